Background: an optimization exercise with open tools, aiming at small area. Do not read the settings as production practice.
Where RTL was checked, it was by simulation tests only, not by an equivalence proof against the original.
The runs stand in the order in which they began. Some may have run side by side, so a run need not build on the results above it, and the first need not be the original design.
The series may have gaps, and a smaller design here may also do less where the tests do not look.
No functional check of the RTL was part of run 1. The clock port is modelled as an ideal driver; clocking choices that lean on that would not hold on a real chip.

`design.v`:
```
module top(
  input clk,
  input [7:0] sig,
  output signed [7:0] out_1M, out_3M
);
  reg [478:0] x3;   
  reg [545:0] x4;   
  reg [946:0] x5;   
  reg [952:0] x6;   
  reg [958:0] x7;   
  reg [452:0] sl;   
  wire n0, n1;
  fa3 un0 (.a(x7[143]), .b(x7[144]), .c(x7[145]), .s(n0), .co(n1));
  wire n2, n3;
  fa3 un2 (.a(x7[159]), .b(x7[160]), .c(x7[161]), .s(n2), .co(n3));
  wire n4, n5;
  fa3 un4 (.a(x7[162]), .b(x7[163]), .c(x7[164]), .s(n4), .co(n5));
  wire n6, n7;
  fa3 un6 (.a(x7[165]), .b(x7[191]), .c(x7[192]), .s(n6), .co(n7));
  wire n8, n9;
  fa3 un8 (.a(x7[146]), .b(x7[147]), .c(x7[175]), .s(n8), .co(n9));
  wire n10, n11;
  fa3 un10 (.a(x7[176]), .b(x7[177]), .c(x7[178]), .s(n10), .co(n11));
  wire n12, n13;
  fa3 un12 (.a(x7[179]), .b(x7[180]), .c(x7[181]), .s(n12), .co(n13));
  wire n14, n15;
  fa3 un14 (.a(x7[193]), .b(x7[194]), .c(x7[195]), .s(n14), .co(n15));
  wire n16, n17;
  fa3 un16 (.a(x7[196]), .b(x7[197]), .c(x7[198]), .s(n16), .co(n17));
  wire n18, n19;
  fa3 un18 (.a(x7[199]), .b(x7[225]), .c(x7[226]), .s(n18), .co(n19));
  wire n20, n21;
  fa3 un20 (.a(x7[182]), .b(x7[208]), .c(x7[209]), .s(n20), .co(n21));
  wire n22, n23;
  fa3 un22 (.a(x7[210]), .b(x7[211]), .c(x7[212]), .s(n22), .co(n23));
  wire n24, n25;
  fa3 un24 (.a(x7[213]), .b(x7[214]), .c(x7[215]), .s(n24), .co(n25));
  wire n26, n27;
  fa3 un26 (.a(x7[227]), .b(x7[228]), .c(x7[229]), .s(n26), .co(n27));
  wire n28, n29;
  fa3 un28 (.a(x7[230]), .b(x7[231]), .c(x7[306]), .s(n28), .co(n29));
  wire n30, n31;
  fa3 un30 (.a(x7[216]), .b(x7[291]), .c(x7[292]), .s(n30), .co(n31));
  wire n32, n33;
  fa3 un32 (.a(x7[293]), .b(x7[294]), .c(x7[295]), .s(n32), .co(n33));
  wire n34, n35;
  fa3 un34 (.a(x7[296]), .b(x7[297]), .c(x7[298]), .s(n34), .co(n35));
  wire n36, n37;
  fa3 un36 (.a(x7[307]), .b(x6[308]), .c(x6[309]), .s(n36), .co(n37));
  wire n38, n39;
  fa3 un38 (.a(x6[310]), .b(x5[311]), .c(x5[312]), .s(n38), .co(n39));
  wire n40, n41;
  fa3 un40 (.a(x7[299]), .b(x7[300]), .c(x7[311]), .s(n40), .co(n41));
  wire n42, n43;
  fa3 un42 (.a(x5[313]), .b(x5[314]), .c(x6[315]), .s(n42), .co(n43));
  wire n44, n45;
  fa3 un44 (.a(x7[312]), .b(x7[313]), .c(x7[314]), .s(n44), .co(n45));
  wire n46, n47;
  fa3 un46 (.a(x6[316]), .b(x7[317]), .c(x7[318]), .s(n46), .co(n47));
  wire n48, n49;
  fa3 un48 (.a(x7[322]), .b(x6[323]), .c(x6[324]), .s(n48), .co(n49));
  wire n50, n51;
  fa3 un50 (.a(x7[325]), .b(x7[326]), .c(x7[332]), .s(n50), .co(n51));
  wire n52, n53;
  fa3 un52 (.a(x5[325]), .b(x5[326]), .c(x5[327]), .s(n52), .co(n53));
  wire n54, n55;
  fa3 un54 (.a(x5[328]), .b(x5[329]), .c(x5[330]), .s(n54), .co(n55));
  wire n56, n57;
  fa3 un56 (.a(x5[331]), .b(x5[332]), .c(x5[333]), .s(n56), .co(n57));
  wire n58, n59;
  fa3 un58 (.a(x7[333]), .b(x7[338]), .c(x6[339]), .s(n58), .co(n59));
  wire n60, n61;
  fa3 un60 (.a(x5[340]), .b(x5[341]), .c(x5[342]), .s(n60), .co(n61));
  wire n62, n63;
  fa3 un62 (.a(x6[334]), .b(x7[335]), .c(x7[340]), .s(n62), .co(n63));
  wire n64, n65;
  fa3 un64 (.a(x5[343]), .b(x7[343]), .c(x5[344]), .s(n64), .co(n65));
  wire n66, n67;
  fa3 un66 (.a(x7[344]), .b(x4[345]), .c(x4[346]), .s(n66), .co(n67));
  wire n68, n69;
  fa3 un68 (.a(x5[347]), .b(x7[347]), .c(x5[348]), .s(n68), .co(n69));
  wire n70, n71;
  fa3 un70 (.a(x7[348]), .b(x5[349]), .c(x5[350]), .s(n70), .co(n71));
  wire n72, n73;
  fa3 un72 (.a(x6[345]), .b(x6[346]), .c(x7[350]), .s(n72), .co(n73));
  wire n74, n75;
  fa3 un74 (.a(x6[351]), .b(x7[352]), .c(x7[356]), .s(n74), .co(n75));
  wire n76, n77;
  fa3 un76 (.a(x6[355]), .b(x5[356]), .c(x5[357]), .s(n76), .co(n77));
  wire n78, n79;
  fa3 un78 (.a(x5[358]), .b(x7[358]), .c(x4[359]), .s(n78), .co(n79));
  wire n80, n81;
  fa3 un80 (.a(x6[359]), .b(x7[360]), .c(x7[361]), .s(n80), .co(n81));
  wire n82, n83;
  fa3 un82 (.a(x4[360]), .b(x4[361]), .c(x4[362]), .s(n82), .co(n83));
  wire n84, n85;
  fa3 un84 (.a(x7[362]), .b(x7[363]), .c(x7[364]), .s(n84), .co(n85));
  wire n86, n87;
  fa3 un86 (.a(x4[363]), .b(x4[364]), .c(x4[365]), .s(n86), .co(n87));
  wire n88, n89;
  fa3 un88 (.a(x6[365]), .b(x7[371]), .c(x5[372]), .s(n88), .co(n89));
  wire n90, n91;
  fa3 un90 (.a(x5[366]), .b(x7[366]), .c(x5[367]), .s(n90), .co(n91));
  wire n92, n93;
  fa3 un92 (.a(x6[368]), .b(x7[369]), .c(x7[372]), .s(n92), .co(n93));
  wire n94, n95;
  fa3 un94 (.a(x5[373]), .b(x5[374]), .c(x7[374]), .s(n94), .co(n95));
  wire n96, n97;
  fa3 un96 (.a(x4[375]), .b(x4[376]), .c(x4[377]), .s(n96), .co(n97));
  wire n98, n99;
  fa3 un98 (.a(x4[378]), .b(x4[379]), .c(x4[380]), .s(n98), .co(n99));
  wire n100, n101;
  fa3 un100 (.a(x4[381]), .b(x4[382]), .c(x5[383]), .s(n100), .co(n101));
  wire n102, n103;
  fa3 un102 (.a(x7[375]), .b(x7[376]), .c(x7[382]), .s(n102), .co(n103));
  wire n104, n105;
  fa3 un104 (.a(x7[383]), .b(x5[384]), .c(x6[385]), .s(n104), .co(n105));
  wire n106, n107;
  fa3 un106 (.a(x7[386]), .b(x7[391]), .c(x7[399]), .s(n106), .co(n107));
  wire n108, n109;
  fa3 un108 (.a(x6[388]), .b(x5[389]), .c(x5[390]), .s(n108), .co(n109));
  wire n110, n111;
  fa3 un110 (.a(x7[390]), .b(x4[391]), .c(x4[392]), .s(n110), .co(n111));
  wire n112, n113;
  fa3 un112 (.a(x4[393]), .b(x7[393]), .c(x4[394]), .s(n112), .co(n113));
  wire n114, n115;
  fa3 un114 (.a(x7[394]), .b(x4[395]), .c(x6[395]), .s(n114), .co(n115));
  wire n116, n117;
  fa3 un116 (.a(x4[396]), .b(x6[396]), .c(x4[397]), .s(n116), .co(n117));
  wire n118, n119;
  fa3 un118 (.a(x7[397]), .b(x4[398]), .c(x4[399]), .s(n118), .co(n119));
  wire n120, n121;
  fa3 un120 (.a(x6[400]), .b(x7[404]), .c(x5[405]), .s(n120), .co(n121));
  wire n122, n123;
  fa3 un122 (.a(x4[400]), .b(x5[401]), .c(x6[402]), .s(n122), .co(n123));
  wire n124, n125;
  fa3 un124 (.a(x5[406]), .b(x7[406]), .c(x4[407]), .s(n124), .co(n125));
  wire n126, n127;
  fa3 un126 (.a(x4[408]), .b(x4[409]), .c(x7[409]), .s(n126), .co(n127));
  wire n128, n129;
  fa3 un128 (.a(x4[410]), .b(x6[410]), .c(x4[411]), .s(n128), .co(n129));
  wire n130, n131;
  fa3 un130 (.a(x6[411]), .b(x3[412]), .c(x4[413]), .s(n130), .co(n131));
  wire n132, n133;
  fa3 un132 (.a(x7[405]), .b(x6[407]), .c(x5[412]), .s(n132), .co(n133));
  wire n134, n135;
  fa3 un134 (.a(x6[413]), .b(x4[414]), .c(x6[414]), .s(n134), .co(n135));
  wire n136, n137;
  fa3 un136 (.a(x4[415]), .b(x7[415]), .c(x4[416]), .s(n136), .co(n137));
  wire n138, n139;
  fa3 un138 (.a(x4[417]), .b(x5[418]), .c(x6[419]), .s(n138), .co(n139));
  wire n140, n141;
  fa3 un140 (.a(x7[412]), .b(x7[416]), .c(x6[417]), .s(n140), .co(n141));
  wire n142, n143;
  fa3 un142 (.a(x6[421]), .b(x5[422]), .c(x4[423]), .s(n142), .co(n143));
  wire n144, n145;
  fa3 un144 (.a(x6[423]), .b(x7[424]), .c(x5[427]), .s(n144), .co(n145));
  wire n146, n147;
  fa3 un146 (.a(x4[424]), .b(x4[425]), .c(x7[425]), .s(n146), .co(n147));
  wire n148, n149;
  fa3 un148 (.a(x4[426]), .b(x6[426]), .c(x3[427]), .s(n148), .co(n149));
  wire n150, n151;
  fa3 un150 (.a(x7[427]), .b(x5[428]), .c(x7[428]), .s(n150), .co(n151));
  wire n152, n153;
  fa3 un152 (.a(x5[429]), .b(x7[429]), .c(x5[430]), .s(n152), .co(n153));
  wire n154, n155;
  fa3 un154 (.a(x3[428]), .b(x3[429]), .c(x3[430]), .s(n154), .co(n155));
  wire n156, n157;
  fa3 un156 (.a(x7[430]), .b(x7[433]), .c(x7[435]), .s(n156), .co(n157));
  wire n158, n159;
  fa3 un158 (.a(x4[431]), .b(x6[431]), .c(x4[432]), .s(n158), .co(n159));
  wire n160, n161;
  fa3 un160 (.a(x7[432]), .b(x4[433]), .c(x5[434]), .s(n160), .co(n161));
  wire n162, n163;
  fa3 un162 (.a(x7[434]), .b(x5[435]), .c(x7[436]), .s(n162), .co(n163));
  wire n164, n165;
  fa3 un164 (.a(x6[438]), .b(x5[439]), .c(x7[439]), .s(n164), .co(n165));
  wire n166, n167;
  fa3 un166 (.a(x4[440]), .b(x4[441]), .c(x4[442]), .s(n166), .co(n167));
  wire n168, n169;
  fa3 un168 (.a(x7[442]), .b(x4[443]), .c(x6[443]), .s(n168), .co(n169));
  wire n170, n171;
  fa3 un170 (.a(x3[444]), .b(x3[445]), .c(x3[446]), .s(n170), .co(n171));
  wire n172, n173;
  fa3 un172 (.a(x6[440]), .b(x5[444]), .c(x7[444]), .s(n172), .co(n173));
  wire n174, n175;
  fa3 un174 (.a(x5[445]), .b(x7[445]), .c(x5[446]), .s(n174), .co(n175));
  wire n176, n177;
  fa3 un176 (.a(x4[447]), .b(x6[447]), .c(x4[448]), .s(n176), .co(n177));
  wire n178, n179;
  fa3 un178 (.a(x7[448]), .b(x4[449]), .c(x4[450]), .s(n178), .co(n179));
  wire n180, n181;
  fa3 un180 (.a(x5[451]), .b(x7[451]), .c(x6[452]), .s(n180), .co(n181));
  wire n182, n183;
  fa3 un182 (.a(x7[446]), .b(x6[450]), .c(x7[454]), .s(n182), .co(n183));
  wire n184, n185;
  fa3 un184 (.a(x7[455]), .b(x7[457]), .c(x5[460]), .s(n184), .co(n185));
  wire n186, n187;
  fa3 un186 (.a(x5[455]), .b(x5[456]), .c(x7[456]), .s(n186), .co(n187));
  wire n188, n189;
  fa3 un188 (.a(x4[457]), .b(x4[458]), .c(x7[458]), .s(n188), .co(n189));
  wire n190, n191;
  fa3 un190 (.a(x4[459]), .b(x6[459]), .c(x3[460]), .s(n190), .co(n191));
  wire n192, n193;
  fa3 un192 (.a(x7[460]), .b(x5[461]), .c(x7[461]), .s(n192), .co(n193));
  wire n194, n195;
  fa3 un194 (.a(x5[462]), .b(x7[462]), .c(x5[463]), .s(n194), .co(n195));
  wire n196, n197;
  fa3 un196 (.a(x3[461]), .b(x3[462]), .c(x3[463]), .s(n196), .co(n197));
  wire n198, n199;
  fa3 un198 (.a(x7[463]), .b(x7[466]), .c(x6[467]), .s(n198), .co(n199));
  wire n200, n201;
  fa3 un200 (.a(x4[464]), .b(x6[464]), .c(x4[465]), .s(n200), .co(n201));
  wire n202, n203;
  fa3 un202 (.a(x7[465]), .b(x4[466]), .c(x4[467]), .s(n202), .co(n203));
  wire n204, n205;
  fa3 un204 (.a(x6[471]), .b(x5[472]), .c(x4[473]), .s(n204), .co(n205));
  wire n206, n207;
  fa3 un206 (.a(x5[468]), .b(x6[469]), .c(x6[473]), .s(n206), .co(n207));
  wire n208, n209;
  fa3 un208 (.a(x4[474]), .b(x4[475]), .c(x7[475]), .s(n208), .co(n209));
  wire n210, n211;
  fa3 un210 (.a(x4[476]), .b(x6[476]), .c(x4[477]), .s(n210), .co(n211));
  wire n212, n213;
  fa3 un212 (.a(x6[477]), .b(x3[478]), .c(x4[479]), .s(n212), .co(n213));
  wire n214, n215;
  fa3 un214 (.a(x7[474]), .b(x5[478]), .c(x7[478]), .s(n214), .co(n215));
  wire n216, n217;
  fa3 un216 (.a(x6[479]), .b(x4[480]), .c(x6[480]), .s(n216), .co(n217));
  wire n218, n219;
  fa3 un218 (.a(x4[481]), .b(x7[481]), .c(x4[482]), .s(n218), .co(n219));
  wire n220, n221;
  fa3 un220 (.a(x4[483]), .b(x5[484]), .c(x7[484]), .s(n220), .co(n221));
  wire n222, n223;
  fa3 un222 (.a(x5[485]), .b(x7[486]), .c(x6[490]), .s(n222), .co(n223));
  wire n224, n225;
  fa3 un224 (.a(x6[483]), .b(x7[485]), .c(x6[488]), .s(n224), .co(n225));
  wire n226, n227;
  fa3 un226 (.a(x5[489]), .b(x4[490]), .c(x4[491]), .s(n226), .co(n227));
  wire n228, n229;
  fa3 un228 (.a(x7[491]), .b(x7[499]), .c(x7[504]), .s(n228), .co(n229));
  wire n230, n231;
  fa3 un230 (.a(x4[492]), .b(x4[493]), .c(x7[493]), .s(n230), .co(n231));
  wire n232, n233;
  fa3 un232 (.a(x4[494]), .b(x6[494]), .c(x4[495]), .s(n232), .co(n233));
  wire n234, n235;
  fa3 un234 (.a(x6[495]), .b(x4[496]), .c(x7[496]), .s(n234), .co(n235));
  wire n236, n237;
  fa3 un236 (.a(x4[497]), .b(x7[497]), .c(x4[498]), .s(n236), .co(n237));
  wire n238, n239;
  fa3 un238 (.a(x4[499]), .b(x5[500]), .c(x7[500]), .s(n238), .co(n239));
  wire n240, n241;
  fa3 un240 (.a(x6[505]), .b(x5[506]), .c(x5[507]), .s(n240), .co(n241));
  wire n242, n243;
  fa3 un242 (.a(x7[507]), .b(x4[508]), .c(x4[509]), .s(n242), .co(n243));
  wire n244, n245;
  fa3 un244 (.a(x5[501]), .b(x6[502]), .c(x7[508]), .s(n244), .co(n245));
  wire n246, n247;
  fa3 un246 (.a(x4[510]), .b(x4[511]), .c(x4[512]), .s(n246), .co(n247));
  wire n248, n249;
  fa3 un248 (.a(x4[513]), .b(x4[514]), .c(x4[515]), .s(n248), .co(n249));
  wire n250, n251;
  fa3 un250 (.a(x5[516]), .b(x7[516]), .c(x5[517]), .s(n250), .co(n251));
  wire n252, n253;
  fa3 un252 (.a(x5[518]), .b(x7[519]), .c(x6[525]), .s(n252), .co(n253));
  wire n254, n255;
  fa3 un254 (.a(x7[514]), .b(x7[515]), .c(x7[518]), .s(n254), .co(n255));
  wire n256, n257;
  fa3 un256 (.a(x7[521]), .b(x6[522]), .c(x5[523]), .s(n256), .co(n257));
  wire n258, n259;
  fa3 un258 (.a(x5[524]), .b(x7[524]), .c(x4[525]), .s(n258), .co(n259));
  wire n260, n261;
  fa3 un260 (.a(x7[526]), .b(x7[527]), .c(x7[528]), .s(n260), .co(n261));
  wire n262, n263;
  fa3 un262 (.a(x4[526]), .b(x4[527]), .c(x4[528]), .s(n262), .co(n263));
  wire n264, n265;
  fa3 un264 (.a(x7[529]), .b(x7[530]), .c(x6[531]), .s(n264), .co(n265));
  wire n266, n267;
  fa3 un266 (.a(x4[529]), .b(x4[530]), .c(x4[531]), .s(n266), .co(n267));
  wire n268, n269;
  fa3 un268 (.a(x5[532]), .b(x7[532]), .c(x5[533]), .s(n268), .co(n269));
  wire n270, n271;
  fa3 un270 (.a(x7[534]), .b(x7[538]), .c(x6[539]), .s(n270), .co(n271));
  wire n272, n273;
  fa3 un272 (.a(x5[540]), .b(x5[541]), .c(x5[542]), .s(n272), .co(n273));
  wire n274, n275;
  fa3 un274 (.a(x5[534]), .b(x6[535]), .c(x7[540]), .s(n274), .co(n275));
  wire n276, n277;
  fa3 un276 (.a(x7[542]), .b(x5[543]), .c(x7[543]), .s(n276), .co(n277));
  wire n278, n279;
  fa3 un278 (.a(x4[544]), .b(x4[545]), .c(x5[546]), .s(n278), .co(n279));
  wire n280, n281;
  fa3 un280 (.a(x7[546]), .b(x5[547]), .c(x7[547]), .s(n280), .co(n281));
  wire n282, n283;
  fa3 un282 (.a(x5[548]), .b(x5[549]), .c(x5[550]), .s(n282), .co(n283));
  wire n284, n285;
  fa3 un284 (.a(x6[544]), .b(x6[545]), .c(x7[550]), .s(n284), .co(n285));
  wire n286, n287;
  fa3 un286 (.a(x6[551]), .b(x7[552]), .c(x7[557]), .s(n286), .co(n287));
  wire n288, n289;
  fa3 un288 (.a(x7[555]), .b(x6[556]), .c(x5[557]), .s(n288), .co(n289));
  wire n290, n291;
  fa3 un290 (.a(x7[558]), .b(x7[564]), .c(x7[565]), .s(n290), .co(n291));
  wire n292, n293;
  fa3 un292 (.a(x5[558]), .b(x5[559]), .c(x5[560]), .s(n292), .co(n293));
  wire n294, n295;
  fa3 un294 (.a(x5[561]), .b(x5[562]), .c(x5[563]), .s(n294), .co(n295));
  wire n296, n297;
  fa3 un296 (.a(x5[564]), .b(x5[565]), .c(x6[566]), .s(n296), .co(n297));
  wire n298, n299;
  fa3 un298 (.a(x7[572]), .b(x7[573]), .c(x6[574]), .s(n298), .co(n299));
  wire n300, n301;
  fa3 un300 (.a(x6[575]), .b(x5[576]), .c(x5[577]), .s(n300), .co(n301));
  wire n302, n303;
  fa3 un302 (.a(x6[567]), .b(x7[568]), .c(x7[576]), .s(n302), .co(n303));
  wire n304, n305;
  fa3 un304 (.a(x5[578]), .b(x5[579]), .c(x6[580]), .s(n304), .co(n305));
  wire n306, n307;
  fa3 un306 (.a(x7[577]), .b(x7[578]), .c(x7[579]), .s(n306), .co(n307));
  wire n308, n309;
  fa3 un308 (.a(x6[581]), .b(x6[582]), .c(x7[583]), .s(n308), .co(n309));
  wire n310, n311;
  fa3 un310 (.a(x7[584]), .b(x7[659]), .c(x7[660]), .s(n310), .co(n311));
  wire n312, n313;
  fa3 un312 (.a(x7[590]), .b(x7[591]), .c(x7[592]), .s(n312), .co(n313));
  wire n314, n315;
  fa3 un314 (.a(x7[593]), .b(x7[594]), .c(x7[595]), .s(n314), .co(n315));
  wire n316, n317;
  fa3 un316 (.a(x7[596]), .b(x7[597]), .c(x7[598]), .s(n316), .co(n317));
  wire n318, n319;
  fa3 un318 (.a(x7[661]), .b(x7[662]), .c(x7[663]), .s(n318), .co(n319));
  wire n320, n321;
  fa3 un320 (.a(x7[664]), .b(x7[665]), .c(x7[691]), .s(n320), .co(n321));
  wire n322, n323;
  fa3 un322 (.a(x7[599]), .b(x7[674]), .c(x7[675]), .s(n322), .co(n323));
  wire n324, n325;
  fa3 un324 (.a(x7[676]), .b(x7[677]), .c(x7[678]), .s(n324), .co(n325));
  wire n326, n327;
  fa3 un326 (.a(x7[679]), .b(x7[680]), .c(x7[681]), .s(n326), .co(n327));
  wire n328, n329;
  fa3 un328 (.a(x7[692]), .b(x7[693]), .c(x7[694]), .s(n328), .co(n329));
  wire n330, n331;
  fa3 un330 (.a(x7[695]), .b(x7[696]), .c(x7[697]), .s(n330), .co(n331));
  wire n332, n333;
  fa3 un332 (.a(x7[698]), .b(x7[699]), .c(x7[725]), .s(n332), .co(n333));
  wire n334, n335;
  fa3 un334 (.a(x7[682]), .b(x7[708]), .c(x7[709]), .s(n334), .co(n335));
  wire n336, n337;
  fa3 un336 (.a(x7[710]), .b(x7[711]), .c(x7[712]), .s(n336), .co(n337));
  wire n338, n339;
  fa3 un338 (.a(x7[713]), .b(x7[714]), .c(x7[715]), .s(n338), .co(n339));
  wire n340, n341;
  fa3 un340 (.a(x7[726]), .b(x7[727]), .c(x7[728]), .s(n340), .co(n341));
  wire n342, n343;
  fa3 un342 (.a(x7[729]), .b(x7[730]), .c(x7[731]), .s(n342), .co(n343));
  wire n344, n345;
  fa3 un344 (.a(x7[743]), .b(x7[744]), .c(x7[745]), .s(n344), .co(n345));
  wire n346 = ~x7[746] ^ ~x7[747] ^ 1'b1;
  wire n347 = (~x7[746] & ~x7[747]) | (~x7[746] & 1'b1) | (~x7[747] & 1'b1);
  wire n348, n349;
  fa3 un348 (.a(n2), .b(n4), .c(n6), .s(n348), .co(n349));
  wire n350, n351;
  fa3 un350 (.a(n0), .b(n8), .c(n10), .s(n350), .co(n351));
  wire n352, n353;
  fa3 un352 (.a(n14), .b(n16), .c(n18), .s(n352), .co(n353));
  wire n354, n355;
  fa3 un354 (.a(n12), .b(n20), .c(n22), .s(n354), .co(n355));
  wire n356, n357;
  fa3 un356 (.a(n26), .b(n28), .c(n36), .s(n356), .co(n357));
  wire n358, n359;
  fa3 un358 (.a(n24), .b(n30), .c(n32), .s(n358), .co(n359));
  wire n360, n361;
  fa3 un360 (.a(n38), .b(n42), .c(n46), .s(n360), .co(n361));
  wire n362, n363;
  fa3 un362 (.a(n34), .b(n40), .c(n44), .s(n362), .co(n363));
  wire n364, n365;
  fa3 un364 (.a(n50), .b(n58), .c(n60), .s(n364), .co(n365));
  wire n366, n367;
  fa3 un366 (.a(n48), .b(n52), .c(n54), .s(n366), .co(n367));
  wire n368, n369;
  fa3 un368 (.a(n64), .b(n66), .c(n68), .s(n368), .co(n369));
  wire n370, n371;
  fa3 un370 (.a(n70), .b(n74), .c(n80), .s(n370), .co(n371));
  wire n372, n373;
  fa3 un372 (.a(n56), .b(n62), .c(n72), .s(n372), .co(n373));
  wire n374, n375;
  fa3 un374 (.a(n76), .b(n78), .c(n82), .s(n374), .co(n375));
  wire n376, n377;
  fa3 un376 (.a(n84), .b(n88), .c(n94), .s(n376), .co(n377));
  wire n378, n379;
  fa3 un378 (.a(n86), .b(n90), .c(n92), .s(n378), .co(n379));
  wire n380, n381;
  fa3 un380 (.a(n96), .b(n98), .c(n100), .s(n380), .co(n381));
  wire n382, n383;
  fa3 un382 (.a(n104), .b(n106), .c(n120), .s(n382), .co(n383));
  wire n384, n385;
  fa3 un384 (.a(n102), .b(n108), .c(n110), .s(n384), .co(n385));
  wire n386, n387;
  fa3 un386 (.a(n112), .b(n114), .c(n116), .s(n386), .co(n387));
  wire n388, n389;
  fa3 un388 (.a(n124), .b(n126), .c(n128), .s(n388), .co(n389));
  wire n390, n391;
  fa3 un390 (.a(n130), .b(n134), .c(n136), .s(n390), .co(n391));
  wire n392, n393;
  fa3 un392 (.a(n118), .b(n122), .c(n132), .s(n392), .co(n393));
  wire n394, n395;
  fa3 un394 (.a(n138), .b(n144), .c(n150), .s(n394), .co(n395));
  wire n396, n397;
  fa3 un396 (.a(n140), .b(n142), .c(n146), .s(n396), .co(n397));
  wire n398, n399;
  fa3 un398 (.a(n152), .b(n156), .c(n164), .s(n398), .co(n399));
  wire n400, n401;
  fa3 un400 (.a(n148), .b(n154), .c(n158), .s(n400), .co(n401));
  wire n402, n403;
  fa3 un402 (.a(n166), .b(n168), .c(n170), .s(n402), .co(n403));
  wire n404, n405;
  fa3 un404 (.a(n160), .b(n162), .c(n172), .s(n404), .co(n405));
  wire n406, n407;
  fa3 un406 (.a(n176), .b(n178), .c(n180), .s(n406), .co(n407));
  wire n408, n409;
  fa3 un408 (.a(n184), .b(n192), .c(n194), .s(n408), .co(n409));
  wire n410, n411;
  fa3 un410 (.a(n174), .b(n182), .c(n186), .s(n410), .co(n411));
  wire n412, n413;
  fa3 un412 (.a(n188), .b(n190), .c(n196), .s(n412), .co(n413));
  wire n414, n415;
  fa3 un414 (.a(n198), .b(n204), .c(n208), .s(n414), .co(n415));
  wire n416, n417;
  fa3 un416 (.a(n200), .b(n202), .c(n206), .s(n416), .co(n417));
  wire n418, n419;
  fa3 un418 (.a(n210), .b(n212), .c(n216), .s(n418), .co(n419));
  wire n420, n421;
  fa3 un420 (.a(n218), .b(n220), .c(n222), .s(n420), .co(n421));
  wire n422, n423;
  fa3 un422 (.a(n214), .b(n224), .c(n226), .s(n422), .co(n423));
  wire n424, n425;
  fa3 un424 (.a(n228), .b(n240), .c(n242), .s(n424), .co(n425));
  wire n426, n427;
  fa3 un426 (.a(n230), .b(n232), .c(n234), .s(n426), .co(n427));
  wire n428, n429;
  fa3 un428 (.a(n236), .b(n238), .c(n244), .s(n428), .co(n429));
  wire n430, n431;
  fa3 un430 (.a(n246), .b(n248), .c(n250), .s(n430), .co(n431));
  wire n432, n433;
  fa3 un432 (.a(n252), .b(n260), .c(n264), .s(n432), .co(n433));
  wire n434, n435;
  fa3 un434 (.a(n254), .b(n256), .c(n258), .s(n434), .co(n435));
  wire n436, n437;
  fa3 un436 (.a(n262), .b(n266), .c(n268), .s(n436), .co(n437));
  wire n438, n439;
  fa3 un438 (.a(n270), .b(n272), .c(n276), .s(n438), .co(n439));
  wire n440, n441;
  fa3 un440 (.a(n278), .b(n280), .c(n282), .s(n440), .co(n441));
  wire n442, n443;
  fa3 un442 (.a(n286), .b(n290), .c(n298), .s(n442), .co(n443));
  wire n444, n445;
  fa3 un444 (.a(n274), .b(n284), .c(n288), .s(n444), .co(n445));
  wire n446, n447;
  fa3 un446 (.a(n292), .b(n294), .c(n296), .s(n446), .co(n447));
  wire n448, n449;
  fa3 un448 (.a(n300), .b(n304), .c(n308), .s(n448), .co(n449));
  wire n450, n451;
  fa3 un450 (.a(n310), .b(n318), .c(n320), .s(n450), .co(n451));
  wire n452, n453;
  fa3 un452 (.a(n302), .b(n306), .c(n312), .s(n452), .co(n453));
  wire n454, n455;
  fa3 un454 (.a(n314), .b(n316), .c(n322), .s(n454), .co(n455));
  wire n456, n457;
  fa3 un456 (.a(n328), .b(n330), .c(n332), .s(n456), .co(n457));
  wire n458, n459;
  fa3 un458 (.a(n324), .b(n326), .c(n334), .s(n458), .co(n459));
  wire n460, n461;
  fa3 un460 (.a(n340), .b(n342), .c(n346), .s(n460), .co(n461));
  wire n462, n463;
  fa3 un462 (.a(n336), .b(n338), .c(n344), .s(n462), .co(n463));
  wire n464, n465;
  fa3 un464 (.a(n348), .b(n352), .c(n356), .s(n464), .co(n465));
  wire n466, n467;
  fa3 un466 (.a(n350), .b(n354), .c(n358), .s(n466), .co(n467));
  wire n468, n469;
  fa3 un468 (.a(n360), .b(n364), .c(n368), .s(n468), .co(n469));
  wire n470, n471;
  fa3 un470 (.a(n370), .b(n376), .c(n380), .s(n470), .co(n471));
  wire n472, n473;
  fa3 un472 (.a(n362), .b(n366), .c(n372), .s(n472), .co(n473));
  wire n474, n475;
  fa3 un474 (.a(n382), .b(n388), .c(n390), .s(n474), .co(n475));
  wire n476, n477;
  fa3 un476 (.a(n374), .b(n378), .c(n384), .s(n476), .co(n477));
  wire n478, n479;
  fa3 un478 (.a(n394), .b(n398), .c(n402), .s(n478), .co(n479));
  wire n480, n481;
  fa3 un480 (.a(n386), .b(n392), .c(n396), .s(n480), .co(n481));
  wire n482, n483;
  fa3 un482 (.a(n406), .b(n408), .c(n414), .s(n482), .co(n483));
  wire n484, n485;
  fa3 un484 (.a(n400), .b(n404), .c(n410), .s(n484), .co(n485));
  wire n486, n487;
  fa3 un486 (.a(n418), .b(n420), .c(n424), .s(n486), .co(n487));
  wire n488, n489;
  fa3 un488 (.a(n412), .b(n416), .c(n422), .s(n488), .co(n489));
  wire n490, n491;
  fa3 un490 (.a(n430), .b(n432), .c(n438), .s(n490), .co(n491));
  wire n492, n493;
  fa3 un492 (.a(n426), .b(n428), .c(n434), .s(n492), .co(n493));
  wire n494, n495;
  fa3 un494 (.a(n440), .b(n442), .c(n448), .s(n494), .co(n495));
  wire n496, n497;
  fa3 un496 (.a(n436), .b(n444), .c(n446), .s(n496), .co(n497));
  wire n498, n499;
  fa3 un498 (.a(n450), .b(n456), .c(n460), .s(n498), .co(n499));
  wire n500, n501;
  fa3 un500 (.a(n452), .b(n454), .c(n458), .s(n500), .co(n501));
  wire n502, n503;
  fa3 un502 (.a(n464), .b(n468), .c(n470), .s(n502), .co(n503));
  wire n504, n505;
  fa3 un504 (.a(n462), .b(n466), .c(n472), .s(n504), .co(n505));
  wire n506, n507;
  fa3 un506 (.a(n474), .b(n478), .c(n482), .s(n506), .co(n507));
  wire n508, n509;
  fa3 un508 (.a(n476), .b(n480), .c(n484), .s(n508), .co(n509));
  wire n510, n511;
  fa3 un510 (.a(n486), .b(n490), .c(n494), .s(n510), .co(n511));
  wire n512, n513;
  fa3 un512 (.a(n488), .b(n492), .c(n496), .s(n512), .co(n513));
  wire n514, n515;
  fa3 un514 (.a(n498), .b(n502), .c(n506), .s(n514), .co(n515));
  wire n516, n517;
  fa3 un516 (.a(n500), .b(n504), .c(n508), .s(n516), .co(n517));
  wire n518, n519;
  fa3 un518 (.a(n510), .b(~n512), .c(n514), .s(n518), .co(n519));
  wire n520 = ~n516 & n518;
  wire n521, n522;
  fa3 un521 (.a(x7[308]), .b(x7[309]), .c(x7[310]), .s(n521), .co(n522));
  wire n523, n524;
  fa3 un523 (.a(x6[311]), .b(x6[312]), .c(x6[313]), .s(n523), .co(n524));
  wire n525, n526;
  fa3 un525 (.a(x6[314]), .b(x7[315]), .c(x7[316]), .s(n525), .co(n526));
  wire n527, n528;
  fa3 un527 (.a(x7[323]), .b(x7[324]), .c(x6[325]), .s(n527), .co(n528));
  wire n529, n530;
  fa3 un529 (.a(x6[326]), .b(x6[327]), .c(x6[328]), .s(n529), .co(n530));
  wire n531, n532;
  fa3 un531 (.a(x6[329]), .b(x6[330]), .c(x6[331]), .s(n531), .co(n532));
  wire n533, n534;
  fa3 un533 (.a(x6[332]), .b(x6[333]), .c(x7[334]), .s(n533), .co(n534));
  wire n535, n536;
  fa3 un535 (.a(x7[339]), .b(x6[340]), .c(x6[341]), .s(n535), .co(n536));
  wire n537, n538;
  fa3 un537 (.a(x6[342]), .b(x6[343]), .c(x6[344]), .s(n537), .co(n538));
  wire n539, n540;
  fa3 un539 (.a(x5[345]), .b(x5[346]), .c(x6[347]), .s(n539), .co(n540));
  wire n541, n542;
  fa3 un541 (.a(x6[348]), .b(x6[349]), .c(x6[350]), .s(n541), .co(n542));
  wire n543, n544;
  fa3 un543 (.a(x7[351]), .b(x7[359]), .c(x7[365]), .s(n543), .co(n544));
  wire n545, n546;
  fa3 un545 (.a(x7[345]), .b(x7[346]), .c(x7[355]), .s(n545), .co(n546));
  wire n547, n548;
  fa3 un547 (.a(x6[356]), .b(x6[357]), .c(x6[358]), .s(n547), .co(n548));
  wire n549, n550;
  fa3 un549 (.a(x5[359]), .b(x5[360]), .c(x5[361]), .s(n549), .co(n550));
  wire n551, n552;
  fa3 un551 (.a(x5[362]), .b(x5[363]), .c(x5[364]), .s(n551), .co(n552));
  wire n553, n554;
  fa3 un553 (.a(x5[365]), .b(x6[366]), .c(x6[367]), .s(n553), .co(n554));
  wire n555, n556;
  fa3 un555 (.a(x6[372]), .b(x6[373]), .c(x6[374]), .s(n555), .co(n556));
  wire n557, n558;
  fa3 un557 (.a(x5[375]), .b(x5[376]), .c(x5[377]), .s(n557), .co(n558));
  wire n559, n560;
  fa3 un559 (.a(x5[378]), .b(x5[379]), .c(x5[380]), .s(n559), .co(n560));
  wire n561, n562;
  fa3 un561 (.a(x5[381]), .b(x5[382]), .c(x6[383]), .s(n561), .co(n562));
  wire n563, n564;
  fa3 un563 (.a(x6[384]), .b(x7[385]), .c(x7[400]), .s(n563), .co(n564));
  wire n565, n566;
  fa3 un565 (.a(x7[368]), .b(x7[388]), .c(x6[389]), .s(n565), .co(n566));
  wire n567, n568;
  fa3 un567 (.a(x6[390]), .b(x5[391]), .c(x5[392]), .s(n567), .co(n568));
  wire n569, n570;
  fa3 un569 (.a(x5[393]), .b(x5[394]), .c(x5[395]), .s(n569), .co(n570));
  wire n571, n572;
  fa3 un571 (.a(x7[395]), .b(x5[396]), .c(x7[396]), .s(n571), .co(n572));
  wire n573, n574;
  fa3 un573 (.a(x5[397]), .b(x5[398]), .c(x5[399]), .s(n573), .co(n574));
  wire n575, n576;
  fa3 un575 (.a(x5[400]), .b(x6[401]), .c(x7[402]), .s(n575), .co(n576));
  wire n577, n578;
  fa3 un577 (.a(x6[405]), .b(x6[406]), .c(x5[407]), .s(n577), .co(n578));
  wire n579, n580;
  fa3 un579 (.a(x5[408]), .b(x5[409]), .c(x5[410]), .s(n579), .co(n580));
  wire n581, n582;
  fa3 un581 (.a(x7[410]), .b(x5[411]), .c(x7[411]), .s(n581), .co(n582));
  wire n583, n584;
  fa3 un583 (.a(x4[412]), .b(x5[413]), .c(x7[413]), .s(n583), .co(n584));
  wire n585, n586;
  fa3 un585 (.a(x5[414]), .b(x7[414]), .c(x5[415]), .s(n585), .co(n586));
  wire n587, n588;
  fa3 un587 (.a(x5[416]), .b(x5[417]), .c(x6[418]), .s(n587), .co(n588));
  wire n589, n590;
  fa3 un589 (.a(x7[407]), .b(x6[412]), .c(x7[417]), .s(n589), .co(n590));
  wire n591, n592;
  fa3 un591 (.a(x7[419]), .b(x7[423]), .c(x6[427]), .s(n591), .co(n592));
  wire n593, n594;
  fa3 un593 (.a(x7[421]), .b(x6[422]), .c(x5[423]), .s(n593), .co(n594));
  wire n595, n596;
  fa3 un595 (.a(x5[424]), .b(x5[425]), .c(x5[426]), .s(n595), .co(n596));
  wire n597, n598;
  fa3 un597 (.a(x7[426]), .b(x4[427]), .c(x4[428]), .s(n597), .co(n598));
  wire n599, n600;
  fa3 un599 (.a(x6[428]), .b(x6[429]), .c(x6[430]), .s(n599), .co(n600));
  wire n601, n602;
  fa3 un601 (.a(x4[429]), .b(x4[430]), .c(x5[431]), .s(n601), .co(n602));
  wire n603, n604;
  fa3 un603 (.a(x7[431]), .b(x5[432]), .c(x5[433]), .s(n603), .co(n604));
  wire n605, n606;
  fa3 un605 (.a(x7[438]), .b(x6[439]), .c(x5[440]), .s(n605), .co(n606));
  wire n607, n608;
  fa3 un607 (.a(x6[434]), .b(x6[435]), .c(x7[440]), .s(n607), .co(n608));
  wire n609, n610;
  fa3 un609 (.a(x5[441]), .b(x5[442]), .c(x5[443]), .s(n609), .co(n610));
  wire n611, n612;
  fa3 un611 (.a(x7[443]), .b(x4[444]), .c(x4[445]), .s(n611), .co(n612));
  wire n613, n614;
  fa3 un613 (.a(x4[446]), .b(x5[447]), .c(x7[447]), .s(n613), .co(n614));
  wire n615, n616;
  fa3 un615 (.a(x6[444]), .b(x6[445]), .c(x6[446]), .s(n615), .co(n616));
  wire n617, n618;
  fa3 un617 (.a(x5[448]), .b(x5[449]), .c(x5[450]), .s(n617), .co(n618));
  wire n619, n620;
  fa3 un619 (.a(x6[451]), .b(x7[452]), .c(x6[460]), .s(n619), .co(n620));
  wire n621, n622;
  fa3 un621 (.a(x7[450]), .b(x6[455]), .c(x6[456]), .s(n621), .co(n622));
  wire n623, n624;
  fa3 un623 (.a(x5[457]), .b(x5[458]), .c(x5[459]), .s(n623), .co(n624));
  wire n625, n626;
  fa3 un625 (.a(x7[459]), .b(x4[460]), .c(x4[461]), .s(n625), .co(n626));
  wire n627, n628;
  fa3 un627 (.a(x6[461]), .b(x6[462]), .c(x6[463]), .s(n627), .co(n628));
  wire n629, n630;
  fa3 un629 (.a(x4[462]), .b(x4[463]), .c(x5[464]), .s(n629), .co(n630));
  wire n631, n632;
  fa3 un631 (.a(x7[464]), .b(x5[465]), .c(x5[466]), .s(n631), .co(n632));
  wire n633, n634;
  fa3 un633 (.a(x7[467]), .b(x7[471]), .c(x6[472]), .s(n633), .co(n634));
  wire n635, n636;
  fa3 un635 (.a(x5[467]), .b(x6[468]), .c(x7[469]), .s(n635), .co(n636));
  wire n637, n638;
  fa3 un637 (.a(x5[473]), .b(x5[474]), .c(x5[475]), .s(n637), .co(n638));
  wire n639, n640;
  fa3 un639 (.a(x5[476]), .b(x7[476]), .c(x5[477]), .s(n639), .co(n640));
  wire n641, n642;
  fa3 un641 (.a(x7[477]), .b(x4[478]), .c(x5[479]), .s(n641), .co(n642));
  wire n643, n644;
  fa3 un643 (.a(x7[479]), .b(x5[480]), .c(x7[480]), .s(n643), .co(n644));
  wire n645, n646;
  fa3 un645 (.a(x5[481]), .b(x5[482]), .c(x5[483]), .s(n645), .co(n646));
  wire n647, n648;
  fa3 un647 (.a(x7[473]), .b(x6[478]), .c(x7[483]), .s(n647), .co(n648));
  wire n649, n650;
  fa3 un649 (.a(x6[484]), .b(x6[485]), .c(x7[490]), .s(n649), .co(n650));
  wire n651, n652;
  fa3 un651 (.a(x7[488]), .b(x6[489]), .c(x5[490]), .s(n651), .co(n652));
  wire n653, n654;
  fa3 un653 (.a(x5[491]), .b(x5[492]), .c(x5[493]), .s(n653), .co(n654));
  wire n655, n656;
  fa3 un655 (.a(x5[494]), .b(x7[494]), .c(x5[495]), .s(n655), .co(n656));
  wire n657, n658;
  fa3 un657 (.a(x7[495]), .b(x5[496]), .c(x5[497]), .s(n657), .co(n658));
  wire n659, n660;
  fa3 un659 (.a(x5[498]), .b(x5[499]), .c(x6[500]), .s(n659), .co(n660));
  wire n661, n662;
  fa3 un661 (.a(x7[505]), .b(x6[506]), .c(x6[507]), .s(n661), .co(n662));
  wire n663, n664;
  fa3 un663 (.a(x5[508]), .b(x5[509]), .c(x5[510]), .s(n663), .co(n664));
  wire n665, n666;
  fa3 un665 (.a(x5[511]), .b(x5[512]), .c(x5[513]), .s(n665), .co(n666));
  wire n667, n668;
  fa3 un667 (.a(x5[514]), .b(x5[515]), .c(x6[516]), .s(n667), .co(n668));
  wire n669, n670;
  fa3 un669 (.a(x6[517]), .b(x6[518]), .c(x7[525]), .s(n669), .co(n670));
  wire n671, n672;
  fa3 un671 (.a(x6[501]), .b(x7[502]), .c(x7[522]), .s(n671), .co(n672));
  wire n673, n674;
  fa3 un673 (.a(x6[523]), .b(x6[524]), .c(x5[525]), .s(n673), .co(n674));
  wire n675, n676;
  fa3 un675 (.a(x5[526]), .b(x5[527]), .c(x5[528]), .s(n675), .co(n676));
  wire n677, n678;
  fa3 un677 (.a(x5[529]), .b(x5[530]), .c(x5[531]), .s(n677), .co(n678));
  wire n679, n680;
  fa3 un679 (.a(x7[531]), .b(x7[539]), .c(x6[540]), .s(n679), .co(n680));
  wire n681, n682;
  fa3 un681 (.a(x6[532]), .b(x6[533]), .c(x6[534]), .s(n681), .co(n682));
  wire n683, n684;
  fa3 un683 (.a(x6[541]), .b(x6[542]), .c(x6[543]), .s(n683), .co(n684));
  wire n685, n686;
  fa3 un685 (.a(x5[544]), .b(x5[545]), .c(x6[546]), .s(n685), .co(n686));
  wire n687, n688;
  fa3 un687 (.a(x7[535]), .b(x7[544]), .c(x7[545]), .s(n687), .co(n688));
  wire n689, n690;
  fa3 un689 (.a(x6[547]), .b(x6[548]), .c(x6[549]), .s(n689), .co(n690));
  wire n691, n692;
  fa3 un691 (.a(x6[550]), .b(x7[551]), .c(x7[574]), .s(n691), .co(n692));
  wire n693, n694;
  fa3 un693 (.a(x7[556]), .b(x6[557]), .c(x6[558]), .s(n693), .co(n694));
  wire n695, n696;
  fa3 un695 (.a(x6[559]), .b(x6[560]), .c(x6[561]), .s(n695), .co(n696));
  wire n697, n698;
  fa3 un697 (.a(x6[562]), .b(x6[563]), .c(x6[564]), .s(n697), .co(n698));
  wire n699, n700;
  fa3 un699 (.a(x6[565]), .b(x7[566]), .c(x7[567]), .s(n699), .co(n700));
  wire n701, n702;
  fa3 un701 (.a(x7[575]), .b(x6[576]), .c(x6[577]), .s(n701), .co(n702));
  wire n703, n704;
  fa3 un703 (.a(x6[578]), .b(x6[579]), .c(x7[580]), .s(n703), .co(n704));
  wire n705 = x7[581] ^ x7[582] ^ 1'b1;
  wire n706 = (x7[581] & x7[582]) | (x7[581] & 1'b1) | (x7[582] & 1'b1);
  wire n707, n708;
  fa3 un707 (.a(n3), .b(n5), .c(n7), .s(n707), .co(n708));
  wire n709, n710;
  fa3 un709 (.a(n1), .b(n9), .c(n11), .s(n709), .co(n710));
  wire n711, n712;
  fa3 un711 (.a(n15), .b(n17), .c(n19), .s(n711), .co(n712));
  wire n713, n714;
  fa3 un713 (.a(n13), .b(n21), .c(n23), .s(n713), .co(n714));
  wire n715, n716;
  fa3 un715 (.a(n27), .b(n29), .c(n37), .s(n715), .co(n716));
  wire n717, n718;
  fa3 un717 (.a(n25), .b(n31), .c(n33), .s(n717), .co(n718));
  wire n719, n720;
  fa3 un719 (.a(n39), .b(n43), .c(n47), .s(n719), .co(n720));
  wire n721, n722;
  fa3 un721 (.a(n35), .b(n41), .c(n45), .s(n721), .co(n722));
  wire n723, n724;
  fa3 un723 (.a(n51), .b(n59), .c(n61), .s(n723), .co(n724));
  wire n725, n726;
  fa3 un725 (.a(n49), .b(n53), .c(n55), .s(n725), .co(n726));
  wire n727, n728;
  fa3 un727 (.a(n65), .b(n67), .c(n69), .s(n727), .co(n728));
  wire n729, n730;
  fa3 un729 (.a(n71), .b(n75), .c(n81), .s(n729), .co(n730));
  wire n731, n732;
  fa3 un731 (.a(n57), .b(n63), .c(n73), .s(n731), .co(n732));
  wire n733, n734;
  fa3 un733 (.a(n77), .b(n79), .c(n83), .s(n733), .co(n734));
  wire n735, n736;
  fa3 un735 (.a(n85), .b(n89), .c(n95), .s(n735), .co(n736));
  wire n737, n738;
  fa3 un737 (.a(n87), .b(n91), .c(n93), .s(n737), .co(n738));
  wire n739, n740;
  fa3 un739 (.a(n97), .b(n99), .c(n101), .s(n739), .co(n740));
  wire n741, n742;
  fa3 un741 (.a(n105), .b(n107), .c(n121), .s(n741), .co(n742));
  wire n743, n744;
  fa3 un743 (.a(n103), .b(n109), .c(n111), .s(n743), .co(n744));
  wire n745, n746;
  fa3 un745 (.a(n113), .b(n115), .c(n117), .s(n745), .co(n746));
  wire n747, n748;
  fa3 un747 (.a(n125), .b(n127), .c(n129), .s(n747), .co(n748));
  wire n749, n750;
  fa3 un749 (.a(n131), .b(n135), .c(n137), .s(n749), .co(n750));
  wire n751, n752;
  fa3 un751 (.a(n119), .b(n123), .c(n133), .s(n751), .co(n752));
  wire n753, n754;
  fa3 un753 (.a(n139), .b(n145), .c(n151), .s(n753), .co(n754));
  wire n755, n756;
  fa3 un755 (.a(n141), .b(n143), .c(n147), .s(n755), .co(n756));
  wire n757, n758;
  fa3 un757 (.a(n153), .b(n157), .c(n165), .s(n757), .co(n758));
  wire n759, n760;
  fa3 un759 (.a(n149), .b(n155), .c(n159), .s(n759), .co(n760));
  wire n761, n762;
  fa3 un761 (.a(n167), .b(n169), .c(n171), .s(n761), .co(n762));
  wire n763, n764;
  fa3 un763 (.a(n161), .b(n163), .c(n173), .s(n763), .co(n764));
  wire n765, n766;
  fa3 un765 (.a(n177), .b(n179), .c(n181), .s(n765), .co(n766));
  wire n767, n768;
  fa3 un767 (.a(n185), .b(n193), .c(n195), .s(n767), .co(n768));
  wire n769, n770;
  fa3 un769 (.a(n175), .b(n183), .c(n187), .s(n769), .co(n770));
  wire n771, n772;
  fa3 un771 (.a(n189), .b(n191), .c(n197), .s(n771), .co(n772));
  wire n773, n774;
  fa3 un773 (.a(n199), .b(n205), .c(n209), .s(n773), .co(n774));
  wire n775, n776;
  fa3 un775 (.a(n201), .b(n203), .c(n207), .s(n775), .co(n776));
  wire n777, n778;
  fa3 un777 (.a(n211), .b(n213), .c(n217), .s(n777), .co(n778));
  wire n779, n780;
  fa3 un779 (.a(n219), .b(n221), .c(n223), .s(n779), .co(n780));
  wire n781, n782;
  fa3 un781 (.a(n215), .b(n225), .c(n227), .s(n781), .co(n782));
  wire n783, n784;
  fa3 un783 (.a(n229), .b(n241), .c(n243), .s(n783), .co(n784));
  wire n785, n786;
  fa3 un785 (.a(n231), .b(n233), .c(n235), .s(n785), .co(n786));
  wire n787, n788;
  fa3 un787 (.a(n237), .b(n239), .c(n245), .s(n787), .co(n788));
  wire n789, n790;
  fa3 un789 (.a(n247), .b(n249), .c(n251), .s(n789), .co(n790));
  wire n791, n792;
  fa3 un791 (.a(n253), .b(n261), .c(n265), .s(n791), .co(n792));
  wire n793, n794;
  fa3 un793 (.a(n255), .b(n257), .c(n259), .s(n793), .co(n794));
  wire n795, n796;
  fa3 un795 (.a(n263), .b(n267), .c(n269), .s(n795), .co(n796));
  wire n797, n798;
  fa3 un797 (.a(n271), .b(n273), .c(n277), .s(n797), .co(n798));
  wire n799, n800;
  fa3 un799 (.a(n279), .b(n281), .c(n283), .s(n799), .co(n800));
  wire n801, n802;
  fa3 un801 (.a(n287), .b(n291), .c(n299), .s(n801), .co(n802));
  wire n803, n804;
  fa3 un803 (.a(n275), .b(n285), .c(n289), .s(n803), .co(n804));
  wire n805, n806;
  fa3 un805 (.a(n293), .b(n295), .c(n297), .s(n805), .co(n806));
  wire n807, n808;
  fa3 un807 (.a(n301), .b(n305), .c(n309), .s(n807), .co(n808));
  wire n809, n810;
  fa3 un809 (.a(n311), .b(n319), .c(n321), .s(n809), .co(n810));
  wire n811, n812;
  fa3 un811 (.a(n303), .b(n307), .c(n313), .s(n811), .co(n812));
  wire n813, n814;
  fa3 un813 (.a(n315), .b(n317), .c(n323), .s(n813), .co(n814));
  wire n815, n816;
  fa3 un815 (.a(n329), .b(n331), .c(n333), .s(n815), .co(n816));
  wire n817, n818;
  fa3 un817 (.a(n325), .b(n327), .c(n335), .s(n817), .co(n818));
  wire n819, n820;
  fa3 un819 (.a(n341), .b(n343), .c(n347), .s(n819), .co(n820));
  wire n821, n822;
  fa3 un821 (.a(n337), .b(n339), .c(n345), .s(n821), .co(n822));
  wire n823, n824;
  fa3 un823 (.a(n521), .b(n523), .c(n525), .s(n823), .co(n824));
  wire n825, n826;
  fa3 un825 (.a(n527), .b(n529), .c(n531), .s(n825), .co(n826));
  wire n827, n828;
  fa3 un827 (.a(n535), .b(n537), .c(n539), .s(n827), .co(n828));
  wire n829, n830;
  fa3 un829 (.a(n541), .b(n543), .c(n555), .s(n829), .co(n830));
  wire n831, n832;
  fa3 un831 (.a(n533), .b(n545), .c(n547), .s(n831), .co(n832));
  wire n833, n834;
  fa3 un833 (.a(n549), .b(n551), .c(n553), .s(n833), .co(n834));
  wire n835, n836;
  fa3 un835 (.a(n557), .b(n559), .c(n561), .s(n835), .co(n836));
  wire n837, n838;
  fa3 un837 (.a(n563), .b(n577), .c(n579), .s(n837), .co(n838));
  wire n839, n840;
  fa3 un839 (.a(n565), .b(n567), .c(n569), .s(n839), .co(n840));
  wire n841, n842;
  fa3 un841 (.a(n571), .b(n573), .c(n575), .s(n841), .co(n842));
  wire n843, n844;
  fa3 un843 (.a(n581), .b(n583), .c(n585), .s(n843), .co(n844));
  wire n845, n846;
  fa3 un845 (.a(n587), .b(n591), .c(n599), .s(n845), .co(n846));
  wire n847, n848;
  fa3 un847 (.a(n589), .b(n593), .c(n595), .s(n847), .co(n848));
  wire n849, n850;
  fa3 un849 (.a(n597), .b(n601), .c(n603), .s(n849), .co(n850));
  wire n851, n852;
  fa3 un851 (.a(n605), .b(n609), .c(n611), .s(n851), .co(n852));
  wire n853, n854;
  fa3 un853 (.a(n613), .b(n617), .c(n619), .s(n853), .co(n854));
  wire n855, n856;
  fa3 un855 (.a(n607), .b(n615), .c(n621), .s(n855), .co(n856));
  wire n857, n858;
  fa3 un857 (.a(n627), .b(n633), .c(n637), .s(n857), .co(n858));
  wire n859, n860;
  fa3 un859 (.a(n623), .b(n625), .c(n629), .s(n859), .co(n860));
  wire n861, n862;
  fa3 un861 (.a(n639), .b(n641), .c(n643), .s(n861), .co(n862));
  wire n863, n864;
  fa3 un863 (.a(n645), .b(n649), .c(n661), .s(n863), .co(n864));
  wire n865, n866;
  fa3 un865 (.a(n631), .b(n635), .c(n647), .s(n865), .co(n866));
  wire n867, n868;
  fa3 un867 (.a(n651), .b(n653), .c(n655), .s(n867), .co(n868));
  wire n869, n870;
  fa3 un869 (.a(n663), .b(n665), .c(n667), .s(n869), .co(n870));
  wire n871, n872;
  fa3 un871 (.a(n669), .b(n679), .c(n683), .s(n871), .co(n872));
  wire n873, n874;
  fa3 un873 (.a(n657), .b(n659), .c(n671), .s(n873), .co(n874));
  wire n875, n876;
  fa3 un875 (.a(n673), .b(n675), .c(n677), .s(n875), .co(n876));
  wire n877, n878;
  fa3 un877 (.a(n685), .b(n689), .c(n691), .s(n877), .co(n878));
  wire n879, n880;
  fa3 un879 (.a(n681), .b(n687), .c(n693), .s(n879), .co(n880));
  wire n881, n882;
  fa3 un881 (.a(n695), .b(n697), .c(n699), .s(n881), .co(n882));
  wire n883, n884;
  fa3 un883 (.a(n701), .b(n703), .c(n705), .s(n883), .co(n884));
  wire n885, n886;
  fa3 un885 (.a(n349), .b(n353), .c(n357), .s(n885), .co(n886));
  wire n887, n888;
  fa3 un887 (.a(n351), .b(n355), .c(n359), .s(n887), .co(n888));
  wire n889, n890;
  fa3 un889 (.a(n361), .b(n365), .c(n369), .s(n889), .co(n890));
  wire n891, n892;
  fa3 un891 (.a(n371), .b(n377), .c(n381), .s(n891), .co(n892));
  wire n893, n894;
  fa3 un893 (.a(n363), .b(n367), .c(n373), .s(n893), .co(n894));
  wire n895, n896;
  fa3 un895 (.a(n383), .b(n389), .c(n391), .s(n895), .co(n896));
  wire n897, n898;
  fa3 un897 (.a(n375), .b(n379), .c(n385), .s(n897), .co(n898));
  wire n899, n900;
  fa3 un899 (.a(n395), .b(n399), .c(n403), .s(n899), .co(n900));
  wire n901, n902;
  fa3 un901 (.a(n387), .b(n393), .c(n397), .s(n901), .co(n902));
  wire n903, n904;
  fa3 un903 (.a(n407), .b(n409), .c(n415), .s(n903), .co(n904));
  wire n905, n906;
  fa3 un905 (.a(n401), .b(n405), .c(n411), .s(n905), .co(n906));
  wire n907, n908;
  fa3 un907 (.a(n419), .b(n421), .c(n425), .s(n907), .co(n908));
  wire n909, n910;
  fa3 un909 (.a(n413), .b(n417), .c(n423), .s(n909), .co(n910));
  wire n911, n912;
  fa3 un911 (.a(n431), .b(n433), .c(n439), .s(n911), .co(n912));
  wire n913, n914;
  fa3 un913 (.a(n427), .b(n429), .c(n435), .s(n913), .co(n914));
  wire n915, n916;
  fa3 un915 (.a(n441), .b(n443), .c(n449), .s(n915), .co(n916));
  wire n917, n918;
  fa3 un917 (.a(n437), .b(n445), .c(n447), .s(n917), .co(n918));
  wire n919, n920;
  fa3 un919 (.a(n451), .b(n457), .c(n461), .s(n919), .co(n920));
  wire n921, n922;
  fa3 un921 (.a(n453), .b(n455), .c(n459), .s(n921), .co(n922));
  wire n923, n924;
  fa3 un923 (.a(n707), .b(n711), .c(n715), .s(n923), .co(n924));
  wire n925, n926;
  fa3 un925 (.a(n463), .b(n709), .c(n713), .s(n925), .co(n926));
  wire n927, n928;
  fa3 un927 (.a(n719), .b(n723), .c(n727), .s(n927), .co(n928));
  wire n929, n930;
  fa3 un929 (.a(n717), .b(n721), .c(n725), .s(n929), .co(n930));
  wire n931, n932;
  fa3 un931 (.a(n729), .b(n735), .c(n739), .s(n931), .co(n932));
  wire n933, n934;
  fa3 un933 (.a(n731), .b(n733), .c(n737), .s(n933), .co(n934));
  wire n935, n936;
  fa3 un935 (.a(n741), .b(n747), .c(n749), .s(n935), .co(n936));
  wire n937, n938;
  fa3 un937 (.a(n743), .b(n745), .c(n751), .s(n937), .co(n938));
  wire n939, n940;
  fa3 un939 (.a(n753), .b(n757), .c(n761), .s(n939), .co(n940));
  wire n941, n942;
  fa3 un941 (.a(n755), .b(n759), .c(n763), .s(n941), .co(n942));
  wire n943, n944;
  fa3 un943 (.a(n765), .b(n767), .c(n773), .s(n943), .co(n944));
  wire n945, n946;
  fa3 un945 (.a(n769), .b(n771), .c(n775), .s(n945), .co(n946));
  wire n947, n948;
  fa3 un947 (.a(n777), .b(n779), .c(n783), .s(n947), .co(n948));
  wire n949, n950;
  fa3 un949 (.a(n781), .b(n785), .c(n787), .s(n949), .co(n950));
  wire n951, n952;
  fa3 un951 (.a(n789), .b(n791), .c(n797), .s(n951), .co(n952));
  wire n953, n954;
  fa3 un953 (.a(n799), .b(n801), .c(n807), .s(n953), .co(n954));
  wire n955, n956;
  fa3 un955 (.a(n793), .b(n795), .c(n803), .s(n955), .co(n956));
  wire n957, n958;
  fa3 un957 (.a(n809), .b(n815), .c(n819), .s(n957), .co(n958));
  wire n959, n960;
  fa3 un959 (.a(n805), .b(n811), .c(n813), .s(n959), .co(n960));
  wire n961, n962;
  fa3 un961 (.a(n823), .b(n827), .c(n829), .s(n961), .co(n962));
  wire n963, n964;
  fa3 un963 (.a(n817), .b(n821), .c(n825), .s(n963), .co(n964));
  wire n965, n966;
  fa3 un965 (.a(n835), .b(n837), .c(n843), .s(n965), .co(n966));
  wire n967, n968;
  fa3 un967 (.a(n831), .b(n833), .c(n839), .s(n967), .co(n968));
  wire n969, n970;
  fa3 un969 (.a(n845), .b(n851), .c(n853), .s(n969), .co(n970));
  wire n971, n972;
  fa3 un971 (.a(n841), .b(n847), .c(n849), .s(n971), .co(n972));
  wire n973, n974;
  fa3 un973 (.a(n857), .b(n861), .c(n863), .s(n973), .co(n974));
  wire n975, n976;
  fa3 un975 (.a(n855), .b(n859), .c(n865), .s(n975), .co(n976));
  wire n977, n978;
  fa3 un977 (.a(n869), .b(n871), .c(n877), .s(n977), .co(n978));
  wire n979, n980;
  fa3 un979 (.a(n867), .b(n873), .c(n875), .s(n979), .co(n980));
  wire n981, n982;
  fa3 un981 (.a(~n879), .b(~n881), .c(n883), .s(n981), .co(n982));
  wire n983, n984;
  fa3 un983 (.a(n465), .b(n469), .c(n471), .s(n983), .co(n984));
  wire n985, n986;
  fa3 un985 (.a(n475), .b(n479), .c(n483), .s(n985), .co(n986));
  wire n987, n988;
  fa3 un987 (.a(n467), .b(n473), .c(n477), .s(n987), .co(n988));
  wire n989, n990;
  fa3 un989 (.a(n487), .b(n491), .c(n495), .s(n989), .co(n990));
  wire n991, n992;
  fa3 un991 (.a(n481), .b(n485), .c(n489), .s(n991), .co(n992));
  wire n993, n994;
  fa3 un993 (.a(n499), .b(n885), .c(n889), .s(n993), .co(n994));
  wire n995, n996;
  fa3 un995 (.a(n493), .b(n497), .c(n501), .s(n995), .co(n996));
  wire n997, n998;
  fa3 un997 (.a(n891), .b(n895), .c(n899), .s(n997), .co(n998));
  wire n999, n1000;
  fa3 un999 (.a(n887), .b(n893), .c(n897), .s(n999), .co(n1000));
  wire n1001, n1002;
  fa3 un1001 (.a(n903), .b(n907), .c(n911), .s(n1001), .co(n1002));
  wire n1003, n1004;
  fa3 un1003 (.a(n901), .b(n905), .c(n909), .s(n1003), .co(n1004));
  wire n1005, n1006;
  fa3 un1005 (.a(n915), .b(n919), .c(n923), .s(n1005), .co(n1006));
  wire n1007, n1008;
  fa3 un1007 (.a(n913), .b(n917), .c(n921), .s(n1007), .co(n1008));
  wire n1009, n1010;
  fa3 un1009 (.a(n927), .b(n931), .c(n935), .s(n1009), .co(n1010));
  wire n1011, n1012;
  fa3 un1011 (.a(n925), .b(n929), .c(n933), .s(n1011), .co(n1012));
  wire n1013, n1014;
  fa3 un1013 (.a(n939), .b(n943), .c(n947), .s(n1013), .co(n1014));
  wire n1015, n1016;
  fa3 un1015 (.a(n937), .b(n941), .c(n945), .s(n1015), .co(n1016));
  wire n1017, n1018;
  fa3 un1017 (.a(n951), .b(n953), .c(n957), .s(n1017), .co(n1018));
  wire n1019, n1020;
  fa3 un1019 (.a(n949), .b(n955), .c(n959), .s(n1019), .co(n1020));
  wire n1021, n1022;
  fa3 un1021 (.a(n961), .b(n965), .c(n969), .s(n1021), .co(n1022));
  wire n1023, n1024;
  fa3 un1023 (.a(n963), .b(n967), .c(n971), .s(n1023), .co(n1024));
  wire n1025, n1026;
  fa3 un1025 (.a(n973), .b(n977), .c(n981), .s(n1025), .co(n1026));
  wire n1027, n1028;
  fa3 un1027 (.a(n503), .b(n507), .c(n511), .s(n1027), .co(n1028));
  wire n1029, n1030;
  fa3 un1029 (.a(n975), .b(n979), .c(n505), .s(n1029), .co(n1030));
  wire n1031, n1032;
  fa3 un1031 (.a(n983), .b(n985), .c(n989), .s(n1031), .co(n1032));
  wire n1033, n1034;
  fa3 un1033 (.a(n509), .b(n513), .c(n987), .s(n1033), .co(n1034));
  wire n1035, n1036;
  fa3 un1035 (.a(n993), .b(n997), .c(n1001), .s(n1035), .co(n1036));
  wire n1037, n1038;
  fa3 un1037 (.a(n991), .b(n995), .c(n999), .s(n1037), .co(n1038));
  wire n1039, n1040;
  fa3 un1039 (.a(n1005), .b(n1009), .c(n1013), .s(n1039), .co(n1040));
  wire n1041, n1042;
  fa3 un1041 (.a(n1003), .b(n1007), .c(n1011), .s(n1041), .co(n1042));
  wire n1043, n1044;
  fa3 un1043 (.a(~n1015), .b(n1017), .c(~n1019), .s(n1043), .co(n1044));
  wire n1045, n1046;
  fa3 un1045 (.a(n1021), .b(~n1023), .c(n1025), .s(n1045), .co(n1046));
  wire n1047, n1048;
  fa3 un1047 (.a(n515), .b(n1027), .c(n1031), .s(n1047), .co(n1048));
  wire n1049, n1050;
  fa3 un1049 (.a(n517), .b(n1029), .c(n1033), .s(n1049), .co(n1050));
  wire n1051, n1052;
  fa3 un1051 (.a(n1035), .b(n1039), .c(n1043), .s(n1051), .co(n1052));
  wire n1053, n1054;
  fa3 un1053 (.a(~n1037), .b(~n1041), .c(n1045), .s(n1053), .co(n1054));
  wire n1055, n1056;
  fa3 un1055 (.a(n519), .b(n1047), .c(n1051), .s(n1055), .co(n1056));
  wire n1057, n1058;
  fa3 un1057 (.a(~n1049), .b(n1053), .c(n520), .s(n1057), .co(n1058));
  wire n1059 = n1055 & n1057;
  wire n1060, n1061;
  fa3 un1060 (.a(x7[311]), .b(x7[312]), .c(x7[313]), .s(n1060), .co(n1061));
  wire n1062, n1063;
  fa3 un1062 (.a(x7[314]), .b(x7[340]), .c(x7[341]), .s(n1062), .co(n1063));
  wire n1064, n1065;
  fa3 un1064 (.a(x7[325]), .b(x7[326]), .c(x7[327]), .s(n1064), .co(n1065));
  wire n1066, n1067;
  fa3 un1066 (.a(x7[328]), .b(x7[329]), .c(x7[330]), .s(n1066), .co(n1067));
  wire n1068, n1069;
  fa3 un1068 (.a(x7[331]), .b(x7[332]), .c(x7[333]), .s(n1068), .co(n1069));
  wire n1070, n1071;
  fa3 un1070 (.a(x7[342]), .b(x7[343]), .c(x7[344]), .s(n1070), .co(n1071));
  wire n1072, n1073;
  fa3 un1072 (.a(x6[345]), .b(x6[346]), .c(x7[347]), .s(n1072), .co(n1073));
  wire n1074, n1075;
  fa3 un1074 (.a(x7[348]), .b(x7[349]), .c(x7[350]), .s(n1074), .co(n1075));
  wire n1076, n1077;
  fa3 un1076 (.a(x7[356]), .b(x7[357]), .c(x7[358]), .s(n1076), .co(n1077));
  wire n1078, n1079;
  fa3 un1078 (.a(x6[359]), .b(x6[360]), .c(x6[361]), .s(n1078), .co(n1079));
  wire n1080, n1081;
  fa3 un1080 (.a(x6[362]), .b(x6[363]), .c(x6[364]), .s(n1080), .co(n1081));
  wire n1082, n1083;
  fa3 un1082 (.a(x6[365]), .b(x7[366]), .c(x7[367]), .s(n1082), .co(n1083));
  wire n1084, n1085;
  fa3 un1084 (.a(x7[372]), .b(x7[373]), .c(x7[374]), .s(n1084), .co(n1085));
  wire n1086, n1087;
  fa3 un1086 (.a(x6[375]), .b(x6[376]), .c(x6[377]), .s(n1086), .co(n1087));
  wire n1088, n1089;
  fa3 un1088 (.a(x6[378]), .b(x6[379]), .c(x6[380]), .s(n1088), .co(n1089));
  wire n1090, n1091;
  fa3 un1090 (.a(x6[381]), .b(x6[382]), .c(x7[383]), .s(n1090), .co(n1091));
  wire n1092, n1093;
  fa3 un1092 (.a(x7[384]), .b(x7[405]), .c(x7[406]), .s(n1092), .co(n1093));
  wire n1094, n1095;
  fa3 un1094 (.a(x7[389]), .b(x7[390]), .c(x6[391]), .s(n1094), .co(n1095));
  wire n1096, n1097;
  fa3 un1096 (.a(x6[392]), .b(x6[393]), .c(x6[394]), .s(n1096), .co(n1097));
  wire n1098, n1099;
  fa3 un1098 (.a(x6[395]), .b(x6[396]), .c(x6[397]), .s(n1098), .co(n1099));
  wire n1100, n1101;
  fa3 un1100 (.a(x6[398]), .b(x6[399]), .c(x6[400]), .s(n1100), .co(n1101));
  wire n1102, n1103;
  fa3 un1102 (.a(x6[407]), .b(x6[408]), .c(x6[409]), .s(n1102), .co(n1103));
  wire n1104, n1105;
  fa3 un1104 (.a(x6[410]), .b(x6[411]), .c(x5[412]), .s(n1104), .co(n1105));
  wire n1106, n1107;
  fa3 un1106 (.a(x6[413]), .b(x6[414]), .c(x6[415]), .s(n1106), .co(n1107));
  wire n1108, n1109;
  fa3 un1108 (.a(x6[416]), .b(x6[417]), .c(x7[418]), .s(n1108), .co(n1109));
  wire n1110, n1111;
  fa3 un1110 (.a(x7[401]), .b(x7[412]), .c(x7[422]), .s(n1110), .co(n1111));
  wire n1112, n1113;
  fa3 un1112 (.a(x6[423]), .b(x6[424]), .c(x6[425]), .s(n1112), .co(n1113));
  wire n1114, n1115;
  fa3 un1114 (.a(x7[427]), .b(x7[428]), .c(x7[429]), .s(n1114), .co(n1115));
  wire n1116, n1117;
  fa3 un1116 (.a(x6[426]), .b(x5[427]), .c(x5[428]), .s(n1116), .co(n1117));
  wire n1118, n1119;
  fa3 un1118 (.a(x7[430]), .b(x7[439]), .c(x6[440]), .s(n1118), .co(n1119));
  wire n1120, n1121;
  fa3 un1120 (.a(x5[429]), .b(x5[430]), .c(x6[431]), .s(n1120), .co(n1121));
  wire n1122, n1123;
  fa3 un1122 (.a(x6[432]), .b(x6[433]), .c(x7[434]), .s(n1122), .co(n1123));
  wire n1124, n1125;
  fa3 un1124 (.a(x6[441]), .b(x6[442]), .c(x6[443]), .s(n1124), .co(n1125));
  wire n1126, n1127;
  fa3 un1126 (.a(x5[444]), .b(x5[445]), .c(x5[446]), .s(n1126), .co(n1127));
  wire n1128, n1129;
  fa3 un1128 (.a(x7[435]), .b(x7[444]), .c(x7[445]), .s(n1128), .co(n1129));
  wire n1130, n1131;
  fa3 un1130 (.a(x6[447]), .b(x6[448]), .c(x6[449]), .s(n1130), .co(n1131));
  wire n1132, n1133;
  fa3 un1132 (.a(x6[450]), .b(x7[451]), .c(x7[460]), .s(n1132), .co(n1133));
  wire n1134, n1135;
  fa3 un1134 (.a(x7[446]), .b(x7[455]), .c(x7[456]), .s(n1134), .co(n1135));
  wire n1136, n1137;
  fa3 un1136 (.a(x6[457]), .b(x6[458]), .c(x6[459]), .s(n1136), .co(n1137));
  wire n1138, n1139;
  fa3 un1138 (.a(x7[461]), .b(x7[462]), .c(x7[463]), .s(n1138), .co(n1139));
  wire n1140, n1141;
  fa3 un1140 (.a(x5[460]), .b(x5[461]), .c(x5[462]), .s(n1140), .co(n1141));
  wire n1142, n1143;
  fa3 un1142 (.a(x5[463]), .b(x6[464]), .c(x6[465]), .s(n1142), .co(n1143));
  wire n1144, n1145;
  fa3 un1144 (.a(x6[466]), .b(x6[467]), .c(x7[468]), .s(n1144), .co(n1145));
  wire n1146, n1147;
  fa3 un1146 (.a(x7[472]), .b(x6[473]), .c(x6[474]), .s(n1146), .co(n1147));
  wire n1148, n1149;
  fa3 un1148 (.a(x6[475]), .b(x6[476]), .c(x6[477]), .s(n1148), .co(n1149));
  wire n1150, n1151;
  fa3 un1150 (.a(x5[478]), .b(x6[479]), .c(x6[480]), .s(n1150), .co(n1151));
  wire n1152, n1153;
  fa3 un1152 (.a(x6[481]), .b(x6[482]), .c(x6[483]), .s(n1152), .co(n1153));
  wire n1154, n1155;
  fa3 un1154 (.a(x7[484]), .b(x7[485]), .c(x7[506]), .s(n1154), .co(n1155));
  wire n1156, n1157;
  fa3 un1156 (.a(x7[478]), .b(x7[489]), .c(x6[490]), .s(n1156), .co(n1157));
  wire n1158, n1159;
  fa3 un1158 (.a(x6[491]), .b(x6[492]), .c(x6[493]), .s(n1158), .co(n1159));
  wire n1160, n1161;
  fa3 un1160 (.a(x6[494]), .b(x6[495]), .c(x6[496]), .s(n1160), .co(n1161));
  wire n1162, n1163;
  fa3 un1162 (.a(x6[497]), .b(x6[498]), .c(x6[499]), .s(n1162), .co(n1163));
  wire n1164, n1165;
  fa3 un1164 (.a(x7[507]), .b(x6[508]), .c(x6[509]), .s(n1164), .co(n1165));
  wire n1166, n1167;
  fa3 un1166 (.a(x6[510]), .b(x6[511]), .c(x6[512]), .s(n1166), .co(n1167));
  wire n1168, n1169;
  fa3 un1168 (.a(x6[513]), .b(x6[514]), .c(x6[515]), .s(n1168), .co(n1169));
  wire n1170, n1171;
  fa3 un1170 (.a(x7[516]), .b(x7[517]), .c(x7[518]), .s(n1170), .co(n1171));
  wire n1172, n1173;
  fa3 un1172 (.a(x7[500]), .b(x7[501]), .c(x7[523]), .s(n1172), .co(n1173));
  wire n1174, n1175;
  fa3 un1174 (.a(x7[524]), .b(x6[525]), .c(x6[526]), .s(n1174), .co(n1175));
  wire n1176, n1177;
  fa3 un1176 (.a(x6[527]), .b(x6[528]), .c(x6[529]), .s(n1176), .co(n1177));
  wire n1178, n1179;
  fa3 un1178 (.a(x6[530]), .b(x6[531]), .c(x7[532]), .s(n1178), .co(n1179));
  wire n1180, n1181;
  fa3 un1180 (.a(x7[540]), .b(x7[541]), .c(x7[542]), .s(n1180), .co(n1181));
  wire n1182, n1183;
  fa3 un1182 (.a(x7[543]), .b(x6[544]), .c(x6[545]), .s(n1182), .co(n1183));
  wire n1184, n1185;
  fa3 un1184 (.a(x7[546]), .b(x7[547]), .c(x7[548]), .s(n1184), .co(n1185));
  wire n1186, n1187;
  fa3 un1186 (.a(x7[549]), .b(x7[550]), .c(x7[576]), .s(n1186), .co(n1187));
  wire n1188, n1189;
  fa3 un1188 (.a(x7[533]), .b(x7[534]), .c(x7[557]), .s(n1188), .co(n1189));
  wire n1190, n1191;
  fa3 un1190 (.a(x7[558]), .b(x7[559]), .c(x7[560]), .s(n1190), .co(n1191));
  wire n1192, n1193;
  fa3 un1192 (.a(x7[561]), .b(x7[562]), .c(x7[563]), .s(n1192), .co(n1193));
  wire n1194, n1195;
  fa3 un1194 (.a(x7[577]), .b(x7[578]), .c(x7[579]), .s(n1194), .co(n1195));
  wire n1196 = ~x7[564] ^ ~x7[565] ^ 1'b1;
  wire n1197 = (~x7[564] & ~x7[565]) | (~x7[564] & 1'b1) | (~x7[565] & 1'b1);
  wire n1198, n1199;
  fa3 un1198 (.a(n522), .b(n524), .c(n526), .s(n1198), .co(n1199));
  wire n1200, n1201;
  fa3 un1200 (.a(n528), .b(n530), .c(n532), .s(n1200), .co(n1201));
  wire n1202, n1203;
  fa3 un1202 (.a(n536), .b(n538), .c(n540), .s(n1202), .co(n1203));
  wire n1204, n1205;
  fa3 un1204 (.a(n542), .b(n544), .c(n556), .s(n1204), .co(n1205));
  wire n1206, n1207;
  fa3 un1206 (.a(n534), .b(n546), .c(n548), .s(n1206), .co(n1207));
  wire n1208, n1209;
  fa3 un1208 (.a(n550), .b(n552), .c(n554), .s(n1208), .co(n1209));
  wire n1210, n1211;
  fa3 un1210 (.a(n558), .b(n560), .c(n562), .s(n1210), .co(n1211));
  wire n1212, n1213;
  fa3 un1212 (.a(n564), .b(n578), .c(n580), .s(n1212), .co(n1213));
  wire n1214, n1215;
  fa3 un1214 (.a(n566), .b(n568), .c(n570), .s(n1214), .co(n1215));
  wire n1216, n1217;
  fa3 un1216 (.a(n572), .b(n574), .c(n576), .s(n1216), .co(n1217));
  wire n1218, n1219;
  fa3 un1218 (.a(n582), .b(n584), .c(n586), .s(n1218), .co(n1219));
  wire n1220, n1221;
  fa3 un1220 (.a(n588), .b(n592), .c(n600), .s(n1220), .co(n1221));
  wire n1222, n1223;
  fa3 un1222 (.a(n590), .b(n594), .c(n596), .s(n1222), .co(n1223));
  wire n1224, n1225;
  fa3 un1224 (.a(n598), .b(n602), .c(n604), .s(n1224), .co(n1225));
  wire n1226, n1227;
  fa3 un1226 (.a(n606), .b(n610), .c(n612), .s(n1226), .co(n1227));
  wire n1228, n1229;
  fa3 un1228 (.a(n614), .b(n618), .c(n620), .s(n1228), .co(n1229));
  wire n1230, n1231;
  fa3 un1230 (.a(n608), .b(n616), .c(n622), .s(n1230), .co(n1231));
  wire n1232, n1233;
  fa3 un1232 (.a(n628), .b(n634), .c(n638), .s(n1232), .co(n1233));
  wire n1234, n1235;
  fa3 un1234 (.a(n624), .b(n626), .c(n630), .s(n1234), .co(n1235));
  wire n1236, n1237;
  fa3 un1236 (.a(n640), .b(n642), .c(n644), .s(n1236), .co(n1237));
  wire n1238, n1239;
  fa3 un1238 (.a(n646), .b(n650), .c(n662), .s(n1238), .co(n1239));
  wire n1240, n1241;
  fa3 un1240 (.a(n632), .b(n636), .c(n648), .s(n1240), .co(n1241));
  wire n1242, n1243;
  fa3 un1242 (.a(n652), .b(n654), .c(n656), .s(n1242), .co(n1243));
  wire n1244, n1245;
  fa3 un1244 (.a(n664), .b(n666), .c(n668), .s(n1244), .co(n1245));
  wire n1246, n1247;
  fa3 un1246 (.a(n670), .b(n680), .c(n684), .s(n1246), .co(n1247));
  wire n1248, n1249;
  fa3 un1248 (.a(n658), .b(n660), .c(n672), .s(n1248), .co(n1249));
  wire n1250, n1251;
  fa3 un1250 (.a(n674), .b(n676), .c(n678), .s(n1250), .co(n1251));
  wire n1252, n1253;
  fa3 un1252 (.a(n686), .b(n690), .c(n692), .s(n1252), .co(n1253));
  wire n1254, n1255;
  fa3 un1254 (.a(n682), .b(n688), .c(n694), .s(n1254), .co(n1255));
  wire n1256, n1257;
  fa3 un1256 (.a(n696), .b(n698), .c(n700), .s(n1256), .co(n1257));
  wire n1258, n1259;
  fa3 un1258 (.a(n702), .b(n704), .c(n706), .s(n1258), .co(n1259));
  wire n1260, n1261;
  fa3 un1260 (.a(n1060), .b(n1062), .c(n1070), .s(n1260), .co(n1261));
  wire n1262, n1263;
  fa3 un1262 (.a(n1064), .b(n1066), .c(n1068), .s(n1262), .co(n1263));
  wire n1264, n1265;
  fa3 un1264 (.a(n1072), .b(n1074), .c(n1084), .s(n1264), .co(n1265));
  wire n1266, n1267;
  fa3 un1266 (.a(n1076), .b(n1078), .c(n1080), .s(n1266), .co(n1267));
  wire n1268, n1269;
  fa3 un1268 (.a(n1086), .b(n1088), .c(n1090), .s(n1268), .co(n1269));
  wire n1270, n1271;
  fa3 un1270 (.a(n1092), .b(n1102), .c(n1104), .s(n1270), .co(n1271));
  wire n1272, n1273;
  fa3 un1272 (.a(n1082), .b(n1094), .c(n1096), .s(n1272), .co(n1273));
  wire n1274, n1275;
  fa3 un1274 (.a(n1106), .b(n1108), .c(n1114), .s(n1274), .co(n1275));
  wire n1276, n1277;
  fa3 un1276 (.a(n1098), .b(n1100), .c(n1110), .s(n1276), .co(n1277));
  wire n1278, n1279;
  fa3 un1278 (.a(n1118), .b(n1124), .c(n1126), .s(n1278), .co(n1279));
  wire n1280, n1281;
  fa3 un1280 (.a(n1112), .b(n1116), .c(n1120), .s(n1280), .co(n1281));
  wire n1282, n1283;
  fa3 un1282 (.a(n1130), .b(n1132), .c(n1138), .s(n1282), .co(n1283));
  wire n1284, n1285;
  fa3 un1284 (.a(n1122), .b(n1128), .c(n1134), .s(n1284), .co(n1285));
  wire n1286, n1287;
  fa3 un1286 (.a(n1136), .b(n1140), .c(n1142), .s(n1286), .co(n1287));
  wire n1288, n1289;
  fa3 un1288 (.a(n1146), .b(n1148), .c(n1150), .s(n1288), .co(n1289));
  wire n1290, n1291;
  fa3 un1290 (.a(n1152), .b(n1154), .c(n1164), .s(n1290), .co(n1291));
  wire n1292, n1293;
  fa3 un1292 (.a(n1144), .b(n1156), .c(n1158), .s(n1292), .co(n1293));
  wire n1294, n1295;
  fa3 un1294 (.a(n1166), .b(n1168), .c(n1170), .s(n1294), .co(n1295));
  wire n1296, n1297;
  fa3 un1296 (.a(n1160), .b(n1162), .c(n1172), .s(n1296), .co(n1297));
  wire n1298, n1299;
  fa3 un1298 (.a(n1174), .b(n1176), .c(n1178), .s(n1298), .co(n1299));
  wire n1300, n1301;
  fa3 un1300 (.a(n1180), .b(n1182), .c(n1184), .s(n1300), .co(n1301));
  wire n1302, n1303;
  fa3 un1302 (.a(n1186), .b(n1194), .c(n1196), .s(n1302), .co(n1303));
  wire n1304, n1305;
  fa3 un1304 (.a(n1188), .b(n1190), .c(n1192), .s(n1304), .co(n1305));
  wire n1306, n1307;
  fa3 un1306 (.a(n708), .b(n712), .c(n716), .s(n1306), .co(n1307));
  wire n1308, n1309;
  fa3 un1308 (.a(n710), .b(n714), .c(n718), .s(n1308), .co(n1309));
  wire n1310, n1311;
  fa3 un1310 (.a(n720), .b(n724), .c(n728), .s(n1310), .co(n1311));
  wire n1312, n1313;
  fa3 un1312 (.a(n730), .b(n736), .c(n740), .s(n1312), .co(n1313));
  wire n1314, n1315;
  fa3 un1314 (.a(n722), .b(n726), .c(n732), .s(n1314), .co(n1315));
  wire n1316, n1317;
  fa3 un1316 (.a(n742), .b(n748), .c(n750), .s(n1316), .co(n1317));
  wire n1318, n1319;
  fa3 un1318 (.a(n734), .b(n738), .c(n744), .s(n1318), .co(n1319));
  wire n1320, n1321;
  fa3 un1320 (.a(n754), .b(n758), .c(n762), .s(n1320), .co(n1321));
  wire n1322, n1323;
  fa3 un1322 (.a(n746), .b(n752), .c(n756), .s(n1322), .co(n1323));
  wire n1324, n1325;
  fa3 un1324 (.a(n766), .b(n768), .c(n774), .s(n1324), .co(n1325));
  wire n1326, n1327;
  fa3 un1326 (.a(n760), .b(n764), .c(n770), .s(n1326), .co(n1327));
  wire n1328, n1329;
  fa3 un1328 (.a(n778), .b(n780), .c(n784), .s(n1328), .co(n1329));
  wire n1330, n1331;
  fa3 un1330 (.a(n772), .b(n776), .c(n782), .s(n1330), .co(n1331));
  wire n1332, n1333;
  fa3 un1332 (.a(n790), .b(n792), .c(n798), .s(n1332), .co(n1333));
  wire n1334, n1335;
  fa3 un1334 (.a(n786), .b(n788), .c(n794), .s(n1334), .co(n1335));
  wire n1336, n1337;
  fa3 un1336 (.a(n800), .b(n802), .c(n808), .s(n1336), .co(n1337));
  wire n1338, n1339;
  fa3 un1338 (.a(n796), .b(n804), .c(n806), .s(n1338), .co(n1339));
  wire n1340, n1341;
  fa3 un1340 (.a(n810), .b(n816), .c(n820), .s(n1340), .co(n1341));
  wire n1342, n1343;
  fa3 un1342 (.a(n812), .b(n814), .c(n818), .s(n1342), .co(n1343));
  wire n1344, n1345;
  fa3 un1344 (.a(n824), .b(n828), .c(n830), .s(n1344), .co(n1345));
  wire n1346, n1347;
  fa3 un1346 (.a(n822), .b(n826), .c(n832), .s(n1346), .co(n1347));
  wire n1348, n1349;
  fa3 un1348 (.a(n836), .b(n838), .c(n844), .s(n1348), .co(n1349));
  wire n1350, n1351;
  fa3 un1350 (.a(n834), .b(n840), .c(n842), .s(n1350), .co(n1351));
  wire n1352, n1353;
  fa3 un1352 (.a(n846), .b(n852), .c(n854), .s(n1352), .co(n1353));
  wire n1354, n1355;
  fa3 un1354 (.a(n848), .b(n850), .c(n856), .s(n1354), .co(n1355));
  wire n1356, n1357;
  fa3 un1356 (.a(n858), .b(n862), .c(n864), .s(n1356), .co(n1357));
  wire n1358, n1359;
  fa3 un1358 (.a(n860), .b(n866), .c(n868), .s(n1358), .co(n1359));
  wire n1360, n1361;
  fa3 un1360 (.a(n870), .b(n872), .c(n878), .s(n1360), .co(n1361));
  wire n1362, n1363;
  fa3 un1362 (.a(n874), .b(n876), .c(n880), .s(n1362), .co(n1363));
  wire n1364, n1365;
  fa3 un1364 (.a(n884), .b(n1198), .c(n1202), .s(n1364), .co(n1365));
  wire n1366, n1367;
  fa3 un1366 (.a(n1204), .b(n1210), .c(n1212), .s(n1366), .co(n1367));
  wire n1368, n1369;
  fa3 un1368 (.a(n882), .b(n1200), .c(n1206), .s(n1368), .co(n1369));
  wire n1370, n1371;
  fa3 un1370 (.a(n1208), .b(n1214), .c(n1216), .s(n1370), .co(n1371));
  wire n1372, n1373;
  fa3 un1372 (.a(n1218), .b(n1220), .c(n1226), .s(n1372), .co(n1373));
  wire n1374, n1375;
  fa3 un1374 (.a(n1228), .b(n1232), .c(n1236), .s(n1374), .co(n1375));
  wire n1376, n1377;
  fa3 un1376 (.a(n1222), .b(n1224), .c(n1230), .s(n1376), .co(n1377));
  wire n1378, n1379;
  fa3 un1378 (.a(n1238), .b(n1244), .c(n1246), .s(n1378), .co(n1379));
  wire n1380, n1381;
  fa3 un1380 (.a(n1234), .b(n1240), .c(n1242), .s(n1380), .co(n1381));
  wire n1382, n1383;
  fa3 un1382 (.a(n1248), .b(n1250), .c(n1254), .s(n1382), .co(n1383));
  wire n1384, n1385;
  fa3 un1384 (.a(n1252), .b(~n1256), .c(n1258), .s(n1384), .co(n1385));
  wire n1386, n1387;
  fa3 un1386 (.a(n1260), .b(n1264), .c(n1268), .s(n1386), .co(n1387));
  wire n1388, n1389;
  fa3 un1388 (.a(n1270), .b(n1274), .c(n1278), .s(n1388), .co(n1389));
  wire n1390, n1391;
  fa3 un1390 (.a(n1262), .b(n1266), .c(n1272), .s(n1390), .co(n1391));
  wire n1392, n1393;
  fa3 un1392 (.a(n1282), .b(n1288), .c(n1290), .s(n1392), .co(n1393));
  wire n1394, n1395;
  fa3 un1394 (.a(n1276), .b(n1280), .c(n1284), .s(n1394), .co(n1395));
  wire n1396, n1397;
  fa3 un1396 (.a(n1294), .b(n1300), .c(n1302), .s(n1396), .co(n1397));
  wire n1398, n1399;
  fa3 un1398 (.a(n1286), .b(n1292), .c(n1296), .s(n1398), .co(n1399));
  wire n1400, n1401;
  fa3 un1400 (.a(n886), .b(n890), .c(n892), .s(n1400), .co(n1401));
  wire n1402, n1403;
  fa3 un1402 (.a(n1298), .b(n1304), .c(n888), .s(n1402), .co(n1403));
  wire n1404, n1405;
  fa3 un1404 (.a(n896), .b(n900), .c(n904), .s(n1404), .co(n1405));
  wire n1406, n1407;
  fa3 un1406 (.a(n894), .b(n898), .c(n902), .s(n1406), .co(n1407));
  wire n1408, n1409;
  fa3 un1408 (.a(n908), .b(n912), .c(n916), .s(n1408), .co(n1409));
  wire n1410, n1411;
  fa3 un1410 (.a(n906), .b(n910), .c(n914), .s(n1410), .co(n1411));
  wire n1412, n1413;
  fa3 un1412 (.a(n920), .b(n924), .c(n928), .s(n1412), .co(n1413));
  wire n1414, n1415;
  fa3 un1414 (.a(n918), .b(n922), .c(n926), .s(n1414), .co(n1415));
  wire n1416, n1417;
  fa3 un1416 (.a(n932), .b(n936), .c(n940), .s(n1416), .co(n1417));
  wire n1418, n1419;
  fa3 un1418 (.a(n930), .b(n934), .c(n938), .s(n1418), .co(n1419));
  wire n1420, n1421;
  fa3 un1420 (.a(n944), .b(n948), .c(n952), .s(n1420), .co(n1421));
  wire n1422, n1423;
  fa3 un1422 (.a(n942), .b(n946), .c(n950), .s(n1422), .co(n1423));
  wire n1424, n1425;
  fa3 un1424 (.a(n954), .b(n958), .c(n1306), .s(n1424), .co(n1425));
  wire n1426, n1427;
  fa3 un1426 (.a(n956), .b(n960), .c(n1308), .s(n1426), .co(n1427));
  wire n1428, n1429;
  fa3 un1428 (.a(n1310), .b(n1312), .c(n1316), .s(n1428), .co(n1429));
  wire n1430, n1431;
  fa3 un1430 (.a(n1320), .b(n1324), .c(n1328), .s(n1430), .co(n1431));
  wire n1432, n1433;
  fa3 un1432 (.a(n1314), .b(n1318), .c(n1322), .s(n1432), .co(n1433));
  wire n1434, n1435;
  fa3 un1434 (.a(n1332), .b(n1336), .c(n1340), .s(n1434), .co(n1435));
  wire n1436, n1437;
  fa3 un1436 (.a(n1326), .b(n1330), .c(n1334), .s(n1436), .co(n1437));
  wire n1438, n1439;
  fa3 un1438 (.a(n962), .b(n966), .c(n970), .s(n1438), .co(n1439));
  wire n1440, n1441;
  fa3 un1440 (.a(n1338), .b(n1342), .c(n964), .s(n1440), .co(n1441));
  wire n1442, n1443;
  fa3 un1442 (.a(n974), .b(n978), .c(n982), .s(n1442), .co(n1443));
  wire n1444, n1445;
  fa3 un1444 (.a(n968), .b(n972), .c(n976), .s(n1444), .co(n1445));
  wire n1446, n1447;
  fa3 un1446 (.a(n1344), .b(n1348), .c(n1352), .s(n1446), .co(n1447));
  wire n1448, n1449;
  fa3 un1448 (.a(n980), .b(n1346), .c(n1350), .s(n1448), .co(n1449));
  wire n1450, n1451;
  fa3 un1450 (.a(n1356), .b(n1360), .c(n1364), .s(n1450), .co(n1451));
  wire n1452, n1453;
  fa3 un1452 (.a(n1354), .b(n1358), .c(n1362), .s(n1452), .co(n1453));
  wire n1454, n1455;
  fa3 un1454 (.a(n1366), .b(n1372), .c(n1374), .s(n1454), .co(n1455));
  wire n1456, n1457;
  fa3 un1456 (.a(n1368), .b(n1370), .c(n1376), .s(n1456), .co(n1457));
  wire n1458, n1459;
  fa3 un1458 (.a(n1378), .b(~n1380), .c(~n1382), .s(n1458), .co(n1459));
  wire n1460, n1461;
  fa3 un1460 (.a(n1384), .b(n1386), .c(n1388), .s(n1460), .co(n1461));
  wire n1462, n1463;
  fa3 un1462 (.a(n1390), .b(n1394), .c(n1398), .s(n1462), .co(n1463));
  wire n1464, n1465;
  fa3 un1464 (.a(n1392), .b(n1396), .c(n984), .s(n1464), .co(n1465));
  wire n1466, n1467;
  fa3 un1466 (.a(n986), .b(n990), .c(n994), .s(n1466), .co(n1467));
  wire n1468, n1469;
  fa3 un1468 (.a(n988), .b(n992), .c(n996), .s(n1468), .co(n1469));
  wire n1470, n1471;
  fa3 un1470 (.a(n998), .b(n1002), .c(n1006), .s(n1470), .co(n1471));
  wire n1472, n1473;
  fa3 un1472 (.a(n1000), .b(n1004), .c(n1008), .s(n1472), .co(n1473));
  wire n1474, n1475;
  fa3 un1474 (.a(n1010), .b(n1014), .c(n1018), .s(n1474), .co(n1475));
  wire n1476, n1477;
  fa3 un1476 (.a(n1012), .b(n1016), .c(n1020), .s(n1476), .co(n1477));
  wire n1478, n1479;
  fa3 un1478 (.a(n1400), .b(n1404), .c(n1408), .s(n1478), .co(n1479));
  wire n1480, n1481;
  fa3 un1480 (.a(n1402), .b(n1406), .c(n1410), .s(n1480), .co(n1481));
  wire n1482, n1483;
  fa3 un1482 (.a(n1412), .b(n1416), .c(n1420), .s(n1482), .co(n1483));
  wire n1484, n1485;
  fa3 un1484 (.a(n1414), .b(n1418), .c(n1422), .s(n1484), .co(n1485));
  wire n1486, n1487;
  fa3 un1486 (.a(n1424), .b(n1428), .c(n1430), .s(n1486), .co(n1487));
  wire n1488, n1489;
  fa3 un1488 (.a(n1426), .b(n1432), .c(n1436), .s(n1488), .co(n1489));
  wire n1490, n1491;
  fa3 un1490 (.a(n1434), .b(n1022), .c(n1026), .s(n1490), .co(n1491));
  wire n1492, n1493;
  fa3 un1492 (.a(n1438), .b(n1442), .c(n1446), .s(n1492), .co(n1493));
  wire n1494, n1495;
  fa3 un1494 (.a(n1024), .b(n1440), .c(n1444), .s(n1494), .co(n1495));
  wire n1496, n1497;
  fa3 un1496 (.a(n1450), .b(n1454), .c(n1458), .s(n1496), .co(n1497));
  wire n1498, n1499;
  fa3 un1498 (.a(n1448), .b(n1452), .c(n1456), .s(n1498), .co(n1499));
  wire n1500, n1501;
  fa3 un1500 (.a(n1460), .b(n1028), .c(n1032), .s(n1500), .co(n1501));
  wire n1502, n1503;
  fa3 un1502 (.a(n1462), .b(n1030), .c(n1034), .s(n1502), .co(n1503));
  wire n1504, n1505;
  fa3 un1504 (.a(n1036), .b(n1040), .c(n1044), .s(n1504), .co(n1505));
  wire n1506, n1507;
  fa3 un1506 (.a(n1464), .b(n1466), .c(n1470), .s(n1506), .co(n1507));
  wire n1508, n1509;
  fa3 un1508 (.a(n1038), .b(n1042), .c(n1468), .s(n1508), .co(n1509));
  wire n1510, n1511;
  fa3 un1510 (.a(n1474), .b(n1478), .c(n1482), .s(n1510), .co(n1511));
  wire n1512, n1513;
  fa3 un1512 (.a(n1472), .b(n1476), .c(n1480), .s(n1512), .co(n1513));
  wire n1514, n1515;
  fa3 un1514 (.a(~n1484), .b(n1486), .c(~n1488), .s(n1514), .co(n1515));
  wire n1516, n1517;
  fa3 un1516 (.a(n1046), .b(n1490), .c(n1492), .s(n1516), .co(n1517));
  wire n1518, n1519;
  fa3 un1518 (.a(~n1494), .b(n1496), .c(~n1498), .s(n1518), .co(n1519));
  wire n1520, n1521;
  fa3 un1520 (.a(n1048), .b(n1052), .c(n1500), .s(n1520), .co(n1521));
  wire n1522, n1523;
  fa3 un1522 (.a(n1504), .b(n1506), .c(n1510), .s(n1522), .co(n1523));
  wire n1524, n1525;
  fa3 un1524 (.a(n1050), .b(n1502), .c(n1508), .s(n1524), .co(n1525));
  wire n1526, n1527;
  fa3 un1526 (.a(n1514), .b(n1054), .c(n1516), .s(n1526), .co(n1527));
  wire n1528, n1529;
  fa3 un1528 (.a(n1518), .b(n1056), .c(n1520), .s(n1528), .co(n1529));
  wire n1530, n1531;
  fa3 un1530 (.a(~n1512), .b(n1522), .c(~n1524), .s(n1530), .co(n1531));
  wire n1532, n1533;
  fa3 un1532 (.a(n1526), .b(n1058), .c(n1528), .s(n1532), .co(n1533));
  wire n1534 = (n1530 & n1059) | (n1530 & n1532) | (n1059 & n1532);
  wire n1535, n1536;
  fa3 un1535 (.a(x7[345]), .b(x7[346]), .c(x7[375]), .s(n1535), .co(n1536));
  wire n1537, n1538;
  fa3 un1537 (.a(x7[359]), .b(x7[360]), .c(x7[361]), .s(n1537), .co(n1538));
  wire n1539, n1540;
  fa3 un1539 (.a(x7[362]), .b(x7[363]), .c(x7[364]), .s(n1539), .co(n1540));
  wire n1541, n1542;
  fa3 un1541 (.a(x7[376]), .b(x7[377]), .c(x7[378]), .s(n1541), .co(n1542));
  wire n1543, n1544;
  fa3 un1543 (.a(x7[379]), .b(x7[380]), .c(x7[381]), .s(n1543), .co(n1544));
  wire n1545, n1546;
  fa3 un1545 (.a(x7[382]), .b(x7[407]), .c(x7[408]), .s(n1545), .co(n1546));
  wire n1547, n1548;
  fa3 un1547 (.a(x7[365]), .b(x7[391]), .c(x7[392]), .s(n1547), .co(n1548));
  wire n1549, n1550;
  fa3 un1549 (.a(x7[393]), .b(x7[394]), .c(x7[395]), .s(n1549), .co(n1550));
  wire n1551, n1552;
  fa3 un1551 (.a(x7[396]), .b(x7[397]), .c(x7[398]), .s(n1551), .co(n1552));
  wire n1553, n1554;
  fa3 un1553 (.a(x7[409]), .b(x7[410]), .c(x7[411]), .s(n1553), .co(n1554));
  wire n1555, n1556;
  fa3 un1555 (.a(x6[412]), .b(x7[413]), .c(x7[414]), .s(n1555), .co(n1556));
  wire n1557, n1558;
  fa3 un1557 (.a(x7[415]), .b(x7[416]), .c(x7[417]), .s(n1557), .co(n1558));
  wire n1559, n1560;
  fa3 un1559 (.a(x7[399]), .b(x7[400]), .c(x7[423]), .s(n1559), .co(n1560));
  wire n1561, n1562;
  fa3 un1561 (.a(x7[424]), .b(x7[425]), .c(x7[426]), .s(n1561), .co(n1562));
  wire n1563, n1564;
  fa3 un1563 (.a(x6[427]), .b(x6[428]), .c(x6[429]), .s(n1563), .co(n1564));
  wire n1565, n1566;
  fa3 un1565 (.a(x6[430]), .b(x7[431]), .c(x7[432]), .s(n1565), .co(n1566));
  wire n1567, n1568;
  fa3 un1567 (.a(x7[440]), .b(x7[441]), .c(x7[442]), .s(n1567), .co(n1568));
  wire n1569, n1570;
  fa3 un1569 (.a(x7[443]), .b(x6[444]), .c(x6[445]), .s(n1569), .co(n1570));
  wire n1571, n1572;
  fa3 un1571 (.a(x6[446]), .b(x7[447]), .c(x7[448]), .s(n1571), .co(n1572));
  wire n1573, n1574;
  fa3 un1573 (.a(x7[449]), .b(x7[450]), .c(x7[473]), .s(n1573), .co(n1574));
  wire n1575, n1576;
  fa3 un1575 (.a(x7[433]), .b(x7[457]), .c(x7[458]), .s(n1575), .co(n1576));
  wire n1577, n1578;
  fa3 un1577 (.a(x7[459]), .b(x6[460]), .c(x6[461]), .s(n1577), .co(n1578));
  wire n1579, n1580;
  fa3 un1579 (.a(x6[462]), .b(x6[463]), .c(x7[464]), .s(n1579), .co(n1580));
  wire n1581, n1582;
  fa3 un1581 (.a(x7[465]), .b(x7[466]), .c(x7[467]), .s(n1581), .co(n1582));
  wire n1583, n1584;
  fa3 un1583 (.a(x7[474]), .b(x7[475]), .c(x7[476]), .s(n1583), .co(n1584));
  wire n1585, n1586;
  fa3 un1585 (.a(x7[477]), .b(x6[478]), .c(x7[479]), .s(n1585), .co(n1586));
  wire n1587, n1588;
  fa3 un1587 (.a(x7[480]), .b(x7[481]), .c(x7[482]), .s(n1587), .co(n1588));
  wire n1589, n1590;
  fa3 un1589 (.a(x7[483]), .b(x7[508]), .c(x7[509]), .s(n1589), .co(n1590));
  wire n1591, n1592;
  fa3 un1591 (.a(x7[490]), .b(x7[491]), .c(x7[492]), .s(n1591), .co(n1592));
  wire n1593, n1594;
  fa3 un1593 (.a(x7[493]), .b(x7[494]), .c(x7[495]), .s(n1593), .co(n1594));
  wire n1595, n1596;
  fa3 un1595 (.a(x7[496]), .b(x7[497]), .c(x7[498]), .s(n1595), .co(n1596));
  wire n1597, n1598;
  fa3 un1597 (.a(x7[510]), .b(x7[511]), .c(x7[512]), .s(n1597), .co(n1598));
  wire n1599, n1600;
  fa3 un1599 (.a(x7[513]), .b(x7[514]), .c(x7[515]), .s(n1599), .co(n1600));
  wire n1601, n1602;
  fa3 un1601 (.a(x7[499]), .b(x7[525]), .c(x7[526]), .s(n1601), .co(n1602));
  wire n1603, n1604;
  fa3 un1603 (.a(x7[527]), .b(x7[528]), .c(x7[529]), .s(n1603), .co(n1604));
  wire n1605, n1606;
  fa3 un1605 (.a(~x7[530]), .b(~x7[531]), .c(x7[544]), .s(n1605), .co(n1606));
  wire n1607, n1608;
  fa3 un1607 (.a(x7[545]), .b(n1061), .c(n1063), .s(n1607), .co(n1608));
  wire n1609, n1610;
  fa3 un1609 (.a(n1065), .b(n1067), .c(n1069), .s(n1609), .co(n1610));
  wire n1611, n1612;
  fa3 un1611 (.a(n1071), .b(n1073), .c(n1075), .s(n1611), .co(n1612));
  wire n1613, n1614;
  fa3 un1613 (.a(n1077), .b(n1079), .c(n1081), .s(n1613), .co(n1614));
  wire n1615, n1616;
  fa3 un1615 (.a(n1085), .b(n1087), .c(n1089), .s(n1615), .co(n1616));
  wire n1617, n1618;
  fa3 un1617 (.a(n1091), .b(n1093), .c(n1103), .s(n1617), .co(n1618));
  wire n1619, n1620;
  fa3 un1619 (.a(n1083), .b(n1095), .c(n1097), .s(n1619), .co(n1620));
  wire n1621, n1622;
  fa3 un1621 (.a(n1105), .b(n1107), .c(n1109), .s(n1621), .co(n1622));
  wire n1623, n1624;
  fa3 un1623 (.a(n1099), .b(n1101), .c(n1111), .s(n1623), .co(n1624));
  wire n1625, n1626;
  fa3 un1625 (.a(n1115), .b(n1119), .c(n1125), .s(n1625), .co(n1626));
  wire n1627, n1628;
  fa3 un1627 (.a(n1113), .b(n1117), .c(n1121), .s(n1627), .co(n1628));
  wire n1629, n1630;
  fa3 un1629 (.a(n1127), .b(n1131), .c(n1133), .s(n1629), .co(n1630));
  wire n1631, n1632;
  fa3 un1631 (.a(n1123), .b(n1129), .c(n1135), .s(n1631), .co(n1632));
  wire n1633, n1634;
  fa3 un1633 (.a(n1139), .b(n1147), .c(n1149), .s(n1633), .co(n1634));
  wire n1635, n1636;
  fa3 un1635 (.a(n1137), .b(n1141), .c(n1143), .s(n1635), .co(n1636));
  wire n1637, n1638;
  fa3 un1637 (.a(n1151), .b(n1153), .c(n1155), .s(n1637), .co(n1638));
  wire n1639, n1640;
  fa3 un1639 (.a(n1145), .b(n1157), .c(n1159), .s(n1639), .co(n1640));
  wire n1641, n1642;
  fa3 un1641 (.a(n1165), .b(n1167), .c(n1169), .s(n1641), .co(n1642));
  wire n1643, n1644;
  fa3 un1643 (.a(n1171), .b(n1181), .c(n1183), .s(n1643), .co(n1644));
  wire n1645, n1646;
  fa3 un1645 (.a(n1161), .b(n1163), .c(n1173), .s(n1645), .co(n1646));
  wire n1647, n1648;
  fa3 un1647 (.a(n1175), .b(n1177), .c(n1179), .s(n1647), .co(n1648));
  wire n1649, n1650;
  fa3 un1649 (.a(n1185), .b(n1187), .c(n1195), .s(n1649), .co(n1650));
  wire n1651, n1652;
  fa3 un1651 (.a(n1189), .b(n1191), .c(n1193), .s(n1651), .co(n1652));
  wire n1653, n1654;
  fa3 un1653 (.a(n1197), .b(n1535), .c(n1541), .s(n1653), .co(n1654));
  wire n1655, n1656;
  fa3 un1655 (.a(n1543), .b(n1545), .c(n1553), .s(n1655), .co(n1656));
  wire n1657, n1658;
  fa3 un1657 (.a(n1537), .b(n1539), .c(n1547), .s(n1657), .co(n1658));
  wire n1659, n1660;
  fa3 un1659 (.a(n1555), .b(n1557), .c(n1567), .s(n1659), .co(n1660));
  wire n1661, n1662;
  fa3 un1661 (.a(n1549), .b(n1551), .c(n1559), .s(n1661), .co(n1662));
  wire n1663, n1664;
  fa3 un1663 (.a(n1561), .b(n1563), .c(n1565), .s(n1663), .co(n1664));
  wire n1665, n1666;
  fa3 un1665 (.a(n1569), .b(n1571), .c(n1573), .s(n1665), .co(n1666));
  wire n1667, n1668;
  fa3 un1667 (.a(n1575), .b(n1577), .c(n1579), .s(n1667), .co(n1668));
  wire n1669, n1670;
  fa3 un1669 (.a(n1583), .b(n1585), .c(n1587), .s(n1669), .co(n1670));
  wire n1671, n1672;
  fa3 un1671 (.a(n1589), .b(n1597), .c(n1599), .s(n1671), .co(n1672));
  wire n1673, n1674;
  fa3 un1673 (.a(n1581), .b(n1591), .c(n1593), .s(n1673), .co(n1674));
  wire n1675, n1676;
  fa3 un1675 (.a(n1595), .b(n1601), .c(n1603), .s(n1675), .co(n1676));
  wire n1677, n1678;
  fa3 un1677 (.a(n1605), .b(n1199), .c(n1203), .s(n1677), .co(n1678));
  wire n1679, n1680;
  fa3 un1679 (.a(n1205), .b(n1211), .c(n1213), .s(n1679), .co(n1680));
  wire n1681, n1682;
  fa3 un1681 (.a(n1201), .b(n1207), .c(n1209), .s(n1681), .co(n1682));
  wire n1683, n1684;
  fa3 un1683 (.a(n1219), .b(n1221), .c(n1227), .s(n1683), .co(n1684));
  wire n1685, n1686;
  fa3 un1685 (.a(n1215), .b(n1217), .c(n1223), .s(n1685), .co(n1686));
  wire n1687, n1688;
  fa3 un1687 (.a(n1229), .b(n1233), .c(n1237), .s(n1687), .co(n1688));
  wire n1689, n1690;
  fa3 un1689 (.a(n1225), .b(n1231), .c(n1235), .s(n1689), .co(n1690));
  wire n1691, n1692;
  fa3 un1691 (.a(n1239), .b(n1245), .c(n1247), .s(n1691), .co(n1692));
  wire n1693, n1694;
  fa3 un1693 (.a(n1241), .b(n1243), .c(n1249), .s(n1693), .co(n1694));
  wire n1695, n1696;
  fa3 un1695 (.a(n1251), .b(n1255), .c(n1257), .s(n1695), .co(n1696));
  wire n1697, n1698;
  fa3 un1697 (.a(n1253), .b(n1259), .c(n1261), .s(n1697), .co(n1698));
  wire n1699, n1700;
  fa3 un1699 (.a(n1265), .b(n1269), .c(n1271), .s(n1699), .co(n1700));
  wire n1701, n1702;
  fa3 un1701 (.a(n1263), .b(n1267), .c(n1273), .s(n1701), .co(n1702));
  wire n1703, n1704;
  fa3 un1703 (.a(n1275), .b(n1279), .c(n1283), .s(n1703), .co(n1704));
  wire n1705, n1706;
  fa3 un1705 (.a(n1277), .b(n1281), .c(n1285), .s(n1705), .co(n1706));
  wire n1707, n1708;
  fa3 un1707 (.a(n1289), .b(n1291), .c(n1295), .s(n1707), .co(n1708));
  wire n1709, n1710;
  fa3 un1709 (.a(n1287), .b(n1293), .c(n1297), .s(n1709), .co(n1710));
  wire n1711, n1712;
  fa3 un1711 (.a(n1301), .b(n1303), .c(n1607), .s(n1711), .co(n1712));
  wire n1713, n1714;
  fa3 un1713 (.a(n1299), .b(n1305), .c(n1609), .s(n1713), .co(n1714));
  wire n1715, n1716;
  fa3 un1715 (.a(n1611), .b(n1615), .c(n1617), .s(n1715), .co(n1716));
  wire n1717, n1718;
  fa3 un1717 (.a(n1621), .b(n1625), .c(n1629), .s(n1717), .co(n1718));
  wire n1719, n1720;
  fa3 un1719 (.a(n1613), .b(n1619), .c(n1623), .s(n1719), .co(n1720));
  wire n1721, n1722;
  fa3 un1721 (.a(n1633), .b(n1637), .c(n1641), .s(n1721), .co(n1722));
  wire n1723, n1724;
  fa3 un1723 (.a(n1627), .b(n1631), .c(n1635), .s(n1723), .co(n1724));
  wire n1725, n1726;
  fa3 un1725 (.a(n1639), .b(n1645), .c(n1647), .s(n1725), .co(n1726));
  wire n1727, n1728;
  fa3 un1727 (.a(n1643), .b(n1649), .c(~n1651), .s(n1727), .co(n1728));
  wire n1729, n1730;
  fa3 un1729 (.a(n1653), .b(n1655), .c(n1659), .s(n1729), .co(n1730));
  wire n1731, n1732;
  fa3 un1731 (.a(n1657), .b(n1661), .c(n1663), .s(n1731), .co(n1732));
  wire n1733, n1734;
  fa3 un1733 (.a(n1665), .b(n1669), .c(n1671), .s(n1733), .co(n1734));
  wire n1735, n1736;
  fa3 un1735 (.a(n1667), .b(n1673), .c(n1675), .s(n1735), .co(n1736));
  wire n1737, n1738;
  fa3 un1737 (.a(n1307), .b(n1311), .c(n1313), .s(n1737), .co(n1738));
  wire n1739, n1740;
  fa3 un1739 (.a(n1317), .b(n1321), .c(n1325), .s(n1739), .co(n1740));
  wire n1741, n1742;
  fa3 un1741 (.a(n1309), .b(n1315), .c(n1319), .s(n1741), .co(n1742));
  wire n1743, n1744;
  fa3 un1743 (.a(n1329), .b(n1333), .c(n1337), .s(n1743), .co(n1744));
  wire n1745, n1746;
  fa3 un1745 (.a(n1323), .b(n1327), .c(n1331), .s(n1745), .co(n1746));
  wire n1747, n1748;
  fa3 un1747 (.a(n1335), .b(n1339), .c(n1343), .s(n1747), .co(n1748));
  wire n1749, n1750;
  fa3 un1749 (.a(n1341), .b(n1345), .c(n1349), .s(n1749), .co(n1750));
  wire n1751, n1752;
  fa3 un1751 (.a(n1353), .b(n1357), .c(n1361), .s(n1751), .co(n1752));
  wire n1753, n1754;
  fa3 un1753 (.a(n1347), .b(n1351), .c(n1355), .s(n1753), .co(n1754));
  wire n1755, n1756;
  fa3 un1755 (.a(n1365), .b(n1367), .c(n1373), .s(n1755), .co(n1756));
  wire n1757, n1758;
  fa3 un1757 (.a(n1359), .b(n1363), .c(n1369), .s(n1757), .co(n1758));
  wire n1759, n1760;
  fa3 un1759 (.a(n1375), .b(n1379), .c(n1385), .s(n1759), .co(n1760));
  wire n1761, n1762;
  fa3 un1761 (.a(n1371), .b(n1377), .c(n1381), .s(n1761), .co(n1762));
  wire n1763, n1764;
  fa3 un1763 (.a(n1677), .b(n1679), .c(n1683), .s(n1763), .co(n1764));
  wire n1765, n1766;
  fa3 un1765 (.a(n1383), .b(n1681), .c(n1685), .s(n1765), .co(n1766));
  wire n1767, n1768;
  fa3 un1767 (.a(n1689), .b(n1693), .c(n1695), .s(n1767), .co(n1768));
  wire n1769, n1770;
  fa3 un1769 (.a(n1687), .b(n1691), .c(n1387), .s(n1769), .co(n1770));
  wire n1771, n1772;
  fa3 un1771 (.a(n1389), .b(n1393), .c(n1397), .s(n1771), .co(n1772));
  wire n1773, n1774;
  fa3 un1773 (.a(n1391), .b(n1395), .c(n1399), .s(n1773), .co(n1774));
  wire n1775, n1776;
  fa3 un1775 (.a(n1697), .b(n1699), .c(n1703), .s(n1775), .co(n1776));
  wire n1777, n1778;
  fa3 un1777 (.a(n1707), .b(n1711), .c(n1715), .s(n1777), .co(n1778));
  wire n1779, n1780;
  fa3 un1779 (.a(n1701), .b(n1705), .c(n1709), .s(n1779), .co(n1780));
  wire n1781, n1782;
  fa3 un1781 (.a(n1717), .b(n1721), .c(n1727), .s(n1781), .co(n1782));
  wire n1783, n1784;
  fa3 un1783 (.a(n1713), .b(n1719), .c(n1723), .s(n1783), .co(n1784));
  wire n1785, n1786;
  fa3 un1785 (.a(n1725), .b(n1731), .c(n1735), .s(n1785), .co(n1786));
  wire n1787, n1788;
  fa3 un1787 (.a(n1729), .b(n1733), .c(n1401), .s(n1787), .co(n1788));
  wire n1789, n1790;
  fa3 un1789 (.a(n1405), .b(n1409), .c(n1413), .s(n1789), .co(n1790));
  wire n1791, n1792;
  fa3 un1791 (.a(n1403), .b(n1407), .c(n1411), .s(n1791), .co(n1792));
  wire n1793, n1794;
  fa3 un1793 (.a(n1417), .b(n1421), .c(n1425), .s(n1793), .co(n1794));
  wire n1795, n1796;
  fa3 un1795 (.a(n1415), .b(n1419), .c(n1423), .s(n1795), .co(n1796));
  wire n1797, n1798;
  fa3 un1797 (.a(n1429), .b(n1431), .c(n1435), .s(n1797), .co(n1798));
  wire n1799, n1800;
  fa3 un1799 (.a(n1427), .b(n1433), .c(n1437), .s(n1799), .co(n1800));
  wire n1801, n1802;
  fa3 un1801 (.a(n1737), .b(n1739), .c(n1743), .s(n1801), .co(n1802));
  wire n1803, n1804;
  fa3 un1803 (.a(n1741), .b(n1745), .c(n1747), .s(n1803), .co(n1804));
  wire n1805, n1806;
  fa3 un1805 (.a(n1439), .b(n1443), .c(n1447), .s(n1805), .co(n1806));
  wire n1807, n1808;
  fa3 un1807 (.a(n1441), .b(n1445), .c(n1449), .s(n1807), .co(n1808));
  wire n1809, n1810;
  fa3 un1809 (.a(n1451), .b(n1455), .c(n1459), .s(n1809), .co(n1810));
  wire n1811, n1812;
  fa3 un1811 (.a(n1749), .b(n1751), .c(n1755), .s(n1811), .co(n1812));
  wire n1813, n1814;
  fa3 un1813 (.a(n1453), .b(n1457), .c(n1753), .s(n1813), .co(n1814));
  wire n1815, n1816;
  fa3 un1815 (.a(n1757), .b(n1761), .c(n1765), .s(n1815), .co(n1816));
  wire n1817, n1818;
  fa3 un1817 (.a(n1759), .b(n1763), .c(~n1767), .s(n1817), .co(n1818));
  wire n1819, n1820;
  fa3 un1819 (.a(n1461), .b(n1769), .c(n1771), .s(n1819), .co(n1820));
  wire n1821, n1822;
  fa3 un1821 (.a(n1775), .b(n1777), .c(n1781), .s(n1821), .co(n1822));
  wire n1823, n1824;
  fa3 un1823 (.a(n1463), .b(n1773), .c(n1779), .s(n1823), .co(n1824));
  wire n1825, n1826;
  fa3 un1825 (.a(n1465), .b(n1467), .c(n1471), .s(n1825), .co(n1826));
  wire n1827, n1828;
  fa3 un1827 (.a(n1783), .b(n1785), .c(n1469), .s(n1827), .co(n1828));
  wire n1829, n1830;
  fa3 un1829 (.a(n1475), .b(n1479), .c(n1483), .s(n1829), .co(n1830));
  wire n1831, n1832;
  fa3 un1831 (.a(n1473), .b(n1477), .c(n1481), .s(n1831), .co(n1832));
  wire n1833, n1834;
  fa3 un1833 (.a(n1487), .b(n1787), .c(n1789), .s(n1833), .co(n1834));
  wire n1835, n1836;
  fa3 un1835 (.a(n1485), .b(n1489), .c(n1791), .s(n1835), .co(n1836));
  wire n1837, n1838;
  fa3 un1837 (.a(n1793), .b(n1797), .c(n1801), .s(n1837), .co(n1838));
  wire n1839, n1840;
  fa3 un1839 (.a(n1795), .b(n1799), .c(n1803), .s(n1839), .co(n1840));
  wire n1841, n1842;
  fa3 un1841 (.a(n1491), .b(n1493), .c(n1497), .s(n1841), .co(n1842));
  wire n1843, n1844;
  fa3 un1843 (.a(n1805), .b(n1809), .c(n1811), .s(n1843), .co(n1844));
  wire n1845, n1846;
  fa3 un1845 (.a(n1495), .b(n1499), .c(n1807), .s(n1845), .co(n1846));
  wire n1847, n1848;
  fa3 un1847 (.a(~n1813), .b(~n1815), .c(n1817), .s(n1847), .co(n1848));
  wire n1849, n1850;
  fa3 un1849 (.a(n1819), .b(n1821), .c(~n1823), .s(n1849), .co(n1850));
  wire n1851, n1852;
  fa3 un1851 (.a(n1501), .b(n1505), .c(n1507), .s(n1851), .co(n1852));
  wire n1853, n1854;
  fa3 un1853 (.a(n1511), .b(n1515), .c(n1825), .s(n1853), .co(n1854));
  wire n1855, n1856;
  fa3 un1855 (.a(n1503), .b(n1509), .c(n1513), .s(n1855), .co(n1856));
  wire n1857, n1858;
  fa3 un1857 (.a(n1829), .b(n1833), .c(n1837), .s(n1857), .co(n1858));
  wire n1859, n1860;
  fa3 un1859 (.a(n1827), .b(n1831), .c(n1835), .s(n1859), .co(n1860));
  wire n1861, n1862;
  fa3 un1861 (.a(n1517), .b(n1519), .c(n1841), .s(n1861), .co(n1862));
  wire n1863, n1864;
  fa3 un1863 (.a(~n1839), .b(n1843), .c(~n1845), .s(n1863), .co(n1864));
  wire n1865, n1866;
  fa3 un1865 (.a(n1847), .b(n1849), .c(n1521), .s(n1865), .co(n1866));
  wire n1867, n1868;
  fa3 un1867 (.a(n1523), .b(n1851), .c(n1853), .s(n1867), .co(n1868));
  wire n1869, n1870;
  fa3 un1869 (.a(n1525), .b(n1855), .c(n1859), .s(n1869), .co(n1870));
  wire n1871, n1872;
  fa3 un1871 (.a(n1857), .b(n1527), .c(n1861), .s(n1871), .co(n1872));
  wire n1873, n1874;
  fa3 un1873 (.a(n1863), .b(n1529), .c(n1531), .s(n1873), .co(n1874));
  wire n1875, n1876;
  fa3 un1875 (.a(n1865), .b(n1867), .c(~n1869), .s(n1875), .co(n1876));
  wire n1877, n1878;
  fa3 un1877 (.a(n1871), .b(n1873), .c(n1533), .s(n1877), .co(n1878));
  wire n1879, n1880;
  fa3 un1879 (.a(n1875), .b(n1534), .c(n1877), .s(n1879), .co(n1880));
  wire n1881, n1882;
  fa3 un1881 (.a(x7[412]), .b(x7[444]), .c(x7[445]), .s(n1881), .co(n1882));
  wire n1883, n1884;
  fa3 un1883 (.a(x7[427]), .b(x7[428]), .c(x7[429]), .s(n1883), .co(n1884));
  wire n1885, n1886;
  fa3 un1885 (.a(x7[430]), .b(x7[460]), .c(x7[461]), .s(n1885), .co(n1886));
  wire n1887, n1888;
  fa3 un1887 (.a(x7[446]), .b(~x7[462]), .c(~x7[463]), .s(n1887), .co(n1888));
  wire n1889, n1890;
  fa3 un1889 (.a(x7[478]), .b(n1536), .c(n1542), .s(n1889), .co(n1890));
  wire n1891, n1892;
  fa3 un1891 (.a(n1544), .b(n1546), .c(n1554), .s(n1891), .co(n1892));
  wire n1893, n1894;
  fa3 un1893 (.a(n1538), .b(n1540), .c(n1548), .s(n1893), .co(n1894));
  wire n1895, n1896;
  fa3 un1895 (.a(n1556), .b(n1558), .c(n1568), .s(n1895), .co(n1896));
  wire n1897, n1898;
  fa3 un1897 (.a(n1550), .b(n1552), .c(n1560), .s(n1897), .co(n1898));
  wire n1899, n1900;
  fa3 un1899 (.a(n1562), .b(n1564), .c(n1566), .s(n1899), .co(n1900));
  wire n1901, n1902;
  fa3 un1901 (.a(n1570), .b(n1572), .c(n1574), .s(n1901), .co(n1902));
  wire n1903, n1904;
  fa3 un1903 (.a(n1576), .b(n1578), .c(n1580), .s(n1903), .co(n1904));
  wire n1905, n1906;
  fa3 un1905 (.a(n1584), .b(n1586), .c(n1588), .s(n1905), .co(n1906));
  wire n1907, n1908;
  fa3 un1907 (.a(n1590), .b(n1598), .c(n1600), .s(n1907), .co(n1908));
  wire n1909, n1910;
  fa3 un1909 (.a(n1582), .b(n1592), .c(n1594), .s(n1909), .co(n1910));
  wire n1911, n1912;
  fa3 un1911 (.a(n1596), .b(n1602), .c(n1604), .s(n1911), .co(n1912));
  wire n1913, n1914;
  fa3 un1913 (.a(n1606), .b(n1881), .c(n1887), .s(n1913), .co(n1914));
  wire n1915, n1916;
  fa3 un1915 (.a(n1608), .b(n1612), .c(n1616), .s(n1915), .co(n1916));
  wire n1917, n1918;
  fa3 un1917 (.a(n1883), .b(n1885), .c(n1610), .s(n1917), .co(n1918));
  wire n1919, n1920;
  fa3 un1919 (.a(n1618), .b(n1622), .c(n1626), .s(n1919), .co(n1920));
  wire n1921, n1922;
  fa3 un1921 (.a(n1614), .b(n1620), .c(n1624), .s(n1921), .co(n1922));
  wire n1923, n1924;
  fa3 un1923 (.a(n1630), .b(n1634), .c(n1638), .s(n1923), .co(n1924));
  wire n1925, n1926;
  fa3 un1925 (.a(n1628), .b(n1632), .c(n1636), .s(n1925), .co(n1926));
  wire n1927, n1928;
  fa3 un1927 (.a(n1642), .b(n1644), .c(n1650), .s(n1927), .co(n1928));
  wire n1929, n1930;
  fa3 un1929 (.a(n1640), .b(n1646), .c(n1648), .s(n1929), .co(n1930));
  wire n1931, n1932;
  fa3 un1931 (.a(n1654), .b(n1656), .c(n1660), .s(n1931), .co(n1932));
  wire n1933, n1934;
  fa3 un1933 (.a(n1652), .b(n1658), .c(n1662), .s(n1933), .co(n1934));
  wire n1935, n1936;
  fa3 un1935 (.a(n1666), .b(n1670), .c(n1672), .s(n1935), .co(n1936));
  wire n1937, n1938;
  fa3 un1937 (.a(n1664), .b(n1668), .c(n1674), .s(n1937), .co(n1938));
  wire n1939, n1940;
  fa3 un1939 (.a(n1889), .b(n1891), .c(n1895), .s(n1939), .co(n1940));
  wire n1941, n1942;
  fa3 un1941 (.a(n1676), .b(n1893), .c(n1897), .s(n1941), .co(n1942));
  wire n1943, n1944;
  fa3 un1943 (.a(n1901), .b(n1905), .c(n1907), .s(n1943), .co(n1944));
  wire n1945, n1946;
  fa3 un1945 (.a(n1899), .b(n1903), .c(n1909), .s(n1945), .co(n1946));
  wire n1947, n1948;
  fa3 un1947 (.a(n1913), .b(n1678), .c(n1680), .s(n1947), .co(n1948));
  wire n1949, n1950;
  fa3 un1949 (.a(n1684), .b(n1688), .c(n1692), .s(n1949), .co(n1950));
  wire n1951, n1952;
  fa3 un1951 (.a(n1911), .b(n1682), .c(n1686), .s(n1951), .co(n1952));
  wire n1953, n1954;
  fa3 un1953 (.a(n1690), .b(n1694), .c(n1696), .s(n1953), .co(n1954));
  wire n1955, n1956;
  fa3 un1955 (.a(n1698), .b(n1700), .c(n1704), .s(n1955), .co(n1956));
  wire n1957, n1958;
  fa3 un1957 (.a(n1708), .b(n1712), .c(n1716), .s(n1957), .co(n1958));
  wire n1959, n1960;
  fa3 un1959 (.a(n1702), .b(n1706), .c(n1710), .s(n1959), .co(n1960));
  wire n1961, n1962;
  fa3 un1961 (.a(n1718), .b(n1722), .c(n1728), .s(n1961), .co(n1962));
  wire n1963, n1964;
  fa3 un1963 (.a(n1714), .b(n1720), .c(n1724), .s(n1963), .co(n1964));
  wire n1965, n1966;
  fa3 un1965 (.a(n1915), .b(n1919), .c(n1923), .s(n1965), .co(n1966));
  wire n1967, n1968;
  fa3 un1967 (.a(n1726), .b(n1917), .c(n1921), .s(n1967), .co(n1968));
  wire n1969, n1970;
  fa3 un1969 (.a(~n1925), .b(n1927), .c(~n1929), .s(n1969), .co(n1970));
  wire n1971, n1972;
  fa3 un1971 (.a(n1730), .b(n1734), .c(n1931), .s(n1971), .co(n1972));
  wire n1973, n1974;
  fa3 un1973 (.a(n1732), .b(n1736), .c(n1933), .s(n1973), .co(n1974));
  wire n1975, n1976;
  fa3 un1975 (.a(n1935), .b(n1939), .c(n1943), .s(n1975), .co(n1976));
  wire n1977, n1978;
  fa3 un1977 (.a(n1937), .b(n1941), .c(n1945), .s(n1977), .co(n1978));
  wire n1979, n1980;
  fa3 un1979 (.a(n1738), .b(n1740), .c(n1744), .s(n1979), .co(n1980));
  wire n1981, n1982;
  fa3 un1981 (.a(n1742), .b(n1746), .c(n1748), .s(n1981), .co(n1982));
  wire n1983, n1984;
  fa3 un1983 (.a(n1750), .b(n1752), .c(n1756), .s(n1983), .co(n1984));
  wire n1985, n1986;
  fa3 un1985 (.a(n1760), .b(n1764), .c(n1947), .s(n1985), .co(n1986));
  wire n1987, n1988;
  fa3 un1987 (.a(n1754), .b(n1758), .c(n1762), .s(n1987), .co(n1988));
  wire n1989, n1990;
  fa3 un1989 (.a(n1766), .b(n1768), .c(n1951), .s(n1989), .co(n1990));
  wire n1991, n1992;
  fa3 un1991 (.a(n1949), .b(n1770), .c(n1772), .s(n1991), .co(n1992));
  wire n1993, n1994;
  fa3 un1993 (.a(n1776), .b(n1778), .c(n1782), .s(n1993), .co(n1994));
  wire n1995, n1996;
  fa3 un1995 (.a(n1953), .b(n1774), .c(n1780), .s(n1995), .co(n1996));
  wire n1997, n1998;
  fa3 un1997 (.a(n1955), .b(n1957), .c(n1961), .s(n1997), .co(n1998));
  wire n1999, n2000;
  fa3 un1999 (.a(n1784), .b(n1959), .c(n1963), .s(n1999), .co(n2000));
  wire n2001, n2002;
  fa3 un2001 (.a(n1965), .b(~n1967), .c(n1969), .s(n2001), .co(n2002));
  wire n2003, n2004;
  fa3 un2003 (.a(n1786), .b(n1973), .c(n1977), .s(n2003), .co(n2004));
  wire n2005, n2006;
  fa3 un2005 (.a(n1971), .b(n1975), .c(n1788), .s(n2005), .co(n2006));
  wire n2007, n2008;
  fa3 un2007 (.a(n1790), .b(n1794), .c(n1798), .s(n2007), .co(n2008));
  wire n2009, n2010;
  fa3 un2009 (.a(n1792), .b(n1796), .c(n1800), .s(n2009), .co(n2010));
  wire n2011, n2012;
  fa3 un2011 (.a(n1802), .b(~n1804), .c(n1979), .s(n2011), .co(n2012));
  wire n2013, n2014;
  fa3 un2013 (.a(n1806), .b(n1810), .c(n1812), .s(n2013), .co(n2014));
  wire n2015, n2016;
  fa3 un2015 (.a(n1981), .b(n1808), .c(n1814), .s(n2015), .co(n2016));
  wire n2017, n2018;
  fa3 un2017 (.a(n1818), .b(n1983), .c(n1985), .s(n2017), .co(n2018));
  wire n2019, n2020;
  fa3 un2019 (.a(n1816), .b(n1987), .c(n1989), .s(n2019), .co(n2020));
  wire n2021, n2022;
  fa3 un2021 (.a(n1820), .b(n1822), .c(n1991), .s(n2021), .co(n2022));
  wire n2023, n2024;
  fa3 un2023 (.a(n1993), .b(n1997), .c(n2001), .s(n2023), .co(n2024));
  wire n2025, n2026;
  fa3 un2025 (.a(n1824), .b(n1995), .c(n1999), .s(n2025), .co(n2026));
  wire n2027, n2028;
  fa3 un2027 (.a(n1826), .b(n1830), .c(n1834), .s(n2027), .co(n2028));
  wire n2029, n2030;
  fa3 un2029 (.a(n2003), .b(n1828), .c(n1832), .s(n2029), .co(n2030));
  wire n2031, n2032;
  fa3 un2031 (.a(n1838), .b(n2005), .c(n2007), .s(n2031), .co(n2032));
  wire n2033, n2034;
  fa3 un2033 (.a(n1836), .b(n1840), .c(n2009), .s(n2033), .co(n2034));
  wire n2035, n2036;
  fa3 un2035 (.a(n2011), .b(n1842), .c(n1844), .s(n2035), .co(n2036));
  wire n2037, n2038;
  fa3 un2037 (.a(n1848), .b(n2013), .c(n2017), .s(n2037), .co(n2038));
  wire n2039, n2040;
  fa3 un2039 (.a(n1846), .b(n2015), .c(n2019), .s(n2039), .co(n2040));
  wire n2041, n2042;
  fa3 un2041 (.a(n1850), .b(n2021), .c(n2023), .s(n2041), .co(n2042));
  wire n2043, n2044;
  fa3 un2043 (.a(n1852), .b(n1854), .c(n1858), .s(n2043), .co(n2044));
  wire n2045, n2046;
  fa3 un2045 (.a(n2025), .b(n1856), .c(n1860), .s(n2045), .co(n2046));
  wire n2047, n2048;
  fa3 un2047 (.a(n2027), .b(~n2029), .c(n2031), .s(n2047), .co(n2048));
  wire n2049, n2050;
  fa3 un2049 (.a(n1862), .b(n1864), .c(n2035), .s(n2049), .co(n2050));
  wire n2051, n2052;
  fa3 un2051 (.a(~n2033), .b(n2037), .c(~n2039), .s(n2051), .co(n2052));
  wire n2053, n2054;
  fa3 un2053 (.a(n2041), .b(n1866), .c(n1868), .s(n2053), .co(n2054));
  wire n2055, n2056;
  fa3 un2055 (.a(~n1870), .b(n2043), .c(~n2045), .s(n2055), .co(n2056));
  wire n2057, n2058;
  fa3 un2057 (.a(n2047), .b(n1872), .c(n2049), .s(n2057), .co(n2058));
  wire n2059, n2060;
  fa3 un2059 (.a(n2051), .b(n1874), .c(n2053), .s(n2059), .co(n2060));
  wire n2061, n2062;
  fa3 un2061 (.a(n2055), .b(n1876), .c(n2057), .s(n2061), .co(n2062));
  wire n2063, n2064;
  fa3 un2063 (.a(n2059), .b(n1878), .c(n2061), .s(n2063), .co(n2064));
  wire n2065 = n1880 & n2063;
  wire n2066 = n1880 ^ n2063;
  wire n2067 = 1'b1 ^ n1882 ^ ~n1884;
  wire n2068 = (1'b1 & n1882) | (1'b1 & ~n1884) | (n1882 & ~n1884);
  wire n2069, n2070;
  fa3 un2069 (.a(n1888), .b(n1890), .c(n1892), .s(n2069), .co(n2070));
  wire n2071, n2072;
  fa3 un2071 (.a(n1896), .b(n1902), .c(n1906), .s(n2071), .co(n2072));
  wire n2073, n2074;
  fa3 un2073 (.a(n1886), .b(n1894), .c(n1898), .s(n2073), .co(n2074));
  wire n2075, n2076;
  fa3 un2075 (.a(n1900), .b(n1904), .c(n1910), .s(n2075), .co(n2076));
  wire n2077, n2078;
  fa3 un2077 (.a(n1908), .b(n1914), .c(n2067), .s(n2077), .co(n2078));
  wire n2079, n2080;
  fa3 un2079 (.a(n1916), .b(n1920), .c(n1924), .s(n2079), .co(n2080));
  wire n2081, n2082;
  fa3 un2081 (.a(n1912), .b(n1918), .c(n1922), .s(n2081), .co(n2082));
  wire n2083, n2084;
  fa3 un2083 (.a(~n1926), .b(n1928), .c(~n1930), .s(n2083), .co(n2084));
  wire n2085, n2086;
  fa3 un2085 (.a(n1932), .b(n1936), .c(n1940), .s(n2085), .co(n2086));
  wire n2087, n2088;
  fa3 un2087 (.a(n1934), .b(n1938), .c(n1942), .s(n2087), .co(n2088));
  wire n2089, n2090;
  fa3 un2089 (.a(n1944), .b(n2069), .c(n2071), .s(n2089), .co(n2090));
  wire n2091, n2092;
  fa3 un2091 (.a(n1946), .b(n2073), .c(n2075), .s(n2091), .co(n2092));
  wire n2093, n2094;
  fa3 un2093 (.a(n2077), .b(n1948), .c(n1950), .s(n2093), .co(n2094));
  wire n2095, n2096;
  fa3 un2095 (.a(n1956), .b(n1958), .c(n1962), .s(n2095), .co(n2096));
  wire n2097, n2098;
  fa3 un2097 (.a(n1952), .b(n1954), .c(n1960), .s(n2097), .co(n2098));
  wire n2099, n2100;
  fa3 un2099 (.a(n1966), .b(n1970), .c(n2079), .s(n2099), .co(n2100));
  wire n2101, n2102;
  fa3 un2101 (.a(n1964), .b(n1968), .c(n2081), .s(n2101), .co(n2102));
  wire n2103, n2104;
  fa3 un2103 (.a(n2083), .b(n1972), .c(n1976), .s(n2103), .co(n2104));
  wire n2105, n2106;
  fa3 un2105 (.a(n1974), .b(n1978), .c(n2087), .s(n2105), .co(n2106));
  wire n2107, n2108;
  fa3 un2107 (.a(n2085), .b(n2089), .c(~n2091), .s(n2107), .co(n2108));
  wire n2109, n2110;
  fa3 un2109 (.a(n1980), .b(n1984), .c(n1986), .s(n2109), .co(n2110));
  wire n2111, n2112;
  fa3 un2111 (.a(n1982), .b(n1988), .c(n1990), .s(n2111), .co(n2112));
  wire n2113, n2114;
  fa3 un2113 (.a(n2093), .b(n1992), .c(n1994), .s(n2113), .co(n2114));
  wire n2115, n2116;
  fa3 un2115 (.a(n1998), .b(n2002), .c(n2095), .s(n2115), .co(n2116));
  wire n2117, n2118;
  fa3 un2117 (.a(n1996), .b(n2000), .c(n2097), .s(n2117), .co(n2118));
  wire n2119, n2120;
  fa3 un2119 (.a(n2099), .b(n2103), .c(n2107), .s(n2119), .co(n2120));
  wire n2121, n2122;
  fa3 un2121 (.a(n2101), .b(n2004), .c(n2105), .s(n2121), .co(n2122));
  wire n2123, n2124;
  fa3 un2123 (.a(n2006), .b(n2008), .c(n2012), .s(n2123), .co(n2124));
  wire n2125, n2126;
  fa3 un2125 (.a(n2014), .b(n2018), .c(n2109), .s(n2125), .co(n2126));
  wire n2127, n2128;
  fa3 un2127 (.a(n2010), .b(n2016), .c(n2020), .s(n2127), .co(n2128));
  wire n2129, n2130;
  fa3 un2129 (.a(n2022), .b(n2024), .c(n2113), .s(n2129), .co(n2130));
  wire n2131, n2132;
  fa3 un2131 (.a(n2111), .b(n2026), .c(n2117), .s(n2131), .co(n2132));
  wire n2133, n2134;
  fa3 un2133 (.a(n2115), .b(n2119), .c(~n2121), .s(n2133), .co(n2134));
  wire n2135, n2136;
  fa3 un2135 (.a(n2028), .b(n2032), .c(n2123), .s(n2135), .co(n2136));
  wire n2137, n2138;
  fa3 un2137 (.a(n2036), .b(n2038), .c(n2125), .s(n2137), .co(n2138));
  wire n2139, n2140;
  fa3 un2139 (.a(n2030), .b(n2034), .c(n2040), .s(n2139), .co(n2140));
  wire n2141, n2142;
  fa3 un2141 (.a(~n2127), .b(n2042), .c(n2129), .s(n2141), .co(n2142));
  wire n2143, n2144;
  fa3 un2143 (.a(n2133), .b(n2044), .c(n2048), .s(n2143), .co(n2144));
  wire n2145, n2146;
  fa3 un2145 (.a(~n2131), .b(~n2046), .c(n2135), .s(n2145), .co(n2146));
  wire n2147, n2148;
  fa3 un2147 (.a(n2050), .b(n2052), .c(n2137), .s(n2147), .co(n2148));
  wire n2149, n2150;
  fa3 un2149 (.a(n2141), .b(n2054), .c(n2056), .s(n2149), .co(n2150));
  wire n2151, n2152;
  fa3 un2151 (.a(~n2139), .b(n2143), .c(n2145), .s(n2151), .co(n2152));
  wire n2153, n2154;
  fa3 un2153 (.a(n2058), .b(n2147), .c(n2060), .s(n2153), .co(n2154));
  wire n2155, n2156;
  fa3 un2155 (.a(n2149), .b(n2151), .c(n2062), .s(n2155), .co(n2156));
  wire n2157, n2158;
  fa3 un2157 (.a(n2153), .b(n2064), .c(n2155), .s(n2157), .co(n2158));
  wire n2159 = n2065 & n2157;
  wire n2160 = n2065 ^ n2157;
  wire n2161, n2162;
  fa3 un2161 (.a(n2068), .b(n2070), .c(n2072), .s(n2161), .co(n2162));
  wire n2163, n2164;
  fa3 un2163 (.a(~n2074), .b(~n2076), .c(n2078), .s(n2163), .co(n2164));
  wire n2165, n2166;
  fa3 un2165 (.a(n2080), .b(~n2082), .c(n2084), .s(n2165), .co(n2166));
  wire n2167, n2168;
  fa3 un2167 (.a(n2086), .b(n2090), .c(n2161), .s(n2167), .co(n2168));
  wire n2169, n2170;
  fa3 un2169 (.a(~n2088), .b(~n2092), .c(n2163), .s(n2169), .co(n2170));
  wire n2171, n2172;
  fa3 un2171 (.a(n2094), .b(n2096), .c(n2100), .s(n2171), .co(n2172));
  wire n2173, n2174;
  fa3 un2173 (.a(~n2098), .b(~n2102), .c(n2165), .s(n2173), .co(n2174));
  wire n2175, n2176;
  fa3 un2175 (.a(n2104), .b(n2108), .c(n2167), .s(n2175), .co(n2176));
  wire n2177, n2178;
  fa3 un2177 (.a(~n2106), .b(n2169), .c(n2110), .s(n2177), .co(n2178));
  wire n2179, n2180;
  fa3 un2179 (.a(n2114), .b(n2116), .c(n2171), .s(n2179), .co(n2180));
  wire n2181, n2182;
  fa3 un2181 (.a(~n2112), .b(~n2118), .c(n2173), .s(n2181), .co(n2182));
  wire n2183, n2184;
  fa3 un2183 (.a(n2120), .b(~n2122), .c(n2175), .s(n2183), .co(n2184));
  wire n2185, n2186;
  fa3 un2185 (.a(n2124), .b(n2126), .c(n2177), .s(n2185), .co(n2186));
  wire n2187, n2188;
  fa3 un2187 (.a(n2130), .b(n2179), .c(n2181), .s(n2187), .co(n2188));
  wire n2189, n2190;
  fa3 un2189 (.a(~n2128), .b(~n2132), .c(n2134), .s(n2189), .co(n2190));
  wire n2191, n2192;
  fa3 un2191 (.a(n2183), .b(n2136), .c(n2138), .s(n2191), .co(n2192));
  wire n2193, n2194;
  fa3 un2193 (.a(n2185), .b(n2142), .c(n2187), .s(n2193), .co(n2194));
  wire n2195, n2196;
  fa3 un2195 (.a(n2189), .b(n2144), .c(n2146), .s(n2195), .co(n2196));
  wire n2197, n2198;
  fa3 un2197 (.a(~n2140), .b(n2148), .c(n2191), .s(n2197), .co(n2198));
  wire n2199, n2200;
  fa3 un2199 (.a(n2193), .b(n2150), .c(n2152), .s(n2199), .co(n2200));
  wire n2201, n2202;
  fa3 un2201 (.a(n2195), .b(n2197), .c(n2154), .s(n2201), .co(n2202));
  wire n2203, n2204;
  fa3 un2203 (.a(n2199), .b(n2156), .c(n2201), .s(n2203), .co(n2204));
  wire n2205, n2206;
  fa3 un2205 (.a(n2158), .b(n2159), .c(n2203), .s(n2205), .co(n2206));
  wire n2207, n2208;
  fa3 un2207 (.a(n2162), .b(n2164), .c(n2166), .s(n2207), .co(n2208));
  wire n2209, n2210;
  fa3 un2209 (.a(n2168), .b(n2170), .c(n2172), .s(n2209), .co(n2210));
  wire n2211, n2212;
  fa3 un2211 (.a(n2174), .b(n2207), .c(n2176), .s(n2211), .co(n2212));
  wire n2213, n2214;
  fa3 un2213 (.a(n2178), .b(n2180), .c(n2182), .s(n2213), .co(n2214));
  wire n2215, n2216;
  fa3 un2215 (.a(n2209), .b(n2184), .c(n2211), .s(n2215), .co(n2216));
  wire n2217, n2218;
  fa3 un2217 (.a(n2186), .b(n2188), .c(n2213), .s(n2217), .co(n2218));
  wire n2219, n2220;
  fa3 un2219 (.a(n2190), .b(n2215), .c(n2192), .s(n2219), .co(n2220));
  wire n2221, n2222;
  fa3 un2221 (.a(n2194), .b(n2217), .c(n2196), .s(n2221), .co(n2222));
  wire n2223, n2224;
  fa3 un2223 (.a(n2198), .b(n2219), .c(n2221), .s(n2223), .co(n2224));
  wire n2225, n2226;
  fa3 un2225 (.a(n2200), .b(n2223), .c(n2202), .s(n2225), .co(n2226));
  wire n2227, n2228;
  fa3 un2227 (.a(n2204), .b(n2225), .c(n2206), .s(n2227), .co(n2228));
  wire n2229, n2230;
  fa3 un2229 (.a(n2208), .b(n2210), .c(n2212), .s(n2229), .co(n2230));
  wire n2231, n2232;
  fa3 un2231 (.a(n2214), .b(n2216), .c(n2229), .s(n2231), .co(n2232));
  wire n2233, n2234;
  fa3 un2233 (.a(n2218), .b(n2231), .c(n2220), .s(n2233), .co(n2234));
  wire n2235, n2236;
  fa3 un2235 (.a(n2222), .b(n2233), .c(n2224), .s(n2235), .co(n2236));
  wire n2237, n2238;
  fa3 un2237 (.a(n2235), .b(n2226), .c(n2228), .s(n2237), .co(n2238));
  wire n2239 = 1'b1 ^ n2230 ^ n2232;
  wire n2240 = (1'b1 & n2230) | (1'b1 & n2232) | (n2230 & n2232);
  wire n2241, n2242;
  fa3 un2241 (.a(n2239), .b(n2234), .c(n2236), .s(n2241), .co(n2242));
  wire n2243 = n2241 & n2238;
  wire n2244 = n2241 ^ n2238;
  wire n2245 = n2240 ^ n2242;
  wire n2246 = n2245 ^ n2243;
  wire n2247, n2248;
  fa3 un2247 (.a(x7[491]), .b(x7[492]), .c(x7[493]), .s(n2247), .co(n2248));
  wire n2249, n2250;
  fa3 un2249 (.a(x7[494]), .b(x7[495]), .c(x7[496]), .s(n2249), .co(n2250));
  wire n2251, n2252;
  fa3 un2251 (.a(x6[497]), .b(x6[498]), .c(x6[499]), .s(n2251), .co(n2252));
  wire n2253, n2254;
  fa3 un2253 (.a(x6[500]), .b(x6[501]), .c(x6[502]), .s(n2253), .co(n2254));
  wire n2255, n2256;
  fa3 un2255 (.a(x5[503]), .b(x5[504]), .c(x5[505]), .s(n2255), .co(n2256));
  wire n2257, n2258;
  fa3 un2257 (.a(x7[503]), .b(x7[504]), .c(x7[505]), .s(n2257), .co(n2258));
  wire n2259, n2260;
  fa3 un2259 (.a(x5[506]), .b(x5[507]), .c(x5[508]), .s(n2259), .co(n2260));
  wire n2261, n2262;
  fa3 un2261 (.a(x7[506]), .b(x7[507]), .c(x7[508]), .s(n2261), .co(n2262));
  wire n2263, n2264;
  fa3 un2263 (.a(x5[509]), .b(x5[510]), .c(x5[511]), .s(n2263), .co(n2264));
  wire n2265, n2266;
  fa3 un2265 (.a(x7[509]), .b(x7[510]), .c(x7[511]), .s(n2265), .co(n2266));
  wire n2267, n2268;
  fa3 un2267 (.a(x5[512]), .b(x5[513]), .c(x5[514]), .s(n2267), .co(n2268));
  wire n2269, n2270;
  fa3 un2269 (.a(x5[515]), .b(x5[516]), .c(x5[517]), .s(n2269), .co(n2270));
  wire n2271, n2272;
  fa3 un2271 (.a(x5[518]), .b(x5[519]), .c(x5[520]), .s(n2271), .co(n2272));
  wire n2273, n2274;
  fa3 un2273 (.a(x7[512]), .b(x7[519]), .c(x7[520]), .s(n2273), .co(n2274));
  wire n2275, n2276;
  fa3 un2275 (.a(x5[521]), .b(x5[522]), .c(x5[523]), .s(n2275), .co(n2276));
  wire n2277, n2278;
  fa3 un2277 (.a(x7[521]), .b(x7[522]), .c(x7[523]), .s(n2277), .co(n2278));
  wire n2279, n2280;
  fa3 un2279 (.a(x5[524]), .b(x5[525]), .c(x5[526]), .s(n2279), .co(n2280));
  wire n2281, n2282;
  fa3 un2281 (.a(x7[524]), .b(x7[525]), .c(x7[526]), .s(n2281), .co(n2282));
  wire n2283, n2284;
  fa3 un2283 (.a(x5[527]), .b(x5[528]), .c(x6[529]), .s(n2283), .co(n2284));
  wire n2285, n2286;
  fa3 un2285 (.a(x6[530]), .b(x6[531]), .c(x6[532]), .s(n2285), .co(n2286));
  wire n2287, n2288;
  fa3 un2287 (.a(x6[533]), .b(x6[534]), .c(x7[535]), .s(n2287), .co(n2288));
  wire n2289, n2290;
  fa3 un2289 (.a(x7[536]), .b(x7[537]), .c(x7[538]), .s(n2289), .co(n2290));
  wire n2291, n2292;
  fa3 un2291 (.a(~x7[527]), .b(~x7[528]), .c(x7[539]), .s(n2291), .co(n2292));
  wire n2293, n2294;
  fa3 un2293 (.a(x7[540]), .b(n2247), .c(n2249), .s(n2293), .co(n2294));
  wire n2295, n2296;
  fa3 un2295 (.a(n2251), .b(n2253), .c(n2255), .s(n2295), .co(n2296));
  wire n2297, n2298;
  fa3 un2297 (.a(n2259), .b(n2263), .c(n2267), .s(n2297), .co(n2298));
  wire n2299, n2300;
  fa3 un2299 (.a(n2257), .b(n2261), .c(n2265), .s(n2299), .co(n2300));
  wire n2301, n2302;
  fa3 un2301 (.a(n2269), .b(n2271), .c(n2275), .s(n2301), .co(n2302));
  wire n2303, n2304;
  fa3 un2303 (.a(n2279), .b(n2283), .c(n2285), .s(n2303), .co(n2304));
  wire n2305, n2306;
  fa3 un2305 (.a(n2273), .b(n2277), .c(n2281), .s(n2305), .co(n2306));
  wire n2307, n2308;
  fa3 un2307 (.a(n2287), .b(n2289), .c(n2291), .s(n2307), .co(n2308));
  wire n2309, n2310;
  fa3 un2309 (.a(n2293), .b(n2295), .c(n2297), .s(n2309), .co(n2310));
  wire n2311, n2312;
  fa3 un2311 (.a(n2301), .b(n2303), .c(n2307), .s(n2311), .co(n2312));
  wire n2313, n2314;
  fa3 un2313 (.a(~n2299), .b(~n2305), .c(n2309), .s(n2313), .co(n2314));
  wire n2315 = n2311 & n2313;
  wire n2316, n2317;
  fa3 un2316 (.a(x7[497]), .b(x7[498]), .c(x7[499]), .s(n2316), .co(n2317));
  wire n2318, n2319;
  fa3 un2318 (.a(x7[500]), .b(x7[501]), .c(x7[502]), .s(n2318), .co(n2319));
  wire n2320, n2321;
  fa3 un2320 (.a(x6[503]), .b(x6[504]), .c(x6[505]), .s(n2320), .co(n2321));
  wire n2322, n2323;
  fa3 un2322 (.a(x6[506]), .b(x6[507]), .c(x6[508]), .s(n2322), .co(n2323));
  wire n2324, n2325;
  fa3 un2324 (.a(x6[509]), .b(x6[510]), .c(x6[511]), .s(n2324), .co(n2325));
  wire n2326, n2327;
  fa3 un2326 (.a(x6[512]), .b(x6[513]), .c(x6[514]), .s(n2326), .co(n2327));
  wire n2328, n2329;
  fa3 un2328 (.a(x6[515]), .b(x6[516]), .c(x6[517]), .s(n2328), .co(n2329));
  wire n2330, n2331;
  fa3 un2330 (.a(x6[518]), .b(x6[519]), .c(x6[520]), .s(n2330), .co(n2331));
  wire n2332, n2333;
  fa3 un2332 (.a(x6[521]), .b(x6[522]), .c(x6[523]), .s(n2332), .co(n2333));
  wire n2334, n2335;
  fa3 un2334 (.a(x6[524]), .b(x6[525]), .c(x6[526]), .s(n2334), .co(n2335));
  wire n2336, n2337;
  fa3 un2336 (.a(x6[527]), .b(x6[528]), .c(x7[529]), .s(n2336), .co(n2337));
  wire n2338, n2339;
  fa3 un2338 (.a(x7[530]), .b(x7[531]), .c(x7[532]), .s(n2338), .co(n2339));
  wire n2340, n2341;
  fa3 un2340 (.a(x7[533]), .b(x7[534]), .c(n2248), .s(n2340), .co(n2341));
  wire n2342, n2343;
  fa3 un2342 (.a(n2250), .b(n2252), .c(n2254), .s(n2342), .co(n2343));
  wire n2344, n2345;
  fa3 un2344 (.a(n2256), .b(n2260), .c(n2264), .s(n2344), .co(n2345));
  wire n2346, n2347;
  fa3 un2346 (.a(n2258), .b(n2262), .c(n2266), .s(n2346), .co(n2347));
  wire n2348, n2349;
  fa3 un2348 (.a(n2268), .b(n2270), .c(n2272), .s(n2348), .co(n2349));
  wire n2350, n2351;
  fa3 un2350 (.a(n2276), .b(n2280), .c(n2284), .s(n2350), .co(n2351));
  wire n2352, n2353;
  fa3 un2352 (.a(n2274), .b(n2278), .c(n2282), .s(n2352), .co(n2353));
  wire n2354, n2355;
  fa3 un2354 (.a(n2286), .b(n2288), .c(n2290), .s(n2354), .co(n2355));
  wire n2356, n2357;
  fa3 un2356 (.a(n2292), .b(n2316), .c(n2318), .s(n2356), .co(n2357));
  wire n2358, n2359;
  fa3 un2358 (.a(n2320), .b(n2322), .c(n2324), .s(n2358), .co(n2359));
  wire n2360, n2361;
  fa3 un2360 (.a(n2326), .b(n2328), .c(n2330), .s(n2360), .co(n2361));
  wire n2362, n2363;
  fa3 un2362 (.a(n2332), .b(n2334), .c(n2336), .s(n2362), .co(n2363));
  wire n2364, n2365;
  fa3 un2364 (.a(n2338), .b(n2294), .c(n2296), .s(n2364), .co(n2365));
  wire n2366, n2367;
  fa3 un2366 (.a(n2298), .b(n2302), .c(n2304), .s(n2366), .co(n2367));
  wire n2368, n2369;
  fa3 un2368 (.a(n2308), .b(n2340), .c(n2342), .s(n2368), .co(n2369));
  wire n2370, n2371;
  fa3 un2370 (.a(n2344), .b(n2348), .c(n2350), .s(n2370), .co(n2371));
  wire n2372, n2373;
  fa3 un2372 (.a(n2300), .b(n2306), .c(n2346), .s(n2372), .co(n2373));
  wire n2374, n2375;
  fa3 un2374 (.a(n2354), .b(n2356), .c(n2358), .s(n2374), .co(n2375));
  wire n2376, n2377;
  fa3 un2376 (.a(~n2352), .b(n2360), .c(n2362), .s(n2376), .co(n2377));
  wire n2378, n2379;
  fa3 un2378 (.a(n2310), .b(n2312), .c(n2364), .s(n2378), .co(n2379));
  wire n2380, n2381;
  fa3 un2380 (.a(n2366), .b(n2368), .c(n2370), .s(n2380), .co(n2381));
  wire n2382, n2383;
  fa3 un2382 (.a(~n2372), .b(n2374), .c(n2376), .s(n2382), .co(n2383));
  wire n2384, n2385;
  fa3 un2384 (.a(n2314), .b(n2378), .c(n2380), .s(n2384), .co(n2385));
  wire n2386 = (n2382 & n2315) | (n2382 & n2384) | (n2315 & n2384);
  wire n2387, n2388;
  fa3 un2387 (.a(x7[503]), .b(x7[504]), .c(x7[505]), .s(n2387), .co(n2388));
  wire n2389, n2390;
  fa3 un2389 (.a(x7[506]), .b(x7[507]), .c(x7[508]), .s(n2389), .co(n2390));
  wire n2391, n2392;
  fa3 un2391 (.a(x7[509]), .b(x7[510]), .c(x7[511]), .s(n2391), .co(n2392));
  wire n2393, n2394;
  fa3 un2393 (.a(x7[512]), .b(x7[513]), .c(x7[514]), .s(n2393), .co(n2394));
  wire n2395, n2396;
  fa3 un2395 (.a(x7[515]), .b(x7[516]), .c(x7[517]), .s(n2395), .co(n2396));
  wire n2397, n2398;
  fa3 un2397 (.a(x7[518]), .b(x7[519]), .c(x7[520]), .s(n2397), .co(n2398));
  wire n2399, n2400;
  fa3 un2399 (.a(x7[521]), .b(x7[522]), .c(x7[523]), .s(n2399), .co(n2400));
  wire n2401, n2402;
  fa3 un2401 (.a(x7[524]), .b(x7[525]), .c(x7[526]), .s(n2401), .co(n2402));
  wire n2403 = x7[527] ^ x7[528] ^ 1'b1;
  wire n2404 = (x7[527] & x7[528]) | (x7[527] & 1'b1) | (x7[528] & 1'b1);
  wire n2405, n2406;
  fa3 un2405 (.a(n2317), .b(n2319), .c(n2321), .s(n2405), .co(n2406));
  wire n2407, n2408;
  fa3 un2407 (.a(n2323), .b(n2325), .c(n2327), .s(n2407), .co(n2408));
  wire n2409, n2410;
  fa3 un2409 (.a(n2329), .b(n2331), .c(n2333), .s(n2409), .co(n2410));
  wire n2411, n2412;
  fa3 un2411 (.a(n2335), .b(n2337), .c(n2339), .s(n2411), .co(n2412));
  wire n2413, n2414;
  fa3 un2413 (.a(n2387), .b(n2389), .c(n2391), .s(n2413), .co(n2414));
  wire n2415, n2416;
  fa3 un2415 (.a(n2393), .b(n2395), .c(n2397), .s(n2415), .co(n2416));
  wire n2417, n2418;
  fa3 un2417 (.a(n2399), .b(n2401), .c(n2403), .s(n2417), .co(n2418));
  wire n2419, n2420;
  fa3 un2419 (.a(n2341), .b(n2343), .c(n2345), .s(n2419), .co(n2420));
  wire n2421, n2422;
  fa3 un2421 (.a(n2349), .b(n2351), .c(n2355), .s(n2421), .co(n2422));
  wire n2423, n2424;
  fa3 un2423 (.a(n2357), .b(n2359), .c(n2361), .s(n2423), .co(n2424));
  wire n2425, n2426;
  fa3 un2425 (.a(n2363), .b(n2405), .c(n2407), .s(n2425), .co(n2426));
  wire n2427, n2428;
  fa3 un2427 (.a(~n2347), .b(~n2353), .c(n2409), .s(n2427), .co(n2428));
  wire n2429, n2430;
  fa3 un2429 (.a(n2411), .b(n2413), .c(n2415), .s(n2429), .co(n2430));
  wire n2431, n2432;
  fa3 un2431 (.a(n2417), .b(n2365), .c(n2367), .s(n2431), .co(n2432));
  wire n2433, n2434;
  fa3 un2433 (.a(n2369), .b(n2371), .c(n2419), .s(n2433), .co(n2434));
  wire n2435, n2436;
  fa3 un2435 (.a(n2421), .b(n2375), .c(n2377), .s(n2435), .co(n2436));
  wire n2437, n2438;
  fa3 un2437 (.a(n2423), .b(n2425), .c(n2427), .s(n2437), .co(n2438));
  wire n2439, n2440;
  fa3 un2439 (.a(n2429), .b(n2379), .c(n2381), .s(n2439), .co(n2440));
  wire n2441, n2442;
  fa3 un2441 (.a(~n2373), .b(n2431), .c(n2433), .s(n2441), .co(n2442));
  wire n2443, n2444;
  fa3 un2443 (.a(n2383), .b(n2435), .c(n2437), .s(n2443), .co(n2444));
  wire n2445, n2446;
  fa3 un2445 (.a(n2385), .b(n2439), .c(n2441), .s(n2445), .co(n2446));
  wire n2447 = (n2443 & n2386) | (n2443 & n2445) | (n2386 & n2445);
  wire n2448, n2449;
  fa3 un2448 (.a(n2388), .b(n2390), .c(n2392), .s(n2448), .co(n2449));
  wire n2450, n2451;
  fa3 un2450 (.a(n2394), .b(n2396), .c(n2398), .s(n2450), .co(n2451));
  wire n2452, n2453;
  fa3 un2452 (.a(n2400), .b(n2402), .c(n2404), .s(n2452), .co(n2453));
  wire n2454, n2455;
  fa3 un2454 (.a(n2406), .b(n2408), .c(n2410), .s(n2454), .co(n2455));
  wire n2456, n2457;
  fa3 un2456 (.a(n2412), .b(n2414), .c(n2416), .s(n2456), .co(n2457));
  wire n2458, n2459;
  fa3 un2458 (.a(n2418), .b(n2448), .c(n2450), .s(n2458), .co(n2459));
  wire n2460, n2461;
  fa3 un2460 (.a(n2452), .b(n2420), .c(n2422), .s(n2460), .co(n2461));
  wire n2462, n2463;
  fa3 un2462 (.a(n2424), .b(n2426), .c(n2428), .s(n2462), .co(n2463));
  wire n2464, n2465;
  fa3 un2464 (.a(n2454), .b(n2430), .c(n2456), .s(n2464), .co(n2465));
  wire n2466, n2467;
  fa3 un2466 (.a(n2458), .b(n2432), .c(n2434), .s(n2466), .co(n2467));
  wire n2468, n2469;
  fa3 un2468 (.a(n2460), .b(n2436), .c(n2438), .s(n2468), .co(n2469));
  wire n2470, n2471;
  fa3 un2470 (.a(n2462), .b(n2464), .c(n2440), .s(n2470), .co(n2471));
  wire n2472, n2473;
  fa3 un2472 (.a(n2442), .b(n2466), .c(n2444), .s(n2472), .co(n2473));
  wire n2474, n2475;
  fa3 un2474 (.a(n2468), .b(n2446), .c(n2470), .s(n2474), .co(n2475));
  wire n2476 = (n2472 & n2447) | (n2472 & n2474) | (n2447 & n2474);
  wire n2477 = 1'b1 ^ n2449 ^ n2451;
  wire n2478 = (1'b1 & n2449) | (1'b1 & n2451) | (n2449 & n2451);
  wire n2479, n2480;
  fa3 un2479 (.a(n2453), .b(n2455), .c(n2457), .s(n2479), .co(n2480));
  wire n2481, n2482;
  fa3 un2481 (.a(n2459), .b(n2477), .c(n2461), .s(n2481), .co(n2482));
  wire n2483, n2484;
  fa3 un2483 (.a(n2463), .b(n2465), .c(n2479), .s(n2483), .co(n2484));
  wire n2485, n2486;
  fa3 un2485 (.a(n2467), .b(n2481), .c(n2469), .s(n2485), .co(n2486));
  wire n2487, n2488;
  fa3 un2487 (.a(n2483), .b(n2471), .c(n2473), .s(n2487), .co(n2488));
  wire n2489, n2490;
  fa3 un2489 (.a(n2485), .b(n2475), .c(n2487), .s(n2489), .co(n2490));
  wire n2491 = n2476 & n2489;
  wire n2492 = 1'b1 ^ n2478 ^ n2480;
  wire n2493 = (1'b1 & n2478) | (1'b1 & n2480) | (n2478 & n2480);
  wire n2494, n2495;
  fa3 un2494 (.a(n2482), .b(n2484), .c(n2492), .s(n2494), .co(n2495));
  wire n2496, n2497;
  fa3 un2496 (.a(n2486), .b(n2494), .c(n2488), .s(n2496), .co(n2497));
  wire n2498 = (n2490 & n2496) | (n2490 & n2491) | (n2496 & n2491);
  wire n2499 = 1'b1 ^ n2493 ^ n2495;
  wire n2500 = (1'b1 & n2493) | (1'b1 & n2495) | (n2493 & n2495);
  wire n2501 = (n2499 & n2497) | (n2499 & n2498) | (n2497 & n2498);
  wire n2502 = n2500 ^ n2501;
  wire n2503, n2504;
  fa3 un2503 (.a(x7[874]), .b(x7[875]), .c(x7[876]), .s(n2503), .co(n2504));
  wire n2505, n2506;
  fa3 un2505 (.a(x7[877]), .b(x7[878]), .c(x7[879]), .s(n2505), .co(n2506));
  wire n2507, n2508;
  fa3 un2507 (.a(x6[880]), .b(x6[881]), .c(x6[882]), .s(n2507), .co(n2508));
  wire n2509, n2510;
  fa3 un2509 (.a(x6[883]), .b(x6[884]), .c(x6[885]), .s(n2509), .co(n2510));
  wire n2511, n2512;
  fa3 un2511 (.a(x5[886]), .b(x5[887]), .c(x5[888]), .s(n2511), .co(n2512));
  wire n2513, n2514;
  fa3 un2513 (.a(x7[886]), .b(x7[887]), .c(x7[888]), .s(n2513), .co(n2514));
  wire n2515, n2516;
  fa3 un2515 (.a(x5[889]), .b(x5[890]), .c(x5[891]), .s(n2515), .co(n2516));
  wire n2517, n2518;
  fa3 un2517 (.a(x7[889]), .b(x7[890]), .c(x7[891]), .s(n2517), .co(n2518));
  wire n2519, n2520;
  fa3 un2519 (.a(x5[892]), .b(x5[893]), .c(x5[894]), .s(n2519), .co(n2520));
  wire n2521, n2522;
  fa3 un2521 (.a(x7[892]), .b(x7[893]), .c(x7[894]), .s(n2521), .co(n2522));
  wire n2523, n2524;
  fa3 un2523 (.a(x5[895]), .b(x5[896]), .c(x5[897]), .s(n2523), .co(n2524));
  wire n2525, n2526;
  fa3 un2525 (.a(x5[898]), .b(x5[899]), .c(x5[900]), .s(n2525), .co(n2526));
  wire n2527, n2528;
  fa3 un2527 (.a(x5[901]), .b(x5[902]), .c(x5[903]), .s(n2527), .co(n2528));
  wire n2529, n2530;
  fa3 un2529 (.a(x7[895]), .b(x7[902]), .c(x7[903]), .s(n2529), .co(n2530));
  wire n2531, n2532;
  fa3 un2531 (.a(x5[904]), .b(x5[905]), .c(x5[906]), .s(n2531), .co(n2532));
  wire n2533, n2534;
  fa3 un2533 (.a(x7[904]), .b(x7[905]), .c(x7[906]), .s(n2533), .co(n2534));
  wire n2535, n2536;
  fa3 un2535 (.a(x5[907]), .b(x5[908]), .c(x5[909]), .s(n2535), .co(n2536));
  wire n2537, n2538;
  fa3 un2537 (.a(x7[907]), .b(x7[908]), .c(x7[909]), .s(n2537), .co(n2538));
  wire n2539, n2540;
  fa3 un2539 (.a(x5[910]), .b(x5[911]), .c(x6[912]), .s(n2539), .co(n2540));
  wire n2541, n2542;
  fa3 un2541 (.a(x6[913]), .b(x6[914]), .c(x6[915]), .s(n2541), .co(n2542));
  wire n2543, n2544;
  fa3 un2543 (.a(x6[916]), .b(x6[917]), .c(x7[918]), .s(n2543), .co(n2544));
  wire n2545, n2546;
  fa3 un2545 (.a(x7[919]), .b(x7[920]), .c(x7[921]), .s(n2545), .co(n2546));
  wire n2547, n2548;
  fa3 un2547 (.a(~x7[910]), .b(~x7[911]), .c(x7[922]), .s(n2547), .co(n2548));
  wire n2549, n2550;
  fa3 un2549 (.a(x7[923]), .b(n2503), .c(n2505), .s(n2549), .co(n2550));
  wire n2551, n2552;
  fa3 un2551 (.a(n2507), .b(n2509), .c(n2511), .s(n2551), .co(n2552));
  wire n2553, n2554;
  fa3 un2553 (.a(n2515), .b(n2519), .c(n2523), .s(n2553), .co(n2554));
  wire n2555, n2556;
  fa3 un2555 (.a(n2513), .b(n2517), .c(n2521), .s(n2555), .co(n2556));
  wire n2557, n2558;
  fa3 un2557 (.a(n2525), .b(n2527), .c(n2531), .s(n2557), .co(n2558));
  wire n2559, n2560;
  fa3 un2559 (.a(n2535), .b(n2539), .c(n2541), .s(n2559), .co(n2560));
  wire n2561, n2562;
  fa3 un2561 (.a(n2529), .b(n2533), .c(n2537), .s(n2561), .co(n2562));
  wire n2563, n2564;
  fa3 un2563 (.a(n2543), .b(n2545), .c(n2547), .s(n2563), .co(n2564));
  wire n2565, n2566;
  fa3 un2565 (.a(n2549), .b(n2551), .c(n2553), .s(n2565), .co(n2566));
  wire n2567, n2568;
  fa3 un2567 (.a(n2557), .b(n2559), .c(n2563), .s(n2567), .co(n2568));
  wire n2569, n2570;
  fa3 un2569 (.a(~n2555), .b(~n2561), .c(n2565), .s(n2569), .co(n2570));
  wire n2571 = n2567 & n2569;
  wire n2572, n2573;
  fa3 un2572 (.a(x7[880]), .b(x7[881]), .c(x7[882]), .s(n2572), .co(n2573));
  wire n2574, n2575;
  fa3 un2574 (.a(x7[883]), .b(x7[884]), .c(x7[885]), .s(n2574), .co(n2575));
  wire n2576, n2577;
  fa3 un2576 (.a(x6[886]), .b(x6[887]), .c(x6[888]), .s(n2576), .co(n2577));
  wire n2578, n2579;
  fa3 un2578 (.a(x6[889]), .b(x6[890]), .c(x6[891]), .s(n2578), .co(n2579));
  wire n2580, n2581;
  fa3 un2580 (.a(x6[892]), .b(x6[893]), .c(x6[894]), .s(n2580), .co(n2581));
  wire n2582, n2583;
  fa3 un2582 (.a(x6[895]), .b(x6[896]), .c(x6[897]), .s(n2582), .co(n2583));
  wire n2584, n2585;
  fa3 un2584 (.a(x6[898]), .b(x6[899]), .c(x6[900]), .s(n2584), .co(n2585));
  wire n2586, n2587;
  fa3 un2586 (.a(x6[901]), .b(x6[902]), .c(x6[903]), .s(n2586), .co(n2587));
  wire n2588, n2589;
  fa3 un2588 (.a(x6[904]), .b(x6[905]), .c(x6[906]), .s(n2588), .co(n2589));
  wire n2590, n2591;
  fa3 un2590 (.a(x6[907]), .b(x6[908]), .c(x6[909]), .s(n2590), .co(n2591));
  wire n2592, n2593;
  fa3 un2592 (.a(x6[910]), .b(x6[911]), .c(x7[912]), .s(n2592), .co(n2593));
  wire n2594, n2595;
  fa3 un2594 (.a(x7[913]), .b(x7[914]), .c(x7[915]), .s(n2594), .co(n2595));
  wire n2596, n2597;
  fa3 un2596 (.a(x7[916]), .b(x7[917]), .c(n2504), .s(n2596), .co(n2597));
  wire n2598, n2599;
  fa3 un2598 (.a(n2506), .b(n2508), .c(n2510), .s(n2598), .co(n2599));
  wire n2600, n2601;
  fa3 un2600 (.a(n2512), .b(n2516), .c(n2520), .s(n2600), .co(n2601));
  wire n2602, n2603;
  fa3 un2602 (.a(n2514), .b(n2518), .c(n2522), .s(n2602), .co(n2603));
  wire n2604, n2605;
  fa3 un2604 (.a(n2524), .b(n2526), .c(n2528), .s(n2604), .co(n2605));
  wire n2606, n2607;
  fa3 un2606 (.a(n2532), .b(n2536), .c(n2540), .s(n2606), .co(n2607));
  wire n2608, n2609;
  fa3 un2608 (.a(n2530), .b(n2534), .c(n2538), .s(n2608), .co(n2609));
  wire n2610, n2611;
  fa3 un2610 (.a(n2542), .b(n2544), .c(n2546), .s(n2610), .co(n2611));
  wire n2612, n2613;
  fa3 un2612 (.a(n2548), .b(n2572), .c(n2574), .s(n2612), .co(n2613));
  wire n2614, n2615;
  fa3 un2614 (.a(n2576), .b(n2578), .c(n2580), .s(n2614), .co(n2615));
  wire n2616, n2617;
  fa3 un2616 (.a(n2582), .b(n2584), .c(n2586), .s(n2616), .co(n2617));
  wire n2618, n2619;
  fa3 un2618 (.a(n2588), .b(n2590), .c(n2592), .s(n2618), .co(n2619));
  wire n2620, n2621;
  fa3 un2620 (.a(n2594), .b(n2550), .c(n2552), .s(n2620), .co(n2621));
  wire n2622, n2623;
  fa3 un2622 (.a(n2554), .b(n2558), .c(n2560), .s(n2622), .co(n2623));
  wire n2624, n2625;
  fa3 un2624 (.a(n2564), .b(n2596), .c(n2598), .s(n2624), .co(n2625));
  wire n2626, n2627;
  fa3 un2626 (.a(n2600), .b(n2604), .c(n2606), .s(n2626), .co(n2627));
  wire n2628, n2629;
  fa3 un2628 (.a(n2556), .b(n2562), .c(n2602), .s(n2628), .co(n2629));
  wire n2630, n2631;
  fa3 un2630 (.a(n2610), .b(n2612), .c(n2614), .s(n2630), .co(n2631));
  wire n2632, n2633;
  fa3 un2632 (.a(~n2608), .b(n2616), .c(n2618), .s(n2632), .co(n2633));
  wire n2634, n2635;
  fa3 un2634 (.a(n2566), .b(n2568), .c(n2620), .s(n2634), .co(n2635));
  wire n2636, n2637;
  fa3 un2636 (.a(n2622), .b(n2624), .c(n2626), .s(n2636), .co(n2637));
  wire n2638, n2639;
  fa3 un2638 (.a(~n2628), .b(n2630), .c(n2632), .s(n2638), .co(n2639));
  wire n2640, n2641;
  fa3 un2640 (.a(n2570), .b(n2634), .c(n2636), .s(n2640), .co(n2641));
  wire n2642 = (n2638 & n2571) | (n2638 & n2640) | (n2571 & n2640);
  wire n2643, n2644;
  fa3 un2643 (.a(x7[886]), .b(x7[887]), .c(x7[888]), .s(n2643), .co(n2644));
  wire n2645, n2646;
  fa3 un2645 (.a(x7[889]), .b(x7[890]), .c(x7[891]), .s(n2645), .co(n2646));
  wire n2647, n2648;
  fa3 un2647 (.a(x7[892]), .b(x7[893]), .c(x7[894]), .s(n2647), .co(n2648));
  wire n2649, n2650;
  fa3 un2649 (.a(x7[895]), .b(x7[896]), .c(x7[897]), .s(n2649), .co(n2650));
  wire n2651, n2652;
  fa3 un2651 (.a(x7[898]), .b(x7[899]), .c(x7[900]), .s(n2651), .co(n2652));
  wire n2653, n2654;
  fa3 un2653 (.a(x7[901]), .b(x7[902]), .c(x7[903]), .s(n2653), .co(n2654));
  wire n2655, n2656;
  fa3 un2655 (.a(x7[904]), .b(x7[905]), .c(x7[906]), .s(n2655), .co(n2656));
  wire n2657, n2658;
  fa3 un2657 (.a(x7[907]), .b(x7[908]), .c(x7[909]), .s(n2657), .co(n2658));
  wire n2659 = x7[910] ^ x7[911] ^ 1'b1;
  wire n2660 = (x7[910] & x7[911]) | (x7[910] & 1'b1) | (x7[911] & 1'b1);
  wire n2661, n2662;
  fa3 un2661 (.a(n2573), .b(n2575), .c(n2577), .s(n2661), .co(n2662));
  wire n2663, n2664;
  fa3 un2663 (.a(n2579), .b(n2581), .c(n2583), .s(n2663), .co(n2664));
  wire n2665, n2666;
  fa3 un2665 (.a(n2585), .b(n2587), .c(n2589), .s(n2665), .co(n2666));
  wire n2667, n2668;
  fa3 un2667 (.a(n2591), .b(n2593), .c(n2595), .s(n2667), .co(n2668));
  wire n2669, n2670;
  fa3 un2669 (.a(n2643), .b(n2645), .c(n2647), .s(n2669), .co(n2670));
  wire n2671, n2672;
  fa3 un2671 (.a(n2649), .b(n2651), .c(n2653), .s(n2671), .co(n2672));
  wire n2673, n2674;
  fa3 un2673 (.a(n2655), .b(n2657), .c(n2659), .s(n2673), .co(n2674));
  wire n2675, n2676;
  fa3 un2675 (.a(n2597), .b(n2599), .c(n2601), .s(n2675), .co(n2676));
  wire n2677, n2678;
  fa3 un2677 (.a(n2605), .b(n2607), .c(n2611), .s(n2677), .co(n2678));
  wire n2679, n2680;
  fa3 un2679 (.a(n2613), .b(n2615), .c(n2617), .s(n2679), .co(n2680));
  wire n2681, n2682;
  fa3 un2681 (.a(n2619), .b(n2661), .c(n2663), .s(n2681), .co(n2682));
  wire n2683, n2684;
  fa3 un2683 (.a(~n2603), .b(~n2609), .c(n2665), .s(n2683), .co(n2684));
  wire n2685, n2686;
  fa3 un2685 (.a(n2667), .b(n2669), .c(n2671), .s(n2685), .co(n2686));
  wire n2687, n2688;
  fa3 un2687 (.a(n2673), .b(n2621), .c(n2623), .s(n2687), .co(n2688));
  wire n2689, n2690;
  fa3 un2689 (.a(n2625), .b(n2627), .c(n2675), .s(n2689), .co(n2690));
  wire n2691, n2692;
  fa3 un2691 (.a(n2677), .b(n2631), .c(n2633), .s(n2691), .co(n2692));
  wire n2693, n2694;
  fa3 un2693 (.a(n2679), .b(n2681), .c(n2683), .s(n2693), .co(n2694));
  wire n2695, n2696;
  fa3 un2695 (.a(n2685), .b(n2635), .c(n2637), .s(n2695), .co(n2696));
  wire n2697, n2698;
  fa3 un2697 (.a(~n2629), .b(n2687), .c(n2689), .s(n2697), .co(n2698));
  wire n2699, n2700;
  fa3 un2699 (.a(n2639), .b(n2691), .c(n2693), .s(n2699), .co(n2700));
  wire n2701, n2702;
  fa3 un2701 (.a(n2641), .b(n2695), .c(n2697), .s(n2701), .co(n2702));
  wire n2703 = (n2699 & n2642) | (n2699 & n2701) | (n2642 & n2701);
  wire n2704, n2705;
  fa3 un2704 (.a(n2644), .b(n2646), .c(n2648), .s(n2704), .co(n2705));
  wire n2706, n2707;
  fa3 un2706 (.a(n2650), .b(n2652), .c(n2654), .s(n2706), .co(n2707));
  wire n2708, n2709;
  fa3 un2708 (.a(n2656), .b(n2658), .c(n2660), .s(n2708), .co(n2709));
  wire n2710, n2711;
  fa3 un2710 (.a(n2662), .b(n2664), .c(n2666), .s(n2710), .co(n2711));
  wire n2712, n2713;
  fa3 un2712 (.a(n2668), .b(n2670), .c(n2672), .s(n2712), .co(n2713));
  wire n2714, n2715;
  fa3 un2714 (.a(n2674), .b(n2704), .c(n2706), .s(n2714), .co(n2715));
  wire n2716, n2717;
  fa3 un2716 (.a(n2708), .b(n2676), .c(n2678), .s(n2716), .co(n2717));
  wire n2718, n2719;
  fa3 un2718 (.a(n2680), .b(n2682), .c(n2684), .s(n2718), .co(n2719));
  wire n2720, n2721;
  fa3 un2720 (.a(n2710), .b(n2686), .c(n2712), .s(n2720), .co(n2721));
  wire n2722, n2723;
  fa3 un2722 (.a(n2714), .b(n2688), .c(n2690), .s(n2722), .co(n2723));
  wire n2724, n2725;
  fa3 un2724 (.a(n2716), .b(n2692), .c(n2694), .s(n2724), .co(n2725));
  wire n2726, n2727;
  fa3 un2726 (.a(n2718), .b(n2720), .c(n2696), .s(n2726), .co(n2727));
  wire n2728, n2729;
  fa3 un2728 (.a(n2698), .b(n2722), .c(n2700), .s(n2728), .co(n2729));
  wire n2730, n2731;
  fa3 un2730 (.a(n2724), .b(n2702), .c(n2726), .s(n2730), .co(n2731));
  wire n2732 = (n2728 & n2703) | (n2728 & n2730) | (n2703 & n2730);
  wire n2733 = 1'b1 ^ n2705 ^ n2707;
  wire n2734 = (1'b1 & n2705) | (1'b1 & n2707) | (n2705 & n2707);
  wire n2735, n2736;
  fa3 un2735 (.a(n2709), .b(n2711), .c(n2713), .s(n2735), .co(n2736));
  wire n2737, n2738;
  fa3 un2737 (.a(n2715), .b(n2733), .c(n2717), .s(n2737), .co(n2738));
  wire n2739, n2740;
  fa3 un2739 (.a(n2719), .b(n2721), .c(n2735), .s(n2739), .co(n2740));
  wire n2741, n2742;
  fa3 un2741 (.a(n2723), .b(n2737), .c(n2725), .s(n2741), .co(n2742));
  wire n2743, n2744;
  fa3 un2743 (.a(n2739), .b(n2727), .c(n2729), .s(n2743), .co(n2744));
  wire n2745, n2746;
  fa3 un2745 (.a(n2741), .b(n2731), .c(n2743), .s(n2745), .co(n2746));
  wire n2747 = n2732 & n2745;
  wire n2748 = 1'b1 ^ n2734 ^ n2736;
  wire n2749 = (1'b1 & n2734) | (1'b1 & n2736) | (n2734 & n2736);
  wire n2750, n2751;
  fa3 un2750 (.a(n2738), .b(n2740), .c(n2748), .s(n2750), .co(n2751));
  wire n2752, n2753;
  fa3 un2752 (.a(n2742), .b(n2750), .c(n2744), .s(n2752), .co(n2753));
  wire n2754 = (n2746 & n2752) | (n2746 & n2747) | (n2752 & n2747);
  wire n2755 = 1'b1 ^ n2749 ^ n2751;
  wire n2756 = (1'b1 & n2749) | (1'b1 & n2751) | (n2749 & n2751);
  wire n2757 = (n2755 & n2753) | (n2755 & n2754) | (n2753 & n2754);
  wire n2758 = n2756 ^ n2757;
  wire n2759, n2760;
  fa3 un2759 (.a(x7[909]), .b(x7[910]), .c(x7[911]), .s(n2759), .co(n2760));
  wire n2761, n2762;
  fa3 un2761 (.a(x7[912]), .b(x7[913]), .c(x7[914]), .s(n2761), .co(n2762));
  wire n2763, n2764;
  fa3 un2763 (.a(x6[915]), .b(x6[916]), .c(x6[917]), .s(n2763), .co(n2764));
  wire n2765, n2766;
  fa3 un2765 (.a(x6[918]), .b(x6[919]), .c(x6[920]), .s(n2765), .co(n2766));
  wire n2767, n2768;
  fa3 un2767 (.a(x5[921]), .b(x5[922]), .c(x5[923]), .s(n2767), .co(n2768));
  wire n2769, n2770;
  fa3 un2769 (.a(x7[921]), .b(x7[922]), .c(x7[923]), .s(n2769), .co(n2770));
  wire n2771, n2772;
  fa3 un2771 (.a(x5[924]), .b(x5[925]), .c(x5[926]), .s(n2771), .co(n2772));
  wire n2773, n2774;
  fa3 un2773 (.a(x7[924]), .b(x7[925]), .c(x7[926]), .s(n2773), .co(n2774));
  wire n2775, n2776;
  fa3 un2775 (.a(x5[927]), .b(x5[928]), .c(x5[929]), .s(n2775), .co(n2776));
  wire n2777, n2778;
  fa3 un2777 (.a(x7[927]), .b(x7[928]), .c(x7[929]), .s(n2777), .co(n2778));
  wire n2779, n2780;
  fa3 un2779 (.a(x5[930]), .b(x5[931]), .c(x5[932]), .s(n2779), .co(n2780));
  wire n2781, n2782;
  fa3 un2781 (.a(x5[933]), .b(x5[934]), .c(x5[935]), .s(n2781), .co(n2782));
  wire n2783, n2784;
  fa3 un2783 (.a(x5[936]), .b(x5[937]), .c(x5[938]), .s(n2783), .co(n2784));
  wire n2785, n2786;
  fa3 un2785 (.a(x7[930]), .b(x7[937]), .c(x7[938]), .s(n2785), .co(n2786));
  wire n2787, n2788;
  fa3 un2787 (.a(x5[939]), .b(x5[940]), .c(x5[941]), .s(n2787), .co(n2788));
  wire n2789, n2790;
  fa3 un2789 (.a(x7[939]), .b(x7[940]), .c(x7[941]), .s(n2789), .co(n2790));
  wire n2791, n2792;
  fa3 un2791 (.a(x5[942]), .b(x5[943]), .c(x5[944]), .s(n2791), .co(n2792));
  wire n2793, n2794;
  fa3 un2793 (.a(x7[942]), .b(x7[943]), .c(x7[944]), .s(n2793), .co(n2794));
  wire n2795, n2796;
  fa3 un2795 (.a(x5[945]), .b(x5[946]), .c(x6[947]), .s(n2795), .co(n2796));
  wire n2797, n2798;
  fa3 un2797 (.a(x6[948]), .b(x6[949]), .c(x6[950]), .s(n2797), .co(n2798));
  wire n2799, n2800;
  fa3 un2799 (.a(x6[951]), .b(x6[952]), .c(x7[953]), .s(n2799), .co(n2800));
  wire n2801, n2802;
  fa3 un2801 (.a(x7[954]), .b(x7[955]), .c(x7[956]), .s(n2801), .co(n2802));
  wire n2803, n2804;
  fa3 un2803 (.a(~x7[945]), .b(~x7[946]), .c(x7[957]), .s(n2803), .co(n2804));
  wire n2805, n2806;
  fa3 un2805 (.a(x7[958]), .b(n2759), .c(n2761), .s(n2805), .co(n2806));
  wire n2807, n2808;
  fa3 un2807 (.a(n2763), .b(n2765), .c(n2767), .s(n2807), .co(n2808));
  wire n2809, n2810;
  fa3 un2809 (.a(n2771), .b(n2775), .c(n2779), .s(n2809), .co(n2810));
  wire n2811, n2812;
  fa3 un2811 (.a(n2769), .b(n2773), .c(n2777), .s(n2811), .co(n2812));
  wire n2813, n2814;
  fa3 un2813 (.a(n2781), .b(n2783), .c(n2787), .s(n2813), .co(n2814));
  wire n2815, n2816;
  fa3 un2815 (.a(n2791), .b(n2795), .c(n2797), .s(n2815), .co(n2816));
  wire n2817, n2818;
  fa3 un2817 (.a(n2785), .b(n2789), .c(n2793), .s(n2817), .co(n2818));
  wire n2819, n2820;
  fa3 un2819 (.a(n2799), .b(n2801), .c(n2803), .s(n2819), .co(n2820));
  wire n2821, n2822;
  fa3 un2821 (.a(n2805), .b(n2807), .c(n2809), .s(n2821), .co(n2822));
  wire n2823, n2824;
  fa3 un2823 (.a(n2813), .b(n2815), .c(n2819), .s(n2823), .co(n2824));
  wire n2825, n2826;
  fa3 un2825 (.a(~n2811), .b(~n2817), .c(n2821), .s(n2825), .co(n2826));
  wire n2827 = n2823 & n2825;
  wire n2828 = n2823 ^ n2825;
  wire n2829, n2830;
  fa3 un2829 (.a(x7[915]), .b(x7[916]), .c(x7[917]), .s(n2829), .co(n2830));
  wire n2831, n2832;
  fa3 un2831 (.a(x7[918]), .b(x7[919]), .c(x7[920]), .s(n2831), .co(n2832));
  wire n2833, n2834;
  fa3 un2833 (.a(x6[921]), .b(x6[922]), .c(x6[923]), .s(n2833), .co(n2834));
  wire n2835, n2836;
  fa3 un2835 (.a(x6[924]), .b(x6[925]), .c(x6[926]), .s(n2835), .co(n2836));
  wire n2837, n2838;
  fa3 un2837 (.a(x6[927]), .b(x6[928]), .c(x6[929]), .s(n2837), .co(n2838));
  wire n2839, n2840;
  fa3 un2839 (.a(x6[930]), .b(x6[931]), .c(x6[932]), .s(n2839), .co(n2840));
  wire n2841, n2842;
  fa3 un2841 (.a(x6[933]), .b(x6[934]), .c(x6[935]), .s(n2841), .co(n2842));
  wire n2843, n2844;
  fa3 un2843 (.a(x6[936]), .b(x6[937]), .c(x6[938]), .s(n2843), .co(n2844));
  wire n2845, n2846;
  fa3 un2845 (.a(x6[939]), .b(x6[940]), .c(x6[941]), .s(n2845), .co(n2846));
  wire n2847, n2848;
  fa3 un2847 (.a(x6[942]), .b(x6[943]), .c(x6[944]), .s(n2847), .co(n2848));
  wire n2849, n2850;
  fa3 un2849 (.a(x6[945]), .b(x6[946]), .c(x7[947]), .s(n2849), .co(n2850));
  wire n2851, n2852;
  fa3 un2851 (.a(x7[948]), .b(x7[949]), .c(x7[950]), .s(n2851), .co(n2852));
  wire n2853, n2854;
  fa3 un2853 (.a(x7[951]), .b(x7[952]), .c(n2760), .s(n2853), .co(n2854));
  wire n2855, n2856;
  fa3 un2855 (.a(n2762), .b(n2764), .c(n2766), .s(n2855), .co(n2856));
  wire n2857, n2858;
  fa3 un2857 (.a(n2768), .b(n2772), .c(n2776), .s(n2857), .co(n2858));
  wire n2859, n2860;
  fa3 un2859 (.a(n2770), .b(n2774), .c(n2778), .s(n2859), .co(n2860));
  wire n2861, n2862;
  fa3 un2861 (.a(n2780), .b(n2782), .c(n2784), .s(n2861), .co(n2862));
  wire n2863, n2864;
  fa3 un2863 (.a(n2788), .b(n2792), .c(n2796), .s(n2863), .co(n2864));
  wire n2865, n2866;
  fa3 un2865 (.a(n2786), .b(n2790), .c(n2794), .s(n2865), .co(n2866));
  wire n2867, n2868;
  fa3 un2867 (.a(n2798), .b(n2800), .c(n2802), .s(n2867), .co(n2868));
  wire n2869, n2870;
  fa3 un2869 (.a(n2804), .b(n2829), .c(n2831), .s(n2869), .co(n2870));
  wire n2871, n2872;
  fa3 un2871 (.a(n2833), .b(n2835), .c(n2837), .s(n2871), .co(n2872));
  wire n2873, n2874;
  fa3 un2873 (.a(n2839), .b(n2841), .c(n2843), .s(n2873), .co(n2874));
  wire n2875, n2876;
  fa3 un2875 (.a(n2845), .b(n2847), .c(n2849), .s(n2875), .co(n2876));
  wire n2877, n2878;
  fa3 un2877 (.a(n2851), .b(n2806), .c(n2808), .s(n2877), .co(n2878));
  wire n2879, n2880;
  fa3 un2879 (.a(n2810), .b(n2814), .c(n2816), .s(n2879), .co(n2880));
  wire n2881, n2882;
  fa3 un2881 (.a(n2820), .b(n2853), .c(n2855), .s(n2881), .co(n2882));
  wire n2883, n2884;
  fa3 un2883 (.a(n2857), .b(n2861), .c(n2863), .s(n2883), .co(n2884));
  wire n2885, n2886;
  fa3 un2885 (.a(n2812), .b(n2818), .c(n2859), .s(n2885), .co(n2886));
  wire n2887, n2888;
  fa3 un2887 (.a(n2867), .b(n2869), .c(n2871), .s(n2887), .co(n2888));
  wire n2889, n2890;
  fa3 un2889 (.a(~n2865), .b(n2873), .c(n2875), .s(n2889), .co(n2890));
  wire n2891, n2892;
  fa3 un2891 (.a(n2822), .b(n2824), .c(n2877), .s(n2891), .co(n2892));
  wire n2893, n2894;
  fa3 un2893 (.a(n2879), .b(n2881), .c(n2883), .s(n2893), .co(n2894));
  wire n2895, n2896;
  fa3 un2895 (.a(~n2885), .b(n2887), .c(n2889), .s(n2895), .co(n2896));
  wire n2897, n2898;
  fa3 un2897 (.a(n2826), .b(n2891), .c(n2893), .s(n2897), .co(n2898));
  wire n2899, n2900;
  fa3 un2899 (.a(n2895), .b(n2827), .c(n2897), .s(n2899), .co(n2900));
  wire n2901, n2902;
  fa3 un2901 (.a(x7[921]), .b(x7[922]), .c(x7[923]), .s(n2901), .co(n2902));
  wire n2903, n2904;
  fa3 un2903 (.a(x7[924]), .b(x7[925]), .c(x7[926]), .s(n2903), .co(n2904));
  wire n2905, n2906;
  fa3 un2905 (.a(x7[927]), .b(x7[928]), .c(x7[929]), .s(n2905), .co(n2906));
  wire n2907, n2908;
  fa3 un2907 (.a(x7[930]), .b(x7[931]), .c(x7[932]), .s(n2907), .co(n2908));
  wire n2909, n2910;
  fa3 un2909 (.a(x7[933]), .b(x7[934]), .c(x7[935]), .s(n2909), .co(n2910));
  wire n2911, n2912;
  fa3 un2911 (.a(x7[936]), .b(x7[937]), .c(x7[938]), .s(n2911), .co(n2912));
  wire n2913, n2914;
  fa3 un2913 (.a(x7[939]), .b(x7[940]), .c(x7[941]), .s(n2913), .co(n2914));
  wire n2915, n2916;
  fa3 un2915 (.a(x7[942]), .b(x7[943]), .c(x7[944]), .s(n2915), .co(n2916));
  wire n2917 = x7[945] ^ x7[946] ^ 1'b1;
  wire n2918 = (x7[945] & x7[946]) | (x7[945] & 1'b1) | (x7[946] & 1'b1);
  wire n2919, n2920;
  fa3 un2919 (.a(n2830), .b(n2832), .c(n2834), .s(n2919), .co(n2920));
  wire n2921, n2922;
  fa3 un2921 (.a(n2836), .b(n2838), .c(n2840), .s(n2921), .co(n2922));
  wire n2923, n2924;
  fa3 un2923 (.a(n2842), .b(n2844), .c(n2846), .s(n2923), .co(n2924));
  wire n2925, n2926;
  fa3 un2925 (.a(n2848), .b(n2850), .c(n2852), .s(n2925), .co(n2926));
  wire n2927, n2928;
  fa3 un2927 (.a(n2901), .b(n2903), .c(n2905), .s(n2927), .co(n2928));
  wire n2929, n2930;
  fa3 un2929 (.a(n2907), .b(n2909), .c(n2911), .s(n2929), .co(n2930));
  wire n2931, n2932;
  fa3 un2931 (.a(n2913), .b(n2915), .c(n2917), .s(n2931), .co(n2932));
  wire n2933, n2934;
  fa3 un2933 (.a(n2854), .b(n2856), .c(n2858), .s(n2933), .co(n2934));
  wire n2935, n2936;
  fa3 un2935 (.a(n2862), .b(n2864), .c(n2868), .s(n2935), .co(n2936));
  wire n2937, n2938;
  fa3 un2937 (.a(n2870), .b(n2872), .c(n2874), .s(n2937), .co(n2938));
  wire n2939, n2940;
  fa3 un2939 (.a(n2876), .b(n2919), .c(n2921), .s(n2939), .co(n2940));
  wire n2941, n2942;
  fa3 un2941 (.a(~n2860), .b(~n2866), .c(n2923), .s(n2941), .co(n2942));
  wire n2943, n2944;
  fa3 un2943 (.a(n2925), .b(n2927), .c(n2929), .s(n2943), .co(n2944));
  wire n2945, n2946;
  fa3 un2945 (.a(n2931), .b(n2878), .c(n2880), .s(n2945), .co(n2946));
  wire n2947, n2948;
  fa3 un2947 (.a(n2882), .b(n2884), .c(n2933), .s(n2947), .co(n2948));
  wire n2949, n2950;
  fa3 un2949 (.a(n2935), .b(n2888), .c(n2890), .s(n2949), .co(n2950));
  wire n2951, n2952;
  fa3 un2951 (.a(n2937), .b(n2939), .c(n2941), .s(n2951), .co(n2952));
  wire n2953, n2954;
  fa3 un2953 (.a(n2943), .b(n2892), .c(n2894), .s(n2953), .co(n2954));
  wire n2955, n2956;
  fa3 un2955 (.a(~n2886), .b(n2945), .c(n2947), .s(n2955), .co(n2956));
  wire n2957, n2958;
  fa3 un2957 (.a(n2896), .b(n2949), .c(n2951), .s(n2957), .co(n2958));
  wire n2959, n2960;
  fa3 un2959 (.a(n2898), .b(n2953), .c(n2955), .s(n2959), .co(n2960));
  wire n2961, n2962;
  fa3 un2961 (.a(n2957), .b(n2900), .c(n2959), .s(n2961), .co(n2962));
  wire n2963, n2964;
  fa3 un2963 (.a(n2902), .b(n2904), .c(n2906), .s(n2963), .co(n2964));
  wire n2965, n2966;
  fa3 un2965 (.a(n2908), .b(n2910), .c(n2912), .s(n2965), .co(n2966));
  wire n2967, n2968;
  fa3 un2967 (.a(n2914), .b(n2916), .c(n2918), .s(n2967), .co(n2968));
  wire n2969, n2970;
  fa3 un2969 (.a(n2920), .b(n2922), .c(n2924), .s(n2969), .co(n2970));
  wire n2971, n2972;
  fa3 un2971 (.a(n2926), .b(n2928), .c(n2930), .s(n2971), .co(n2972));
  wire n2973, n2974;
  fa3 un2973 (.a(n2932), .b(n2963), .c(n2965), .s(n2973), .co(n2974));
  wire n2975, n2976;
  fa3 un2975 (.a(n2967), .b(n2934), .c(n2936), .s(n2975), .co(n2976));
  wire n2977, n2978;
  fa3 un2977 (.a(n2938), .b(n2940), .c(n2942), .s(n2977), .co(n2978));
  wire n2979, n2980;
  fa3 un2979 (.a(n2969), .b(n2944), .c(n2971), .s(n2979), .co(n2980));
  wire n2981, n2982;
  fa3 un2981 (.a(n2973), .b(n2946), .c(n2948), .s(n2981), .co(n2982));
  wire n2983, n2984;
  fa3 un2983 (.a(n2975), .b(n2950), .c(n2952), .s(n2983), .co(n2984));
  wire n2985, n2986;
  fa3 un2985 (.a(n2977), .b(n2979), .c(n2954), .s(n2985), .co(n2986));
  wire n2987, n2988;
  fa3 un2987 (.a(n2956), .b(n2981), .c(n2958), .s(n2987), .co(n2988));
  wire n2989, n2990;
  fa3 un2989 (.a(n2983), .b(n2960), .c(n2985), .s(n2989), .co(n2990));
  wire n2991, n2992;
  fa3 un2991 (.a(n2987), .b(n2962), .c(n2989), .s(n2991), .co(n2992));
  wire n2993 = 1'b1 ^ n2964 ^ n2966;
  wire n2994 = (1'b1 & n2964) | (1'b1 & n2966) | (n2964 & n2966);
  wire n2995, n2996;
  fa3 un2995 (.a(n2968), .b(n2970), .c(n2972), .s(n2995), .co(n2996));
  wire n2997, n2998;
  fa3 un2997 (.a(n2974), .b(n2993), .c(n2976), .s(n2997), .co(n2998));
  wire n2999, n3000;
  fa3 un2999 (.a(n2978), .b(n2980), .c(n2995), .s(n2999), .co(n3000));
  wire n3001, n3002;
  fa3 un3001 (.a(n2982), .b(n2997), .c(n2984), .s(n3001), .co(n3002));
  wire n3003, n3004;
  fa3 un3003 (.a(n2999), .b(n2986), .c(n2988), .s(n3003), .co(n3004));
  wire n3005, n3006;
  fa3 un3005 (.a(n3001), .b(n2990), .c(n3003), .s(n3005), .co(n3006));
  wire n3007 = n2992 & n3005;
  wire n3008 = n2992 ^ n3005;
  wire n3009 = 1'b1 ^ n2994 ^ n2996;
  wire n3010 = (1'b1 & n2994) | (1'b1 & n2996) | (n2994 & n2996);
  wire n3011, n3012;
  fa3 un3011 (.a(n2998), .b(n3000), .c(n3009), .s(n3011), .co(n3012));
  wire n3013, n3014;
  fa3 un3013 (.a(n3002), .b(n3011), .c(n3004), .s(n3013), .co(n3014));
  wire n3015, n3016;
  fa3 un3015 (.a(n3006), .b(n3013), .c(n3007), .s(n3015), .co(n3016));
  wire n3017 = 1'b1 ^ n3010 ^ n3012;
  wire n3018 = (1'b1 & n3010) | (1'b1 & n3012) | (n3010 & n3012);
  wire n3019, n3020;
  fa3 un3019 (.a(n3017), .b(n3014), .c(n3016), .s(n3019), .co(n3020));
  wire n3021 = n3018 ^ n3020;
  wire n3022, n3023;
  fa3 un3022 (.a(sl[0]), .b(sl[1]), .c(sl[2]), .s(n3022), .co(n3023));
  wire n3024, n3025;
  fa3 un3024 (.a(sl[3]), .b(sl[4]), .c(sl[5]), .s(n3024), .co(n3025));
  wire n3026, n3027;
  fa3 un3026 (.a(sl[6]), .b(sl[7]), .c(sl[8]), .s(n3026), .co(n3027));
  wire n3028, n3029;
  fa3 un3028 (.a(sl[9]), .b(sl[10]), .c(sl[11]), .s(n3028), .co(n3029));
  wire n3030, n3031;
  fa3 un3030 (.a(sl[12]), .b(sl[13]), .c(sl[14]), .s(n3030), .co(n3031));
  wire n3032, n3033;
  fa3 un3032 (.a(sl[15]), .b(sl[16]), .c(sl[17]), .s(n3032), .co(n3033));
  wire n3034, n3035;
  fa3 un3034 (.a(sl[18]), .b(sl[19]), .c(sl[20]), .s(n3034), .co(n3035));
  wire n3036, n3037;
  fa3 un3036 (.a(sl[21]), .b(sl[22]), .c(sl[23]), .s(n3036), .co(n3037));
  wire n3038, n3039;
  fa3 un3038 (.a(sl[24]), .b(sl[25]), .c(sl[26]), .s(n3038), .co(n3039));
  wire n3040, n3041;
  fa3 un3040 (.a(sl[27]), .b(sl[28]), .c(sl[29]), .s(n3040), .co(n3041));
  wire n3042, n3043;
  fa3 un3042 (.a(sl[30]), .b(sl[31]), .c(sl[32]), .s(n3042), .co(n3043));
  wire n3044, n3045;
  fa3 un3044 (.a(sl[33]), .b(sl[35]), .c(sl[36]), .s(n3044), .co(n3045));
  wire n3046, n3047;
  fa3 un3046 (.a(sl[37]), .b(sl[38]), .c(sl[39]), .s(n3046), .co(n3047));
  wire n3048, n3049;
  fa3 un3048 (.a(sl[40]), .b(sl[41]), .c(sl[42]), .s(n3048), .co(n3049));
  wire n3050, n3051;
  fa3 un3050 (.a(sl[43]), .b(sl[44]), .c(sl[45]), .s(n3050), .co(n3051));
  wire n3052, n3053;
  fa3 un3052 (.a(sl[46]), .b(sl[47]), .c(sl[48]), .s(n3052), .co(n3053));
  wire n3054, n3055;
  fa3 un3054 (.a(sl[49]), .b(sl[50]), .c(sl[51]), .s(n3054), .co(n3055));
  wire n3056, n3057;
  fa3 un3056 (.a(sl[52]), .b(sl[53]), .c(sl[54]), .s(n3056), .co(n3057));
  wire n3058, n3059;
  fa3 un3058 (.a(sl[55]), .b(sl[56]), .c(sl[57]), .s(n3058), .co(n3059));
  wire n3060, n3061;
  fa3 un3060 (.a(sl[58]), .b(sl[59]), .c(sl[60]), .s(n3060), .co(n3061));
  wire n3062, n3063;
  fa3 un3062 (.a(sl[61]), .b(sl[62]), .c(sl[63]), .s(n3062), .co(n3063));
  wire n3064, n3065;
  fa3 un3064 (.a(sl[64]), .b(sl[65]), .c(sl[66]), .s(n3064), .co(n3065));
  wire n3066, n3067;
  fa3 un3066 (.a(sl[67]), .b(sl[68]), .c(~sl[452]), .s(n3066), .co(n3067));
  wire n3068 = 1'b1 ^ n3022 ^ n3024;
  wire n3069 = (1'b1 & n3022) | (1'b1 & n3024) | (n3022 & n3024);
  wire n3070, n3071;
  fa3 un3070 (.a(n3026), .b(n3028), .c(n3030), .s(n3070), .co(n3071));
  wire n3072, n3073;
  fa3 un3072 (.a(n3032), .b(n3034), .c(n3036), .s(n3072), .co(n3073));
  wire n3074, n3075;
  fa3 un3074 (.a(n3038), .b(n3040), .c(n3042), .s(n3074), .co(n3075));
  wire n3076, n3077;
  fa3 un3076 (.a(n3044), .b(n3046), .c(n3048), .s(n3076), .co(n3077));
  wire n3078, n3079;
  fa3 un3078 (.a(n3050), .b(n3052), .c(n3054), .s(n3078), .co(n3079));
  wire n3080, n3081;
  fa3 un3080 (.a(n3056), .b(n3058), .c(n3060), .s(n3080), .co(n3081));
  wire n3082, n3083;
  fa3 un3082 (.a(n3062), .b(n3064), .c(n3066), .s(n3082), .co(n3083));
  wire n3084, n3085;
  fa3 un3084 (.a(n3068), .b(n3070), .c(n3072), .s(n3084), .co(n3085));
  wire n3086, n3087;
  fa3 un3086 (.a(n3074), .b(n3076), .c(n3078), .s(n3086), .co(n3087));
  wire n3088, n3089;
  fa3 un3088 (.a(n3080), .b(n3082), .c(n3084), .s(n3088), .co(n3089));
  wire n3090, n3091;
  fa3 un3090 (.a(n3086), .b(n3088), .c(n2828), .s(n3090), .co(n3091));
  wire n3092, n3093;
  fa3 un3092 (.a(n3090), .b(~n2502), .c(~n3019), .s(n3092), .co(n3093));
  wire n3094, n3095;
  fa3 un3094 (.a(n3023), .b(n3025), .c(n3027), .s(n3094), .co(n3095));
  wire n3096, n3097;
  fa3 un3096 (.a(n3029), .b(n3031), .c(n3033), .s(n3096), .co(n3097));
  wire n3098, n3099;
  fa3 un3098 (.a(n3035), .b(n3037), .c(n3039), .s(n3098), .co(n3099));
  wire n3100, n3101;
  fa3 un3100 (.a(n3041), .b(n3043), .c(n3045), .s(n3100), .co(n3101));
  wire n3102, n3103;
  fa3 un3102 (.a(n3047), .b(n3049), .c(n3051), .s(n3102), .co(n3103));
  wire n3104, n3105;
  fa3 un3104 (.a(n3053), .b(n3055), .c(n3057), .s(n3104), .co(n3105));
  wire n3106, n3107;
  fa3 un3106 (.a(n3059), .b(n3061), .c(n3063), .s(n3106), .co(n3107));
  wire n3108, n3109;
  fa3 un3108 (.a(n3065), .b(n3067), .c(n3069), .s(n3108), .co(n3109));
  wire n3110, n3111;
  fa3 un3110 (.a(n3071), .b(n3073), .c(n3075), .s(n3110), .co(n3111));
  wire n3112, n3113;
  fa3 un3112 (.a(n3077), .b(n3079), .c(n3081), .s(n3112), .co(n3113));
  wire n3114, n3115;
  fa3 un3114 (.a(n3083), .b(n3094), .c(n3096), .s(n3114), .co(n3115));
  wire n3116, n3117;
  fa3 un3116 (.a(n3098), .b(n3100), .c(n3102), .s(n3116), .co(n3117));
  wire n3118, n3119;
  fa3 un3118 (.a(n3104), .b(n3106), .c(n3085), .s(n3118), .co(n3119));
  wire n3120, n3121;
  fa3 un3120 (.a(n3087), .b(n3108), .c(n3110), .s(n3120), .co(n3121));
  wire n3122, n3123;
  fa3 un3122 (.a(n3112), .b(n3114), .c(n3116), .s(n3122), .co(n3123));
  wire n3124, n3125;
  fa3 un3124 (.a(n3089), .b(n3118), .c(n3120), .s(n3124), .co(n3125));
  wire n3126, n3127;
  fa3 un3126 (.a(n3122), .b(n3124), .c(n3091), .s(n3126), .co(n3127));
  wire n3128, n3129;
  fa3 un3128 (.a(n2899), .b(n3126), .c(n3021), .s(n3128), .co(n3129));
  wire n3130 = n3093 & n3128;
  wire n3131 = n3093 ^ n3128;
  wire n3132 = 1'b1 ^ n3095 ^ n3097;
  wire n3133 = (1'b1 & n3095) | (1'b1 & n3097) | (n3095 & n3097);
  wire n3134, n3135;
  fa3 un3134 (.a(n3099), .b(n3101), .c(n3103), .s(n3134), .co(n3135));
  wire n3136, n3137;
  fa3 un3136 (.a(n3105), .b(n3107), .c(n3109), .s(n3136), .co(n3137));
  wire n3138, n3139;
  fa3 un3138 (.a(n3111), .b(n3113), .c(n3115), .s(n3138), .co(n3139));
  wire n3140, n3141;
  fa3 un3140 (.a(n3117), .b(n3132), .c(n3134), .s(n3140), .co(n3141));
  wire n3142, n3143;
  fa3 un3142 (.a(n3119), .b(n3121), .c(n3123), .s(n3142), .co(n3143));
  wire n3144, n3145;
  fa3 un3144 (.a(n3136), .b(n3138), .c(n3140), .s(n3144), .co(n3145));
  wire n3146, n3147;
  fa3 un3146 (.a(n3125), .b(n3142), .c(n3144), .s(n3146), .co(n3147));
  wire n3148, n3149;
  fa3 un3148 (.a(n3146), .b(n3127), .c(n2961), .s(n3148), .co(n3149));
  wire n3150, n3151;
  fa3 un3150 (.a(n3148), .b(n3129), .c(n3130), .s(n3150), .co(n3151));
  wire n3152 = 1'b1 ^ n3133 ^ n3135;
  wire n3153 = (1'b1 & n3133) | (1'b1 & n3135) | (n3133 & n3135);
  wire n3154, n3155;
  fa3 un3154 (.a(n3137), .b(n3139), .c(n3141), .s(n3154), .co(n3155));
  wire n3156, n3157;
  fa3 un3156 (.a(n3152), .b(n3143), .c(n3145), .s(n3156), .co(n3157));
  wire n3158, n3159;
  fa3 un3158 (.a(n3154), .b(n3147), .c(n3156), .s(n3158), .co(n3159));
  wire n3160, n3161;
  fa3 un3160 (.a(n3158), .b(n2991), .c(n3149), .s(n3160), .co(n3161));
  wire n3162 = n3160 & n3151;
  wire n3163 = n3160 ^ n3151;
  wire n3164 = 1'b1 ^ n3153 ^ n3155;
  wire n3165 = (1'b1 & n3153) | (1'b1 & n3155) | (n3153 & n3155);
  wire n3166, n3167;
  fa3 un3166 (.a(n3157), .b(n3164), .c(n3159), .s(n3166), .co(n3167));
  wire n3168, n3169;
  fa3 un3168 (.a(n3166), .b(n3008), .c(n3161), .s(n3168), .co(n3169));
  wire n3170 = n3168 & n3162;
  wire n3171 = n3168 ^ n3162;
  wire n3172 = 1'b1 ^ n3165 ^ n3167;
  wire n3173 = (1'b1 & n3165) | (1'b1 & n3167) | (n3165 & n3167);
  wire n3174, n3175;
  fa3 un3174 (.a(n3172), .b(n3015), .c(n3169), .s(n3174), .co(n3175));
  wire n3176 = n3174 & n3170;
  wire n3177 = n3174 ^ n3170;
  wire n3178 = 1'b1 ^ n3173 ^ n3019;
  wire n3179 = (1'b1 & n3173) | (1'b1 & n3019) | (n3173 & n3019);
  wire n3180, n3181;
  fa3 un3180 (.a(n3175), .b(n3178), .c(n3176), .s(n3180), .co(n3181));
  wire n3182 = n3021 ^ n3179;
  wire n3183 = n3182 ^ n3181;
  always @(posedge clk) begin
    x3 <= {x3[477:0], sig[3]};
    x4 <= {x4[544:0], sig[4]};
    x5 <= {x5[945:0], sig[5]};
    x6 <= {x6[951:0], sig[6]};
    x7 <= {x7[957:0], sig[7]};
    sl <= {sl[451:0], n2758};
  end
  assign out_3M = {n2246, n2244, n2237, n2227, n2205, n2160, n2066, n1879};
  assign out_1M = {~n3183, n3180, n3177, n3171, n3163, n3150, n3131, n3092};
endmodule
module fa3(input a, input b, input c, output s, output co);
  assign s = a ^ b ^ c;
  assign co = (a & b) | (a & c) | (b & c);
endmodule
```
`run.sh`:
```
#!/bin/bash
# synth_recipe.tcl (not shown) runs the flow's synth.tcl, then flattens the netlist and writes it again
# the make line also repeats each setting of config.mk as NAME=value (left out here)
make -C /OpenROAD-flow-scripts/flow DESIGN_CONFIG=/design/flow/config.mk WORK_HOME=/design/flow/orfs CLKGATE_MAP_FILE= SYNTH_SCRIPT=/design/flow/synth_recipe.tcl finish
```
`config.mk`:
```
export PLATFORM = sky130hd
export DESIGN_NAME = top
export DESIGN_NICKNAME = top
export VERILOG_FILES = /design/flow/design.v
export SDC_FILE = /design/flow/constraint.sdc
export NUM_CORES = 8
export LEC_CHECK = 0
export ABC_AREA = 1
export CAP_MARGIN = 20
export CORE_MARGIN = 2
export CORE_UTILIZATION = 60
export PLACE_DENSITY = 0.7
export SLEW_MARGIN = 20
export SYNTH_HIERARCHICAL = 1
```
`constraint.sdc`:
```
create_clock -name core_clock -period 10.0 [get_ports {clk}]
set_input_delay 2.0000 -clock core_clock [delete_from_list [all_inputs] [get_ports {clk}]]
set_output_delay 2.0000 -clock core_clock [all_outputs]
set_load 0.01 [all_outputs]
```
==> impl_metrics.yaml, run 1 <==
synthesis:
  yosysTopAreaCell: "dfxtp_1"
  synth_area_leaders: "dfxtp_1 (73%), fa_1 (26%), inv_1 (0.50%), ha_1 (0.34%), buf_4 (0.094%)"
  async_reset_ff_share_pct: 0
  yosysTopAreaCellShare_pct: 72.9
  ys_seq_elements: 4337
  synth_warnings: 7
  synthCells: 6142
  synth_edf_count: 0
  synth_most_common_cell: "dfxtp_1"
  syn_area_sq_um: 119000
  synth_cell_types: 15
  synth_ff_type: "dfxtp_1"
  synth_common_cells: "dfxtp_1 (4337), fa_1 (1548), inv_1 (158)"
  avgSynthCellArea_sq_um: 19.4
  seq_area_frac_synth_pct: 72.9
grt:
  antenna_found_initial: 2
  grt_overflow: 0
  grtUsageTotal_pct: 21.2
  grt_pass1_wl_um: 316000
  grt_pass1_vias: 52500
  grt_max_degree: 18
sta:
  rsz0062_at_grt: "yes"
  max_freq_mhz: 89.5
  tns_ps: -3640
  timing.final.hold_violations: 0
  final.setup.worst_slack_ps: -1180
  period_needed_ps: 11180
  min_period_over_period_pct: 112
  finClkSkew_ps: 96.2
  setup_viol: 7
  max-slew-margin-rel_pct: 76.1
  maxSlewViolCount: 0
  worst_slew_pin_slew_ps: 357
floorplanning:
  start_util_pct: 60.4
  placementRows: 163
  io_pins: 25
  dieArea_sq_um: 202000
  die_h_um: 450
  fp.dieW_um: 450
  coreArea_sq_um: 197000
clock_network:
  hold_buffers: 0
  numCtsBuffers: 391
  root_buffer: "clkbuf_16"
  clock_path_buffers: 4
  clk_pin_slew_ps: 70
  cts.sinks: 4337
  htree_num_levels: 5
  tritoncts: "yes"
  insertion_delay_ps: 990
detailed_routing:
  drt-initial-drc-count: 2360
  dr_total_vias: 44600
  wl_um: 202000
  drc: 0
  routedWlPerCell_um: 20.4
  viasPerCell: 4.51
  first_pass_iters: 5
  ant_nets: 0
final_layout:
  fin_cells: 9894
  fillCellCount: 12200
  area_growth_pct: 17.8
  drive_gt1_share_pct: 20.9
  nNetsFinal: 8548
setup_path:
  cp_max_fo: 2
  crit_start: "x7[399]"
  rr_worst_depth: 16
  regToRegSetupSlack_ps: 5140
  r2r_start: "x6[916]"
  r2r-end: "sl[0]"
  path_class: "flop to primary output"
  cp-end-kind: "primary output"
  cp.arrival_ps: 9180
  cp_data_required_time_ps: 8000
  start_kind: "flop"
  setup.worst_path.end: "out_3M[7]"
placed_design:
  hpwl_um: 143000
  gp_congestion: 0.910
  dp_cells: 9209
  pre_cts_ws_ps: -1500
  port_buffers: 21
outcome:
  so_faults: "negative setup slack"
  outcome: "failed layout checks"
job:
  cap_violations: 0
min_path:
  min_path_type: "flop to flop"
  hp-start: "sl[132]"
[cell type report]
| cell class | instances | area, sq um | area share [%] |
|---|---|---|---|
| clock buffer | 541 | 11300 | 8.06 |
| clock inverter | 145 | 2100 | 1.50 |
| timing repair buffer | 439 | 3400 | 2.42 |
| multi-input combinational | 1632 | 32800 | 23.3 |
| inverter | 158 | 593 | 0.423 |
| antenna | 2 | 5.00 | 0.00357 |
| sequential | 4337 | 86900 | 61.9 |
| tap | 2640 | 3300 | 2.35 |
[cell usage in the layout (no fill, tap or decap), types with 4 or more instances in the layout]
cell type	n
dfxtp_1	4294
fa_1	1145
buf_4	411
fa_2	403
clkbuf_16	396
inv_1	154
clkbuf_8	86
clkinv_2	62
clkbuf_1	59
bufinv_16	49
dfxtp_2	43
nand2_1	28
ha_1	25
inv_6	14
clkdlybuf4s50_1	10
clkinv_4	9
buf_6	8
clkinvlp_4	7
nor2_1	6
inv_2	4
nand3_1	4
ha_4	4
buf_12	4
[worst min-delay path by stage]
| stage | to | slack [ps] | cells past startpoint |
|---|---|---|---|
| 2_1_floorplan | sl[100] | 310 | 0 |
| 3_3_place_gp | x7[222] | 310 | 0 |
| 3_5_place_dp | sl[170] | 310 | 0 |
| 4_1_cts | x7[77] | 250 | 0 |
| 5_1_grt | x7[77] | 250 | 0 |
| 6_report | sl[133] | 260 | 0 |
[layer usage]
metal | share of wire (%) | GRT usage, %
met3 | 5.5 | 4.95
met1 | 45 | 30.4
met5 | 0 | 0
met2 | 46 | 32.5
met4 | 3.1 | 7.03
[worst max-delay path, stage by stage (launching register included)]
cell and delay [ps]:
dfxtp_1 340, fa_1 480, fa_2 410, fa_2 670
fa_2 520, fa_2 390, fa_1 440, fa_2 550
fa_2 480, fa_1 590, fa_2 460, fa_2 350
fa_1 460, ha_2 210, fa_2 350, fa_2 340
fa_2 380, ha_4 190, xnor2_4 180, xor2_4 240
buf_2 170
[flip-flops by register name, indices dropped and copies added (netlist names)]
register,cells
x7,959
x6,953
x5,947
x4,546
x3,479
sl,453
[what timing repair did]
item,in CTS,in global routing
setup endpoints to repair,13,11
pin swaps,153,78
endpoints found under the hold margin,0,0
setup buffers,1,0
gates resized for setup,395,108
cloned,0,0
[per-module statistics from Yosys, one instance, submodules excluded]
module	cells	cell area (sq um)	copies in the design	flops+latches
top	4594	88200	1	4337
fa3	1	20.0	1548	0
[stage by stage]
step           cell area, sq um  utilization [%]  hold slack, ps
2_1_floorplan            119000                -             310
3_3_place_gp             126000             63.7             310
3_5_place_dp             126000             63.7             312
4_1_cts                  140000             71.0             250
5_1_grt                  140000             71.1             252
6_report                 140000             71.1             263
[logic make-up (layout without fill, tap and decap cells)]
logic type                 Yosys count  after routing  share of synthesized area (%)
DFF                               4337           4337                           72.9
AOI/OAI and AO/OA                    5              5                         0.0252
adders and majority gates         1580           1580                           26.3
xor gates and xnor gates             5              5                         0.0367
other                                0              2                              0
and+or+nand+nor                     42             42                          0.145
buffers and inverters              173           1283                          0.592
Power of run 1 is not shown: the default activity estimate is doubtful for this run.
--- run 2: outline of the changes from run 1 ---
design.v: 3210 -> 3213 lines; modules unchanged: 1
  top: edited, 3206 -> 3209 lines, shown in part
==> module top, changes in run 2, first 44 of 1615 lines <==
@@ -3,360 +3,361 @@
   input [7:0] sig,
   output signed [7:0] out_1M, out_3M
 );
-  reg [478:0] x3;   
-  reg [545:0] x4;   
-  reg [946:0] x5;   
-  reg [952:0] x6;   
-  reg [958:0] x7;   
-  reg [452:0] sl;   
+  reg [477:0] x3;   
+  reg [544:0] x4;   
+  reg [945:0] x5;   
+  reg [951:0] x6;   
+  reg [957:0] x7;   
+  reg [451:0] sl;   
+  reg [7:0] o3, o1;   
   wire n0, n1;
-  fa3 un0 (.a(x7[143]), .b(x7[144]), .c(x7[145]), .s(n0), .co(n1));
+  fa3 un0 (.a(x7[142]), .b(x7[143]), .c(x7[144]), .s(n0), .co(n1));
   wire n2, n3;
-  fa3 un2 (.a(x7[159]), .b(x7[160]), .c(x7[161]), .s(n2), .co(n3));
+  fa3 un2 (.a(x7[158]), .b(x7[159]), .c(x7[160]), .s(n2), .co(n3));
   wire n4, n5;
-  fa3 un4 (.a(x7[162]), .b(x7[163]), .c(x7[164]), .s(n4), .co(n5));
+  fa3 un4 (.a(x7[161]), .b(x7[162]), .c(x7[163]), .s(n4), .co(n5));
   wire n6, n7;
-  fa3 un6 (.a(x7[165]), .b(x7[191]), .c(x7[192]), .s(n6), .co(n7));
+  fa3 un6 (.a(x7[164]), .b(x7[190]), .c(x7[191]), .s(n6), .co(n7));
   wire n8, n9;
-  fa3 un8 (.a(x7[146]), .b(x7[147]), .c(x7[175]), .s(n8), .co(n9));
+  fa3 un8 (.a(x7[145]), .b(x7[146]), .c(x7[174]), .s(n8), .co(n9));
   wire n10, n11;
-  fa3 un10 (.a(x7[176]), .b(x7[177]), .c(x7[178]), .s(n10), .co(n11));
+  fa3 un10 (.a(x7[175]), .b(x7[176]), .c(x7[177]), .s(n10), .co(n11));
   wire n12, n13;
-  fa3 un12 (.a(x7[179]), .b(x7[180]), .c(x7[181]), .s(n12), .co(n13));
+  fa3 un12 (.a(x7[178]), .b(x7[179]), .c(x7[180]), .s(n12), .co(n13));
   wire n14, n15;
-  fa3 un14 (.a(x7[193]), .b(x7[194]), .c(x7[195]), .s(n14), .co(n15));
+  fa3 un14 (.a(x7[192]), .b(x7[193]), .c(x7[194]), .s(n14), .co(n15));
   wire n16, n17;
-  fa3 un16 (.a(x7[196]), .b(x7[197]), .c(x7[198]), .s(n16), .co(n17));
+  fa3 un16 (.a(x7[195]), .b(x7[196]), .c(x7[197]), .s(n16), .co(n17));
--- a/config.mk
+++ b/config.mk
@@ -9,6 +9,8 @@
 export CAP_MARGIN = 20
 export CORE_MARGIN = 2
 export CORE_UTILIZATION = 60
+export CTS_BUF_LIST = sky130_fd_sc_hd__clkbuf_2 sky130_fd_sc_hd__clkbuf_8
+export GPL_TIMING_DRIVEN = 0
 export PLACE_DENSITY = 0.7
 export SLEW_MARGIN = 20
 export SYNTH_HIERARCHICAL = 1
==> run 2 against run 1 <==
Net effect:
- sequential share of layout area rose by 2.2 points
- synthesized cell count fell by 0.11%
- register-to-register slack got worse by 4300 ps
- setup slack improved by 2000 ps
- critical endpoint is now o3[7]
- the run now finishes clean
- cell area fell by 3.3%
- clock skew fell by 5.0 ps
- die area barely moved
- core utilization fell by 2.3 points
==> impl_metrics.yaml, run 2 <==
placed_design:
  post_dp_cell_area_sq_um: 123000
  gp_congestion: 0.925
  hpwl_um: 138000
  dp_cells: 8796
  port_buffers: 21
detailed_routing:
  dr_total_vias: 44200
  viasPerCell: 4.46
  drc: 0
  routedWlPerCell_um: 19.3
  drt-initial-drc-count: 2210
  first_pass_iters: 7
  ant_nets: 0
  wl_um: 191000
grt:
  grt_max_degree: 17
  antenna_found_initial: 3
  grtUsageTotal_pct: 20.1
  grt_pass1_vias: 52000
  grt_overflow: 0
  grt_pass1_wl_um: 303000
synthesis:
  synthCells: 6135
  synth_cell_types: 14
  synth_warnings: 7
  synth_edf_count: 0
  yosysTopAreaCellShare_pct: 73.0
  synth_area_leaders: "dfxtp_1 (73%), fa_1 (26%), inv_1 (0.49%), ha_1 (0.34%), nand2_1 (0.088%)"
  seq_area_frac_synth_pct: 73.0
  avgSynthCellArea_sq_um: 19.4
  syn_area_sq_um: 119000
  async_reset_ff_share_pct: 0
  synth_most_common_cell: "dfxtp_1"
  ys_seq_elements: 4347
  synth_common_cells: "dfxtp_1 (4347), fa_1 (1548), inv_1 (156)"
  synth_ff_type: "dfxtp_1"
  yosysTopAreaCell: "dfxtp_1"
final_layout:
  final_core_util_pct: 68.8
  fillCellCount: 12800
  nNetsFinal: 8383
  fin_cells: 9895
  top_register: "x7"
  largest_reg_flops: 958
  area_growth_pct: 13.8
  mostFrequentLayoutCells: "dfxtp_1 (4347), fa_1 (1548), clkbuf_8 (804)"
  drive_gt1_share_pct: 15.1
  fin_area_sq_um: 136000
  final_common_cell: "dfxtp_1"
  reg_top3: "x7: 958 flops, x6: 952 flops, x5: 946 flops"
sta:
  max-slew-margin-rel_pct: 68.3
  worst_slew_pin_slew_ps: 475
  rsz0062_at_grt: "no"
  min_period_over_period_pct: 91.5
  finClkSkew_ps: 91.3
  setup_viol: 0
  maxSlewViolCount: 0
  period_needed_ps: 9150
  max_freq_mhz: 109
  timing.final.hold_violations: 0
  tns_ps: 0
clock_network:
  cts_resized: 0
  insertion_delay_ps: 1060
  root_buffer: "clkbuf_8"
  clk_pin_slew_ps: 60
  cts_setup_buffers: 0
  numCtsBuffers: 636
  htree_num_levels: 6
  tritoncts: "yes"
  clock_path_buffers: 4
  cts.sinks: 4347
  hold_buffers: 0
setup_path:
  start_kind: "flop"
  regToRegSetupSlack_ps: 850
  cp_data_required_time_ps: 10920
  path_class: "flop to flop"
  cp-end-kind: "flop"
  cp_max_fo: 4
  cp.arrival_ps: 10070
floorplanning:
  die_h_um: 450
  placementRows: 163
  coreArea_sq_um: 197000
  dieArea_sq_um: 202000
  start_util_pct: 60.4
  fp.dieW_um: 450
  io_pins: 25
min_path:
  min_path_type: "flop to flop"
outcome:
  outcome: "no timing/DRC/antenna violations"
job:
  cap_violations: 0
==> run 2: per-module statistics from Yosys (local to each module, per instance) <==
module	cells	cell area, sq um
fa3	1	20.0
top	4587	88300
==> run 2: metrics by stage <==
step	hold WS (ps)	setup WS (ps)
6_report	280	852
2_1_floorplan	310	2000
4_1_cts	266	826
5_1_grt	277	666
3_5_place_dp	312	815
3_3_place_gp	310	822
==> run 2: area by class of cell <==
class | count | area [sq um] | area share [%]
multi-input cells | 1632 | 31600 | 23.3
diodes | 7 | 17.5 | 0.0129
inverters | 156 | 586 | 0.431
clock inverters | 95 | 925 | 0.681
well taps | 2640 | 3300 | 2.43
clock buffers | 997 | 12000 | 8.86
flip-flops and latches | 4347 | 87000 | 64.1
repair buffers | 21 | 210 | 0.155
==> run 2: final timing paths <==
path	startpoint	to	cells after the start
setup / recovery	x7[411]	o3[7]	20
setup reg to reg	x7[411]	o3[7]	20
hold reg to reg	x5[822]	x5[823]	0
hold / removal	x5[822]	x5[823]	0
==> run 2: critical path: stages (launching register included) <==
cell     delay [ps]
dfxtp_1         430
fa_1            500
fa_1            560
fa_1            660
fa_1            670
inv_1           100
fa_1            440
fa_1            470
fa_1            470
fa_1            490
fa_1            480
fa_1            390
fa_1            420
fa_1            520
fa_1            430
fa_1            410
fa_1            390
fa_1            390
ha_1            230
xnor2_1         170
xor2_1          400
==> run 2: cells by family (layout without fill, tap and decap cells) <==
family / count (synthesis) / count (layout) / synth area share [%]
simple gates: 42 / 42 / 0.145
other cells: 0 / 7 / 0
fa+ha+maj: 1580 / 1580 / 26.3
compound gates: 5 / 5 / 0.0252
flops: 4347 / 4347 / 73.0
buf+inv: 156 / 1269 / 0.491
xor+xnor: 5 / 5 / 0.0367
==> run 2: per-layer routing <==
metal | share of wire (%) | vias up | global-route usage (%)
met3 | 7.1 | 392 | 6.98
met5 | 0.11 | - | 0.758
met4 | 3.3 | 2 | 7.93
met1 | 45 | 22700 | 28.0
met2 | 44 | 925 | 29.2
li1 | - | 20200 | -
Power of run 2 is not shown: the default activity estimate is doubtful for this run.
==> run 3: changes to the inputs <==
--- a/config.mk
+++ b/config.mk
@@ -9,7 +9,7 @@
 export CAP_MARGIN = 20
 export CORE_MARGIN = 2
 export CORE_UTILIZATION = 60
-export CTS_BUF_LIST = sky130_fd_sc_hd__clkbuf_2 sky130_fd_sc_hd__clkbuf_8
+export CTS_BUF_LIST = sky130_fd_sc_hd__clkbuf_4
 export GPL_TIMING_DRIVEN = 0
 export PLACE_DENSITY = 0.7
 export SLEW_MARGIN = 20
==> run 3 against run 2 <==
Net effect:
- highest routed layer is now met4
- register-to-register slack better by 40 ps
- count of clock-buffer cells in the layout is 470 higher
- synthesized area stayed put
- fmax is 0.49% higher
==> impl_metrics.yaml, run 3 <==
outcome:
  outcome: "no timing/DRC/antenna violations"
final_layout:
  final_core_util_pct: 68.4
  fin_cells: 10500
  drive_gt1_share_pct: 19.5
  reg_top3: "x7: 958 flops, x6: 952 flops, x5: 946 flops"
  nNetsFinal: 8714
  mostFrequentLayoutCells: "dfxtp_1 (4347), fa_1 (1548), clkbuf_4 (1467)"
  final_common_cell: "dfxtp_1"
  largest_reg_flops: 958
  top_register: "x7"
  fillCellCount: 13300
  area_growth_pct: 13.3
min_path:
  min_path_type: "flop to flop"
  hp-start: "x5[857]"
placed_design:
  dp_cells: 8796
  gp_congestion: 0.925
  hpwl_um: 138000
  port_buffers: 21
sta:
  setup_viol: 0
  timing.final.hold_violations: 0
  period_needed_ps: 9100
  worst_slew_pin_slew_ps: 662
  finClkSkew_ps: 166
  maxSlewViolCount: 0
  min_period_over_period_pct: 91.0
  tns_ps: 0
  max_freq_mhz: 110
  max-slew-margin-rel_pct: 55.9
  rsz0062_at_grt: "no"
setup_path:
  start_kind: "flop"
  cp.arrival_ps: 10420
  cp_max_fo: 4
  r2r_start: "x7[411]"
  r2r-end: "o3[7]"
  cp-end-kind: "flop"
  setup.worst_path.end: "o3[7]"
  regToRegSetupSlack_ps: 900
  rr_worst_depth: 20
  cp_data_required_time_ps: 11320
  crit_start: "x7[411]"
  path_class: "flop to flop"
floorplanning:
  fp.dieW_um: 450
  coreArea_sq_um: 197000
  io_pins: 25
  start_util_pct: 60.4
  placementRows: 163
  die_h_um: 450
  dieArea_sq_um: 202000
detailed_routing:
  dr_total_vias: 46300
  drc: 0
  drt-initial-drc-count: 2047
  routedWlPerCell_um: 18.3
  ant_nets: 0
  viasPerCell: 4.41
  first_pass_iters: 5
  wl_um: 192000
clock_network:
  clock_path_buffers: 4
  hold_buffers: 0
  htree_num_levels: 6
  insertion_delay_ps: 1460
  cts_setup_buffers: 0
  numCtsBuffers: 967
  cts_resized: 0
  clk_pin_slew_ps: 70
  root_buffer: "clkbuf_4"
  cts.sinks: 4347
  tritoncts: "yes"
synthesis:
  yosysTopAreaCell: "dfxtp_1"
  yosysTopAreaCellShare_pct: 73.0
  seq_area_frac_synth_pct: 73.0
  synthCells: 6135
  ys_seq_elements: 4347
  synth_warnings: 7
  syn_area_sq_um: 119000
  synth_common_cells: "dfxtp_1 (4347), fa_1 (1548), inv_1 (156)"
  async_reset_ff_share_pct: 0
  synth_edf_count: 0
  synth_cell_types: 14
  synth_most_common_cell: "dfxtp_1"
  synth_ff_type: "dfxtp_1"
  synth_area_leaders: "dfxtp_1 (73%), fa_1 (26%), inv_1 (0.49%), ha_1 (0.34%), nand2_1 (0.088%)"
  avgSynthCellArea_sq_um: 19.4
grt:
  grt_overflow: 0
  grt_pass1_vias: 54700
  grtUsageTotal_pct: 20.3
  grt_max_degree: 23
  antenna_found_initial: 5
  grt_pass1_wl_um: 306000
job:
  cap_violations: 0
[run 3: routing by layer]
| metal | GRT usage (%) | part of all wire [%] | up-vias |
|---|---|---|---|
| li1 | - | - | 21400 |
| met1 | 27.6 | 45 | 23500 |
| met2 | 29.3 | 45 | 1002 |
| met3 | 7.90 | 7.3 | 325 |
| met4 | 8.45 | 3.1 | 0 |
| met5 | 0 | 0 | - |
[run 3: cell type report]
| class | instances | area (sq um) | share of cell area, % |
|---|---|---|---|
| Antenna cell | 12 | 30.0 | 0.0222 |
| Clock buffer | 1467 | 11000 | 8.15 |
| Clock inverter | 216 | 1310 | 0.968 |
| Inverter | 156 | 586 | 0.433 |
| Multi-Input combinational cell | 1632 | 31600 | 23.4 |
| Sequential cell | 4347 | 87000 | 64.4 |
| Tap cell | 2640 | 3300 | 2.44 |
| Timing Repair Buffer | 21 | 210 | 0.156 |
[run 3: per-module statistics from Yosys (local to each module, per instance)]
module / copies in the design / cell area [sq um] / cells inside
top: 1 / 88300 / 4587
fa3: 1548 / 20.0 / 1
[run 3: critical path, stage by stage (launching register included)]
cell and delay (ps):
dfxtp_1 430, fa_1 490, fa_1 570, fa_1 650
fa_1 670, inv_1 100, fa_1 440, fa_1 470
fa_1 470, fa_1 500, fa_1 480, fa_1 390
fa_1 420, fa_1 520, fa_1 430, fa_1 410
fa_1 390, fa_1 390, ha_1 230, xnor2_1 170
xor2_1 380
[run 3: worst min-delay path by stage]
stage | endpoint | depth (start not counted)
2_1_floorplan | sl[100] | 0
3_3_place_gp | x7[101] | 0
3_5_place_dp | sl[189] | 0
4_1_cts | x5[827] | 0
5_1_grt | x5[235] | 0
6_report | x5[858] | 0
[run 3: kinds of logic after synthesis]
family                   count (synthesis)  synth area share, %
AO/OA/AOI/OAI                            5               0.0252
XOR/XNOR                                 5               0.0367
adder cells (fa/ha/maj)               1580                 26.3
AND/OR/NAND/NOR                         42                0.145
buffers and inverters                  156                0.491
flip-flops                            4347                 73.0
[run 3: metrics by stage]
step	setup WS, ps	hold slack (ps)	instance area [sq um]
2_1_floorplan	2000	310	119000
3_3_place_gp	822	310	123000
3_5_place_dp	815	312	123000
4_1_cts	853	230	135000
5_1_grt	694	246	135000
6_report	897	250	135000
Power of run 3 is not shown: the default activity estimate is doubtful for this run.
==> run 4: changes to the inputs <==
--- a/config.mk
+++ b/config.mk
@@ -9,7 +9,9 @@
 export CAP_MARGIN = 20
 export CORE_MARGIN = 2
 export CORE_UTILIZATION = 60
-export CTS_BUF_LIST = sky130_fd_sc_hd__clkbuf_4
+export CTS_BUF_LIST = sky130_fd_sc_hd__clkbuf_8
+export CTS_CLUSTER_DIAMETER = 60
+export CTS_CLUSTER_SIZE = 18
 export GPL_TIMING_DRIVEN = 0
 export PLACE_DENSITY = 0.7
 export SLEW_MARGIN = 20
==> run 4 against run 3 <==
Net effect:
- still clean
- cell count fell by 13%
- via count down 10%
- hold slack lost 5.6 ps
- setup slack got worse by 65 ps
- register-to-register slack worse by 70 ps
- non-clock buffer count did not move
- fmax fell by 0.71%
- wire length fell by 5.1%
- synthesized area unchanged
- critical path depth stayed put
- sequential cell count unchanged
- highest routed layer unchanged
==> impl_metrics.yaml, run 4 <==
clock_network:
  cts_resized: 0
  root_buffer: "clkbuf_8"
  clock_path_buffers: 4
  numCtsBuffers: 302
  tritoncts: "yes"
  hold_buffers: 0
  cts.sinks: 4347
  insertion_delay_ps: 1090
  clk_pin_slew_ps: 110
  htree_num_levels: 5
  cts_setup_buffers: 0
synthesis:
  async_reset_ff_share_pct: 0
  synth_ff_type: "dfxtp_1"
  yosysTopAreaCell: "dfxtp_1"
  synth_common_cells: "dfxtp_1 (4347), fa_1 (1548), inv_1 (156)"
  yosysTopAreaCellShare_pct: 73.0
  synth-compound-area-share_pct: 0.0252
  ys_seq_elements: 4347
  synthSimpleGateAreaFrac_pct: 0.145
  syn_area_sq_um: 119000
  synth_warnings: 7
  synth-xor-area-share_pct: 0.0367
  synth_top_family_by_area: "adder cells"
  muxShareOfSynthArea_pct: 0
  synth_area_leaders: "dfxtp_1 (73%), fa_1 (26%), inv_1 (0.49%), ha_1 (0.34%), nand2_1 (0.088%)"
  synthCells: 6135
  synth_fa_ha_area_share_pct: 26.3
  synth_most_common_cell: "dfxtp_1"
  synth_edf_count: 0
  seq_area_frac_synth_pct: 73.0
  avgSynthCellArea_sq_um: 19.4
  synth_cell_types: 14
placed_design:
  pre_cts_ws_ps: 815
  port_buffers: 21
  post_dp_cell_area_sq_um: 123000
  hpwl_um: 138000
  gp_congestion: 0.925
final_layout:
  final_common_cell: "dfxtp_1"
  final_core_util_pct: 64.6
  fillCellCount: 13700
  top_register: "x7"
  largest_reg_flops: 958
  mostFrequentLayoutCells: "dfxtp_1 (4347), fa_1 (1548), clkbuf_8 (314)"
  regArea_sq_um: 87000
  area_growth_pct: 6.89
  nNetsFinal: 8049
  reg_top3: "x7: 958 flops, x6: 952 flops, x5: 946 flops"
  drive_gt1_share_pct: 5.36
  multiInputGateArea_sq_um: 31600
  fin_area_sq_um: 127000
grt:
  grt_pass1_wl_um: 286000
  grt_max_degree: 19
  grt_pass1_vias: 47900
  antenna_found_initial: 2
  grtUsageTotal_pct: 19.2
  grt_overflow: 0
sta:
  period_needed_ps: 9170
  maxSlewViolCount: 0
  min_period_over_period_pct: 91.7
  tns_ps: 0
  worst_slew_pin_slew_ps: 531
  rsz0062_at_grt: "no"
  max_freq_mhz: 109
  setup_viol: 0
  timing.final.hold_violations: 0
  final.setup.worst_slack_ps: 831
  max-slew-margin-rel_pct: 64.5
  finClkSkew_ps: 102
setup_path:
  crit_family: "adder cells"
  path_class: "flop to flop"
  start_kind: "flop"
  crit_chain: "fa_1, fa_1, fa_1, fa_1, inv_1, fa_1, fa_1, fa_1, fa_1, fa_1, fa_1, fa_1, fa_1, fa_1, fa_1, fa_1, fa_1, ha_1, xnor2_1, xor2_1"
  crit_buf_inv: 1
  cp-end-kind: "flop"
  r2r_start: "x7[411]"
  crit_path_max_incr_delay_ps: 680
  cp_data_required_time_ps: 10900
  crit_start: "x7[411]"
  cp_slowest_cell: "fa_1"
  cp_max_fo: 4
  cp.arrival_ps: 10070
  cp_common_cell: "fa_1"
min_path:
  hp-start: "x5[568]"
  min_path_type: "flop to flop"
detailed_routing:
  dr_wl_met3_um: 12800
  routedWlPerCell_um: 19.9
  dr_total_vias: 41600
  viasPerCell: 4.54
  drc: 0
  drt-initial-drc-count: 2302
  ant_nets: 0
  wl_met2_um: 79000
  wl_um: 182000
  wl_met1_um: 84300
  top_layer_used: "met4"
  first_pass_iters: 7
floorplanning:
  fp.dieW_um: 450
  io_pins: 25
  coreArea_sq_um: 197000
  placementRows: 163
  start_util_pct: 60.4
  dieArea_sq_um: 202000
  die_h_um: 450
outcome:
  outcome: "no timing/DRC/antenna violations"
job:
  cap_violations: 0
run 4: cell count changes in the layout (fill, tap and decap cells not counted), sizes merged:
cell / change
diode: -9
clkinvlp: -1
inv: +8
clkbuf: -1153
bufinv: -13
clkinv: -171
run 4: layout make-up:
type,instances,area share [%]
inverter,156,0.459
tap,2640,2.59
clock buffer,314,3.39
multi-input combinational,1632,24.8
sequential,4347,68.3
clock inverter,39,0.296
antenna,3,0.00589
timing repair buffer,21,0.165
run 4: metal layers:
| layer | up-vias | global-route usage, % |
|---|---|---|
| met3 | 314 | 6.04 |
| met1 | 21400 | 27.8 |
| li1 | 19100 | - |
| met4 | 0 | 6.34 |
| met5 | - | 0 |
| met2 | 729 | 27.7 |
run 4: logic make-up after synthesis:
kind of cell             after synthesis
flip-flops                          4347
adder cells (fa/ha/maj)             1580
buffers and inverters                156
AND/OR/NAND/NOR                       42
AO/OA/AOI/OAI                          5
XOR/XNOR                               5
run 4: final timing paths:
check,endpoint,slack (ps),depth (start not counted)
hold / removal,x5[569],240,0
setup / recovery,o3[7],830,20
setup reg to reg,o3[7],830,20
hold reg to reg,x5[569],240,0
run 4: per-stage QoR:
step           cells  hold slack (ps)
4_1_cts         9149              234
2_1_floorplan   6135              310
5_1_grt         9150              236
3_5_place_dp    8796              312
6_report        9152              245
3_3_place_gp    8796              310
run 4: modules after synthesis (local to each module, per instance):
module	flip-flops and latches	times used	cells
fa3	0	1548	1
top	4347	1	4587
Power of run 4 is not shown: the default activity estimate is doubtful for this run.
==> run 5: changes to the inputs <==
--- a/config.mk
+++ b/config.mk
@@ -9,9 +9,9 @@
 export CAP_MARGIN = 20
 export CORE_MARGIN = 2
 export CORE_UTILIZATION = 60
-export CTS_BUF_LIST = sky130_fd_sc_hd__clkbuf_8
-export CTS_CLUSTER_DIAMETER = 60
-export CTS_CLUSTER_SIZE = 18
+export CTS_BUF_LIST = sky130_fd_sc_hd__clkbuf_16
+export CTS_CLUSTER_DIAMETER = 80
+export CTS_CLUSTER_SIZE = 28
 export GPL_TIMING_DRIVEN = 0
 export PLACE_DENSITY = 0.7
 export SLEW_MARGIN = 20
==> run 5 against run 4 <==
Net effect:
- still clean
- non-clock buffer count unchanged
- critical path depth unchanged
- global-route usage decreased by 0.11 points
- hold slack improved by 58 ps
- setup slack improved by 11 ps
- synthesized cell count unchanged
- count of clock-buffer cells in the layout decreased by 131
- core utilization increased by 0.26 points
- sequential share of layout area decreased by 0.27 points
- die area unchanged
- cell count decreased by 1.4%
- fmax increased by 0.12%
- largest cell class unchanged
- highest routed layer unchanged
==> impl_metrics.yaml, run 5 <==
outcome:
  outcome: "no timing/DRC/antenna violations"
setup_path:
  cp_data_required_time_ps: 10730
  cp-end-kind: "flop"
  crit_chain: "fa_1, fa_1, fa_1, fa_1, inv_1, fa_1, fa_1, fa_1, fa_1, fa_1, fa_1, fa_1, fa_1, fa_1, fa_1, fa_1, fa_1, ha_1, xnor2_1, xor2_1"
  crit_family: "adder cells"
  crit_buf_inv: 1
  regToRegSetupSlack_ps: 840
  r2r_start: "x7[411]"
  cp_max_fo: 4
  start_kind: "flop"
  crit_path_max_incr_delay_ps: 660
  cp.arrival_ps: 9890
  cp_common_cell: "fa_1"
  path_class: "flop to flop"
  rr_worst_depth: 20
  worst-path-stages: 20
  crit_start: "x7[411]"
  cp_slowest_cell: "fa_1"
synthesis:
  synth_most_common_cell: "dfxtp_1"
  yosysTopAreaCell: "dfxtp_1"
  syn_area_sq_um: 119000
  async_reset_ff_share_pct: 0
  synth_common_cells: "dfxtp_1 (4347), fa_1 (1548), inv_1 (156)"
  synth_cell_types: 14
  seq_area_frac_synth_pct: 73.0
  synthCells: 6135
  avgSynthCellArea_sq_um: 19.4
  synth_warnings: 7
  ys_seq_elements: 4347
  yosysTopAreaCellShare_pct: 73.0
  synth_area_leaders: "dfxtp_1 (73%), fa_1 (26%), inv_1 (0.49%), ha_1 (0.34%), nand2_1 (0.088%)"
  synth_edf_count: 0
  synth_ff_type: "dfxtp_1"
clock_network:
  htree_num_levels: 4
  cts_resized: 0
  clk_pin_slew_ps: 110
  insertion_delay_ps: 860
  clock_path_buffers: 3
  tritoncts: "yes"
  cts_setup_buffers: 0
  cts.sinks: 4347
  root_buffer: "clkbuf_16"
  hold_buffers: 0
  numCtsBuffers: 182
detailed_routing:
  drc: 0
  wl_um: 181000
  first_pass_iters: 5
  ant_nets: 0
  dr_total_vias: 41000
  viasPerCell: 4.54
  drt-initial-drc-count: 2246
  routedWlPerCell_um: 20.1
final_layout:
  largest_reg_flops: 958
  nNetsFinal: 7929
  top_register: "x7"
  final_common_cell: "dfxtp_1"
  final_core_util_pct: 64.8
  mostFrequentLayoutCells: "dfxtp_1 (4347), fa_1 (1548), clkbuf_16 (183)"
  area_growth_pct: 7.32
  drive_gt1_share_pct: 3.54
  reg_top3: "x7: 958 flops, x6: 952 flops, x5: 946 flops"
sta:
  setup_viol: 0
  maxSlewViolCount: 0
  min_period_over_period_pct: 91.6
  finClkSkew_ps: 70.4
  worst_slew_pin_slew_ps: 524
  timing.final.hold_violations: 0
  tns_ps: 0
  period_needed_ps: 9160
  rsz0062_at_grt: "no"
  max-slew-margin-rel_pct: 65.0
  max_freq_mhz: 109
min_path:
  hp-start: "x5[501]"
  holdPathStages: 0
  min_path_type: "flop to flop"
placed_design:
  port_buffers: 21
  gp_congestion: 0.925
  hpwl_um: 138000
floorplanning:
  fp.dieW_um: 450
  die_h_um: 450
  placementRows: 163
  dieArea_sq_um: 202000
  start_util_pct: 60.4
  coreArea_sq_um: 197000
  io_pins: 25
grt:
  antenna_found_initial: 2
  grt_pass1_vias: 46900
  grt_max_degree: 29
  grt_overflow: 0
  grt_pass1_wl_um: 284000
  grtUsageTotal_pct: 19.0
job:
  cap_violations: 0
-- run 5: changes by cell type in the layout (fill, tap and decap cells not counted), moves of 2 or more --
cell / before / now
inv_12: 3 / 0
clkinvlp_4: 5 / 2
inv_16: 0 / 7
bufinv_16: 2 / 0
clkbuf_8: 314 / 0
inv_1: 164 / 156
clkinv_16: 0 / 9
clkbuf_16: 0 / 183
-- run 5: routing by layer --
metal / share of wire (%) / global-route usage (%) / vias to the layer above
li1: - / - / 18900
met1: 47 / 27.9 / 21200
met2: 44 / 27.9 / 596
met3: 6.6 / 5.45 / 265
met4: 2.9 / 5.70 / 0
met5: 0 / 0 / -
-- run 5: metrics by stage --
step	worst slack (ps)	cell area, sq um	hold slack (ps)	instances
2_1_floorplan	2000	119000	310	6135
3_3_place_gp	822	123000	310	8796
3_5_place_dp	815	123000	312	8796
4_1_cts	785	128000	299	9019
5_1_grt	624	128000	303	9020
6_report	842	128000	303	9021
-- run 5: cell type report --
type                    count  area, sq um
multi-input cells        1632        31600
clock buffers             183         4580
fillers                 13600        69400
well taps                2640         3300
diodes                      2         5.00
clock inverters            40          634
flip-flops and latches   4347        87000
repair buffers             21          210
inverters                 156          586
-- run 5: path summary, 6_finish.rpt --
| check | to |
|---|---|
| worst max-delay path | o3[7] |
| worst min-delay path | x5[502] |
| worst max register to register | o3[7] |
| worst min register to register | x5[502] |
-- run 5: logic make-up after synthesis --
family	synth area share (%)
AOI/OAI and AO/OA	0.0252
and+or+nand+nor	0.145
adders and majority gates	26.3
xor gates and xnor gates	0.0367
buffers and inverters	0.491
DFF	73.0
-- run 5: modules after synthesis, one instance, submodules excluded --
module  cells inside  times used  area, sq um
top             4587           1        88300
fa3                1        1548         20.0
Power of run 5 is not shown: the default activity estimate is doubtful for this run.
==> run 6: too many edits to list; what changed since run 5 <==
design.v: 3213 -> 3274 lines; modules unchanged: 1
  top: edited, 3209 -> 3270 lines, shown in part
==> module top, changes in run 6, first 35 of 5643 lines <==
@@ -11,1546 +11,1546 @@
   reg [451:0] sl;   
   reg [7:0] o3, o1;   
   wire n0, n1;
-  fa3 un0 (.a(x7[142]), .b(x7[143]), .c(x7[144]), .s(n0), .co(n1));
+  fa3 un0 (.a(x7[158]), .b(x7[159]), .c(x7[160]), .s(n0), .co(n1));
   wire n2, n3;
-  fa3 un2 (.a(x7[158]), .b(x7[159]), .c(x7[160]), .s(n2), .co(n3));
+  fa3 un2 (.a(x7[161]), .b(x7[162]), .c(x7[163]), .s(n2), .co(n3));
   wire n4, n5;
-  fa3 un4 (.a(x7[161]), .b(x7[162]), .c(x7[163]), .s(n4), .co(n5));
+  fa3 un4 (.a(x7[164]), .b(x7[190]), .c(x7[191]), .s(n4), .co(n5));
   wire n6, n7;
-  fa3 un6 (.a(x7[164]), .b(x7[190]), .c(x7[191]), .s(n6), .co(n7));
+  fa3 un6 (.a(x7[192]), .b(x7[193]), .c(x7[194]), .s(n6), .co(n7));
   wire n8, n9;
-  fa3 un8 (.a(x7[145]), .b(x7[146]), .c(x7[174]), .s(n8), .co(n9));
+  fa3 un8 (.a(x7[195]), .b(x7[196]), .c(x7[197]), .s(n8), .co(n9));
   wire n10, n11;
-  fa3 un10 (.a(x7[175]), .b(x7[176]), .c(x7[177]), .s(n10), .co(n11));
+  fa3 un10 (.a(x7[198]), .b(x7[224]), .c(x7[225]), .s(n10), .co(n11));
   wire n12, n13;
-  fa3 un12 (.a(x7[178]), .b(x7[179]), .c(x7[180]), .s(n12), .co(n13));
+  fa3 un12 (.a(x7[226]), .b(x7[227]), .c(x7[228]), .s(n12), .co(n13));
   wire n14, n15;
-  fa3 un14 (.a(x7[192]), .b(x7[193]), .c(x7[194]), .s(n14), .co(n15));
+  fa3 un14 (.a(x7[229]), .b(x7[230]), .c(x7[305]), .s(n14), .co(n15));
   wire n16, n17;
-  fa3 un16 (.a(x7[195]), .b(x7[196]), .c(x7[197]), .s(n16), .co(n17));
+  fa3 un16 (.a(x7[306]), .b(x6[307]), .c(x6[308]), .s(n16), .co(n17));
   wire n18, n19;
-  fa3 un18 (.a(x7[198]), .b(x7[224]), .c(x7[225]), .s(n18), .co(n19));
+  fa3 un18 (.a(x6[309]), .b(x5[310]), .c(x5[311]), .s(n18), .co(n19));
   wire n20, n21;
-  fa3 un20 (.a(x7[181]), .b(x7[207]), .c(x7[208]), .s(n20), .co(n21));
--- a/config.mk
+++ b/config.mk
@@ -9,9 +9,9 @@
 export CAP_MARGIN = 20
 export CORE_MARGIN = 2
 export CORE_UTILIZATION = 60
-export CTS_BUF_LIST = sky130_fd_sc_hd__clkbuf_16
-export CTS_CLUSTER_DIAMETER = 80
-export CTS_CLUSTER_SIZE = 28
+export CTS_BUF_LIST = sky130_fd_sc_hd__clkbuf_4
+export CTS_CLUSTER_DIAMETER = 40
+export CTS_CLUSTER_SIZE = 10
 export GPL_TIMING_DRIVEN = 0
 export PLACE_DENSITY = 0.7
 export SLEW_MARGIN = 20
==> run 6 against run 5 <==
Net effect:
- fmax grew 1.8%
- global-route usage grew 0.88 points
- critical path depth is the same
- die area is essentially flat
- via count grew 5.6%
- first-iteration DRC count shrank 7.9%
- clock skew grew 5.2 ps
- cell count grew 4.9%
- highest routed layer unchanged
==> impl_metrics.yaml, run 6 <==
final_layout:
  fillCellCount: 13900
  final_common_cell: "dfxtp_1"
  reg_top3: "x7: 958 flops, x6: 952 flops, x5: 946 flops"
  mostFrequentLayoutCells: "dfxtp_1 (4347), fa_1 (1548), clkbuf_4 (579)"
  drive_gt1_share_pct: 9.65
  largest_reg_flops: 958
  nNetsFinal: 8286
  top_register: "x7"
  area_growth_pct: 7.39
setup_path:
  cp_slowest_cell: "fa_1"
  crit_path_max_incr_delay_ps: 700
  crit_start: "x7[411]"
  crit_buf_inv: 1
  cp_common_cell: "fa_1"
  cp-end-kind: "flop"
  crit_family: "adder cells"
  cp_data_required_time_ps: 11190
  cp.arrival_ps: 10190
  start_kind: "flop"
  rr_worst_depth: 20
  worst-path-stages: 20
  crit_chain: "fa_1, fa_1, fa_1, fa_1, fa_1, fa_1, fa_1, fa_1, fa_1, fa_1, fa_1, fa_1, fa_1, fa_1, fa_1, inv_1, fa_1, ha_1, xnor2_1, xor2_1"
  r2r_start: "x7[411]"
  path_class: "flop to flop"
  cp_max_fo: 4
grt:
  grt_max_degree: 17
  antenna_found_initial: 3
  grt_pass1_wl_um: 299000
  grt_pass1_vias: 50400
  grtUsageTotal_pct: 19.9
  grt_overflow: 0
floorplanning:
  io_pins: 25
  fp.dieW_um: 450
  coreArea_sq_um: 197000
  placementRows: 163
  die_h_um: 450
  dieArea_sq_um: 202000
  start_util_pct: 60.4
clock_network:
  hold_buffers: 0
  cts_resized: 0
  root_buffer: "clkbuf_4"
  htree_num_levels: 6
  insertion_delay_ps: 1370
  cts.sinks: 4347
  clk_pin_slew_ps: 100
  clock_path_buffers: 4
  tritoncts: "yes"
  cts_setup_buffers: 0
  numCtsBuffers: 547
detailed_routing:
  first_pass_iters: 5
  routedWlPerCell_um: 19.8
  drc: 0
  wl_um: 187000
  dr_total_vias: 43300
  drt-initial-drc-count: 2069
  viasPerCell: 4.57
  ant_nets: 0
synthesis:
  synth_warnings: 7
  ys_seq_elements: 4347
  synth_area_leaders: "dfxtp_1 (73%), fa_1 (26%), inv_1 (0.47%), ha_1 (0.34%), nand2_1 (0.082%)"
  synthCells: 6127
  async_reset_ff_share_pct: 0
  synth_common_cells: "dfxtp_1 (4347), fa_1 (1548), inv_1 (148)"
  synth_edf_count: 0
  synth_ff_type: "dfxtp_1"
  avgSynthCellArea_sq_um: 19.5
  seq_area_frac_synth_pct: 73.0
  yosysTopAreaCellShare_pct: 73.0
  yosysTopAreaCell: "dfxtp_1"
  syn_area_sq_um: 119000
  synth_cell_types: 16
  synth_most_common_cell: "dfxtp_1"
sta:
  setup_viol: 0
  max-slew-margin-rel_pct: 56.0
  timing.final.hold_violations: 0
  period_needed_ps: 8990
  max_freq_mhz: 111
  tns_ps: 0
  worst_slew_pin_slew_ps: 660
  min_period_over_period_pct: 89.9
  rsz0062_at_grt: "no"
  finClkSkew_ps: 75.6
  maxSlewViolCount: 0
min_path:
  hp-start: "x7[52]"
  min_path_type: "flop to flop"
  holdPathStages: 0
placed_design:
  port_buffers: 21
  gp_congestion: 0.908
  hpwl_um: 141000
outcome:
  outcome: "no timing/DRC/antenna violations"
job:
  cap_violations: 0
-- run 6: changes by cell type after synthesis, sizes merged --
cell / delta
nand3: -2
inv: -6
o21ai: +3
a21oi: +1
nand2: -4
-- run 6: per-layer routing --
metal / GRT usage [%] / vias up / wire, um
li1: - / 19800 / -
met1: 29.5 / 22400 / 89400
met2: 29.6 / 778 / 84500
met3: 4.85 / 287 / 9410
met4: 5.78 / 0 / 3810
met5: 0 / - / 0
-- run 6: layout make-up --
| type | count | area, sq um | area share [%] |
|---|---|---|---|
| antenna | 3 | 7.51 | 0.00586 |
| clock buffer | 579 | 4350 | 3.39 |
| clock inverter | 94 | 947 | 0.740 |
| inverter | 150 | 563 | 0.440 |
| multi-input combinational | 1630 | 31600 | 24.7 |
| sequential | 4347 | 87000 | 68.0 |
| tap | 2640 | 3300 | 2.58 |
| timing repair buffer | 21 | 210 | 0.164 |
-- run 6: stage by stage --
stage | hold slack (ps) | cell area [sq um] | utilization (%) | setup WS (ps) | cells
after detailed placement | 312 | 123000 | 62.2 | 961 | 8788
after global placement | 310 | 123000 | 62.2 | 992 | 8788
after global routing | 245 | 128000 | 64.9 | 768 | 9464
after floorplan | 310 | 119000 | - | 2090 | 6127
after CTS | 249 | 128000 | 64.9 | 935 | 9461
final | 262 | 128000 | 64.9 | 1010 | 9464
-- run 6: logic make-up (layout without fill, tap and decap cells) --
logic type | count (synthesis) | after routing | share of synthesized area, %
DFF | 4347 | 4347 | 73.0
other | 0 | 3 | 0
AOI/OAI and AO/OA | 9 | 9 | 0.0420
xor gates and xnor gates | 5 | 5 | 0.0430
and+or+nand+nor | 36 | 36 | 0.124
adders and majority gates | 1580 | 1580 | 26.3
buffers and inverters | 150 | 844 | 0.472
-- run 6: worst reg2reg max path: stages (launching register included) --
cell     delay [ps]
dfxtp_1         590
fa_1            510
fa_1            700
fa_1            600
fa_1            490
fa_1            410
fa_1            470
fa_1            520
fa_1            530
fa_1            580
fa_1            460
fa_1            450
fa_1            400
fa_1            460
fa_1            400
fa_1            380
inv_1            80
fa_1            170
ha_1            170
xnor2_1         130
xor2_1          350
-- run 6: final timing paths --
check	end	slack [ps]
setup / recovery	o3[7]	1010
hold / removal	x7[53]	260
setup reg to reg	o3[7]	1010
hold reg to reg	x7[53]	260
-- run 6: modules after synthesis (local to each module, per instance) --
| module | times used | cells | flip-flops and latches | cell area [sq um] |
|---|---|---|---|---|
| top | 1 | 4579 | 4347 | 88200 |
| fa3 | 1548 | 1 | 0 | 20.0 |
Power of run 6 is not shown: the default activity estimate is doubtful for this run.
==> run 7: changes to the inputs <==
--- a/config.mk
+++ b/config.mk
@@ -9,9 +9,9 @@
 export CAP_MARGIN = 20
 export CORE_MARGIN = 2
 export CORE_UTILIZATION = 60
-export CTS_BUF_LIST = sky130_fd_sc_hd__clkbuf_4
-export CTS_CLUSTER_DIAMETER = 40
-export CTS_CLUSTER_SIZE = 10
+export CTS_BUF_LIST = sky130_fd_sc_hd__clkbuf_4 sky130_fd_sc_hd__clkbuf_8
+export CTS_CLUSTER_DIAMETER = 50
+export CTS_CLUSTER_SIZE = 16
 export GPL_TIMING_DRIVEN = 0
 export PLACE_DENSITY = 0.7
 export SLEW_MARGIN = 20
==> run 7 against run 6 <==
Net effect:
- still clean on timing, DRC and antenna
- core utilization up 0.18 points
- count of clock-buffer cells in the layout is 213 lower
- cell count decreased by 2.6%
- critical path type unchanged
- highest routed layer unchanged
==> impl_metrics.yaml, run 7 <==
grt:
  grtUsageTotal_pct: 19.6
  grt_pass1_vias: 48500
  grt_overflow: 0
  grt_pass1_wl_um: 293000
  grt_max_degree: 17
  antenna_found_initial: 3
placed_design:
  port_buffers: 21
  gp_congestion: 0.908
  hpwl_um: 141000
floorplanning:
  placementRows: 163
  dieArea_sq_um: 202000
  io_pins: 25
  start_util_pct: 60.4
  fp.dieW_um: 450
  die_h_um: 450
  coreArea_sq_um: 197000
sta:
  min_period_over_period_pct: 89.5
  maxSlewViolCount: 0
  max_freq_mhz: 112
  setup_viol: 0
  period_needed_ps: 8950
  rsz0062_at_grt: "no"
  worst_slew_pin_slew_ps: 461
  tns_ps: 0
  timing.final.hold_violations: 0
  finClkSkew_ps: 89.8
  max-slew-margin-rel_pct: 69.2
final_layout:
  final_core_util_pct: 65.0
  top_register: "x7"
  area_growth_pct: 7.69
  largest_reg_flops: 958
  drive_gt1_share_pct: 6.49
  fillCellCount: 13600
  multiInputGateArea_sq_um: 31600
  regArea_sq_um: 87000
  mostFrequentLayoutCells: "dfxtp_1 (4347), fa_1 (1548), clkbuf_8 (360)"
  reg_top3: "x7: 958 flops, x6: 952 flops, x5: 946 flops"
  nNetsFinal: 8083
  final_common_cell: "dfxtp_1"
min_path:
  min_path_type: "flop to flop"
setup_path:
  crit_path_max_incr_delay_ps: 690
  cp_data_required_time_ps: 10950
  cp-end-kind: "flop"
  crit_buf_inv: 1
  cp_slowest_cell: "fa_1"
  path_class: "flop to flop"
  cp.arrival_ps: 9900
  start_kind: "flop"
  cp_common_cell: "fa_1"
  crit_chain: "fa_1, fa_1, fa_1, fa_1, fa_1, fa_1, fa_1, fa_1, fa_1, fa_1, fa_1, fa_1, fa_1, fa_1, fa_1, inv_1, fa_1, ha_1, xnor2_1, xor2_1"
  crit_family: "adder cells"
  cp_max_fo: 4
synthesis:
  avgSynthCellArea_sq_um: 19.5
  synth_area_leaders: "dfxtp_1 (73%), fa_1 (26%), inv_1 (0.47%), ha_1 (0.34%), nand2_1 (0.082%)"
  synth_edf_count: 0
  synth_most_common_cell: "dfxtp_1"
  synth_warnings: 7
  synth_common_cells: "dfxtp_1 (4347), fa_1 (1548), inv_1 (148)"
  yosysTopAreaCell: "dfxtp_1"
  synth_ff_type: "dfxtp_1"
  yosysTopAreaCellShare_pct: 73.0
  async_reset_ff_share_pct: 0
  syn_area_sq_um: 119000
  synthCells: 6127
  seq_area_frac_synth_pct: 73.0
  ys_seq_elements: 4347
  synth_cell_types: 16
detailed_routing:
  wl_um: 185000
  ant_nets: 0
  drc: 0
  dr_total_vias: 42000
  routedWlPerCell_um: 20.1
  viasPerCell: 4.55
  drt-initial-drc-count: 2118
  first_pass_iters: 5
clock_network:
  insertion_delay_ps: 1080
  clock_path_buffers: 4
  cts.sinks: 4347
  cts_resized: 0
  cts_setup_buffers: 0
  hold_buffers: 0
  clk_pin_slew_ps: 100
  numCtsBuffers: 344
  tritoncts: "yes"
  root_buffer: "clkbuf_8"
  htree_num_levels: 5
outcome:
  outcome: "no timing/DRC/antenna violations"
job:
  cap_violations: 0
==> run 7: changes by cell type in the layout (fill, tap and decap cells not counted), moves of 7 or more <==
cell / previous run / this run
clkbuf_4: 579 / 6
inv_8: 0 / 8
clkinv_2: 24 / 8
clkbuf_8: 0 / 360
inv_2: 9 / 2
clkinv_1: 20 / 0
clkinv_8: 0 / 8
bufinv_16: 17 / 5
==> run 7: final timing paths <==
path	slack, ps	cells after the start	end	start
setup / recovery	1050	20	o3[7]	x7[411]
hold / removal	270	0	sl[439]	sl[438]
setup reg to reg	1050	20	o3[7]	x7[411]
hold reg to reg	270	0	sl[439]	sl[438]
==> run 7: per-stage QoR <==
stage               area [sq um]  instances  hold WS (ps)  worst slack [ps]
finish                    128000       9216           267              1050
global route              128000       9215           267               741
CTS                       128000       9209           256               937
detailed placement        123000       8788           312               961
global placement          123000       8788           310               992
floorplan                 119000       6127           310              2090
==> run 7: routing by layer <==
layer  share of wire (%)  GRT usage [%]  wire length (um)
met5                   0              0                 0
met2                  45           29.3             83100
met4                 2.3           5.21              4280
met3                 4.5           4.02              8430
met1                  48           29.6             89500
==> run 7: cells by family (layout without fill, tap and decap cells) <==
kind of cell / Yosys count / count (layout) / share of synthesized area [%]
DFF: 4347 / 4347 / 73.0
adders and majority gates: 1580 / 1580 / 26.3
buffers and inverters: 150 / 592 / 0.472
and+or+nand+nor: 36 / 36 / 0.124
AOI/OAI and AO/OA: 9 / 9 / 0.0420
xor gates and xnor gates: 5 / 5 / 0.0430
other: 0 / 7 / 0
==> run 7: layout make-up <==
| cell class | instances | share of cell area, % |
|---|---|---|
| Antenna cell | 7 | 0.0136 |
| Tap cell | 2640 | 2.57 |
| Clock buffer | 366 | 3.89 |
| Timing Repair Buffer | 21 | 0.164 |
| Clock inverter | 55 | 0.498 |
| Sequential cell | 4347 | 67.8 |
| Inverter | 150 | 0.439 |
| Multi-Input combinational cell | 1630 | 24.6 |
==> run 7: per-module statistics from Yosys (local to each module, per instance) <==
| module | area (sq um) | copies in the design | flops+latches |
|---|---|---|---|
| fa3 | 20.0 | 1548 | 0 |
| top | 88200 | 1 | 4347 |
Power of run 7 is not shown: the default activity estimate is doubtful for this run.
==> run 8: changes to the inputs <==
--- a/config.mk
+++ b/config.mk
@@ -9,8 +9,8 @@
 export CAP_MARGIN = 20
 export CORE_MARGIN = 2
 export CORE_UTILIZATION = 60
-export CTS_BUF_LIST = sky130_fd_sc_hd__clkbuf_4 sky130_fd_sc_hd__clkbuf_8
-export CTS_CLUSTER_DIAMETER = 50
+export CTS_BUF_LIST = sky130_fd_sc_hd__clkbuf_8
+export CTS_CLUSTER_DIAMETER = 80
 export CTS_CLUSTER_SIZE = 16
 export GPL_TIMING_DRIVEN = 0
 export PLACE_DENSITY = 0.7
==> run 8 against run 7 <==
Net effect:
- core utilization decreased by 0.47 points
- via count is 0.23% lower
- count of clock-buffer cells in the layout down 37
- first-iteration DRC count decreased by 1.2%
- synthesized area stayed put
- synthesized cell count stayed put
- largest cell class unchanged
- cell count fell by 0.84%
- wire length down 0.18%
==> impl_metrics.yaml, run 8 <==
outcome:
  outcome: "no timing/DRC/antenna violations"
floorplanning:
  coreArea_sq_um: 197000
  placementRows: 163
  io_pins: 25
  fp.dieW_um: 450
  start_util_pct: 60.4
  die_h_um: 450
  dieArea_sq_um: 202000
synthesis:
  synth_warnings: 7
  synth_common_cells: "dfxtp_1 (4347), fa_1 (1548), inv_1 (148)"
  synthSimpleGateAreaFrac_pct: 0.124
  yosysTopAreaCell: "dfxtp_1"
  yosysTopAreaCellShare_pct: 73.0
  synth-compound-area-share_pct: 0.0420
  synth_area_leaders: "dfxtp_1 (73%), fa_1 (26%), inv_1 (0.47%), ha_1 (0.34%), nand2_1 (0.082%)"
  synthCells: 6127
  synth_edf_count: 0
  synth_fa_ha_area_share_pct: 26.3
  synth_cell_types: 16
  muxShareOfSynthArea_pct: 0
  seq_area_frac_synth_pct: 73.0
  synth-xor-area-share_pct: 0.0430
  async_reset_ff_share_pct: 0
  ys_seq_elements: 4347
  synth_most_common_cell: "dfxtp_1"
  syn_area_sq_um: 119000
  synth_top_family_by_area: "adder cells"
  synth_ff_type: "dfxtp_1"
  avgSynthCellArea_sq_um: 19.5
sta:
  max-slew-margin-rel_pct: 68.9
  finClkSkew_ps: 99.3
  setup_viol: 0
  min_period_over_period_pct: 89.6
  period_needed_ps: 8960
  tns_ps: 0
  final.setup.worst_slack_ps: 1040
  rsz0062_at_grt: "no"
  worst_slew_pin_slew_ps: 466
  maxSlewViolCount: 0
  max_freq_mhz: 112
  hold_slack_ps: 254
  timing.final.hold_violations: 0
clock_network:
  clock_path_buffers: 4
  root_buffer: "clkbuf_8"
  numCtsBuffers: 325
  cts.sinks: 4347
  tritoncts: "yes"
  cts_resized: 0
  cts_setup_buffers: 0
  hold_buffers: 0
  htree_num_levels: 5
  insertion_delay_ps: 1070
  clk_pin_slew_ps: 100
placed_design:
  gp_congestion: 0.908
  hpwl_um: 141000
  port_buffers: 21
  pre_cts_ws_ps: 961
final_layout:
  mostFrequentLayoutCells: "dfxtp_1 (4347), fa_1 (1548), clkbuf_8 (329)"
  final_core_util_pct: 64.6
  drive_gt1_share_pct: 5.40
  top_register: "x7"
  reg_top3: "x7: 958 flops, x6: 952 flops, x5: 946 flops"
  largest_reg_flops: 958
  final_common_cell: "dfxtp_1"
  area_growth_pct: 6.91
  nNetsFinal: 8064
setup_path:
  cp-end-kind: "flop"
  cp_max_fo: 3
  cp.arrival_ps: 9910
  rr_worst_depth: 21
  path_class: "flop to flop"
  cp_data_required_time_ps: 10950
  r2r_start: "x6[399]"
  regToRegSetupSlack_ps: 1040
  start_kind: "flop"
  crit_start: "x6[399]"
detailed_routing:
  drt-initial-drc-count: 2093
  ant_nets: 0
  first_pass_iters: 5
  drc: 0
  routedWlPerCell_um: 20.2
  viasPerCell: 4.58
  dr_total_vias: 41900
  wl_um: 185000
grt:
  grt_overflow: 0
  grtUsageTotal_pct: 19.6
  grt_pass1_vias: 48200
  grt_pass1_wl_um: 293000
  antenna_found_initial: 2
  grt_max_degree: 17
min_path:
  hp-start: "x4[238]"
  holdPathStages: 0
  min_path_type: "flop to flop"
job:
  cap_violations: 0
-- run 8: cell count changes in the layout (fill, tap and decap cells not counted), sizes merged --
| cell | change |
|---|---|
| bufinv | -4 |
| clkbuf | -37 |
| clkinvlp | -4 |
| clkinv | -19 |
| diode | -2 |
| inv | -11 |
-- run 8: layer usage --
layer,track usage [%],up-vias,part of all wire (%)
met2,29.3,623,45
met1,29.7,21800,48
met3,3.77,334,4.5
met5,0,-,0
li1,-,19100,-
met4,5.44,0,2.6
-- run 8: modules after synthesis (local to each module, per instance) --
module	flops+latches	cells inside
top	4347	4579
fa3	0	1
-- run 8: worst max-delay path, stage by stage (launching register included) --
cell,delay (ps)
dfxtp_1,380
fa_1,540
fa_1,490
fa_1,580
fa_1,780
fa_1,470
fa_1,470
fa_1,480
fa_1,470
fa_1,570
fa_1,450
fa_1,520
inv_1,50
fa_1,420
fa_1,470
fa_1,400
fa_1,380
inv_1,80
fa_1,180
ha_1,170
xnor2_1,130
xor2_1,350
-- run 8: metrics by stage --
step / std cells / cell area [sq um]
detailed placement: 8788 / 123000
floorplan: 6127 / 119000
CTS: 9134 / 127000
finish: 9139 / 127000
global placement: 8788 / 123000
global route: 9139 / 127000
-- run 8: cell families (layout without fill, tap and decap cells) --
logic type / count (synthesis) / count (layout)
AND/OR/NAND/NOR: 36 / 36
AO/OA/AOI/OAI: 9 / 9
other: 0 / 5
flip-flops: 4347 / 4347
XOR/XNOR: 5 / 5
buffers and inverters: 150 / 517
adder cells (fa/ha/maj): 1580 / 1580
-- run 8: final cells by class --
| class | count | area [sq um] |
|---|---|---|
| Antenna cell | 5 | 12.5 |
| Clock buffer | 329 | 4530 |
| Clock inverter | 17 | 180 |
| Fill cell | 13700 | 70000 |
| Inverter | 150 | 563 |
| Multi-Input combinational cell | 1630 | 31600 |
| Sequential cell | 4347 | 87000 |
| Tap cell | 2640 | 3300 |
| Timing Repair Buffer | 21 | 210 |
-- run 8: path summary, 6_finish.rpt --
| kind | endpoint |
|---|---|
| hold / removal | x4[239] |
| setup reg to reg | o3[7] |
| setup / recovery | o3[7] |
| hold reg to reg | x4[239] |
Power of run 8 is not shown: the default activity estimate is doubtful for this run.
==> run 9: changes to the inputs <==
--- a/config.mk
+++ b/config.mk
@@ -10,8 +10,8 @@
 export CORE_MARGIN = 2
 export CORE_UTILIZATION = 60
 export CTS_BUF_LIST = sky130_fd_sc_hd__clkbuf_8
-export CTS_CLUSTER_DIAMETER = 80
-export CTS_CLUSTER_SIZE = 16
+export CTS_CLUSTER_DIAMETER = 60
+export CTS_CLUSTER_SIZE = 20
 export GPL_TIMING_DRIVEN = 0
 export PLACE_DENSITY = 0.7
 export SLEW_MARGIN = 20
==> run 9 against run 8 <==
Net effect:
- first-iteration DRC count up 5.4%
- sequential cell count did not move
- still clean on timing, DRC and antenna
- critical endpoint unchanged
- sequential share of layout area is 0.10 points higher
- critical path depth is 1 lower
- synthesized area unchanged
- fmax about the same
- synthesized cell count unchanged
- wire length down 0.44%
- hold slack better by 14 ps
- via count fell by 0.65%
- core utilization decreased by 0.096 points
- count of clock-buffer cells in the layout down 39
==> impl_metrics.yaml, run 9 <==
outcome:
  outcome: "no timing/DRC/antenna violations"
floorplanning:
  die_h_um: 450
  coreArea_sq_um: 197000
  placementRows: 163
  dieArea_sq_um: 202000
  fp.dieW_um: 450
  start_util_pct: 60.4
  io_pins: 25
sta:
  maxSlewViolCount: 0
  finClkSkew_ps: 79.8
  max_freq_mhz: 112
  min_period_over_period_pct: 89.7
  rsz0062_at_grt: "no"
  max-slew-margin-rel_pct: 70.6
  period_needed_ps: 8970
  worst_slew_pin_slew_ps: 440
  setup_viol: 0
  timing.final.hold_violations: 0
  tns_ps: 0
synthesis:
  synth_area_leaders: "dfxtp_1 (73%), fa_1 (26%), inv_1 (0.47%), ha_1 (0.34%), nand2_1 (0.082%)"
  synthCells: 6127
  ys_seq_elements: 4347
  synth_common_cells: "dfxtp_1 (4347), fa_1 (1548), inv_1 (148)"
  synth_most_common_cell: "dfxtp_1"
  synth_cell_types: 16
  avgSynthCellArea_sq_um: 19.5
  seq_area_frac_synth_pct: 73.0
  yosysTopAreaCell: "dfxtp_1"
  synth_ff_type: "dfxtp_1"
  yosysTopAreaCellShare_pct: 73.0
  async_reset_ff_share_pct: 0
  synth_edf_count: 0
  synth_warnings: 7
  syn_area_sq_um: 119000
setup_path:
  r2r-end: "o3[7]"
  start_kind: "flop"
  setup.worst_path.end: "o3[7]"
  cp_max_fo: 4
  crit_start: "x7[411]"
  cp.arrival_ps: 9900
  regToRegSetupSlack_ps: 1030
  path_class: "flop to flop"
  r2r_start: "x7[411]"
  cp_data_required_time_ps: 10930
  rr_worst_depth: 20
  cp-end-kind: "flop"
clock_network:
  tritoncts: "yes"
  cts_setup_buffers: 0
  cts.sinks: 4347
  clk_pin_slew_ps: 120
  root_buffer: "clkbuf_8"
  hold_buffers: 0
  insertion_delay_ps: 1080
  htree_num_levels: 5
  clock_path_buffers: 4
  numCtsBuffers: 280
  cts_resized: 0
placed_design:
  gp_congestion: 0.908
  hpwl_um: 141000
  port_buffers: 21
  post_dp_cell_area_sq_um: 123000
grt:
  grtUsageTotal_pct: 19.5
  grt_overflow: 0
  grt_pass1_vias: 47600
  grt_pass1_wl_um: 291000
  antenna_found_initial: 3
  grt_max_degree: 21
detailed_routing:
  top_layer_used: "met4"
  dr_total_vias: 41600
  wl_um: 184000
  drc: 0
  first_pass_iters: 5
  wl_met1_um: 89400
  dr_wl_met3_um: 8090
  ant_nets: 0
  viasPerCell: 4.55
  routedWlPerCell_um: 20.2
  drt-initial-drc-count: 2206
  wl_met2_um: 82200
final_layout:
  area_growth_pct: 6.75
  nNetsFinal: 8019
  largest_reg_flops: 958
  reg_top3: "x7: 958 flops, x6: 952 flops, x5: 946 flops"
  fin_area_sq_um: 127000
  final_common_cell: "dfxtp_1"
  drive_gt1_share_pct: 5.14
  mostFrequentLayoutCells: "dfxtp_1 (4347), fa_1 (1548), clkbuf_8 (290)"
  top_register: "x7"
  fillCellCount: 13700
job:
  cap_violations: 0
min_path:
  min_path_type: "flop to flop"
## run 9: cells by family after synthesis
logic type                 after synthesis  share of synthesized area, %
and+or+nand+nor                         36                         0.124
xor gates and xnor gates                 5                        0.0430
DFF                                   4347                          73.0
AOI/OAI and AO/OA                        9                        0.0420
buffers and inverters                  150                         0.472
adders and majority gates             1580                          26.3
## run 9: area by class of cell
type                            count  area, sq um  share of cell area (%)
Multi-Input combinational cell   1630        31600                    24.9
Timing Repair Buffer               21          210                   0.165
Clock buffer                      290         3990                    3.14
Tap cell                         2640         3300                    2.60
Inverter                          150          563                   0.442
Sequential cell                  4347        87000                    68.4
Clock inverter                     43          512                   0.402
Antenna cell                       11         27.5                  0.0216
## run 9: stage by stage
stage	utilization (%)	setup slack [ps]	std cells	hold slack (ps)
3_5_place_dp	62.2	961	8788	312
5_1_grt	64.5	753	9132	264
4_1_cts	64.5	939	9121	256
6_report	64.5	1030	9132	268
2_1_floorplan	-	2090	6127	310
3_3_place_gp	62.2	992	8788	310
## run 9: worst min path at each step
stage | startpoint | end | depth (start not counted)
after floorplan | sl[99] | sl[100] | 0
after global placement | x7[104] | x7[105] | 0
after detailed placement | sl[140] | sl[141] | 0
after CTS | x5[835] | x5[836] | 0
after global routing | x5[835] | x5[836] | 0
final | x5[835] | x5[836] | 0
## run 9: per-layer routing
metal | up-vias | track usage [%]
met2 | 605 | 29.0
li1 | 19100 | -
met3 | 293 | 3.58
met1 | 21600 | 29.7
met5 | - | 0
met4 | 0 | 5.27
## run 9: Yosys stat by module (local to each module, per instance)
module  times used  cell area (sq um)  cells  flip-flops and latches
top              1              88200   4579                    4347
fa3           1548               20.0      1                       0
## run 9: worst max-delay path: stages, from the launching register on
cell and delay [ps]:
dfxtp_1 600, fa_1 500, fa_1 690, fa_1 590, fa_1 490, fa_1 410
fa_1 470, fa_1 510, fa_1 530, fa_1 580, fa_1 450, fa_1 450
fa_1 400, fa_1 460, fa_1 400, fa_1 380, inv_1 80, fa_1 180
ha_1 170, xnor2_1 130, xor2_1 350
Power of run 9 is not shown: the default activity estimate is doubtful for this run.
==> run 10: changes to the inputs <==
==> flow/run.sh (new file) <==
#!/bin/bash
bash standard.sh CTS_ARGS="-sink_clustering_enable -repair_clock_nets -sink_clustering_size 20 -sink_clustering_max_diameter 60 -buf_list sky130_fd_sc_hd__clkbuf_8 -dont_use_dummy_load" finish > standard.log 2>&1
==> standard.sh (new file) <==
#!/bin/bash
# synth_recipe.tcl (not shown) runs the flow's synth.tcl, then flattens the netlist and writes it again
# the make line also repeats each setting of config.mk as NAME=value (left out here)
make -C /OpenROAD-flow-scripts/flow DESIGN_CONFIG=/design/flow/config.mk WORK_HOME=/design/flow/orfs CLKGATE_MAP_FILE= SYNTH_SCRIPT=/design/flow/synth_recipe.tcl "${@:-finish}"
--- a/config.mk
+++ b/config.mk
@@ -9,9 +9,6 @@
 export CAP_MARGIN = 20
 export CORE_MARGIN = 2
 export CORE_UTILIZATION = 60
-export CTS_BUF_LIST = sky130_fd_sc_hd__clkbuf_8
-export CTS_CLUSTER_DIAMETER = 60
-export CTS_CLUSTER_SIZE = 20
 export GPL_TIMING_DRIVEN = 0
 export PLACE_DENSITY = 0.7
 export SLEW_MARGIN = 20
removed: run.sh
==> run 10 against run 9 <==
Net effect:
- register-to-register slack improved by 40 ps
- die area unchanged
- sequential cell count unchanged
- count of clock-buffer cells in the layout decreased by 10
- synthesized cell count unchanged
- global-route usage about the same
- critical path depth unchanged
- synthesized area unchanged
- setup slack improved by 44 ps
- highest routed layer unchanged
==> impl_metrics.yaml, run 10 <==
clock_network:
  cts_setup_buffers: 0
  clock_path_buffers: 4
  cts.sinks: 4347
  cts_resized: 0
  clk_pin_slew_ps: 120
  htree_num_levels: 5
  root_buffer: "clkbuf_8"
  numCtsBuffers: 280
  tritoncts: "yes"
  insertion_delay_ps: 1080
  hold_buffers: 0
final_layout:
  mostFrequentLayoutCells: "dfxtp_1 (4347), fa_1 (1548), clkbuf_8 (280)"
  nNetsFinal: 8019
  fin_cells: 9074
  drive_gt1_share_pct: 4.43
  reg_top3: "x7: 958 flops, x6: 952 flops, x5: 946 flops"
  area_growth_pct: 6.19
  top_register: "x7"
  final_common_cell: "dfxtp_1"
  largest_reg_flops: 958
sta:
  maxSlewViolCount: 0
  timing.final.hold_violations: 0
  tns_ps: 0
  min_period_over_period_pct: 89.2
  worst_slew_pin_slew_ps: 440
  finClkSkew_ps: 104
  setup_viol: 0
  period_needed_ps: 8920
  max-slew-margin-rel_pct: 70.6
  max_freq_mhz: 112
  rsz0062_at_grt: "no"
synthesis:
  synth_area_leaders: "dfxtp_1 (73%), fa_1 (26%), inv_1 (0.47%), ha_1 (0.34%), nand2_1 (0.082%)"
  ys_seq_elements: 4347
  synth_edf_count: 0
  avgSynthCellArea_sq_um: 19.5
  synth_most_common_cell: "dfxtp_1"
  synth-compound-area-share_pct: 0.0420
  async_reset_ff_share_pct: 0
  synthSimpleGateAreaFrac_pct: 0.124
  synth_cell_types: 16
  synth_fa_ha_area_share_pct: 26.3
  synth-xor-area-share_pct: 0.0430
  synthCells: 6127
  synth_common_cells: "dfxtp_1 (4347), fa_1 (1548), inv_1 (148)"
  yosysTopAreaCell: "dfxtp_1"
  seq_area_frac_synth_pct: 73.0
  synth_warnings: 7
  syn_area_sq_um: 119000
  synth_ff_type: "dfxtp_1"
  yosysTopAreaCellShare_pct: 73.0
  muxShareOfSynthArea_pct: 0
  synth_top_family_by_area: "adder cells"
setup_path:
  crit_path_max_incr_delay_ps: 690
  cp_common_cell: "fa_1"
  crit_start: "x7[411]"
  setup.worst_path.end: "o3[7]"
  crit_buf_inv: 1
  start_kind: "flop"
  cp.arrival_ps: 9860
  regToRegSetupSlack_ps: 1080
  cp_slowest_cell: "fa_1"
  worst-path-stages: 20
  r2r-end: "o3[7]"
  r2r_start: "x7[411]"
  crit_chain: "fa_1, fa_1, fa_1, fa_1, fa_1, fa_1, fa_1, fa_1, fa_1, fa_1, fa_1, fa_1, fa_1, fa_1, fa_1, inv_1, fa_1, ha_1, xnor2_1, xor2_1"
  cp_data_required_time_ps: 10940
  cp_max_fo: 4
  crit_family: "adder cells"
  path_class: "flop to flop"
  rr_worst_depth: 20
  cp-end-kind: "flop"
detailed_routing:
  first_pass_iters: 5
  wl_um: 184000
  viasPerCell: 4.56
  ant_nets: 0
  dr_total_vias: 41400
  drt-initial-drc-count: 2124
  drc: 0
  routedWlPerCell_um: 20.2
floorplanning:
  dieArea_sq_um: 202000
  io_pins: 25
  placementRows: 163
  start_util_pct: 60.4
  coreArea_sq_um: 197000
  die_h_um: 450
  fp.dieW_um: 450
min_path:
  hp-start: "x6[273]"
  min_path_type: "flop to flop"
grt:
  grtUsageTotal_pct: 19.4
  grt_pass1_wl_um: 290000
  grt_pass1_vias: 47600
  grt_overflow: 0
  antenna_found_initial: 3
  grt_max_degree: 21
placed_design:
  dp_cells: 8788
  gp_congestion: 0.908
  port_buffers: 21
  hpwl_um: 141000
outcome:
  outcome: "no timing/DRC/antenna violations"
job:
  cap_violations: 0
[run 10: worst min-delay path by stage]
stage / slack [ps] / end / cells after the start
5_1_grt: 180 / x6[274] / 0
4_1_cts: 200 / x6[274] / 0
2_1_floorplan: 310 / sl[100] / 0
6_report: 220 / x6[274] / 0
3_5_place_dp: 310 / sl[141] / 0
3_3_place_gp: 310 / x7[105] / 0
[run 10: per-module statistics from Yosys (local to each module, per instance)]
module | flip-flops and latches | cells inside | area [sq um]
fa3 | 0 | 1 | 20.0
top | 4347 | 4579 | 88200
[run 10: cell families after synthesis]
| group | count (synthesis) |
|---|---|
| adder cells (fa/ha/maj) | 1580 |
| flip-flops | 4347 |
| AND/OR/NAND/NOR | 36 |
| buffers and inverters | 150 |
| AO/OA/AOI/OAI | 9 |
| XOR/XNOR | 5 |
[run 10: area by class of cell]
class                   count  area (sq um)
diodes                      6          15.0
clock buffers             280          3850
fillers                 13800         70800
inverters                 150           563
multi-input cells        1630         31600
flip-flops and latches   4347         87000
well taps                2640          3300
repair buffers             21           210
[run 10: per-layer routing]
metal | wire length, um | GRT usage [%]
met5 | 0 | 0
met4 | 4550 | 5.30
met3 | 7450 | 3.59
met2 | 82100 | 29.0
met1 | 89600 | 29.5
[run 10: metrics by stage]
stage	worst slack [ps]	utilization (%)	area [sq um]	hold slack (ps)
after floorplan	2090	-	119000	310
after global placement	992	62.2	123000	310
after detailed placement	961	62.2	123000	312
after CTS	939	64.1	127000	195
after global routing	753	64.1	127000	184
final	1080	64.1	127000	221
Power of run 10 is not shown: the default activity estimate is doubtful for this run.
==> run 11: changes to the inputs <==
==> flow/run.sh (replaced) <==
#!/bin/bash
bash standard.sh CTS_ARGS="-sink_clustering_enable -repair_clock_nets -sink_clustering_size 16 -sink_clustering_max_diameter 60 -buf_list sky130_fd_sc_hd__clkbuf_8 -dont_use_dummy_load" finish > standard.log 2>&1
==> run 11 against run 10 <==
Net effect:
- largest cell class unchanged
- core utilization increased by 0.35 points
- critical path type unchanged
- synthesized area unchanged
- clock skew increased by 4.9 ps
==> impl_metrics.yaml, run 11 <==
sta:
  tns_ps: 0
  setup_viol: 0
  min_period_over_period_pct: 89.6
  worst_slew_pin_slew_ps: 452
  max_freq_mhz: 112
  max-slew-margin-rel_pct: 69.8
  rsz0062_at_grt: "no"
  final.setup.worst_slack_ps: 1040
  period_needed_ps: 8960
  maxSlewViolCount: 0
  finClkSkew_ps: 109
  timing.final.hold_violations: 0
final_layout:
  fillCellCount: 13700
  mostFrequentLayoutCells: "dfxtp_1 (4347), fa_1 (1548), clkbuf_8 (331)"
  regArea_sq_um: 87000
  reg_top3: "x7: 958 flops, x6: 952 flops, x5: 946 flops"
  multiInputGateArea_sq_um: 31600
  drive_gt1_share_pct: 5.19
  final_common_cell: "dfxtp_1"
  top_register: "x7"
  fin_cells: 9120
  area_growth_pct: 6.77
  largest_reg_flops: 958
  nNetsFinal: 8070
min_path:
  holdPathStages: 0
  min_path_type: "flop to flop"
grt:
  grt_pass1_wl_um: 292000
  grt_pass1_vias: 48200
  grtUsageTotal_pct: 19.5
  grt_use_met2_pct: 29.2
  use_met1_pct: 29.6
  antenna_found_initial: 2
  gr-max-usage-layer: "met1"
  grt_max_degree: 17
  use_met3_pct: 4.10
  grt_overflow: 0
setup_path:
  cp_data_required_time_ps: 10910
  cp.arrival_ps: 9860
  crit_path_max_incr_delay_ps: 690
  path_class: "flop to flop"
  cp-end-kind: "flop"
  cp_max_fo: 4
  cp_slowest_cell: "fa_1"
  crit_chain: "fa_1, fa_1, fa_1, fa_1, fa_1, fa_1, fa_1, fa_1, fa_1, fa_1, fa_1, fa_1, fa_1, fa_1, fa_1, inv_1, fa_1, ha_1, xnor2_1, xor2_1"
  cp_common_cell: "fa_1"
  start_kind: "flop"
  rr_worst_depth: 20
clock_network:
  clock_path_buffers: 4
  htree_num_levels: 5
  cts_resized: 0
  cts_setup_buffers: 0
  insertion_delay_ps: 1040
  numCtsBuffers: 331
  clk_pin_slew_ps: 100
  tritoncts: "yes"
  hold_buffers: 0
  cts.sinks: 4347
  root_buffer: "clkbuf_8"
detailed_routing:
  first_pass_iters: 5
  wl_um: 184000
  dr_total_vias: 41700
  drt-initial-drc-count: 2199
  viasPerCell: 4.57
  ant_nets: 0
  drc: 0
  routedWlPerCell_um: 20.2
synthesis:
  synth_area_leaders: "dfxtp_1 (73%), fa_1 (26%), inv_1 (0.47%), ha_1 (0.34%), nand2_1 (0.082%)"
  synth_most_common_cell: "dfxtp_1"
  yosysTopAreaCellShare_pct: 73.0
  seq_area_frac_synth_pct: 73.0
  synth_edf_count: 0
  synth_cell_types: 16
  yosysTopAreaCell: "dfxtp_1"
  async_reset_ff_share_pct: 0
  syn_area_sq_um: 119000
  ys_seq_elements: 4347
  synth_warnings: 7
  synthCells: 6127
  synth_common_cells: "dfxtp_1 (4347), fa_1 (1548), inv_1 (148)"
  synth_ff_type: "dfxtp_1"
  avgSynthCellArea_sq_um: 19.5
floorplanning:
  coreArea_sq_um: 197000
  die_h_um: 450
  io_pins: 25
  start_util_pct: 60.4
  placementRows: 163
  fp.dieW_um: 450
  dieArea_sq_um: 202000
placed_design:
  dp_cells: 8788
  pre_cts_ws_ps: 961
  gp_congestion: 0.908
  hpwl_um: 141000
  port_buffers: 21
outcome:
  outcome: "no timing/DRC/antenna violations"
job:
  cap_violations: 0
run 11: cell counts after synthesis:
Identical to the previous run, type by type.
run 11: per-module statistics from Yosys, one instance, submodules excluded:
module | area, sq um | flip-flops and latches
fa3 | 20.0 | 0
top | 88200 | 4347
run 11: final cells by class:
class	instances	area share [%]
Antenna cell	1	0.00197
Tap cell	2640	2.59
Timing Repair Buffer	21	0.165
Inverter	150	0.442
Sequential cell	4347	68.4
Multi-Input combinational cell	1630	24.9
Clock buffer	331	3.58
run 11: cell families after synthesis:
group | share of synthesized area [%]
AND/OR/NAND/NOR | 0.124
AO/OA/AOI/OAI | 0.0420
XOR/XNOR | 0.0430
adder cells (fa/ha/maj) | 26.3
buffers and inverters | 0.472
flip-flops | 73.0
run 11: critical path: cells and delay by family, from the launching register on:
kind                     cells  cell delay, ps
adder cells (fa/ha/maj)     17            7690
flip-flops                   1             580
XOR/XNOR                     2             490
buffers and inverters        1              80
run 11: worst paths after layout:
| check | end | slack, ps | from |
|---|---|---|---|
| hold / removal | x7[120] | 280 | x7[119] |
| hold reg to reg | x7[120] | 280 | x7[119] |
| setup reg to reg | o3[7] | 1040 | x7[411] |
| setup / recovery | o3[7] | 1040 | x7[411] |
run 11: metrics by stage:
stage / hold slack (ps) / util [%] / instance area (sq um)
final: 275 / 64.5 / 127000
after global routing: 260 / 64.5 / 127000
after detailed placement: 312 / 62.2 / 123000
after global placement: 310 / 62.2 / 123000
after floorplan: 310 / - / 119000
after CTS: 266 / 64.5 / 127000
run 11: layer usage:
layer,up-vias,part of all wire [%]
met1,21700,48
met4,0,2.0
met3,283,4.8
li1,19100,-
met2,628,45
met5,-,0
Power of run 11 is not shown: the default activity estimate is doubtful for this run.
==> run 12: changes to the inputs <==
==> flow/run.sh (replaced) <==
#!/bin/bash
bash standard.sh CTS_ARGS="-sink_clustering_enable -repair_clock_nets -sink_clustering_size 10 -sink_clustering_max_diameter 40 -buf_list sky130_fd_sc_hd__clkbuf_4 -dont_use_dummy_load" finish > standard.log 2>&1
==> run 12 against run 11 <==
Net effect:
- cell count rose by 2.4%
- sequential cell count did not move
- global-route usage rose by 0.36 points
- setup slack got worse by 49 ps
- cell area fell by 0.35%
- die area did not move
- synthesized cell count did not move
- fmax fell by 0.55%
- hold slack got worse by 30 ps
- highest routed layer unchanged
==> impl_metrics.yaml, run 12 <==
detailed_routing:
  drt-initial-drc-count: 2051
  drc: 0
  first_pass_iters: 5
  viasPerCell: 4.61
  dr_total_vias: 43100
  ant_nets: 0
  wl_um: 187000
  routedWlPerCell_um: 20.0
grt:
  grt_pass1_vias: 50100
  antenna_found_initial: 2
  grtUsageTotal_pct: 19.9
  grt_pass1_wl_um: 298000
  grt_max_degree: 17
  grt_overflow: 0
sta:
  setup_viol: 0
  period_needed_ps: 9000
  min_period_over_period_pct: 90.0
  rsz0062_at_grt: "no"
  max-slew-margin-rel_pct: 55.9
  hold_slack_ps: 245
  worst_slew_pin_slew_ps: 662
  timing.final.hold_violations: 0
  maxSlewViolCount: 0
  tns_ps: 0
  max_freq_mhz: 111
  finClkSkew_ps: 106
final_layout:
  final_common_cell: "dfxtp_1"
  nNetsFinal: 8286
  largest_reg_flops: 958
  reg_top3: "x7: 958 flops, x6: 952 flops, x5: 946 flops"
  mostFrequentLayoutCells: "dfxtp_1 (4347), fa_1 (1548), clkbuf_4 (547)"
  drive_gt1_share_pct: 8.24
  area_growth_pct: 6.39
  final_core_util_pct: 64.3
  top_register: "x7"
synthesis:
  synth_common_cells: "dfxtp_1 (4347), fa_1 (1548), inv_1 (148)"
  synth_edf_count: 0
  seq_area_frac_synth_pct: 73.0
  synthCells: 6127
  ys_seq_elements: 4347
  synth_warnings: 7
  yosysTopAreaCellShare_pct: 73.0
  synth_ff_type: "dfxtp_1"
  yosysTopAreaCell: "dfxtp_1"
  avgSynthCellArea_sq_um: 19.5
  synth_area_leaders: "dfxtp_1 (73%), fa_1 (26%), inv_1 (0.47%), ha_1 (0.34%), nand2_1 (0.082%)"
  synth_cell_types: 16
  syn_area_sq_um: 119000
  synth_most_common_cell: "dfxtp_1"
  async_reset_ff_share_pct: 0
setup_path:
  cp_max_fo: 4
  path_class: "flop to flop"
  cp_data_required_time_ps: 11200
  cp.arrival_ps: 10200
  start_kind: "flop"
  cp-end-kind: "flop"
job:
  cap_violations: 0
placed_design:
  hpwl_um: 141000
  gp_congestion: 0.908
  port_buffers: 21
clock_network:
  clock_path_buffers: 4
  cts_setup_buffers: 0
  root_buffer: "clkbuf_4"
  insertion_delay_ps: 1350
  htree_num_levels: 6
  cts_resized: 0
  hold_buffers: 0
  numCtsBuffers: 547
  cts.sinks: 4347
  clk_pin_slew_ps: 100
  tritoncts: "yes"
floorplanning:
  die_h_um: 450
  io_pins: 25
  coreArea_sq_um: 197000
  dieArea_sq_um: 202000
  placementRows: 163
  start_util_pct: 60.4
  fp.dieW_um: 450
outcome:
  outcome: "no timing/DRC/antenna violations"
min_path:
  min_path_type: "flop to flop"
## run 12: changes by cell type in the layout (fill, tap and decap cells not counted), sizes merged
| cell | change |
|---|---|
| clkbuf | +216 |
| diode | +1 |
## run 12: layout make-up
class                      count  area (sq um)
tap                         2640          3300
clock buffer                 547          4110
antenna                        2          5.00
multi-input combinational   1630         31600
sequential                  4347         87000
inverter                     150           563
timing repair buffer          21           210
fill                       14000         70600
## run 12: per-module statistics from Yosys (local to each module, per instance)
module  flops+latches  copies in the design  cell area (sq um)
top              4347                     1              88200
fa3                 0                  1548               20.0
## run 12: per-stage QoR
step,instance area (sq um),setup slack (ps),std cells
2_1_floorplan,119000,2090,6127
3_3_place_gp,123000,992,8788
3_5_place_dp,123000,961,8788
4_1_cts,127000,942,9335
5_1_grt,127000,764,9337
6_report,127000,996,9337
## run 12: final timing paths
| kind | startpoint | to | slack [ps] | depth (start not counted) |
|---|---|---|---|---|
| worst max-delay path | x7[411] | o3[7] | 1000 | 20 |
| worst min-delay path | x7[114] | x7[115] | 240 | 0 |
| worst max register to register | x7[411] | o3[7] | 1000 | 20 |
| worst min register to register | x7[114] | x7[115] | 240 | 0 |
## run 12: worst max-delay path: stages (launching register included)
cell,delay (ps)
dfxtp_1,600
fa_1,510
fa_1,690
fa_1,590
fa_1,490
fa_1,410
fa_1,470
fa_1,520
fa_1,530
fa_1,580
fa_1,460
fa_1,450
fa_1,400
fa_1,460
fa_1,400
fa_1,380
inv_1,80
fa_1,180
ha_1,170
xnor2_1,130
xor2_1,340
## run 12: cell families after synthesis
logic type                 synth area share [%]
and+or+nand+nor                           0.124
adders and majority gates                  26.3
buffers and inverters                     0.472
DFF                                        73.0
AOI/OAI and AO/OA                        0.0420
xor gates and xnor gates                 0.0430
## run 12: per-layer routing
metal  global-route usage (%)  wire, um  vias up
li1                         -         -    19700
met1                     29.4     88800    22300
met2                     29.5     83900      781
met3                     4.80      9680      298
met4                     5.91      4170        0
met5                        0         0        -
Power of run 12 is not shown: the default activity estimate is doubtful for this run.
==> run 13: too many edits to list; what changed since run 12 <==
design.v: 3274 -> 1784 lines; modules unchanged: 1
  top: edited, 3270 -> 1780 lines, shown in part
==> module top, changes in run 13, first 49 of 4893 lines <==
@@ -3,3268 +3,1778 @@
   input [7:0] sig,
   output signed [7:0] out_1M, out_3M
 );
-  reg [477:0] x3;   
-  reg [544:0] x4;   
+  reg [478:0] x3;   
+  reg [545:0] x4;   
   reg [945:0] x5;   
   reg [951:0] x6;   
   reg [957:0] x7;   
   reg [451:0] sl;   
-  reg [7:0] o3, o1;   
-  wire n0, n1;
-  fa3 un0 (.a(x7[158]), .b(x7[159]), .c(x7[160]), .s(n0), .co(n1));
-  wire n2, n3;
-  fa3 un2 (.a(x7[161]), .b(x7[162]), .c(x7[163]), .s(n2), .co(n3));
-  wire n4, n5;
-  fa3 un4 (.a(x7[164]), .b(x7[190]), .c(x7[191]), .s(n4), .co(n5));
-  wire n6, n7;
-  fa3 un6 (.a(x7[192]), .b(x7[193]), .c(x7[194]), .s(n6), .co(n7));
-  wire n8, n9;
-  fa3 un8 (.a(x7[195]), .b(x7[196]), .c(x7[197]), .s(n8), .co(n9));
-  wire n10, n11;
-  fa3 un10 (.a(x7[198]), .b(x7[224]), .c(x7[225]), .s(n10), .co(n11));
-  wire n12, n13;
-  fa3 un12 (.a(x7[226]), .b(x7[227]), .c(x7[228]), .s(n12), .co(n13));
-  wire n14, n15;
-  fa3 un14 (.a(x7[229]), .b(x7[230]), .c(x7[305]), .s(n14), .co(n15));
-  wire n16, n17;
-  fa3 un16 (.a(x7[306]), .b(x6[307]), .c(x6[308]), .s(n16), .co(n17));
-  wire n18, n19;
-  fa3 un18 (.a(x6[309]), .b(x5[310]), .c(x5[311]), .s(n18), .co(n19));
-  wire n20, n21;
-  fa3 un20 (.a(x5[312]), .b(x5[313]), .c(x6[314]), .s(n20), .co(n21));
-  wire n22, n23;
-  fa3 un22 (.a(x6[315]), .b(x7[316]), .c(x7[317]), .s(n22), .co(n23));
-  wire n24, n25;
-  fa3 un24 (.a(x7[324]), .b(x7[325]), .c(x7[331]), .s(n24), .co(n25));
-  wire n26, n27;
-  fa3 un26 (.a(x7[332]), .b(x7[337]), .c(x6[338]), .s(n26), .co(n27));
-  wire n28, n29;
-  fa3 un28 (.a(x5[339]), .b(x5[340]), .c(x5[341]), .s(n28), .co(n29));
-  wire n30, n31;
-  fa3 un30 (.a(x5[342]), .b(x7[342]), .c(x5[343]), .s(n30), .co(n31));
+  reg [7:0] o1;   
+  wire [9:0] wb_i;
+  reg [4:0] wb_c;   
+  reg [1:0] wb_m3;
removed: flow/run.sh
removed: standard.sh
==> run.sh (new file) <==
#!/bin/bash
# synth_recipe.tcl (not shown) runs the flow's synth.tcl, then flattens the netlist and writes it again
# the make line also repeats each setting of config.mk as NAME=value (left out here)
make -C /OpenROAD-flow-scripts/flow DESIGN_CONFIG=/design/flow/config.mk WORK_HOME=/design/flow/orfs CLKGATE_MAP_FILE= SYNTH_SCRIPT=/design/flow/synth_recipe.tcl finish
--- a/config.mk
+++ b/config.mk
@@ -9,7 +9,11 @@
 export CAP_MARGIN = 20
 export CORE_MARGIN = 2
 export CORE_UTILIZATION = 60
+export CTS_BUF_LIST = sky130_fd_sc_hd__clkbuf_8
+export CTS_CLUSTER_DIAMETER = 60
+export CTS_CLUSTER_SIZE = 20
 export GPL_TIMING_DRIVEN = 0
 export PLACE_DENSITY = 0.7
 export SLEW_MARGIN = 20
 export SYNTH_HIERARCHICAL = 1
+export SYNTH_MEMORY_MAX_BITS = 65536
==> run 13 against run 12 <==
Net effect:
- cell area fell by 11%
- wire length fell by 31%
- first-iteration DRC count fell by 17%
- register-to-register slack got worse by 480 ps
- cell count fell by 9.4%
- count of clock-buffer cells in the layout fell by 260
- via count fell by 15%
- sequential share of layout area rose by 9.9 points
- fmax fell by 5.0%
- critical endpoint is now bh[10]
==> impl_metrics.yaml, run 13 <==
placed_design:
  port_buffers: 21
  hpwl_um: 82700
  gp_congestion: 0.831
final_layout:
  drive_gt1_share_pct: 6.72
  final_common_cell: "dfxtp_1"
  area_growth_pct: 7.13
  reg_top3: "x7: 958 flops, x6: 952 flops, x5: 946 flops"
  largest_reg_flops: 958
  regArea_sq_um: 88400
  top_register: "x7"
  nNetsFinal: 6803
  mostFrequentLayoutCells: "dfxtp_1 (4405), fa_1 (598), clkbuf_8 (287)"
  fillCellCount: 11900
  multiInputGateArea_sq_um: 15700
detailed_routing:
  drc: 0
  dr_total_vias: 36700
  first_pass_iters: 5
  viasPerCell: 4.33
  drt-initial-drc-count: 1696
  routedWlPerCell_um: 15.1
  wl_um: 128000
  ant_nets: 0
setup_path:
  cp_slowest_cell: "fa_1"
  crit_start: "cnt[1]"
  cp.arrival_ps: 10370
  start_kind: "flop"
  setup.worst_path.end: "bh[10]"
  r2r_start: "cnt[1]"
  cp_data_required_time_ps: 10890
  cp_max_fo: 10
  cp_common_cell: "fa_1"
  crit_path_max_incr_delay_ps: 580
  regToRegSetupSlack_ps: 520
  r2r-end: "bh[10]"
  rr_worst_depth: 28
  cp-end-kind: "flop"
  path_class: "flop to flop"
job:
  cap_violations: 0
synthesis:
  synth_edf_count: 8
  synth_warnings: 7
  synth_area_leaders: "dfxtp_1 (84%), fa_1 (11%), ha_1 (1.2%), inv_1 (0.68%), nand2_1 (0.66%)"
  synth_most_common_cell: "dfxtp_1"
  yosysTopAreaCellShare_pct: 83.9
  async_reset_ff_share_pct: 0
  syn_area_sq_um: 105000
  synth_ff_type: "dfxtp_1"
  yosysTopAreaCell: "dfxtp_1"
  seq_area_frac_synth_pct: 84.1
  avgSynthCellArea_sq_um: 18.1
  synth_cell_types: 52
  synthCells: 5792
  ys_seq_elements: 4413
  synth_common_cells: "dfxtp_1 (4405), fa_1 (598), inv_1 (191)"
clock_network:
  numCtsBuffers: 280
  cts_setup_buffers: 0
  root_buffer: "clkbuf_8"
  clock_path_buffers: 4
  insertion_delay_ps: 1020
  htree_num_levels: 5
  hold_buffers: 0
  cts_resized: 0
  clk_pin_slew_ps: 110
  cts.sinks: 4413
  tritoncts: "yes"
sta:
  max-slew-margin-rel_pct: 41.3
  maxSlewViolCount: 0
  setup_viol: 0
  period_needed_ps: 9480
  max_freq_mhz: 105
  finClkSkew_ps: 69.7
  min_period_over_period_pct: 94.8
  tns_ps: 0
  rsz0062_at_grt: "no"
  timing.final.hold_violations: 0
  worst_slew_pin_slew_ps: 879
grt:
  grt_overflow: 0
  grtUsageTotal_pct: 15.0
  antenna_found_initial: 2
  grt_pass1_vias: 39200
  grt_pass1_wl_um: 210000
  grt_max_degree: 22
floorplanning:
  die_h_um: 423
  coreArea_sq_um: 174000
  fp.dieW_um: 423
  placementRows: 153
  io_pins: 25
  start_util_pct: 60.4
  dieArea_sq_um: 179000
outcome:
  outcome: "no timing/DRC/antenna violations"
min_path:
  min_path_type: "flop to flop"
run 13: cell count changes after synthesis, sizes merged, moves of 27 or more:
cell and delta:
fa -950, nand2 +177, ha +66, dfxtp +58
inv +55, nor2 +49, nand3 +48, a21oi +32
o21ai +27
run 13: how the worst min path moves through the flow:
stage / cells after the start / startpoint / slack [ps] / to
floorplan: 0 / sl[99] / 310 / sl[100]
global placement: 0 / x6[330] / 310 / x6[331]
detailed placement: 0 / sl[259] / 310 / sl[260]
CTS: 0 / x5[658] / 280 / x5[659]
global route: 0 / sl[268] / 280 / sl[269]
finish: 0 / x7[42] / 290 / x7[43]
run 13: cells by family (layout without fill, tap and decap cells):
group                      count (synthesis)  after routing  share of synthesized area, %
AOI/OAI and AO/OA                         82             82                         0.496
xor gates and xnor gates                  30             30                         0.279
adders and majority gates                696            696                          12.6
buffers and inverters                    228            570                         0.925
DFF                                     4413           4413                          84.1
muxes                                     15             15                         0.151
other                                      2              6                       0.00715
and+or+nand+nor                          326            326                          1.45
run 13: layout make-up:
| class | instances | share of cell area (%) |
|---|---|---|
| Antenna cell | 3 | 0.00667 |
| Buffer | 23 | 0.174 |
| Clock buffer | 287 | 3.51 |
| Clock inverter | 32 | 0.341 |
| Inverter | 205 | 0.690 |
| Multi-Input combinational cell | 1152 | 14.0 |
| Sequential cell | 4413 | 78.5 |
| Tap cell | 2325 | 2.58 |
| Timing Repair Buffer | 23 | 0.198 |
run 13: per-module statistics from Yosys (local to each module, per instance):
| module | flip-flops and latches | cells | times used |
|---|---|---|---|
| fa3 | 0 | 1 | 598 |
| top | 4413 | 5194 | 1 |
run 13: critical path: cells and delay by family, from the launching register on:
| kind | cells | cell delay [ps] |
|---|---|---|
| buffers and inverters | 4 | 660 |
| adder cells (fa/ha/maj) | 17 | 7250 |
| AO/OA/AOI/OAI | 1 | 250 |
| XOR/XNOR | 2 | 300 |
| flip-flops | 1 | 510 |
| AND/OR/NAND/NOR | 4 | 450 |
run 13: metal layers:
layer	global-route usage (%)	share of wire, %
met1	22.6	51
met2	21.5	42
met3	2.99	3.5
met4	5.93	3.5
met5	0	0
run 13: through the flow:
step | instance area, sq um | setup WS (ps) | hold slack (ps) | instances | utilization [%]
finish | 113000 | 517 | 290 | 8463 | 64.7
global route | 113000 | 6.11 | 279 | 8462 | 64.7
CTS | 113000 | 28.1 | 283 | 8460 | 64.7
detailed placement | 108000 | 15.3 | 312 | 8141 | 62.2
global placement | 108000 | 6.20 | 310 | 8139 | 62.2
floorplan | 105000 | 1400 | 310 | 5793 | -
Power of run 13 is not shown: the default activity estimate is doubtful for this run.
==> run 14: too many edits to list; what changed since run 13 <==
design.v: 1784 -> 1724 lines; modules unchanged: 1
  top: edited, 1780 -> 1720 lines, shown in part
==> module top, changes in run 14, first 60 of 407 lines <==
@@ -5,11 +5,10 @@
 );
   reg [478:0] x3;   
   reg [545:0] x4;   
-  reg [945:0] x5;   
-  reg [951:0] x6;   
-  reg [957:0] x7;   
+  reg [946:0] x5;   
+  reg [952:0] x6;   
+  reg [958:0] x7;   
   reg [451:0] sl;   
-  reg [7:0] o1;   
   wire [9:0] wb_i;
   reg [4:0] wb_c;   
   reg [1:0] wb_m3;
@@ -29,6 +28,7 @@
   wire [8:0] wl;
   reg [7:0] la, lb, lc, ls;   
   reg [7:0] accl;   
+  reg [6:0] ws, accw;   
   assign wb_i = cnt < 10'd303 ? cnt : 10'd604 - cnt;
   always @* begin
     case (wb_i)
@@ -283,6 +283,9 @@
   wire cals = cnt[8:0] == 9'd51;
   wire calbb = cnt[8:0] == 9'd434;
   wire calc = cnt[8:0] == 9'd468;
+  wire w0 = cnt[8:0] == 9'd64;
+  wire wtake = cnt[8:0] != 9'd98;
+  wire calw = cnt[8:0] == 9'd132;
   wire n0 = accb[0] & nzb;
   wire n1 = accb[1] & nzb;
   wire n2 = accb[2] & nzb;
@@ -1388,12 +1391,12 @@
   wire n1102 = accl[5] & nzl;
   wire n1103 = accl[6] & nzl;
   wire n1104 = accl[7] & nzl;
-  wire n1105 = wl[0] & x5[489];
-  wire n1106 = wl[1] & x5[489];
-  wire n1107 = wl[2] & x6[489];
-  wire n1108 = wl[3] & x6[489];
-  wire n1109 = wl[4] & x6[489];
-  wire n1110 = ~x7[489];
+  wire n1105 = wl[0] & x5[490];
+  wire n1106 = wl[1] & x5[490];
+  wire n1107 = wl[2] & x6[490];
+  wire n1108 = wl[3] & x6[490];
+  wire n1109 = wl[4] & x6[490];
+  wire n1110 = ~x7[490];
   wire n1111 = wl[5] & n1110;
   wire n1112 = wl[6] & n1110;
   wire n1113 = wl[7] & n1110;
@@ -1445,16 +1448,16 @@
   wire n1159 = cala ? accl[6] : la[6];
   wire n1160 = cala ? accl[7] : la[7];
   wire n1161, n1162;
-  fa3 un1161 (.a(n1153), .b(x7[489]), .c(x6[495]), .s(n1161), .co(n1162));
+  fa3 un1161 (.a(n1153), .b(x7[490]), .c(x6[496]), .s(n1161), .co(n1162));
   wire n1163, n1164;
-  fa3 un1163 (.a(x7[495]), .b(x5[501]), .c(x6[501]), .s(n1163), .co(n1164));
==> run 14 against run 13 <==
Net effect:
- highest routed layer is now met5
- critical path type unchanged
- cell area decreased by 0.58%
- via count increased by 0.40%
- setup slack improved by 250 ps
- first-iteration DRC count decreased by 4.2%
- sequential share of layout area increased by 0.62 points
- die area decreased by 0.55%
==> impl_metrics.yaml, run 14 <==
outcome:
  outcome: "no timing/DRC/antenna violations"
setup_path:
  cp-end-kind: "flop"
  cp_data_required_time_ps: 10930
  path_class: "flop to flop"
  cp.arrival_ps: 10160
  start_kind: "flop"
  cp_max_fo: 11
clock_network:
  tritoncts: "yes"
  clock_path_buffers: 4
  htree_num_levels: 5
  cts_resized: 0
  numCtsBuffers: 279
  hold_buffers: 0
  root_buffer: "clkbuf_8"
  clk_pin_slew_ps: 110
  cts.sinks: 4422
  insertion_delay_ps: 1040
grt:
  grt_overflow: 0
  grt_pass1_wl_um: 212000
  grt_pass1_vias: 39400
  grt_max_degree: 22
  antenna_found_initial: 5
  grtUsageTotal_pct: 15.2
detailed_routing:
  dr_total_vias: 36800
  first_pass_iters: 5
  ant_nets: 0
  wl_um: 129000
  routedWlPerCell_um: 15.1
  viasPerCell: 4.33
  drc: 0
  drt-initial-drc-count: 1624
sta:
  timing.final.hold_violations: 0
  tns_ps: 0
  setup_viol: 0
  worst_slew_pin_slew_ps: 709
  min_period_over_period_pct: 92.3
  period_needed_ps: 9230
  maxSlewViolCount: 0
  finClkSkew_ps: 73.0
  rsz0062_at_grt: "no"
  max_freq_mhz: 108
  max-slew-margin-rel_pct: 52.4
final_layout:
  fillCellCount: 12000
  mostFrequentLayoutCells: "dfxtp_1 (4414), fa_1 (539), clkbuf_8 (291)"
  regArea_sq_um: 88600
  multiInputGateArea_sq_um: 14800
  reg_top3: "x7: 959 flops, x6: 953 flops, x5: 947 flops"
  final_common_cell: "dfxtp_1"
  top_register: "x7"
  drive_gt1_share_pct: 6.36
  final_core_util_pct: 64.5
  nNetsFinal: 6804
  largest_reg_flops: 959
  area_growth_pct: 7.11
  fin_cells: 8506
synthesis:
  syn_area_sq_um: 105000
  avgSynthCellArea_sq_um: 17.9
  synthCells: 5835
  yosysTopAreaCell: "dfxtp_1"
  synth_area_leaders: "dfxtp_1 (85%), fa_1 (10%), ha_1 (1.4%), inv_1 (0.76%), nand2_1 (0.68%)"
  synth_most_common_cell: "dfxtp_1"
  synth_common_cells: "dfxtp_1 (4414), fa_1 (539), inv_1 (213)"
  ys_seq_elements: 4422
  synth_ff_type: "dfxtp_1"
  yosysTopAreaCellShare_pct: 84.5
  synth_edf_count: 8
  async_reset_ff_share_pct: 0
  synth_warnings: 7
  seq_area_frac_synth_pct: 84.8
  synth_cell_types: 44
job:
  cap_violations: 0
floorplanning:
  dieArea_sq_um: 178000
  die_h_um: 421
  placementRows: 153
  start_util_pct: 60.3
  io_pins: 25
  fp.dieW_um: 421
  coreArea_sq_um: 173000
min_path:
  min_path_type: "flop to flop"
placed_design:
  gp_congestion: 0.846
  port_buffers: 21
  dp_cells: 8183
  hpwl_um: 83500
[run 14: changes by cell type in the layout (fill, tap and decap cells not counted), moves of 8 or more]
cell	before	now
fa_1	598	539
dfxtp_1	4405	4414
buf_4	12	20
o21ai_0	19	37
inv_1	197	219
nor2_1	48	77
ha_1	98	116
[run 14: through the flow]
stage | hold slack (ps) | worst slack (ps) | area, sq um
floorplan | 310 | 1390 | 105000
global placement | 310 | 4.64 | 108000
detailed placement | 312 | 9.77 | 108000
CTS | 296 | 298 | 112000
global route | 307 | 303 | 112000
finish | 293 | 767 | 112000
[run 14: final cells by class]
cell class | count | area share (%)
Multi-Input combinational cell | 1157 | 13.3
Sequential cell | 4422 | 79.2
Antenna cell | 5 | 0.0112
Inverter | 224 | 0.758
Tap cell | 2325 | 2.60
Clock inverter | 26 | 0.236
Clock buffer | 291 | 3.58
Timing Repair Buffer | 24 | 0.206
Buffer | 32 | 0.202
[run 14: worst paths after layout]
path	slack [ps]	start	endpoint	cells after the start
max	770	cnt[2]	bh[10]	25
max reg2reg	770	cnt[2]	bh[10]	25
min reg2reg	290	x7[750]	x7[751]	0
min	290	x7[750]	x7[751]	0
[run 14: per-module statistics from Yosys, one instance, submodules excluded]
| module | copies in the design | flops+latches |
|---|---|---|
| fa3 | 539 | 0 |
| top | 1 | 4422 |
[run 14: kinds of logic (layout without fill, tap and decap cells)]
logic type / Yosys count / count (layout) / share of synthesized area, %
other cells: 2 / 8 / 0.00719
simple gates: 366 / 366 / 1.60
mux: 12 / 12 / 0.119
buf+inv: 257 / 597 / 1.03
flops: 4422 / 4422 / 84.8
fa+ha+maj: 655 / 655 / 11.7
compound gates: 88 / 88 / 0.468
xor+xnor: 33 / 33 / 0.284
[run 14: critical path, stage by stage (launching register included)]
cell and delay (ps):
dfxtp_1 550, nand2_2 160, nor4_1 280, nand4_1 130
buf_4 220, o21ai_0 440, fa_1 590, fa_1 460
fa_1 420, fa_1 480, fa_1 580, fa_1 430
fa_1 500, inv_1 70, fa_1 450, fa_1 500
inv_1 50, fa_1 400, fa_1 420, fa_1 390
fa_1 460, ha_1 220, fa_1 360, ha_1 220
xnor2_1 200, xor2_1 160
[run 14: timing repair]
action                     in CTS  in global routing
setup endpoints to repair       1                  1
pin swaps                       1                  0
buffers inserted                2                  0
[run 14: per-layer routing]
metal,GRT usage (%),vias up,wire length [um],share of wire [%]
li1,-,18300,-,-
met1,22.4,17800,64900,50
met2,22.4,466,54400,42
met3,3.21,305,5070,3.9
met4,5.67,2,4300,3.3
met5,0,-,12,0.0093
Power of run 14 is not shown: the default activity estimate is doubtful for this run.
==> run 15: changes to the inputs <==
==> flow/run.sh (new file) <==
#!/bin/bash
# The standard flow, with a clock tree built without dummy loads and
# the smallest buffer on each port.
bash standard.sh CTS_ARGS="-sink_clustering_enable -repair_clock_nets -sink_clustering_size 20 -sink_clustering_max_diameter 60 -buf_list sky130_fd_sc_hd__clkbuf_8 -dont_use_dummy_load" BUFFER_PORTS_ARGS="-buffer_cell sky130_fd_sc_hd__buf_1" finish > standard.log 2>&1
==> standard.sh (new file) <==
#!/bin/bash
# synth_recipe.tcl (not shown) runs the flow's synth.tcl, then flattens the netlist and writes it again
# the make line also repeats each setting of config.mk as NAME=value (left out here)
make -C /OpenROAD-flow-scripts/flow DESIGN_CONFIG=/design/flow/config.mk WORK_HOME=/design/flow/orfs CLKGATE_MAP_FILE= SYNTH_SCRIPT=/design/flow/synth_recipe.tcl "${@:-finish}"
--- a/config.mk
+++ b/config.mk
@@ -9,9 +9,6 @@
 export CAP_MARGIN = 20
 export CORE_MARGIN = 2
 export CORE_UTILIZATION = 60
-export CTS_BUF_LIST = sky130_fd_sc_hd__clkbuf_8
-export CTS_CLUSTER_DIAMETER = 60
-export CTS_CLUSTER_SIZE = 20
 export GPL_TIMING_DRIVEN = 0
 export PLACE_DENSITY = 0.7
 export SLEW_MARGIN = 20
removed: run.sh
==> run 15 against run 14 <==
Net effect:
- still clean
- count of clock-buffer cells in the layout fell by 11
- global-route usage decreased by 0.30 points
- cell area down 0.48%
- register-to-register slack lost 230 ps
- highest routed layer is now met4
==> impl_metrics.yaml, run 15 <==
outcome:
  outcome: "no timing/DRC/antenna violations"
synthesis:
  synth_common_cells: "dfxtp_1 (4414), fa_1 (539), inv_1 (213)"
  syn_area_sq_um: 105000
  synthCells: 5835
  synth_edf_count: 8
  synth_cell_types: 44
  synth_warnings: 7
  yosysTopAreaCell: "dfxtp_1"
  avgSynthCellArea_sq_um: 17.9
  ys_seq_elements: 4422
  seq_area_frac_synth_pct: 84.8
  synth_ff_type: "dfxtp_1"
  synth_area_leaders: "dfxtp_1 (85%), fa_1 (10%), ha_1 (1.4%), inv_1 (0.76%), nand2_1 (0.68%)"
  synth_most_common_cell: "dfxtp_1"
  yosysTopAreaCellShare_pct: 84.5
  async_reset_ff_share_pct: 0
setup_path:
  cp.arrival_ps: 10300
  cp_max_fo: 10
  start_kind: "flop"
  path_class: "flop to flop"
  cp_data_required_time_ps: 10830
  r2r_start: "cnt[2]"
  cp-end-kind: "flop"
  crit_start: "cnt[2]"
clock_network:
  tritoncts: "yes"
  hold_buffers: 0
  clock_path_buffers: 4
  insertion_delay_ps: 1020
  htree_num_levels: 5
  cts.sinks: 4422
  numCtsBuffers: 280
  clk_pin_slew_ps: 110
  root_buffer: "clkbuf_8"
final_layout:
  drive_gt1_share_pct: 5.93
  final_common_cell: "dfxtp_1"
  mostFrequentLayoutCells: "dfxtp_1 (4414), fa_1 (539), clkbuf_8 (280)"
  fin_area_sq_um: 111000
  largest_reg_flops: 959
  top_register: "x7"
  fillCellCount: 12100
  nNetsFinal: 6807
  area_growth_pct: 6.59
  reg_top3: "x7: 959 flops, x6: 953 flops, x5: 947 flops"
detailed_routing:
  wl_um: 127000
  dr_total_vias: 36600
  viasPerCell: 4.33
  drt-initial-drc-count: 1722
  drc: 0
  ant_nets: 0
  routedWlPerCell_um: 15.0
  first_pass_iters: 4
floorplanning:
  coreArea_sq_um: 173000
  io_pins: 25
  placementRows: 153
  die_h_um: 421
  dieArea_sq_um: 178000
  fp.dieW_um: 421
  start_util_pct: 60.3
min_path:
  min_path_type: "flop to flop"
  hp-start: "x7[188]"
placed_design:
  gp_congestion: 0.817
  post_dp_cell_area_sq_um: 108000
  port_buffers: 21
  hpwl_um: 82000
  pre_cts_ws_ps: -117
job:
  cap_violations: 0
sta:
  min_period_over_period_pct: 94.7
  rsz0062_at_grt: "no"
  maxSlewViolCount: 0
  max_freq_mhz: 106
  worst_slew_pin_slew_ps: 639
  timing.final.hold_violations: 0
  setup_viol: 0
  tns_ps: 0
  finClkSkew_ps: 122
  period_needed_ps: 9470
  max-slew-margin-rel_pct: 57.2
  final.setup.worst_slack_ps: 532
grt:
  grt_pass1_wl_um: 208000
  grt_max_degree: 21
  antenna_found_initial: 5
  grtUsageTotal_pct: 14.9
  grt_pass1_vias: 38500
  grt_overflow: 0
run 15: final timing paths:
kind	endpoint	slack, ps	cells past startpoint
setup reg to reg	bh[10]	530	26
setup / recovery	bh[10]	530	26
hold / removal	x7[189]	260	0
hold reg to reg	x7[189]	260	0
run 15: cells by family (layout without fill, tap and decap cells):
| family | Yosys count | count (layout) | synth area share [%] |
|---|---|---|---|
| adder cells (fa/ha/maj) | 655 | 655 | 11.7 |
| flip-flops | 4422 | 4422 | 84.8 |
| XOR/XNOR | 33 | 33 | 0.284 |
| AO/OA/AOI/OAI | 88 | 88 | 0.468 |
| other | 2 | 7 | 0.00719 |
| AND/OR/NAND/NOR | 366 | 366 | 1.60 |
| buffers and inverters | 257 | 562 | 1.03 |
| multiplexers | 12 | 12 | 0.119 |
run 15: critical path, cell delays in order, from the launching register on:
cell,delay (ps)
dfxtp_1,550
nand2_2,160
nor4_1,300
nand4_1,130
buf_4,180
clkbuf_2,270
o21ai_1,370
fa_1,490
fa_1,540
fa_1,430
fa_1,450
fa_1,440
fa_1,520
fa_1,540
inv_1,60
fa_1,460
fa_1,490
inv_1,50
fa_1,390
fa_1,430
fa_1,410
fa_1,490
ha_1,240
fa_1,400
ha_1,220
xnor2_1,130
xor2_1,160
run 15: routing by layer:
layer | share of wire, % | up-vias | GRT usage [%]
met2 | 42 | 474 | 21.4
met4 | 3.5 | 0 | 5.85
met1 | 51 | 17600 | 22.3
met5 | 0 | - | 0
met3 | 3.8 | 316 | 3.06
li1 | - | 18300 | -
run 15: Yosys stat by module, one instance, submodules excluded:
module | flip-flops and latches | area (sq um) | cells inside
top | 4422 | 93700 | 5296
fa3 | 0 | 20.0 | 1
run 15: cell type report:
type | count | area [sq um] | area share [%]
Sequential cell | 4422 | 88600 | 79.5
Antenna cell | 4 | 10.0 | 0.00898
Buffer | 33 | 231 | 0.208
Clock buffer | 280 | 3850 | 3.46
Inverter | 224 | 848 | 0.761
Timing Repair Buffer | 25 | 109 | 0.0977
Tap cell | 2325 | 2910 | 2.61
Multi-Input combinational cell | 1157 | 14800 | 13.3
run 15: timing repair:
action,4_1_cts,5_1_grt
pin swaps,0,1
cloned,0,0
setup endpoints to repair,1,1
gates resized for setup,2,1
buffers inserted,0,3
run 15: stage by stage:
stage / util (%) / std cells / hold WS (ps)
5_1_grt: 64.2 / 8469 / 248
2_1_floorplan: - / 5836 / 310
6_report: 64.2 / 8470 / 256
4_1_cts: 64.2 / 8463 / 253
3_5_place_dp: 62.0 / 8183 / 312
3_3_place_gp: 62.0 / 8182 / 310
Power of run 15 is not shown: the default activity estimate is doubtful for this run.
==> run 16: changes to the inputs <==
==> flow/run.sh (replaced) <==
#!/bin/bash
# The standard flow, with a clock tree built without dummy loads and
# the smallest buffer on each port.
bash standard.sh CTS_ARGS="-sink_clustering_enable -repair_clock_nets -sink_clustering_size 10 -sink_clustering_max_diameter 40 -buf_list sky130_fd_sc_hd__clkbuf_4 -dont_use_dummy_load" BUFFER_PORTS_ARGS="-buffer_cell sky130_fd_sc_hd__buf_1" finish > standard.log 2>&1
==> run 16 against run 15 <==
Net effect:
- count of clock-buffer cells in the layout is 263 higher
- synthesized area did not move
- highest routed layer unchanged
- critical path type unchanged
- global-route usage up 0.50 points
==> impl_metrics.yaml, run 16 <==
clock_network:
  numCtsBuffers: 543
  hold_buffers: 0
  cts.sinks: 4422
  root_buffer: "clkbuf_4"
  htree_num_levels: 6
  clock_path_buffers: 4
  clk_pin_slew_ps: 100
  tritoncts: "yes"
  insertion_delay_ps: 1360
placed_design:
  gp_congestion: 0.817
  post_dp_cell_area_sq_um: 108000
  hpwl_um: 82000
  port_buffers: 21
final_layout:
  fin_area_sq_um: 112000
  largest_reg_flops: 959
  final_common_cell: "dfxtp_1"
  top_register: "x7"
  nNetsFinal: 7070
  drive_gt1_share_pct: 9.79
  mostFrequentLayoutCells: "dfxtp_1 (4414), clkbuf_4 (543), fa_1 (539)"
  area_growth_pct: 6.83
  fillCellCount: 12300
  reg_top3: "x7: 959 flops, x6: 953 flops, x5: 947 flops"
setup_path:
  r2r-end: "bh[10]"
  rr_worst_depth: 26
  crit_start: "cnt[2]"
  setup.worst_path.end: "bh[10]"
  cp.arrival_ps: 10570
  start_kind: "flop"
  cp_data_required_time_ps: 11140
  regToRegSetupSlack_ps: 570
  r2r_start: "cnt[2]"
  path_class: "flop to flop"
  cp_max_fo: 10
  cp-end-kind: "flop"
synthesis:
  async_reset_ff_share_pct: 0
  synthCells: 5835
  ys_seq_elements: 4422
  synth_warnings: 7
  yosysTopAreaCellShare_pct: 84.5
  avgSynthCellArea_sq_um: 17.9
  synth_cell_types: 44
  syn_area_sq_um: 105000
  synth_area_leaders: "dfxtp_1 (85%), fa_1 (10%), ha_1 (1.4%), inv_1 (0.76%), nand2_1 (0.68%)"
  synth_common_cells: "dfxtp_1 (4414), fa_1 (539), inv_1 (213)"
  yosysTopAreaCell: "dfxtp_1"
  synth_edf_count: 8
  synth_most_common_cell: "dfxtp_1"
  seq_area_frac_synth_pct: 84.8
  synth_ff_type: "dfxtp_1"
detailed_routing:
  viasPerCell: 4.37
  routedWlPerCell_um: 14.8
  dr_total_vias: 38200
  drt-initial-drc-count: 1445
  drc: 0
  first_pass_iters: 5
  ant_nets: 0
  wl_um: 130000
floorplanning:
  coreArea_sq_um: 173000
  fp.dieW_um: 421
  io_pins: 25
  start_util_pct: 60.3
  die_h_um: 421
  dieArea_sq_um: 178000
  placementRows: 153
grt:
  antenna_found_initial: 4
  grt_overflow: 0
  grt_max_degree: 17
  grt_pass1_wl_um: 215000
  grt_pass1_vias: 41300
  grtUsageTotal_pct: 15.4
sta:
  tns_ps: 0
  max-slew-margin-rel_pct: 56.8
  worst_slew_pin_slew_ps: 646
  finClkSkew_ps: 138
  hold_slack_ps: 240
  min_period_over_period_pct: 94.3
  rsz0062_at_grt: "no"
  max_freq_mhz: 106
  maxSlewViolCount: 0
  setup_viol: 0
  timing.final.hold_violations: 0
  period_needed_ps: 9430
job:
  cap_violations: 0
min_path:
  min_path_type: "flop to flop"
outcome:
  outcome: "no timing/DRC/antenna violations"
==> run 16: worst max-delay path, stage by stage (launching register included) <==
cell	delay, ps
dfxtp_1	530
nand2_2	160
nor4_1	320
nand4_1	130
buf_4	180
clkbuf_2	260
o21ai_1	360
fa_1	500
fa_1	550
fa_1	430
fa_1	460
fa_1	440
fa_1	520
fa_1	540
inv_1	60
fa_1	460
fa_1	490
inv_1	50
fa_1	390
fa_1	430
fa_1	410
fa_1	490
ha_1	240
fa_1	390
ha_1	220
xnor2_1	130
xor2_1	160
==> run 16: area by class of cell <==
class	instances	area, sq um	area share (%)
diodes	14	35.0	0.0314
plain buffers	33	231	0.207
clock buffers	543	4080	3.65
inverters	224	848	0.760
multi-input cells	1157	14800	13.3
flip-flops and latches	4422	88600	79.4
well taps	2325	2910	2.61
repair buffers	25	109	0.0975
==> run 16: timing repair <==
| action | CTS | global route |
|---|---|---|
| gates cloned | 0 | 0 |
| setup endpoints to repair | 1 | 1 |
| buffers inserted | 0 | 3 |
| resized for setup | 1 | 3 |
| pin swaps | 0 | 1 |
| hold endpoints to repair | 0 | 0 |
==> run 16: cells by family (layout without fill, tap and decap cells) <==
group | Yosys count | count (layout) | synth area share, %
compound gates | 88 | 88 | 0.468
xor+xnor | 33 | 33 | 0.284
fa+ha+maj | 655 | 655 | 11.7
buf+inv | 257 | 825 | 1.03
flops | 4422 | 4422 | 84.8
mux | 12 | 12 | 0.119
other cells | 2 | 17 | 0.00719
simple gates | 366 | 366 | 1.60
==> run 16: how the worst min path moves through the flow <==
stage / start / to / slack (ps) / cells after the start
after floorplan: sl[99] / sl[100] / 310 / 0
after global placement: sl[428] / sl[429] / 310 / 0
after detailed placement: sl[335] / sl[336] / 310 / 0
after CTS: x4[491] / x4[492] / 250 / 0
after global routing: x7[225] / x7[226] / 250 / 0
final: x4[429] / x4[430] / 240 / 0
==> run 16: through the flow <==
step                setup WS (ps)  std cells  util [%]
finish                        573       8743      64.4
global route                  169       8742      64.4
CTS                          65.4       8726      64.3
detailed placement           -117       8183      62.0
global placement             -129       8182      62.0
floorplan                    1390       5836         -
==> run 16: Yosys stat by module (local to each module, per instance) <==
module / flops+latches / copies in the design
fa3: 0 / 539
top: 4422 / 1
==> run 16: per-layer routing <==
layer | GRT usage [%] | part of all wire, %
met1 | 22.1 | 50
met4 | 7.29 | 3.6
met2 | 21.9 | 42
met3 | 4.13 | 4.6
met5 | 0 | 0
Power of run 16 is not shown: the default activity estimate is doubtful for this run.
==> run 17: changes to the inputs <==
==> flow/run.sh (replaced) <==
#!/bin/bash
# The standard flow, with a clock tree built without dummy loads and
# the smallest buffer on each port.
bash standard.sh CTS_ARGS="-sink_clustering_enable -repair_clock_nets -sink_clustering_size 28 -sink_clustering_max_diameter 70 -buf_list sky130_fd_sc_hd__clkbuf_16 -dont_use_dummy_load" BUFFER_PORTS_ARGS="-buffer_cell sky130_fd_sc_hd__buf_1" finish > standard.log 2>&1
==> run 17 against run 16 <==
Net effect:
- hold slack improved by 3.9 ps
- cell count fell by 4.2%
- count of clock-buffer cells in the layout fell by 356
- still clean
- fmax fell by 0.16%
- synthesized cell count did not move
- cell area rose by 0.52%
- sequential cell count did not move
- die area did not move
- wire length fell by 0.13%
- clock skew fell by 43 ps
- core utilization rose by 0.33 points
==> impl_metrics.yaml, run 17 <==
outcome:
  outcome: "no timing/DRC/antenna violations"
clock_network:
  hold_buffers: 0
  numCtsBuffers: 187
  htree_num_levels: 4
  cts_setup_buffers: 0
  root_buffer: "clkbuf_16"
  tritoncts: "yes"
  clk_pin_slew_ps: 100
  cts_resized: 1
  insertion_delay_ps: 830
  cts.sinks: 4422
  clock_path_buffers: 3
setup_path:
  cp_max_fo: 10
  r2r_start: "cnt[2]"
  cp.arrival_ps: 10070
  r2r-end: "bh[10]"
  cp_data_required_time_ps: 10630
  regToRegSetupSlack_ps: 560
  rr_worst_depth: 26
  start_kind: "flop"
  path_class: "flop to flop"
  cp-end-kind: "flop"
sta:
  finClkSkew_ps: 94.6
  rsz0062_at_grt: "no"
  tns_ps: 0
  period_needed_ps: 9440
  min_period_over_period_pct: 94.4
  max-slew-margin-rel_pct: 56.4
  setup_viol: 0
  worst_slew_pin_slew_ps: 652
  timing.final.hold_violations: 0
  maxSlewViolCount: 0
  max_freq_mhz: 106
floorplanning:
  fp.dieW_um: 421
  dieArea_sq_um: 178000
  start_util_pct: 60.3
  die_h_um: 421
  coreArea_sq_um: 173000
  placementRows: 153
  io_pins: 25
grt:
  grt_max_degree: 29
  grtUsageTotal_pct: 15.2
  gr-max-usage-layer: "met2"
  antenna_found_initial: 2
  use_met1_pct: 22.5
  grt_overflow: 0
  use_met3_pct: 2.84
  grt_pass1_vias: 38400
  grt_use_met2_pct: 22.9
  grt_pass1_wl_um: 210000
final_layout:
  drive_gt1_share_pct: 4.48
  area_growth_pct: 7.38
  top_register: "x7"
  nNetsFinal: 6714
  largest_reg_flops: 959
  reg_top3: "x7: 959 flops, x6: 953 flops, x5: 947 flops"
  mostFrequentLayoutCells: "dfxtp_1 (4414), fa_1 (539), inv_1 (213)"
  final_common_cell: "dfxtp_1"
  fillCellCount: 12000
min_path:
  holdPathEnd: "sl[275]"
  hp-start: "sl[274]"
  holdPathStages: 0
  min_path_type: "flop to flop"
detailed_routing:
  ant_nets: 0
  drt-initial-drc-count: 1932
  first_pass_iters: 5
  routedWlPerCell_um: 15.5
  viasPerCell: 4.34
  wl_um: 129000
  dr_total_vias: 36300
  drc: 0
synthesis:
  synth_most_common_cell: "dfxtp_1"
  yosysTopAreaCellShare_pct: 84.5
  synth_warnings: 7
  synth_area_leaders: "dfxtp_1 (85%), fa_1 (10%), ha_1 (1.4%), inv_1 (0.76%), nand2_1 (0.68%)"
  synth_cell_types: 44
  synthCells: 5835
  yosysTopAreaCell: "dfxtp_1"
  avgSynthCellArea_sq_um: 17.9
  syn_area_sq_um: 105000
  synth_ff_type: "dfxtp_1"
  synth_edf_count: 8
  seq_area_frac_synth_pct: 84.8
  async_reset_ff_share_pct: 0
  synth_common_cells: "dfxtp_1 (4414), fa_1 (539), inv_1 (213)"
  ys_seq_elements: 4422
job:
  cap_violations: 0
placed_design:
  port_buffers: 21
  gp_congestion: 0.817
  hpwl_um: 82000
-- run 17: cell counts after synthesis --
Identical to the previous run, type by type.
-- run 17: layout make-up --
cell class	count	area, sq um	share of cell area (%)
antenna	4	10.0	0.00892
buffer	33	231	0.206
clock buffer	187	4680	4.17
inverter	224	848	0.756
multi-input combinational	1157	14800	13.2
sequential	4422	88600	78.9
tap	2325	2910	2.59
timing repair buffer	25	109	0.0970
-- run 17: routing by layer --
layer	vias up	part of all wire [%]	routed length, um
li1	18100	-	-
met1	17700	51	65600
met2	348	44	56400
met3	217	3.4	4390
met4	0	2.4	3170
met5	-	0	0
-- run 17: per-module statistics from Yosys (local to each module, per instance) --
| module | copies in the design | flops+latches | cells inside | cell area (sq um) |
|---|---|---|---|---|
| top | 1 | 4422 | 5296 | 93700 |
| fa3 | 539 | 0 | 1 | 20.0 |
-- run 17: how the worst max path moves through the flow --
stage / startpoint / endpoint / slack, ps / cells past startpoint
after CTS: cnt[2] / bh[10] / 40 / 25
after global routing: cnt[2] / bh[10] / 150 / 24
after detailed placement: cnt[2] / bh[10] / -120 / 25
after floorplan: cnt[2] / bh[10] / 1390 / 24
final: cnt[2] / bh[10] / 560 / 26
after global placement: cnt[2] / bh[10] / -130 / 23
-- run 17: critical path, cell delays in order (launching register included) --
cell      delay, ps
dfxtp_1         530
nand2_2         160
nor4_1          300
nand4_1         130
buf_4           180
clkbuf_2        270
o21ai_1         370
fa_1            490
fa_1            550
fa_1            430
fa_1            450
fa_1            440
fa_1            520
fa_1            540
inv_1            60
fa_1            460
fa_1            490
inv_1            50
fa_1            390
fa_1            430
fa_1            410
fa_1            490
ha_1            240
fa_1            390
ha_1            220
xnor2_1         130
xor2_1          160
-- run 17: cell families after synthesis --
logic type	Yosys count	synth area share (%)
AO/OA/AOI/OAI	88	0.468
XOR/XNOR	33	0.284
adder cells (fa/ha/maj)	655	11.7
buffers and inverters	257	1.03
flip-flops	4422	84.8
multiplexers	12	0.119
other	2	0.00719
AND/OR/NAND/NOR	366	1.60
-- run 17: metrics by stage --
| stage | setup WS, ps | instance area, sq um | std cells | hold slack, ps | util, % |
|---|---|---|---|---|---|
| finish | 557 | 112000 | 8377 | 244 | 64.7 |
| global route | 147 | 112000 | 8374 | 258 | 64.7 |
| CTS | 44.5 | 112000 | 8370 | 249 | 64.7 |
| detailed placement | -117 | 108000 | 8183 | 312 | 62.0 |
| global placement | -129 | 108000 | 8182 | 310 | 62.0 |
| floorplan | 1390 | 105000 | 5836 | 310 | - |
Power of run 17 is not shown: the default activity estimate is doubtful for this run.
==> run 18: changes to the inputs <==
==> flow/run.sh (replaced) <==
#!/bin/bash
# The standard flow, with a clock tree built without dummy loads and
# the smallest buffer on each port.
bash standard.sh CTS_ARGS="-sink_clustering_enable -repair_clock_nets -sink_clustering_size 36 -sink_clustering_max_diameter 80 -buf_list sky130_fd_sc_hd__clkbuf_16 -dont_use_dummy_load" BUFFER_PORTS_ARGS="-buffer_cell sky130_fd_sc_hd__buf_1" finish > standard.log 2>&1
==> run 18 against run 17 <==
Net effect:
- setup slack better by 0.86 ps
- count of clock-buffer cells in the layout down 36
- clock skew up 26 ps
- core utilization down 0.52 points
- critical path depth down 2
- hold slack worse by 11 ps
- synthesized area unchanged
- via count down 1.2%
- critical path type unchanged
- highest routed layer unchanged
==> impl_metrics.yaml, run 18 <==
outcome:
  outcome: "no timing/DRC/antenna violations"
final_layout:
  mostFrequentLayoutCells: "dfxtp_1 (4414), fa_1 (539), inv_1 (213)"
  reg_top3: "x7: 959 flops, x6: 953 flops, x5: 947 flops"
  largest_reg_flops: 959
  fin_cells: 8339
  fin_area_sq_um: 111000
  drive_gt1_share_pct: 3.91
  final_core_util_pct: 64.2
  top_register: "x7"
  final_common_cell: "dfxtp_1"
  nNetsFinal: 6678
  area_growth_pct: 6.52
placed_design:
  gp_congestion: 0.817
  port_buffers: 21
  hpwl_um: 82000
  dp_cells: 8183
  post_dp_cell_area_sq_um: 108000
detailed_routing:
  ant_nets: 0
  dr_total_vias: 35900
  first_pass_iters: 5
  drt-initial-drc-count: 1846
  drc: 0
  routedWlPerCell_um: 15.1
  viasPerCell: 4.31
  wl_um: 126000
synthesis:
  synth_most_common_cell: "dfxtp_1"
  synth_edf_count: 8
  yosysTopAreaCell: "dfxtp_1"
  ys_seq_elements: 4422
  syn_area_sq_um: 105000
  seq_area_frac_synth_pct: 84.8
  async_reset_ff_share_pct: 0
  synth_area_leaders: "dfxtp_1 (85%), fa_1 (10%), ha_1 (1.4%), inv_1 (0.76%), nand2_1 (0.68%)"
  synth_ff_type: "dfxtp_1"
  synthCells: 5835
  avgSynthCellArea_sq_um: 17.9
  synth_cell_types: 44
  synth_common_cells: "dfxtp_1 (4414), fa_1 (539), inv_1 (213)"
  synth_warnings: 7
  yosysTopAreaCellShare_pct: 84.5
floorplanning:
  die_h_um: 421
  fp.dieW_um: 421
  dieArea_sq_um: 178000
  start_util_pct: 60.3
  io_pins: 25
  placementRows: 153
  coreArea_sq_um: 173000
sta:
  setup_viol: 0
  max-slew-margin-rel_pct: 56.9
  worst_slew_pin_slew_ps: 644
  timing.final.hold_violations: 0
  max_freq_mhz: 106
  period_needed_ps: 9440
  hold_slack_ps: 233
  finClkSkew_ps: 121
  maxSlewViolCount: 0
  min_period_over_period_pct: 94.4
  rsz0062_at_grt: "no"
setup_path:
  cp_data_required_time_ps: 10600
  cp_slowest_cell: "fa_1"
  regToRegSetupSlack_ps: 560
  crit_buf_inv: 2
  cp_common_cell: "fa_1"
  worst-path-stages: 24
  crit_family: "adder cells"
  cp_max_fo: 10
  crit_chain: "nand2_2, nor4_1, nand4_1, buf_4, clkbuf_2, o21ai_1, fa_1, fa_1, fa_1, fa_1, fa_1, fa_1, fa_1, fa_1, fa_1, fa_1, fa_1, fa_1, fa_1, ha_1, fa_1, ha_1, xnor2_1, xor2_1"
  crit_path_max_incr_delay_ps: 550
  cp.arrival_ps: 10050
  rr_worst_depth: 24
  cp-end-kind: "flop"
  start_kind: "flop"
  path_class: "flop to flop"
clock_network:
  clk_pin_slew_ps: 120
  insertion_delay_ps: 840
  root_buffer: "clkbuf_16"
  numCtsBuffers: 151
  htree_num_levels: 4
  clock_path_buffers: 3
  tritoncts: "yes"
  cts.sinks: 4422
grt:
  grt_max_degree: 37
  grtUsageTotal_pct: 14.7
  grt_pass1_wl_um: 205000
  antenna_found_initial: 1
  grt_overflow: 0
  grt_pass1_vias: 37500
min_path:
  min_path_type: "flop to flop"
  holdPathStages: 0
job:
  cap_violations: 0
## run 18: cell counts after synthesis
Identical to the previous run, type by type.
## run 18: timing repair
action / 4_1_cts / 5_1_grt
hold buffers: 0 / 0
resized for setup: 1 / 3
setup buffers: 0 / 3
endpoints found under the setup margin: 1 / 1
pin swaps: 0 / 1
## run 18: layer usage
metal,share of wire (%),track usage (%),vias to the layer above
met1,52,22.4,17400
met2,42,21.6,306
li1,-,-,18100
met4,2.8,4.51,0
met3,3.1,2.61,190
met5,0,0,-
## run 18: cells by family after synthesis
logic type / share of synthesized area [%]
XOR/XNOR: 0.284
multiplexers: 0.119
buffers and inverters: 1.03
AND/OR/NAND/NOR: 1.60
AO/OA/AOI/OAI: 0.468
adder cells (fa/ha/maj): 11.7
other: 0.00719
flip-flops: 84.8
## run 18: worst paths after layout
path,startpoint,end
setup / recovery,cnt[2],bh[10]
hold reg to reg,x5[150],x5[151]
hold / removal,x5[150],x5[151]
setup reg to reg,cnt[2],bh[10]
## run 18: Yosys stat by module, one instance, submodules excluded
| module | cells inside | times used | cell area [sq um] | flip-flops and latches |
|---|---|---|---|---|
| fa3 | 1 | 539 | 20.0 | 0 |
| top | 5296 | 1 | 93700 | 4422 |
## run 18: worst register-to-register path, delay by kind of cell (launching register included)
kind                     cells  cell delay, ps
adder cells (fa/ha/maj)     16            7070
flip-flops                   1             530
AO/OA/AOI/OAI                1             370
AND/OR/NAND/NOR              3             600
buffers and inverters        2             450
XOR/XNOR                     2             290
## run 18: through the flow
stage / worst slack, ps / TNS [ps]
CTS: 44.5 / 0
detailed placement: -117 / -117
global route: 144 / 0
floorplan: 1390 / 0
finish: 558 / 0
global placement: -129 / -129
## run 18: layout make-up
type | instances | area [sq um]
flip-flops and latches | 4422 | 88600
diodes | 2 | 5.00
clock buffers | 151 | 3780
fillers | 12100 | 62100
well taps | 2325 | 2910
inverters | 224 | 848
repair buffers | 25 | 109
multi-input cells | 1157 | 14800
plain buffers | 33 | 231
Power of run 18 is not shown: the default activity estimate is doubtful for this run.
==> run 19: changes to the inputs <==
--- a/config.mk
+++ b/config.mk
@@ -8,9 +8,9 @@
 export ABC_AREA = 1
 export CAP_MARGIN = 20
 export CORE_MARGIN = 2
-export CORE_UTILIZATION = 60
+export CORE_UTILIZATION = 75
 export GPL_TIMING_DRIVEN = 0
-export PLACE_DENSITY = 0.7
+export PLACE_DENSITY = 0.8
 export SLEW_MARGIN = 20
 export SYNTH_HIERARCHICAL = 1
 export SYNTH_MEMORY_MAX_BITS = 65536
==> run 19 against run 18 <==
Net effect:
- the run now fails in 3_5_place_dp
- synthesized area is the same
- synthesized cell count is the same
==> impl_metrics.yaml, run 19 <==
floorplanning:
  fp.dieW_um: 377
  start_util_pct: 75.8
  die_h_um: 377
  placementRows: 136
  io_pins: 25
synthesis:
  synth_common_cells: "dfxtp_1 (4414), fa_1 (539), inv_1 (213)"
  yosysTopAreaCellShare_pct: 84.5
  synth_most_common_cell: "dfxtp_1"
  seq_area_frac_synth_pct: 84.8
  synth_area_leaders: "dfxtp_1 (85%), fa_1 (10%), ha_1 (1.4%), inv_1 (0.76%), nand2_1 (0.68%)"
  ys_seq_elements: 4422
  async_reset_ff_share_pct: 0
  syn_area_sq_um: 105000
  synth_ff_type: "dfxtp_1"
  synth_warnings: 7
  avgSynthCellArea_sq_um: 17.9
  synth_edf_count: 8
  synth_cell_types: 44
  synthCells: 5835
  yosysTopAreaCell: "dfxtp_1"
placed_design:
  port_buffers: 21
  gp_congestion: 0.884
  hpwl_um: 109000
outcome:
  stop_stage: "3_5_place_dp"
  outcome: "did not finish"
  error_line: "[ERROR DPL-0033] detailed placement checks failed during check placement."
==> run 19: cell counts after synthesis <==
No cell type changed its count.
==> run 19: per-module statistics from Yosys, one instance, submodules excluded <==
module | flops+latches | area (sq um) | cells | times used
top | 4422 | 93700 | 5296 | 1
fa3 | 0 | 20.0 | 1 | 539
==> run 19: worst min path at each step <==
| stage | start | depth (start not counted) | endpoint | slack (ps) |
|---|---|---|---|---|
| after floorplan | sl[99] | 0 | sl[100] | 310 |
| after global placement | x6[357] | 0 | x6[358] | 310 |
==> run 19: per-stage QoR <==
stage	hold WS (ps)	setup WS, ps	std cells	area [sq um]	TNS (ps)
after global placement	310	-60.7	7651	107000	-60.7
after floorplan	310	1390	5836	105000	0
==> run 19: kinds of logic after synthesis <==
group,share of synthesized area (%)
other cells,0.00719
xor+xnor,0.284
fa+ha+maj,11.7
flops,84.8
compound gates,0.468
mux,0.119
simple gates,1.60
buf+inv,1.03
==> run 20: changes to the inputs <==
--- a/config.mk
+++ b/config.mk
@@ -8,9 +8,9 @@
 export ABC_AREA = 1
 export CAP_MARGIN = 20
 export CORE_MARGIN = 2
-export CORE_UTILIZATION = 75
+export CORE_UTILIZATION = 85
 export GPL_TIMING_DRIVEN = 0
-export PLACE_DENSITY = 0.8
+export PLACE_DENSITY = 0.9
 export SLEW_MARGIN = 20
 export SYNTH_HIERARCHICAL = 1
 export SYNTH_MEMORY_MAX_BITS = 65536
==> run 20 against run 19 <==
Net effect:
- the flow again stops in 3_5_place_dp
- synthesized cell count unchanged
- synthesized area stayed put
==> impl_metrics.yaml, run 20 <==
placed_design:
  gp_congestion: 0.890
  port_buffers: 21
floorplanning:
  io_pins: 25
  fp.dieW_um: 355
  placementRows: 128
  start_util_pct: 85.8
  die_h_um: 355
synthesis:
  avgSynthCellArea_sq_um: 17.9
  synthCells: 5835
  synth_common_cells: "dfxtp_1 (4414), fa_1 (539), inv_1 (213)"
  synth_ff_type: "dfxtp_1"
  synthSimpleGateAreaFrac_pct: 1.60
  synth-xor-area-share_pct: 0.284
  syn_area_sq_um: 105000
  ys_seq_elements: 4422
  synth_area_leaders: "dfxtp_1 (85%), fa_1 (10%), ha_1 (1.4%), inv_1 (0.76%), nand2_1 (0.68%)"
  synth_edf_count: 8
  synth_cell_types: 44
  seq_area_frac_synth_pct: 84.8
  muxShareOfSynthArea_pct: 0.119
  synth_fa_ha_area_share_pct: 11.7
  synth_most_common_cell: "dfxtp_1"
  synth-compound-area-share_pct: 0.468
  yosysTopAreaCellShare_pct: 84.5
  synth_top_family_by_area: "adder cells"
  async_reset_ff_share_pct: 0
  yosysTopAreaCell: "dfxtp_1"
  synth_warnings: 7
outcome:
  error_line: "Error: detail_place.tcl, 38 bad optional access"
  stop_stage: "3_5_place_dp"
  outcome: "did not finish"
run 20: cell families after synthesis:
group	after synthesis
other cells	2
buf+inv	257
mux	12
xor+xnor	33
simple gates	366
flops	4422
compound gates	88
fa+ha+maj	655
run 20: modules after synthesis, one instance, submodules excluded:
module / area [sq um] / cells inside / flops+latches
fa3: 20.0 / 1 / 0
top: 93700 / 5296 / 4422
run 20: per-stage QoR:
step,worst slack [ps],hold WS [ps],instances,area (sq um)
3_3_place_gp,-768,309,7482,107000
2_1_floorplan,1390,310,5836,105000
run 20: how the worst max path moves through the flow:
stage | endpoint | cells after the start | slack (ps)
after global placement | bh[10] | 25 | -770
after floorplan | bh[10] | 24 | 1390
==> run 21: changes to the inputs <==
==> flow/run.sh (replaced) <==
#!/bin/bash
# The standard flow, with a clock tree built without dummy loads and
# the smallest buffer on each port.
bash standard.sh CTS_ARGS="-sink_clustering_enable -repair_clock_nets -sink_clustering_size 36 -sink_clustering_max_diameter 60 -buf_list sky130_fd_sc_hd__clkbuf_16 -dont_use_dummy_load" BUFFER_PORTS_ARGS="-buffer_cell sky130_fd_sc_hd__buf_1" finish > standard.log 2>&1
--- a/config.mk
+++ b/config.mk
@@ -8,9 +8,9 @@
 export ABC_AREA = 1
 export CAP_MARGIN = 20
 export CORE_MARGIN = 2
-export CORE_UTILIZATION = 85
+export CORE_UTILIZATION = 60
 export GPL_TIMING_DRIVEN = 0
-export PLACE_DENSITY = 0.9
+export PLACE_DENSITY = 0.7
 export SLEW_MARGIN = 20
 export SYNTH_HIERARCHICAL = 1
 export SYNTH_MEMORY_MAX_BITS = 65536
==> run 21 against run 20 <==
Net effect:
- the run now finishes clean
- synthesized cell count unchanged
- synthesized area stayed put
==> impl_metrics.yaml, run 21 <==
setup_path:
  crit_path_max_incr_delay_ps: 560
  cp_data_required_time_ps: 10610
  cp_max_fo: 10
  crit_buf_inv: 4
  regToRegSetupSlack_ps: 530
  cp-end-kind: "flop"
  cp.arrival_ps: 10080
  crit_family: "adder cells"
  path_class: "flop to flop"
  start_kind: "flop"
  cp_slowest_cell: "fa_1"
  cp_common_cell: "fa_1"
clock_network:
  hold_buffers: 0
  cts.sinks: 4422
  clock_path_buffers: 3
  root_buffer: "clkbuf_16"
  clk_pin_slew_ps: 120
  htree_num_levels: 4
  insertion_delay_ps: 840
  tritoncts: "yes"
  numCtsBuffers: 174
detailed_routing:
  viasPerCell: 4.32
  ant_nets: 0
  wl_um: 127000
  dr_total_vias: 36100
  drc: 0
  routedWlPerCell_um: 15.2
  drt-initial-drc-count: 1764
  first_pass_iters: 6
placed_design:
  post_dp_cell_area_sq_um: 108000
  port_buffers: 21
  hpwl_um: 82000
  gp_congestion: 0.817
outcome:
  outcome: "no timing/DRC/antenna violations"
floorplanning:
  io_pins: 25
  start_util_pct: 60.3
  dieArea_sq_um: 178000
  coreArea_sq_um: 173000
  placementRows: 153
  fp.dieW_um: 421
  die_h_um: 421
sta:
  maxSlewViolCount: 0
  max-slew-margin-rel_pct: 56.7
  timing.final.hold_violations: 0
  period_needed_ps: 9470
  min_period_over_period_pct: 94.7
  hold_slack_ps: 252
  rsz0062_at_grt: "no"
  finClkSkew_ps: 111
  worst_slew_pin_slew_ps: 647
  max_freq_mhz: 106
  setup_viol: 0
grt:
  grt_pass1_wl_um: 206000
  antenna_found_initial: 2
  grt_pass1_vias: 37700
  grtUsageTotal_pct: 14.8
  grt_overflow: 0
  grt_max_degree: 37
final_layout:
  top_register: "x7"
  largest_reg_flops: 959
  final_common_cell: "dfxtp_1"
  mostFrequentLayoutCells: "dfxtp_1 (4414), fa_1 (539), inv_1 (213)"
  drive_gt1_share_pct: 4.28
  nNetsFinal: 6701
  reg_top3: "x7: 959 flops, x6: 953 flops, x5: 947 flops"
  fillCellCount: 12000
  area_growth_pct: 7.07
  final_core_util_pct: 64.5
  fin_area_sq_um: 112000
min_path:
  min_path_type: "flop to flop"
synthesis:
  synthCells: 5835
  yosysTopAreaCell: "dfxtp_1"
  avgSynthCellArea_sq_um: 17.9
  synth_cell_types: 44
  ys_seq_elements: 4422
  synth_ff_type: "dfxtp_1"
  synth_common_cells: "dfxtp_1 (4414), fa_1 (539), inv_1 (213)"
  synth_edf_count: 8
  seq_area_frac_synth_pct: 84.8
  synth_warnings: 7
  synth_area_leaders: "dfxtp_1 (85%), fa_1 (10%), ha_1 (1.4%), inv_1 (0.76%), nand2_1 (0.68%)"
  async_reset_ff_share_pct: 0
  syn_area_sq_um: 105000
  yosysTopAreaCellShare_pct: 84.5
  synth_most_common_cell: "dfxtp_1"
job:
  cap_violations: 0
run 21: cell counts after synthesis:
No cell type changed its count.
run 21: kinds of logic (layout without fill, tap and decap cells):
group	Yosys count	in the layout	synth area share, %
xor gates and xnor gates	33	33	0.284
muxes	12	12	0.119
other	2	5	0.00719
AOI/OAI and AO/OA	88	88	0.468
DFF	4422	4422	84.8
adders and majority gates	655	655	11.7
and+or+nand+nor	366	366	1.60
buffers and inverters	257	456	1.03
run 21: Yosys stat by module (local to each module, per instance):
module / flops+latches / copies in the design / area, sq um / cells inside
top: 4422 / 1 / 93700 / 5296
fa3: 0 / 539 / 20.0 / 1
run 21: worst register-to-register path, cell delays in order, from the launching register on:
cell,delay [ps]
dfxtp_1,540
nand2_2,160
nor4_1,310
nand4_1,130
buf_4,180
clkbuf_2,270
o21ai_1,370
fa_1,500
fa_1,560
fa_1,430
fa_1,450
fa_1,440
fa_1,520
fa_1,540
inv_1,60
fa_1,460
fa_1,490
inv_1,50
fa_1,390
fa_1,430
fa_1,410
fa_1,490
ha_1,240
fa_1,390
ha_1,220
xnor2_1,130
xor2_1,160
run 21: worst paths after layout:
| kind | from | endpoint | cells past startpoint |
|---|---|---|---|
| max | cnt[2] | bh[10] | 26 |
| min | x3[63] | x3[64] | 0 |
| max reg2reg | cnt[2] | bh[10] | 26 |
| min reg2reg | x3[63] | x3[64] | 0 |
run 21: metrics by stage:
| step | cells | worst slack [ps] | setup TNS (ps) |
|---|---|---|---|
| 6_report | 8362 | 529 | 0 |
| 5_1_grt | 8360 | 124 | 0 |
| 4_1_cts | 8357 | 26.6 | 0 |
| 3_5_place_dp | 8183 | -117 | -117 |
| 3_3_place_gp | 8182 | -129 | -129 |
| 2_1_floorplan | 5836 | 1390 | 0 |
run 21: area by class of cell:
type	count	area, sq um	share of cell area, %
sequential	4422	88600	79.2
multi-input combinational	1157	14800	13.3
clock buffer	174	4350	3.89
tap	2325	2910	2.60
inverter	224	848	0.758
buffer	33	231	0.207
timing repair buffer	25	109	0.0973
antenna	2	5.00	0.00447
run 21: timing repair:
action,CTS,global route
endpoints found under the setup margin,1,2
buffers inserted,0,3
gates resized for setup,1,3
pin swaps,0,1
run 21: layer usage:
layer / track usage [%] / routed length [um] / up-vias
met5: 0 / 0 / -
met3: 2.77 / 4440 / 209
met4: 4.56 / 3420 / 0
li1: - / - / 18100
met2: 22.0 / 53900 / 354
met1: 22.3 / 65500 / 17500
Power of run 21 is not shown: the default activity estimate is doubtful for this run.
==> run 22: changes to the inputs <==
==> flow/run.sh (replaced) <==
#!/bin/bash
# The standard flow, with a clock tree built without dummy loads and
# the smallest buffer on each port.
bash standard.sh CTS_ARGS="-sink_clustering_enable -repair_clock_nets -sink_clustering_size 32 -sink_clustering_max_diameter 100 -buf_list sky130_fd_sc_hd__clkbuf_16 -dont_use_dummy_load" BUFFER_PORTS_ARGS="-buffer_cell sky130_fd_sc_hd__buf_1" finish > standard.log 2>&1
==> run 22 against run 21 <==
Net effect:
- cell count shrank 0.19%
- register-to-register slack gained 50 ps
- global-route usage is essentially flat
- synthesized area is the same
- via count shrank 0.23%
- core utilization shrank 0.23 points
- clock skew shrank 21 ps
- hold slack gained 3.2 ps
- setup slack gained 54 ps
- sequential cell count is the same
- sequential share of layout area grew 0.28 points
- largest cell class unchanged
- highest routed layer unchanged
==> impl_metrics.yaml, run 22 <==
final_layout:
  area_growth_pct: 6.69
  mostFrequentLayoutCells: "dfxtp_1 (4414), fa_1 (539), inv_1 (213)"
  nNetsFinal: 6685
  largest_reg_flops: 959
  final_common_cell: "dfxtp_1"
  drive_gt1_share_pct: 4.02
  reg_top3: "x7: 959 flops, x6: 953 flops, x5: 947 flops"
  top_register: "x7"
  fin_area_sq_um: 112000
  fin_cells: 8346
setup_path:
  cp_max_fo: 10
  crit_family: "adder cells"
  start_kind: "flop"
  cp_slowest_cell: "dfxtp_1"
  cp-end-kind: "flop"
  cp_data_required_time_ps: 10690
  crit_path_max_incr_delay_ps: 550
  regToRegSetupSlack_ps: 580
  cp_common_cell: "fa_1"
  path_class: "flop to flop"
  crit_buf_inv: 4
  cp.arrival_ps: 10100
floorplanning:
  die_h_um: 421
  io_pins: 25
  start_util_pct: 60.3
  fp.dieW_um: 421
  coreArea_sq_um: 173000
  placementRows: 153
  dieArea_sq_um: 178000
placed_design:
  post_dp_cell_area_sq_um: 108000
  hpwl_um: 82000
  gp_congestion: 0.817
  port_buffers: 21
  dp_cells: 8183
synthesis:
  syn_area_sq_um: 105000
  synth_warnings: 7
  synth_common_cells: "dfxtp_1 (4414), fa_1 (539), inv_1 (213)"
  synthCells: 5835
  async_reset_ff_share_pct: 0
  synth_edf_count: 8
  yosysTopAreaCell: "dfxtp_1"
  yosysTopAreaCellShare_pct: 84.5
  ys_seq_elements: 4422
  synth_ff_type: "dfxtp_1"
  synth_area_leaders: "dfxtp_1 (85%), fa_1 (10%), ha_1 (1.4%), inv_1 (0.76%), nand2_1 (0.68%)"
  avgSynthCellArea_sq_um: 17.9
  synth_cell_types: 44
  seq_area_frac_synth_pct: 84.8
  synth_most_common_cell: "dfxtp_1"
outcome:
  outcome: "no timing/DRC/antenna violations"
detailed_routing:
  routedWlPerCell_um: 15.1
  drc: 0
  ant_nets: 0
  dr_total_vias: 36000
  wl_um: 126000
  drt-initial-drc-count: 1905
  first_pass_iters: 4
  viasPerCell: 4.31
clock_network:
  htree_num_levels: 4
  clk_pin_slew_ps: 120
  cts.sinks: 4422
  insertion_delay_ps: 830
  root_buffer: "clkbuf_16"
  hold_buffers: 0
  numCtsBuffers: 158
  clock_path_buffers: 3
  tritoncts: "yes"
sta:
  max_freq_mhz: 106
  finClkSkew_ps: 90.0
  min_period_over_period_pct: 94.2
  period_needed_ps: 9420
  timing.final.hold_violations: 0
  max-slew-margin-rel_pct: 57.1
  setup_viol: 0
  maxSlewViolCount: 0
  rsz0062_at_grt: "no"
  worst_slew_pin_slew_ps: 641
grt:
  grt_max_degree: 33
  grt_pass1_wl_um: 206000
  grt_pass1_vias: 37600
  antenna_found_initial: 1
  grt_overflow: 0
  grtUsageTotal_pct: 14.8
min_path:
  min_path_type: "flop to flop"
job:
  cap_violations: 0
[run 22: final cells by class]
cell class / instances / area, sq um
fillers: 12100 / 61900
diodes: 2 / 5.00
inverters: 224 / 848
well taps: 2325 / 2910
clock buffers: 158 / 3950
repair buffers: 25 / 109
plain buffers: 33 / 231
flip-flops and latches: 4422 / 88600
multi-input cells: 1157 / 14800
[run 22: worst reg2reg max path: cells and delay by family, from the launching register on]
kind,cells,cell delay (ps)
buf+inv,4,570
compound gates,1,370
xor+xnor,2,290
fa+ha+maj,16,6950
flops,1,550
simple gates,3,600
[run 22: through the flow]
| stage | hold slack, ps | worst slack (ps) | util (%) | TNS [ps] |
|---|---|---|---|---|
| 5_1_grt | 256 | 164 | 64.3 | 0 |
| 4_1_cts | 250 | 66.0 | 64.3 | 0 |
| 6_report | 255 | 583 | 64.3 | 0 |
| 2_1_floorplan | 310 | 1390 | - | 0 |
| 3_5_place_dp | 312 | -117 | 62.0 | -117 |
| 3_3_place_gp | 310 | -129 | 62.0 | -129 |
[run 22: metal layers]
metal / GRT usage (%) / wire length (um)
met1: 22.5 / 65500
met3: 2.70 / 3950
met5: 0 / 0
met2: 21.8 / 53700
met4: 4.34 / 3280
[run 22: worst paths after layout]
| path | from | endpoint | cells after the start |
|---|---|---|---|
| setup / recovery | cnt[2] | bh[10] | 26 |
| hold / removal | x5[150] | x5[151] | 0 |
| setup reg to reg | cnt[2] | bh[10] | 26 |
| hold reg to reg | x5[150] | x5[151] | 0 |
[run 22: cells by family after synthesis]
group | count (synthesis) | share of synthesized area (%)
other cells | 2 | 0.00719
flops | 4422 | 84.8
mux | 12 | 0.119
simple gates | 366 | 1.60
xor+xnor | 33 | 0.284
buf+inv | 257 | 1.03
fa+ha+maj | 655 | 11.7
compound gates | 88 | 0.468
[run 22: per-module statistics from Yosys (local to each module, per instance)]
module / flip-flops and latches / area (sq um)
fa3: 0 / 20.0
top: 4422 / 93700
[run 22: timing repair]
action	4_1_cts	5_1_grt
pin swaps	0	1
resized for setup	1	3
endpoints found under the setup margin	1	2
gates cloned	0	0
setup buffers	0	3
Power of run 22 is not shown: the default activity estimate is doubtful for this run.
==> run 23: changes to the inputs <==
==> flow/run.sh (replaced) <==
#!/bin/bash
# The standard flow, with a clock tree built without dummy loads and
# the smallest buffer on each port.
bash standard.sh CTS_ARGS="-sink_clustering_enable -repair_clock_nets -sink_clustering_size 36 -sink_clustering_max_diameter 80 -buf_list sky130_fd_sc_hd__clkbuf_16 -dont_use_dummy_load" BUFFER_PORTS_ARGS="-buffer_cell sky130_fd_sc_hd__buf_1" finish > standard.log 2>&1
--- a/config.mk
+++ b/config.mk
@@ -6,11 +6,11 @@
 export NUM_CORES = 8
 export LEC_CHECK = 0
 export ABC_AREA = 1
-export CAP_MARGIN = 20
+export CAP_MARGIN = 0
 export CORE_MARGIN = 2
 export CORE_UTILIZATION = 60
 export GPL_TIMING_DRIVEN = 0
 export PLACE_DENSITY = 0.7
-export SLEW_MARGIN = 20
+export SLEW_MARGIN = 0
 export SYNTH_HIERARCHICAL = 1
 export SYNTH_MEMORY_MAX_BITS = 65536
==> run 23 against run 22 <==
Net effect:
- via count decreased by 0.15%
- cell area decreased by 0.16%
- count of clock-buffer cells in the layout decreased by 7
- core utilization decreased by 0.10 points
==> impl_metrics.yaml, run 23 <==
outcome:
  outcome: "no timing/DRC/antenna violations"
grt:
  antenna_found_initial: 3
  grt_pass1_wl_um: 206000
  grt_use_met2_pct: 21.9
  grtUsageTotal_pct: 14.8
  gr-max-usage-layer: "met1"
  use_met3_pct: 2.69
  grt_overflow: 0
  use_met1_pct: 22.5
  grt_pass1_vias: 37700
  grt_max_degree: 37
clock_network:
  root_buffer: "clkbuf_16"
  clk_pin_slew_ps: 110
  clock_path_buffers: 3
  numCtsBuffers: 151
  cts.sinks: 4422
  tritoncts: "yes"
  htree_num_levels: 4
  insertion_delay_ps: 840
synthesis:
  ys_seq_elements: 4422
  syn_area_sq_um: 105000
  yosysTopAreaCellShare_pct: 84.5
  synth_ff_type: "dfxtp_1"
  seq_area_frac_synth_pct: 84.8
  synth_most_common_cell: "dfxtp_1"
  synthCells: 5835
  synth_common_cells: "dfxtp_1 (4414), fa_1 (539), inv_1 (213)"
  synth_area_leaders: "dfxtp_1 (85%), fa_1 (10%), ha_1 (1.4%), inv_1 (0.76%), nand2_1 (0.68%)"
  synth_warnings: 7
  yosysTopAreaCell: "dfxtp_1"
  synth_cell_types: 44
  avgSynthCellArea_sq_um: 17.9
  async_reset_ff_share_pct: 0
  synth_edf_count: 8
sta:
  setup_viol: 0
  max_freq_mhz: 105
  finClkSkew_ps: 123
  min_period_over_period_pct: 95.0
  tns_ps: 0
  max-slew-margin-rel_pct: 57.9
  worst_slew_pin_slew_ps: 629
  period_needed_ps: 9500
  rsz0062_at_grt: "no"
  timing.final.hold_violations: 0
  maxSlewViolCount: 0
setup_path:
  regToRegSetupSlack_ps: 500
  start_kind: "flop"
  r2r-end: "bh[10]"
  r2r_start: "cnt[2]"
  cp_data_required_time_ps: 10640
  cp.arrival_ps: 10150
  rr_worst_depth: 26
  cp-end-kind: "flop"
  path_class: "flop to flop"
  cp_max_fo: 10
final_layout:
  final_core_util_pct: 64.2
  nNetsFinal: 6678
  mostFrequentLayoutCells: "dfxtp_1 (4414), fa_1 (539), inv_1 (213)"
  top_register: "x7"
  reg_top3: "x7: 959 flops, x6: 953 flops, x5: 947 flops"
  drive_gt1_share_pct: 3.91
  area_growth_pct: 6.52
  final_common_cell: "dfxtp_1"
  largest_reg_flops: 959
placed_design:
  gp_congestion: 0.817
  hpwl_um: 82200
  port_buffers: 21
job:
  cap_violations: 0
detailed_routing:
  ant_nets: 0
  routedWlPerCell_um: 15.2
  dr_total_vias: 36000
  drt-initial-drc-count: 1889
  wl_um: 127000
  first_pass_iters: 5
  drc: 0
  viasPerCell: 4.31
floorplanning:
  placementRows: 153
  fp.dieW_um: 421
  io_pins: 25
  die_h_um: 421
  start_util_pct: 60.3
  coreArea_sq_um: 173000
  dieArea_sq_um: 178000
min_path:
  min_path_type: "flop to flop"
  holdPathStages: 0
  hp-start: "x4[16]"
  holdPathEnd: "x4[17]"
==> run 23: cell types whose count changed in the layout (fill, tap and decap cells not counted), sizes merged <==
cell / before / now
clkbuf: 162 / 155
==> run 23: what timing repair did <==
item,4_1_cts,5_1_grt
resized for setup,1,3
hold endpoints to repair,0,0
pin swaps,0,1
hold buffers,0,0
endpoints found under the setup margin,1,2
buffers inserted,0,3
==> run 23: per-module statistics from Yosys, one instance, submodules excluded <==
module  flip-flops and latches  copies in the design  cells
fa3                          0                   539      1
top                       4422                     1   5296
==> run 23: layout make-up <==
cell class	instances	area (sq um)
diodes	2	5.00
plain buffers	33	231
clock buffers	151	3780
fillers	12100	62100
inverters	224	848
multi-input cells	1157	14800
flip-flops and latches	4422	88600
well taps	2325	2910
repair buffers	25	109
==> run 23: cells by family after synthesis <==
family,after synthesis,share of synthesized area [%]
flops,4422,84.8
other cells,2,0.00719
compound gates,88,0.468
xor+xnor,33,0.284
fa+ha+maj,655,11.7
simple gates,366,1.60
buf+inv,257,1.03
mux,12,0.119
==> run 23: stage by stage <==
step	setup WS [ps]	std cells	hold slack [ps]	area, sq um
after floorplan	1390	5836	310	105000
after global placement	-129	8182	310	108000
after detailed placement	-152	8183	312	108000
after CTS	5.61	8334	256	111000
after global routing	116	8337	250	111000
final	497	8339	255	111000
==> run 23: worst max-delay path, cell delays in order (launching register included) <==
cell and delay (ps):
dfxtp_1 540, nand2_2 160, nor4_1 330, nand4_1 130, buf_4 180, clkbuf_2 270, o21ai_1 360, fa_1 500
fa_1 560, fa_1 430, fa_1 450, fa_1 440, fa_1 520, fa_1 560, inv_1 60, fa_1 450
fa_1 490, inv_1 50, fa_1 390, fa_1 430, fa_1 410, fa_1 500, ha_1 250, fa_1 400
ha_1 220, xnor2_1 130, xor2_1 160
==> run 23: worst max-delay path by stage <==
stage / end / slack [ps] / start / depth (start not counted)
3_5_place_dp: bh[10] / -150 / cnt[2] / 25
6_report: bh[10] / 500 / cnt[2] / 26
2_1_floorplan: bh[10] / 1390 / cnt[2] / 24
5_1_grt: bh[10] / 120 / cnt[2] / 26
4_1_cts: bh[10] / 6 / cnt[2] / 23
3_3_place_gp: bh[10] / -130 / cnt[2] / 23
==> run 23: metal layers <==
metal,up-vias,wire length [um]
li1,18000,-
met1,17400,65900
met2,312,53900
met3,179,4060
met4,0,3110
met5,-,0
Power of run 23 is not shown: the default activity estimate is doubtful for this run.
==> run 24: changes to the inputs <==
--- a/config.mk
+++ b/config.mk
@@ -6,11 +6,11 @@
 export NUM_CORES = 8
 export LEC_CHECK = 0
 export ABC_AREA = 1
-export CAP_MARGIN = 0
+export CAP_MARGIN = 10
 export CORE_MARGIN = 2
 export CORE_UTILIZATION = 60
 export GPL_TIMING_DRIVEN = 0
 export PLACE_DENSITY = 0.7
-export SLEW_MARGIN = 0
+export SLEW_MARGIN = 10
 export SYNTH_HIERARCHICAL = 1
 export SYNTH_MEMORY_MAX_BITS = 65536
==> run 24 against run 23 <==
Net effect:
- fmax increased by 0.65%
- sequential cell count unchanged
- setup slack better by 61 ps
- wire length decreased by 0.97%
- register-to-register slack better by 60 ps
- global-route usage is 0.078 points lower
- critical endpoint unchanged
- cell count did not move
- core utilization stayed put
- critical path type unchanged
==> impl_metrics.yaml, run 24 <==
detailed_routing:
  wl_um: 126000
  routedWlPerCell_um: 15.1
  viasPerCell: 4.31
  top_layer_used: "met4"
  drc: 0
  wl_met1_um: 65500
  drt-initial-drc-count: 1846
  first_pass_iters: 5
  dr_total_vias: 35900
  dr_wl_met3_um: 3860
  ant_nets: 0
  wl_met2_um: 52800
grt:
  grtUsageTotal_pct: 14.7
  grt_overflow: 0
  grt_pass1_vias: 37500
  grt_pass1_wl_um: 205000
  antenna_found_initial: 1
  grt_max_degree: 37
final_layout:
  final_common_cell: "dfxtp_1"
  fillCellCount: 12100
  reg_top3: "x7: 959 flops, x6: 953 flops, x5: 947 flops"
  area_growth_pct: 6.52
  mostFrequentLayoutCells: "dfxtp_1 (4414), fa_1 (539), inv_1 (213)"
  drive_gt1_share_pct: 3.91
  top_register: "x7"
  nNetsFinal: 6678
  largest_reg_flops: 959
sta:
  max_freq_mhz: 106
  hold_slack_ps: 233
  rsz0062_at_grt: "no"
  worst_slew_pin_slew_ps: 644
  setup_viol: 0
  max-slew-margin-rel_pct: 56.9
  timing.final.hold_violations: 0
  finClkSkew_ps: 121
  min_period_over_period_pct: 94.4
  maxSlewViolCount: 0
  period_needed_ps: 9440
synthesis:
  ys_seq_elements: 4422
  seq_area_frac_synth_pct: 84.8
  synth_edf_count: 8
  async_reset_ff_share_pct: 0
  avgSynthCellArea_sq_um: 17.9
  synth_cell_types: 44
  synth_area_leaders: "dfxtp_1 (85%), fa_1 (10%), ha_1 (1.4%), inv_1 (0.76%), nand2_1 (0.68%)"
  synth_ff_type: "dfxtp_1"
  synthCells: 5835
  synth_common_cells: "dfxtp_1 (4414), fa_1 (539), inv_1 (213)"
  yosysTopAreaCellShare_pct: 84.5
  synth_most_common_cell: "dfxtp_1"
  syn_area_sq_um: 105000
  yosysTopAreaCell: "dfxtp_1"
  synth_warnings: 7
setup_path:
  crit_buf_inv: 2
  crit_path_max_incr_delay_ps: 550
  cp_slowest_cell: "fa_1"
  cp_max_fo: 10
  cp.arrival_ps: 10050
  cp_common_cell: "fa_1"
  path_class: "flop to flop"
  crit_chain: "nand2_2, nor4_1, nand4_1, buf_4, clkbuf_2, o21ai_1, fa_1, fa_1, fa_1, fa_1, fa_1, fa_1, fa_1, fa_1, fa_1, fa_1, fa_1, fa_1, fa_1, ha_1, fa_1, ha_1, xnor2_1, xor2_1"
  cp_data_required_time_ps: 10600
  crit_family: "adder cells"
  start_kind: "flop"
  cp-end-kind: "flop"
clock_network:
  root_buffer: "clkbuf_16"
  cts.sinks: 4422
  numCtsBuffers: 151
  clk_pin_slew_ps: 120
  htree_num_levels: 4
  insertion_delay_ps: 840
  clock_path_buffers: 3
  tritoncts: "yes"
floorplanning:
  placementRows: 153
  coreArea_sq_um: 173000
  start_util_pct: 60.3
  fp.dieW_um: 421
  io_pins: 25
  die_h_um: 421
  dieArea_sq_um: 178000
placed_design:
  port_buffers: 21
  hpwl_um: 82000
  gp_congestion: 0.817
min_path:
  min_path_type: "flop to flop"
outcome:
  outcome: "no timing/DRC/antenna violations"
job:
  cap_violations: 0
-- run 24: per-stage QoR --
step / std cells / cell area [sq um] / setup WS (ps) / utilization [%] / TNS (ps)
after floorplan: 5836 / 105000 / 1390 / - / 0
after global placement: 8182 / 108000 / -129 / 62.0 / -129
after detailed placement: 8183 / 108000 / -117 / 62.0 / -117
after CTS: 8334 / 111000 / 44.5 / 64.2 / 0
after global routing: 8337 / 111000 / 144 / 64.2 / 0
final: 8339 / 111000 / 558 / 64.2 / 0
-- run 24: per-module statistics from Yosys, one instance, submodules excluded --
module	times used	cells	flops+latches
top	1	5296	4422
fa3	539	1	0
-- run 24: cell type report --
class / instances / area (sq um) / area share, %
Sequential cell: 4422 / 88600 / 79.6
Timing Repair Buffer: 25 / 109 / 0.0978
Buffer: 33 / 231 / 0.208
Multi-Input combinational cell: 1157 / 14800 / 13.3
Tap cell: 2325 / 2910 / 2.61
Antenna cell: 2 / 5.00 / 0.00450
Inverter: 224 / 848 / 0.762
Clock buffer: 151 / 3780 / 3.39
-- run 24: path summary, 6_finish.rpt --
kind	from	to	slack, ps	cells after the start
setup / recovery	cnt[2]	bh[10]	560	24
hold / removal	x5[150]	x5[151]	230	0
setup reg to reg	cnt[2]	bh[10]	560	24
hold reg to reg	x5[150]	x5[151]	230	0
-- run 24: repair_timing --
item	in CTS	in global routing
pin swaps	0	1
gates resized for setup	1	3
buffers inserted	0	3
setup endpoints to repair	1	1
hold buffers	0	0
-- run 24: cell families (layout without fill, tap and decap cells) --
group                      after synthesis  after routing  synth area share, %
DFF                                   4422           4422                 84.8
adders and majority gates              655            655                 11.7
and+or+nand+nor                        366            366                 1.60
buffers and inverters                  257            433                 1.03
AOI/OAI and AO/OA                       88             88                0.468
xor gates and xnor gates                33             33                0.284
muxes                                   12             12                0.119
other                                    2              5              0.00719
-- run 24: per-layer routing --
metal	vias up	GRT usage, %
met5	-	0
met4	0	4.51
met3	190	2.61
met2	306	21.6
met1	17400	22.4
li1	18100	-
Power of run 24 is not shown: the default activity estimate is doubtful for this run.
==> run 25: changes to the inputs <==
==> flow/run.sh (replaced) <==
#!/bin/bash
# The standard flow, with a clock tree built without dummy loads and
# the smallest buffer on each port.
bash standard.sh CTS_ARGS="-sink_clustering_enable -repair_clock_nets -sink_clustering_size 36 -sink_clustering_max_diameter 80 -sink_clustering_buffer sky130_fd_sc_hd__clkbuf_16 -buf_list {sky130_fd_sc_hd__clkbuf_4 sky130_fd_sc_hd__clkbuf_16} -dont_use_dummy_load" BUFFER_PORTS_ARGS="-buffer_cell sky130_fd_sc_hd__buf_1" finish > standard.log 2>&1
--- a/config.mk
+++ b/config.mk
@@ -6,11 +6,11 @@
 export NUM_CORES = 8
 export LEC_CHECK = 0
 export ABC_AREA = 1
-export CAP_MARGIN = 10
+export CAP_MARGIN = 20
 export CORE_MARGIN = 2
 export CORE_UTILIZATION = 60
 export GPL_TIMING_DRIVEN = 0
 export PLACE_DENSITY = 0.7
-export SLEW_MARGIN = 10
+export SLEW_MARGIN = 20
 export SYNTH_HIERARCHICAL = 1
 export SYNTH_MEMORY_MAX_BITS = 65536
==> run 25 against run 24 <==
Net effect:
- cell count stayed put
- clock skew is the same
- largest cell class unchanged
- critical path depth is the same
- setup slack unchanged
- non-clock buffer count stayed put
- count of clock-buffer cells in the layout did not move
- sequential share of layout area is the same
- hold slack unchanged
- first-iteration DRC count did not move
- via count stayed put
==> impl_metrics.yaml, run 25 <==
placed_design:
  pre_cts_ws_ps: -117
  port_buffers: 21
  hpwl_um: 82000
  gp_congestion: 0.817
final_layout:
  reg_top3: "x7: 959 flops, x6: 953 flops, x5: 947 flops"
  nNetsFinal: 6678
  regArea_sq_um: 88600
  top_register: "x7"
  final_core_util_pct: 64.2
  fillCellCount: 12100
  mostFrequentLayoutCells: "dfxtp_1 (4414), fa_1 (539), inv_1 (213)"
  final_common_cell: "dfxtp_1"
  multiInputGateArea_sq_um: 14800
  largest_reg_flops: 959
  area_growth_pct: 6.52
  drive_gt1_share_pct: 3.91
synthesis:
  synth_cell_types: 44
  synth_ff_type: "dfxtp_1"
  synth_warnings: 7
  synth_most_common_cell: "dfxtp_1"
  async_reset_ff_share_pct: 0
  yosysTopAreaCellShare_pct: 84.5
  syn_area_sq_um: 105000
  ys_seq_elements: 4422
  seq_area_frac_synth_pct: 84.8
  synth_edf_count: 8
  avgSynthCellArea_sq_um: 17.9
  synth_common_cells: "dfxtp_1 (4414), fa_1 (539), inv_1 (213)"
  synthCells: 5835
  synth_area_leaders: "dfxtp_1 (85%), fa_1 (10%), ha_1 (1.4%), inv_1 (0.76%), nand2_1 (0.68%)"
  yosysTopAreaCell: "dfxtp_1"
floorplanning:
  io_pins: 25
  dieArea_sq_um: 178000
  coreArea_sq_um: 173000
  placementRows: 153
  start_util_pct: 60.3
  fp.dieW_um: 421
  die_h_um: 421
sta:
  period_needed_ps: 9440
  final.setup.worst_slack_ps: 558
  setup_viol: 0
  max_freq_mhz: 106
  hold_slack_ps: 233
  min_period_over_period_pct: 94.4
  tns_ps: 0
  timing.final.hold_violations: 0
  rsz0062_at_grt: "no"
  worst_slew_pin_slew_ps: 644
  max-slew-margin-rel_pct: 56.9
  finClkSkew_ps: 121
  maxSlewViolCount: 0
detailed_routing:
  drt-initial-drc-count: 1846
  routedWlPerCell_um: 15.1
  drc: 0
  wl_um: 126000
  viasPerCell: 4.31
  ant_nets: 0
  first_pass_iters: 5
  dr_total_vias: 35900
clock_network:
  cts.sinks: 4422
  htree_num_levels: 4
  tritoncts: "yes"
  hold_buffers: 0
  clk_pin_slew_ps: 120
  clock_path_buffers: 3
  root_buffer: "clkbuf_16"
  insertion_delay_ps: 840
  numCtsBuffers: 151
setup_path:
  cp-end-kind: "flop"
  crit_chain: "nand2_2, nor4_1, nand4_1, buf_4, clkbuf_2, o21ai_1, fa_1, fa_1, fa_1, fa_1, fa_1, fa_1, fa_1, fa_1, fa_1, fa_1, fa_1, fa_1, fa_1, ha_1, fa_1, ha_1, xnor2_1, xor2_1"
  crit_path_max_incr_delay_ps: 550
  cp_common_cell: "fa_1"
  cp_max_fo: 10
  cp_data_required_time_ps: 10600
  crit_buf_inv: 2
  cp.arrival_ps: 10050
  path_class: "flop to flop"
  crit_family: "adder cells"
  start_kind: "flop"
  cp_slowest_cell: "fa_1"
grt:
  grt_overflow: 0
  grtUsageTotal_pct: 14.7
  grt_pass1_wl_um: 205000
  grt_max_degree: 37
  grt_pass1_vias: 37500
  antenna_found_initial: 1
job:
  cap_violations: 0
outcome:
  outcome: "no timing/DRC/antenna violations"
min_path:
  min_path_type: "flop to flop"
## run 25: cell counts in the layout (fill, tap and decap cells not counted)
No cell type changed its count.
## run 25: cell type report
type	instances	area share (%)
inverters	224	0.762
plain buffers	33	0.208
clock buffers	151	3.39
well taps	2325	2.61
flip-flops and latches	4422	79.6
repair buffers	25	0.0978
diodes	2	0.00450
multi-input cells	1157	13.3
## run 25: worst paths after layout
check | startpoint | end | slack [ps] | depth (start not counted)
max | cnt[2] | bh[10] | 560 | 24
min | x5[150] | x5[151] | 230 | 0
min reg2reg | x5[150] | x5[151] | 230 | 0
max reg2reg | cnt[2] | bh[10] | 560 | 24
## run 25: metal layers
layer	global-route usage, %	vias up	wire length (um)
li1	-	18100	-
met1	22.4	17400	65500
met2	21.6	306	52800
met3	2.61	190	3860
met4	4.51	0	3490
met5	0	-	0
## run 25: kinds of logic (layout without fill, tap and decap cells)
logic type               after synthesis  count (layout)  share of synthesized area [%]
AND/OR/NAND/NOR                      366             366                           1.60
flip-flops                          4422            4422                           84.8
multiplexers                          12              12                          0.119
buffers and inverters                257             433                           1.03
AO/OA/AOI/OAI                         88              88                          0.468
XOR/XNOR                              33              33                          0.284
adder cells (fa/ha/maj)              655             655                           11.7
other                                  2               5                        0.00719
## run 25: repair_timing
action / CTS / global route
pin swaps: 0 / 1
endpoints found under the setup margin: 1 / 1
setup buffers: 0 / 3
gates resized for setup: 1 / 3
cloned: 0 / 0
## run 25: modules after synthesis, one instance, submodules excluded
module,cell area [sq um],times used
fa3,20.0,539
top,93700,1
## run 25: through the flow
stage          cell area, sq um  instances
2_1_floorplan            105000       5836
3_5_place_dp             108000       8183
3_3_place_gp             108000       8182
5_1_grt                  111000       8337
6_report                 111000       8339
4_1_cts                  111000       8334
Power of run 25 is not shown: the default activity estimate is doubtful for this run.
==> run 26: changes to the inputs <==
==> flow/run.sh (replaced) <==
#!/bin/bash
# The standard flow, with a clock tree built without dummy loads and
# the smallest buffer on each port.
bash standard.sh CTS_ARGS="-sink_clustering_enable -repair_clock_nets -sink_clustering_size 36 -sink_clustering_max_diameter 80 -sink_clustering_buffer sky130_fd_sc_hd__clkbuf_16 -buf_list {sky130_fd_sc_hd__clkbuf_8 sky130_fd_sc_hd__clkbuf_16} -dont_use_dummy_load" BUFFER_PORTS_ARGS="-buffer_cell sky130_fd_sc_hd__buf_1" finish > standard.log 2>&1
==> run 26 against run 25 <==
Net effect:
- cell area did not move
- cell count unchanged
- wire length did not move
==> impl_metrics.yaml, run 26 <==
outcome:
  outcome: "no timing/DRC/antenna violations"
placed_design:
  gp_congestion: 0.817
  hpwl_um: 82000
  port_buffers: 21
setup_path:
  crit_family: "adder cells"
  start_kind: "flop"
  regToRegSetupSlack_ps: 560
  r2r-end: "bh[10]"
  cp.arrival_ps: 10050
  r2r_start: "cnt[2]"
  crit_path_max_incr_delay_ps: 550
  cp_max_fo: 10
  cp-end-kind: "flop"
  crit_chain: "nand2_2, nor4_1, nand4_1, buf_4, clkbuf_2, o21ai_1, fa_1, fa_1, fa_1, fa_1, fa_1, fa_1, fa_1, fa_1, fa_1, fa_1, fa_1, fa_1, fa_1, ha_1, fa_1, ha_1, xnor2_1, xor2_1"
  cp_common_cell: "fa_1"
  rr_worst_depth: 24
  cp_slowest_cell: "fa_1"
  cp_data_required_time_ps: 10600
  path_class: "flop to flop"
  crit_buf_inv: 2
sta:
  min_period_over_period_pct: 94.4
  maxSlewViolCount: 0
  worst_slew_pin_slew_ps: 644
  max_freq_mhz: 106
  rsz0062_at_grt: "no"
  timing.final.hold_violations: 0
  max-slew-margin-rel_pct: 56.9
  finClkSkew_ps: 121
  tns_ps: 0
  period_needed_ps: 9440
  setup_viol: 0
clock_network:
  clk_pin_slew_ps: 120
  hold_buffers: 0
  insertion_delay_ps: 840
  root_buffer: "clkbuf_16"
  clock_path_buffers: 3
  numCtsBuffers: 151
  cts.sinks: 4422
  tritoncts: "yes"
  htree_num_levels: 4
detailed_routing:
  viasPerCell: 4.31
  drt-initial-drc-count: 1846
  ant_nets: 0
  wl_um: 126000
  first_pass_iters: 5
  dr_total_vias: 35900
  routedWlPerCell_um: 15.1
  drc: 0
grt:
  gr-max-usage-layer: "met1"
  antenna_found_initial: 1
  grt_max_degree: 37
  grt_overflow: 0
  grtUsageTotal_pct: 14.7
  grt_use_met2_pct: 21.6
  grt_pass1_wl_um: 205000
  use_met3_pct: 2.61
  use_met1_pct: 22.4
  grt_pass1_vias: 37500
final_layout:
  largest_reg_flops: 959
  nNetsFinal: 6678
  area_growth_pct: 6.52
  reg_top3: "x7: 959 flops, x6: 953 flops, x5: 947 flops"
  top_register: "x7"
  mostFrequentLayoutCells: "dfxtp_1 (4414), fa_1 (539), inv_1 (213)"
  final_common_cell: "dfxtp_1"
  drive_gt1_share_pct: 3.91
synthesis:
  synth_area_leaders: "dfxtp_1 (85%), fa_1 (10%), ha_1 (1.4%), inv_1 (0.76%), nand2_1 (0.68%)"
  synth_cell_types: 44
  synth_most_common_cell: "dfxtp_1"
  ys_seq_elements: 4422
  synth_edf_count: 8
  synth_warnings: 7
  yosysTopAreaCellShare_pct: 84.5
  seq_area_frac_synth_pct: 84.8
  synth_ff_type: "dfxtp_1"
  syn_area_sq_um: 105000
  synth_common_cells: "dfxtp_1 (4414), fa_1 (539), inv_1 (213)"
  synth-xor-area-share_pct: 0.284
  synthCells: 5835
  async_reset_ff_share_pct: 0
  synthSimpleGateAreaFrac_pct: 1.60
  synth-compound-area-share_pct: 0.468
  yosysTopAreaCell: "dfxtp_1"
  synth_top_family_by_area: "adder cells"
  muxShareOfSynthArea_pct: 0.119
  synth_fa_ha_area_share_pct: 11.7
  avgSynthCellArea_sq_um: 17.9
min_path:
  min_path_type: "flop to flop"
  holdPathStages: 0
  hp-start: "x5[150]"
  holdPathEnd: "x5[151]"
floorplanning:
  dieArea_sq_um: 178000
  start_util_pct: 60.3
  placementRows: 153
  io_pins: 25
  coreArea_sq_um: 173000
  die_h_um: 421
  fp.dieW_um: 421
job:
  cap_violations: 0
==> run 26: cell counts after synthesis <==
Identical to the previous run, type by type.
==> run 26: cells by family after synthesis <==
logic type / Yosys count
multiplexers: 12
AO/OA/AOI/OAI: 88
AND/OR/NAND/NOR: 366
XOR/XNOR: 33
flip-flops: 4422
buffers and inverters: 257
other: 2
adder cells (fa/ha/maj): 655
==> run 26: layout make-up <==
cell class	count	area [sq um]
clock buffer	151	3780
sequential	4422	88600
multi-input combinational	1157	14800
antenna	2	5.00
inverter	224	848
tap	2325	2910
buffer	33	231
timing repair buffer	25	109
fill	12100	62100
==> run 26: what timing repair did <==
item,in CTS,in global routing
setup buffers,0,3
setup endpoints to repair,1,1
pin swaps,0,1
cloned,0,0
gates resized for setup,1,3
endpoints found under the hold margin,0,0
==> run 26: how the worst max path moves through the flow <==
stage                      start     end  slack (ps)  cells after the start
after CTS                 cnt[2]  bh[10]          40                     23
after global routing      cnt[2]  bh[10]         140                     24
after global placement    cnt[2]  bh[10]        -130                     23
final                     cnt[2]  bh[10]         560                     24
after detailed placement  cnt[2]  bh[10]        -120                     25
after floorplan           cnt[2]  bh[10]        1390                     24
==> run 26: modules after synthesis (local to each module, per instance) <==
module  area, sq um  flip-flops and latches  copies in the design
top           93700                    4422                     1
fa3            20.0                       0                   539
==> run 26: routing by layer <==
metal  part of all wire [%]  up-vias  routed length [um]
met5                      0        -                   0
met4                    2.8        0                3490
met3                    3.1      190                3860
met2                     42      306               52800
met1                     52    17400               65500
li1                       -    18100                   -
==> run 26: metrics by stage <==
step	setup slack, ps	util (%)	instances	instance area [sq um]	hold slack, ps
5_1_grt	144	64.2	8337	111000	239
2_1_floorplan	1390	-	5836	105000	310
3_3_place_gp	-129	62.0	8182	108000	310
3_5_place_dp	-117	62.0	8183	108000	312
4_1_cts	44.5	64.2	8334	111000	230
6_report	558	64.2	8339	111000	233
Power of run 26 is not shown: the default activity estimate is doubtful for this run.
==> run 27: changes to the inputs <==
--- a/design.v
+++ b/design.v
@@ -8,7 +8,7 @@
   reg [946:0] x5;   
   reg [952:0] x6;   
   reg [958:0] x7;   
-  reg [451:0] sl;   
+  reg [417:0] sl;   
   wire [9:0] wb_i;
   reg [4:0] wb_c;   
   reg [1:0] wb_m3;
@@ -220,17 +220,17 @@
   end
   always @* begin
     case (wb_c[3:0])
-      1: begin wb_m3 = 0; wb_m4 = 0; wb_m5 = 0; wb_m6 = 0; wb_m7 = 1; end
-      2: begin wb_m3 = 0; wb_m4 = 0; wb_m5 = 0; wb_m6 = 1; wb_m7 = 2; end
-      3: begin wb_m3 = 0; wb_m4 = 0; wb_m5 = 1; wb_m6 = 2; wb_m7 = 3; end
-      4: begin wb_m3 = 0; wb_m4 = 0; wb_m5 = 1; wb_m6 = 2; wb_m7 = 4; end
-      5: begin wb_m3 = 0; wb_m4 = 0; wb_m5 = 1; wb_m6 = 2; wb_m7 = 5; end
-      6: begin wb_m3 = 0; wb_m4 = 1; wb_m5 = 2; wb_m6 = 3; wb_m7 = 6; end
-      7: begin wb_m3 = 0; wb_m4 = 1; wb_m5 = 2; wb_m6 = 4; wb_m7 = 7; end
-      8: begin wb_m3 = 0; wb_m4 = 1; wb_m5 = 2; wb_m6 = 4; wb_m7 = 8; end
-      9: begin wb_m3 = 0; wb_m4 = 1; wb_m5 = 2; wb_m6 = 4; wb_m7 = 9; end
-      10: begin wb_m3 = 0; wb_m4 = 1; wb_m5 = 2; wb_m6 = 5; wb_m7 = 10; end
-      11: begin wb_m3 = 1; wb_m4 = 2; wb_m5 = 3; wb_m6 = 6; wb_m7 = 11; end
+      1: begin wb_m3 = 2'd0; wb_m4 = 3'd0; wb_m5 = 3'd0; wb_m6 = 4'd0; wb_m7 = 5'd1; end
+      2: begin wb_m3 = 2'd0; wb_m4 = 3'd0; wb_m5 = 3'd0; wb_m6 = 4'd1; wb_m7 = 5'd2; end
+      3: begin wb_m3 = 2'd0; wb_m4 = 3'd0; wb_m5 = 3'd1; wb_m6 = 4'd2; wb_m7 = 5'd3; end
+      4: begin wb_m3 = 2'd0; wb_m4 = 3'd0; wb_m5 = 3'd1; wb_m6 = 4'd2; wb_m7 = 5'd4; end
+      5: begin wb_m3 = 2'd0; wb_m4 = 3'd0; wb_m5 = 3'd1; wb_m6 = 4'd2; wb_m7 = 5'd5; end
+      6: begin wb_m3 = 2'd0; wb_m4 = 3'd1; wb_m5 = 3'd2; wb_m6 = 4'd3; wb_m7 = 5'd6; end
+      7: begin wb_m3 = 2'd0; wb_m4 = 3'd1; wb_m5 = 3'd2; wb_m6 = 4'd4; wb_m7 = 5'd7; end
+      8: begin wb_m3 = 2'd0; wb_m4 = 3'd1; wb_m5 = 3'd2; wb_m6 = 4'd4; wb_m7 = 5'd8; end
+      9: begin wb_m3 = 2'd0; wb_m4 = 3'd1; wb_m5 = 3'd2; wb_m6 = 4'd4; wb_m7 = 5'd9; end
+      10: begin wb_m3 = 2'd0; wb_m4 = 3'd1; wb_m5 = 3'd2; wb_m6 = 4'd5; wb_m7 = 5'd10; end
+      11: begin wb_m3 = 2'd1; wb_m4 = 3'd2; wb_m5 = 3'd3; wb_m6 = 4'd6; wb_m7 = 5'd11; end
       default: begin wb_m3 = 0; wb_m4 = 0; wb_m5 = 0; wb_m6 = 0; wb_m7 = 0; end
     endcase
   end
@@ -270,10 +270,10 @@
   end
   always @* begin
     case (wl_c[2:0])
-      1: begin wl_m5 = 0; wl_m6 = 0; wl_m7 = 1; end
-      2: begin wl_m5 = 0; wl_m6 = 1; wl_m7 = 2; end
-      3: begin wl_m5 = 1; wl_m6 = 2; wl_m7 = 3; end
-      4: begin wl_m5 = 1; wl_m6 = 2; wl_m7 = 4; end
+      1: begin wl_m5 = 2'd0; wl_m6 = 3'd0; wl_m7 = 4'd1; end
+      2: begin wl_m5 = 2'd0; wl_m6 = 3'd1; wl_m7 = 4'd2; end
+      3: begin wl_m5 = 2'd1; wl_m6 = 3'd2; wl_m7 = 4'd3; end
+      4: begin wl_m5 = 2'd1; wl_m6 = 3'd2; wl_m7 = 4'd4; end
       default: begin wl_m5 = 0; wl_m6 = 0; wl_m7 = 0; end
     endcase
   end
@@ -1597,113 +1597,114 @@
   wire n1308 = n1306 ^ n1303;
   wire n1309 = lc[7] ^ n1305;
   wire n1310 = n1309 ^ n1307;
-  wire n1311 = accw[0] & ~w0;
-  wire n1312 = accw[1] & ~w0;
-  wire n1313 = accw[2] & ~w0;
-  wire n1314 = accw[3] & ~w0;
-  wire n1315 = accw[4] & ~w0;
-  wire n1316 = accw[5] & ~w0;
-  wire n1317 = accw[6] & ~w0;
-  wire n1318 = lb[7] & wtake;
-  wire n1319 = n1311 & n1318;
-  wire n1320 = n1311 ^ n1318;
-  wire n1321 = n1312 & n1319;
-  wire n1322 = n1312 ^ n1319;
-  wire n1323 = n1313 & n1321;
-  wire n1324 = n1313 ^ n1321;
-  wire n1325 = n1314 & n1323;
-  wire n1326 = n1314 ^ n1323;
-  wire n1327 = n1315 & n1325;
-  wire n1328 = n1315 ^ n1325;
-  wire n1329 = n1316 & n1327;
-  wire n1330 = n1316 ^ n1327;
-  wire n1331 = n1317 ^ n1329;
-  wire n1332 = calw ? accw[0] : ws[0];
-  wire n1333 = calw ? accw[1] : ws[1];
-  wire n1334 = calw ? accw[2] : ws[2];
-  wire n1335 = calw ? accw[3] : ws[3];
-  wire n1336 = calw ? accw[4] : ws[4];
-  wire n1337 = calw ? accw[5] : ws[5];
-  wire n1338 = calw ? accw[6] : ws[6];
-  wire n1339, n1340;
-  fa3 un1339 (.a(n1332), .b(lb[7]), .c(sl[33]), .s(n1339), .co(n1340));
-  wire n1341 = ~n1339;
-  wire n1342, n1343;
-  fa3 un1342 (.a(sl[32]), .b(sl[67]), .c(n1341), .s(n1342), .co(n1343));
-  wire n1344 = (n1333 & 1'b1) | (n1333 & n1340) | (1'b1 & n1340);
-  wire n1345 = n1333 ^ 1'b1 ^ n1340;
-  wire n1346 = n1345 & ~n1343;
-  wire n1347 = n1345 ^ ~n1343;
-  wire n1348 = (n1334 & 1'b1) | (n1334 & n1344) | (1'b1 & n1344);
-  wire n1349 = n1334 ^ 1'b1 ^ n1344;
-  wire n1350 = n1349 & n1346;
-  wire n1351 = n1349 ^ n1346;
-  wire n1352 = (n1335 & 1'b1) | (n1335 & n1348) | (1'b1 & n1348);
-  wire n1353 = n1335 ^ 1'b1 ^ n1348;
-  wire n1354 = n1353 & n1350;
-  wire n1355 = n1353 ^ n1350;
-  wire n1356 = (n1336 & 1'b1) | (n1336 & n1352) | (1'b1 & n1352);
-  wire n1357 = n1336 ^ 1'b1 ^ n1352;
-  wire n1358 = n1357 & n1354;
-  wire n1359 = n1357 ^ n1354;
-  wire n1360 = (n1337 & 1'b1) | (n1337 & n1356) | (1'b1 & n1356);
-  wire n1361 = n1337 ^ 1'b1 ^ n1356;
-  wire n1362 = n1361 & n1358;
-  wire n1363 = n1361 ^ n1358;
-  wire n1364 = n1338 ^ n1360;
-  wire n1365 = n1364 ^ n1362;
-  wire n1366, n1367;
-  fa3 un1366 (.a(lb[7]), .b(lc[0]), .c(ws[0]), .s(n1366), .co(n1367));
-  wire n1368, n1369;
-  fa3 un1368 (.a(la[7]), .b(lc[6]), .c(sl[451]), .s(n1368), .co(n1369));
-  wire n1370 = (1'b1 & n1366) | (1'b1 & ~n1368) | (n1366 & ~n1368);
-  wire n1371 = 1'b1 ^ n1366 ^ ~n1368;
-  wire n1372, n1373;
-  fa3 un1372 (.a(lc[1]), .b(lc[7]), .c(ws[1]), .s(n1372), .co(n1373));
-  wire n1374, n1375;
-  fa3 un1374 (.a(n1367), .b(n1372), .c(n1370), .s(n1374), .co(n1375));
-  wire n1376 = ~n1369 & n1374;
-  wire n1377 = ~n1369 ^ n1374;
-  wire n1378 = (lc[2] & ws[2]) | (lc[2] & 1'b1) | (ws[2] & 1'b1);
-  wire n1379 = lc[2] ^ ws[2] ^ 1'b1;
-  wire n1380, n1381;
-  fa3 un1380 (.a(n1379), .b(n1373), .c(n1375), .s(n1380), .co(n1381));
-  wire n1382 = n1376 & n1380;
-  wire n1383 = n1376 ^ n1380;
-  wire n1384, n1385;
-  fa3 un1384 (.a(lc[3]), .b(ws[3]), .c(n1378), .s(n1384), .co(n1385));
-  wire n1386 = (1'b1 & n1384) | (1'b1 & n1381) | (n1384 & n1381);
-  wire n1387 = 1'b1 ^ n1384 ^ n1381;
-  wire n1388 = n1387 & n1382;
-  wire n1389 = n1387 ^ n1382;
-  wire n1390 = (lc[4] & ws[4]) | (lc[4] & 1'b1) | (ws[4] & 1'b1);
-  wire n1391 = lc[4] ^ ws[4] ^ 1'b1;
-  wire n1392, n1393;
-  fa3 un1392 (.a(n1391), .b(n1385), .c(n1386), .s(n1392), .co(n1393));
-  wire n1394 = n1388 & n1392;
-  wire n1395 = n1388 ^ n1392;
-  wire n1396, n1397;
-  fa3 un1396 (.a(lc[5]), .b(ws[5]), .c(n1390), .s(n1396), .co(n1397));
-  wire n1398 = (1'b1 & n1396) | (1'b1 & n1393) | (n1396 & n1393);
-  wire n1399 = 1'b1 ^ n1396 ^ n1393;
-  wire n1400 = n1399 & n1394;
-  wire n1401 = n1399 ^ n1394;
-  wire n1402 = (lc[6] & ws[6]) | (lc[6] & 1'b1) | (ws[6] & 1'b1);
-  wire n1403 = lc[6] ^ ws[6] ^ 1'b1;
-  wire n1404, n1405;
-  fa3 un1404 (.a(n1403), .b(n1397), .c(n1398), .s(n1404), .co(n1405));
-  wire n1406 = n1400 & n1404;
-  wire n1407 = n1400 ^ n1404;
-  wire n1408 = lc[7] ^ n1402;
-  wire n1409 = n1408 ^ n1405;
+  wire n1311 = calc ? ls[7] : ~n1310;
+  wire n1312 = accw[0] & ~w0;
+  wire n1313 = accw[1] & ~w0;
+  wire n1314 = accw[2] & ~w0;
+  wire n1315 = accw[3] & ~w0;
+  wire n1316 = accw[4] & ~w0;
+  wire n1317 = accw[5] & ~w0;
+  wire n1318 = accw[6] & ~w0;
+  wire n1319 = lb[7] & wtake;
+  wire n1320 = n1312 & n1319;
+  wire n1321 = n1312 ^ n1319;
+  wire n1322 = n1313 & n1320;
+  wire n1323 = n1313 ^ n1320;
+  wire n1324 = n1314 & n1322;
+  wire n1325 = n1314 ^ n1322;
+  wire n1326 = n1315 & n1324;
+  wire n1327 = n1315 ^ n1324;
+  wire n1328 = n1316 & n1326;
+  wire n1329 = n1316 ^ n1326;
+  wire n1330 = n1317 & n1328;
+  wire n1331 = n1317 ^ n1328;
+  wire n1332 = n1318 ^ n1330;
+  wire n1333 = calw ? accw[0] : ws[0];
+  wire n1334 = calw ? accw[1] : ws[1];
+  wire n1335 = calw ? accw[2] : ws[2];
+  wire n1336 = calw ? accw[3] : ws[3];
+  wire n1337 = calw ? accw[4] : ws[4];
+  wire n1338 = calw ? accw[5] : ws[5];
+  wire n1339 = calw ? accw[6] : ws[6];
+  wire n1340, n1341;
+  fa3 un1340 (.a(n1333), .b(lb[7]), .c(lc[7]), .s(n1340), .co(n1341));
+  wire n1342 = ~n1340;
+  wire n1343, n1344;
+  fa3 un1343 (.a(n1311), .b(sl[33]), .c(n1342), .s(n1343), .co(n1344));
+  wire n1345 = (n1334 & 1'b1) | (n1334 & n1341) | (1'b1 & n1341);
+  wire n1346 = n1334 ^ 1'b1 ^ n1341;
+  wire n1347 = n1346 & ~n1344;
+  wire n1348 = n1346 ^ ~n1344;
+  wire n1349 = (n1335 & 1'b1) | (n1335 & n1345) | (1'b1 & n1345);
+  wire n1350 = n1335 ^ 1'b1 ^ n1345;
+  wire n1351 = n1350 & n1347;
+  wire n1352 = n1350 ^ n1347;
+  wire n1353 = (n1336 & 1'b1) | (n1336 & n1349) | (1'b1 & n1349);
+  wire n1354 = n1336 ^ 1'b1 ^ n1349;
+  wire n1355 = n1354 & n1351;
+  wire n1356 = n1354 ^ n1351;
+  wire n1357 = (n1337 & 1'b1) | (n1337 & n1353) | (1'b1 & n1353);
+  wire n1358 = n1337 ^ 1'b1 ^ n1353;
+  wire n1359 = n1358 & n1355;
+  wire n1360 = n1358 ^ n1355;
+  wire n1361 = (n1338 & 1'b1) | (n1338 & n1357) | (1'b1 & n1357);
+  wire n1362 = n1338 ^ 1'b1 ^ n1357;
+  wire n1363 = n1362 & n1359;
+  wire n1364 = n1362 ^ n1359;
+  wire n1365 = n1339 ^ n1361;
+  wire n1366 = n1365 ^ n1363;
+  wire n1367, n1368;
+  fa3 un1367 (.a(lb[7]), .b(lc[0]), .c(ws[0]), .s(n1367), .co(n1368));
+  wire n1369, n1370;
+  fa3 un1369 (.a(la[7]), .b(lc[6]), .c(sl[417]), .s(n1369), .co(n1370));
+  wire n1371 = (1'b1 & n1367) | (1'b1 & ~n1369) | (n1367 & ~n1369);
+  wire n1372 = 1'b1 ^ n1367 ^ ~n1369;
+  wire n1373, n1374;
+  fa3 un1373 (.a(lc[1]), .b(lc[7]), .c(ws[1]), .s(n1373), .co(n1374));
+  wire n1375, n1376;
+  fa3 un1375 (.a(n1368), .b(n1373), .c(n1371), .s(n1375), .co(n1376));
+  wire n1377 = ~n1370 & n1375;
+  wire n1378 = ~n1370 ^ n1375;
+  wire n1379 = (lc[2] & ws[2]) | (lc[2] & 1'b1) | (ws[2] & 1'b1);
+  wire n1380 = lc[2] ^ ws[2] ^ 1'b1;
+  wire n1381, n1382;
+  fa3 un1381 (.a(n1380), .b(n1374), .c(n1376), .s(n1381), .co(n1382));
+  wire n1383 = n1377 & n1381;
+  wire n1384 = n1377 ^ n1381;
+  wire n1385, n1386;
+  fa3 un1385 (.a(lc[3]), .b(ws[3]), .c(n1379), .s(n1385), .co(n1386));
+  wire n1387 = (1'b1 & n1385) | (1'b1 & n1382) | (n1385 & n1382);
+  wire n1388 = 1'b1 ^ n1385 ^ n1382;
+  wire n1389 = n1388 & n1383;
+  wire n1390 = n1388 ^ n1383;
+  wire n1391 = (lc[4] & ws[4]) | (lc[4] & 1'b1) | (ws[4] & 1'b1);
+  wire n1392 = lc[4] ^ ws[4] ^ 1'b1;
+  wire n1393, n1394;
+  fa3 un1393 (.a(n1392), .b(n1386), .c(n1387), .s(n1393), .co(n1394));
+  wire n1395 = n1389 & n1393;
+  wire n1396 = n1389 ^ n1393;
+  wire n1397, n1398;
+  fa3 un1397 (.a(lc[5]), .b(ws[5]), .c(n1391), .s(n1397), .co(n1398));
+  wire n1399 = (1'b1 & n1397) | (1'b1 & n1394) | (n1397 & n1394);
+  wire n1400 = 1'b1 ^ n1397 ^ n1394;
+  wire n1401 = n1400 & n1395;
+  wire n1402 = n1400 ^ n1395;
+  wire n1403 = (lc[6] & ws[6]) | (lc[6] & 1'b1) | (ws[6] & 1'b1);
+  wire n1404 = lc[6] ^ ws[6] ^ 1'b1;
+  wire n1405, n1406;
+  fa3 un1405 (.a(n1404), .b(n1398), .c(n1399), .s(n1405), .co(n1406));
+  wire n1407 = n1401 & n1405;
+  wire n1408 = n1401 ^ n1405;
+  wire n1409 = lc[7] ^ n1403;
   wire n1410 = n1409 ^ n1406;
+  wire n1411 = n1410 ^ n1407;
   always @(posedge clk) begin
     x3 <= {x3[477:0], sig[3]};
     x4 <= {x4[544:0], sig[4]};
     x5 <= {x5[945:0], sig[5]};
     x6 <= {x6[951:0], sig[6]};
     x7 <= {x7[957:0], sig[7]};
-    sl <= {sl[450:0], lb[7]};
+    sl <= {sl[416:0], lc[7]};
     cnt <= cnt + 10'd1;
     accb <= {~n97, n95, n91, n87, n83, n79, n74, n67, n57, n46, n35};
     bh <= {~n1096, n1094, n1089, n1086, n1078, n1063, n1039, n1001, n926, ~n784, n510};
@@ -1712,11 +1713,11 @@
     lb <= calbb ? ls : {~n1260, n1258, n1254, n1250, n1246, n1241, n1236, n1227};
     lc <= calc ? ls : {~n1310, n1308, n1304, n1300, n1296, n1291, n1286, n1277};
     if (cals) ls <= la;
-    accw <= {n1331, n1330, n1328, n1326, n1324, n1322, n1320};
-    ws <= {~n1365, n1363, n1359, n1355, n1351, n1347, ~n1342};
+    accw <= {n1332, n1331, n1329, n1327, n1325, n1323, n1321};
+    ws <= {~n1366, n1364, n1360, n1356, n1352, n1348, ~n1343};
   end
   assign out_3M = bh[10:3];
-  assign out_1M = {~n1410, n1407, n1401, n1395, n1389, n1383, n1377, n1371};
+  assign out_1M = {~n1411, n1408, n1402, n1396, n1390, n1384, n1378, n1372};
 endmodule
 module fa3(input a, input b, input c, output s, output co);
   assign s = a ^ b ^ c;
==> flow/run.sh (replaced) <==
#!/bin/bash
# The standard flow, with a clock tree built without dummy loads and
# the smallest buffer on each port.
bash standard.sh CTS_ARGS="-sink_clustering_enable -repair_clock_nets -sink_clustering_size 36 -sink_clustering_max_diameter 80 -buf_list sky130_fd_sc_hd__clkbuf_16 -dont_use_dummy_load" BUFFER_PORTS_ARGS="-buffer_cell sky130_fd_sc_hd__buf_1" finish > standard.log 2>&1
==> run 27 against run 26 <==
Net effect:
- still clean
- sequential cell count fell by 34
- die area fell by 0.64%
- cell count fell by 0.61%
- critical path type unchanged
- critical endpoint unchanged
==> impl_metrics.yaml, run 27 <==
final_layout:
  final_common_cell: "dfxtp_1"
  reg_top3: "x7: 959 flops, x6: 953 flops, x5: 947 flops"
  top_register: "x7"
  fillCellCount: 11900
  drive_gt1_share_pct: 3.90
  mostFrequentLayoutCells: "dfxtp_1 (4380), fa_1 (539), inv_1 (213)"
  regArea_sq_um: 87900
  fin_cells: 8288
  multiInputGateArea_sq_um: 14800
  nNetsFinal: 6642
  largest_reg_flops: 959
  area_growth_pct: 6.51
job:
  cap_violations: 0
floorplanning:
  start_util_pct: 60.5
  dieArea_sq_um: 176000
  io_pins: 25
  coreArea_sq_um: 172000
  fp.dieW_um: 420
  die_h_um: 420
  placementRows: 152
clock_network:
  tritoncts: "yes"
  root_buffer: "clkbuf_16"
  insertion_delay_ps: 830
  cts.sinks: 4388
  numCtsBuffers: 150
  clk_pin_slew_ps: 120
  clock_path_buffers: 3
  hold_buffers: 0
  htree_num_levels: 4
synthesis:
  yosysTopAreaCell: "dfxtp_1"
  synth_common_cells: "dfxtp_1 (4380), fa_1 (539), inv_1 (213)"
  synth_area_leaders: "dfxtp_1 (84%), fa_1 (10%), ha_1 (1.4%), inv_1 (0.77%), nand2_1 (0.68%)"
  synthCells: 5801
  synth_edf_count: 8
  ys_seq_elements: 4388
  synth_ff_type: "dfxtp_1"
  synth_cell_types: 44
  synth_most_common_cell: "dfxtp_1"
  async_reset_ff_share_pct: 0
  synth_warnings: 7
  syn_area_sq_um: 104000
  avgSynthCellArea_sq_um: 17.9
  seq_area_frac_synth_pct: 84.7
  yosysTopAreaCellShare_pct: 84.4
placed_design:
  pre_cts_ws_ps: -148
  dp_cells: 8134
  gp_congestion: 0.861
  hpwl_um: 82900
  port_buffers: 21
setup_path:
  setup.worst_path.end: "bh[10]"
  cp-end-kind: "flop"
  path_class: "flop to flop"
  crit_chain: "nand2_2, nor4_1, nand4_1, buf_4, clkbuf_2, o21ai_1, fa_1, fa_1, fa_1, fa_1, fa_1, fa_1, fa_1, fa_1, fa_1, fa_1, fa_1, fa_1, fa_1, ha_1, fa_1, ha_1, xnor2_1, xor2_1"
  crit_family: "adder cells"
  worst-path-stages: 24
  regToRegSetupSlack_ps: 540
  r2r-end: "bh[10]"
  r2r_start: "cnt[2]"
  crit_buf_inv: 2
  crit_start: "cnt[2]"
  cp_data_required_time_ps: 10640
  cp_slowest_cell: "fa_1"
  cp_common_cell: "fa_1"
  rr_worst_depth: 24
  cp.arrival_ps: 10100
  crit_path_max_incr_delay_ps: 700
  cp_max_fo: 10
  start_kind: "flop"
detailed_routing:
  dr_total_vias: 35700
  first_pass_iters: 5
  ant_nets: 0
  viasPerCell: 4.31
  drt-initial-drc-count: 1742
  wl_um: 128000
  drc: 0
  routedWlPerCell_um: 15.4
sta:
  min_period_over_period_pct: 94.6
  worst_slew_pin_slew_ps: 687
  final.setup.worst_slack_ps: 545
  hold_slack_ps: 230
  max_freq_mhz: 106
  max-slew-margin-rel_pct: 54.0
  setup_viol: 0
  maxSlewViolCount: 0
  finClkSkew_ps: 106
  rsz0062_at_grt: "no"
  tns_ps: 0
  timing.final.hold_violations: 0
  period_needed_ps: 9460
grt:
  grt_pass1_wl_um: 204000
  grt_max_degree: 37
  grtUsageTotal_pct: 15.0
  grt_overflow: 0
  antenna_found_initial: 5
  grt_pass1_vias: 37300
min_path:
  min_path_type: "flop to flop"
outcome:
  outcome: "no timing/DRC/antenna violations"
## run 27: cells by family after synthesis
| kind of cell | after synthesis | synth area share (%) |
|---|---|---|
| xor gates and xnor gates | 33 | 0.286 |
| buffers and inverters | 257 | 1.04 |
| and+or+nand+nor | 366 | 1.61 |
| AOI/OAI and AO/OA | 88 | 0.471 |
| DFF | 4388 | 84.7 |
| muxes | 12 | 0.119 |
| other | 2 | 0.00723 |
| adders and majority gates | 655 | 11.8 |
## run 27: per-stage QoR
step	util (%)	area, sq um
final	64.4	111000
after global routing	64.4	111000
after CTS	64.4	111000
after detailed placement	62.2	107000
after global placement	62.2	107000
after floorplan	-	104000
## run 27: area by class of cell
type,instances,area share [%]
Inverter,224,0.767
Timing Repair Buffer,24,0.0894
Antenna cell,2,0.00453
Tap cell,2310,2.61
Multi-Input combinational cell,1157,13.4
Sequential cell,4388,79.5
Clock buffer,150,3.39
Buffer,33,0.209
## run 27: how the worst min path moves through the flow
stage          startpoint      end  slack, ps  depth (start not counted)
6_report          x5[152]  x5[153]        230                          0
5_1_grt           x5[152]  x5[153]        220                          0
4_1_cts           x5[152]  x5[153]        240                          0
3_5_place_dp      sl[209]  sl[210]        310                          0
3_3_place_gp      x4[485]  x4[486]        310                          0
2_1_floorplan      sl[99]  sl[100]        310                          0
## run 27: per-layer routing
layer / GRT usage (%) / share of wire, % / vias up
li1: - / - / 17900
met1: 22.4 / 51 / 17200
met2: 22.1 / 42 / 339
met3: 3.23 / 4.0 / 214
met4: 4.89 / 2.9 / 2
met5: 0 / 0.010 / -
## run 27: Yosys stat by module (local to each module, per instance)
module | flops+latches | cells
fa3 | 0 | 1
top | 4388 | 5262
## run 27: repair_timing
item / in CTS / in global routing
pin swaps: 1 / 0
setup endpoints to repair: 1 / 1
buffers inserted: 2 / 0
gates resized for setup: 1 / 1
Power of run 27 is not shown: the default activity estimate is doubtful for this run.
==> run 28: too many edits to list; what changed since run 27 <==
design.v: 1725 -> 1690 lines; modules unchanged: 1
  top: edited, 1721 -> 1686 lines, shown in part
==> module top, changes in run 28, first 66 of 2764 lines <==
@@ -9,6 +9,8 @@
   reg [952:0] x6;   
   reg [958:0] x7;   
   reg [417:0] sl;   
+  reg [9:0] cnt;   
+  reg [10:0] acc;   
   wire [9:0] wb_i;
   reg [4:0] wb_c;   
   reg [1:0] wb_m3;
@@ -17,18 +19,15 @@
   reg [3:0] wb_m6;
   reg [4:0] wb_m7;
   wire [16:0] wb;
-  reg [9:0] cnt;   
-  reg [10:0] bh;    
-  reg [10:0] accb;  
-  wire [9:0] wl_i;
+  wire [5:0] wl_i;
   reg [3:0] wl_c;   
   reg [1:0] wl_m5;
   reg [2:0] wl_m6;
   reg [3:0] wl_m7;
   wire [8:0] wl;
-  reg [7:0] la, lb, lc, ls;   
-  reg [7:0] accl;   
-  reg [6:0] ws, accw;   
+  reg [10:0] bh;    
+  reg [7:0] la, lb, lc;   
+  reg [6:0] ws;   
   assign wb_i = cnt < 10'd303 ? cnt : 10'd604 - cnt;
   always @* begin
     case (wb_i)
@@ -235,9 +234,8 @@
     endcase
   end
   assign wb = {wb_c[4] ? -wb_m7 : wb_m7, wb_c[4] ? -wb_m6 : wb_m6, wb_c[4] ? -wb_m5 : wb_m5, wb_c[4] ? -wb_m4 : wb_m4, wb_c[4] ? -wb_m3 : wb_m3};
-  wire nzb = |cnt;
-  wire calb = cnt == 10'd605;
-  assign wl_i = cnt[8:0] < 10'd25 ? cnt[8:0] : 10'd49 - cnt[8:0];
+  wire lpon = cnt >= 10'd640 && cnt < 10'd832;
+  assign wl_i = cnt[5:0] < 6'd25 ? cnt[5:0] : 6'd49 - cnt[5:0];
   always @* begin
     case (wl_i)
       0: wl_c = 1;
@@ -267,6 +265,7 @@
       24: wl_c = 4;
       default: wl_c = 0;
     endcase
+    if (!lpon) wl_c = 0;
   end
   always @* begin
     case (wl_c[2:0])
@@ -278,25 +277,27 @@
     endcase
   end
   assign wl = {wl_c[3] ? -wl_m7 : wl_m7, wl_c[3] ? -wl_m6 : wl_m6, wl_c[3] ? -wl_m5 : wl_m5};
-  wire nzl = |cnt[8:0];
-  wire cala = cnt[8:0] == 9'd50;
-  wire cals = cnt[8:0] == 9'd51;
-  wire calbb = cnt[8:0] == 9'd434;
-  wire calc = cnt[8:0] == 9'd468;
-  wire w0 = cnt[8:0] == 9'd64;
-  wire wtake = cnt[8:0] != 9'd98;
-  wire calw = cnt[8:0] == 9'd132;
-  wire n0 = accb[0] & nzb;
-  wire n1 = accb[1] & nzb;
==> flow/run.sh (replaced) <==
#!/bin/bash
# The standard flow, with a clock tree built without dummy loads and
# the smallest buffer on each port.
bash standard.sh CTS_ARGS="-sink_clustering_enable -repair_clock_nets -sink_clustering_size 32 -sink_clustering_max_diameter 80 -buf_list sky130_fd_sc_hd__clkbuf_16 -dont_use_dummy_load" BUFFER_PORTS_ARGS="-buffer_cell sky130_fd_sc_hd__buf_1" finish > standard.log 2>&1
==> run 28 against run 27 <==
Net effect:
- synthesized area down 0.80%
- global-route usage up 0.090 points
- largest cell class unchanged
- core utilization down 0.19 points
- hold slack better by 22 ps
- setup slack got worse by 32 ps
- highest routed layer is now met4
- synthesized cell count fell by 1.1%
- non-clock buffer count is 1 lower
- first-iteration DRC count up 4.5%
- cell area decreased by 0.62%
- via count down 0.29%
- cell count fell by 1.6%
==> impl_metrics.yaml, run 28 <==
sta:
  rsz0062_at_grt: "no"
  hold_slack_ps: 252
  max-slew-margin-rel_pct: 37.0
  max_freq_mhz: 105
  min_period_over_period_pct: 94.9
  timing.final.hold_violations: 0
  maxSlewViolCount: 0
  setup_viol: 0
  finClkSkew_ps: 131
  period_needed_ps: 9490
  worst_slew_pin_slew_ps: 936
  tns_ps: 0
setup_path:
  rr_worst_depth: 28
  r2r_start: "cnt[7]"
  cp_slowest_cell: "fa_1"
  cp.arrival_ps: 10130
  cp-end-kind: "flop"
  regToRegSetupSlack_ps: 510
  crit_start: "cnt[7]"
  crit_path_max_incr_delay_ps: 580
  path_class: "flop to flop"
  start_kind: "flop"
  cp_data_required_time_ps: 10640
  cp_common_cell: "fa_1"
  crit_family: "adder cells"
  r2r-end: "bh[10]"
  worst-path-stages: 28
  cp_max_fo: 10
  crit_buf_inv: 6
floorplanning:
  placementRows: 152
  dieArea_sq_um: 175000
  coreArea_sq_um: 171000
  io_pins: 25
  start_util_pct: 60.2
  die_h_um: 418
  fp.dieW_um: 418
outcome:
  outcome: "no timing/DRC/antenna violations"
synthesis:
  synth_fa_ha_area_share_pct: 11.7
  synth_ff_type: "dfxtp_1"
  synthSimpleGateAreaFrac_pct: 1.68
  synth_edf_count: 0
  synthCells: 5739
  muxShareOfSynthArea_pct: 0.0875
  synth-xor-area-share_pct: 0.203
  yosysTopAreaCellShare_pct: 84.8
  syn_area_sq_um: 103000
  synth_warnings: 7
  synth_cell_types: 49
  synth-compound-area-share_pct: 0.521
  synth_top_family_by_area: "adder cells"
  synth_area_leaders: "dfxtp_1 (85%), fa_1 (11%), ha_1 (1.2%), nand2_1 (0.71%), inv_1 (0.64%)"
  ys_seq_elements: 4365
  seq_area_frac_synth_pct: 84.8
  avgSynthCellArea_sq_um: 17.9
  synth_common_cells: "dfxtp_1 (4365), fa_1 (542), nand2_1 (195)"
  async_reset_ff_share_pct: 0
  synth_most_common_cell: "dfxtp_1"
  yosysTopAreaCell: "dfxtp_1"
placed_design:
  port_buffers: 21
  hpwl_um: 83700
  gp_congestion: 0.809
  post_dp_cell_area_sq_um: 106000
clock_network:
  clk_pin_slew_ps: 110
  tritoncts: "yes"
  htree_num_levels: 4
  hold_buffers: 0
  clock_path_buffers: 3
  root_buffer: "clkbuf_16"
  cts.sinks: 4365
  numCtsBuffers: 160
  insertion_delay_ps: 830
final_layout:
  area_growth_pct: 6.70
  drive_gt1_share_pct: 4.31
  final_common_cell: "dfxtp_1"
  largest_reg_flops: 959
  mostFrequentLayoutCells: "dfxtp_1 (4365), fa_1 (542), nand2_1 (195)"
  top_register: "x7"
  nNetsFinal: 6571
  reg_top3: "x7: 959 flops, x6: 953 flops, x5: 947 flops"
  fin_area_sq_um: 110000
min_path:
  holdPathEnd: "x5[915]"
  hp-start: "x5[914]"
  min_path_type: "flop to flop"
  holdPathStages: 0
detailed_routing:
  routedWlPerCell_um: 15.7
  wl_um: 128000
  viasPerCell: 4.37
  drt-initial-drc-count: 1820
  dr_total_vias: 35600
  ant_nets: 0
  first_pass_iters: 5
  drc: 0
grt:
  grt_max_degree: 33
  grt_overflow: 0
  grt_pass1_vias: 37400
  grtUsageTotal_pct: 15.1
  antenna_found_initial: 2
  grt_pass1_wl_um: 205000
job:
  cap_violations: 0
[run 28: cell types whose count changed in the layout (fill, tap and decap cells not counted), moves of 4 or more]
cell	before	now
clkbuf_16	150	160
dfxtp_1	4380	4365
diode_2	2	6
edfxtp_1	8	0
ha_1	116	98
inv_1	213	175
inv_2	7	11
nand2_1	189	195
nand2_2	9	18
nand4_1	8	4
nor2_1	77	70
xnor2_1	13	3
[run 28: routing by layer]
metal,part of all wire [%],up-vias,GRT usage (%)
met4,2.3,0,4.10
li1,-,17800,-
met3,3.5,202,2.85
met1,53,17300,23.3
met2,42,343,22.1
met5,0,-,0
[run 28: logic make-up after synthesis]
| kind of cell | Yosys count |
|---|---|
| xor gates and xnor gates | 23 |
| DFF | 4365 |
| muxes | 9 |
| AOI/OAI and AO/OA | 97 |
| adders and majority gates | 640 |
| other | 2 |
| buffers and inverters | 227 |
| and+or+nand+nor | 376 |
[run 28: cell type report]
| class | instances | area, sq um |
|---|---|---|
| Sequential cell | 4365 | 87400 |
| Tap cell | 2233 | 2790 |
| Antenna cell | 6 | 15.0 |
| Timing Repair Buffer | 22 | 86.3 |
| Multi-Input combinational cell | 1148 | 14700 |
| Inverter | 191 | 727 |
| Clock buffer | 160 | 4000 |
| Buffer | 34 | 244 |
| Fill cell | 11900 | 61300 |
[run 28: metrics by stage]
step / std cells / utilization (%) / setup slack [ps]
floorplan: 5740 / - / 1200
global placement: 7994 / 61.9 / -230
detailed placement: 7994 / 61.9 / -246
CTS: 8153 / 64.2 / 12.9
global route: 8153 / 64.2 / 130
finish: 8159 / 64.2 / 513
[run 28: worst register-to-register path: cells and delay by family (launching register included)]
kind | cells | cell delay [ps]
AND/OR/NAND/NOR | 3 | 720
adder cells (fa/ha/maj) | 16 | 6960
flip-flops | 1 | 300
AO/OA/AOI/OAI | 1 | 350
buffers and inverters | 6 | 800
XOR/XNOR | 2 | 300
[run 28: how the worst max path moves through the flow]
stage	endpoint	slack, ps
2_1_floorplan	bh[10]	1200
3_3_place_gp	bh[10]	-230
3_5_place_dp	bh[10]	-250
4_1_cts	bh[10]	10
5_1_grt	bh[10]	130
6_report	bh[10]	510
[run 28: modules after synthesis (local to each module, per instance)]
module / cell area [sq um] / cells / times used
top: 92200 / 5197 / 1
fa3: 20.0 / 1 / 542
[run 28: repair_timing]
item,in CTS,in global routing
buffers inserted,0,1
resized for setup,2,2
setup endpoints to repair,2,2
Power of run 28 is not shown: the default activity estimate is doubtful for this run.
==> run 29: changes to the inputs <==
==> flow/run.sh (replaced) <==
#!/bin/bash
# The standard flow, with a clock tree built without dummy loads and
# the smallest buffer on each port.
bash standard.sh CTS_ARGS="-sink_clustering_enable -repair_clock_nets -sink_clustering_size 36 -sink_clustering_max_diameter 80 -buf_list sky130_fd_sc_hd__clkbuf_16 -dont_use_dummy_load" BUFFER_PORTS_ARGS="-buffer_cell sky130_fd_sc_hd__buf_1" finish > standard.log 2>&1
==> run 29 against run 28 <==
Net effect:
- clock skew shrank 26 ps
- wire length shrank 0.19%
- still clean on timing, DRC and antenna
- cell area shrank 0.32%
- hold slack gained 4.3 ps
- die area is the same
- critical path depth is the same
- cell count shrank 0.18%
- setup slack lost 35 ps
- fmax shrank 0.36%
- synthesized area is the same
==> impl_metrics.yaml, run 29 <==
clock_network:
  tritoncts: "yes"
  cts.sinks: 4365
  clock_path_buffers: 3
  numCtsBuffers: 146
  hold_buffers: 0
  htree_num_levels: 4
  insertion_delay_ps: 810
  clk_pin_slew_ps: 110
  root_buffer: "clkbuf_16"
setup_path:
  cp_common_cell: "fa_1"
  start_kind: "flop"
  rr_worst_depth: 28
  r2r-end: "bh[10]"
  regToRegSetupSlack_ps: 480
  cp_slowest_cell: "fa_1"
  path_class: "flop to flop"
  cp.arrival_ps: 10170
  crit_path_max_incr_delay_ps: 580
  setup.worst_path.end: "bh[10]"
  cp-end-kind: "flop"
  cp_data_required_time_ps: 10650
  crit_start: "cnt[7]"
  r2r_start: "cnt[7]"
  cp_max_fo: 10
synthesis:
  synth_common_cells: "dfxtp_1 (4365), fa_1 (542), nand2_1 (195)"
  async_reset_ff_share_pct: 0
  synth_most_common_cell: "dfxtp_1"
  seq_area_frac_synth_pct: 84.8
  synthCells: 5739
  synth_ff_type: "dfxtp_1"
  yosysTopAreaCellShare_pct: 84.8
  synth_warnings: 7
  ys_seq_elements: 4365
  synth_edf_count: 0
  synth_area_leaders: "dfxtp_1 (85%), fa_1 (11%), ha_1 (1.2%), nand2_1 (0.71%), inv_1 (0.64%)"
  synth_cell_types: 49
  yosysTopAreaCell: "dfxtp_1"
  syn_area_sq_um: 103000
  avgSynthCellArea_sq_um: 17.9
min_path:
  holdPathStages: 0
  min_path_type: "flop to flop"
  hp-start: "x5[914]"
sta:
  max_freq_mhz: 105
  rsz0062_at_grt: "no"
  timing.final.hold_violations: 0
  finClkSkew_ps: 105
  hold_slack_ps: 256
  max-slew-margin-rel_pct: 33.8
  maxSlewViolCount: 0
  min_period_over_period_pct: 95.2
  setup_viol: 0
  worst_slew_pin_slew_ps: 985
  period_needed_ps: 9520
  final.setup.worst_slack_ps: 478
final_layout:
  final_common_cell: "dfxtp_1"
  mostFrequentLayoutCells: "dfxtp_1 (4365), fa_1 (542), nand2_1 (195)"
  top_register: "x7"
  reg_top3: "x7: 959 flops, x6: 953 flops, x5: 947 flops"
  area_growth_pct: 6.36
  drive_gt1_share_pct: 4.08
  largest_reg_flops: 959
  fillCellCount: 11900
  nNetsFinal: 6557
floorplanning:
  placementRows: 152
  io_pins: 25
  die_h_um: 418
  fp.dieW_um: 418
  dieArea_sq_um: 175000
  coreArea_sq_um: 171000
  start_util_pct: 60.2
detailed_routing:
  routedWlPerCell_um: 15.6
  first_pass_iters: 5
  dr_total_vias: 35600
  drc: 0
  drt-initial-drc-count: 1917
  ant_nets: 0
  wl_um: 127000
  viasPerCell: 4.37
job:
  cap_violations: 0
grt:
  antenna_found_initial: 2
  grt_overflow: 0
  grt_pass1_vias: 37100
  grt_pass1_wl_um: 204000
  grt_max_degree: 37
  grtUsageTotal_pct: 15.1
placed_design:
  pre_cts_ws_ps: -246
  hpwl_um: 83700
  port_buffers: 21
  gp_congestion: 0.809
outcome:
  outcome: "no timing/DRC/antenna violations"
run 29: cell counts after synthesis:
No cell type changed its count.
run 29: cell families after synthesis:
group | share of synthesized area, %
AO/OA/AOI/OAI | 0.521
XOR/XNOR | 0.203
adder cells (fa/ha/maj) | 11.7
buffers and inverters | 0.946
flip-flops | 84.8
multiplexers | 0.0875
other | 0.00729
AND/OR/NAND/NOR | 1.68
run 29: per-module statistics from Yosys, one instance, submodules excluded:
module | copies in the design | flip-flops and latches | cells
top | 1 | 4365 | 5197
fa3 | 542 | 0 | 1
run 29: area by class of cell:
class | instances | area [sq um] | share of cell area [%]
sequential | 4365 | 87400 | 79.8
multi-input combinational | 1148 | 14700 | 13.4
clock buffer | 146 | 3650 | 3.33
tap | 2233 | 2790 | 2.55
inverter | 191 | 727 | 0.664
buffer | 34 | 244 | 0.223
timing repair buffer | 22 | 86.3 | 0.0788
antenna | 5 | 12.5 | 0.0114
run 29: layer usage:
metal  share of wire [%]  wire [um]  vias to the layer above  GRT usage [%]
met4                 2.5       3140                        0           4.19
met5                   0          0                        -              0
met2                  42      53400                      339           22.1
met3                 3.5       4510                      198           2.77
met1                  52      66400                    17300           23.2
li1                    -          -                    17800              -
run 29: worst min-delay path by stage:
stage                         end  slack, ps
after floorplan           sl[100]        310
after global placement    x6[517]        310
after detailed placement   sl[38]        310
after CTS                 x5[915]        260
after global routing      x5[915]        260
final                     x5[915]        260
run 29: worst max-delay path, delay by kind of cell, from the launching register on:
family                   cells  cell delay (ps)
adder cells (fa/ha/maj)     16             6970
buffers and inverters        6              780
AND/OR/NAND/NOR              3              720
AO/OA/AOI/OAI                1              370
flip-flops                   1              300
XOR/XNOR                     2              300
run 29: timing repair:
item,CTS,global route
pin swaps,0,0
setup buffers,0,1
resized for setup,1,3
endpoints found under the setup margin,2,2
run 29: through the flow:
step	utilization [%]	instance area, sq um	setup TNS [ps]	cells
6_report	64.0	110000	0	8144
5_1_grt	64.0	110000	0	8139
3_3_place_gp	61.9	106000	-230	7994
2_1_floorplan	-	103000	0	5740
4_1_cts	64.0	110000	0	8139
3_5_place_dp	61.9	106000	-272	7994
Power of run 29 is not shown: the default activity estimate is doubtful for this run.
==> run 30: changes to the inputs <==
==> flow/run.sh (replaced) <==
#!/bin/bash
# The standard flow, with a clock tree built without dummy loads and
# the smallest buffer on each port.
bash standard.sh CTS_ARGS="-sink_clustering_enable -repair_clock_nets -sink_clustering_size 34 -sink_clustering_max_diameter 70 -buf_list sky130_fd_sc_hd__clkbuf_16 -dont_use_dummy_load" BUFFER_PORTS_ARGS="-buffer_cell sky130_fd_sc_hd__buf_1" finish > standard.log 2>&1
==> run 30 against run 29 <==
Net effect:
- wire length shrank 0.13%
- first-iteration DRC count grew 0.52%
- count of clock-buffer cells in the layout grew 11
- non-clock buffer count is the same
- register-to-register slack gained 50 ps
- core utilization grew 0.16 points
- global-route usage is essentially flat
- die area is the same
- critical endpoint unchanged
- highest routed layer unchanged
==> impl_metrics.yaml, run 30 <==
detailed_routing:
  first_pass_iters: 4
  dr_total_vias: 35600
  viasPerCell: 4.36
  drc: 0
  drt-initial-drc-count: 1927
  routedWlPerCell_um: 15.6
  ant_nets: 0
  wl_um: 127000
clock_network:
  root_buffer: "clkbuf_16"
  numCtsBuffers: 157
  insertion_delay_ps: 830
  clk_pin_slew_ps: 120
  htree_num_levels: 4
  hold_buffers: 0
  tritoncts: "yes"
  cts_resized: 1
  cts_setup_buffers: 0
  clock_path_buffers: 3
  cts.sinks: 4365
min_path:
  holdPathEnd: "x4[545]"
  hp-start: "x4[544]"
  holdPathStages: 0
  min_path_type: "flop to flop"
synthesis:
  syn_area_sq_um: 103000
  yosysTopAreaCellShare_pct: 84.8
  synth_most_common_cell: "dfxtp_1"
  ys_seq_elements: 4365
  async_reset_ff_share_pct: 0
  synth_common_cells: "dfxtp_1 (4365), fa_1 (542), nand2_1 (195)"
  synth_cell_types: 49
  seq_area_frac_synth_pct: 84.8
  synthCells: 5739
  synth_warnings: 7
  synth_ff_type: "dfxtp_1"
  avgSynthCellArea_sq_um: 17.9
  yosysTopAreaCell: "dfxtp_1"
  synth_area_leaders: "dfxtp_1 (85%), fa_1 (11%), ha_1 (1.2%), nand2_1 (0.71%), inv_1 (0.64%)"
  synth_edf_count: 0
sta:
  timing.final.hold_violations: 0
  hold_slack_ps: 247
  setup_viol: 0
  max-slew-margin-rel_pct: 33.1
  period_needed_ps: 9470
  max_freq_mhz: 106
  maxSlewViolCount: 0
  rsz0062_at_grt: "no"
  min_period_over_period_pct: 94.7
  finClkSkew_ps: 117
  worst_slew_pin_slew_ps: 995
final_layout:
  area_growth_pct: 6.63
  mostFrequentLayoutCells: "dfxtp_1 (4365), fa_1 (542), nand2_1 (195)"
  fin_area_sq_um: 110000
  nNetsFinal: 6568
  top_register: "x7"
  reg_top3: "x7: 959 flops, x6: 953 flops, x5: 947 flops"
  final_common_cell: "dfxtp_1"
  drive_gt1_share_pct: 4.26
  largest_reg_flops: 959
setup_path:
  path_class: "flop to flop"
  rr_worst_depth: 27
  start_kind: "flop"
  r2r-end: "bh[10]"
  cp_data_required_time_ps: 10660
  r2r_start: "cnt[7]"
  cp.arrival_ps: 10140
  regToRegSetupSlack_ps: 530
  cp-end-kind: "flop"
  cp_max_fo: 10
placed_design:
  post_dp_cell_area_sq_um: 106000
  hpwl_um: 83700
  port_buffers: 21
  gp_congestion: 0.809
grt:
  grt_max_degree: 35
  antenna_found_initial: 2
  grt_pass1_wl_um: 204000
  grt_overflow: 0
  grt_pass1_vias: 37200
  grtUsageTotal_pct: 15.1
floorplanning:
  dieArea_sq_um: 175000
  fp.dieW_um: 418
  io_pins: 25
  placementRows: 152
  die_h_um: 418
  coreArea_sq_um: 171000
  start_util_pct: 60.2
job:
  cap_violations: 0
outcome:
  outcome: "no timing/DRC/antenna violations"
==> run 30: cell count changes in the layout (fill, tap and decap cells not counted) <==
cell       previous run  this run
diode_2               5         6
clkbuf_16           146       157
==> run 30: routing by layer <==
metal	GRT usage (%)	vias up	part of all wire, %
met5	0	-	0
met4	4.60	0	2.5
met3	2.77	193	3.3
met2	21.9	329	42
met1	23.3	17300	53
li1	-	17800	-
==> run 30: worst max path at each step <==
stage | cells after the start | startpoint | slack [ps] | end
final | 27 | cnt[7] | 530 | bh[10]
after global routing | 27 | cnt[7] | 130 | bh[10]
after CTS | 26 | cnt[1] | 10 | bh[10]
after detailed placement | 25 | cnt[1] | -250 | bh[10]
after global placement | 25 | cnt[1] | -230 | bh[10]
after floorplan | 28 | cnt[7] | 1200 | bh[10]
==> run 30: layout make-up <==
type / count / area (sq um)
well taps: 2233 / 2790
repair buffers: 22 / 86.3
flip-flops and latches: 4365 / 87400
fillers: 11900 / 61300
inverters: 191 / 727
plain buffers: 34 / 244
diodes: 6 / 15.0
clock buffers: 157 / 3930
multi-input cells: 1148 / 14700
==> run 30: logic make-up (layout without fill, tap and decap cells) <==
| group | Yosys count | count (layout) | synth area share, % |
|---|---|---|---|
| muxes | 9 | 9 | 0.0875 |
| DFF | 4365 | 4365 | 84.8 |
| AOI/OAI and AO/OA | 97 | 97 | 0.521 |
| buffers and inverters | 227 | 404 | 0.946 |
| other | 2 | 9 | 0.00729 |
| and+or+nand+nor | 376 | 376 | 1.68 |
| xor gates and xnor gates | 23 | 23 | 0.203 |
| adders and majority gates | 640 | 640 | 11.7 |
==> run 30: critical path, cell delays in order, from the launching register on <==
cell and delay, ps:
dfxtp_1 290, buf_4 170, clkinv_1 170, nand2_1 100, nor3_1 210, and3_2 410, clkinvlp_4 140, buf_4 200
nand2_1 70, o21ai_1 150, fa_1 490, fa_1 520, fa_1 570, fa_1 550, fa_1 440, fa_1 470
fa_1 470, fa_1 490, fa_1 530, fa_1 470, fa_1 420, fa_1 430, fa_1 450, ha_1 230
fa_1 390, ha_1 220, xor2_1 150, xor2_1 150
==> run 30: modules after synthesis (local to each module, per instance) <==
module	cells inside	flops+latches
top	5197	4365
fa3	1	0
==> run 30: through the flow <==
stage | TNS (ps) | util (%) | std cells | worst slack, ps
floorplan | 0 | - | 5740 | 1200
global placement | -230 | 61.9 | 7994 | -230
detailed placement | -272 | 61.9 | 7994 | -246
CTS | 0 | 64.2 | 8150 | 11.8
global route | 0 | 64.2 | 8150 | 129
finish | 0 | 64.2 | 8156 | 529
Power of run 30 is not shown: the default activity estimate is doubtful for this run.
==> run 31: changes to the inputs <==
==> flow/run.sh (replaced) <==
#!/bin/bash
# The standard flow, with a clock tree built without dummy loads and
# the smallest buffer on each port.
bash standard.sh CTS_ARGS="-sink_clustering_enable -repair_clock_nets -sink_clustering_size 36 -sink_clustering_max_diameter 70 -buf_list sky130_fd_sc_hd__clkbuf_16 -dont_use_dummy_load" BUFFER_PORTS_ARGS="-buffer_cell sky130_fd_sc_hd__buf_1" finish > standard.log 2>&1
==> run 31 against run 30 <==
Net effect:
- critical endpoint unchanged
- register-to-register slack worse by 20 ps
- die area stayed put
- highest routed layer unchanged
- first-iteration DRC count is 1.9% higher
- core utilization is 0.060 points lower
- fmax is 0.17% lower
- count of clock-buffer cells in the layout is 4 lower
- cell area hardly changed
- sequential cell count stayed put
- still clean
- sequential share of layout area is 0.075 points higher
==> impl_metrics.yaml, run 31 <==
synthesis:
  synth_warnings: 7
  synth_common_cells: "dfxtp_1 (4365), fa_1 (542), nand2_1 (195)"
  synth_cell_types: 49
  muxShareOfSynthArea_pct: 0.0875
  yosysTopAreaCell: "dfxtp_1"
  synth-xor-area-share_pct: 0.203
  synth_area_leaders: "dfxtp_1 (85%), fa_1 (11%), ha_1 (1.2%), nand2_1 (0.71%), inv_1 (0.64%)"
  synth_fa_ha_area_share_pct: 11.7
  synth_most_common_cell: "dfxtp_1"
  synth_edf_count: 0
  avgSynthCellArea_sq_um: 17.9
  seq_area_frac_synth_pct: 84.8
  synth-compound-area-share_pct: 0.521
  synth_top_family_by_area: "adder cells"
  synthSimpleGateAreaFrac_pct: 1.68
  ys_seq_elements: 4365
  syn_area_sq_um: 103000
  synthCells: 5739
  yosysTopAreaCellShare_pct: 84.8
  async_reset_ff_share_pct: 0
  synth_ff_type: "dfxtp_1"
sta:
  final.setup.worst_slack_ps: 513
  min_period_over_period_pct: 94.9
  finClkSkew_ps: 94.2
  setup_viol: 0
  worst_slew_pin_slew_ps: 953
  maxSlewViolCount: 0
  max_freq_mhz: 105
  period_needed_ps: 9490
  max-slew-margin-rel_pct: 35.9
  hold_slack_ps: 242
  timing.final.hold_violations: 0
  rsz0062_at_grt: "no"
detailed_routing:
  wl_um: 127000
  routedWlPerCell_um: 15.6
  ant_nets: 0
  drc: 0
  viasPerCell: 4.36
  drt-initial-drc-count: 1963
  first_pass_iters: 4
  dr_total_vias: 35500
setup_path:
  cp-end-kind: "flop"
  crit_buf_inv: 6
  cp_max_fo: 10
  cp.arrival_ps: 10130
  cp_data_required_time_ps: 10650
  cp_common_cell: "fa_1"
  start_kind: "flop"
  path_class: "flop to flop"
  rr_worst_depth: 28
  cp_slowest_cell: "fa_1"
  crit_family: "adder cells"
  crit_path_max_incr_delay_ps: 580
  worst-path-stages: 28
final_layout:
  largest_reg_flops: 959
  fin_area_sq_um: 110000
  final_common_cell: "dfxtp_1"
  final_core_util_pct: 64.1
  top_register: "x7"
  regArea_sq_um: 87400
  reg_top3: "x7: 959 flops, x6: 953 flops, x5: 947 flops"
  fillCellCount: 11900
  mostFrequentLayoutCells: "dfxtp_1 (4365), fa_1 (542), nand2_1 (195)"
  multiInputGateArea_sq_um: 14700
  nNetsFinal: 6564
  area_growth_pct: 6.53
  drive_gt1_share_pct: 4.19
clock_network:
  cts.sinks: 4365
  tritoncts: "yes"
  clk_pin_slew_ps: 110
  htree_num_levels: 4
  root_buffer: "clkbuf_16"
  hold_buffers: 0
  numCtsBuffers: 153
  clock_path_buffers: 3
  insertion_delay_ps: 790
floorplanning:
  dieArea_sq_um: 175000
  fp.dieW_um: 418
  placementRows: 152
  io_pins: 25
  start_util_pct: 60.2
  coreArea_sq_um: 171000
  die_h_um: 418
grt:
  grt_pass1_wl_um: 204000
  grtUsageTotal_pct: 15.0
  antenna_found_initial: 2
  grt_overflow: 0
  grt_max_degree: 37
  grt_pass1_vias: 37200
placed_design:
  port_buffers: 21
  hpwl_um: 83700
  post_dp_cell_area_sq_um: 106000
  gp_congestion: 0.809
  pre_cts_ws_ps: -246
min_path:
  holdPathStages: 0
  min_path_type: "flop to flop"
job:
  cap_violations: 0
outcome:
  outcome: "no timing/DRC/antenna violations"
## run 31: cell count changes in the layout (fill, tap and decap cells not counted)
| cell | change |
|---|---|
| clkbuf_16 | -4 |
| diode_2 | -1 |
## run 31: worst paths after layout
check	from	to	slack, ps
setup reg to reg	cnt[7]	bh[10]	510
setup / recovery	cnt[7]	bh[10]	510
hold / removal	x7[624]	x7[625]	240
hold reg to reg	x7[624]	x7[625]	240
## run 31: kinds of logic after synthesis
| logic type | Yosys count |
|---|---|
| buffers and inverters | 227 |
| multiplexers | 9 |
| AND/OR/NAND/NOR | 376 |
| adder cells (fa/ha/maj) | 640 |
| AO/OA/AOI/OAI | 97 |
| XOR/XNOR | 23 |
| flip-flops | 4365 |
| other | 2 |
## run 31: cell type report
cell class	instances	area share [%]
Tap cell	2233	2.55
Multi-Input combinational cell	1148	13.4
Antenna cell	5	0.0114
Buffer	34	0.222
Sequential cell	4365	79.6
Timing Repair Buffer	22	0.0787
Clock buffer	153	3.49
Inverter	191	0.663
## run 31: routing by layer
metal,vias up,track usage (%),wire (um)
met4,0,4.22,3110
met3,213,2.78,4360
met5,-,0,0
li1,17700,-,-
met1,17200,23.2,66700
met2,332,21.9,53100
## run 31: Yosys stat by module, one instance, submodules excluded
module	cells inside	flip-flops and latches	copies in the design
fa3	1	0	542
top	5197	4365	1
## run 31: repair_timing
| action | CTS | global route |
|---|---|---|
| resized for setup | 1 | 3 |
| buffers inserted | 0 | 1 |
| setup endpoints to repair | 2 | 2 |
| hold endpoints to repair | 0 | 0 |
## run 31: worst register-to-register path: cells and delay by family, from the launching register on
family | cells | cell delay (ps)
compound gates | 1 | 360
xor+xnor | 2 | 300
fa+ha+maj | 16 | 6930
buf+inv | 6 | 800
flops | 1 | 290
simple gates | 3 | 720
## run 31: through the flow
step	setup TNS, ps	instances
CTS	0	8146
global placement	-230	7994
finish	0	8151
detailed placement	-272	7994
floorplan	0	5740
global route	0	8146
Power of run 31 is not shown: the default activity estimate is doubtful for this run.
==> run 32: changes to the inputs <==
==> flow/run.sh (replaced) <==
#!/bin/bash
# The standard flow, with a clock tree built without dummy loads and
# the smallest buffer on each port.
bash standard.sh CTS_ARGS="-sink_clustering_enable -repair_clock_nets -sink_clustering_size 35 -sink_clustering_max_diameter 80 -buf_list sky130_fd_sc_hd__clkbuf_16 -dont_use_dummy_load" BUFFER_PORTS_ARGS="-buffer_cell sky130_fd_sc_hd__buf_1" finish > standard.log 2>&1
==> run 32 against run 31 <==
Net effect:
- still clean
- first-iteration DRC count about the same
- cell area is essentially flat
- clock skew grew 51 ps
- cell count about the same
- sequential cell count did not move
- critical endpoint unchanged
==> impl_metrics.yaml, run 32 <==
synthesis:
  avgSynthCellArea_sq_um: 17.9
  async_reset_ff_share_pct: 0
  synth_most_common_cell: "dfxtp_1"
  muxShareOfSynthArea_pct: 0.0875
  synth_ff_type: "dfxtp_1"
  synth_fa_ha_area_share_pct: 11.7
  synth-compound-area-share_pct: 0.521
  yosysTopAreaCell: "dfxtp_1"
  synth_top_family_by_area: "adder cells"
  seq_area_frac_synth_pct: 84.8
  ys_seq_elements: 4365
  synth_edf_count: 0
  synth-xor-area-share_pct: 0.203
  synth_cell_types: 49
  synth_warnings: 7
  synth_area_leaders: "dfxtp_1 (85%), fa_1 (11%), ha_1 (1.2%), nand2_1 (0.71%), inv_1 (0.64%)"
  syn_area_sq_um: 103000
  synthSimpleGateAreaFrac_pct: 1.68
  synth_common_cells: "dfxtp_1 (4365), fa_1 (542), nand2_1 (195)"
  yosysTopAreaCellShare_pct: 84.8
  synthCells: 5739
final_layout:
  reg_top3: "x7: 959 flops, x6: 953 flops, x5: 947 flops"
  multiInputGateArea_sq_um: 14700
  drive_gt1_share_pct: 4.15
  final_common_cell: "dfxtp_1"
  nNetsFinal: 6561
  regArea_sq_um: 87400
  area_growth_pct: 6.46
  fillCellCount: 11900
  largest_reg_flops: 959
  fin_cells: 8149
  top_register: "x7"
  mostFrequentLayoutCells: "dfxtp_1 (4365), fa_1 (542), nand2_1 (195)"
sta:
  timing.final.hold_violations: 0
  worst_slew_pin_slew_ps: 971
  max_freq_mhz: 106
  maxSlewViolCount: 0
  rsz0062_at_grt: "no"
  setup_viol: 0
  max-slew-margin-rel_pct: 34.7
  finClkSkew_ps: 146
  min_period_over_period_pct: 94.5
  period_needed_ps: 9450
clock_network:
  insertion_delay_ps: 840
  tritoncts: "yes"
  htree_num_levels: 4
  numCtsBuffers: 150
  clock_path_buffers: 3
  cts.sinks: 4365
  clk_pin_slew_ps: 110
  root_buffer: "clkbuf_16"
  hold_buffers: 0
detailed_routing:
  viasPerCell: 4.36
  drt-initial-drc-count: 1964
  wl_um: 128000
  dr_total_vias: 35500
  first_pass_iters: 7
  routedWlPerCell_um: 15.7
  drc: 0
  ant_nets: 0
floorplanning:
  start_util_pct: 60.2
  fp.dieW_um: 418
  placementRows: 152
  die_h_um: 418
  dieArea_sq_um: 175000
  io_pins: 25
  coreArea_sq_um: 171000
setup_path:
  cp_common_cell: "fa_1"
  crit_path_max_incr_delay_ps: 570
  start_kind: "flop"
  path_class: "flop to flop"
  cp.arrival_ps: 10090
  cp_data_required_time_ps: 10640
  cp_max_fo: 10
  cp_slowest_cell: "fa_1"
  crit_family: "adder cells"
  cp-end-kind: "flop"
  crit_buf_inv: 4
min_path:
  min_path_type: "flop to flop"
grt:
  grt_pass1_vias: 37200
  grt_pass1_wl_um: 205000
  grt_overflow: 0
  antenna_found_initial: 3
  grtUsageTotal_pct: 15.2
  grt_max_degree: 36
outcome:
  outcome: "no timing/DRC/antenna violations"
placed_design:
  hpwl_um: 83700
  gp_congestion: 0.809
  port_buffers: 21
  dp_cells: 7994
job:
  cap_violations: 0
[run 32: cell count changes in the layout (fill, tap and decap cells not counted)]
| cell | before | now |
|---|---|---|
| clkbuf_16 | 153 | 150 |
| diode_2 | 5 | 6 |
[run 32: area by class of cell]
class / instances / share of cell area (%)
sequential: 4365 / 79.7
multi-input combinational: 1148 / 13.4
clock buffer: 150 / 3.42
tap: 2233 / 2.55
inverter: 191 / 0.663
buffer: 34 / 0.223
timing repair buffer: 22 / 0.0787
antenna: 6 / 0.0137
[run 32: modules after synthesis (local to each module, per instance)]
module | cells inside | times used | area (sq um)
fa3 | 1 | 542 | 20.0
top | 5197 | 1 | 92200
[run 32: metal layers]
metal	part of all wire [%]	GRT usage (%)	wire length [um]
met4	2.4	4.56	3120
met2	42	22.2	53500
met1	52	23.3	67100
met5	0	0	0
met3	3.5	2.81	4440
[run 32: repair_timing]
item	4_1_cts	5_1_grt
gates resized for setup	2	2
setup buffers	0	1
setup endpoints to repair	2	2
[run 32: cells by family (layout without fill, tap and decap cells)]
group | count (synthesis) | after routing
multiplexers | 9 | 9
AO/OA/AOI/OAI | 97 | 97
buffers and inverters | 227 | 397
AND/OR/NAND/NOR | 376 | 376
other | 2 | 9
flip-flops | 4365 | 4365
adder cells (fa/ha/maj) | 640 | 640
XOR/XNOR | 23 | 23
[run 32: final timing paths]
path	slack [ps]	from	to	cells past startpoint
max	550	cnt[7]	bh[10]	27
min	230	x5[914]	x5[915]	0
max reg2reg	550	cnt[7]	bh[10]	27
min reg2reg	230	x5[914]	x5[915]	0
[run 32: per-stage QoR]
step	setup WS, ps	hold slack, ps	area [sq um]	utilization (%)	setup TNS [ps]
3_5_place_dp	-246	312	106000	61.9	-272
5_1_grt	128	233	110000	64.1	0
3_3_place_gp	-230	310	106000	61.9	-230
6_report	548	226	110000	64.1	0
2_1_floorplan	1200	310	103000	-	0
4_1_cts	28.7	224	110000	64.0	0
Power of run 32 is not shown: the default activity estimate is doubtful for this run.
==> run 33: changes to the inputs <==
==> flow/run.sh (replaced) <==
#!/bin/bash
# The standard flow, with a clock tree built without dummy loads and
# the smallest buffer on each port.
bash standard.sh CTS_ARGS="-sink_clustering_enable -repair_clock_nets -sink_clustering_size 36 -sink_clustering_max_diameter 80 -buf_list sky130_fd_sc_hd__clkbuf_16 -dont_use_dummy_load" BUFFER_PORTS_ARGS="-buffer_cell sky130_fd_sc_hd__buf_1" finish > standard.log 2>&1
--- a/config.mk
+++ b/config.mk
@@ -8,9 +8,9 @@
 export ABC_AREA = 1
 export CAP_MARGIN = 20
 export CORE_MARGIN = 2
-export CORE_UTILIZATION = 60
+export CORE_UTILIZATION = 50
 export GPL_TIMING_DRIVEN = 0
-export PLACE_DENSITY = 0.7
+export PLACE_DENSITY = 0.6
 export SLEW_MARGIN = 20
 export SYNTH_HIERARCHICAL = 1
 export SYNTH_MEMORY_MAX_BITS = 65536
==> run 33 against run 32 <==
Net effect:
- cell area up 0.45%
- first-iteration DRC count is 5.7% lower
- critical path depth stayed put
- fmax shrank 0.58%
- clock skew is 57 ps lower
- core utilization is 10 points lower
- sequential share of layout area fell by 0.35 points
==> impl_metrics.yaml, run 33 <==
floorplanning:
  die_h_um: 458
  start_util_pct: 50.3
  dieArea_sq_um: 210000
  fp.dieW_um: 458
  coreArea_sq_um: 205000
  io_pins: 25
  placementRows: 166
detailed_routing:
  wl_um: 128000
  viasPerCell: 4.14
  dr_total_vias: 35600
  ant_nets: 0
  drt-initial-drc-count: 1852
  drc: 0
  first_pass_iters: 5
  routedWlPerCell_um: 14.9
setup_path:
  crit_family: "adder cells"
  crit_buf_inv: 4
  cp.arrival_ps: 10180
  path_class: "flop to flop"
  worst-path-stages: 27
  cp-end-kind: "flop"
  cp_max_fo: 10
  cp_common_cell: "fa_1"
  crit_start: "cnt[7]"
  rr_worst_depth: 27
  start_kind: "flop"
  cp_slowest_cell: "fa_1"
  r2r_start: "cnt[7]"
  crit_path_max_incr_delay_ps: 770
  cp_data_required_time_ps: 10680
sta:
  worst_slew_pin_slew_ps: 773
  finClkSkew_ps: 88.2
  period_needed_ps: 9510
  tns_ps: 0
  setup_viol: 0
  rsz0062_at_grt: "no"
  maxSlewViolCount: 0
  max_freq_mhz: 105
  max-slew-margin-rel_pct: 47.9
  min_period_over_period_pct: 95.1
  timing.final.hold_violations: 0
outcome:
  outcome: "no timing/DRC/antenna violations"
clock_network:
  htree_num_levels: 4
  hold_buffers: 0
  clock_path_buffers: 3
  clk_pin_slew_ps: 120
  numCtsBuffers: 146
  cts.sinks: 4365
  root_buffer: "clkbuf_16"
  tritoncts: "yes"
  insertion_delay_ps: 810
grt:
  grtUsageTotal_pct: 12.6
  grt_max_degree: 37
  grt_overflow: 0
  grt_pass1_vias: 36900
  antenna_found_initial: 7
  grt_pass1_wl_um: 206000
final_layout:
  drive_gt1_share_pct: 4.13
  mostFrequentLayoutCells: "dfxtp_1 (4365), fa_1 (542), nand2_1 (195)"
  final_core_util_pct: 53.8
  top_register: "x7"
  fin_cells: 8601
  final_common_cell: "dfxtp_1"
  area_growth_pct: 6.93
  reg_top3: "x7: 959 flops, x6: 953 flops, x5: 947 flops"
  fillCellCount: 16400
  largest_reg_flops: 959
  nNetsFinal: 6558
synthesis:
  seq_area_frac_synth_pct: 84.8
  synth_warnings: 7
  synth_area_leaders: "dfxtp_1 (85%), fa_1 (11%), ha_1 (1.2%), nand2_1 (0.71%), inv_1 (0.64%)"
  ys_seq_elements: 4365
  synthCells: 5739
  synth_cell_types: 49
  avgSynthCellArea_sq_um: 17.9
  async_reset_ff_share_pct: 0
  synth_most_common_cell: "dfxtp_1"
  synth_ff_type: "dfxtp_1"
  yosysTopAreaCellShare_pct: 84.8
  yosysTopAreaCell: "dfxtp_1"
  syn_area_sq_um: 103000
  synth_common_cells: "dfxtp_1 (4365), fa_1 (542), nand2_1 (195)"
  synth_edf_count: 0
placed_design:
  port_buffers: 21
  gp_congestion: 0.829
  dp_cells: 8449
  hpwl_um: 85500
min_path:
  holdPathStages: 0
  min_path_type: "flop to flop"
  hp-start: "x5[838]"
job:
  cap_violations: 0
-- run 33: cell counts after synthesis --
Identical to the previous run, type by type.
-- run 33: metrics by stage --
step           worst slack [ps]  area [sq um]  hold slack, ps
5_1_grt                    81.4        110000             236
3_5_place_dp               -324        106000             312
3_3_place_gp               -308        106000             310
4_1_cts                     125        110000             241
2_1_floorplan              1200        103000             310
6_report                    494        110000             244
-- run 33: per-module statistics from Yosys (local to each module, per instance) --
| module | flip-flops and latches | area [sq um] |
|---|---|---|
| fa3 | 0 | 20.0 |
| top | 4365 | 92200 |
-- run 33: area by class of cell --
| cell class | instances | area [sq um] | share of cell area, % |
|---|---|---|---|
| flip-flops and latches | 4365 | 87400 | 79.3 |
| multi-input cells | 1148 | 14700 | 13.3 |
| clock buffers | 146 | 3650 | 3.32 |
| well taps | 2688 | 3360 | 3.05 |
| inverters | 191 | 727 | 0.660 |
| plain buffers | 34 | 244 | 0.222 |
| repair buffers | 23 | 93.8 | 0.0852 |
| diodes | 6 | 15.0 | 0.0136 |
-- run 33: worst paths after layout --
kind,slack [ps],endpoint
worst max-delay path,490,bh[10]
worst min-delay path,240,x5[839]
worst max register to register,490,bh[10]
worst min register to register,240,x5[839]
-- run 33: cell families (layout without fill, tap and decap cells) --
logic type	count (synthesis)	in the layout	synth area share [%]
simple gates	376	376	1.68
fa+ha+maj	640	640	11.7
flops	4365	4365	84.8
buf+inv	227	394	0.946
compound gates	97	97	0.521
mux	9	9	0.0875
other cells	2	9	0.00729
xor+xnor	23	23	0.203
-- run 33: layer usage --
| metal | part of all wire (%) | GRT usage [%] | vias to the layer above |
|---|---|---|---|
| met5 | 0.020 | 0 | - |
| met4 | 2.4 | 3.49 | 4 |
| met3 | 3.8 | 2.71 | 182 |
| met2 | 41 | 18.3 | 313 |
| met1 | 52 | 19.1 | 17400 |
| li1 | - | - | 17700 |
-- run 33: what timing repair did --
item / in CTS / in global routing
buffers inserted: 0 / 2
resized for setup: 3 / 3
setup endpoints to repair: 2 / 2
Power of run 33 is not shown: the default activity estimate is doubtful for this run.

## re-timing with driven ports
Ports are ideal in the flow. The routed layouts listed here were re-timed in OpenROAD. Step 1, drivers: a clkbuf_16 drives clk and a buf_2 each remaining input, both assumed. Step 2 moves the port delays by t, midway between the first and last clock arrival at a register: inputs arrive t later, outputs are due t later. That takes back most of the time a late clock gives input paths. Three values: ideal ports, drivers, drivers and shift; two values: the first two.
run	shift t [ns]	setup slack, ns	latest minus earliest clock arrival (ns)	worst data-port slew with drivers (ns)
run 1	1.015	-1.179 / -1.260 / -0.245	0.120 / 0.120	0.03
run 2	1.095	0.852 / 0.852 / 0.852	0.093 / 0.093	0.03
run 3	1.450	0.897 / 0.897 / 0.897	0.169 / 0.169	0.03
run 4	1.114	0.831 / 0.831 / 0.831	0.110 / 0.110	0.03
run 5	0.909	0.842 / 0.842 / 0.842	0.077 / 0.077	0.03
run 6	1.383	1.007 / 1.007 / 1.007	0.118 / 0.118	0.03
run 7	1.120	1.053 / 1.053 / 1.053	0.107 / 0.107	0.03
run 8	1.105	1.040 / 1.040 / 1.040	0.109 / 0.109	0.03
run 9	1.123	1.033 / 1.033 / 1.033	0.116 / 0.115	0.03
run 10	1.103	1.076 / 1.076 / 1.076	0.147 / 0.147	0.03
run 11	1.078	1.045 / 1.045 / 1.045	0.136 / 0.136	0.03
run 12	1.371	0.996 / 0.996 / 0.996	0.144 / 0.145	0.03
run 13	1.062	0.517 / 0.517 / 0.517	0.091 / 0.091	0.03
run 14	1.071	0.767 / 0.767 / 0.767	0.098 / 0.097	0.03
run 15	1.037	0.532 / 0.532 / 0.532	0.149 / 0.150	0.03
run 16	1.365	0.573 / 0.573 / 0.573	0.139 / 0.139	0.03
run 17	0.870	0.557 / 0.557 / 0.557	0.115 / 0.115	0.03
run 18	0.855	0.558 / 0.558 / 0.558	0.120 / 0.120	0.03
run 21	0.857	0.529 / 0.529 / 0.529	0.127 / 0.127	0.03
run 22	0.859	0.583 / 0.583 / 0.583	0.090 / 0.090	0.03
run 23	0.856	0.497 / 0.497 / 0.497	0.130 / 0.130	0.03
run 24	0.855	0.558 / 0.558 / 0.558	0.120 / 0.120	0.03
run 25	0.855	0.558 / 0.558 / 0.558	0.120 / 0.120	0.03
run 26	0.855	0.558 / 0.558 / 0.558	0.120 / 0.120	0.03
run 27	0.857	0.545 / 0.545 / 0.545	0.125 / 0.125	0.03
run 28	0.846	0.513 / 0.513 / 0.513	0.140 / 0.141	0.03
run 29	0.840	0.478 / 0.478 / 0.478	0.106 / 0.106	0.03
run 30	0.854	0.529 / 0.529 / 0.529	0.125 / 0.125	0.03
run 31	0.830	0.513 / 0.513 / 0.513	0.117 / 0.117	0.03
run 32	0.855	0.548 / 0.548 / 0.548	0.153 / 0.152	0.03
run 33	0.848	0.494 / 0.494 / 0.494	0.146 / 0.146	0.03
